Source: an optimization exercise on an open RTL-to-GDS flow (aim: small area, a short achievable clock period and few clock cycles). Production flows keep margins and buffers that such runs may drop.
RTL that was checked went through simulation tests only; none was proved equivalent to the original.
Runs are listed by start time; runs that overlapped did not see each other's results, and the first one shown may already differ from the original design.
The series may have gaps, and a smaller design here may also do less where the tests do not look.
Only the layout flow was run in runs 1, 3 to 17, 24, 25, 28, 29 and 46 to 48; the RTL was not checked for function there.
No activity file was given, so power comes from the tool's default toggle rates.

==> design.v <==
module LASER(
	CLK,
	RST,
	X,
	Y,
	C1X,
	C1Y,
	C2X,
	C2Y,
	DONE
);
input 		    CLK, RST;
input [3:0]         X, Y;
output reg	    DONE;
output reg [3:0]    C1X, C1Y, C2X, C2Y;
parameter    s_idle    = 'd0,
	     s_input   = 'd1,
	     s_circle1 = 'd2,
             s_circle2 = 'd3,
	     s_check   = 'd4,
	     s_output  = 'd5;
integer    i,j;
reg 	     map[0:15][0:15];
reg [2:0]    current_state, next_state;
reg [5:0]    cover_num1, best_num1, cover_num2, best_num2, previous_sum; 	
reg [6:0]    cnt, cnt1;
reg signed [4:0]    bias_x, bias_y;
reg signed [4:0]    cur_x, cur_y, cir1_x, cir1_y, cir2_x, cir2_y;
reg signed [4:0]    best_x1, best_y1, best_x2, best_y2;
reg signed [4:0]    last_x1, last_y1, last_x2, last_y2;
wire	convergence, search_finish, delay_flag;
wire    outside_x1, outside_y1, outside_x2, outside_y2;
wire signed[5:0]    dis1, dis2; 		
assign dis1 = (cur_x-cir1_x)*(cur_x-cir1_x) + (cur_y-cir1_y)*(cur_y-cir1_y);
assign dis2 = (cur_x-cir2_x)*(cur_x-cir2_x) + (cur_y-cir2_y)*(cur_y-cir2_y);
assign search_finish = (cnt == 'd63 && cnt1 == 'd80);
assign delay_flag = (cnt1 == 'd80);
assign convergence = (best_num1 + best_num2 <= previous_sum );
assign outside_x1 = (cir1_x + bias_x > 'd15 || cir1_x + bias_x < 0);
assign outside_y1 = (cir1_y + bias_y > 'd15 || cir1_y + bias_y < 0);
assign outside_x2 = (cir2_x + bias_x > 'd15 || cir2_x + bias_x < 0);
assign outside_y2 = (cir2_y + bias_y > 'd15 || cir2_y + bias_y < 0);
always@(posedge CLK) begin
        if(RST)	
            current_state <= s_idle;
        else	
	    current_state <= next_state;
end
always@(*) begin
        next_state = current_state;
        case(current_state)
            s_idle   : 			     next_state = s_input;
	    s_input  :  if(cnt == 'd39)	     next_state = s_circle1;
	    s_circle1:  if(search_finish)    next_state = s_circle2;
	    s_circle2:  if(search_finish)    next_state = s_check;
	    s_check  :  if(convergence)	     next_state = s_output;
	                else	             next_state = s_circle2;
	    s_output : 			     next_state = s_input;
        endcase
end
always@(posedge CLK) begin
        case(current_state)
            s_idle   :  if(RST)			       cnt <= 'd0;  
	    s_input  :  if(cnt == 'd39)		       cnt <= 'd0;
		        else 			       cnt <= cnt+1;
	    s_circle1:  if(next_state == s_circle2)    cnt <= 'd0;
		        else if(delay_flag)	       cnt <= cnt+1;
	    s_circle2:  if(next_state == s_check)      cnt <= 'd0;     
	                else if(delay_flag)	       cnt <= cnt+1;
	    s_output :				       cnt <= 'd0;					
        endcase
end
always@(posedge CLK) begin
        case(current_state)
            s_idle   :  if(RST)		  cnt1 <= 'd0;  
	    s_circle1:  if(delay_flag)    cnt1 <= 'd0;
	                else 		  cnt1 <= cnt1+1;
	    s_circle2:  if(delay_flag)	  cnt1 <= 'd0;
		        else 		  cnt1 <= cnt1+1;
	    s_output :			  cnt1 <= 'd0;
    endcase
end
always@(posedge CLK) begin
        case(current_state)
            s_idle   : if(RST)
		           for(i=0;i<16;i=i+1)
		               for(j=0;j<16;j=j+1)
		                   map[i][j] <= 'd0;
	    s_input  : map[X][Y] <= 'd1;
	    s_output : for(i=0;i<16;i=i+1)
		           for(j=0;j<16;j=j+1)
			       map[i][j] <= 'd0;		
        endcase
end
always@(posedge CLK) begin
	case(current_state)
		s_idle   : if(RST)    cur_x <= 0;
		s_circle1: 	      cur_x <= (outside_x1) ? 0 : cir1_x + bias_x;
		s_circle2:	      cur_x <= (outside_x2) ? 0 : cir2_x + bias_x;
		s_output : 	      cur_x <= 0;
	endcase
end
always@(posedge CLK) begin
	case(current_state)
		s_idle   : if(RST)    cur_y <= 0;
		s_circle1: 	      cur_y <= (outside_y1) ? 0 : cir1_y + bias_y;
		s_circle2:	      cur_y <= (outside_y2) ? 0 : cir2_y + bias_y;
		s_output : 	      cur_y <= 0;
	endcase
end
always@(posedge CLK) begin
	case(current_state)
	    s_idle   : 	if(RST)    
                            begin	
                                cir1_x <= 2; 			
                                cir1_y <= 0; 		 	
                            end
	    s_circle1:  if(delay_flag)			
			    begin	
			        if(cir1_x == 'd14)	
                                    begin	
                                        cir1_x <= 2; 			
                                        cir1_y <= cir1_y+2; 	
                                    end
			        else				
                                    begin	
                                        cir1_x <= cir1_x + 2;
				    end
			     end
			 else if(delay_flag)		
                             begin	
                                 cir1_x <= cir1_x + 2;
			     end 
	     s_check  :  if(!convergence)
		             begin   
                                 cir1_x <= best_x2;
		                 cir1_y <= best_y2;
		             end  
	     s_output :	 begin	
                             cir1_x <= 2; 			
                             cir1_y <= 0;
 			 end
	 endcase
end
always@(posedge CLK) begin
	case(current_state)
	    s_idle   : 	if(RST)					
                            begin
                                cir2_x <= 2; 			
                                cir2_y <= 0; 			
                            end
	    s_circle2:  if(delay_flag)
			    begin	
			        if(cir2_x == 'd14)	
                                    begin	
                                        cir2_x <= 2; 			
                                        cir2_y <= cir2_y+2;
                                    end
				else
				    begin
                                	cir2_x <= cir2_x + 2;
				    end
			     end
	    s_check  :  if(!convergence)
		            begin	
                                cir2_x <= 2; 			
                                cir2_y <= 0; 			
                            end
	    s_output :	
		        begin	
                            cir2_x <= 2; 			
                            cir2_y <= 0; 			
                        end
	endcase
end
always@(posedge CLK) begin
	case(current_state)
	    s_idle   :  if(RST)					
                            begin	
                                best_x1 <= 0; 
                                best_y1 <= 0; 												
                            end
	    s_circle1:  if(delay_flag)			
                            begin	
                                best_x1 <= (cover_num1 > best_num1) ? cir1_x : best_x1;
				best_y1 <= (cover_num1 > best_num1) ? cir1_y : best_y1;
                            end
	    s_check  :  if(!convergence)		
                            begin	
                                best_x1 <= best_x2;
			        best_y1 <= best_y2;										
                            end
	    s_output :							
                            begin	
                                best_x1 <= 0; 
				best_y1 <= 0; 												
                            end
	endcase
end
always@(posedge CLK) begin
	case(current_state)
            s_idle   : 	if(RST)					
                            begin
	                        best_x2 <= 0; 
				best_y2 <= 0;
 			    end
	    s_circle2:  if(delay_flag)			
                            begin
                         	best_x2 <= (cover_num2 > best_num2) ? cir2_x : best_x2;
				best_y2 <= (cover_num2 > best_num2) ? cir2_y : best_y2;
                            end 
	    s_output :	begin	
                            best_x2 <= 0; 
			    best_y2 <= 0; 	
                        end
	endcase
end
always@(posedge CLK) begin
	case(current_state)
	    s_idle   : if(RST) 					
                           bias_x <= -'d4;
	    s_circle1: if(bias_x == 'd4)
		           bias_x <= -'d4;
		       else
			   bias_x <= bias_x+1;
	    s_circle2: if(bias_x == 'd4)		
                           bias_x <= -'d4;
		       else	
			   bias_x <= bias_x+1;
	    s_output : bias_x <= -'d4;
	endcase
end
always@(posedge CLK) begin
	case(current_state)
	    s_idle   : if(RST) 					
                           bias_y <= -'d4;
	    s_circle1: if(delay_flag)			
                           bias_y <= -'d4;
		       else if(bias_x == 'd4)	
                           bias_y <= bias_y+1;	 			
	    s_circle2: if(delay_flag)			
                           bias_y <= -'d4;
		       else if(bias_x == 'd4)	
                           bias_y <= bias_y+1;	
	    s_output : bias_y <= -'d4;
	endcase
end
always@(posedge CLK) begin
	case(current_state)
	    s_idle   : if(RST) 												
                           cover_num1 <= 'd0;
	    s_circle1: if(delay_flag)										
                           cover_num1 <= 'd0;
		       else if(outside_x1 || outside_y1)					
                           cover_num1 <= cover_num1;
		       else if(dis1 <= 'sd16  && map[cur_x][cur_y] == 'd1)	
                           cover_num1 <= cover_num1+1;					 
	    s_output : 						 								
                       cover_num1 <= 'd0;
	endcase
end
always@(posedge CLK) begin
	case(current_state)
	    s_idle   : if(RST) 												
                           best_num1 <= 'd0;
	    s_circle1: if(delay_flag)										
                           best_num1 <= (cover_num1 > best_num1) ? cover_num1 : best_num1;					
	    s_check  : if(!convergence)										
                           best_num1 <= best_num2;		
	    s_output : 														
                           best_num1 <= 'd0;
	endcase
end
always@(posedge CLK) begin
	case(current_state)
	    s_idle   : if(RST) 												
                           cover_num2 <= 'd0;				
	    s_circle2: if(delay_flag)										
                           cover_num2 <= 'd0;
		       else if(outside_x2 || outside_y2)					
                           cover_num2 <= cover_num2;
		       else if(dis2 <= 'sd16  && map[cur_x][cur_y] == 'd1)	
                           cover_num2 <= (dis1 > 'sd16) ? cover_num2+1 : cover_num2;	
	    s_output : 														
                       cover_num2 <= 'd0;
	endcase
end
always@(posedge CLK) begin
	case(current_state)
	    s_idle   : if(RST) 												
                           best_num2 <= 'd0;				
	    s_circle2: if(delay_flag)										
                           best_num2 <= (cover_num2 > best_num2) ? cover_num2 : best_num2;
	    s_check	 : if(!convergence)										
                           best_num2 <= 'd0;
	    s_output : 														
                           best_num2 <= 'd0;
	endcase
end
always@(posedge CLK) begin
	case(current_state)
	    s_idle   : if(RST) 	           previous_sum <= 'd0;				
	    s_check  : if(!convergence)    previous_sum <= best_num1 + best_num2;	
	    s_output : 		           previous_sum <= 'd0;
	endcase
end
always@(posedge CLK) begin
	if(current_state == s_check && !convergence)
	begin
	    last_x1 <= best_x1;
	    last_y1 <= best_y1;
	    last_x2 <= best_x2;
	    last_y2 <= best_y2;
	end
	else if(current_state == s_output)
	begin
            last_x1 <= 'd0;
	    last_y1 <= 'd0;
	    last_x2 <= 'd0;
	    last_y2 <= 'd0;
	end
end
always@(posedge CLK) begin
	if(next_state == s_output)    DONE <= 'd1;
	else			      DONE <= 'd0;
end
always@(posedge CLK) begin
	if(next_state == s_output) 
	begin
	    C1X <= last_x1[3:0];
	    C1Y <= last_y1[3:0];
	    C2X <= last_x2[3:0];
	    C2Y <= last_y2[3:0];
	end
	else
	begin
	    C1X <= 'd0;
	    C1Y <= 'd0;
	    C2X <= 'd0;
	    C2Y <= 'd0;
	end
end
endmodule 
==> run.sh <==
#!/bin/bash
# synth_recipe.tcl (not shown) runs the flow's synth.tcl, then flattens the netlist and writes it again
# the make line also repeats each setting of config.mk as NAME=value (left out here)
make -C /OpenROAD-flow-scripts/flow DESIGN_CONFIG=/design/flow/config.mk WORK_HOME=/design/flow/orfs CLKGATE_MAP_FILE= SYNTH_SCRIPT=/design/flow/synth_recipe.tcl finish
==> config.mk <==
export PLATFORM = sky130hd
export DESIGN_NAME = LASER
export DESIGN_NICKNAME = LASER
export VERILOG_FILES = /design/flow/design.v
export SDC_FILE = /design/flow/constraint.sdc
export NUM_CORES = 4
export LEC_CHECK = 0
export CAP_MARGIN = 20
export CORE_MARGIN = 2
export CORE_UTILIZATION = 40
export SLEW_MARGIN = 20
==> constraint.sdc <==
create_clock -name core_clock -period 6.0 [get_ports {CLK}]
set_input_delay 1.2000 -clock core_clock [delete_from_list [all_inputs] [get_ports {CLK}]]
set_output_delay 1.2000 -clock core_clock [all_outputs]
set_load 0.01 [all_outputs]
==> flow_metrics.env, run 1 <==
export IMPL_grt_overflow=0
export IMPL_slew_viol_final=0
export IMPL_area_growth_pct=12.5
export IMPL_async_reset_ff_share_pct=0
export IMPL_seqPwrFrac_pct=44.4
export IMPL_cp_slowest_cell="fa_1"
export IMPL_layout_commonest_cell="dfxtp_1"
export IMPL_portBuffers=22
export IMPL_grtUsageTotal_pct=19.4
export IMPL_synth_largest_area_cell="dfxtp_1"
export IMPL_intPower_w=0.00455
export IMPL_worst_setup_path_type="register to register"
export IMPL_vias_per_cell=5.61
export IMPL_grt_pass1_vias=12500
export IMPL_start_util_pct=40.3
export IMPL_num_antenna_cells=0
export IMPL_switching_share_pct=25.3
export IMPL_syn_area_per_cell_um2=10.9
export IMPL_required_ns=6.28
export IMPL_fp_dieH_um=217
export IMPL_numCtsBuffers=42
export IMPL_seq_area_frac_synth_pct=47.4
export IMPL_fill_cells=4124
export IMPL_placed_cells=2214
export IMPL_p_per_area_nw_per_um2=297
export IMPL_crit_top_cell="inv_1"
export IMPL_drtIter0Drc=1002
export IMPL_ioPinCount=27
export IMPL_fin_cells=2297
export IMPL_drt_total_wl_um=45600
export IMPL_gp_congestion=0.837
export IMPL_cts_tree="yes"
export IMPL_switching_power_w=0.00154
export IMPL_status="complete, no violations"
export IMPL_worst_pin_slew_ns=1.14
export IMPL_period_minus_slack_ns=5.70
export IMPL_final_cell_area_um2=20500
export IMPL_clk_latency_ns=0.58
export IMPL_synth_top_area_share_pct=29.9
export IMPL_critPathBufInv=7
export IMPL_die_area_um2=47300
export IMPL_antenna_left=0
export IMPL_cp_top_family="adder cells"
export IMPL_synth_area_um2=18200
export IMPL_multi_input_area_um2=8870
export IMPL_cts_root_buf="clkbuf_16"
export IMPL_layout_common_cells="dfxtp_1 (272), a22o_1 (189), nand2_1 (141)"
export IMPL_cp_start_kind="register"
export IMPL_dpl_instance_area_um2=19000
export IMPL_max_slew_margin_pct=23.7
export IMPL_cpPeakStageDelay_ns=0.54
export IMPL_end_kind="register"
export IMPL_htreeDepth=2
export IMPL_hold_viol=0
export IMPL_pwr_share_comb_pct=11.7
export IMPL_fin_skew_ns=0.0295
export IMPL_grt_pass1_wl_um=72000
export IMPL_ir_worst_vdd_uv=200
export IMPL_finalSetupViolations=0
export IMPL_dpl_hpwl_um=30400
export IMPL_holdCritPathClass="register to register"
export IMPL_synth_cell_type_count=65
export IMPL_synthCells=1668
export IMPL_maxCapViolCount=0
export IMPL_grt_max_degree=115
export IMPL_synthTopCellsByArea="dfxtp_1 (30%), edfxtp_1 (17%), a22o_1 (9.1%), mux4_2 (6.7%), ha_1 (6.5%)"
export IMPL_synth_seq_cells=378
export IMPL_ys_flop_type="dfxtp_1"
export IMPL_max_freq_mhz=175
export IMPL_regArea_um2=8630
export IMPL_numClockSinks=378
export IMPL_drc=0
export IMPL_p_clk_share_pct=44.0
export IMPL_timing_final_crit_share_pct=95.1
export IMPL_die_x_um=217
export IMPL_drt_pass1_iterations=5
export IMPL_wl_per_cell_um=19.8
export IMPL_p_total_w=0.00609
export IMPL_leakage_nw=7.90
export IMPL_cts_path_max_buffers=3
export IMPL_yosysWarningCount=1
export IMPL_fin_nets=1788
export IMPL_vias=12900
export IMPL_antenna_found_initial=0
export IMPL_crit_arrival_ns=5.99
export IMPL_cp_max_fo=6
export IMPL_fp_row_count=78
export IMPL_core_um2=45200
export IMPL_layout_drive_gt1_share_pct=12.8
export IMPL_path_clk_slew_ns=0.06
export IMPL_synth_edff_count=106
[power by group through the flow]
stage | registers (W) | logic [W] | clock network [W]
2_1_floorplan | 0.00275 | 0.000518 | 0
3_3_place_gp | 0.00276 | 0.000686 | 0
3_5_place_dp | 0.00276 | 0.000700 | 0
4_1_cts | 0.00270 | 0.000705 | 0.00273
5_1_grt | 0.00271 | 0.000793 | 0.00284
6_report | 0.00270 | 0.000712 | 0.00268
[final timing paths]
kind,startpoint,end,slack [ns],cells past startpoint
max reg2reg,cir1_x[1]$_SDFFCE_PN1P_,cover_num2[3]$_SDFFCE_PN0P_,0.30,25
min reg2reg,last_x1[1]$_SDFFCE_PN0P_,C1X[1]$_SDFF_PN0_,0.44,1
min,last_x1[1]$_SDFFCE_PN0P_,C1X[1]$_SDFF_PN0_,0.44,1
max,cir1_x[1]$_SDFFCE_PN1P_,cover_num2[3]$_SDFFCE_PN0P_,0.30,25
[flip-flops by register name, summed over array words and instances, names as in the netlist, 5 cells and up]
name / count
previous_sum: 6
cnt1: 7
cnt: 7
cur_x: 5
cur_y: 5
cover_num1: 6
best_num2: 6
best_num1: 6
bias_x: 5
bias_y: 5
map: 256
cover_num2: 6
[synth_stat cells, drive strengths merged (15+ instances only)]
cell	n
and2	40
nand2	141
a21oi	30
xor2	21
nor3	41
inv	78
clkbuf	84
nor2	83
mux2	24
buf	27
o21ai	104
dfxtp	272
xnor2	50
or2	15
nand3	25
and3	25
nand2b	20
a22o	189
ha	94
fa	20
edfxtp	106
mux4	54
[kinds of logic after synthesis]
family	share of synthesized area, %
XOR/XNOR	3.41
other	0.0412
AND/OR/NAND/NOR	11.4
adder cells (fa/ha/maj)	8.65
buffers and inverters	4.36
multiplexers	8.93
AO/OA/AOI/OAI	15.9
flip-flops	47.4
[metal layers]
| metal | vias up | global-route usage, % | part of all wire (%) |
|---|---|---|---|
| met5 | - | 0 | 0 |
| met4 | 0 | 4.79 | 1.9 |
| met3 | 64 | 3.22 | 5.9 |
| met2 | 358 | 31.1 | 47 |
| met1 | 6395 | 27.5 | 45 |
| li1 | 6069 | - | - |
[timing repair]
action,in CTS,in global routing
buffers inserted,0,4
setup endpoints to repair,0,6
resized for setup,0,2
hold buffers,0,0
[cell type report]
cell class	count	share of cell area (%)
clock inverter	16	0.806
multi-input combinational	1106	43.3
timing repair buffer	58	2.45
inverter	78	1.43
sequential	378	42.1
clock buffer	61	6.28
tap	600	3.66
[metrics by stage]
step | utilization [%] | setup TNS [ns] | hold slack [ns] | worst slack (ns)
after floorplan | - | 0 | 0.420 | 0.566
after global placement | 42.0 | 0 | 0.423 | 0.296
after detailed placement | 42.0 | 0 | 0.426 | 0.237
after CTS | 45.2 | 0 | 0.440 | 0.196
after global routing | 45.4 | -0.320 | 0.465 | -0.0536
final | 45.4 | 0 | 0.438 | 0.295
--- run 2: outline of the changes from run 1 ---
design.v: 343 -> 242 lines; modules unchanged: 0
  LASER: edited, 343 -> 242 lines, shown in part
==> module LASER, changes in run 2, first 35 of 583 lines <==
@@ -1,343 +1,242 @@
-module LASER(
-	CLK,
-	RST,
-	X,
-	Y,
-	C1X,
-	C1Y,
-	C2X,
-	C2Y,
-	DONE
-);
-input 		    CLK, RST;
-input [3:0]         X, Y;
-output reg	    DONE;
-output reg [3:0]    C1X, C1Y, C2X, C2Y;
-parameter    s_idle    = 'd0,
-	     s_input   = 'd1,
-	     s_circle1 = 'd2,
-             s_circle2 = 'd3,
-	     s_check   = 'd4,
-	     s_output  = 'd5;
-integer    i,j;
-reg 	     map[0:15][0:15];
-reg [2:0]    current_state, next_state;
-reg [5:0]    cover_num1, best_num1, cover_num2, best_num2, previous_sum; 	
-reg [6:0]    cnt, cnt1;
-reg signed [4:0]    bias_x, bias_y;
-reg signed [4:0]    cur_x, cur_y, cir1_x, cir1_y, cir2_x, cir2_y;
-reg signed [4:0]    best_x1, best_y1, best_x2, best_y2;
-reg signed [4:0]    last_x1, last_y1, last_x2, last_y2;
-wire	convergence, search_finish, delay_flag;
-wire    outside_x1, outside_y1, outside_x2, outside_y2;
-wire signed[5:0]    dis1, dis2; 		
-assign dis1 = (cur_x-cir1_x)*(cur_x-cir1_x) + (cur_y-cir1_y)*(cur_y-cir1_y);
==> run 2 against run 1 <==
The layout now fails its checks (negative setup slack). Sequential share of layout area down 6.5 points. Total power down 27%. Register-to-register slack worse by 0.35 ns. Hold slack worse by 0.024 ns. Clock skew down 0.012 ns. Count of clock-buffer cells in the layout down 12. Critical path type unchanged. Largest power group is now clock.
==> flow_metrics.env, run 2 <==
export IMPL_status="failed layout checks"
export IMPL_failed_checks="negative setup slack"
export IMPL_clk_latency_ns=0.53
export IMPL_p_per_area_nw_per_um2=264
export IMPL_grtUsageTotal_pct=19.1
export IMPL_drtIter0Drc=670
export IMPL_start_util_pct=40.6
export IMPL_synth_top_area_share_pct=43.1
export IMPL_portBuffers=22
export IMPL_worstRegToRegCells=30
export IMPL_syn_area_per_cell_um2=9.25
export IMPL_dr_wl_met2_um=16500
export IMPL_use_met3_pct=2.59
export IMPL_regArea_um2=6040
export IMPL_die_x_um=191
export IMPL_grt_pass1_vias=10200
export IMPL_period_minus_slack_ns=6.05
export IMPL_fp_dieH_um=191
export IMPL_drc=0
export IMPL_cpPeakStageDelay_ns=0.41
export IMPL_ir_worst_vdd_uv=238
export IMPL_ioPinCount=27
export IMPL_cp_start_kind="register"
export IMPL_gp_congestion=0.901
export IMPL_worst_pin_slew_ns=1.17
export IMPL_setup_tns_ns=-0.310
export IMPL_yosysWarningCount=1
export IMPL_met3_length_um=1280
export IMPL_synth_largest_area_cell="dfxtp_1"
export IMPL_synthCells=1512
export IMPL_drt_met1_wl_um=15600
export IMPL_synthTopCellsByArea="dfxtp_1 (43%), fa_1 (12%), o21ai_0 (8.1%), ha_1 (7.6%), nand2_1 (7.4%)"
export IMPL_synth_edff_count=0
export IMPL_final_cell_area_um2=17000
export IMPL_rrSetupSlack_ns=-0.05
export IMPL_layout_commonest_cell="dfxtp_1"
export IMPL_multi_input_area_um2=7600
export IMPL_leakage_nw=7.30
export IMPL_path_clk_slew_ns=0.06
export IMPL_drt_total_wl_um=34600
export IMPL_grt_use_met1_pct=24.9
export IMPL_r2r_start="sc3[3]$_DFF_P_"
export IMPL_seq_area_frac_synth_pct=43.1
export IMPL_dr_max_layer_used="met4"
export IMPL_r2r_end="b1r[0]$_SDFFE_PP0P_"
export IMPL_area_growth_pct=21.2
export IMPL_wl_per_cell_um=16.7
export IMPL_die_area_um2=36500
export IMPL_holdWs_ns=0.414
export IMPL_numClockSinks=301
export IMPL_grt_util_met2_pct=32.1
export IMPL_setup_slack_ns=-0.0500
export IMPL_synth_area_um2=14000
export IMPL_grt_pass1_wl_um=54600
export IMPL_maxCapViolCount=0
export IMPL_hold_viol=0
export IMPL_cts_path_max_buffers=3
export IMPL_crit_arrival_ns=6.46
export IMPL_min_to="m11[3]$_DFF_P_"
export IMPL_holdCritPathClass="register to register"
export IMPL_vias=10300
export IMPL_cp_max_fo=4
export IMPL_drt_pass1_iterations=6
export IMPL_core_um2=34500
export IMPL_htreeDepth=2
export IMPL_layout_drive_gt1_share_pct=15.4
export IMPL_num_antenna_cells=0
export IMPL_max_slew_margin_pct=22.0
export IMPL_fin_skew_ns=0.0173
export IMPL_grt_overflow=0
export IMPL_hold_buffers=0
export IMPL_cts_root_buf="clkbuf_16"
export IMPL_rsz0062_at_grt="true"
export IMPL_synth_common_cells="dfxtp_1 (301), nand2_1 (274), o21ai_0 (225)"
export IMPL_synth_seq_cells=301
export IMPL_holdPathStages=2
export IMPL_fill_cells=3227
export IMPL_dpl_instance_area_um2=15100
export IMPL_fin_nets=1766
export IMPL_numCtsBuffers=34
export IMPL_finalSetupViolations=10
export IMPL_antenna_left=0
export IMPL_worst_setup_path_type="register to register"
export IMPL_fp_row_count=68
export IMPL_cp_slowest_cell="o21ai_0"
export IMPL_min_delay_start="m11[5]$_DFF_P_"
export IMPL_slew_viol_final=0
export IMPL_top_usage_layer="met2"
export IMPL_ys_flop_type="dfxtp_1"
export IMPL_layout_common_cells="dfxtp_1 (290), nand2_1 (273), o21ai_0 (211)"
export IMPL_async_reset_ff_share_pct=0
export IMPL_required_ns=6.41
export IMPL_vias_per_cell=4.99
export IMPL_timing_final_crit_share_pct=101
export IMPL_antenna_found_initial=0
export IMPL_end_kind="register"
export IMPL_yosysMostFrequentCell="dfxtp_1"
export IMPL_grt_max_degree=225
export IMPL_cts_tree="yes"
export IMPL_synth_cell_type_count=52
export IMPL_dpl_hpwl_um=24400
export IMPL_max_freq_mhz=165
[run 2: cell types whose count changed in the layout (fill, tap and decap cells not counted), moves of 22 or more]
cell,previous run,this run
nand2_1,141,273
a22o_1,189,28
inv_1,77,146
o21ai_0,102,211
edfxtp_1,106,0
buf_4,35,84
ha_1,94,72
mux4_2,54,0
nor3_1,35,10
fa_1,20,79
nor2_1,79,43
xnor2_1,48,13
and2_1,40,10
[run 2: power breakdown]
part | switching, W | leakage [nW] | internal [W] | total [W]
Clock | 0.000858 | 0.582 | 0.00131 | 0.00217
Combinational | 0.000183 | 4.28 | 0.0000910 | 0.000274
Sequential | 0.0000187 | 2.43 | 0.00202 | 0.00204
[run 2: cells by family (layout without fill, tap and decap cells)]
| group | Yosys count | count (layout) | synth area share (%) |
|---|---|---|---|
| mux | 43 | 43 | 3.15 |
| xor+xnor | 19 | 19 | 1.19 |
| other cells | 1 | 4 | 0.0268 |
| flops | 301 | 301 | 43.1 |
| fa+ha+maj | 168 | 168 | 19.5 |
| buf+inv | 233 | 331 | 6.41 |
| simple gates | 404 | 404 | 12.2 |
| compound gates | 343 | 343 | 14.4 |
[run 2: repair_timing]
action                     in CTS  in global routing
setup endpoints to repair      26                 30
pin swaps                      14                 27
cloned                          2                  0
buffers inserted               13                  9
gates resized for setup        45                 69
[run 2: worst max-delay path, delay by kind of cell, from the launching register on]
family                     cells  cell delay (ns)
and+or+nand+nor                8             1.27
muxes                          3             0.80
DFF                            1             0.39
AOI/OAI and AO/OA              9             1.76
buffers and inverters          6             0.63
adders and majority gates      4             1.07
[run 2: area by class of cell]
cell class | count | area share (%)
Timing Repair Buffer | 116 | 5.73
Clock inverter | 12 | 1.15
Sequential cell | 301 | 35.6
Multi-Input combinational cell | 981 | 44.8
Tap cell | 455 | 3.36
Clock buffer | 49 | 5.88
Inverter | 154 | 3.41
[run 2: worst max path at each step]
stage	slack [ns]	startpoint	endpoint
floorplan	0.009	sc2[0]$_DFF_P_	b1s[2]$_SDFFE_PP0P_
global placement	-0.08	sc2[0]$_DFF_P_	b1x[0]$_SDFFE_PP0P_
detailed placement	-0.26	sc2[0]$_DFF_P_	b1x[0]$_SDFFE_PP0P_
CTS	-0.03	sc2[0]$_DFF_P_	b1r[0]$_SDFFE_PP0P_
global route	-0.41	sc3[3]$_DFF_P_	b2r[0]$_SDFFE_PP0P_
finish	-0.05	sc3[3]$_DFF_P_	b1r[0]$_SDFFE_PP0P_
[run 2: per-stage QoR]
step,std cells,util (%),setup slack (ns),power (W)
finish,2068,49.2,-0.0500,0.00448
global route,2068,49.2,-0.406,0.00463
CTS,2061,48.2,-0.0272,0.00450
detailed placement,1985,43.9,-0.262,0.00233
global placement,1985,43.9,-0.0785,0.00233
floorplan,1515,-,0.00946,0.00225
Testbench counts for the RTL of run 2, summed over its fixed seeds: cycles 15,096.
==> run 3: too many edits to list; what changed since run 2 <==
design.v: 242 -> 282 lines; modules unchanged: 0
  LASER: edited, 242 -> 282 lines, not shown
==> run 3 against run 2 <==
Now clean on timing, DRC and antenna. Critical path type unchanged. Die area up 6.4%. Largest cell class is now registers. Setup slack improved by 2.0 ns. Final area fell by 0.98%. Register-to-register slack improved by 2.0 ns. Via count down 7.7%. Total power grew 11%. Highest routed layer unchanged. Synthesized cell count fell by 11%.
==> flow_metrics.env, run 3 <==
export IMPL_status="complete, no violations"
export IMPL_synth_seq_cells=367
export IMPL_cts_setup_buffers=0
export IMPL_slew_viol_final=0
export IMPL_cts_resized=0
export IMPL_antenna_left=0
export IMPL_clk_latency_ns=0.54
export IMPL_dr_wl_met2_um=15400
export IMPL_core_um2=36600
export IMPL_synth_edff_count=0
export IMPL_drt_total_wl_um=32700
export IMPL_dr_max_layer_used="met4"
export IMPL_cp_max_fo=16
export IMPL_synth_top_area_share_pct=49.3
export IMPL_dpl_hpwl_um=23700
export IMPL_numCtsBuffers=37
export IMPL_grt_overflow=0
export IMPL_die_x_um=197
export IMPL_yosysWarningCount=2
export IMPL_synth_common_cells="dfxtp_1 (367), a22o_1 (198), inv_1 (101)"
export IMPL_ys_flop_type="dfxtp_1"
export IMPL_layout_drive_gt1_share_pct=7.54
export IMPL_dpl_instance_area_um2=15600
export IMPL_fill_cells=3389
export IMPL_die_area_um2=38800
export IMPL_cp_slowest_cell="nor2b_1"
export IMPL_cts_path_max_buffers=3
export IMPL_vias_per_cell=5.16
export IMPL_fp_dieH_um=197
export IMPL_portBuffers=22
export IMPL_grt_util_met2_pct=28.7
export IMPL_fin_nets=1507
export IMPL_gp_congestion=0.836
export IMPL_finalSetupViolations=0
export IMPL_async_reset_ff_share_pct=0
export IMPL_vias=9531
export IMPL_grtUsageTotal_pct=17.1
export IMPL_synth_area_um2=14900
export IMPL_path_clk_slew_ns=0.06
export IMPL_worst_pin_slew_ns=0.988
export IMPL_synth_cell_type_count=78
export IMPL_syn_area_per_cell_um2=11.0
export IMPL_grt_use_met1_pct=23.3
export IMPL_crit_arrival_ns=4.48
export IMPL_cp_top_family="simple AND/OR/NAND/NOR gates"
export IMPL_cpPeakStageDelay_ns=0.58
export IMPL_cts_tree="yes"
export IMPL_synthTopCellsByArea="dfxtp_1 (49%), a22o_1 (12%), fa_1 (8.3%), ha_1 (6.7%), inv_1 (2.5%)"
export IMPL_fin_skew_ns=0.0405
export IMPL_met3_length_um=1210
export IMPL_required_ns=6.42
export IMPL_period_minus_slack_ns=4.06
export IMPL_cts_root_buf="clkbuf_16"
export IMPL_synthCells=1350
export IMPL_worst_setup_path_type="register to register"
export IMPL_htreeDepth=2
export IMPL_rsz0062_at_grt="false"
export IMPL_final_cell_area_um2=16800
export IMPL_layout_commonest_cell="dfxtp_1"
export IMPL_timing_final_crit_share_pct=67.6
export IMPL_ir_worst_vdd_uv=202
export IMPL_ioPinCount=27
export IMPL_setup_tns_ns=0
export IMPL_maxCapViolCount=0
export IMPL_drt_pass1_iterations=7
export IMPL_hold_viol=0
export IMPL_grt_pass1_wl_um=52400
export IMPL_drc=0
export IMPL_max_slew_margin_pct=33.9
export IMPL_num_antenna_cells=0
export IMPL_seq_area_frac_synth_pct=49.3
export IMPL_grt_max_degree=225
export IMPL_area_growth_pct=12.7
export IMPL_yosysMostFrequentCell="dfxtp_1"
export IMPL_layout_common_cells="dfxtp_1 (367), a22o_1 (198), inv_1 (101)"
export IMPL_grt_pass1_vias=9320
export IMPL_start_util_pct=40.7
export IMPL_p_per_area_nw_per_um2=296
export IMPL_numClockSinks=367
export IMPL_max_freq_mhz=246
export IMPL_top_usage_layer="met2"
export IMPL_critPathBufInv=0
export IMPL_drtIter0Drc=556
export IMPL_crit_chain="or4_4 -> nor3_4 -> o21ai_4 -> a21oi_2 -> o211ai_2 -> nor3_1 -> nor2b_1 -> o2111a_1 -> o221ai_1 -> o2111ai_2 -> a21o_1 -> nand2_1 -> o311a_1"
export IMPL_antenna_found_initial=0
export IMPL_wl_per_cell_um=17.7
export IMPL_hold_buffers=0
export IMPL_use_met3_pct=2.24
export IMPL_leakage_nw=7.50
export IMPL_holdCritPathClass="register to register"
export IMPL_cp_start_kind="register"
export IMPL_end_kind="register"
export IMPL_drt_met1_wl_um=15400
export IMPL_synth_largest_area_cell="dfxtp_1"
export IMPL_fp_row_count=70
## run 3: cell count changes after synthesis, sizes merged, moves of 21 or more
| cell | before | now |
|---|---|---|
| o21ai | 225 | 39 |
| inv | 154 | 101 |
| nor2 | 48 | 76 |
| fa | 83 | 62 |
| a22o | 28 | 198 |
| nand2 | 274 | 67 |
| dfxtp | 301 | 367 |
## run 3: through the flow
step | worst slack (ns) | cells | util [%] | hold slack (ns) | total power, W
finish | 1.94 | 1848 | 45.9 | 0.321 | 0.00497
floorplan | 2.53 | 1353 | - | 0.310 | 0.00273
CTS | 1.95 | 1845 | 45.8 | 0.323 | 0.00502
global placement | 1.88 | 1780 | 42.5 | 0.316 | 0.00281
detailed placement | 1.91 | 1781 | 42.5 | 0.313 | 0.00281
global route | 1.68 | 1848 | 45.9 | 0.337 | 0.00516
## run 3: worst paths after layout
kind | startpoint | end | slack (ns) | depth (start not counted)
min reg2reg | row2[2]$_DFF_P_ | rr[2]$_DFF_P_ | 0.32 | 0
min | row2[2]$_DFF_P_ | rr[2]$_DFF_P_ | 0.32 | 0
max | sc1[4]$_DFF_P_ | rx[1]$_SDFF_PP0_ | 1.94 | 13
max reg2reg | sc1[4]$_DFF_P_ | rx[1]$_SDFF_PP0_ | 1.94 | 13
## run 3: worst reg2reg max path, cell delays in order (launching register included)
cell and delay, ns:
dfxtp_1 0.35, or4_4 0.57, nor3_4 0.48, o21ai_4 0.16, a21oi_2 0.22, o211ai_2 0.12, nor3_1 0.43, nor2b_1 0.58
o2111a_1 0.29, o221ai_1 0.13, o2111ai_2 0.14, a21o_1 0.14, nand2_1 0.06, o311a_1 0.31
## run 3: power breakdown
| group | total, W | switching (W) | internal [W] |
|---|---|---|---|
| combinational | 0.000252 | 0.000174 | 0.0000784 |
| clock | 0.00221 | 0.000943 | 0.00127 |
| sequential | 0.00250 | 0.0000324 | 0.00247 |
| total | 0.00497 | 0.00115 | 0.00382 |
## run 3: area by class of cell
class | count | area (um2) | share of cell area (%)
clock buffer | 54 | 1050 | 6.25
sequential | 367 | 7350 | 43.8
tap | 468 | 586 | 3.49
timing repair buffer | 39 | 360 | 2.15
multi-input combinational | 809 | 6940 | 41.3
inverter | 101 | 379 | 2.26
clock inverter | 10 | 125 | 0.745
## run 3: cells by family (layout without fill, tap and decap cells)
group,Yosys count,in the layout,synth area share (%)
DFF,367,367,49.3
AOI/OAI and AO/OA,339,339,18.5
xor gates and xnor gates,24,24,1.41
buffers and inverters,177,204,4.58
adders and majority gates,142,142,15.0
other,1,4,0.0252
muxes,28,28,1.89
and+or+nand+nor,272,272,9.20
==> run 4, diff against run 3 <==
--- a/design.v
+++ b/design.v
@@ -4,7 +4,7 @@
 output reg DONE;
 output [3:0] C1X, C1Y, C2X, C2Y;
 reg rq;
-reg [3:0] xq, yq;
+reg [3:0] xq;
 reg [5:0] t;
 reg [2:0] ph;
 reg [15:0] m0;
@@ -21,17 +21,22 @@
 reg [15:0] m12;
 reg [15:0] m13;
 reg [15:0] m14;
-wire we    = ~rq & (t >= 6'd1) & (t <= 6'd40);
-wire keep  = ~rq & (t >= 6'd1) & (t <= 6'd55);
-wire pass2 = (t >= 6'd49);
-wire [3:0] prow = yq - {ph, 1'b0} - 4'd2;
-wire [15:0] pdec = we ? (16'd1 << prow) : 16'd0;
+reg we, keep, pass2, upd, upd2, clr;
+reg [3:0] yo;    
+wire [5:0] tn = rq ? 6'd0 : (t == 6'd60) ? 6'd0 : t + 6'd1;
+wire [15:0] pdec = we ? (16'd1 << yo) : 16'd0;
 always @(posedge CLK) begin
   rq <= RST;
   xq <= X;
-  yq <= Y;
-  if (rq) begin t <= 6'd0; ph <= 3'd0; end
-  else begin t <= (t == 6'd60) ? 6'd0 : t + 6'd1; ph <= ph + 3'd1; end
+  yo <= Y - {ph, 1'b0} - 4'd4;
+  t <= tn;
+  ph <= rq ? 3'd0 : ph + 3'd1;
+  we    <= ~RST & (tn >= 6'd1) & (tn <= 6'd40);
+  keep  <= ~RST & (tn >= 6'd1) & (tn <= 6'd55);
+  pass2 <= (tn >= 6'd49);
+  upd   <= ~RST & (tn >= 6'd44) & (tn <= 6'd59);
+  upd2  <= (tn >= 6'd52);
+  clr   <= RST | (tn == 6'd0);
 end
 always @(posedge CLK) m0 <= (keep ? {m0[1:0], m0[15:2]} : 16'd0) | ((xq == 4'd0) ? pdec : 16'd0);
 always @(posedge CLK) m2 <= (keep ? {m2[1:0], m2[15:2]} : 16'd0) | ((xq == 4'd2) ? pdec : 16'd0);
@@ -260,13 +265,11 @@
 end
 reg [4:0] b1s, b2s;
 reg [2:0] b1x, b1r, b2x, b2r;
-wire upd  = ~rq & (t >= 6'd44) & (t <= 6'd59);
-wire upd2 = (t >= 6'd52);
 wire [4:0] bs = upd2 ? b2s : b1s;
 wire [2:0] br = upd2 ? b2r : b1r;
 wire win = (rs > bs) | ((rs == bs) & (rr < br));
 always @(posedge CLK) begin
-  if (rq | (t == 6'd0)) begin
+  if (clr) begin
     b1s <= 5'd0; b1x <= 3'd0; b1r <= 3'd0;
     b2s <= 5'd0; b2x <= 3'd0; b2r <= 3'd0;
   end else if (upd & win) begin
==> run 4 against run 3 <==
Still clean. Via count grew 1.2%. Count of clock-buffer cells in the layout shrank 1. Global-route usage grew 0.37 points. Final area grew 1.6%. Setup slack lost 0.10 ns. Sequential power grew 3%. Critical path depth grew 1. Register-to-register slack lost 0.10 ns. Clock power grew 18%. Critical path type unchanged. Highest routed layer unchanged.
==> flow_metrics.env, run 4 <==
export IMPL_synthCells=1382
export IMPL_vias=9647
export IMPL_setup_slack_ns=1.84
export IMPL_synthTopCellsByArea="dfxtp_1 (50%), a22o_1 (8.9%), fa_1 (8.3%), ha_1 (6.5%), o21ai_0 (2.8%)"
export IMPL_async_reset_ff_share_pct=0
export IMPL_min_delay_start="row1[2]$_DFF_P_"
export IMPL_worst_setup_path_type="register to register"
export IMPL_path_clk_slew_ns=0.06
export IMPL_die_area_um2=38900
export IMPL_die_x_um=197
export IMPL_ys_flop_type="dfxtp_1"
export IMPL_end_kind="register"
export IMPL_yosysMostFrequentCell="dfxtp_1"
export IMPL_synth_edff_count=0
export IMPL_fp_dieH_um=197
export IMPL_vias_per_cell=5.09
export IMPL_clk_latency_ns=0.55
export IMPL_timing_final_crit_share_pct=69.4
export IMPL_period_minus_slack_ns=4.16
export IMPL_cp_slowest_cell="or4_4"
export IMPL_regArea_um2=7470
export IMPL_start_util_pct=40.7
export IMPL_synth_largest_area_cell="dfxtp_1"
export IMPL_dpl_hpwl_um=24000
export IMPL_fp_row_count=70
export IMPL_grt_overflow=0
export IMPL_num_antenna_cells=0
export IMPL_leakage_nw=7.26
export IMPL_cts_tree="yes"
export IMPL_cts_root_buf="clkbuf_16"
export IMPL_drt_pass1_iterations=8
export IMPL_drt_total_wl_um=33200
export IMPL_drtIter0Drc=510
export IMPL_holdCritPathClass="register to register"
export IMPL_fill_cells=3368
export IMPL_cp_max_fo=11
export IMPL_drc=0
export IMPL_cpPeakStageDelay_ns=0.60
export IMPL_antenna_left=0
export IMPL_multi_input_area_um2=6860
export IMPL_grtUsageTotal_pct=17.5
export IMPL_fin_nets=1548
export IMPL_cp_start_kind="register"
export IMPL_area_growth_pct=14.3
export IMPL_layout_common_cells="dfxtp_1 (372), a22o_1 (152), nand2_1 (104)"
export IMPL_synth_cell_type_count=69
export IMPL_rsz0062_at_grt="false"
export IMPL_max_freq_mhz=240
export IMPL_slew_viol_final=0
export IMPL_htreeDepth=2
export IMPL_portBuffers=22
export IMPL_finalSetupViolations=0
export IMPL_setup_tns_ns=0
export IMPL_r2r_start="sc5[4]$_DFF_P_"
export IMPL_maxCapViolCount=0
export IMPL_cts_path_max_buffers=3
export IMPL_core_um2=36700
export IMPL_worst_pin_slew_ns=1.13
export IMPL_grt_pass1_vias=9695
export IMPL_cp_startpoint="sc5[4]$_DFF_P_"
export IMPL_preCtsSetupSlack_ns=1.86
export IMPL_syn_area_per_cell_um2=10.8
export IMPL_max_slew_margin_pct=23.8
export IMPL_layout_commonest_cell="dfxtp_1"
export IMPL_p_per_area_nw_per_um2=317
export IMPL_antenna_found_initial=0
export IMPL_gp_congestion=0.848
export IMPL_ioPinCount=27
export IMPL_numClockSinks=373
export IMPL_synth_seq_cells=373
export IMPL_layout_drive_gt1_share_pct=7.78
export IMPL_fin_skew_ns=0.0336
export IMPL_wl_per_cell_um=17.5
export IMPL_grt_pass1_wl_um=53700
export IMPL_synth_top_area_share_pct=50.0
export IMPL_seq_area_frac_synth_pct=50.0
export IMPL_crit_chain="or4_4 -> o21bai_4 -> a211oi_2 -> a21oi_1 -> o22ai_1 -> nor4_4 -> o211a_1 -> nor3_1 -> buf_4 -> o21ai_1 -> o2111ai_1 -> or3_4 -> a21oi_2 -> and3b_1"
export IMPL_status="complete, no violations"
export IMPL_cts_resized=0
export IMPL_numCtsBuffers=39
export IMPL_dpl_instance_area_um2=15600
export IMPL_ir_worst_vdd_uv=220
export IMPL_synth_common_cells="dfxtp_1 (373), a22o_1 (152), nand2_1 (104)"
export IMPL_hold_buffers=0
export IMPL_final_cell_area_um2=17100
export IMPL_final_util_pct=46.5
export IMPL_grt_max_degree=225
export IMPL_holdWs_ns=0.325
export IMPL_hold_viol=0
export IMPL_cts_setup_buffers=0
export IMPL_required_ns=6.43
export IMPL_yosysWarningCount=2
export IMPL_crit_arrival_ns=4.59
export IMPL_synth_area_um2=14900
-- run 4: final timing paths --
| kind | slack (ns) | cells after the start | endpoint |
|---|---|---|---|
| max | 1.84 | 14 | rx[2]$_SDFF_PP0_ |
| min | 0.33 | 0 | row2[2]$_DFF_P_ |
| max reg2reg | 1.84 | 14 | rx[2]$_SDFF_PP0_ |
| min reg2reg | 0.33 | 0 | row2[2]$_DFF_P_ |
-- run 4: per-stage QoR --
step / total power (W) / cells
finish: 0.00541 / 1894
global placement: 0.00286 / 1825
CTS: 0.00548 / 1894
global route: 0.00561 / 1894
detailed placement: 0.00286 / 1825
floorplan: 0.00278 / 1385
-- run 4: layout make-up --
class                           count  area share (%)
Sequential cell                   373            43.8
Multi-Input combinational cell    843            40.2
Clock buffer                       53            6.38
Tap cell                          468            3.43
Inverter                          104            2.29
Timing Repair Buffer               37            2.02
Clock inverter                     16            1.88
-- run 4: metal layers --
layer / GRT usage [%] / share of wire [%] / up-vias
met5: 0 / 0 / -
met4: 6.54 / 3.1 / 0
met3: 2.78 / 3.1 / 54
met2: 29.0 / 47 / 178
met1: 23.1 / 47 / 4612
li1: - / - / 4803
-- run 4: critical path: cells and delay by family (launching register included) --
family | cells | cell delay, ns
DFF | 1 | 0.40
and+or+nand+nor | 5 | 1.76
buffers and inverters | 1 | 0.17
AOI/OAI and AO/OA | 8 | 1.72
-- run 4: kinds of logic (layout without fill, tap and decap cells) --
logic type / count (synthesis) / in the layout / share of synthesized area (%)
buf+inv: 169 / 210 / 4.45
other cells: 1 / 4 / 0.0251
xor+xnor: 26 / 26 / 1.52
compound gates: 341 / 341 / 17.2
simple gates: 302 / 302 / 9.98
flops: 373 / 373 / 50.0
fa+ha+maj: 140 / 140 / 14.8
mux: 30 / 30 / 2.02
-- run 4: power by group --
part / internal (W) / switching, W
Sequential: 0.00252 / 0.0000594
Clock: 0.00162 / 0.000980
Combinational: 0.0000735 / 0.000156
==> run 5, diff against run 4 <==
--- a/config.mk
+++ b/config.mk
@@ -8,4 +8,5 @@
 export CAP_MARGIN = 20
 export CORE_MARGIN = 2
 export CORE_UTILIZATION = 40
+export SETUP_SLACK_MARGIN = 3.0
 export SLEW_MARGIN = 20
==> run 5 against run 4 <==
First-iteration DRC count increased by 2.2%. Sequential share of layout area decreased by 0.91 points. Critical path type unchanged. Cell count rose by 1.4%. Largest cell class unchanged. Still clean. Clock skew fell by 0.0075 ns.
==> flow_metrics.env, run 5 <==
export IMPL_synth_area_um2=14900
export IMPL_fp_row_count=70
export IMPL_htreeDepth=2
export IMPL_maxCapViolCount=0
export IMPL_die_x_um=197
export IMPL_hold_viol=0
export IMPL_vias_per_cell=5.09
export IMPL_drtIter0Drc=521
export IMPL_synthCells=1382
export IMPL_dpl_instance_area_um2=15700
export IMPL_ioPinCount=27
export IMPL_period_minus_slack_ns=3.70
export IMPL_start_util_pct=40.7
export IMPL_dpl_hpwl_um=24100
export IMPL_core_um2=36700
export IMPL_rrSetupSlack_ns=2.30
export IMPL_grt_max_degree=225
export IMPL_cp_start_kind="register"
export IMPL_holdWs_ns=0.326
export IMPL_final_cell_area_um2=17500
export IMPL_timing_final_crit_share_pct=61.7
export IMPL_crit_arrival_ns=4.12
export IMPL_slew_viol_final=0
export IMPL_ys_flop_type="dfxtp_1"
export IMPL_drt_pass1_iterations=4
export IMPL_final_util_pct=47.7
export IMPL_setup_slack_ns=2.30
export IMPL_path_clk_slew_ns=0.06
export IMPL_yosysMostFrequentCell="dfxtp_1"
export IMPL_num_antenna_cells=0
export IMPL_fin_cells=1920
export IMPL_synth_edff_count=0
export IMPL_synth_common_cells="dfxtp_1 (373), a22o_1 (152), nand2_1 (104)"
export IMPL_drt_total_wl_um=33600
export IMPL_status="complete, no violations"
export IMPL_layout_drive_gt1_share_pct=12.8
export IMPL_min_delay_start="row1[0]$_DFF_P_"
export IMPL_r2r_end="rx[2]$_SDFF_PP0_"
export IMPL_synth_cell_type_count=69
export IMPL_drc=0
export IMPL_synth_top_area_share_pct=50.0
export IMPL_syn_area_per_cell_um2=10.8
export IMPL_die_area_um2=38900
export IMPL_fin_skew_ns=0.0261
export IMPL_fill_cells=3379
export IMPL_holdCritPathClass="register to register"
export IMPL_min_to="row2[0]$_DFF_P_"
export IMPL_finalSetupViolations=0
export IMPL_yosysWarningCount=2
export IMPL_layout_common_cells="dfxtp_1 (361), a22o_1 (152), nand2_1 (104)"
export IMPL_required_ns=6.42
export IMPL_area_growth_pct=17.1
export IMPL_grtUsageTotal_pct=17.9
export IMPL_p_total_w=0.00533
export IMPL_worst_pin_slew_ns=1.06
export IMPL_vias=9766
export IMPL_leakage_nw=7.46
export IMPL_cts_path_max_buffers=3
export IMPL_antenna_left=0
export IMPL_clk_latency_ns=0.54
export IMPL_synthTopCellsByArea="dfxtp_1 (50%), a22o_1 (8.9%), fa_1 (8.3%), ha_1 (6.5%), o21ai_0 (2.8%)"
export IMPL_layout_commonest_cell="dfxtp_1"
export IMPL_numClockSinks=373
export IMPL_placed_cells=1827
export IMPL_pwr_share_comb_pct=4.5
export IMPL_seq_area_frac_synth_pct=50.0
export IMPL_antenna_found_initial=0
export IMPL_grt_pass1_vias=9952
export IMPL_p_clk_share_pct=47.3
export IMPL_worst_setup_path_type="register to register"
export IMPL_numCtsBuffers=40
export IMPL_portBuffers=22
export IMPL_synth_seq_cells=373
export IMPL_p_per_area_nw_per_um2=305
export IMPL_setup_tns_ns=0
export IMPL_worstRegToRegCells=15
export IMPL_regArea_um2=7500
export IMPL_rsz0062_at_grt="true"
export IMPL_cp_max_fo=5
export IMPL_wl_per_cell_um=17.5
export IMPL_grt_overflow=0
export IMPL_ir_worst_vdd_uv=186
export IMPL_preCtsSetupSlack_ns=1.92
export IMPL_cts_root_buf="clkbuf_16"
export IMPL_seqPwrFrac_pct=48.2
export IMPL_grt_pass1_wl_um=54800
export IMPL_multi_input_area_um2=7100
export IMPL_async_reset_ff_share_pct=0
export IMPL_r2r_start="sc2[4]$_DFF_P_"
export IMPL_max_freq_mhz=270
export IMPL_cts_tree="yes"
export IMPL_intPower_w=0.00412
export IMPL_gp_congestion=0.872
export IMPL_hold_buffers=0
export IMPL_switching_power_w=0.00121
export IMPL_fin_nets=1573
export IMPL_synth_largest_area_cell="dfxtp_1"
export IMPL_fp_dieH_um=197
export IMPL_end_kind="register"
export IMPL_holdPathStages=0
export IMPL_switching_share_pct=22.7
export IMPL_max_slew_margin_pct=28.8
[run 5: cell counts after synthesis]
No cell type changed its count.
[run 5: worst max-delay path by stage]
stage / startpoint / end / slack (ns) / depth (start not counted)
global placement: sc5[4]$_DFF_P_ / rx[1]$_SDFF_PP0_ / 1.82 / 14
detailed placement: sc5[4]$_DFF_P_ / rx[1]$_SDFF_PP0_ / 1.92 / 14
CTS: sc2[4]$_DFF_P_ / rx[2]$_SDFF_PP0_ / 2.31 / 14
finish: sc2[4]$_DFF_P_ / rx[2]$_SDFF_PP0_ / 2.30 / 15
floorplan: sc3[4]$_DFF_P_ / rx[2]$_SDFF_PP0_ / 2.37 / 14
global route: sc2[4]$_DFF_P_ / rx[2]$_SDFF_PP0_ / 2.15 / 14
[run 5: kinds of logic (layout without fill, tap and decap cells)]
family / after synthesis / count (layout) / synth area share (%)
xor gates and xnor gates: 26 / 26 / 1.52
buffers and inverters: 169 / 236 / 4.45
AOI/OAI and AO/OA: 341 / 341 / 17.2
adders and majority gates: 140 / 140 / 14.8
and+or+nand+nor: 302 / 302 / 9.98
muxes: 30 / 30 / 2.02
DFF: 373 / 373 / 50.0
other: 1 / 4 / 0.0251
[run 5: power by group through the flow]
stage	clock, W	sequential, W	combinational, W
detailed placement	0	0.00263	0.000232
CTS	0.00258	0.00257	0.000240
global placement	0	0.00263	0.000231
global route	0.00269	0.00257	0.000269
floorplan	0	0.00259	0.000192
finish	0.00252	0.00257	0.000241
[run 5: what timing repair did]
action                                  in CTS  in global routing
cloned                                       1                  0
resized for setup                           41                 23
setup buffers                               17                  4
endpoints found under the setup margin      29                 26
pin swaps                                   18                 14
[run 5: worst max-delay path, stage by stage, from the launching register on]
cell     delay (ns)
dfxtp_4        0.33
or4_4          0.58
o21ba_4        0.23
o21a_4         0.23
buf_12         0.14
a21oi_4        0.20
o22ai_4        0.12
nor3_4         0.21
o21a_1         0.18
nor3_2         0.06
buf_4          0.16
o221a_1        0.23
and2_4         0.18
or3_4          0.39
a21oi_2        0.17
and3b_1        0.19
[run 5: layout make-up]
class	count	area share, %
Sequential cell	373	42.9
Clock buffer	55	6.62
Tap cell	468	3.35
Timing Repair Buffer	61	3.08
Inverter	104	2.24
Clock inverter	16	1.25
Multi-Input combinational cell	843	40.6
[run 5: routing by layer]
layer	track usage (%)	part of all wire, %	wire length, um	vias up
li1	-	-	-	4858
met1	23.2	46	15600	4705
met2	30.8	49	16400	146
met3	2.68	3.0	1010	57
met4	5.51	2.1	703	0
met5	0	0	0	-
--- run 6: outline of the changes from run 5 ---
design.v: 285 -> 230 lines; modules unchanged: 0
  LASER: edited, 285 -> 230 lines, not shown
--- a/config.mk
+++ b/config.mk
@@ -8,5 +8,4 @@
 export CAP_MARGIN = 20
 export CORE_MARGIN = 2
 export CORE_UTILIZATION = 40
-export SETUP_SLACK_MARGIN = 3.0
 export SLEW_MARGIN = 20
==> run 6 against run 5 <==
Fmax decreased by 4.3%. Setup slack got worse by 0.16 ns. Critical endpoint is now bx[2]$_SDFFE_PP0P_. First-iteration DRC count increased by 40%. Largest cell class is now multi-input gates. Clock power decreased by 2%. Critical path type unchanged. Non-clock buffer count decreased by 19. Final area increased by 18%.
==> flow_metrics.env, run 6 <==
export IMPL_status="complete, no violations"
export IMPL_yosysWarningCount=2
export IMPL_rsz0062_at_grt="false"
export IMPL_synth_edff_count=0
export IMPL_cp_start_kind="register"
export IMPL_worst_setup_path_type="register to register"
export IMPL_setup_tns_ns=0
export IMPL_p_per_area_nw_per_um2=263
export IMPL_die_area_um2=47900
export IMPL_crit_chain="nor2b_1 -> ha_1 -> nand2b_1 -> a21oi_1 -> o21ai_0 -> and3b_1 -> and4_4 -> or4_4 -> o31ai_4 -> mux2_4"
export IMPL_clk_latency_ns=0.57
export IMPL_critPathBufInv=0
export IMPL_path_clk_slew_ns=0.06
export IMPL_synth_common_cells="dfxtp_1 (386), ha_1 (233), inv_1 (182)"
export IMPL_period_minus_slack_ns=3.86
export IMPL_end_kind="register"
export IMPL_htreeDepth=2
export IMPL_area_growth_pct=12.0
export IMPL_vias_per_cell=5.29
export IMPL_p_clk_share_pct=45.4
export IMPL_seq_area_frac_synth_pct=41.8
export IMPL_synth_area_um2=18500
export IMPL_numClockSinks=386
export IMPL_core_um2=45500
export IMPL_cts_root_buf="clkbuf_16"
export IMPL_yosysMostFrequentCell="dfxtp_1"
export IMPL_drc=0
export IMPL_gp_congestion=0.886
export IMPL_num_antenna_cells=0
export IMPL_vias=12900
export IMPL_drtIter0Drc=731
export IMPL_cts_setup_buffers=0
export IMPL_regArea_um2=7730
export IMPL_fill_cells=4307
export IMPL_largest_reg_flops=35
export IMPL_finalSetupViolations=0
export IMPL_rrSetupSlack_ns=2.14
export IMPL_worst_pin_slew_ns=1.04
export IMPL_dpl_hpwl_um=34400
export IMPL_synth_seq_cells=386
export IMPL_holdCritPathClass="register to register"
export IMPL_die_x_um=219
export IMPL_slew_viol_final=0
export IMPL_async_reset_ff_share_pct=0
export IMPL_grt_overflow=0
export IMPL_intPower_w=0.00412
export IMPL_cp_slowest_cell="nor2b_1"
export IMPL_crit_arrival_ns=4.32
export IMPL_synth_cell_type_count=76
export IMPL_timing_final_crit_share_pct=64.4
export IMPL_switching_power_w=0.00131
export IMPL_seqPwrFrac_pct=48.9
export IMPL_cts_tree="yes"
export IMPL_cp_top_family="simple AND/OR/NAND/NOR gates"
export IMPL_multi_input_area_um2=9810
export IMPL_layout_common_cells="dfxtp_1 (385), ha_1 (233), inv_1 (182)"
export IMPL_grt_max_degree=102
export IMPL_maxCapViolCount=0
export IMPL_fin_nets=2123
export IMPL_final_util_pct=45.5
export IMPL_hold_buffers=0
export IMPL_synthTopCellsByArea="dfxtp_1 (42%), ha_1 (16%), a22o_1 (7.2%), fa_1 (7.0%), inv_1 (3.7%)"
export IMPL_largestRegisters="sc x35, mk x23"
export IMPL_grtUsageTotal_pct=19.6
export IMPL_layout_drive_gt1_share_pct=6.40
export IMPL_ir_worst_vdd_uv=234
export IMPL_synth_top_area_share_pct=41.8
export IMPL_fp_dieH_um=219
export IMPL_antenna_found_initial=0
export IMPL_synth_largest_area_cell="dfxtp_1"
export IMPL_fp_row_count=78
export IMPL_antenna_left=0
export IMPL_leakage_nw=9.31
export IMPL_numCtsBuffers=41
export IMPL_required_ns=6.45
export IMPL_grt_pass1_wl_um=72800
export IMPL_hold_viol=0
export IMPL_start_util_pct=40.6
export IMPL_pwr_share_comb_pct=5.6
export IMPL_placed_cells=2371
export IMPL_fin_cells=2444
export IMPL_fin_skew_ns=0.0241
export IMPL_ys_flop_type="dfxtp_1"
export IMPL_max_freq_mhz=259
export IMPL_switching_share_pct=24.2
export IMPL_max_slew_margin_pct=30.5
export IMPL_portBuffers=22
export IMPL_syn_area_per_cell_um2=10.3
export IMPL_cts_path_max_buffers=3
export IMPL_ioPinCount=27
export IMPL_drt_total_wl_um=46300
export IMPL_drt_pass1_iterations=5
export IMPL_p_total_w=0.00543
export IMPL_layout_commonest_cell="dfxtp_1"
export IMPL_cts_resized=0
export IMPL_synthCells=1793
export IMPL_grt_pass1_vias=13000
export IMPL_cpPeakStageDelay_ns=0.65
export IMPL_cp_max_fo=11
export IMPL_wl_per_cell_um=18.9
export IMPL_top_register="sc"
run 6: cell count changes after synthesis, sizes merged, moves of 8 or more:
cell	delta
mux2i	-21
ha	+155
inv	+79
xnor2	+13
a21boi	+13
a21oi	+36
nor2	-13
dfxtp	+13
nand2b	+8
o32ai	+8
a21o	+16
nand3	+18
nand4	+21
nand2	+38
run 6: area by class of cell:
type / instances / area share, %
Multi-Input combinational cell: 1160 / 47.4
Sequential cell: 386 / 37.4
Clock buffer: 59 / 5.53
Tap cell: 600 / 3.63
Inverter: 184 / 3.34
Timing Repair Buffer: 42 / 1.81
Clock inverter: 13 / 0.853
run 6: kinds of logic (layout without fill, tap and decap cells):
group,count (synthesis),count (layout),synth area share (%)
AO/OA/AOI/OAI,423,423,16.9
AND/OR/NAND/NOR,387,387,10.7
flip-flops,386,386,41.8
adder cells (fa/ha/maj),298,298,22.8
buffers and inverters,250,298,5.26
XOR/XNOR,37,37,1.75
multiplexers,11,11,0.678
other,1,4,0.0203
run 6: power groups by stage:
stage,Combinational (W),Clock [W],Sequential [W]
finish,0.000305,0.00247,0.00266
CTS,0.000302,0.00253,0.00266
detailed placement,0.000300,0,0.00271
floorplan,0.000236,0,0.00267
global route,0.000338,0.00264,0.00266
global placement,0.000297,0,0.00271
run 6: final timing paths:
path                                 startpoint                 end  cells past startpoint
worst max-delay path             first2$_DFF_P_  bx[2]$_SDFFE_PP0P_                     10
worst min-delay path            row1[1]$_DFF_P_     row2[1]$_DFF_P_                      0
worst max register to register   first2$_DFF_P_  bx[2]$_SDFFE_PP0P_                     10
worst min register to register  row1[1]$_DFF_P_     row2[1]$_DFF_P_                      0
run 6: through the flow:
stage | setup slack (ns) | hold slack [ns] | area [um2]
5_1_grt | 1.84 | 0.330 | 20700
3_3_place_gp | 2.17 | 0.311 | 19300
3_5_place_dp | 2.10 | 0.312 | 19300
4_1_cts | 2.08 | 0.325 | 20700
2_1_floorplan | 2.52 | 0.310 | 18500
6_report | 2.14 | 0.325 | 20700
run 6: metal layers:
layer | wire, um | up-vias | GRT usage, %
met3 | 1810 | 94 | 2.79
li1 | - | 6318 | -
met5 | 0 | - | 0
met2 | 21700 | 267 | 32.6
met1 | 21200 | 6239 | 25.6
met4 | 1490 | 0 | 7.55
==> run 7, diff against run 6 <==
--- a/config.mk
+++ b/config.mk
@@ -8,4 +8,5 @@
 export CAP_MARGIN = 20
 export CORE_MARGIN = 2
 export CORE_UTILIZATION = 40
+export SETUP_SLACK_MARGIN = 3.3
 export SLEW_MARGIN = 20
==> run 7 against run 6 <==
Critical path depth grew 1. Critical path type unchanged. Combinational power grew 6.9%. First-iteration DRC count grew 12%.
==> flow_metrics.env, run 7 <==
export IMPL_htreeDepth=2
export IMPL_grt_overflow=0
export IMPL_preCtsSetupSlack_ns=2.27
export IMPL_cts_root_buf="clkbuf_16"
export IMPL_die_x_um=219
export IMPL_fill_cells=4236
export IMPL_layout_drive_gt1_share_pct=16.4
export IMPL_clk_latency_ns=0.57
export IMPL_holdWs_ns=0.330
export IMPL_vias_per_cell=5.28
export IMPL_cts_path_max_buffers=3
export IMPL_syn_area_per_cell_um2=10.3
export IMPL_setup_tns_ns=0
export IMPL_drc=0
export IMPL_cts_tree="yes"
export IMPL_gp_congestion=0.965
export IMPL_path_clk_slew_ns=0.07
export IMPL_leakage_nw=9.63
export IMPL_antenna_found_initial=0
export IMPL_grt_max_degree=225
export IMPL_largestRegisters="sc x35, mk x23"
export IMPL_dpl_instance_area_um2=19500
export IMPL_cpPeakStageDelay_ns=0.54
export IMPL_holdCritPathClass="register to register"
export IMPL_p_per_area_nw_per_um2=250
export IMPL_drt_pass1_iterations=5
export IMPL_ioPinCount=27
export IMPL_synth_top_area_share_pct=41.8
export IMPL_max_slew_margin_pct=27.9
export IMPL_ys_flop_type="dfxtp_1"
export IMPL_dpl_hpwl_um=33400
export IMPL_largest_reg_flops=35
export IMPL_required_ns=6.45
export IMPL_numCtsBuffers=40
export IMPL_status="complete, no violations"
export IMPL_rsz0062_at_grt="true"
export IMPL_synthTopCellsByArea="dfxtp_1 (42%), ha_1 (16%), a22o_1 (7.2%), fa_1 (7.0%), inv_1 (3.7%)"
export IMPL_final_cell_area_um2=21700
export IMPL_numClockSinks=386
export IMPL_cp_slowest_cell="or4_4"
export IMPL_finalSetupViolations=0
export IMPL_grt_pass1_wl_um=74000
export IMPL_setup_slack_ns=2.80
export IMPL_synth_edff_count=0
export IMPL_yosysMostFrequentCell="dfxtp_1"
export IMPL_synth_area_um2=18500
export IMPL_synth_common_cells="dfxtp_1 (386), ha_1 (233), inv_1 (182)"
export IMPL_grt_pass1_vias=13300
export IMPL_cp_max_fo=8
export IMPL_period_minus_slack_ns=3.20
export IMPL_synth_cell_type_count=76
export IMPL_drt_total_wl_um=47000
export IMPL_crit_chain="nand2b_4 -> buf_4 -> ha_4 -> a21o_1 -> a21oi_1 -> o21ai_1 -> and3b_1 -> and4_4 -> or4_4 -> o311a_4 -> mux2_4"
export IMPL_layout_common_cells="dfxtp_1 (344), ha_1 (208), inv_1 (159)"
export IMPL_critPathBufInv=1
export IMPL_hold_buffers=0
export IMPL_ir_worst_vdd_uv=213
export IMPL_cp_start_kind="register"
export IMPL_synth_seq_cells=386
export IMPL_top_register="sc"
export IMPL_synth_largest_area_cell="dfxtp_1"
export IMPL_fp_row_count=78
export IMPL_num_antenna_cells=0
export IMPL_drtIter0Drc=820
export IMPL_seq_area_frac_synth_pct=41.8
export IMPL_grtUsageTotal_pct=19.7
export IMPL_crit_arrival_ns=3.64
export IMPL_wl_per_cell_um=18.9
export IMPL_vias=13100
export IMPL_layout_commonest_cell="dfxtp_1"
export IMPL_end_kind="register"
export IMPL_antenna_left=0
export IMPL_core_um2=45500
export IMPL_worst_pin_slew_ns=1.08
export IMPL_async_reset_ff_share_pct=0
export IMPL_fp_dieH_um=219
export IMPL_maxCapViolCount=0
export IMPL_yosysWarningCount=2
export IMPL_max_freq_mhz=313
export IMPL_hold_viol=0
export IMPL_timing_final_crit_share_pct=53.3
export IMPL_die_area_um2=47900
export IMPL_portBuffers=22
export IMPL_area_growth_pct=17.3
export IMPL_worst_setup_path_type="register to register"
export IMPL_cp_top_family="simple AND/OR/NAND/NOR gates"
export IMPL_final_util_pct=47.6
export IMPL_synthCells=1793
export IMPL_slew_viol_final=0
export IMPL_fin_skew_ns=0.0370
export IMPL_start_util_pct=40.6
export IMPL_fin_nets=2165
run 7: cell families after synthesis:
| logic type | count (synthesis) | synth area share [%] |
|---|---|---|
| adders and majority gates | 298 | 22.8 |
| muxes | 11 | 0.678 |
| and+or+nand+nor | 387 | 10.7 |
| DFF | 386 | 41.8 |
| xor gates and xnor gates | 37 | 1.75 |
| buffers and inverters | 250 | 5.26 |
| AOI/OAI and AO/OA | 423 | 16.9 |
| other | 1 | 0.0203 |
run 7: power by group:
group | leakage (nW) | internal [W] | switching [W] | total (W)
combinational | 5.87 | 0.000104 | 0.000222 | 0.000326
sequential | 3.14 | 0.00258 | 0.0000568 | 0.00264
clock | 0.623 | 0.00140 | 0.00104 | 0.00245
run 7: worst paths after layout:
kind | start | to | slack (ns) | depth (start not counted)
setup / recovery | first2$_DFF_P_ | b1x[2]$_SDFFE_PP0P_ | 2.80 | 11
hold reg to reg | row1[2]$_DFF_P_ | row2[2]$_DFF_P_ | 0.33 | 0
hold / removal | row1[2]$_DFF_P_ | row2[2]$_DFF_P_ | 0.33 | 0
setup reg to reg | first2$_DFF_P_ | b1x[2]$_SDFFE_PP0P_ | 2.80 | 11
run 7: layout make-up:
type | instances | area (um2) | area share [%]
clock buffers | 57 | 1160 | 5.34
clock inverters | 14 | 148 | 0.682
inverters | 184 | 706 | 3.26
multi-input cells | 1160 | 10300 | 47.6
flip-flops and latches | 386 | 7830 | 36.1
well taps | 600 | 751 | 3.47
repair buffers | 85 | 758 | 3.50
run 7: repair_timing:
item | 4_1_cts | 5_1_grt
gates resized for setup | 96 | 60
pin swaps | 31 | 30
setup buffers | 37 | 13
hold endpoints to repair | 0 | 0
endpoints found under the setup margin | 42 | 44
run 7: layer usage:
metal / GRT usage [%] / up-vias / wire length [um]
li1: - / 6405 / -
met1: 25.8 / 6364 / 21100
met2: 33.4 / 274 / 22600
met3: 2.41 / 94 / 1920
met4: 7.21 / 0 / 1400
met5: 0 / - / 0
run 7: through the flow:
stage,power [W],cells
global route,0.00561,2486
CTS,0.00545,2473
floorplan,0.00290,1796
detailed placement,0.00300,2365
global placement,0.00300,2364
finish,0.00541,2486
==> run 8, diff against run 7 <==
--- a/design.v
+++ b/design.v
@@ -194,14 +194,22 @@
 wire [4:0] bse = first2 ? 5'd0 : bs;
 wire [2:0] bre = first2 ? 3'd0 : br;
 wire early = row2 < bre;
+function gt5(input [4:0] a, input [4:0] b);
+  reg [4:0] e;
+  begin
+    e = a ~^ b;
+    gt5 = (a[4] & ~b[4]) | (e[4] & a[3] & ~b[3]) | (e[4] & e[3] & a[2] & ~b[2]) |
+          (e[4] & e[3] & e[2] & a[1] & ~b[1]) | (e[4] & e[3] & e[2] & e[1] & a[0] & ~b[0]);
+  end
+endfunction
 reg [6:0] win;
 integer i, j;
 always @(*) begin
   for (i = 0; i < 7; i = i + 1) begin
-    win[i] = early ? (sc[i] >= bse) : (sc[i] > bse);
+    win[i] = early ? ~gt5(bse, sc[i]) : gt5(sc[i], bse);
     for (j = 0; j < 7; j = j + 1)
-      if (j < i) win[i] = win[i] & (sc[i] > sc[j]);
-      else if (j > i) win[i] = win[i] & (sc[i] >= sc[j]);
+      if (j < i) win[i] = win[i] & gt5(sc[i], sc[j]);
+      else if (j > i) win[i] = win[i] & ~gt5(sc[j], sc[i]);
   end
 end
 reg [4:0] ws;
==> run 8 against run 7 <==
First-iteration DRC count up 7.7%. Setup slack better by 0.088 ns. Critical path type unchanged. Clock power up 2%. Highest routed layer unchanged. Critical path depth up 4.
==> flow_metrics.env, run 8 <==
export IMPL_ioPinCount=27
export IMPL_final_cell_area_um2=21600
export IMPL_largestRegisters="sc x35, mk x23"
export IMPL_gp_congestion=0.990
export IMPL_drt_total_wl_um=51200
export IMPL_htreeDepth=2
export IMPL_fin_skew_ns=0.0291
export IMPL_status="complete, no violations"
export IMPL_dr_max_layer_used="met4"
export IMPL_hold_buffers=0
export IMPL_numClockSinks=386
export IMPL_switching_power_w=0.00131
export IMPL_clk_latency_ns=0.57
export IMPL_synth_edff_count=0
export IMPL_dpl_hpwl_um=36100
export IMPL_drc=0
export IMPL_crit_chain="buf_6 -> nand2b_4 -> ha_4 -> or4b_4 -> a21oi_4 -> buf_8 -> buf_4 -> buf_4 -> nor2_1 -> a22oi_2 -> a32o_2 -> nor2_4 -> a31o_4 -> clkbuf_16 -> a31o_1"
export IMPL_largest_reg_flops=35
export IMPL_drtIter0Drc=883
export IMPL_placed_cells=2411
export IMPL_antenna_found_initial=0
export IMPL_finalSetupViolations=0
export IMPL_path_clk_slew_ns=0.06
export IMPL_core_um2=45600
export IMPL_cpPeakStageDelay_ns=0.49
export IMPL_max_slew_margin_pct=28.1
export IMPL_worst_setup_path_type="register to register"
export IMPL_fin_cells=2543
export IMPL_die_area_um2=48100
export IMPL_area_growth_pct=16.3
export IMPL_cp_start_kind="register"
export IMPL_pwr_share_comb_pct=6.9
export IMPL_synth_largest_area_cell="dfxtp_1"
export IMPL_hold_viol=0
export IMPL_switching_share_pct=23.8
export IMPL_leakage_nw=9.10
export IMPL_worstRegToRegCells=15
export IMPL_maxCapViolCount=0
export IMPL_fin_nets=2112
export IMPL_fp_row_count=78
export IMPL_vias=13900
export IMPL_intPower_w=0.00421
export IMPL_start_util_pct=40.7
export IMPL_cp_slowest_cell="or4b_4"
export IMPL_numCtsBuffers=42
export IMPL_cp_max_fo=6
export IMPL_grt_max_degree=225
export IMPL_cts_tree="yes"
export IMPL_antenna_left=0
export IMPL_grtUsageTotal_pct=21.3
export IMPL_required_ns=6.45
export IMPL_grt_pass1_vias=13900
export IMPL_p_total_w=0.00552
export IMPL_yosysWarningCount=2
export IMPL_dr_wl_met2_um=24000
export IMPL_seqPwrFrac_pct=47.7
export IMPL_dpl_instance_area_um2=19200
export IMPL_die_x_um=219
export IMPL_drt_pass1_iterations=6
export IMPL_synth_seq_cells=386
export IMPL_wl_per_cell_um=20.2
export IMPL_crit_top_cell="buf_4"
export IMPL_syn_area_per_cell_um2=9.89
export IMPL_cp_top_family="compound AO/OA/AOI/OAI gates"
export IMPL_synthCells=1874
export IMPL_seq_area_frac_synth_pct=41.7
export IMPL_portBuffers=22
export IMPL_slew_viol_final=0
export IMPL_cts_root_buf="clkbuf_16"
export IMPL_ys_flop_type="dfxtp_1"
export IMPL_holdPathStages=0
export IMPL_drt_met1_wl_um=22200
export IMPL_p_clk_share_pct=45.4
export IMPL_critPathBufInv=5
export IMPL_synth_common_cells="dfxtp_1 (386), inv_1 (170), a22o_1 (157)"
export IMPL_grt_overflow=0
export IMPL_layout_commonest_cell="dfxtp_1"
export IMPL_layout_drive_gt1_share_pct=16.3
export IMPL_period_minus_slack_ns=3.11
export IMPL_p_per_area_nw_per_um2=256
export IMPL_max_freq_mhz=322
export IMPL_end_kind="register"
export IMPL_setup_tns_ns=0
export IMPL_met3_length_um=2620
export IMPL_timing_final_crit_share_pct=51.8
export IMPL_async_reset_ff_share_pct=0
export IMPL_num_antenna_cells=0
export IMPL_worst_pin_slew_ns=1.08
export IMPL_crit_arrival_ns=3.56
export IMPL_ir_worst_vdd_uv=251
export IMPL_rsz0062_at_grt="true"
export IMPL_holdCritPathClass="register to register"
export IMPL_fp_dieH_um=219
export IMPL_yosysMostFrequentCell="dfxtp_1"
export IMPL_worstSetupPathDepth=15
export IMPL_grt_pass1_wl_um=79100
export IMPL_cts_path_max_buffers=3
export IMPL_synthTopCellsByArea="dfxtp_1 (42%), ha_1 (8.4%), a22o_1 (7.4%), fa_1 (7.0%), inv_1 (3.4%)"
export IMPL_synth_top_area_share_pct=41.7
export IMPL_holdWs_ns=0.351
export IMPL_synth_cell_type_count=97
export IMPL_top_register="sc"
export IMPL_layout_common_cells="dfxtp_1 (344), a22o_1 (157), nand2_1 (153)"
export IMPL_synth_area_um2=18500
export IMPL_vias_per_cell=5.48
## run 8: final cells by class
class	instances	area (um2)
fillers	4254	24000
flip-flops and latches	386	7810
repair buffers	97	900
clock buffers	66	1250
inverters	180	697
well taps	600	751
multi-input cells	1206	10100
clock inverters	8	103
## run 8: path summary, 6_finish.rpt
kind | from | slack (ns) | endpoint
setup / recovery | first2$_DFF_P_ | 2.89 | bx[1]$_SDFFE_PP0P_
setup reg to reg | first2$_DFF_P_ | 2.89 | bx[1]$_SDFFE_PP0P_
hold / removal | row1[1]$_DFF_P_ | 0.35 | row2[1]$_DFF_P_
hold reg to reg | row1[1]$_DFF_P_ | 0.35 | row2[1]$_DFF_P_
## run 8: power by group through the flow
| stage | Sequential, W | Clock [W] | Combinational [W] |
|---|---|---|---|
| floorplan | 0.00267 | 0 | 0.000247 |
| global route | 0.00264 | 0.00267 | 0.000408 |
| detailed placement | 0.00269 | 0 | 0.000329 |
| finish | 0.00263 | 0.00251 | 0.000379 |
| global placement | 0.00269 | 0 | 0.000329 |
| CTS | 0.00263 | 0.00256 | 0.000360 |
## run 8: worst reg2reg max path, cell delays in order, from the launching register on
cell and delay [ns]:
dfxtp_4 0.36, buf_6 0.13, nand2b_4 0.14, ha_4 0.15, or4b_4 0.49, a21oi_4 0.16, buf_8 0.15, buf_4 0.13
buf_4 0.10, nor2_1 0.05, a22oi_2 0.18, a32o_2 0.29, nor2_4 0.07, a31o_4 0.27, clkbuf_16 0.15, a31o_1 0.16
## run 8: metrics by stage
step	worst slack [ns]	utilization [%]
after CTS	2.94	46.7
after global placement	2.40	42.1
after floorplan	2.87	-
final	2.89	47.3
after global routing	2.84	47.3
after detailed placement	2.40	42.2
## run 8: metal layers
layer | track usage, % | up-vias
li1 | - | 6625
met1 | 26.8 | 6721
met2 | 35.4 | 445
met3 | 3.56 | 138
met4 | 10.2 | 0
met5 | 0 | -
## run 8: logic make-up (layout without fill, tap and decap cells)
kind of cell             after synthesis  count (layout)  share of synthesized area (%)
flip-flops                           386             386                           41.7
buffers and inverters                285             351                           6.58
AO/OA/AOI/OAI                        509             509                           20.6
adder cells (fa/ha/maj)              194             194                           15.7
other                                  1               4                         0.0202
XOR/XNOR                              48              48                           2.27
multiplexers                          12              12                          0.709
AND/OR/NAND/NOR                      439             439                           12.5
## run 8: timing repair
item                                   4_1_cts  5_1_grt
resized for setup                          126       29
buffers inserted                            38       18
pin swaps                                   38       38
setup endpoints to repair                   45       41
endpoints found under the hold margin        0        0
gates cloned                                 0        1
==> run 9, diff against run 8 <==
--- a/config.mk
+++ b/config.mk
@@ -8,5 +8,4 @@
 export CAP_MARGIN = 20
 export CORE_MARGIN = 2
 export CORE_UTILIZATION = 40
-export SETUP_SLACK_MARGIN = 3.3
 export SLEW_MARGIN = 20
==> run 9 against run 8 <==
Register-to-register slack worse by 0.86 ns. Critical path depth fell by 3. Global-route usage is 0.81 points lower. Setup slack lost 0.86 ns. First-iteration DRC count increased by 25%. Hold slack worse by 0.026 ns. Sequential share of layout area grew 1.6 points. Via count down 3.4%. Critical path type unchanged. Critical endpoint is now bx[2]$_SDFFE_PP0P_. Highest routed layer unchanged.
==> flow_metrics.env, run 9 <==
export IMPL_grt_max_degree=105
export IMPL_timing_final_crit_share_pct=66.1
export IMPL_cp_slowest_cell="dfxtp_1"
export IMPL_status="complete, no violations"
export IMPL_dpl_instance_area_um2=19100
export IMPL_p_total_w=0.00533
export IMPL_clk_latency_ns=0.57
export IMPL_layout_common_cells="dfxtp_1 (385), inv_1 (170), a22o_1 (157)"
export IMPL_cts_path_max_buffers=3
export IMPL_finalSetupViolations=0
export IMPL_numClockSinks=386
export IMPL_fill_cells=4348
export IMPL_min_to="row2[0]$_DFF_P_"
export IMPL_max_slew_margin_pct=26.5
export IMPL_synth_common_cells="dfxtp_1 (386), inv_1 (170), a22o_1 (157)"
export IMPL_cts_resized=0
export IMPL_hold_viol=0
export IMPL_synth_edff_count=0
export IMPL_synth_area_um2=18500
export IMPL_top_register="sc"
export IMPL_fp_dieH_um=219
export IMPL_cts_root_buf="clkbuf_16"
export IMPL_syn_area_per_cell_um2=9.89
export IMPL_p_per_area_nw_per_um2=261
export IMPL_cts_setup_buffers=0
export IMPL_start_util_pct=40.7
export IMPL_die_area_um2=48100
export IMPL_cts_tree="yes"
export IMPL_end_kind="register"
export IMPL_portBuffers=22
export IMPL_yosysMostFrequentCell="dfxtp_1"
export IMPL_largest_reg_flops=35
export IMPL_layout_commonest_cell="dfxtp_1"
export IMPL_cpPeakStageDelay_ns=0.66
export IMPL_synth_seq_cells=386
export IMPL_ir_worst_vdd_uv=329
export IMPL_gp_congestion=0.984
export IMPL_leakage_nw=8.65
export IMPL_worst_pin_slew_ns=1.10
export IMPL_holdWs_ns=0.326
export IMPL_critPathBufInv=1
export IMPL_grtUsageTotal_pct=20.5
export IMPL_ys_flop_type="dfxtp_1"
export IMPL_hold_buffers=0
export IMPL_synth_largest_area_cell="dfxtp_1"
export IMPL_yosysWarningCount=2
export IMPL_fin_cells=2479
export IMPL_antenna_found_initial=0
export IMPL_htreeDepth=2
export IMPL_area_growth_pct=10.2
export IMPL_crit_chain="nand2b_1 -> inv_1 -> ha_1 -> nor2b_1 -> o21ai_0 -> a2111oi_0 -> o31a_1 -> a211oi_1 -> and3_1 -> nor2_8 -> a31o_4 -> mux2_1"
export IMPL_cp_start_kind="register"
export IMPL_numCtsBuffers=41
export IMPL_cp_top_family="simple AND/OR/NAND/NOR gates"
export IMPL_holdCritPathClass="register to register"
export IMPL_regArea_um2=7730
export IMPL_worst_setup_path_type="register to register"
export IMPL_vias_per_cell=5.43
export IMPL_synth_cell_type_count=97
export IMPL_synthCells=1874
export IMPL_crit_arrival_ns=4.40
export IMPL_setup_tns_ns=0
export IMPL_r2r_end="bx[2]$_SDFFE_PP0P_"
export IMPL_synth_top_area_share_pct=41.7
export IMPL_drtIter0Drc=1103
export IMPL_drc=0
export IMPL_ioPinCount=27
export IMPL_core_um2=45600
export IMPL_min_delay_start="row1[0]$_DFF_P_"
export IMPL_grt_pass1_wl_um=76600
export IMPL_fin_nets=2053
export IMPL_async_reset_ff_share_pct=0
export IMPL_drt_pass1_iterations=7
export IMPL_rrSetupSlack_ns=2.04
export IMPL_largestRegisters="sc x35, mk x23"
export IMPL_fin_skew_ns=0.0342
export IMPL_layout_drive_gt1_share_pct=6.60
export IMPL_worstRegToRegCells=12
export IMPL_rsz0062_at_grt="false"
export IMPL_slew_viol_final=0
export IMPL_dpl_hpwl_um=35500
export IMPL_seq_area_frac_synth_pct=41.7
export IMPL_holdPathStages=0
export IMPL_period_minus_slack_ns=3.96
export IMPL_num_antenna_cells=0
export IMPL_vias=13500
export IMPL_path_clk_slew_ns=0.06
export IMPL_wl_per_cell_um=19.7
export IMPL_drt_total_wl_um=48700
export IMPL_r2r_start="first2$_DFF_P_"
export IMPL_die_x_um=219
export IMPL_required_ns=6.44
export IMPL_grt_overflow=0
export IMPL_maxCapViolCount=0
export IMPL_synthTopCellsByArea="dfxtp_1 (42%), ha_1 (8.4%), a22o_1 (7.4%), fa_1 (7.0%), inv_1 (3.4%)"
export IMPL_grt_pass1_vias=13400
export IMPL_max_freq_mhz=252
export IMPL_cp_max_fo=17
export IMPL_antenna_left=0
export IMPL_final_cell_area_um2=20400
export IMPL_placed_cells=2410
export IMPL_fp_row_count=78
export IMPL_multi_input_area_um2=9660
## run 9: how the worst max path moves through the flow
stage	to	from	cells past startpoint	slack [ns]
6_report	bx[2]$_SDFFE_PP0P_	first2$_DFF_P_	12	2.04
3_5_place_dp	bx[2]$_SDFFE_PP0P_	first2$_DFF_P_	12	2.08
2_1_floorplan	b1x[1]$_SDFFE_PP0P_	first2$_DFF_P_	15	2.49
4_1_cts	bx[2]$_SDFFE_PP0P_	first2$_DFF_P_	12	2.08
5_1_grt	bx[2]$_SDFFE_PP0P_	first2$_DFF_P_	12	1.74
3_3_place_gp	bx[2]$_SDFFE_PP0P_	first2$_DFF_P_	12	2.26
## run 9: through the flow
| stage | setup WS, ns | utilization [%] |
|---|---|---|
| after detailed placement | 2.08 | 42.0 |
| after floorplan | 2.49 | - |
| final | 2.04 | 44.8 |
| after CTS | 2.08 | 44.7 |
| after global routing | 1.74 | 44.8 |
| after global placement | 2.26 | 42.0 |
## run 9: logic make-up after synthesis
family / count (synthesis) / synth area share, %
other: 1 / 0.0202
and+or+nand+nor: 439 / 12.5
muxes: 12 / 0.709
adders and majority gates: 194 / 15.7
DFF: 386 / 41.7
buffers and inverters: 285 / 6.58
xor gates and xnor gates: 48 / 2.27
AOI/OAI and AO/OA: 509 / 20.6
## run 9: routing by layer
layer  vias up  track usage [%]  routed length, um  part of all wire (%)
met3       105             2.80               2210                   4.5
li1       6504                -                  -                     -
met2       374             34.2              22600                    46
met4         0             9.26               2040                   4.2
met5         -                0                  0                     0
met1      6467             26.3              21900                    45
## run 9: layout make-up
cell class	instances	share of cell area, %
inverters	180	3.31
clock inverters	9	0.392
clock buffers	59	5.70
flip-flops and latches	386	37.8
well taps	600	3.67
multi-input cells	1206	47.3
repair buffers	39	1.82
## run 9: worst reg2reg max path, stage by stage (launching register included)
cell and delay [ns]:
dfxtp_1 0.66, nand2b_1 0.40, inv_1 0.28, ha_1 0.36, nor2b_1 0.22, o21ai_0 0.12
a2111oi_0 0.44, o31a_1 0.20, a211oi_1 0.05, and3_1 0.33, nor2_8 0.17, a31o_4 0.28
mux2_1 0.34
## run 9: power by group
part	total [W]	switching (W)	internal (W)
sequential	0.00264	0.0000495	0.00259
combinational	0.000330	0.000228	0.000101
clock	0.00236	0.00101	0.00135
total	0.00533	0.00129	0.00405
==> run 10, diff against run 9 <==
--- a/design.v
+++ b/design.v
@@ -24,7 +24,7 @@
 reg we, keep, upd, first2, upd1, clr;
 reg [3:0] yo;    
 reg [24:0] mk;   
-wire [5:0] tn = rq ? 6'd0 : (t == 6'd59) ? 6'd0 : t + 6'd1;
+wire [5:0] tn = rq ? 6'd0 : (t == 6'd58) ? 6'd0 : t + 6'd1;
 wire [2:0] phn = rq ? 3'd0 : ph + 3'd1;
 wire pn = (tn >= 6'd49);
 wire [15:0] pdec = we ? (16'd1 << yo) : 16'd0;
@@ -36,9 +36,9 @@
   ph <= phn;
   we     <= ~RST & (tn >= 6'd1) & (tn <= 6'd40);
   keep   <= ~RST & (tn >= 6'd1) & (tn <= 6'd55);
-  upd    <= ~RST & (tn >= 6'd43) & (tn <= 6'd58);
-  upd1   <= (tn <= 6'd50);
-  first2 <= (tn == 6'd51);
+  upd    <= ~RST & (tn >= 6'd42) & (tn <= 6'd57);
+  upd1   <= (tn <= 6'd49);
+  first2 <= (tn == 6'd50);
   clr    <= RST | (tn == 6'd0);
   mk[0] <= pn ? 8'b00000000 >> phn : 8'b00111111 >> phn;
   mk[1] <= pn ? 8'b00000001 >> phn : 8'b00111111 >> phn;
@@ -150,86 +150,50 @@
 wire w14_2 = m14[2] & mk[5];
 wire w14_3 = m14[3] & mk[10];
 wire w14_4 = m14[4] & mk[0];
-reg [2:0] c0s; reg c00, c04;
-reg [3:0] qa0, qb0;
-reg [3:0] qa1, qb1;
-reg [3:0] qa2, qb2;
-reg [3:0] qa3, qb3;
-reg [3:0] qa4, qb4;
-reg [3:0] qa5, qb5;
-reg [3:0] qa6, qb6;
-reg [2:0] row1, row2;
+reg [4:0] sc [0:6];
+reg [2:0] row1;
 always @(posedge CLK) begin
   row1 <= ph;
-  c0s <= {2'd0, w0_0} + {2'd0, w0_1} + {2'd0, w0_2} + {2'd0, w0_3};
-  c00 <= w0_0; c04 <= w0_4;
-  qa0 <= {3'd0, w2_0} + {3'd0, w2_1} + {3'd0, w2_2} + {3'd0, w2_3} + {3'd0, w2_4} + {3'd0, w3_0} + {3'd0, w3_1} + {3'd0, w3_2} + {3'd0, w3_3};
-  qb0 <= {3'd0, w4_0} + {3'd0, w4_1} + {3'd0, w4_2} + {3'd0, w4_3} + {3'd0, w5_0} + {3'd0, w5_1} + {3'd0, w5_2};
-  qa1 <= {3'd0, w4_0} + {3'd0, w4_1} + {3'd0, w4_2} + {3'd0, w4_3} + {3'd0, w4_4} + {3'd0, w5_0} + {3'd0, w5_1} + {3'd0, w5_2} + {3'd0, w5_3};
-  qb1 <= {3'd0, w6_0} + {3'd0, w6_1} + {3'd0, w6_2} + {3'd0, w6_3} + {3'd0, w7_0} + {3'd0, w7_1} + {3'd0, w7_2};
-  qa2 <= {3'd0, w6_0} + {3'd0, w6_1} + {3'd0, w6_2} + {3'd0, w6_3} + {3'd0, w6_4} + {3'd0, w7_0} + {3'd0, w7_1} + {3'd0, w7_2} + {3'd0, w7_3};
-  qb2 <= {3'd0, w8_0} + {3'd0, w8_1} + {3'd0, w8_2} + {3'd0, w8_3} + {3'd0, w9_0} + {3'd0, w9_1} + {3'd0, w9_2};
-  qa3 <= {3'd0, w8_0} + {3'd0, w8_1} + {3'd0, w8_2} + {3'd0, w8_3} + {3'd0, w8_4} + {3'd0, w9_0} + {3'd0, w9_1} + {3'd0, w9_2} + {3'd0, w9_3};
-  qb3 <= {3'd0, w10_0} + {3'd0, w10_1} + {3'd0, w10_2} + {3'd0, w10_3} + {3'd0, w11_0} + {3'd0, w11_1} + {3'd0, w11_2};
-  qa4 <= {3'd0, w10_0} + {3'd0, w10_1} + {3'd0, w10_2} + {3'd0, w10_3} + {3'd0, w10_4} + {3'd0, w11_0} + {3'd0, w11_1} + {3'd0, w11_2} + {3'd0, w11_3};
-  qb4 <= {3'd0, w12_0} + {3'd0, w12_1} + {3'd0, w12_2} + {3'd0, w12_3} + {3'd0, w13_0} + {3'd0, w13_1} + {3'd0, w13_2};
-  qa5 <= {3'd0, w12_0} + {3'd0, w12_1} + {3'd0, w12_2} + {3'd0, w12_3} + {3'd0, w12_4} + {3'd0, w13_0} + {3'd0, w13_1} + {3'd0, w13_2} + {3'd0, w13_3};
-  qb5 <= {3'd0, w14_0} + {3'd0, w14_1} + {3'd0, w14_2} + {3'd0, w14_3};
-  qa6 <= {3'd0, w14_0} + {3'd0, w14_1} + {3'd0, w14_2} + {3'd0, w14_3} + {3'd0, w14_4};
-  qb6 <= 4'd0;
-end
-reg [4:0] sc [0:6];
-always @(posedge CLK) begin
-  row2 <= row1;
-  sc[0] <= {1'd0, qa0} + {1'd0, qb0} + {2'd0, c0s};
-  sc[1] <= {1'd0, qa1} + {1'd0, qb1} + {4'd0, c00} + {4'd0, c04};
-  sc[2] <= {1'd0, qa2} + {1'd0, qb2} + {2'd0, c0s} + {4'd0, c04};
-  sc[3] <= {1'd0, qa3} + {1'd0, qb3} + {2'd0, c0s} + {4'd0, c04};
-  sc[4] <= {1'd0, qa4} + {1'd0, qb4} + {2'd0, c0s} + {4'd0, c04};
-  sc[5] <= {1'd0, qa5} + {1'd0, qb5} + {4'd0, c00} + {4'd0, c04};
-  sc[6] <= {1'd0, qa6} + {1'd0, qb6} + {2'd0, c0s};
+  sc[0] <= {4'd0, w2_0} + {4'd0, w2_1} + {4'd0, w2_2} + {4'd0, w2_3} + {4'd0, w2_4} + {4'd0, w3_0} + {4'd0, w3_1} + {4'd0, w3_2} + {4'd0, w3_3} + {4'd0, w4_0} + {4'd0, w4_1} + {4'd0, w4_2} + {4'd0, w4_3} + {4'd0, w5_0} + {4'd0, w5_1} + {4'd0, w5_2} + {4'd0, w0_0} + {4'd0, w0_1} + {4'd0, w0_2} + {4'd0, w0_3};
+  sc[1] <= {4'd0, w4_0} + {4'd0, w4_1} + {4'd0, w4_2} + {4'd0, w4_3} + {4'd0, w4_4} + {4'd0, w5_0} + {4'd0, w5_1} + {4'd0, w5_2} + {4'd0, w5_3} + {4'd0, w6_0} + {4'd0, w6_1} + {4'd0, w6_2} + {4'd0, w6_3} + {4'd0, w7_0} + {4'd0, w7_1} + {4'd0, w7_2} + {4'd0, w0_0} + {4'd0, w0_4};
+  sc[2] <= {4'd0, w6_0} + {4'd0, w6_1} + {4'd0, w6_2} + {4'd0, w6_3} + {4'd0, w6_4} + {4'd0, w7_0} + {4'd0, w7_1} + {4'd0, w7_2} + {4'd0, w7_3} + {4'd0, w8_0} + {4'd0, w8_1} + {4'd0, w8_2} + {4'd0, w8_3} + {4'd0, w9_0} + {4'd0, w9_1} + {4'd0, w9_2} + {4'd0, w0_0} + {4'd0, w0_1} + {4'd0, w0_2} + {4'd0, w0_3} + {4'd0, w0_4};
+  sc[3] <= {4'd0, w8_0} + {4'd0, w8_1} + {4'd0, w8_2} + {4'd0, w8_3} + {4'd0, w8_4} + {4'd0, w9_0} + {4'd0, w9_1} + {4'd0, w9_2} + {4'd0, w9_3} + {4'd0, w10_0} + {4'd0, w10_1} + {4'd0, w10_2} + {4'd0, w10_3} + {4'd0, w11_0} + {4'd0, w11_1} + {4'd0, w11_2} + {4'd0, w0_0} + {4'd0, w0_1} + {4'd0, w0_2} + {4'd0, w0_3} + {4'd0, w0_4};
+  sc[4] <= {4'd0, w10_0} + {4'd0, w10_1} + {4'd0, w10_2} + {4'd0, w10_3} + {4'd0, w10_4} + {4'd0, w11_0} + {4'd0, w11_1} + {4'd0, w11_2} + {4'd0, w11_3} + {4'd0, w12_0} + {4'd0, w12_1} + {4'd0, w12_2} + {4'd0, w12_3} + {4'd0, w13_0} + {4'd0, w13_1} + {4'd0, w13_2} + {4'd0, w0_0} + {4'd0, w0_1} + {4'd0, w0_2} + {4'd0, w0_3} + {4'd0, w0_4};
+  sc[5] <= {4'd0, w12_0} + {4'd0, w12_1} + {4'd0, w12_2} + {4'd0, w12_3} + {4'd0, w12_4} + {4'd0, w13_0} + {4'd0, w13_1} + {4'd0, w13_2} + {4'd0, w13_3} + {4'd0, w14_0} + {4'd0, w14_1} + {4'd0, w14_2} + {4'd0, w14_3} + {4'd0, w0_0} + {4'd0, w0_4};
+  sc[6] <= {4'd0, w14_0} + {4'd0, w14_1} + {4'd0, w14_2} + {4'd0, w14_3} + {4'd0, w14_4} + {4'd0, w0_0} + {4'd0, w0_1} + {4'd0, w0_2} + {4'd0, w0_3};
 end
 reg [4:0] bs;
 reg [2:0] bx, br, b1x, b1r;
 wire [4:0] bse = first2 ? 5'd0 : bs;
 wire [2:0] bre = first2 ? 3'd0 : br;
-wire early = row2 < bre;
-function gt5(input [4:0] a, input [4:0] b);
-  reg [4:0] e;
-  begin
-    e = a ~^ b;
-    gt5 = (a[4] & ~b[4]) | (e[4] & a[3] & ~b[3]) | (e[4] & e[3] & a[2] & ~b[2]) |
-          (e[4] & e[3] & e[2] & a[1] & ~b[1]) | (e[4] & e[3] & e[2] & e[1] & a[0] & ~b[0]);
+reg [7:0] al;
+reg [4:0] mx;
+reg any_b;
+integer i, b;
+always @(*) begin
+  al = 8'hff;
+  for (b = 4; b >= 0; b = b - 1) begin
+    any_b = al[7] & bse[b];
+    for (i = 0; i < 7; i = i + 1) any_b = any_b | (al[i] & sc[i][b]);
+    mx[b] = any_b;
+    for (i = 0; i < 7; i = i + 1) al[i] = al[i] & (sc[i][b] | ~any_b);
+    al[7] = al[7] & (bse[b] | ~any_b);
   end
-endfunction
-reg [6:0] win;
-integer i, j;
-always @(*) begin
-  for (i = 0; i < 7; i = i + 1) begin
-    win[i] = early ? ~gt5(bse, sc[i]) : gt5(sc[i], bse);
-    for (j = 0; j < 7; j = j + 1)
-      if (j < i) win[i] = win[i] & gt5(sc[i], sc[j]);
-      else if (j > i) win[i] = win[i] & ~gt5(sc[j], sc[i]);
-  end
-end
-reg [4:0] ws;
-always @(*) begin
-  ws = 5'd0;
-  for (i = 0; i < 7; i = i + 1) ws = ws | (win[i] ? sc[i] : 5'd0);
-end
-wire [2:0] wx = {win[3] | win[4] | win[5] | win[6], win[1] | win[2] | win[5] | win[6],
-                 win[0] | win[2] | win[4] | win[6]};
-wire any = |win;
+end
+wire early = row1 < bre;
+wire rwin = (|al[6:0]) & (~al[7] | early);
+wire [2:0] wx = al[0] ? 3'd1 : al[1] ? 3'd2 : al[2] ? 3'd3 : al[3] ? 3'd4 :
+                al[4] ? 3'd5 : al[5] ? 3'd6 : 3'd7;
 always @(posedge CLK) begin
   if (clr) begin
     bs <= 5'd0; bx <= 3'd0; br <= 3'd0; b1x <= 3'd0; b1r <= 3'd0;
-  end else if (upd & (any | first2)) begin
-    bs <= ws;
-    bx <= any ? wx : 3'd0;
-    br <= any ? row2 : 3'd0;
-    if (upd1) begin b1x <= wx; b1r <= row2; end
+  end else if (upd & (rwin | first2)) begin
+    bs <= rwin ? mx : 5'd0;
+    bx <= rwin ? wx : 3'd0;
+    br <= rwin ? row1 : 3'd0;
+    if (upd1) begin b1x <= wx; b1r <= row1; end
   end
-  DONE <= ~rq & (t == 6'd58);
+  DONE <= ~rq & (t == 6'd57);
 end
 assign C1X = {b1x, 1'b0};
 assign C1Y = {b1r, 1'b0};
--- a/config.mk
+++ b/config.mk
@@ -8,4 +8,5 @@
 export CAP_MARGIN = 20
 export CORE_MARGIN = 2
 export CORE_UTILIZATION = 40
+export SETUP_SLACK_MARGIN = 2.5
 export SLEW_MARGIN = 20
==> run 10 against run 9 <==
First-iteration DRC count fell by 42%. Critical endpoint is now sc[4][4]$_DFF_P_. Utilization rose by 3.8 points. Combinational power fell by 12%. Total power fell by 12%. Register-to-register slack got worse by 0.32 ns. Largest power group unchanged. Sequential share of layout area rose by 1.1 points. Wire length fell by 29%. Critical path depth did not move. Synthesized cell count fell by 27%. Fmax fell by 7.4%. Sequential power fell by 15%. Still clean on timing, DRC and antenna.
==> flow_metrics.env, run 10 <==
export IMPL_status="complete, no violations"
export IMPL_start_util_pct=40.7
export IMPL_cp_start_kind="register"
export IMPL_synth_common_cells="dfxtp_1 (325), nand2_1 (161), a22o_1 (151)"
export IMPL_yosysWarningCount=2
export IMPL_synth_top_area_share_pct=46.0
export IMPL_fin_nets=1567
export IMPL_period_minus_slack_ns=4.28
export IMPL_numClockSinks=325
export IMPL_synth_simple_gate_area_share_pct=11.1
export IMPL_holdCritPathClass="register to register"
export IMPL_fin_skew_ns=0.0114
export IMPL_cts_path_max_buffers=3
export IMPL_cts_tree="yes"
export IMPL_crit_chain="and2_4 -> fa_1 -> inv_4 -> fa_1 -> fa_1 -> fa_1 -> fa_1 -> inv_2 -> fa_2 -> fa_2 -> a21o_1 -> a21o_1"
export IMPL_async_reset_ff_share_pct=0
export IMPL_grt_pass1_wl_um=55600
export IMPL_synth_top_family_by_area="compound AO/OA/AOI/OAI gates"
export IMPL_critPathBufInv=2
export IMPL_die_x_um=192
export IMPL_holdWs_ns=0.415
export IMPL_crit_top_cell="fa_1"
export IMPL_maxCapViolCount=0
export IMPL_worstSetupPathDepth=12
export IMPL_portBuffers=22
export IMPL_end_kind="register"
export IMPL_synth_xor_area_share_pct=1.36
export IMPL_synthCells=1363
export IMPL_crit_arrival_ns=4.68
export IMPL_clk_latency_ns=0.53
export IMPL_grtUsageTotal_pct=19.4
export IMPL_cp_top_family="adder cells"
export IMPL_dpl_instance_area_um2=15000
export IMPL_grt_overflow=0
export IMPL_top_register="sc"
export IMPL_hold_viol=0
export IMPL_required_ns=6.40
export IMPL_finalSetupViolations=0
export IMPL_antenna_left=0
export IMPL_holdPathStages=0
export IMPL_max_slew_margin_pct=29.4
export IMPL_layout_common_cells="dfxtp_1 (300), a22o_1 (151), nand2_1 (149)"
export IMPL_synthTopCellsByArea="dfxtp_1 (46%), fa_1 (12%), a22o_1 (9.4%), nand2_1 (4.3%), ha_1 (4.0%)"
export IMPL_slew_viol_final=0
export IMPL_core_um2=34700
export IMPL_worst_setup_path_type="register to register"
export IMPL_largestRegisters="sc x33, mk x23"
export IMPL_fp_dieH_um=192
export IMPL_synth_edff_count=0
export IMPL_final_cell_area_um2=16900
export IMPL_syn_area_per_cell_um2=10.4
export IMPL_grt_pass1_vias=10100
export IMPL_fin_cells=1907
export IMPL_ys_flop_type="dfxtp_1"
export IMPL_vias=9844
export IMPL_path_clk_slew_ns=0.06
export IMPL_wl_per_cell_um=18.2
export IMPL_drtIter0Drc=645
export IMPL_cp_slowest_cell="fa_1"
export IMPL_synth_largest_area_cell="dfxtp_1"
export IMPL_seq_area_frac_synth_pct=46.0
export IMPL_drt_total_wl_um=34700
export IMPL_ir_worst_vdd_uv=172
export IMPL_layout_drive_gt1_share_pct=18.3
export IMPL_synth_mux_area_share_pct=1.13
export IMPL_numCtsBuffers=35
export IMPL_fp_row_count=68
export IMPL_placed_cells=1793
export IMPL_grt_max_degree=84
export IMPL_hold_buffers=0
export IMPL_worstRegToRegCells=12
export IMPL_rrSetupSlack_ns=1.72
export IMPL_max_freq_mhz=234
export IMPL_cp_max_fo=5
export IMPL_yosysMostFrequentCell="dfxtp_1"
export IMPL_synthAdderAreaFrac_pct=15.7
export IMPL_num_antenna_cells=0
export IMPL_synth_seq_cells=325
export IMPL_setup_tns_ns=0
export IMPL_p_per_area_nw_per_um2=279
export IMPL_timing_final_crit_share_pct=71.4
export IMPL_htreeDepth=2
export IMPL_area_growth_pct=19.3
export IMPL_antenna_found_initial=0
export IMPL_gp_congestion=0.900
export IMPL_ioPinCount=27
export IMPL_layout_commonest_cell="dfxtp_1"
export IMPL_cpPeakStageDelay_ns=0.54
export IMPL_drc=0
export IMPL_drt_pass1_iterations=5
export IMPL_vias_per_cell=5.16
export IMPL_largest_reg_flops=33
export IMPL_dpl_hpwl_um=25200
export IMPL_cts_root_buf="clkbuf_16"
export IMPL_rsz0062_at_grt="true"
export IMPL_synth_cell_type_count=78
export IMPL_worst_pin_slew_ns=1.06
export IMPL_synth_area_um2=14100
export IMPL_synth_compound_area_share_pct=19.8
export IMPL_leakage_nw=7.29
export IMPL_die_area_um2=36900
## run 10: worst reg2reg max path, delay by kind of cell (launching register included)
kind	cells	cell delay, ns
adders and majority gates	7	3.18
DFF	1	0.36
AOI/OAI and AO/OA	2	0.36
and+or+nand+nor	1	0.14
buffers and inverters	2	0.11
## run 10: worst paths after layout
check	start	end
setup / recovery	mk[22]$_SDFF_PP1_	sc[4][4]$_DFF_P_
hold / removal	ph[1]$_DFF_P_	row1[1]$_DFF_P_
setup reg to reg	mk[22]$_SDFF_PP1_	sc[4][4]$_DFF_P_
hold reg to reg	ph[1]$_DFF_P_	row1[1]$_DFF_P_
## run 10: what timing repair did
| action | 4_1_cts | 5_1_grt |
|---|---|---|
| setup buffers | 44 | 9 |
| pin swaps | 31 | 22 |
| setup endpoints to repair | 45 | 45 |
| gates cloned | 1 | 0 |
| gates resized for setup | 71 | 23 |
## run 10: layer usage
layer / GRT usage (%) / part of all wire, % / up-vias / wire length (um)
met2: 33.4 / 48 / 174 / 16700
met5: 0 / 0 / - / 0
met1: 24.6 / 46 / 4764 / 15800
met3: 2.76 / 3.0 / 61 / 1050
met4: 7.66 / 3.4 / 0 / 1180
li1: - / - / 4845 / -
## run 10: kinds of logic (layout without fill, tap and decap cells)
| kind of cell | count (synthesis) | in the layout |
|---|---|---|
| compound gates | 363 | 363 |
| xor+xnor | 22 | 22 |
| fa+ha+maj | 128 | 128 |
| buf+inv | 177 | 262 |
| flops | 325 | 325 |
| mux | 16 | 16 |
| other cells | 1 | 4 |
| simple gates | 331 | 332 |
## run 10: final cells by class
type | count | area [um2]
fillers | 3213 | 17800
flip-flops and latches | 325 | 6570
multi-input cells | 865 | 7360
clock buffers | 46 | 998
repair buffers | 90 | 777
well taps | 455 | 569
clock inverters | 14 | 171
inverters | 112 | 425
## run 10: through the flow
step	setup slack, ns	utilization [%]	power, W
after floorplan	1.88	-	0.00247
after global placement	1.37	43.1	0.00255
after detailed placement	1.24	43.1	0.00256
after CTS	1.73	48.2	0.00475
after global routing	1.59	48.6	0.00487
final	1.72	48.6	0.00471
## run 10: power by group
part           internal [W]  switching, W
clock network       0.00131      0.000861
logic              0.000107      0.000182
registers           0.00218     0.0000701
total               0.00359       0.00111
==> run 11, diff against run 10 <==
--- a/config.mk
+++ b/config.mk
@@ -8,5 +8,5 @@
 export CAP_MARGIN = 20
 export CORE_MARGIN = 2
 export CORE_UTILIZATION = 40
-export SETUP_SLACK_MARGIN = 2.5
+export SETUP_SLACK_MARGIN = 3.2
 export SLEW_MARGIN = 20
==> run 11 against run 10 <==
Still clean. Sequential power is essentially flat. First-iteration DRC count shrank 20%. Global-route usage grew 0.086 points. Utilization grew 0.27 points. Fmax shrank 1.4%. Synthesized area is the same. Register-to-register slack lost 0.06 ns. Final area grew 0.56%. Synthesized cell count is the same. Non-clock buffer count grew 7. Sequential share of layout area shrank 0.25 points. Critical path type unchanged. Largest cell class unchanged.
==> flow_metrics.env, run 11 <==
export IMPL_worst_setup_path_type="register to register"
export IMPL_fp_dieH_um=192
export IMPL_worstRegToRegCells=12
export IMPL_ys_flop_type="dfxtp_1"
export IMPL_grt_pass1_wl_um=56000
export IMPL_layout_commonest_cell="dfxtp_1"
export IMPL_r2r_start="m0[1]$_DFF_P_"
export IMPL_synth_area_um2=14100
export IMPL_grtUsageTotal_pct=19.5
export IMPL_final_util_pct=48.9
export IMPL_path_clk_slew_ns=0.06
export IMPL_largest_reg_flops=33
export IMPL_yosysWarningCount=2
export IMPL_crit_arrival_ns=4.74
export IMPL_switching_share_pct=24.6
export IMPL_max_freq_mhz=230
export IMPL_synth_seq_cells=325
export IMPL_synth_common_cells="dfxtp_1 (325), nand2_1 (161), a22o_1 (151)"
export IMPL_required_ns=6.40
export IMPL_cts_path_max_buffers=3
export IMPL_rsz0062_at_grt="true"
export IMPL_holdCritPathClass="register to register"
export IMPL_holdPathStages=0
export IMPL_fin_nets=1574
export IMPL_htreeDepth=2
export IMPL_layout_drive_gt1_share_pct=19.8
export IMPL_synth_cell_type_count=78
export IMPL_ir_worst_vdd_uv=177
export IMPL_antenna_left=0
export IMPL_numClockSinks=325
export IMPL_yosysMostFrequentCell="dfxtp_1"
export IMPL_portBuffers=22
export IMPL_hold_viol=0
export IMPL_slew_viol_final=0
export IMPL_cts_root_buf="clkbuf_16"
export IMPL_worst_pin_slew_ns=1.05
export IMPL_seq_area_frac_synth_pct=46.0
export IMPL_status="complete, no violations"
export IMPL_timing_final_crit_share_pct=72.4
export IMPL_seqPwrFrac_pct=48.4
export IMPL_min_to="row1[1]$_DFF_P_"
export IMPL_synth_edff_count=0
export IMPL_die_area_um2=36900
export IMPL_intPower_w=0.00350
export IMPL_p_per_area_nw_per_um2=274
export IMPL_syn_area_per_cell_um2=10.4
export IMPL_ioPinCount=27
export IMPL_fin_cells=1917
export IMPL_rrSetupSlack_ns=1.66
export IMPL_synth_top_area_share_pct=46.0
export IMPL_gp_congestion=0.917
export IMPL_cts_tree="yes"
export IMPL_die_x_um=192
export IMPL_largestRegisters="sc x33, mk x23"
export IMPL_period_minus_slack_ns=4.34
export IMPL_maxCapViolCount=0
export IMPL_leakage_nw=7.30
export IMPL_max_slew_margin_pct=30.0
export IMPL_min_delay_start="ph[1]$_DFF_P_"
export IMPL_synth_largest_area_cell="dfxtp_1"
export IMPL_pwr_share_comb_pct=6.5
export IMPL_numCtsBuffers=35
export IMPL_cp_startpoint="m0[1]$_DFF_P_"
export IMPL_area_growth_pct=20.0
export IMPL_hold_buffers=0
export IMPL_layout_common_cells="dfxtp_1 (294), a22o_1 (151), nand2_1 (147)"
export IMPL_num_antenna_cells=0
export IMPL_finalSetupViolations=0
export IMPL_drt_total_wl_um=35400
export IMPL_top_register="sc"
export IMPL_drt_pass1_iterations=5
export IMPL_drc=0
export IMPL_switching_power_w=0.00114
export IMPL_vias_per_cell=5.18
export IMPL_core_um2=34700
export IMPL_setup_tns_ns=0
export IMPL_grt_overflow=0
export IMPL_wl_per_cell_um=18.5
export IMPL_fp_row_count=68
export IMPL_grt_pass1_vias=9809
export IMPL_cp_max_fo=5
export IMPL_cp_start_kind="register"
export IMPL_end_kind="register"
export IMPL_placed_cells=1792
export IMPL_synthTopCellsByArea="dfxtp_1 (46%), fa_1 (12%), a22o_1 (9.4%), nand2_1 (4.3%), ha_1 (4.0%)"
export IMPL_async_reset_ff_share_pct=0
export IMPL_clk_latency_ns=0.53
export IMPL_synthCells=1363
export IMPL_fin_skew_ns=0.0235
export IMPL_p_clk_share_pct=45.2
export IMPL_dpl_hpwl_um=25700
export IMPL_vias=9936
export IMPL_drtIter0Drc=518
export IMPL_start_util_pct=40.7
export IMPL_grt_max_degree=111
export IMPL_r2r_end="sc[3][4]$_DFF_P_"
export IMPL_antenna_found_initial=0
==> run 11: changes by cell type in the layout (fill, tap and decap cells not counted), sizes merged <==
cell | before | now
buf | 68 | 75
bufinv | 3 | 1
clkbuf | 46 | 51
==> run 11: power by group through the flow <==
stage	registers, W	logic [W]	clock network, W
after floorplan	0.00225	0.000225	0
after global placement	0.00229	0.000261	0
after detailed placement	0.00229	0.000264	0
after CTS	0.00224	0.000288	0.00215
after global routing	0.00225	0.000331	0.00224
final	0.00225	0.000300	0.00210
==> run 11: cell type report <==
cell class              count  area, um2
fillers                  3201      17700
multi-input cells         865       7400
flip-flops and latches    325       6560
repair buffers             97        872
well taps                 455        569
clock buffers              51        996
inverters                 112        425
clock inverters            12        136
==> run 11: kinds of logic after synthesis <==
logic type	after synthesis	synth area share [%]
AO/OA/AOI/OAI	363	19.8
AND/OR/NAND/NOR	331	11.1
flip-flops	325	46.0
buffers and inverters	177	4.88
adder cells (fa/ha/maj)	128	15.7
XOR/XNOR	22	1.36
multiplexers	16	1.13
other	1	0.0265
==> run 11: timing repair <==
item                                    in CTS  in global routing
cloned                                       1                  0
setup buffers                               40                 21
endpoints found under the setup margin      49                 50
pin swaps                                   42                 51
resized for setup                           61                 53
==> run 11: stage by stage <==
| stage | instance area (um2) | total power (W) | worst slack, ns | hold WS, ns |
|---|---|---|---|---|
| floorplan | 14300 | 0.00247 | 1.88 | 0.354 |
| global placement | 15000 | 0.00255 | 1.41 | 0.402 |
| detailed placement | 15000 | 0.00256 | 1.29 | 0.408 |
| CTS | 16600 | 0.00468 | 1.66 | 0.417 |
| global route | 17000 | 0.00482 | 1.49 | 0.418 |
| finish | 17000 | 0.00464 | 1.66 | 0.417 |
==> run 11: worst max-delay path, cell delays in order, from the launching register on <==
cell	delay (ns)
dfxtp_2	0.33
and2_4	0.16
fa_1	0.58
inv_4	0.08
fa_1	0.45
fa_1	0.51
fa_1	0.44
fa_1	0.57
inv_2	0.04
fa_2	0.35
fa_2	0.36
a21o_1	0.17
a21o_1	0.17
==> run 11: routing by layer <==
layer / vias up / global-route usage (%) / part of all wire, %
met3: 63 / 2.69 / 3.1
met2: 175 / 33.0 / 48
met5: - / 0 / 0
met4: 0 / 7.31 / 3.5
met1: 4854 / 25.4 / 45
li1: 4844 / - / -
==> run 11: how the worst max path moves through the flow <==
stage	depth (start not counted)	endpoint	slack, ns
2_1_floorplan	12	sc[3][4]$_DFF_P_	1.88
3_3_place_gp	14	bx[1]$_SDFFE_PP0P_	1.41
3_5_place_dp	14	bx[1]$_SDFFE_PP0P_	1.29
4_1_cts	12	sc[4][4]$_DFF_P_	1.66
5_1_grt	15	b1x[1]$_SDFFE_PP0P_	1.49
6_report	12	sc[3][4]$_DFF_P_	1.66
--- run 12: outline of the changes from run 11 ---
design.v: 202 -> 253 lines; modules unchanged: 0
  LASER: edited, 202 -> 253 lines, not shown
--- a/config.mk
+++ b/config.mk
@@ -8,5 +8,5 @@
 export CAP_MARGIN = 20
 export CORE_MARGIN = 2
 export CORE_UTILIZATION = 40
-export SETUP_SLACK_MARGIN = 3.2
+export SETUP_SLACK_MARGIN = 3.3
 export SLEW_MARGIN = 20
==> run 12 against run 11 <==
Sequential share of layout area increased by 0.87 points. Critical path depth unchanged. Fmax increased by 45%. Sequential power increased by 16%. Clock power increased by 15%. Non-clock buffer count decreased by 18. First-iteration DRC count increased by 57%. Via count increased by 22%. Wire length increased by 25%. Synthesized area increased by 18%. Cell count increased by 17%. Register-to-register slack improved by 1.4 ns. Critical path type unchanged. Highest routed layer unchanged.
==> flow_metrics.env, run 12 <==
export IMPL_status="complete, no violations"
export IMPL_layout_common_cells="dfxtp_1 (338), a22o_1 (151), nand2_1 (134)"
export IMPL_cp_endpoint="sc[3][4]$_DFF_P_"
export IMPL_ir_worst_vdd_uv=282
export IMPL_synth_top_area_share_pct=45.5
export IMPL_gp_congestion=0.938
export IMPL_synth_seq_cells=379
export IMPL_yosysWarningCount=2
export IMPL_hold_viol=0
export IMPL_synth_edff_count=0
export IMPL_fp_dieH_um=208
export IMPL_grt_pass1_vias=12100
export IMPL_rrSetupSlack_ns=3.01
export IMPL_setup_slack_ns=3.01
export IMPL_seqPwrFrac_pct=49.1
export IMPL_clk_latency_ns=0.56
export IMPL_antenna_found_initial=0
export IMPL_drt_total_wl_um=44400
export IMPL_preCtsSetupSlack_ns=2.20
export IMPL_largestRegisters="sc x34, mk x23"
export IMPL_synth_area_um2=16700
export IMPL_die_area_um2=43400
export IMPL_vias_per_cell=5.40
export IMPL_syn_area_per_cell_um2=10.1
export IMPL_max_slew_margin_pct=29.1
export IMPL_required_ns=6.43
export IMPL_setup_tns_ns=0
export IMPL_synth_cell_type_count=79
export IMPL_end_kind="register"
export IMPL_cts_path_max_buffers=3
export IMPL_worst_setup_path_type="register to register"
export IMPL_seq_area_frac_synth_pct=45.5
export IMPL_synthCells=1646
export IMPL_ioPinCount=27
export IMPL_layout_commonest_cell="dfxtp_1"
export IMPL_fin_nets=1840
export IMPL_cts_tree="yes"
export IMPL_worstRegToRegCells=12
export IMPL_leakage_nw=8.10
export IMPL_intPower_w=0.00405
export IMPL_switching_power_w=0.00126
export IMPL_finalSetupViolations=0
export IMPL_layout_drive_gt1_share_pct=16.8
export IMPL_grt_max_degree=92
export IMPL_r2r_end="sc[3][4]$_DFF_P_"
export IMPL_switching_share_pct=23.7
export IMPL_cp_start_kind="register"
export IMPL_antenna_left=0
export IMPL_start_util_pct=40.7
export IMPL_path_clk_slew_ns=0.06
export IMPL_hold_buffers=0
export IMPL_synth_common_cells="dfxtp_1 (379), a22o_1 (151), inv_1 (139)"
export IMPL_grt_pass1_wl_um=69000
export IMPL_p_clk_share_pct=45.3
export IMPL_drt_pass1_iterations=5
export IMPL_r2r_start="p0_4[0]$_DFF_P_"
export IMPL_cts_root_buf="clkbuf_16"
export IMPL_dpl_hpwl_um=31400
export IMPL_drc=0
export IMPL_numClockSinks=379
export IMPL_period_minus_slack_ns=2.99
export IMPL_num_antenna_cells=0
export IMPL_cp_max_fo=5
export IMPL_fin_skew_ns=0.0165
export IMPL_max_freq_mhz=334
export IMPL_die_x_um=208
export IMPL_async_reset_ff_share_pct=0
export IMPL_numCtsBuffers=40
export IMPL_vias=12100
export IMPL_cp_startpoint="p0_4[0]$_DFF_P_"
export IMPL_rsz0062_at_grt="true"
export IMPL_p_per_area_nw_per_um2=274
export IMPL_area_growth_pct=16.3
export IMPL_maxCapViolCount=0
export IMPL_slew_viol_final=0
export IMPL_pwr_share_comb_pct=5.6
export IMPL_core_um2=41000
export IMPL_timing_final_crit_share_pct=49.8
export IMPL_fin_cells=2238
export IMPL_htreeDepth=2
export IMPL_crit_arrival_ns=3.42
export IMPL_top_register="sc"
export IMPL_largest_reg_flops=34
export IMPL_synth_largest_area_cell="dfxtp_1"
export IMPL_grtUsageTotal_pct=20.4
export IMPL_drtIter0Drc=815
export IMPL_portBuffers=22
export IMPL_wl_per_cell_um=19.8
export IMPL_fp_row_count=74
export IMPL_placed_cells=2127
export IMPL_holdCritPathClass="register to register"
export IMPL_worst_pin_slew_ns=1.06
export IMPL_grt_overflow=0
export IMPL_synthTopCellsByArea="dfxtp_1 (45%), a22o_1 (7.9%), fa_1 (7.4%), ha_1 (6.6%), inv_1 (3.1%)"
export IMPL_yosysMostFrequentCell="dfxtp_1"
export IMPL_ys_flop_type="dfxtp_1"
[run 12: cell types whose count changed after synthesis, sizes merged, moves of 18 or more]
| cell | change |
|---|---|
| buf | +21 |
| ha | +43 |
| nor2 | +24 |
| fa | -21 |
| maj3 | +18 |
| nor2b | +18 |
| a21oi | +20 |
| inv | +33 |
| nand2 | -22 |
| dfxtp | +54 |
[run 12: area by class of cell]
| class | instances | area (um2) |
|---|---|---|
| clock inverters | 10 | 115 |
| multi-input cells | 1034 | 8510 |
| inverters | 146 | 566 |
| repair buffers | 79 | 711 |
| clock buffers | 58 | 1170 |
| flip-flops and latches | 379 | 7680 |
| well taps | 532 | 666 |
| fillers | 3787 | 21600 |
[run 12: what timing repair did]
action / in CTS / in global routing
endpoints found under the setup margin: 40 / 41
buffers inserted: 29 / 14
gates resized for setup: 98 / 49
pin swaps: 36 / 31
[run 12: worst min-delay path by stage]
stage                          startpoint               to  slack [ns]  cells after the start
after floorplan           row1[0]$_DFF_P_  row2[0]$_DFF_P_        0.31                      0
after global placement    row1[1]$_DFF_P_  row2[1]$_DFF_P_        0.31                      0
after detailed placement  row1[1]$_DFF_P_  row2[1]$_DFF_P_        0.31                      0
after CTS                 row1[1]$_DFF_P_  row2[1]$_DFF_P_        0.33                      0
after global routing      row1[1]$_DFF_P_  row2[1]$_DFF_P_        0.34                      0
final                     row1[1]$_DFF_P_  row2[1]$_DFF_P_        0.33                      0
[run 12: critical path, cell delays in order (launching register included)]
cell	delay (ns)
dfxtp_4	0.38
fa_1	0.54
inv_1	0.05
fa_1	0.50
fa_1	0.42
inv_1	0.07
ha_2	0.17
inv_2	0.04
fa_2	0.36
inv_2	0.06
a21o_1	0.12
a21oi_2	0.05
xnor2_1	0.11
[run 12: per-layer routing]
metal  GRT usage (%)  vias to the layer above  routed length, um
met3            3.02                       85               1640
li1                -                     5803                  -
met5               0                        -                  0
met1            26.0                     5907              19900
met4            8.24                        0               1440
met2            34.6                      288              21400
[run 12: kinds of logic after synthesis]
group	share of synthesized area, %
compound gates	19.4
xor+xnor	2.05
other cells	0.0225
fa+ha+maj	15.1
simple gates	11.8
flops	45.5
mux	0.360
buf+inv	5.80
[run 12: through the flow]
stage	hold WS (ns)	cell area [um2]	power (W)	utilization (%)
final	0.326	19400	0.00532	47.3
after global placement	0.313	17400	0.00293	42.4
after global routing	0.337	19400	0.00551	47.3
after floorplan	0.310	16800	0.00284	-
after detailed placement	0.314	17400	0.00293	42.4
after CTS	0.328	19100	0.00536	46.7
[run 12: power groups by stage]
stage	logic, W	registers (W)	clock network, W
after floorplan	0.000221	0.00262	0
after global placement	0.000258	0.00267	0
after global routing	0.000323	0.00262	0.00257
after CTS	0.000291	0.00261	0.00246
after detailed placement	0.000258	0.00267	0
final	0.000296	0.00261	0.00241
==> run 13, diff against run 12 <==
--- a/design.v
+++ b/design.v
@@ -204,37 +204,55 @@
           (e[4] & e[3] & e[2] & a[1] & ~b[1]) | (e[4] & e[3] & e[2] & e[1] & a[0] & ~b[0]);
   end
 endfunction
-wire c0_1 = gt5(sc[1], sc[0]);   
-wire c0_2 = gt5(sc[2], sc[0]);   
-wire c0_3 = gt5(sc[3], sc[0]);   
-wire c0_4 = gt5(sc[4], sc[0]);   
-wire c0_5 = gt5(sc[5], sc[0]);   
-wire c0_6 = gt5(sc[6], sc[0]);   
-wire c1_2 = gt5(sc[2], sc[1]);   
-wire c1_3 = gt5(sc[3], sc[1]);   
-wire c1_4 = gt5(sc[4], sc[1]);   
-wire c1_5 = gt5(sc[5], sc[1]);   
-wire c1_6 = gt5(sc[6], sc[1]);   
-wire c2_3 = gt5(sc[3], sc[2]);   
-wire c2_4 = gt5(sc[4], sc[2]);   
-wire c2_5 = gt5(sc[5], sc[2]);   
-wire c2_6 = gt5(sc[6], sc[2]);   
-wire c3_4 = gt5(sc[4], sc[3]);   
-wire c3_5 = gt5(sc[5], sc[3]);   
-wire c3_6 = gt5(sc[6], sc[3]);   
-wire c4_5 = gt5(sc[5], sc[4]);   
-wire c4_6 = gt5(sc[6], sc[4]);   
-wire c5_6 = gt5(sc[6], sc[5]);   
-wire win0 = (gt5(sc[0], bs) | (early & (sc[0] == bs))) & ~c0_1 & ~c0_2 & ~c0_3 & ~c0_4 & ~c0_5 & ~c0_6;
-wire win1 = (gt5(sc[1], bs) | (early & (sc[1] == bs))) & c0_1 & ~c1_2 & ~c1_3 & ~c1_4 & ~c1_5 & ~c1_6;
-wire win2 = (gt5(sc[2], bs) | (early & (sc[2] == bs))) & c0_2 & c1_2 & ~c2_3 & ~c2_4 & ~c2_5 & ~c2_6;
-wire win3 = (gt5(sc[3], bs) | (early & (sc[3] == bs))) & c0_3 & c1_3 & c2_3 & ~c3_4 & ~c3_5 & ~c3_6;
-wire win4 = (gt5(sc[4], bs) | (early & (sc[4] == bs))) & c0_4 & c1_4 & c2_4 & c3_4 & ~c4_5 & ~c4_6;
-wire win5 = (gt5(sc[5], bs) | (early & (sc[5] == bs))) & c0_5 & c1_5 & c2_5 & c3_5 & c4_5 & ~c5_6;
-wire win6 = (gt5(sc[6], bs) | (early & (sc[6] == bs))) & c0_6 & c1_6 & c2_6 & c3_6 & c4_6 & c5_6;
-wire [4:0] ws = ({5{win0}} & sc[0]) | ({5{win1}} & sc[1]) | ({5{win2}} & sc[2]) | ({5{win3}} & sc[3]) | ({5{win4}} & sc[4]) | ({5{win5}} & sc[5]) | ({5{win6}} & sc[6]);
-wire rwin = win0 | win1 | win2 | win3 | win4 | win5 | win6;
-wire [2:0] wx = {win3 | win4 | win5 | win6, win1 | win2 | win5 | win6, win0 | win2 | win4 | win6};
+wire mx4 = sc[0][4] | sc[1][4] | sc[2][4] | sc[3][4] | sc[4][4] | sc[5][4] | sc[6][4] | bs[4];
+wire al4_0 = (sc[0][4] | ~mx4);
+wire al4_1 = (sc[1][4] | ~mx4);
+wire al4_2 = (sc[2][4] | ~mx4);
+wire al4_3 = (sc[3][4] | ~mx4);
+wire al4_4 = (sc[4][4] | ~mx4);
+wire al4_5 = (sc[5][4] | ~mx4);
+wire al4_6 = (sc[6][4] | ~mx4);
+wire al4_7 = (bs[4] | ~mx4);
+wire mx3 = (al4_0 & sc[0][3]) | (al4_1 & sc[1][3]) | (al4_2 & sc[2][3]) | (al4_3 & sc[3][3]) | (al4_4 & sc[4][3]) | (al4_5 & sc[5][3]) | (al4_6 & sc[6][3]) | (al4_7 & bs[3]);
+wire al3_0 = al4_0 & (sc[0][3] | ~mx3);
+wire al3_1 = al4_1 & (sc[1][3] | ~mx3);
+wire al3_2 = al4_2 & (sc[2][3] | ~mx3);
+wire al3_3 = al4_3 & (sc[3][3] | ~mx3);
+wire al3_4 = al4_4 & (sc[4][3] | ~mx3);
+wire al3_5 = al4_5 & (sc[5][3] | ~mx3);
+wire al3_6 = al4_6 & (sc[6][3] | ~mx3);
+wire al3_7 = al4_7 & (bs[3] | ~mx3);
+wire mx2 = (al3_0 & sc[0][2]) | (al3_1 & sc[1][2]) | (al3_2 & sc[2][2]) | (al3_3 & sc[3][2]) | (al3_4 & sc[4][2]) | (al3_5 & sc[5][2]) | (al3_6 & sc[6][2]) | (al3_7 & bs[2]);
+wire al2_0 = al3_0 & (sc[0][2] | ~mx2);
+wire al2_1 = al3_1 & (sc[1][2] | ~mx2);
+wire al2_2 = al3_2 & (sc[2][2] | ~mx2);
+wire al2_3 = al3_3 & (sc[3][2] | ~mx2);
+wire al2_4 = al3_4 & (sc[4][2] | ~mx2);
+wire al2_5 = al3_5 & (sc[5][2] | ~mx2);
+wire al2_6 = al3_6 & (sc[6][2] | ~mx2);
+wire al2_7 = al3_7 & (bs[2] | ~mx2);
+wire mx1 = (al2_0 & sc[0][1]) | (al2_1 & sc[1][1]) | (al2_2 & sc[2][1]) | (al2_3 & sc[3][1]) | (al2_4 & sc[4][1]) | (al2_5 & sc[5][1]) | (al2_6 & sc[6][1]) | (al2_7 & bs[1]);
+wire al1_0 = al2_0 & (sc[0][1] | ~mx1);
+wire al1_1 = al2_1 & (sc[1][1] | ~mx1);
+wire al1_2 = al2_2 & (sc[2][1] | ~mx1);
+wire al1_3 = al2_3 & (sc[3][1] | ~mx1);
+wire al1_4 = al2_4 & (sc[4][1] | ~mx1);
+wire al1_5 = al2_5 & (sc[5][1] | ~mx1);
+wire al1_6 = al2_6 & (sc[6][1] | ~mx1);
+wire al1_7 = al2_7 & (bs[1] | ~mx1);
+wire mx0 = (al1_0 & sc[0][0]) | (al1_1 & sc[1][0]) | (al1_2 & sc[2][0]) | (al1_3 & sc[3][0]) | (al1_4 & sc[4][0]) | (al1_5 & sc[5][0]) | (al1_6 & sc[6][0]) | (al1_7 & bs[0]);
+wire al0_0 = al1_0 & (sc[0][0] | ~mx0);
+wire al0_1 = al1_1 & (sc[1][0] | ~mx0);
+wire al0_2 = al1_2 & (sc[2][0] | ~mx0);
+wire al0_3 = al1_3 & (sc[3][0] | ~mx0);
+wire al0_4 = al1_4 & (sc[4][0] | ~mx0);
+wire al0_5 = al1_5 & (sc[5][0] | ~mx0);
+wire al0_6 = al1_6 & (sc[6][0] | ~mx0);
+wire al0_7 = al1_7 & (bs[0] | ~mx0);
+wire [4:0] ws = {mx4, mx3, mx2, mx1, mx0};
+wire rwin = (al0_0 | al0_1 | al0_2 | al0_3 | al0_4 | al0_5 | al0_6) & (~al0_7 | early);
+wire [2:0] wx = al0_0 ? 3'd1 : al0_1 ? 3'd2 : al0_2 ? 3'd3 : al0_3 ? 3'd4 :
+                al0_4 ? 3'd5 : al0_5 ? 3'd6 : 3'd7;
 always @(posedge CLK) begin
   if (clr) begin
     bs <= 5'd0; bx <= 3'd0; br <= 3'd0; b1x <= 3'd0; b1r <= 3'd0;
==> run 13 against run 12 <==
Utilization is 1.0 points higher. Final area is 5.9% lower. Flip-flop and latch count stayed put. Clock skew is 0.035 ns higher. Critical endpoint is now bs[1]$_SDFFE_PP0P_. Combinational power is about 10% higher. Highest routed layer unchanged. Largest power group unchanged. Hold slack better by 0.033 ns. Non-clock buffer count is 6 lower. Sequential power hardly changed. Synthesized cell count is 12% lower.
==> flow_metrics.env, run 13 <==
export IMPL_leakage_nw=7.74
export IMPL_fp_dieH_um=200
export IMPL_timing_final_crit_share_pct=70.7
export IMPL_period_minus_slack_ns=4.24
export IMPL_rsz0062_at_grt="true"
export IMPL_rrSetupSlack_ns=1.76
export IMPL_dr_max_layer_used="met4"
export IMPL_cp_startpoint="sc[2][3]$_DFF_P_"
export IMPL_antenna_left=0
export IMPL_syn_area_per_cell_um2=10.6
export IMPL_placed_cells=1930
export IMPL_num_antenna_cells=0
export IMPL_portBuffers=22
export IMPL_gp_congestion=0.852
export IMPL_fin_nets=1645
export IMPL_cts_path_max_buffers=3
export IMPL_end_kind="register"
export IMPL_drtIter0Drc=469
export IMPL_cts_tree="yes"
export IMPL_cp_endpoint="bs[1]$_SDFFE_PP0P_"
export IMPL_layout_commonest_cell="dfxtp_1"
export IMPL_dpl_instance_area_um2=16100
export IMPL_ioPinCount=27
export IMPL_crit_top_cell="buf_6"
export IMPL_r2r_end="bs[1]$_SDFFE_PP0P_"
export IMPL_cts_root_buf="clkbuf_16"
export IMPL_maxCapViolCount=0
export IMPL_met3_length_um=1090
export IMPL_seq_area_frac_synth_pct=49.3
export IMPL_fin_skew_ns=0.0512
export IMPL_r2r_start="sc[2][3]$_DFF_P_"
export IMPL_final_cell_area_um2=18300
export IMPL_status="complete, no violations"
export IMPL_drt_pass1_iterations=5
export IMPL_antenna_found_initial=0
export IMPL_slew_viol_final=0
export IMPL_worst_setup_path_type="register to register"
export IMPL_area_growth_pct=18.7
export IMPL_numCtsBuffers=40
export IMPL_synth_cell_type_count=82
export IMPL_ir_worst_vdd_uv=211
export IMPL_synthCells=1451
export IMPL_grt_pass1_wl_um=57100
export IMPL_numClockSinks=379
export IMPL_fp_row_count=71
export IMPL_dpl_hpwl_um=25500
export IMPL_crit_chain="or4_4 -> a32oi_4 -> buf_6 -> nand3_1 -> o31a_1 -> a221o_1 -> o211ai_1 -> a221oi_4 -> buf_6 -> a41oi_2 -> o21a_1 -> nor3b_4 -> buf_6 -> a21oi_4 -> o221ai_4 -> o211ai_4 -> buf_4 -> or2_2 -> a21oi_1"
export IMPL_async_reset_ff_share_pct=0
export IMPL_max_freq_mhz=236
export IMPL_grt_overflow=0
export IMPL_synth_seq_cells=379
export IMPL_ys_flop_type="dfxtp_1"
export IMPL_grtUsageTotal_pct=17.7
export IMPL_top_register="sc"
export IMPL_hold_viol=0
export IMPL_finalSetupViolations=0
export IMPL_worstRegToRegCells=19
export IMPL_final_util_pct=48.4
export IMPL_start_util_pct=40.8
export IMPL_path_clk_slew_ns=0.06
export IMPL_grt_max_degree=100
export IMPL_layout_drive_gt1_share_pct=16.3
export IMPL_holdCritPathClass="register to register"
export IMPL_layout_common_cells="dfxtp_1 (364), a22o_1 (153), nand2_1 (142)"
export IMPL_required_ns=6.47
export IMPL_cp_start_kind="register"
export IMPL_drt_met1_wl_um=16600
export IMPL_dr_wl_met2_um=17300
export IMPL_synth_area_um2=15400
export IMPL_max_slew_margin_pct=30.8
export IMPL_synth_largest_area_cell="dfxtp_1"
export IMPL_yosysWarningCount=2
export IMPL_largestRegisters="sc x34, mk x23"
export IMPL_synth_edff_count=0
export IMPL_synthTopCellsByArea="dfxtp_1 (49%), a22o_1 (8.7%), fa_1 (8.1%), ha_1 (5.8%), nand2_1 (3.5%)"
export IMPL_die_x_um=200
export IMPL_cp_slowest_cell="or4_4"
export IMPL_htreeDepth=2
export IMPL_synth_top_area_share_pct=49.3
export IMPL_setup_tns_ns=0
export IMPL_yosysMostFrequentCell="dfxtp_1"
export IMPL_largest_reg_flops=34
export IMPL_vias_per_cell=5.09
export IMPL_cp_max_fo=7
export IMPL_drc=0
export IMPL_hold_buffers=0
export IMPL_worst_pin_slew_ns=1.03
export IMPL_crit_arrival_ns=4.72
export IMPL_p_per_area_nw_per_um2=293
export IMPL_vias=10400
export IMPL_grt_pass1_vias=10400
export IMPL_fin_cells=2037
export IMPL_wl_per_cell_um=17.6
export IMPL_die_area_um2=40100
export IMPL_clk_latency_ns=0.56
export IMPL_synth_common_cells="dfxtp_1 (379), a22o_1 (153), nand2_1 (143)"
export IMPL_cpPeakStageDelay_ns=0.56
export IMPL_drt_total_wl_um=35800
export IMPL_core_um2=37800
[run 13: logic make-up (layout without fill, tap and decap cells)]
family / Yosys count / count (layout) / share of synthesized area [%]
and+or+nand+nor: 340 / 340 / 10.7
buffers and inverters: 178 / 250 / 4.55
other: 1 / 4 / 0.0244
xor gates and xnor gates: 26 / 26 / 1.48
DFF: 379 / 379 / 49.3
muxes: 9 / 9 / 0.586
AOI/OAI and AO/OA: 385 / 385 / 19.5
adders and majority gates: 133 / 133 / 13.8
[run 13: worst min-delay path by stage]
| stage | startpoint | depth (start not counted) | slack, ns | end |
|---|---|---|---|---|
| 4_1_cts | row1[0]$_DFF_P_ | 0 | 0.36 | row2[0]$_DFF_P_ |
| 5_1_grt | row1[0]$_DFF_P_ | 0 | 0.36 | row2[0]$_DFF_P_ |
| 3_3_place_gp | row1[2]$_DFF_P_ | 0 | 0.36 | row2[2]$_DFF_P_ |
| 6_report | row1[0]$_DFF_P_ | 0 | 0.36 | row2[0]$_DFF_P_ |
| 2_1_floorplan | row1[0]$_DFF_P_ | 0 | 0.31 | row2[0]$_DFF_P_ |
| 3_5_place_dp | row1[0]$_DFF_P_ | 0 | 0.35 | row2[0]$_DFF_P_ |
[run 13: what timing repair did]
action                     in CTS  in global routing
resized for setup              82                 52
cloned                          0                  1
pin swaps                      46                 40
setup endpoints to repair      47                 45
buffers inserted               24                 14
[run 13: layout make-up]
class | instances | area, um2
Clock buffer | 50 | 1080
Clock inverter | 16 | 211
Fill cell | 3474 | 19500
Inverter | 111 | 417
Multi-Input combinational cell | 897 | 7620
Sequential cell | 379 | 7620
Tap cell | 511 | 639
Timing Repair Buffer | 73 | 673
[run 13: where the power goes]
part | total [W] | internal (W) | switching [W]
logic | 0.000327 | 0.000127 | 0.000201
clock network | 0.00242 | 0.00141 | 0.00100
registers | 0.00261 | 0.00254 | 0.0000643
total | 0.00535 | 0.00408 | 0.00127
[run 13: metal layers]
metal | GRT usage (%) | vias up
met5 | 0 | -
met2 | 29.8 | 151
met4 | 5.14 | 0
li1 | - | 5137
met3 | 2.44 | 50
met1 | 23.7 | 5024
[run 13: critical path: cells and delay by family, from the launching register on]
kind	cells	cell delay, ns
AO/OA/AOI/OAI	11	2.12
flip-flops	1	0.36
AND/OR/NAND/NOR	4	1.10
buffers and inverters	4	0.61
[run 13: per-stage QoR]
stage          setup WS, ns  hold WS (ns)  total power (W)
6_report               1.76         0.359          0.00535
4_1_cts                1.79         0.357          0.00537
3_5_place_dp           1.13         0.349          0.00293
3_3_place_gp           1.24         0.362          0.00293
2_1_floorplan          2.01         0.310          0.00286
5_1_grt                1.59         0.363          0.00555
==> run 14, diff against run 13 <==
==> design.v: back to that of run 12 <==
--- a/config.mk
+++ b/config.mk
@@ -8,5 +8,5 @@
 export CAP_MARGIN = 20
 export CORE_MARGIN = 2
 export CORE_UTILIZATION = 40
-export SETUP_SLACK_MARGIN = 3.3
+export SETUP_SLACK_MARGIN = 3.6
 export SLEW_MARGIN = 20
==> run 14 against run 13 <==
Critical endpoint is now sc[3][4]$_DFF_P_. Setup slack improved by 1.3 ns. Critical path depth fell by 7. Count of clock-buffer cells in the layout increased by 10. Sequential power is essentially flat. Flip-flop and latch count is the same. Combinational power down 3%. Still clean on timing, DRC and antenna.
==> flow_metrics.env, run 14 <==
export IMPL_status="complete, no violations"
export IMPL_critPathBufInv=4
export IMPL_fp_dieH_um=208
export IMPL_worst_pin_slew_ns=1.20
export IMPL_drtIter0Drc=748
export IMPL_largest_reg_flops=34
export IMPL_synthTopCellsByArea="dfxtp_1 (45%), a22o_1 (7.9%), fa_1 (7.4%), ha_1 (6.6%), inv_1 (3.1%)"
export IMPL_ioPinCount=27
export IMPL_synth_common_cells="dfxtp_1 (379), a22o_1 (151), inv_1 (139)"
export IMPL_placed_cells=2124
export IMPL_numCtsBuffers=39
export IMPL_p_per_area_nw_per_um2=278
export IMPL_ir_worst_vdd_uv=260
export IMPL_synth_edff_count=0
export IMPL_async_reset_ff_share_pct=0
export IMPL_path_clk_slew_ns=0.06
export IMPL_synthCells=1646
export IMPL_leakage_nw=8.07
export IMPL_seq_area_frac_synth_pct=45.5
export IMPL_synth_top_area_share_pct=45.5
export IMPL_vias_per_cell=5.35
export IMPL_max_freq_mhz=335
export IMPL_cpPeakStageDelay_ns=0.54
export IMPL_cp_start_kind="register"
export IMPL_synth_cell_type_count=79
export IMPL_finalSetupViolations=0
export IMPL_layout_drive_gt1_share_pct=17.4
export IMPL_period_minus_slack_ns=2.98
export IMPL_grt_pass1_wl_um=66700
export IMPL_cp_max_fo=5
export IMPL_numClockSinks=379
export IMPL_crit_arrival_ns=3.41
export IMPL_htreeDepth=2
export IMPL_synth_largest_area_cell="dfxtp_1"
export IMPL_antenna_found_initial=0
export IMPL_grt_overflow=0
export IMPL_synth_area_um2=16700
export IMPL_synth_seq_cells=379
export IMPL_core_um2=41000
export IMPL_worst_setup_path_type="register to register"
export IMPL_cp_slowest_cell="fa_1"
export IMPL_holdCritPathClass="register to register"
export IMPL_end_kind="register"
export IMPL_cts_tree="yes"
export IMPL_setup_tns_ns=0
export IMPL_syn_area_per_cell_um2=10.1
export IMPL_ys_flop_type="dfxtp_1"
export IMPL_maxCapViolCount=0
export IMPL_yosysMostFrequentCell="dfxtp_1"
export IMPL_slew_viol_final=0
export IMPL_fp_row_count=74
export IMPL_required_ns=6.43
export IMPL_fin_skew_ns=0.0121
export IMPL_start_util_pct=40.7
export IMPL_top_register="sc"
export IMPL_crit_chain="fa_1 -> inv_2 -> fa_1 -> fa_2 -> inv_2 -> ha_4 -> inv_2 -> fa_2 -> inv_2 -> a21o_1 -> a21oi_2 -> xnor2_1"
export IMPL_timing_final_crit_share_pct=49.7
export IMPL_p_total_w=0.00540
export IMPL_fin_cells=2230
export IMPL_portBuffers=22
export IMPL_drt_pass1_iterations=6
export IMPL_die_x_um=208
export IMPL_dpl_hpwl_um=30000
export IMPL_grtUsageTotal_pct=19.5
export IMPL_die_area_um2=43400
export IMPL_gp_congestion=0.914
export IMPL_cp_top_family="adder cells"
export IMPL_wl_per_cell_um=19.2
export IMPL_grt_max_degree=225
export IMPL_hold_viol=0
export IMPL_num_antenna_cells=0
export IMPL_crit_top_cell="inv_2"
export IMPL_yosysWarningCount=2
export IMPL_layout_commonest_cell="dfxtp_1"
export IMPL_cts_root_buf="clkbuf_16"
export IMPL_antenna_left=0
export IMPL_holdWs_ns=0.326
export IMPL_holdPathStages=0
export IMPL_layout_common_cells="dfxtp_1 (328), a22o_1 (151), nand2_1 (132)"
export IMPL_drc=0
export IMPL_max_slew_margin_pct=20.3
export IMPL_drt_total_wl_um=42800
export IMPL_largestRegisters="sc x34, mk x23"
export IMPL_worstRegToRegCells=12
export IMPL_rsz0062_at_grt="true"
export IMPL_area_growth_pct=16.4
export IMPL_clk_latency_ns=0.54
export IMPL_grt_pass1_vias=11800
export IMPL_fin_nets=1828
export IMPL_cts_path_max_buffers=3
export IMPL_worstSetupPathDepth=12
export IMPL_vias=11900
-- run 14: cell types whose count changed after synthesis, sizes merged, moves of 13 or more --
cell | previous run | this run
buf | 10 | 30
a21oi | 32 | 46
maj3 | 0 | 18
o21ai | 82 | 95
nor2b | 6 | 23
ha | 71 | 88
inv | 111 | 145
nand2b | 11 | 25
a222oi | 0 | 14
-- run 14: routing by layer --
metal | global-route usage [%] | wire length (um) | up-vias
met1 | 25.1 | 19300 | 5824
met3 | 3.22 | 1710 | 91
met4 | 7.64 | 1420 | 0
li1 | - | - | 5776
met5 | 0 | 0 | -
met2 | 32.6 | 20400 | 247
-- run 14: kinds of logic after synthesis --
| kind of cell | Yosys count | synth area share (%) |
|---|---|---|
| AOI/OAI and AO/OA | 427 | 19.4 |
| buffers and inverters | 236 | 5.80 |
| DFF | 379 | 45.5 |
| xor gates and xnor gates | 39 | 2.05 |
| adders and majority gates | 168 | 15.1 |
| other | 1 | 0.0225 |
| and+or+nand+nor | 390 | 11.8 |
| muxes | 6 | 0.360 |
-- run 14: final timing paths --
check	from	slack (ns)	endpoint
max	p0_r4$_DFF_P_	3.02	sc[3][4]$_DFF_P_
min	row1[2]$_DFF_P_	0.33	row2[2]$_DFF_P_
max reg2reg	p0_r4$_DFF_P_	3.02	sc[3][4]$_DFF_P_
min reg2reg	row1[2]$_DFF_P_	0.33	row2[2]$_DFF_P_
-- run 14: power breakdown --
part / switching, W / internal, W / total, W
registers: 0.0000565 / 0.00254 / 0.00259
clock network: 0.000976 / 0.00152 / 0.00249
logic: 0.000199 / 0.000118 / 0.000317
total: 0.00123 / 0.00417 / 0.00540
-- run 14: repair_timing --
action                     in CTS  in global routing
setup endpoints to repair      54                 54
gates cloned                    0                  1
resized for setup             111                 60
pin swaps                      40                 38
setup buffers                  24                 10
hold buffers                    0                  0
-- run 14: through the flow --
step	area, um2	utilization, %	setup slack (ns)
3_5_place_dp	17400	42.5	2.21
4_1_cts	19200	46.7	3.00
5_1_grt	19400	47.4	2.91
6_report	19400	47.4	3.02
3_3_place_gp	17400	42.5	2.15
2_1_floorplan	16800	-	3.16
-- run 14: cell type report --
class                      count  area (um2)
timing repair buffer          68         637
sequential                   379        7700
clock buffer                  60        1210
multi-input combinational   1034        8530
fill                        3819       21600
clock inverter                11         134
inverter                     146         554
tap                          532         666
==> run 15, diff against run 14 <==
--- a/config.mk
+++ b/config.mk
@@ -7,6 +7,6 @@
 export LEC_CHECK = 0
 export CAP_MARGIN = 20
 export CORE_MARGIN = 2
-export CORE_UTILIZATION = 40
-export SETUP_SLACK_MARGIN = 3.6
+export CORE_UTILIZATION = 60
+export SETUP_SLACK_MARGIN = 3.3
 export SLEW_MARGIN = 20
==> run 15 against run 14 <==
Critical path depth up 2. Cell count is 6.8% lower. Synthesized area unchanged. Hold slack got worse by 0.00057 ns. Final area decreased by 1.4%. First-iteration DRC count grew 20%. Utilization rose by 22 points. Fmax shrank 1.5%. Critical path type unchanged. Largest power group unchanged.
==> flow_metrics.env, run 15 <==
export IMPL_finalSetupViolations=0
export IMPL_fp_row_count=61
export IMPL_synthCells=1646
export IMPL_fin_skew_ns=0.0140
export IMPL_hold_viol=0
export IMPL_maxCapViolCount=0
export IMPL_dpl_hpwl_um=29800
export IMPL_drt_met1_wl_um=17900
export IMPL_cts_path_max_buffers=3
export IMPL_synth_common_cells="dfxtp_1 (379), a22o_1 (151), inv_1 (139)"
export IMPL_synth_seq_cells=379
export IMPL_fin_nets=1833
export IMPL_antenna_left=0
export IMPL_worst_setup_path_type="register to register"
export IMPL_path_clk_slew_ns=0.06
export IMPL_drc=0
export IMPL_regArea_um2=7670
export IMPL_ir_worst_vdd_uv=268
export IMPL_vias_per_cell=5.92
export IMPL_die_area_um2=29200
export IMPL_largest_reg_flops=34
export IMPL_dr_max_layer_used="met4"
export IMPL_syn_area_per_cell_um2=10.1
export IMPL_ys_flop_type="dfxtp_1"
export IMPL_num_antenna_cells=0
export IMPL_area_growth_pct=14.8
export IMPL_top_register="sc"
export IMPL_synth_edff_count=0
export IMPL_cts_root_buf="clkbuf_16"
export IMPL_status="complete, no violations"
export IMPL_fill_cells=2073
export IMPL_max_slew_margin_pct=25.4
export IMPL_worst_pin_slew_ns=1.11
export IMPL_rsz0062_at_grt="true"
export IMPL_wl_per_cell_um=20.4
export IMPL_layout_common_cells="dfxtp_1 (337), a22o_1 (151), nand2_1 (132)"
export IMPL_seq_area_frac_synth_pct=45.5
export IMPL_async_reset_ff_share_pct=0
export IMPL_synth_area_um2=16700
export IMPL_cp_start_kind="register"
export IMPL_drt_total_wl_um=42300
export IMPL_ioPinCount=27
export IMPL_die_x_um=171
export IMPL_start_util_pct=60.6
export IMPL_timing_final_crit_share_pct=50.5
export IMPL_holdCritPathClass="register to register"
export IMPL_yosysWarningCount=2
export IMPL_hold_buffers=0
export IMPL_core_um2=27600
export IMPL_clk_latency_ns=0.53
export IMPL_largestRegisters="sc x34, mk x23"
export IMPL_antenna_found_initial=0
export IMPL_p_per_area_nw_per_um2=274
export IMPL_grtUsageTotal_pct=29.0
export IMPL_setup_tns_ns=0
export IMPL_vias=12300
export IMPL_grt_pass1_wl_um=66000
export IMPL_crit_arrival_ns=3.41
export IMPL_slew_viol_final=0
export IMPL_grt_overflow=0
export IMPL_dr_wl_met2_um=20900
export IMPL_synth_largest_area_cell="dfxtp_1"
export IMPL_multi_input_area_um2=8550
export IMPL_portBuffers=22
export IMPL_layout_drive_gt1_share_pct=16.6
export IMPL_numCtsBuffers=39
export IMPL_layout_commonest_cell="dfxtp_1"
export IMPL_synth_cell_type_count=79
export IMPL_grt_max_degree=97
export IMPL_fp_dieH_um=171
export IMPL_leakage_nw=8.05
export IMPL_drtIter0Drc=896
export IMPL_met3_length_um=1660
export IMPL_htreeDepth=2
export IMPL_end_kind="register"
export IMPL_cp_max_fo=5
export IMPL_gp_congestion=0.991
export IMPL_yosysMostFrequentCell="dfxtp_1"
export IMPL_period_minus_slack_ns=3.03
export IMPL_required_ns=6.38
export IMPL_grt_pass1_vias=11900
export IMPL_synthTopCellsByArea="dfxtp_1 (45%), a22o_1 (7.9%), fa_1 (7.4%), ha_1 (6.6%), inv_1 (3.1%)"
export IMPL_crit_chain="inv_2 -> ha_4 -> nand2_4 -> o21a_4 -> maj3_2 -> maj3_2 -> a41oi_4 -> nor4_4 -> buf_6 -> buf_12 -> nor4_4 -> buf_6 -> mux2i_1 -> a211oi_1"
export IMPL_drt_pass1_iterations=5
export IMPL_cpPeakStageDelay_ns=0.35
export IMPL_cp_slowest_cell="dfxtp_4"
export IMPL_max_freq_mhz=330
export IMPL_cts_tree="yes"
export IMPL_synth_top_area_share_pct=45.5
export IMPL_numClockSinks=379
export IMPL_p_total_w=0.00525
## run 15: cell counts after synthesis
No cell type changed its count.
## run 15: timing repair
| action | 4_1_cts | 5_1_grt |
|---|---|---|
| pin swaps | 40 | 20 |
| cloned | 0 | 0 |
| buffers inserted | 26 | 16 |
| resized for setup | 87 | 57 |
| endpoints found under the setup margin | 44 | 49 |
## run 15: power by group
part           internal, W  switching, W  total [W]
combinational     0.000123      0.000185   0.000308
sequential         0.00254     0.0000698    0.00261
clock              0.00137      0.000958    0.00233
## run 15: metrics by stage
step	hold WS, ns	setup slack (ns)	instances	cell area, um2	utilization, %
2_1_floorplan	0.310	3.16	1649	16800	-
3_3_place_gp	0.312	2.31	1966	17200	62.3
3_5_place_dp	0.312	2.24	1966	17200	62.3
4_1_cts	0.325	2.97	2060	18900	68.5
5_1_grt	0.343	2.87	2078	19200	69.5
6_report	0.325	2.97	2078	19200	69.5
## run 15: layout make-up
cell class / count / share of cell area (%)
clock inverter: 10 / 0.509
clock buffer: 58 / 6.00
timing repair buffer: 73 / 3.46
tap: 378 / 2.47
sequential: 379 / 40.1
multi-input combinational: 1034 / 44.6
inverter: 146 / 2.89
## run 15: critical path, delay by kind of cell, from the launching register on
kind	cells	cell delay [ns]
fa+ha+maj	3	0.97
compound gates	3	0.50
buf+inv	4	0.49
flops	1	0.35
simple gates	3	0.35
mux	1	0.22
## run 15: layer usage
layer / vias to the layer above / track usage, %
li1: 5802 / -
met1: 5972 / 36.1
met2: 392 / 50.5
met3: 130 / 3.42
met4: 0 / 13.3
met5: - / 0
## run 15: cell families (layout without fill, tap and decap cells)
logic type	after synthesis	after routing	share of synthesized area, %
AO/OA/AOI/OAI	427	427	19.4
XOR/XNOR	39	39	2.05
adder cells (fa/ha/maj)	168	168	15.1
buffers and inverters	236	287	5.80
flip-flops	379	379	45.5
multiplexers	6	6	0.360
other	1	4	0.0225
AND/OR/NAND/NOR	390	390	11.8
## run 15: path summary, 6_finish.rpt
| check | start | end | slack (ns) | cells past startpoint |
|---|---|---|---|---|
| setup / recovery | br[2]$_SDFFE_PP0P_ | b1r[1]$_SDFFE_PP0P_ | 2.97 | 14 |
| setup reg to reg | br[2]$_SDFFE_PP0P_ | b1r[1]$_SDFFE_PP0P_ | 2.97 | 14 |
| hold / removal | row1[0]$_DFF_P_ | row2[0]$_DFF_P_ | 0.33 | 0 |
| hold reg to reg | row1[0]$_DFF_P_ | row2[0]$_DFF_P_ | 0.33 | 0 |
## Run 16: large edit since run 15, in outline
design.v: 253 -> 251 lines; modules unchanged: 0
  LASER: edited, 253 -> 251 lines, not shown
--- a/config.mk
+++ b/config.mk
@@ -7,6 +7,6 @@
 export LEC_CHECK = 0
 export CAP_MARGIN = 20
 export CORE_MARGIN = 2
-export CORE_UTILIZATION = 60
+export CORE_UTILIZATION = 40
 export SETUP_SLACK_MARGIN = 3.3
 export SLEW_MARGIN = 20
==> run 16 against run 15 <==
First-iteration DRC count is 20% lower. Wire length is 8.1% lower. Global-route usage is 9.1 points lower. Count of clock-buffer cells in the layout is 6 lower. Setup slack hardly changed. Clock power hardly changed. Die area is 34% higher. Critical path type unchanged. Critical endpoint is now bs[1]$_SDFFE_PP0P_.
==> flow_metrics.env, run 16 <==
export IMPL_status="complete, no violations"
export IMPL_placed_cells=1860
export IMPL_hold_viol=0
export IMPL_clk_latency_ns=0.53
export IMPL_core_um2=36700
export IMPL_timing_final_crit_share_pct=50.5
export IMPL_gp_congestion=0.932
export IMPL_p_per_area_nw_per_um2=297
export IMPL_start_util_pct=40.8
export IMPL_drc=0
export IMPL_worst_pin_slew_ns=1.10
export IMPL_fin_skew_ns=0.0319
export IMPL_finalSetupViolations=0
export IMPL_seq_area_frac_synth_pct=46.4
export IMPL_ir_worst_vdd_uv=254
export IMPL_dpl_hpwl_um=26500
export IMPL_antenna_found_initial=0
export IMPL_synth_edff_count=0
export IMPL_async_reset_ff_share_pct=0
export IMPL_die_x_um=197
export IMPL_layout_common_cells="dfxtp_1 (308), a22o_1 (148), nand2_1 (131)"
export IMPL_drt_pass1_iterations=5
export IMPL_max_freq_mhz=330
export IMPL_max_slew_margin_pct=26.1
export IMPL_slew_viol_final=0
export IMPL_drtIter0Drc=714
export IMPL_required_ns=6.40
export IMPL_synth_top_area_share_pct=46.4
export IMPL_synth_largest_area_cell="dfxtp_1"
export IMPL_num_antenna_cells=0
export IMPL_cts_path_max_buffers=3
export IMPL_p_total_w=0.00520
export IMPL_grt_overflow=0
export IMPL_grt_pass1_wl_um=61000
export IMPL_layout_drive_gt1_share_pct=16.7
export IMPL_layout_commonest_cell="dfxtp_1"
export IMPL_fin_nets=1612
export IMPL_cts_tree="yes"
export IMPL_fp_dieH_um=197
export IMPL_synth_seq_cells=347
export IMPL_htreeDepth=2
export IMPL_final_util_pct=47.8
export IMPL_vias=10800
export IMPL_fp_row_count=70
export IMPL_cp_max_fo=8
export IMPL_antenna_left=0
export IMPL_wl_per_cell_um=19.8
export IMPL_period_minus_slack_ns=3.03
export IMPL_maxCapViolCount=0
export IMPL_dpl_instance_area_um2=15500
export IMPL_synth_common_cells="dfxtp_1 (347), a22o_1 (148), nand2_1 (131)"
export IMPL_fin_cells=1969
export IMPL_die_area_um2=39000
export IMPL_ys_flop_type="dfxtp_1"
export IMPL_syn_area_per_cell_um2=10.3
export IMPL_vias_per_cell=5.49
export IMPL_leakage_nw=7.04
export IMPL_end_kind="register"
export IMPL_portBuffers=22
export IMPL_rsz0062_at_grt="true"
export IMPL_cp_start_kind="register"
export IMPL_drt_total_wl_um=38900
export IMPL_area_growth_pct=17.1
export IMPL_holdCritPathClass="register to register"
export IMPL_grt_pass1_vias=10700
export IMPL_synth_cell_type_count=80
export IMPL_yosysMostFrequentCell="dfxtp_1"
export IMPL_synth_area_um2=15000
export IMPL_path_clk_slew_ns=0.06
export IMPL_numCtsBuffers=37
export IMPL_top_register="sc"
export IMPL_setup_tns_ns=0
export IMPL_final_cell_area_um2=17500
export IMPL_cts_root_buf="clkbuf_16"
export IMPL_numClockSinks=347
export IMPL_synthTopCellsByArea="dfxtp_1 (46%), a22o_1 (8.7%), fa_1 (8.0%), ha_1 (5.6%), nand2_1 (3.3%)"
export IMPL_worst_setup_path_type="register to register"
export IMPL_grt_max_degree=107
export IMPL_synthCells=1448
export IMPL_yosysWarningCount=2
export IMPL_largest_reg_flops=34
export IMPL_crit_arrival_ns=3.43
export IMPL_grtUsageTotal_pct=20.0
export IMPL_ioPinCount=27
run 16: critical path: stages (launching register included):
cell	delay [ns]
dfxtp_4	0.35
nor2b_1	0.13
maj3_2	0.31
maj3_2	0.34
maj3_2	0.34
a21oi_4	0.21
nor4b_4	0.07
buf_6	0.15
or3_4	0.36
o21ai_4	0.31
mux2_4	0.34
run 16: cell type report:
| class | instances | area [um2] |
|---|---|---|
| fill | 3394 | 19200 |
| multi-input combinational | 899 | 7480 |
| sequential | 347 | 7050 |
| clock buffer | 52 | 1060 |
| timing repair buffer | 75 | 721 |
| tap | 468 | 586 |
| inverter | 115 | 449 |
| clock inverter | 13 | 180 |
run 16: path summary, 6_finish.rpt:
check                       end  cells past startpoint  slack (ns)        startpoint
max          bs[1]$_SDFFE_PP0P_                     10        2.97  sc[4][0]$_DFF_P_
min reg2reg     row2[0]$_DFF_P_                      0        0.33   row1[0]$_DFF_P_
max reg2reg  bs[1]$_SDFFE_PP0P_                     10        2.97  sc[4][0]$_DFF_P_
min             row2[0]$_DFF_P_                      0        0.33   row1[0]$_DFF_P_
run 16: cell families after synthesis:
logic type	count (synthesis)	share of synthesized area, %
buf+inv	205	5.66
other cells	1	0.0250
mux	10	0.769
simple gates	322	11.1
flops	347	46.4
compound gates	400	20.1
xor+xnor	17	0.994
fa+ha+maj	146	15.0
run 16: what timing repair did:
item | CTS | global route
pin swaps | 22 | 31
gates cloned | 0 | 1
gates resized for setup | 70 | 53
buffers inserted | 17 | 24
hold buffers | 0 | 0
endpoints found under the setup margin | 23 | 18
run 16: where the power goes:
part	switching [W]	internal, W	total [W]
clock	0.000903	0.00141	0.00231
sequential	0.000132	0.00236	0.00249
combinational	0.000248	0.000146	0.000394
run 16: metrics by stage:
stage / worst slack, ns / hold slack [ns]
2_1_floorplan: 3.28 / 0.310
3_3_place_gp: 2.61 / 0.310
3_5_place_dp: 2.66 / 0.319
4_1_cts: 3.03 / 0.332
5_1_grt: 2.92 / 0.341
6_report: 2.97 / 0.328
run 16: metal layers:
layer	track usage, %	routed length [um]
met3	2.65	1780
met4	6.32	1050
met1	26.9	17600
met5	0	0
met2	33.2	18500
==> run 17, diff against run 16 <==
--- a/config.mk
+++ b/config.mk
@@ -8,5 +8,5 @@
 export CAP_MARGIN = 20
 export CORE_MARGIN = 2
 export CORE_UTILIZATION = 40
-export SETUP_SLACK_MARGIN = 3.3
+export SETUP_SLACK_MARGIN = 3.6
 export SLEW_MARGIN = 20
==> run 17 against run 16 <==
Still clean. Flip-flop and latch count unchanged. Hold slack better by 0.0088 ns. Combinational power barely moved. Utilization rose by 0.20 points. Clock skew rose by 0.0051 ns. Total power down 0.57%. Die area is the same. Non-clock buffer count up 11. Setup slack improved by 0.092 ns. Synthesized cell count is the same. Largest cell class unchanged. Highest routed layer unchanged.
==> flow_metrics.env, run 17 <==
export IMPL_holdWs_ns=0.337
export IMPL_async_reset_ff_share_pct=0
export IMPL_ys_flop_type="dfxtp_1"
export IMPL_cts_path_max_buffers=3
export IMPL_required_ns=6.43
export IMPL_end_kind="register"
export IMPL_synthTopCellsByArea="dfxtp_1 (46%), a22o_1 (8.7%), fa_1 (8.0%), ha_1 (5.6%), nand2_1 (3.3%)"
export IMPL_synth_cell_type_count=80
export IMPL_largest_reg_flops=34
export IMPL_gp_congestion=0.961
export IMPL_r2r_start="sc[3][0]$_DFF_P_"
export IMPL_fin_cells=1982
export IMPL_die_area_um2=39000
export IMPL_core_um2=36700
export IMPL_leakage_nw=7.12
export IMPL_fill_cells=3300
export IMPL_cp_start_kind="register"
export IMPL_cts_root_buf="clkbuf_16"
export IMPL_finalSetupViolations=0
export IMPL_worstRegToRegCells=10
export IMPL_synthCells=1448
export IMPL_synth_largest_area_cell="dfxtp_1"
export IMPL_syn_area_per_cell_um2=10.3
export IMPL_slew_viol_final=0
export IMPL_wl_per_cell_um=19.6
export IMPL_start_util_pct=40.8
export IMPL_preCtsSetupSlack_ns=2.57
export IMPL_ioPinCount=27
export IMPL_min_to="row2[2]$_DFF_P_"
export IMPL_min_delay_start="row1[2]$_DFF_P_"
export IMPL_grt_pass1_vias=10500
export IMPL_layout_drive_gt1_share_pct=19.9
export IMPL_grt_max_degree=65
export IMPL_numCtsBuffers=38
export IMPL_synth_edff_count=0
export IMPL_worst_pin_slew_ns=1.12
export IMPL_antenna_left=0
export IMPL_synth_common_cells="dfxtp_1 (347), a22o_1 (148), nand2_1 (131)"
export IMPL_fp_dieH_um=197
export IMPL_holdPathStages=0
export IMPL_r2r_end="bs[1]$_SDFFE_PP0P_"
export IMPL_yosysMostFrequentCell="dfxtp_1"
export IMPL_numClockSinks=347
export IMPL_final_util_pct=48.0
export IMPL_grt_pass1_wl_um=61500
export IMPL_drc=0
export IMPL_yosysWarningCount=2
export IMPL_worst_setup_path_type="register to register"
export IMPL_grt_overflow=0
export IMPL_timing_final_crit_share_pct=49.0
export IMPL_fin_skew_ns=0.0371
export IMPL_placed_cells=1862
export IMPL_p_per_area_nw_per_um2=294
export IMPL_maxCapViolCount=0
export IMPL_period_minus_slack_ns=2.94
export IMPL_synth_area_um2=15000
export IMPL_htreeDepth=2
export IMPL_setup_slack_ns=3.06
export IMPL_dpl_hpwl_um=26400
export IMPL_fin_nets=1624
export IMPL_crit_arrival_ns=3.37
export IMPL_grtUsageTotal_pct=20.2
export IMPL_max_freq_mhz=340
export IMPL_hold_viol=0
export IMPL_status="complete, no violations"
export IMPL_vias=10800
export IMPL_setup_tns_ns=0
export IMPL_cp_max_fo=4
export IMPL_drt_total_wl_um=38900
export IMPL_area_growth_pct=17.5
export IMPL_rrSetupSlack_ns=3.06
export IMPL_max_slew_margin_pct=25.3
export IMPL_fp_row_count=70
export IMPL_die_x_um=197
export IMPL_vias_per_cell=5.47
export IMPL_drt_pass1_iterations=6
export IMPL_rsz0062_at_grt="true"
export IMPL_top_register="sc"
export IMPL_synth_seq_cells=347
export IMPL_ir_worst_vdd_uv=237
export IMPL_num_antenna_cells=0
export IMPL_path_clk_slew_ns=0.06
export IMPL_antenna_found_initial=1
export IMPL_portBuffers=22
export IMPL_layout_commonest_cell="dfxtp_1"
export IMPL_seq_area_frac_synth_pct=46.4
export IMPL_synth_top_area_share_pct=46.4
export IMPL_layout_common_cells="dfxtp_1 (291), a22o_1 (148), nand2_1 (130)"
export IMPL_holdCritPathClass="register to register"
export IMPL_clk_latency_ns=0.56
export IMPL_drtIter0Drc=787
export IMPL_cts_tree="yes"
## run 17: cell counts after synthesis
No cell type changed its count.
## run 17: power by group
part | switching, W | internal (W)
Sequential | 0.000136 | 0.00236
Clock | 0.000931 | 0.00134
Combinational | 0.000251 | 0.000145
## run 17: timing repair
item | in CTS | in global routing
pin swaps | 54 | 26
hold buffers | 0 | 0
gates resized for setup | 164 | 27
setup endpoints to repair | 62 | 37
gates cloned | 1 | 0
setup buffers | 42 | 9
## run 17: worst max path at each step
stage | startpoint | end | slack, ns | cells after the start
2_1_floorplan | sc[0][0]$_DFF_P_ | bs[0]$_SDFFE_PP0P_ | 3.28 | 10
5_1_grt | sc[4][0]$_DFF_P_ | br[0]$_SDFFE_PP0P_ | 3.00 | 14
3_5_place_dp | sc[6][3]$_DFF_P_ | bs[0]$_SDFFE_PP0P_ | 2.57 | 8
3_3_place_gp | sc[6][3]$_DFF_P_ | bs[0]$_SDFFE_PP0P_ | 2.59 | 8
6_report | sc[3][0]$_DFF_P_ | bs[1]$_SDFFE_PP0P_ | 3.06 | 10
4_1_cts | sc[4][0]$_DFF_P_ | bs[1]$_SDFFE_PP0P_ | 3.11 | 10
## run 17: per-stage QoR
stage          area (um2)  power (W)
6_report            17600    0.00517
2_1_floorplan       15000    0.00276
5_1_grt             17600    0.00537
4_1_cts             17400    0.00522
3_3_place_gp        15500    0.00290
3_5_place_dp        15500    0.00291
## run 17: cell families after synthesis
family	after synthesis	synth area share, %
flip-flops	347	46.4
buffers and inverters	205	5.66
XOR/XNOR	17	0.994
other	1	0.0250
adder cells (fa/ha/maj)	146	15.0
multiplexers	10	0.769
AND/OR/NAND/NOR	322	11.1
AO/OA/AOI/OAI	400	20.1
## run 17: routing by layer
metal	GRT usage (%)	vias up	share of wire (%)
li1	-	5194	-
met5	0	-	0
met1	26.9	5279	46
met3	3.02	82	4.7
met2	33.0	293	47
met4	8.10	0	3.2
## run 17: area by class of cell
| class | instances | area, um2 | share of cell area [%] |
|---|---|---|---|
| inverter | 115 | 444 | 2.52 |
| tap | 468 | 586 | 3.33 |
| sequential | 347 | 7070 | 40.2 |
| clock buffer | 58 | 1130 | 6.40 |
| timing repair buffer | 86 | 757 | 4.30 |
| multi-input combinational | 899 | 7500 | 42.6 |
| clock inverter | 9 | 113 | 0.640 |
## run 17: worst max-delay path, stage by stage (launching register included)
cell and delay (ns):
dfxtp_4 0.36, nor2b_1 0.13, maj3_2 0.30, maj3_2 0.33
maj3_2 0.32, a21oi_2 0.19, nor4b_4 0.07, buf_6 0.15
or3_4 0.41, o21ai_4 0.25, mux2_4 0.33
==> run 18, diff against run 17 <==
--- a/design.v
+++ b/design.v
@@ -23,7 +23,7 @@
 reg [15:0] m14;
 reg we, keep, cut, v6, v5, upd, last1, clr;
 reg [3:0] yo;    
-wire [5:0] tn = rq ? 6'd0 : (t == 6'd59) ? 6'd0 : t + 6'd1;
+wire [5:0] tn = rq ? 6'd0 : (t == 6'd60) ? 6'd0 : t + 6'd1;
 wire [2:0] phn = (tn == 6'd0) ? 3'd7 : ph + 3'd1;
 wire [15:0] pdec = we ? (16'd1 << yo) : 16'd0;
 always @(posedge CLK) begin
@@ -37,8 +37,8 @@
   cut   <= (tn >= 6'd41) & (tn <= 6'd48);
   v6    <= (phn <= 3'd6);
   v5    <= (phn <= 3'd5);
-  upd   <= ~RST & (tn >= 6'd43) & (tn <= 6'd58);
-  last1 <= (tn == 6'd50);
+  upd   <= ~RST & (tn >= 6'd44) & (tn <= 6'd59);
+  last1 <= (tn == 6'd51);
   clr   <= RST | (tn == 6'd0);
 end
 localparam [7:0] E0_0 = 8'b11111010, E0_1 = 8'b01111111;
@@ -192,8 +192,6 @@
   sc[5] <= {2'd0, e12} + {3'd0, f12} + {2'd0, e14} + {4'd0, c00} + {4'd0, c04};
   sc[6] <= {2'd0, e14} + {3'd0, f14} + {2'd0, c0s};
 end
-reg [4:0] bs;
-reg [2:0] bx, br, b1x, b1r;
 function gt5(input [4:0] a, input [4:0] b);
   reg [4:0] e;
   begin
@@ -223,26 +221,33 @@
 wire c4_5 = gt5(sc[5], sc[4]);   
 wire c4_6 = gt5(sc[6], sc[4]);   
 wire c5_6 = gt5(sc[6], sc[5]);   
-wire win0 = gt5(sc[0], bs) & ~c0_1 & ~c0_2 & ~c0_3 & ~c0_4 & ~c0_5 & ~c0_6;
-wire win1 = gt5(sc[1], bs) & c0_1 & ~c1_2 & ~c1_3 & ~c1_4 & ~c1_5 & ~c1_6;
-wire win2 = gt5(sc[2], bs) & c0_2 & c1_2 & ~c2_3 & ~c2_4 & ~c2_5 & ~c2_6;
-wire win3 = gt5(sc[3], bs) & c0_3 & c1_3 & c2_3 & ~c3_4 & ~c3_5 & ~c3_6;
-wire win4 = gt5(sc[4], bs) & c0_4 & c1_4 & c2_4 & c3_4 & ~c4_5 & ~c4_6;
-wire win5 = gt5(sc[5], bs) & c0_5 & c1_5 & c2_5 & c3_5 & c4_5 & ~c5_6;
-wire win6 = gt5(sc[6], bs) & c0_6 & c1_6 & c2_6 & c3_6 & c4_6 & c5_6;
-wire [4:0] ws = ({5{win0}} & sc[0]) | ({5{win1}} & sc[1]) | ({5{win2}} & sc[2]) | ({5{win3}} & sc[3]) | ({5{win4}} & sc[4]) | ({5{win5}} & sc[5]) | ({5{win6}} & sc[6]);
-wire rwin = win0 | win1 | win2 | win3 | win4 | win5 | win6;
-wire [2:0] wx = {win3 | win4 | win5 | win6, win1 | win2 | win5 | win6, win0 | win2 | win4 | win6};
+wire win0 = ~c0_1 & ~c0_2 & ~c0_3 & ~c0_4 & ~c0_5 & ~c0_6;
+wire win1 = c0_1 & ~c1_2 & ~c1_3 & ~c1_4 & ~c1_5 & ~c1_6;
+wire win2 = c0_2 & c1_2 & ~c2_3 & ~c2_4 & ~c2_5 & ~c2_6;
+wire win3 = c0_3 & c1_3 & c2_3 & ~c3_4 & ~c3_5 & ~c3_6;
+wire win4 = c0_4 & c1_4 & c2_4 & c3_4 & ~c4_5 & ~c4_6;
+wire win5 = c0_5 & c1_5 & c2_5 & c3_5 & c4_5 & ~c5_6;
+wire win6 = c0_6 & c1_6 & c2_6 & c3_6 & c4_6 & c5_6;
+reg [4:0] rs;
+reg [2:0] rx, row3;
+always @(posedge CLK) begin
+  rs <= ({5{win0}} & sc[0]) | ({5{win1}} & sc[1]) | ({5{win2}} & sc[2]) | ({5{win3}} & sc[3]) | ({5{win4}} & sc[4]) | ({5{win5}} & sc[5]) | ({5{win6}} & sc[6]);
+  rx <= {win3 | win4 | win5 | win6, win1 | win2 | win5 | win6, win0 | win2 | win4 | win6};
+  row3 <= row2;
+end
+reg [4:0] bs;
+reg [2:0] bx, br, b1x, b1r;
+wire rwin = gt5(rs, bs);
 always @(posedge CLK) begin
   if (clr) begin
     bs <= 5'd0; bx <= 3'd0; br <= 3'd0; b1x <= 3'd0; b1r <= 3'd0;
   end else if (last1) begin
-    b1x <= rwin ? wx : bx; b1r <= rwin ? row2 : br;
+    b1x <= rwin ? rx : bx; b1r <= rwin ? row3 : br;
     bs <= 5'd0; bx <= 3'd0; br <= 3'd0;
   end else if (upd & rwin) begin
-    bs <= ws; bx <= wx; br <= row2;
+    bs <= rs; bx <= rx; br <= row3;
   end
-  DONE <= ~rq & (t == 6'd58);
+  DONE <= ~rq & (t == 6'd59);
 end
 assign C1X = {b1x, 1'b0};
 assign C1Y = {b1r, 1'b0};
--- a/config.mk
+++ b/config.mk
@@ -8,5 +8,5 @@
 export CAP_MARGIN = 20
 export CORE_MARGIN = 2
 export CORE_UTILIZATION = 40
-export SETUP_SLACK_MARGIN = 3.6
+export SETUP_SLACK_MARGIN = 4.0
 export SLEW_MARGIN = 20
==> run 18 against run 17 <==
Synthesized cell count shrank 3.3%. Setup slack better by 0.54 ns. Utilization rose by 0.97 points. Still clean. Cell count decreased by 2.0%.
==> flow_metrics.env, run 18 <==
export IMPL_ys_flop_type="dfxtp_1"
export IMPL_antenna_found_initial=0
export IMPL_max_slew_margin_pct=25.6
export IMPL_maxCapViolCount=0
export IMPL_drtIter0Drc=612
export IMPL_die_x_um=195
export IMPL_critPathBufInv=4
export IMPL_worst_setup_path_type="register to register"
export IMPL_dpl_hpwl_um=24300
export IMPL_grt_pass1_vias=10500
export IMPL_vias=10400
export IMPL_holdWs_ns=0.326
export IMPL_holdCritPathClass="register to register"
export IMPL_synth_top_area_share_pct=49.0
export IMPL_crit_chain="fa_1 -> inv_2 -> fa_1 -> inv_1 -> fa_2 -> inv_2 -> fa_1 -> inv_1"
export IMPL_max_freq_mhz=417
export IMPL_yosysMostFrequentCell="dfxtp_1"
export IMPL_required_ns=6.45
export IMPL_synth_common_cells="dfxtp_1 (358), a22o_1 (149), nand2_1 (120)"
export IMPL_fp_dieH_um=195
export IMPL_hold_buffers=0
export IMPL_numCtsBuffers=39
export IMPL_final_cell_area_um2=17800
export IMPL_setup_tns_ns=0
export IMPL_grt_pass1_wl_um=58300
export IMPL_grtUsageTotal_pct=19.1
export IMPL_p_per_area_nw_per_um2=306
export IMPL_cts_tree="yes"
export IMPL_top_register="sc"
export IMPL_fin_skew_ns=0.0201
export IMPL_synth_largest_area_cell="dfxtp_1"
export IMPL_setup_slack_ns=3.60
export IMPL_synth_cell_type_count=71
export IMPL_end_kind="register"
export IMPL_start_util_pct=40.3
export IMPL_worst_pin_slew_ns=1.11
export IMPL_rsz0062_at_grt="true"
export IMPL_area_growth_pct=21.5
export IMPL_drt_total_wl_um=36900
export IMPL_drc=0
export IMPL_dpl_instance_area_um2=15300
export IMPL_cp_start_kind="register"
export IMPL_clk_latency_ns=0.52
export IMPL_layout_commonest_cell="dfxtp_1"
export IMPL_synth_seq_cells=358
export IMPL_htreeDepth=2
export IMPL_antenna_left=0
export IMPL_period_minus_slack_ns=2.40
export IMPL_path_clk_slew_ns=0.06
export IMPL_yosysWarningCount=2
export IMPL_fp_row_count=70
export IMPL_wl_per_cell_um=19.0
export IMPL_largest_reg_flops=34
export IMPL_die_area_um2=38100
export IMPL_cp_slowest_cell="fa_1"
export IMPL_vias_per_cell=5.36
export IMPL_grt_overflow=0
export IMPL_fin_nets=1578
export IMPL_numClockSinks=358
export IMPL_ir_worst_vdd_uv=191
export IMPL_synthCells=1400
export IMPL_status="complete, no violations"
export IMPL_cpPeakStageDelay_ns=0.56
export IMPL_hold_viol=0
export IMPL_gp_congestion=0.933
export IMPL_drt_pass1_iterations=5
export IMPL_async_reset_ff_share_pct=0
export IMPL_grt_max_degree=99
export IMPL_fill_cells=3276
export IMPL_core_um2=36300
export IMPL_num_antenna_cells=0
export IMPL_crit_top_cell="fa_1"
export IMPL_crit_arrival_ns=2.85
export IMPL_cts_root_buf="clkbuf_16"
export IMPL_slew_viol_final=0
export IMPL_cp_max_fo=2
export IMPL_portBuffers=22
export IMPL_seq_area_frac_synth_pct=49.0
export IMPL_syn_area_per_cell_um2=10.5
export IMPL_leakage_nw=7.17
export IMPL_layout_drive_gt1_share_pct=24.5
export IMPL_finalSetupViolations=0
export IMPL_timing_final_crit_share_pct=40.0
export IMPL_cts_path_max_buffers=3
export IMPL_synth_edff_count=0
export IMPL_cp_top_family="adder cells"
export IMPL_synthTopCellsByArea="dfxtp_1 (49%), a22o_1 (8.9%), fa_1 (8.2%), ha_1 (5.3%), nand2_1 (3.1%)"
export IMPL_synth_area_um2=14600
export IMPL_layout_common_cells="dfxtp_1 (289), a22o_1 (149), nand2_1 (113)"
export IMPL_preCtsSetupSlack_ns=3.27
export IMPL_ioPinCount=27
run 18: changes by cell type after synthesis, moves of 6 or more:
cell / previous run / this run
buf_2: 14 / 2
clkbuf_1: 63 / 75
dfxtp_1: 347 / 358
nand2_1: 131 / 120
a221oi_1: 1 / 10
maj3_2: 11 / 2
a311oi_1: 9 / 2
a31oi_1: 12 / 5
mux2i_1: 7 / 14
a222oi_1: 11 / 5
a2bb2oi_1: 0 / 6
o22ai_1: 13 / 7
run 18: through the flow:
step / std cells / util [%] / total power [W]
finish: 1943 / 48.9 / 0.00543
global route: 1943 / 48.9 / 0.00564
CTS: 1918 / 47.7 / 0.00547
detailed placement: 1818 / 42.2 / 0.00296
global placement: 1818 / 42.2 / 0.00296
floorplan: 1403 / - / 0.00283
run 18: what timing repair did:
item / 4_1_cts / 5_1_grt
pin swaps: 31 / 40
resized for setup: 206 / 68
setup buffers: 29 / 24
gates cloned: 1 / 0
endpoints found under the setup margin: 179 / 127
run 18: worst register-to-register path, stage by stage (launching register included):
cell and delay, ns:
dfxtp_2 0.33, fa_1 0.56, inv_2 0.04, fa_1 0.48
inv_1 0.06, fa_2 0.34, inv_2 0.06, fa_1 0.40
inv_1 0.06
run 18: where the power goes:
part           switching (W)  internal (W)
Clock               0.000944       0.00154
Sequential          0.000137       0.00244
Combinational       0.000240      0.000140
run 18: layout make-up:
type	instances	area [um2]	share of cell area [%]
repair buffers	85	736	4.14
well taps	468	586	3.29
clock inverters	16	220	1.24
multi-input cells	848	7330	41.2
clock buffers	54	1130	6.37
flip-flops and latches	358	7330	41.2
inverters	114	452	2.54
run 18: kinds of logic after synthesis:
kind of cell | count (synthesis) | synth area share (%)
xor gates and xnor gates | 17 | 1.02
DFF | 358 | 49.0
buffers and inverters | 198 | 5.26
muxes | 14 | 0.957
and+or+nand+nor | 295 | 9.75
adders and majority gates | 134 | 14.3
AOI/OAI and AO/OA | 383 | 19.7
other | 1 | 0.0256
run 18: final timing paths:
check                          to             from  slack [ns]  cells past startpoint
setup reg to reg   e10[1]$_DFF_P_   m11[1]$_DFF_P_        3.60                      8
hold reg to reg   row3[0]$_DFF_P_  row2[0]$_DFF_P_        0.33                      0
setup / recovery   e10[1]$_DFF_P_   m11[1]$_DFF_P_        3.60                      8
hold / removal    row3[0]$_DFF_P_  row2[0]$_DFF_P_        0.33                      0
run 18: per-layer routing:
metal,vias up,share of wire [%],track usage (%)
met5,-,0,0
met4,0,3.0,5.91
met3,90,4.3,2.47
met2,276,47,32.2
met1,5064,46,25.5
li1,4990,-,-
Testbench counts for the RTL of run 18, summed over its fixed seeds: cycles 15,608.
==> run 19, diff against run 18 <==
--- a/config.mk
+++ b/config.mk
@@ -8,5 +8,5 @@
 export CAP_MARGIN = 20
 export CORE_MARGIN = 2
 export CORE_UTILIZATION = 40
-export SETUP_SLACK_MARGIN = 4.0
+export SETUP_SLACK_MARGIN = 3.6
 export SLEW_MARGIN = 20
==> run 19 against run 18 <==
Clock skew is 0.015 ns higher. Non-clock buffer count is 41 lower. Combinational power is 9.0% lower. Largest power group unchanged. Highest routed layer unchanged.
==> flow_metrics.env, run 19 <==
export IMPL_antenna_found_initial=1
export IMPL_yosysMostFrequentCell="dfxtp_1"
export IMPL_top_usage_layer="met2"
export IMPL_layout_common_cells="dfxtp_1 (324), a22o_1 (149), nand2_1 (119)"
export IMPL_holdCritPathClass="register to register"
export IMPL_die_x_um=195
export IMPL_grt_pass1_vias=9925
export IMPL_fin_skew_ns=0.0355
export IMPL_synth_edff_count=0
export IMPL_p_per_area_nw_per_um2=316
export IMPL_synth_common_cells="dfxtp_1 (358), a22o_1 (149), nand2_1 (120)"
export IMPL_drt_total_wl_um=35100
export IMPL_antenna_left=0
export IMPL_area_growth_pct=15.6
export IMPL_grt_util_met2_pct=29.6
export IMPL_synth_top_family_by_area="compound AO/OA/AOI/OAI gates"
export IMPL_required_ns=6.45
export IMPL_numClockSinks=358
export IMPL_max_freq_mhz=419
export IMPL_cts_path_max_buffers=3
export IMPL_numCtsBuffers=38
export IMPL_drt_pass1_iterations=7
export IMPL_switching_power_w=0.00131
export IMPL_synthCells=1400
export IMPL_start_util_pct=40.3
export IMPL_synthAdderAreaFrac_pct=14.3
export IMPL_synthTopCellsByArea="dfxtp_1 (49%), a22o_1 (8.9%), fa_1 (8.2%), ha_1 (5.3%), nand2_1 (3.1%)"
export IMPL_fill_cells=3380
export IMPL_fp_dieH_um=195
export IMPL_seqPwrFrac_pct=48.0
export IMPL_cts_tree="yes"
export IMPL_maxCapViolCount=0
export IMPL_yosysWarningCount=2
export IMPL_vias_per_cell=5.36
export IMPL_grt_pass1_wl_um=56000
export IMPL_pwr_share_comb_pct=6.5
export IMPL_holdWs_ns=0.317
export IMPL_largest_reg_flops=34
export IMPL_async_reset_ff_share_pct=0
export IMPL_p_clk_share_pct=45.6
export IMPL_synth_area_um2=14600
export IMPL_synth_largest_area_cell="dfxtp_1"
export IMPL_portBuffers=22
export IMPL_worst_pin_slew_ns=1.10
export IMPL_grtUsageTotal_pct=18.4
export IMPL_fp_row_count=70
export IMPL_multi_input_area_um2=6960
export IMPL_finalSetupViolations=0
export IMPL_grt_max_degree=97
export IMPL_seq_area_frac_synth_pct=49.0
export IMPL_path_clk_slew_ns=0.06
export IMPL_synth_compound_area_share_pct=19.7
export IMPL_core_um2=36300
export IMPL_intPower_w=0.00403
export IMPL_top_register="sc"
export IMPL_cp_start_kind="register"
export IMPL_layout_commonest_cell="dfxtp_1"
export IMPL_synth_xor_area_share_pct=1.02
export IMPL_layout_drive_gt1_share_pct=12.9
export IMPL_synth_simple_gate_area_share_pct=9.75
export IMPL_max_slew_margin_pct=26.4
export IMPL_vias=10200
export IMPL_drc=0
export IMPL_use_met3_pct=2.94
export IMPL_cp_max_fo=2
export IMPL_syn_area_per_cell_um2=10.5
export IMPL_ioPinCount=27
export IMPL_gp_congestion=0.942
export IMPL_hold_buffers=0
export IMPL_crit_arrival_ns=2.84
export IMPL_slew_viol_final=0
export IMPL_synth_mux_area_share_pct=0.957
export IMPL_synth_seq_cells=358
export IMPL_grt_overflow=0
export IMPL_fin_nets=1537
export IMPL_regArea_um2=7230
export IMPL_worst_setup_path_type="register to register"
export IMPL_timing_final_crit_share_pct=39.8
export IMPL_ys_flop_type="dfxtp_1"
export IMPL_clk_latency_ns=0.54
export IMPL_synth_cell_type_count=71
export IMPL_wl_per_cell_um=18.5
export IMPL_leakage_nw=6.96
export IMPL_die_area_um2=38100
export IMPL_hold_viol=0
export IMPL_drtIter0Drc=679
export IMPL_status="complete, no violations"
export IMPL_setup_tns_ns=0
export IMPL_ir_worst_vdd_uv=240
export IMPL_num_antenna_cells=0
export IMPL_switching_share_pct=24.5
export IMPL_htreeDepth=2
export IMPL_cts_root_buf="clkbuf_16"
export IMPL_rsz0062_at_grt="true"
export IMPL_end_kind="register"
export IMPL_synth_top_area_share_pct=49.0
export IMPL_dpl_hpwl_um=24500
export IMPL_period_minus_slack_ns=2.39
export IMPL_grt_use_met1_pct=25.4
run 19: changes by cell type in the layout (fill, tap and decap cells not counted), moves of 12 or more:
| cell | previous run | this run |
|---|---|---|
| buf_4 | 56 | 19 |
| dfxtp_1 | 289 | 324 |
| dfxtp_4 | 31 | 8 |
| fa_1 | 35 | 54 |
| fa_2 | 25 | 6 |
| buf_6 | 18 | 2 |
| ha_1 | 48 | 62 |
| inv_1 | 86 | 99 |
| dfxtp_2 | 38 | 26 |
| ha_4 | 12 | 0 |
run 19: per-stage QoR:
step | std cells | util (%) | worst slack [ns] | instance area [um2] | power [W]
finish | 1901 | 46.5 | 3.61 | 16900 | 0.00534
global route | 1901 | 46.5 | 3.54 | 16900 | 0.00554
CTS | 1895 | 46.1 | 3.60 | 16800 | 0.00538
detailed placement | 1817 | 41.8 | 3.16 | 15200 | 0.00293
global placement | 1817 | 41.8 | 3.09 | 15200 | 0.00293
floorplan | 1403 | - | 3.62 | 14600 | 0.00281
run 19: what timing repair did:
action / CTS / global route
setup endpoints to repair: 155 / 129
resized for setup: 76 / 41
cloned: 0 / 2
pin swaps: 21 / 21
endpoints found under the hold margin: 0 / 0
setup buffers: 10 / 4
run 19: worst max-delay path: stages (launching register included):
cell and delay [ns]:
dfxtp_2 0.33, fa_1 0.55, inv_2 0.04, fa_1 0.52, inv_1 0.05, fa_2 0.33
inv_2 0.06, fa_1 0.39, inv_1 0.06
run 19: path summary, 6_finish.rpt:
| kind | startpoint | endpoint | slack, ns | cells past startpoint |
|---|---|---|---|---|
| worst max-delay path | m6[0]$_DFF_P_ | e6[1]$_DFF_P_ | 3.61 | 8 |
| worst min-delay path | row1[1]$_DFF_P_ | row2[1]$_DFF_P_ | 0.32 | 0 |
| worst max register to register | m6[0]$_DFF_P_ | e6[1]$_DFF_P_ | 3.61 | 8 |
| worst min register to register | row1[1]$_DFF_P_ | row2[1]$_DFF_P_ | 0.32 | 0 |
run 19: power groups by stage:
stage,logic (W),clock network [W],registers [W]
3_5_place_dp,0.000317,0,0.00262
3_3_place_gp,0.000316,0,0.00262
2_1_floorplan,0.000283,0,0.00253
5_1_grt,0.000381,0.00259,0.00258
6_report,0.000345,0.00243,0.00256
4_1_cts,0.000335,0.00248,0.00256
run 19: layout make-up:
type	instances	area share, %
well taps	468	3.46
clock inverters	18	1.58
repair buffers	44	2.29
clock buffers	50	6.24
flip-flops and latches	358	42.7
multi-input cells	849	41.1
inverters	114	2.56
run 19: per-layer routing:
metal,wire (um),vias up
met5,0,-
met4,1060,0
met3,1550,90
met2,15900,265
met1,16600,4944
li1,-,4895
==> run 20, diff against run 19 <==
--- a/config.mk
+++ b/config.mk
@@ -5,6 +5,7 @@
 export SDC_FILE = /design/flow/constraint.sdc
 export NUM_CORES = 4
 export LEC_CHECK = 0
+export ABC_AREA = 1
 export CAP_MARGIN = 20
 export CORE_MARGIN = 2
 export CORE_UTILIZATION = 40
==> run 20 against run 19 <==
Via count is 9.8% higher. Highest routed layer unchanged. Die area rose by 2.7%. Hold slack gained 0.013 ns. Critical endpoint is now e2[1]$_DFF_P_.
==> flow_metrics.env, run 20 <==
export IMPL_status="complete, no violations"
export IMPL_htreeDepth=2
export IMPL_hold_buffers=0
export IMPL_core_um2=37300
export IMPL_switching_share_pct=24.3
export IMPL_grtUsageTotal_pct=18.5
export IMPL_cts_resized=37
export IMPL_fin_nets=1929
export IMPL_largest_reg_flops=34
export IMPL_synthCells=1805
export IMPL_synth_seq_cells=358
export IMPL_seqPwrFrac_pct=49.9
export IMPL_drc=0
export IMPL_setup_tns_ns=0
export IMPL_async_reset_ff_share_pct=0
export IMPL_period_minus_slack_ns=2.37
export IMPL_finalSetupViolations=0
export IMPL_ioPinCount=27
export IMPL_fin_skew_ns=0.0214
export IMPL_grt_pass1_wl_um=57600
export IMPL_gp_congestion=0.910
export IMPL_synth_cell_type_count=43
export IMPL_cts_setup_buffers=0
export IMPL_vias=11200
export IMPL_layout_commonest_cell="nand2_1"
export IMPL_fp_row_count=71
export IMPL_path_clk_slew_ns=0.06
export IMPL_slew_viol_final=0
export IMPL_num_antenna_cells=0
export IMPL_synth_common_cells="nand2_1 (509), dfxtp_1 (358), o21ai_0 (252)"
export IMPL_drt_pass1_iterations=5
export IMPL_portBuffers=22
export IMPL_p_per_area_nw_per_um2=301
export IMPL_pwr_share_comb_pct=6.2
export IMPL_ys_flop_type="dfxtp_1"
export IMPL_wl_per_cell_um=15.6
export IMPL_dpl_hpwl_um=25400
export IMPL_cts_tree="yes"
export IMPL_required_ns=6.46
export IMPL_area_growth_pct=11.6
export IMPL_yosysMostFrequentCell="nand2_1"
export IMPL_crit_chain="fa_1 -> inv_2 -> fa_1 -> inv_2 -> fa_2 -> inv_2 -> fa_1 -> inv_1"
export IMPL_cts_root_buf="clkbuf_16"
export IMPL_cpPeakStageDelay_ns=0.55
export IMPL_timing_final_crit_share_pct=39.5
export IMPL_p_total_w=0.00506
export IMPL_intPower_w=0.00383
export IMPL_antenna_found_initial=0
export IMPL_synth_area_um2=15000
export IMPL_cts_path_max_buffers=3
export IMPL_leakage_nw=7.18
export IMPL_layout_drive_gt1_share_pct=8.18
export IMPL_start_util_pct=40.3
export IMPL_p_clk_share_pct=44.0
export IMPL_drt_total_wl_um=35900
export IMPL_synth_largest_area_cell="dfxtp_1"
export IMPL_synthTopCellsByArea="dfxtp_1 (48%), nand2_1 (13%), o21ai_0 (8.4%), fa_1 (8.0%), ha_1 (5.2%)"
export IMPL_grt_overflow=0
export IMPL_hold_viol=0
export IMPL_vias_per_cell=4.88
export IMPL_max_slew_margin_pct=37.5
export IMPL_ir_worst_vdd_uv=190
export IMPL_synth_edff_count=0
export IMPL_clk_latency_ns=0.53
export IMPL_switching_power_w=0.00123
export IMPL_yosysWarningCount=2
export IMPL_seq_area_frac_synth_pct=47.7
export IMPL_grt_max_degree=114
export IMPL_syn_area_per_cell_um2=8.33
export IMPL_top_register="sc"
export IMPL_drtIter0Drc=699
export IMPL_cp_slowest_cell="fa_1"
export IMPL_layout_common_cells="nand2_1 (509), dfxtp_1 (343), o21ai_0 (252)"
export IMPL_max_freq_mhz=422
export IMPL_maxCapViolCount=0
export IMPL_cp_max_fo=2
export IMPL_rsz0062_at_grt="true"
export IMPL_numClockSinks=358
export IMPL_worst_setup_path_type="register to register"
export IMPL_die_area_um2=39200
export IMPL_end_kind="register"
export IMPL_cp_start_kind="register"
export IMPL_numCtsBuffers=38
export IMPL_die_x_um=198
export IMPL_worst_pin_slew_ns=0.934
export IMPL_grt_pass1_vias=10800
export IMPL_fp_dieH_um=198
export IMPL_crit_arrival_ns=2.83
export IMPL_holdCritPathClass="register to register"
export IMPL_antenna_left=0
export IMPL_final_util_pct=45.0
export IMPL_synth_top_area_share_pct=47.7
[run 20: changes by cell type after synthesis, moves of 16 or more]
| cell | previous run | this run |
|---|---|---|
| o22ai_1 | 7 | 26 |
| nand2_1 | 120 | 509 |
| nand2b_1 | 18 | 0 |
| nor2b_1 | 20 | 1 |
| and2_1 | 24 | 0 |
| inv_1 | 113 | 199 |
| clkbuf_1 | 75 | 59 |
| a22o_1 | 149 | 0 |
| inv_2 | 0 | 21 |
| nand3_1 | 18 | 52 |
| o21ai_0 | 82 | 252 |
[run 20: power groups by stage]
stage	clock network, W	registers (W)	logic, W
2_1_floorplan	0	0.00253	0.000242
3_3_place_gp	0	0.00258	0.000295
3_5_place_dp	0	0.00258	0.000298
4_1_cts	0.00227	0.00253	0.000300
5_1_grt	0.00237	0.00253	0.000352
6_report	0.00222	0.00252	0.000312
[run 20: kinds of logic after synthesis]
group / count (synthesis) / synth area share (%)
flip-flops: 358 / 47.7
adder cells (fa/ha/maj): 122 / 13.1
XOR/XNOR: 14 / 0.816
other: 1 / 0.0249
buffers and inverters: 300 / 7.83
AO/OA/AOI/OAI: 350 / 12.4
AND/OR/NAND/NOR: 660 / 18.1
[run 20: path summary, 6_finish.rpt]
check / slack (ns) / end / depth (start not counted) / startpoint
worst max register to register: 3.63 / e2[1]$_DFF_P_ / 8 / m2[0]$_DFF_P_
worst max-delay path: 3.63 / e2[1]$_DFF_P_ / 8 / m2[0]$_DFF_P_
worst min register to register: 0.33 / row2[0]$_DFF_P_ / 0 / row1[0]$_DFF_P_
worst min-delay path: 0.33 / row2[0]$_DFF_P_ / 0 / row1[0]$_DFF_P_
[run 20: critical path: cells and delay by family, from the launching register on]
| family | cells | cell delay [ns] |
|---|---|---|
| buffers and inverters | 4 | 0.19 |
| adders and majority gates | 4 | 1.76 |
| DFF | 1 | 0.33 |
[run 20: final cells by class]
| cell class | count | area (um2) |
|---|---|---|
| inverters | 224 | 841 |
| repair buffers | 25 | 253 |
| clock inverters | 10 | 73.8 |
| multi-input cells | 1150 | 6720 |
| flip-flops and latches | 358 | 7190 |
| fillers | 3682 | 20500 |
| well taps | 474 | 593 |
| clock buffers | 54 | 1110 |
[run 20: per-layer routing]
layer	vias to the layer above	share of wire (%)	track usage, %
li1	5692	-	-
met1	5223	47	24.7
met2	225	48	31.4
met3	52	4.0	2.55
met4	0	1.8	5.10
met5	-	0	0
[run 20: per-stage QoR]
step / setup WS (ns) / cells / hold slack (ns) / cell area, um2
final: 3.63 / 2295 / 0.329 / 16800
after CTS: 3.60 / 2294 / 0.329 / 16700
after global placement: 3.14 / 2230 / 0.312 / 15500
after detailed placement: 3.15 / 2230 / 0.315 / 15500
after global routing: 3.54 / 2295 / 0.339 / 16800
after floorplan: 3.62 / 1808 / 0.310 / 15000
==> run 21, diff against run 20 <==
--- a/design.v
+++ b/design.v
@@ -5,8 +5,6 @@
 output [3:0] C1X, C1Y, C2X, C2Y;
 reg rq;
 reg [3:0] xq;
-reg [5:0] t;
-reg [2:0] ph;
 reg [15:0] m0;
 reg [15:0] m2;
 reg [15:0] m3;
@@ -21,25 +19,25 @@
 reg [15:0] m12;
 reg [15:0] m13;
 reg [15:0] m14;
+reg [5:0] u;
+wire [2:0] ph = u[2:0];
 reg we, keep, cut, v6, v5, upd, last1, clr;
 reg [3:0] yo;    
-wire [5:0] tn = rq ? 6'd0 : (t == 6'd60) ? 6'd0 : t + 6'd1;
-wire [2:0] phn = (tn == 6'd0) ? 3'd7 : ph + 3'd1;
+wire [5:0] un = (rq | (u == 6'd59)) ? 6'd63 : u + 6'd1;
 wire [15:0] pdec = we ? (16'd1 << yo) : 16'd0;
 always @(posedge CLK) begin
   rq <= RST;
   xq <= X;
   yo <= Y - {ph, 1'b0} - 4'd4;
-  t <= tn;
-  ph <= phn;
-  we    <= ~RST & (tn >= 6'd1) & (tn <= 6'd40);
-  keep  <= ~RST & (tn >= 6'd1) & (tn <= 6'd55);
-  cut   <= (tn >= 6'd41) & (tn <= 6'd48);
-  v6    <= (phn <= 3'd6);
-  v5    <= (phn <= 3'd5);
-  upd   <= ~RST & (tn >= 6'd44) & (tn <= 6'd59);
-  last1 <= (tn == 6'd51);
-  clr   <= RST | (tn == 6'd0);
+  u <= un;
+  we    <= ~RST & (un <= 6'd39);
+  keep  <= ~RST & (un <= 6'd54);
+  cut   <= (un >= 6'd40) & (un <= 6'd47);
+  v6    <= (un[2:0] <= 3'd6);
+  v5    <= (un[2:0] <= 3'd5);
+  upd   <= ~RST & (un >= 6'd43) & (un <= 6'd58);
+  last1 <= (un == 6'd50);
+  clr   <= RST | (un == 6'd63);
 end
 localparam [7:0] E0_0 = 8'b11111010, E0_1 = 8'b01111111;
 wire [1:0] wr0 = m0[1:0] & ~({2{cut}} & {E0_1[ph], E0_0[ph]});
@@ -161,9 +159,7 @@
 reg [2:0] e10; reg [1:0] f10;
 reg [2:0] e12; reg [1:0] f12;
 reg [2:0] e14; reg [1:0] f14;
-reg [2:0] row1, row2;
-always @(posedge CLK) begin
-  row1 <= ph;
+always @(posedge CLK) begin
   c0s <= {2'd0, w0_0} + {2'd0, w0_1} + {2'd0, w0_2} + {2'd0, w0_3};
   c00 <= w0_0; c04 <= w0_4;
   e2 <= {2'd0, w2_0} + {2'd0, w2_1} + {2'd0, w2_2} + {2'd0, w2_3} + {2'd0, w3_0} + {2'd0, w3_1} + {2'd0, w3_2};
@@ -183,7 +179,6 @@
 end
 reg [4:0] sc [0:6];
 always @(posedge CLK) begin
-  row2 <= row1;
   sc[0] <= {2'd0, e2} + {3'd0, f2} + {2'd0, e4} + {2'd0, c0s};
   sc[1] <= {2'd0, e4} + {3'd0, f4} + {2'd0, e6} + {4'd0, c00} + {4'd0, c04};
   sc[2] <= {2'd0, e6} + {3'd0, f6} + {2'd0, e8} + {2'd0, c0s} + {4'd0, c04};
@@ -229,15 +224,15 @@
 wire win5 = c0_5 & c1_5 & c2_5 & c3_5 & c4_5 & ~c5_6;
 wire win6 = c0_6 & c1_6 & c2_6 & c3_6 & c4_6 & c5_6;
 reg [4:0] rs;
-reg [2:0] rx, row3;
+reg [2:0] rx;
 always @(posedge CLK) begin
   rs <= ({5{win0}} & sc[0]) | ({5{win1}} & sc[1]) | ({5{win2}} & sc[2]) | ({5{win3}} & sc[3]) | ({5{win4}} & sc[4]) | ({5{win5}} & sc[5]) | ({5{win6}} & sc[6]);
   rx <= {win3 | win4 | win5 | win6, win1 | win2 | win5 | win6, win0 | win2 | win4 | win6};
-  row3 <= row2;
 end
 reg [4:0] bs;
 reg [2:0] bx, br, b1x, b1r;
 wire rwin = gt5(rs, bs);
+wire [2:0] row3 = ph - 3'd3;    
 always @(posedge CLK) begin
   if (clr) begin
     bs <= 5'd0; bx <= 3'd0; br <= 3'd0; b1x <= 3'd0; b1r <= 3'd0;
@@ -247,7 +242,7 @@
   end else if (upd & rwin) begin
     bs <= rs; bx <= rx; br <= row3;
   end
-  DONE <= ~rq & (t == 6'd59);
+  DONE <= ~rq & (u == 6'd58);
 end
 assign C1X = {b1x, 1'b0};
 assign C1Y = {b1r, 1'b0};
==> run 21 against run 20 <==
Largest cell class unchanged. Clock skew down 0.0011 ns. Non-clock buffer count rose by 4. Combinational power rose by 75%. Total power grew 3.7%. Still clean on timing, DRC and antenna. Final area shrank 1.7%. Cell count fell by 1.3%. Hold slack better by 0.048 ns. Flip-flop and latch count is 12 lower. First-iteration DRC count increased by 7.7%.
==> flow_metrics.env, run 21 <==
export IMPL_status="complete, no violations"
export IMPL_worst_pin_slew_ns=0.916
export IMPL_end_kind="register"
export IMPL_holdCritPathClass="register to register"
export IMPL_die_x_um=196
export IMPL_start_util_pct=40.5
export IMPL_multi_input_area_um2=6640
export IMPL_drt_total_wl_um=35700
export IMPL_regArea_um2=6950
export IMPL_fp_row_count=70
export IMPL_synthAdderAreaFrac_pct=13.2
export IMPL_met3_length_um=1690
export IMPL_dr_max_layer_used="met4"
export IMPL_drtIter0Drc=753
export IMPL_layout_commonest_cell="nand2_1"
export IMPL_path_clk_slew_ns=0.06
export IMPL_cts_path_max_buffers=3
export IMPL_synth_compound_area_share_pct=12.7
export IMPL_max_slew_margin_pct=38.7
export IMPL_top_register="sc"
export IMPL_period_minus_slack_ns=2.37
export IMPL_ys_flop_type="dfxtp_1"
export IMPL_crit_arrival_ns=2.84
export IMPL_grt_overflow=0
export IMPL_holdWs_ns=0.377
export IMPL_dpl_hpwl_um=25100
export IMPL_synth_edff_count=0
export IMPL_worst_setup_path_type="register to register"
export IMPL_grt_pass1_vias=10900
export IMPL_synthTopCellsByArea="dfxtp_1 (47%), nand2_1 (13%), o21ai_0 (8.3%), fa_1 (8.1%), ha_1 (5.0%)"
export IMPL_syn_area_per_cell_um2=8.28
export IMPL_p_total_w=0.00524
export IMPL_synth_xor_area_share_pct=0.832
export IMPL_seq_area_frac_synth_pct=47.0
export IMPL_clk_latency_ns=0.53
export IMPL_p_per_area_nw_per_um2=318
export IMPL_fp_dieH_um=196
export IMPL_die_area_um2=38400
export IMPL_synth_top_area_share_pct=47.0
export IMPL_layout_common_cells="nand2_1 (503), dfxtp_1 (331), o21ai_0 (245)"
export IMPL_maxCapViolCount=0
export IMPL_antenna_found_initial=0
export IMPL_synth_seq_cells=346
export IMPL_yosysWarningCount=2
export IMPL_cp_max_fo=2
export IMPL_portBuffers=22
export IMPL_numCtsBuffers=36
export IMPL_timing_final_crit_share_pct=39.5
export IMPL_antenna_left=0
export IMPL_synth_largest_area_cell="dfxtp_1"
export IMPL_synthCells=1780
export IMPL_drc=0
export IMPL_hold_buffers=0
export IMPL_ioPinCount=27
export IMPL_grt_max_degree=90
export IMPL_cp_start_kind="register"
export IMPL_gp_congestion=0.908
export IMPL_vias=11100
export IMPL_rsz0062_at_grt="true"
export IMPL_wl_per_cell_um=15.8
export IMPL_max_freq_mhz=422
export IMPL_synth_area_um2=14700
export IMPL_hold_viol=0
export IMPL_drt_met1_wl_um=16500
export IMPL_drt_pass1_iterations=6
export IMPL_synth_simple_gate_area_share_pct=18.1
export IMPL_dpl_instance_area_um2=15200
export IMPL_async_reset_ff_share_pct=0
export IMPL_vias_per_cell=4.90
export IMPL_finalSetupViolations=0
export IMPL_ir_worst_vdd_uv=226
export IMPL_layout_drive_gt1_share_pct=8.95
export IMPL_area_growth_pct=11.9
export IMPL_fin_nets=1901
export IMPL_grtUsageTotal_pct=19.0
export IMPL_dr_wl_met2_um=16500
export IMPL_cts_tree="yes"
export IMPL_grt_pass1_wl_um=58600
export IMPL_core_um2=36400
export IMPL_slew_viol_final=0
export IMPL_fill_cells=3579
export IMPL_synth_common_cells="nand2_1 (503), dfxtp_1 (346), o21ai_0 (245)"
export IMPL_final_cell_area_um2=16500
export IMPL_numClockSinks=346
export IMPL_cts_root_buf="clkbuf_16"
export IMPL_synth_mux_area_share_pct=0
export IMPL_yosysMostFrequentCell="nand2_1"
export IMPL_htreeDepth=2
export IMPL_required_ns=6.46
export IMPL_largest_reg_flops=34
export IMPL_synth_top_family_by_area="simple AND/OR/NAND/NOR gates"
export IMPL_synth_cell_type_count=39
export IMPL_setup_tns_ns=0
export IMPL_num_antenna_cells=0
export IMPL_leakage_nw=7.04
export IMPL_fin_skew_ns=0.0203
## run 21: changes by cell type in the layout (fill, tap and decap cells not counted), sizes merged, moves of 3 or more
| cell | previous run | this run |
|---|---|---|
| a211oi | 1 | 4 |
| buf | 3 | 7 |
| clkinv | 10 | 18 |
| dfxtp | 358 | 346 |
| ha | 62 | 59 |
| inv | 222 | 210 |
| nand2 | 518 | 521 |
| nand3 | 53 | 43 |
| nand4 | 6 | 13 |
| nor2 | 66 | 58 |
## run 21: routing by layer
metal	GRT usage [%]	vias to the layer above
li1	-	5609
met1	25.5	5160
met2	31.6	262
met3	2.85	66
met4	6.06	0
met5	0	-
## run 21: power by group
part / internal [W] / switching, W
logic: 0.000139 / 0.000408
clock network: 0.00133 / 0.000911
registers: 0.00236 / 0.0000901
## run 21: layout make-up
class,instances,share of cell area [%]
sequential,346,42.1
multi-input combinational,1137,40.2
clock buffer,56,6.77
inverter,222,5.10
tap,468,3.55
timing repair buffer,29,1.56
clock inverter,8,0.652
## run 21: path summary, 6_finish.rpt
kind / depth (start not counted) / slack, ns / to / startpoint
setup / recovery: 8 / 3.63 / e2[1]$_DFF_P_ / m3[1]$_DFF_P_
hold / removal: 0 / 0.38 / c00$_DFF_P_ / m0[0]$_DFF_P_
setup reg to reg: 8 / 3.63 / e2[1]$_DFF_P_ / m3[1]$_DFF_P_
hold reg to reg: 0 / 0.38 / c00$_DFF_P_ / m0[0]$_DFF_P_
## run 21: kinds of logic after synthesis
logic type	Yosys count
flip-flops	346
other	1
AO/OA/AOI/OAI	350
AND/OR/NAND/NOR	650
buffers and inverters	300
adder cells (fa/ha/maj)	119
XOR/XNOR	14
## run 21: worst max-delay path, cell delays in order (launching register included)
cell	delay, ns
dfxtp_2	0.33
fa_1	0.54
inv_2	0.04
fa_1	0.48
inv_2	0.04
fa_2	0.35
inv_2	0.06
fa_1	0.40
inv_1	0.06
## run 21: what timing repair did
action,CTS,global route
endpoints found under the setup margin,27,12
resized for setup,34,14
buffers inserted,3,1
pin swaps,14,13
## run 21: through the flow
step	utilization (%)	std cells	setup slack [ns]
after global routing	45.3	2266	3.54
after floorplan	-	1783	3.62
after detailed placement	41.8	2198	3.13
final	45.3	2266	3.63
after global placement	41.8	2198	3.15
after CTS	45.2	2265	3.60
Testbench counts for the RTL of run 21, summed over its fixed seeds: cycles 15,608.
==> run 22, diff against run 21 <==
--- a/config.mk
+++ b/config.mk
@@ -8,6 +8,6 @@
 export ABC_AREA = 1
 export CAP_MARGIN = 20
 export CORE_MARGIN = 2
-export CORE_UTILIZATION = 40
+export CORE_UTILIZATION = 60
 export SETUP_SLACK_MARGIN = 3.6
 export SLEW_MARGIN = 20
==> run 22 against run 21 <==
Wire length down 0.41%. Highest routed layer unchanged. Still clean. Largest power group unchanged. First-iteration DRC count up 26%. Cell count down 6.5%. Final area down 0.93%. Hold slack worse by 0.058 ns. Count of clock-buffer cells in the layout down 5. Clock power up 3%. Critical path depth unchanged.
==> flow_metrics.env, run 22 <==
export IMPL_status="complete, no violations"
export IMPL_crit_arrival_ns=2.84
export IMPL_die_area_um2=25800
export IMPL_p_per_area_nw_per_um2=326
export IMPL_drc=0
export IMPL_holdCritPathClass="register to register"
export IMPL_async_reset_ff_share_pct=0
export IMPL_synthCells=1780
export IMPL_portBuffers=22
export IMPL_cts_path_max_buffers=3
export IMPL_synth_area_um2=14700
export IMPL_synth_seq_cells=346
export IMPL_synth_top_area_share_pct=47.0
export IMPL_slew_viol_final=0
export IMPL_maxCapViolCount=0
export IMPL_grtUsageTotal_pct=28.1
export IMPL_r2r_start="m8[0]$_DFF_P_"
export IMPL_max_freq_mhz=419
export IMPL_ys_flop_type="dfxtp_1"
export IMPL_dr_max_layer_used="met4"
export IMPL_drtIter0Drc=952
export IMPL_cp_endpoint="e8[1]$_DFF_P_"
export IMPL_synth_common_cells="nand2_1 (503), dfxtp_1 (346), o21ai_0 (245)"
export IMPL_die_x_um=161
export IMPL_grt_pass1_wl_um=57900
export IMPL_antenna_found_initial=0
export IMPL_cp_startpoint="m8[0]$_DFF_P_"
export IMPL_cts_tree="yes"
export IMPL_area_growth_pct=10.8
export IMPL_vias=11300
export IMPL_end_kind="register"
export IMPL_dr_wl_met2_um=17100
export IMPL_synth_edff_count=0
export IMPL_leakage_nw=7.06
export IMPL_top_register="sc"
export IMPL_numClockSinks=346
export IMPL_path_clk_slew_ns=0.06
export IMPL_yosysWarningCount=2
export IMPL_rsz0062_at_grt="true"
export IMPL_setup_tns_ns=0
export IMPL_grt_overflow=0
export IMPL_met3_length_um=1590
export IMPL_syn_area_per_cell_um2=8.28
export IMPL_ioPinCount=27
export IMPL_synthTopCellsByArea="dfxtp_1 (47%), nand2_1 (13%), o21ai_0 (8.3%), fa_1 (8.1%), ha_1 (5.0%)"
export IMPL_fin_skew_ns=0.0391
export IMPL_drt_met1_wl_um=15500
export IMPL_dpl_hpwl_um=24700
export IMPL_period_minus_slack_ns=2.39
export IMPL_wl_per_cell_um=16.8
export IMPL_start_util_pct=60.8
export IMPL_worst_setup_path_type="register to register"
export IMPL_gp_congestion=0.902
export IMPL_drt_pass1_iterations=5
export IMPL_ir_worst_vdd_uv=287
export IMPL_r2r_end="e8[1]$_DFF_P_"
export IMPL_numCtsBuffers=36
export IMPL_synth_cell_type_count=39
export IMPL_worstRegToRegCells=8
export IMPL_clk_latency_ns=0.53
export IMPL_drt_total_wl_um=35500
export IMPL_grt_pass1_vias=11000
export IMPL_required_ns=6.46
export IMPL_yosysMostFrequentCell="nand2_1"
export IMPL_layout_common_cells="nand2_1 (503), dfxtp_1 (333), o21ai_0 (245)"
export IMPL_holdWs_ns=0.320
export IMPL_hold_viol=0
export IMPL_cts_root_buf="clkbuf_16"
export IMPL_layout_drive_gt1_share_pct=8.58
export IMPL_grt_max_degree=91
export IMPL_rrSetupSlack_ns=3.61
export IMPL_vias_per_cell=5.32
export IMPL_htreeDepth=2
export IMPL_num_antenna_cells=0
export IMPL_synth_largest_area_cell="dfxtp_1"
export IMPL_timing_final_crit_share_pct=39.8
export IMPL_max_slew_margin_pct=40.8
export IMPL_hold_buffers=0
export IMPL_fp_dieH_um=161
export IMPL_antenna_left=0
export IMPL_cp_max_fo=2
export IMPL_layout_commonest_cell="nand2_1"
export IMPL_cp_start_kind="register"
export IMPL_largest_reg_flops=34
export IMPL_fin_nets=1900
export IMPL_worst_pin_slew_ns=0.887
export IMPL_core_um2=24200
export IMPL_fp_row_count=57
export IMPL_seq_area_frac_synth_pct=47.0
export IMPL_finalSetupViolations=0
[run 22: routing by layer]
layer | global-route usage, % | vias up
met4 | 10.8 | 0
li1 | - | 5601
met2 | 48.1 | 307
met3 | 3.67 | 96
met1 | 36.5 | 5264
met5 | 0 | -
[run 22: through the flow]
step / cells / power [W] / setup WS, ns / cell area (um2) / utilization [%]
after detailed placement: 2054 / 0.00305 / 3.15 / 15000 / 62.0
after global routing: 2119 / 0.00553 / 3.53 / 16300 / 67.4
after floorplan: 1783 / 0.00289 / 3.62 / 14800 / -
after global placement: 2054 / 0.00305 / 3.17 / 15000 / 62.0
final: 2119 / 0.00533 / 3.61 / 16300 / 67.4
after CTS: 2119 / 0.00536 / 3.60 / 16300 / 67.4
[run 22: kinds of logic (layout without fill, tap and decap cells)]
kind of cell               after synthesis  after routing  share of synthesized area [%]
other                                    1              4                         0.0254
DFF                                    346            346                           47.0
AOI/OAI and AO/OA                      350            350                           12.7
and+or+nand+nor                        650            650                           18.1
xor gates and xnor gates                14             14                          0.832
buffers and inverters                  300            312                           8.21
adders and majority gates              119            119                           13.2
[run 22: power by group]
group          internal (W)  switching, W  total [W]
registers           0.00236     0.0000996    0.00246
clock network       0.00142      0.000894    0.00232
logic              0.000139      0.000416   0.000555
total               0.00392       0.00141    0.00533
[run 22: how the worst min path moves through the flow]
stage	from	depth (start not counted)	slack [ns]	endpoint
floorplan	m0[0]$_DFF_P_	0	0.33	c00$_DFF_P_
global placement	m0[0]$_DFF_P_	0	0.34	c00$_DFF_P_
detailed placement	m0[0]$_DFF_P_	0	0.34	c00$_DFF_P_
CTS	m0[0]$_DFF_P_	0	0.32	c00$_DFF_P_
global route	m0[0]$_DFF_P_	0	0.33	c00$_DFF_P_
finish	m0[0]$_DFF_P_	0	0.32	c00$_DFF_P_
[run 22: layout make-up]
class                      count  area (um2)
sequential                   346        6950
inverter                     222         841
clock inverter                11         198
fill                        2003        7910
tap                          324         405
timing repair buffer          28         249
clock buffer                  51        1070
multi-input combinational   1137        6630
[run 22: worst max-delay path, stage by stage (launching register included)]
cell and delay [ns]:
dfxtp_2 0.33, fa_1 0.56, inv_2 0.04, fa_1 0.48, inv_2 0.04, fa_2 0.35
inv_2 0.06, fa_1 0.39, inv_1 0.06
[run 22: timing repair]
| item | in CTS | in global routing |
|---|---|---|
| pin swaps | 14 | 9 |
| hold endpoints to repair | 0 | 0 |
| buffers inserted | 3 | 0 |
| gates resized for setup | 37 | 4 |
| setup endpoints to repair | 27 | 8 |
==> run 23, diff against run 22 <==
--- a/config.mk
+++ b/config.mk
@@ -8,6 +8,8 @@
 export ABC_AREA = 1
 export CAP_MARGIN = 20
 export CORE_MARGIN = 2
-export CORE_UTILIZATION = 60
+export CORE_UTILIZATION = 40
+export CTS_BUF_LIST = sky130_fd_sc_hd__clkbuf_8
+export CTS_CLUSTER_SIZE = 40
 export SETUP_SLACK_MARGIN = 3.6
 export SLEW_MARGIN = 20
==> run 23 against run 22 <==
Utilization down 22 points. Fmax down 0.56%. Hold slack better by 0.068 ns. Count of clock-buffer cells in the layout up 17. Combinational power down 2%. First-iteration DRC count down 23%. Via count down 0.89%. Die area up 49%. Final area up 0.50%. Cell count up 8.6%. Setup slack worse by 0.013 ns. Sequential power about the same.
==> flow_metrics.env, run 23 <==
export IMPL_max_slew_margin_pct=39.5
export IMPL_drc=0
export IMPL_numClockSinks=346
export IMPL_area_growth_pct=11.4
export IMPL_fin_skew_ns=0.0442
export IMPL_setup_tns_ns=0
export IMPL_synth_area_um2=14700
export IMPL_rsz0062_at_grt="true"
export IMPL_crit_arrival_ns=1.20
export IMPL_worst_setup_path_type="register to output pin"
export IMPL_finalSetupViolations=0
export IMPL_cp_slowest_cell="dfxtp_1"
export IMPL_maxCapViolCount=0
export IMPL_grt_overflow=0
export IMPL_hold_buffers=0
export IMPL_cp_top_family="flip-flops"
export IMPL_p_clk_share_pct=40.4
export IMPL_synthCells=1780
export IMPL_holdCritPathClass="register to register"
export IMPL_async_reset_ff_share_pct=0
export IMPL_grt_pass1_wl_um=58700
export IMPL_seq_area_frac_synth_pct=47.0
export IMPL_leakage_nw=7.07
export IMPL_fin_nets=1923
export IMPL_yosysMostFrequentCell="nand2_1"
export IMPL_fp_dieH_um=196
export IMPL_cts_path_max_buffers=3
export IMPL_slew_viol_final=0
export IMPL_synth_cell_type_count=39
export IMPL_grtUsageTotal_pct=19.0
export IMPL_drt_pass1_iterations=5
export IMPL_status="complete, no violations"
export IMPL_clk_latency_ns=0.60
export IMPL_cpPeakStageDelay_ns=0.36
export IMPL_numCtsBuffers=55
export IMPL_switching_power_w=0.00141
export IMPL_grt_pass1_vias=10900
export IMPL_max_freq_mhz=417
export IMPL_yosysWarningCount=2
export IMPL_largest_reg_flops=34
export IMPL_layout_common_cells="nand2_1 (503), dfxtp_1 (329), o21ai_0 (245)"
export IMPL_synth_edff_count=0
export IMPL_vias=11200
export IMPL_cp_max_fo=3
export IMPL_syn_area_per_cell_um2=8.28
export IMPL_crit_chain="clkdlybuf4s15_1"
export IMPL_die_area_um2=38400
export IMPL_dpl_hpwl_um=25100
export IMPL_path_clk_slew_ns=0.06
export IMPL_intPower_w=0.00362
export IMPL_layout_drive_gt1_share_pct=10.9
export IMPL_synth_largest_area_cell="dfxtp_1"
export IMPL_worst_pin_slew_ns=0.904
export IMPL_switching_share_pct=28.1
export IMPL_fp_row_count=70
export IMPL_grt_max_degree=90
export IMPL_start_util_pct=40.5
export IMPL_drtIter0Drc=734
export IMPL_antenna_found_initial=0
export IMPL_cts_root_buf="clkbuf_8"
export IMPL_core_um2=36400
export IMPL_htreeDepth=2
export IMPL_synth_seq_cells=346
export IMPL_ir_worst_vdd_uv=282
export IMPL_end_kind="output pin"
export IMPL_hold_viol=0
export IMPL_cp_start_kind="register"
export IMPL_rrSetupSlack_ns=3.62
export IMPL_top_register="sc"
export IMPL_required_ns=4.80
export IMPL_portBuffers=22
export IMPL_ys_flop_type="dfxtp_1"
export IMPL_p_per_area_nw_per_um2=307
export IMPL_pwr_share_comb_pct=10.8
export IMPL_final_util_pct=45.1
export IMPL_synth_common_cells="nand2_1 (503), dfxtp_1 (346), o21ai_0 (245)"
export IMPL_wl_per_cell_um=15.5
export IMPL_cts_tree="yes"
export IMPL_drt_total_wl_um=35700
export IMPL_seqPwrFrac_pct=48.7
export IMPL_synth_top_area_share_pct=47.0
export IMPL_die_x_um=196
export IMPL_period_minus_slack_ns=2.40
export IMPL_antenna_left=0
export IMPL_vias_per_cell=4.85
export IMPL_timing_final_crit_share_pct=40.0
export IMPL_synthTopCellsByArea="dfxtp_1 (47%), nand2_1 (13%), o21ai_0 (8.3%), fa_1 (8.1%), ha_1 (5.0%)"
export IMPL_num_antenna_cells=0
export IMPL_critPathBufInv=1
export IMPL_ioPinCount=27
export IMPL_gp_congestion=0.908
export IMPL_layout_commonest_cell="nand2_1"
## run 23: final timing paths
kind | start | endpoint | depth (start not counted)
max | br[2]$_SDFFE_PP0P_ | C2Y[3] | 1
min | m0[0]$_DFF_P_ | c00$_DFF_P_ | 0
max reg2reg | m3[1]$_DFF_P_ | e2[1]$_DFF_P_ | 8
min reg2reg | m0[0]$_DFF_P_ | c00$_DFF_P_ | 0
## run 23: timing repair
item | in CTS | in global routing
buffers inserted | 5 | 2
endpoints found under the setup margin | 27 | 19
pin swaps | 18 | 7
resized for setup | 58 | 13
## run 23: logic make-up (layout without fill, tap and decap cells)
family,Yosys count,after routing,synth area share [%]
flops,346,346,47.0
fa+ha+maj,119,119,13.2
xor+xnor,14,14,0.832
simple gates,650,650,18.1
buf+inv,300,351,8.21
other cells,1,4,0.0254
compound gates,350,350,12.7
## run 23: area by class of cell
class	count	area, um2
clock inverter	29	204
tap	468	586
fill	3597	20000
timing repair buffer	32	272
multi-input combinational	1137	6630
clock buffer	68	936
inverter	222	841
sequential	346	6950
## run 23: power groups by stage
stage / clock, W / sequential (W) / combinational [W]
after CTS: 0.00208 / 0.00246 / 0.000547
after global placement: 0 / 0.00251 / 0.000538
after floorplan: 0 / 0.00245 / 0.000442
final: 0.00204 / 0.00245 / 0.000545
after global routing: 0.00219 / 0.00247 / 0.000609
after detailed placement: 0 / 0.00250 / 0.000541
## run 23: per-stage QoR
stage	setup slack (ns)	total power [W]	hold slack (ns)	instance area, um2	instances
finish	3.60	0.00503	0.388	16400	2302
global route	3.53	0.00527	0.405	16400	2302
CTS	3.53	0.00508	0.398	16400	2300
detailed placement	3.13	0.00305	0.345	15200	2198
global placement	3.15	0.00304	0.351	15200	2198
floorplan	3.62	0.00289	0.331	14800	1783
## run 23: routing by layer
metal	up-vias	track usage, %	wire length (um)
met2	246	31.6	16500
met3	58	2.89	1540
li1	5665	-	-
met1	5199	25.5	16800
met5	-	0	0
met4	0	5.86	836
==> run 24, diff against run 23 <==
--- a/design.v
+++ b/design.v
@@ -151,41 +151,65 @@
 wire w14_2 = m14[2] & v6;
 wire w14_3 = m14[3] & v6;
 wire w14_4 = m14[4] & v5;
-reg [2:0] c0s; reg c00, c04;
-reg [2:0] e2; reg [1:0] f2;
-reg [2:0] e4; reg [1:0] f4;
-reg [2:0] e6; reg [1:0] f6;
-reg [2:0] e8; reg [1:0] f8;
-reg [2:0] e10; reg [1:0] f10;
-reg [2:0] e12; reg [1:0] f12;
-reg [2:0] e14; reg [1:0] f14;
-always @(posedge CLK) begin
-  c0s <= {2'd0, w0_0} + {2'd0, w0_1} + {2'd0, w0_2} + {2'd0, w0_3};
-  c00 <= w0_0; c04 <= w0_4;
-  e2 <= {2'd0, w2_0} + {2'd0, w2_1} + {2'd0, w2_2} + {2'd0, w2_3} + {2'd0, w3_0} + {2'd0, w3_1} + {2'd0, w3_2};
-  f2 <= {1'd0, w2_4} + {1'd0, w3_3};
-  e4 <= {2'd0, w4_0} + {2'd0, w4_1} + {2'd0, w4_2} + {2'd0, w4_3} + {2'd0, w5_0} + {2'd0, w5_1} + {2'd0, w5_2};
-  f4 <= {1'd0, w4_4} + {1'd0, w5_3};
-  e6 <= {2'd0, w6_0} + {2'd0, w6_1} + {2'd0, w6_2} + {2'd0, w6_3} + {2'd0, w7_0} + {2'd0, w7_1} + {2'd0, w7_2};
-  f6 <= {1'd0, w6_4} + {1'd0, w7_3};
-  e8 <= {2'd0, w8_0} + {2'd0, w8_1} + {2'd0, w8_2} + {2'd0, w8_3} + {2'd0, w9_0} + {2'd0, w9_1} + {2'd0, w9_2};
-  f8 <= {1'd0, w8_4} + {1'd0, w9_3};
-  e10 <= {2'd0, w10_0} + {2'd0, w10_1} + {2'd0, w10_2} + {2'd0, w10_3} + {2'd0, w11_0} + {2'd0, w11_1} + {2'd0, w11_2};
-  f10 <= {1'd0, w10_4} + {1'd0, w11_3};
-  e12 <= {2'd0, w12_0} + {2'd0, w12_1} + {2'd0, w12_2} + {2'd0, w12_3} + {2'd0, w13_0} + {2'd0, w13_1} + {2'd0, w13_2};
-  f12 <= {1'd0, w12_4} + {1'd0, w13_3};
-  e14 <= {2'd0, w14_0} + {2'd0, w14_1} + {2'd0, w14_2} + {2'd0, w14_3};
-  f14 <= {1'd0, w14_4};
+reg c0s, c0c, c03, c00, c04;
+reg [2:0] e2; reg g2, h2;
+reg [2:0] e4; reg g4, h4;
+reg [2:0] e6; reg g6, h6;
+reg [2:0] e8; reg g8, h8;
+reg [2:0] e10; reg g10, h10;
+reg [2:0] e12; reg g12, h12;
+reg [2:0] e14; reg g14;
+wire as1_2, ac1_2, as2_2, ac2_2, as3_2, ac3_2, as4_2, ac4_2;
+assign {ac1_2, as1_2} = {1'b0, w2_0} + {1'b0, w2_1} + {1'b0, w2_2};
+assign {ac2_2, as2_2} = {1'b0, w3_0} + {1'b0, w3_1} + {1'b0, w3_2};
+assign {ac3_2, as3_2} = {1'b0, as1_2} + {1'b0, as2_2} + {1'b0, w2_3};
+assign {ac4_2, as4_2} = {1'b0, ac1_2} + {1'b0, ac2_2} + {1'b0, ac3_2};
+wire as1_4, ac1_4, as2_4, ac2_4, as3_4, ac3_4, as4_4, ac4_4;
+assign {ac1_4, as1_4} = {1'b0, w4_0} + {1'b0, w4_1} + {1'b0, w4_2};
+assign {ac2_4, as2_4} = {1'b0, w5_0} + {1'b0, w5_1} + {1'b0, w5_2};
+assign {ac3_4, as3_4} = {1'b0, as1_4} + {1'b0, as2_4} + {1'b0, w4_3};
+assign {ac4_4, as4_4} = {1'b0, ac1_4} + {1'b0, ac2_4} + {1'b0, ac3_4};
+wire as1_6, ac1_6, as2_6, ac2_6, as3_6, ac3_6, as4_6, ac4_6;
+assign {ac1_6, as1_6} = {1'b0, w6_0} + {1'b0, w6_1} + {1'b0, w6_2};
+assign {ac2_6, as2_6} = {1'b0, w7_0} + {1'b0, w7_1} + {1'b0, w7_2};
+assign {ac3_6, as3_6} = {1'b0, as1_6} + {1'b0, as2_6} + {1'b0, w6_3};
+assign {ac4_6, as4_6} = {1'b0, ac1_6} + {1'b0, ac2_6} + {1'b0, ac3_6};
+wire as1_8, ac1_8, as2_8, ac2_8, as3_8, ac3_8, as4_8, ac4_8;
+assign {ac1_8, as1_8} = {1'b0, w8_0} + {1'b0, w8_1} + {1'b0, w8_2};
+assign {ac2_8, as2_8} = {1'b0, w9_0} + {1'b0, w9_1} + {1'b0, w9_2};
+assign {ac3_8, as3_8} = {1'b0, as1_8} + {1'b0, as2_8} + {1'b0, w8_3};
+assign {ac4_8, as4_8} = {1'b0, ac1_8} + {1'b0, ac2_8} + {1'b0, ac3_8};
+wire as1_10, ac1_10, as2_10, ac2_10, as3_10, ac3_10, as4_10, ac4_10;
+assign {ac1_10, as1_10} = {1'b0, w10_0} + {1'b0, w10_1} + {1'b0, w10_2};
+assign {ac2_10, as2_10} = {1'b0, w11_0} + {1'b0, w11_1} + {1'b0, w11_2};
+assign {ac3_10, as3_10} = {1'b0, as1_10} + {1'b0, as2_10} + {1'b0, w10_3};
+assign {ac4_10, as4_10} = {1'b0, ac1_10} + {1'b0, ac2_10} + {1'b0, ac3_10};
+wire as1_12, ac1_12, as2_12, ac2_12, as3_12, ac3_12, as4_12, ac4_12;
+assign {ac1_12, as1_12} = {1'b0, w12_0} + {1'b0, w12_1} + {1'b0, w12_2};
+assign {ac2_12, as2_12} = {1'b0, w13_0} + {1'b0, w13_1} + {1'b0, w13_2};
+assign {ac3_12, as3_12} = {1'b0, as1_12} + {1'b0, as2_12} + {1'b0, w12_3};
+assign {ac4_12, as4_12} = {1'b0, ac1_12} + {1'b0, ac2_12} + {1'b0, ac3_12};
+wire as1_0, ac1_0;
+assign {ac1_0, as1_0} = {1'b0, w0_0} + {1'b0, w0_1} + {1'b0, w0_2};
+always @(posedge CLK) begin
+  c0s <= as1_0; c0c <= ac1_0; c03 <= w0_3; c00 <= w0_0; c04 <= w0_4;
+  e2 <= {ac4_2, as4_2, as3_2}; g2 <= w2_4; h2 <= w3_3;
+  e4 <= {ac4_4, as4_4, as3_4}; g4 <= w4_4; h4 <= w5_3;
+  e6 <= {ac4_6, as4_6, as3_6}; g6 <= w6_4; h6 <= w7_3;
+  e8 <= {ac4_8, as4_8, as3_8}; g8 <= w8_4; h8 <= w9_3;
+  e10 <= {ac4_10, as4_10, as3_10}; g10 <= w10_4; h10 <= w11_3;
+  e12 <= {ac4_12, as4_12, as3_12}; g12 <= w12_4; h12 <= w13_3;
+  e14 <= {2'd0, w14_0} + {2'd0, w14_1} + {2'd0, w14_2} + {2'd0, w14_3}; g14 <= w14_4;
 end
 reg [4:0] sc [0:6];
 always @(posedge CLK) begin
-  sc[0] <= {2'd0, e2} + {3'd0, f2} + {2'd0, e4} + {2'd0, c0s};
-  sc[1] <= {2'd0, e4} + {3'd0, f4} + {2'd0, e6} + {4'd0, c00} + {4'd0, c04};
-  sc[2] <= {2'd0, e6} + {3'd0, f6} + {2'd0, e8} + {2'd0, c0s} + {4'd0, c04};
-  sc[3] <= {2'd0, e8} + {3'd0, f8} + {2'd0, e10} + {2'd0, c0s} + {4'd0, c04};
-  sc[4] <= {2'd0, e10} + {3'd0, f10} + {2'd0, e12} + {2'd0, c0s} + {4'd0, c04};
-  sc[5] <= {2'd0, e12} + {3'd0, f12} + {2'd0, e14} + {4'd0, c00} + {4'd0, c04};
-  sc[6] <= {2'd0, e14} + {3'd0, f14} + {2'd0, c0s};
+  sc[0] <= {2'd0, e2} + {4'd0, g2} + {4'd0, h2} + {2'd0, e4} + {4'd0, c0s} + {3'd0, c0c, 1'b0} + {4'd0, c03};
+  sc[1] <= {2'd0, e4} + {4'd0, g4} + {4'd0, h4} + {2'd0, e6} + {4'd0, c00} + {4'd0, c04};
+  sc[2] <= {2'd0, e6} + {4'd0, g6} + {4'd0, h6} + {2'd0, e8} + {4'd0, c0s} + {3'd0, c0c, 1'b0} + {4'd0, c03} + {4'd0, c04};
+  sc[3] <= {2'd0, e8} + {4'd0, g8} + {4'd0, h8} + {2'd0, e10} + {4'd0, c0s} + {3'd0, c0c, 1'b0} + {4'd0, c03} + {4'd0, c04};
+  sc[4] <= {2'd0, e10} + {4'd0, g10} + {4'd0, h10} + {2'd0, e12} + {4'd0, c0s} + {3'd0, c0c, 1'b0} + {4'd0, c03} + {4'd0, c04};
+  sc[5] <= {2'd0, e12} + {4'd0, g12} + {4'd0, h12} + {2'd0, e14} + {4'd0, c00} + {4'd0, c04};
+  sc[6] <= {2'd0, e14} + {4'd0, g14} + {4'd0, c0s} + {3'd0, c0c, 1'b0} + {4'd0, c03};
 end
 function gt5(input [4:0] a, input [4:0] b);
   reg [4:0] e;
--- a/config.mk
+++ b/config.mk
@@ -9,7 +9,5 @@
 export CAP_MARGIN = 20
 export CORE_MARGIN = 2
 export CORE_UTILIZATION = 40
-export CTS_BUF_LIST = sky130_fd_sc_hd__clkbuf_8
-export CTS_CLUSTER_SIZE = 40
-export SETUP_SLACK_MARGIN = 3.6
+export SETUP_SLACK_MARGIN = 3.7
 export SLEW_MARGIN = 20
==> run 24 against run 23 <==
Synthesized area up 2.2%. Highest routed layer unchanged. Global-route usage up 0.13 points. Critical path type is now register to register. Final area up 3.6%. Clock skew down 0.026 ns. Count of clock-buffer cells in the layout down 19. Wire length up 2.2%. Synthesized cell count up 4.7%. Total power up 8.7%. Via count up 1.2%. Setup slack worse by 0.12 ns.
==> flow_metrics.env, run 24 <==
export IMPL_syn_area_per_cell_um2=8.09
export IMPL_hold_viol=0
export IMPL_cp_startpoint="c03$_DFF_P_"
export IMPL_cts_root_buf="clkbuf_16"
export IMPL_grt_max_degree=86
export IMPL_cp_max_fo=5
export IMPL_dpl_hpwl_um=25800
export IMPL_layout_drive_gt1_share_pct=8.49
export IMPL_area_growth_pct=12.9
export IMPL_period_minus_slack_ns=2.52
export IMPL_synth_cell_type_count=36
export IMPL_holdCritPathClass="register to register"
export IMPL_drt_total_wl_um=36500
export IMPL_fill_cells=3718
export IMPL_hold_buffers=0
export IMPL_crit_arrival_ns=2.94
export IMPL_maxCapViolCount=0
export IMPL_largest_reg_flops=34
export IMPL_r2r_start="c03$_DFF_P_"
export IMPL_critPathBufInv=2
export IMPL_cts_path_max_buffers=3
export IMPL_clk_latency_ns=0.54
export IMPL_grtUsageTotal_pct=19.1
export IMPL_numClockSinks=346
export IMPL_seq_area_frac_synth_pct=46.0
export IMPL_slew_viol_final=0
export IMPL_preCtsSetupSlack_ns=3.18
export IMPL_gp_congestion=0.891
export IMPL_htreeDepth=2
export IMPL_synth_edff_count=0
export IMPL_antenna_left=0
export IMPL_grt_overflow=0
export IMPL_grt_pass1_wl_um=59200
export IMPL_cpPeakStageDelay_ns=0.51
export IMPL_required_ns=6.41
export IMPL_vias=11300
export IMPL_die_area_um2=39200
export IMPL_cp_slowest_cell="fa_1"
export IMPL_end_kind="register"
export IMPL_layout_commonest_cell="nand2_1"
export IMPL_synth_area_um2=15100
export IMPL_rsz0062_at_grt="true"
export IMPL_synth_common_cells="nand2_1 (521), dfxtp_1 (346), o21ai_0 (254)"
export IMPL_min_delay_start="m0[0]$_DFF_P_"
export IMPL_max_slew_margin_pct=49.6
export IMPL_async_reset_ff_share_pct=0
export IMPL_max_freq_mhz=396
export IMPL_layout_common_cells="nand2_1 (519), dfxtp_1 (333), o21ai_0 (252)"
export IMPL_antenna_found_initial=0
export IMPL_synth_largest_area_cell="dfxtp_1"
export IMPL_regArea_um2=6960
export IMPL_crit_chain="fa_1 -> inv_1 -> fa_1 -> inv_2 -> fa_2 -> fa_2 -> a21oi_2 -> o21bai_1"
export IMPL_timing_final_crit_share_pct=42.0
export IMPL_multi_input_area_um2=6870
export IMPL_synth_seq_cells=346
export IMPL_cp_start_kind="register"
export IMPL_final_util_pct=45.5
export IMPL_path_clk_slew_ns=0.06
export IMPL_vias_per_cell=4.72
export IMPL_worst_pin_slew_ns=0.757
export IMPL_grt_pass1_vias=10900
export IMPL_fp_dieH_um=198
export IMPL_ioPinCount=27
export IMPL_worst_setup_path_type="register to register"
export IMPL_fp_row_count=71
export IMPL_top_register="sc"
export IMPL_fin_skew_ns=0.0179
export IMPL_ir_worst_vdd_uv=242
export IMPL_ys_flop_type="dfxtp_1"
export IMPL_synth_top_area_share_pct=46.0
export IMPL_synthTopCellsByArea="dfxtp_1 (46%), nand2_1 (13%), o21ai_0 (8.4%), fa_1 (8.0%), inv_1 (6.2%)"
export IMPL_finalSetupViolations=0
export IMPL_synthCells=1863
export IMPL_cts_tree="yes"
export IMPL_placed_cells=2320
export IMPL_holdWs_ns=0.385
export IMPL_num_antenna_cells=0
export IMPL_core_um2=37400
export IMPL_fin_cells=2396
export IMPL_p_per_area_nw_per_um2=322
export IMPL_start_util_pct=40.3
export IMPL_fin_nets=1996
export IMPL_numCtsBuffers=38
export IMPL_wl_per_cell_um=15.2
export IMPL_leakage_nw=7.40
export IMPL_yosysWarningCount=2
export IMPL_die_x_um=198
export IMPL_status="complete, no violations"
export IMPL_cp_top_family="adder cells"
export IMPL_drtIter0Drc=647
export IMPL_portBuffers=22
export IMPL_yosysMostFrequentCell="nand2_1"
export IMPL_setup_tns_ns=0
export IMPL_drc=0
export IMPL_drt_pass1_iterations=6
export IMPL_setup_slack_ns=3.48
[run 24: cell type report]
class / instances / share of cell area (%)
tap: 511 / 3.76
multi-input combinational: 1175 / 40.4
sequential: 346 / 40.9
inverter: 264 / 5.83
clock buffer: 49 / 6.25
timing repair buffer: 30 / 1.31
clock inverter: 21 / 1.57
[run 24: through the flow]
| step | area, um2 | power, W |
|---|---|---|
| after floorplan | 15100 | 0.00292 |
| after global routing | 17000 | 0.00571 |
| after CTS | 17000 | 0.00551 |
| after global placement | 15600 | 0.00309 |
| final | 17000 | 0.00547 |
| after detailed placement | 15600 | 0.00310 |
[run 24: power by group]
part           leakage [nW]  switching [W]  internal [W]
sequential             2.80       0.000136       0.00237
clock                 0.646       0.000959       0.00144
combinational          3.95       0.000418      0.000147
total                  7.40        0.00151       0.00396
[run 24: cell families (layout without fill, tap and decap cells)]
kind of cell | count (synthesis) | in the layout | synth area share, %
other | 1 | 4 | 0.0249
xor gates and xnor gates | 18 | 18 | 1.05
adders and majority gates | 131 | 131 | 13.9
and+or+nand+nor | 675 | 675 | 17.9
DFF | 346 | 346 | 46.0
buffers and inverters | 345 | 364 | 8.94
AOI/OAI and AO/OA | 347 | 347 | 12.2
[run 24: repair_timing]
| action | 4_1_cts | 5_1_grt |
|---|---|---|
| pin swaps | 4 | 7 |
| buffers inserted | 3 | 3 |
| setup endpoints to repair | 44 | 46 |
| resized for setup | 59 | 25 |
[run 24: path summary, 6_finish.rpt]
path	to	slack, ns	cells after the start
min	c00$_DFF_P_	0.39	0
max reg2reg	sc[4][4]$_DFF_P_	3.48	8
min reg2reg	c00$_DFF_P_	0.39	0
max	sc[4][4]$_DFF_P_	3.48	8
[run 24: metal layers]
metal | track usage [%] | up-vias | wire length [um]
met5 | 0 | - | 0
met4 | 4.96 | 0 | 690
met3 | 2.74 | 55 | 1420
met2 | 31.8 | 211 | 17000
met1 | 26.0 | 5224 | 17300
li1 | - | 5814 | -
==> run 25, diff against run 24 <==
--- a/config.mk
+++ b/config.mk
@@ -9,5 +9,5 @@
 export CAP_MARGIN = 20
 export CORE_MARGIN = 2
 export CORE_UTILIZATION = 40
-export SETUP_SLACK_MARGIN = 3.7
+export SETUP_SLACK_MARGIN = 3.6
 export SLEW_MARGIN = 20
==> run 25 against run 24 <==
Final area is 0.48% lower. Cell count unchanged. Via count grew 1.3%. Global-route usage shrank 0.21 points. Hold slack improved by 0.016 ns. Utilization down 0.22 points. Combinational power is 4.8% lower. Clock skew rose by 0.013 ns.
==> flow_metrics.env, run 25 <==
export IMPL_placed_cells=2320
export IMPL_htreeDepth=2
export IMPL_worst_pin_slew_ns=0.846
export IMPL_num_antenna_cells=0
export IMPL_cp_top_family="adder cells"
export IMPL_max_slew_margin_pct=43.6
export IMPL_synthCells=1863
export IMPL_die_area_um2=39200
export IMPL_preCtsSetupSlack_ns=3.18
export IMPL_drt_pass1_iterations=5
export IMPL_dr_wl_met2_um=16700
export IMPL_cts_root_buf="clkbuf_16"
export IMPL_layout_drive_gt1_share_pct=6.63
export IMPL_cts_path_max_buffers=3
export IMPL_grt_max_degree=87
export IMPL_max_freq_mhz=405
export IMPL_end_kind="register"
export IMPL_synth_cell_type_count=36
export IMPL_regArea_um2=6950
export IMPL_layout_common_cells="nand2_1 (519), dfxtp_1 (337), o21ai_0 (253)"
export IMPL_cp_slowest_cell="fa_1"
export IMPL_worstRegToRegCells=8
export IMPL_drc=0
export IMPL_synth_edff_count=0
export IMPL_synth_seq_cells=346
export IMPL_fin_skew_ns=0.0309
export IMPL_worst_setup_path_type="register to register"
export IMPL_required_ns=6.41
export IMPL_timing_final_crit_share_pct=41.1
export IMPL_ioPinCount=27
export IMPL_vias_per_cell=4.78
export IMPL_grt_pass1_wl_um=58900
export IMPL_path_clk_slew_ns=0.06
export IMPL_die_x_um=198
export IMPL_seq_area_frac_synth_pct=46.0
export IMPL_core_um2=37400
export IMPL_cp_max_fo=5
export IMPL_multi_input_area_um2=6860
export IMPL_rsz0062_at_grt="true"
export IMPL_grt_pass1_vias=11100
export IMPL_critPathBufInv=2
export IMPL_synthTopCellsByArea="dfxtp_1 (46%), nand2_1 (13%), o21ai_0 (8.4%), fa_1 (8.0%), inv_1 (6.2%)"
export IMPL_finalSetupViolations=0
export IMPL_synth_area_um2=15100
export IMPL_cpPeakStageDelay_ns=0.50
export IMPL_start_util_pct=40.3
export IMPL_synth_top_area_share_pct=46.0
export IMPL_antenna_found_initial=0
export IMPL_vias=11400
export IMPL_fin_cells=2396
export IMPL_period_minus_slack_ns=2.47
export IMPL_setup_slack_ns=3.53
export IMPL_slew_viol_final=0
export IMPL_area_growth_pct=12.3
export IMPL_cp_start_kind="register"
export IMPL_cts_tree="yes"
export IMPL_p_per_area_nw_per_um2=309
export IMPL_setup_tns_ns=0
export IMPL_dpl_hpwl_um=25700
export IMPL_grtUsageTotal_pct=18.9
export IMPL_largest_reg_flops=34
export IMPL_fp_row_count=71
export IMPL_dr_max_layer_used="met4"
export IMPL_fin_nets=2000
export IMPL_worstSetupPathDepth=8
export IMPL_drt_met1_wl_um=16900
export IMPL_ys_flop_type="dfxtp_1"
export IMPL_numClockSinks=346
export IMPL_numCtsBuffers=38
export IMPL_leakage_nw=7.37
export IMPL_syn_area_per_cell_um2=8.09
export IMPL_holdWs_ns=0.401
export IMPL_drtIter0Drc=681
export IMPL_status="complete, no violations"
export IMPL_clk_latency_ns=0.53
export IMPL_yosysMostFrequentCell="nand2_1"
export IMPL_holdPathStages=0
export IMPL_drt_total_wl_um=36000
export IMPL_portBuffers=22
export IMPL_grt_overflow=0
export IMPL_synth_common_cells="nand2_1 (521), dfxtp_1 (346), o21ai_0 (254)"
export IMPL_yosysWarningCount=2
export IMPL_maxCapViolCount=0
export IMPL_layout_commonest_cell="nand2_1"
export IMPL_hold_viol=0
export IMPL_crit_arrival_ns=2.88
export IMPL_ir_worst_vdd_uv=278
export IMPL_gp_congestion=0.913
export IMPL_antenna_left=0
export IMPL_met3_length_um=1510
export IMPL_fill_cells=3644
export IMPL_top_register="sc"
export IMPL_async_reset_ff_share_pct=0
export IMPL_fp_dieH_um=198
export IMPL_final_util_pct=45.3
export IMPL_wl_per_cell_um=15.0
export IMPL_holdCritPathClass="register to register"
export IMPL_synth_largest_area_cell="dfxtp_1"
export IMPL_crit_chain="fa_1 -> inv_1 -> fa_1 -> inv_1 -> fa_2 -> fa_2 -> a21oi_2 -> o21bai_1"
run 25: cell counts after synthesis:
No cell type changed its count.
run 25: final timing paths:
path / start / end / slack [ns]
min: m0[0]$_DFF_P_ / c00$_DFF_P_ / 0.40
max: c0s$_DFF_P_ / sc[2][4]$_DFF_P_ / 3.53
min reg2reg: m0[0]$_DFF_P_ / c00$_DFF_P_ / 0.40
max reg2reg: c0s$_DFF_P_ / sc[2][4]$_DFF_P_ / 3.53
run 25: repair_timing:
action	in CTS	in global routing
pin swaps	12	8
hold buffers	0	0
endpoints found under the setup margin	32	29
buffers inserted	6	3
gates resized for setup	21	18
run 25: metrics by stage:
stage	power, W	cell area (um2)
after detailed placement	0.00309	15600
after global routing	0.00546	16900
after floorplan	0.00292	15100
after CTS	0.00527	16900
after global placement	0.00308	15600
final	0.00523	16900
run 25: where the power goes:
group | leakage [nW] | internal, W | switching [W]
registers | 2.80 | 0.00237 | 0.000142
clock network | 0.576 | 0.00127 | 0.000909
logic | 3.99 | 0.000141 | 0.000396
total | 7.37 | 0.00378 | 0.00145
run 25: logic make-up (layout without fill, tap and decap cells):
group                      count (synthesis)  in the layout  share of synthesized area, %
AOI/OAI and AO/OA                        347            347                          12.2
DFF                                      346            346                          46.0
xor gates and xnor gates                  18             18                          1.05
and+or+nand+nor                          675            675                          17.9
other                                      1              4                        0.0249
buffers and inverters                    345            364                          8.94
adders and majority gates                131            131                          13.9
run 25: final cells by class:
cell class	instances	area share, %
clock buffers	59	6.50
clock inverters	7	0.510
inverters	264	5.85
multi-input cells	1175	40.5
flip-flops and latches	346	41.1
well taps	511	3.78
repair buffers	34	1.80
run 25: metal layers:
metal,track usage [%],vias up
li1,-,5818
met4,5.79,0
met3,2.73,71
met2,31.5,234
met5,0,-
met1,25.3,5326
==> run 26, diff against run 25 <==
==> design.v: back to that of run 21 <==
--- a/config.mk
+++ b/config.mk
@@ -9,5 +9,6 @@
 export CAP_MARGIN = 20
 export CORE_MARGIN = 2
 export CORE_UTILIZATION = 40
+export CTS_BUF_LIST = sky130_fd_sc_hd__clkbuf_4 sky130_fd_sc_hd__clkbuf_8
 export SETUP_SLACK_MARGIN = 3.6
 export SLEW_MARGIN = 20
==> run 26 against run 25 <==
Clock skew increased by 0.013 ns. Wire length decreased by 0.60%. Setup slack improved by 0.10 ns. Synthesized cell count decreased by 4.5%. Final area decreased by 2.7%. Via count decreased by 2.3%. Utilization decreased by 0.065 points. Flip-flop and latch count unchanged. Critical endpoint is now e2[1]$_DFF_P_. Hold slack got worse by 0.0070 ns.
==> flow_metrics.env, run 26 <==
export IMPL_seq_area_frac_synth_pct=47.0
export IMPL_syn_area_per_cell_um2=8.28
export IMPL_grt_pass1_vias=11000
export IMPL_grt_overflow=0
export IMPL_holdWs_ns=0.394
export IMPL_cts_root_buf="clkbuf_8"
export IMPL_gp_congestion=0.908
export IMPL_crit_top_cell="fa_1"
export IMPL_pwr_share_comb_pct=10.6
export IMPL_start_util_pct=40.5
export IMPL_critPathBufInv=4
export IMPL_synth_area_um2=14700
export IMPL_maxCapViolCount=0
export IMPL_max_freq_mhz=422
export IMPL_synth_largest_area_cell="dfxtp_1"
export IMPL_p_clk_share_pct=41.4
export IMPL_wl_per_cell_um=15.6
export IMPL_vias_per_cell=4.86
export IMPL_leakage_nw=7.05
export IMPL_yosysWarningCount=2
export IMPL_cp_start_kind="register"
export IMPL_drt_total_wl_um=35800
export IMPL_dr_wl_met2_um=16800
export IMPL_required_ns=6.52
export IMPL_placed_cells=2198
export IMPL_seqPwrFrac_pct=48.0
export IMPL_numClockSinks=346
export IMPL_numCtsBuffers=55
export IMPL_cp_slowest_cell="fa_1"
export IMPL_slew_viol_final=0
export IMPL_crit_arrival_ns=2.88
export IMPL_drt_pass1_iterations=5
export IMPL_portBuffers=22
export IMPL_drt_met1_wl_um=16600
export IMPL_synth_seq_cells=346
export IMPL_layout_common_cells="nand2_1 (503), dfxtp_1 (329), o21ai_0 (245)"
export IMPL_fp_row_count=70
export IMPL_synth_cell_type_count=39
export IMPL_synthTopCellsByArea="dfxtp_1 (47%), nand2_1 (13%), o21ai_0 (8.3%), fa_1 (8.1%), ha_1 (5.0%)"
export IMPL_synthCells=1780
export IMPL_rsz0062_at_grt="true"
export IMPL_switching_power_w=0.00141
export IMPL_cpPeakStageDelay_ns=0.55
export IMPL_status="complete, no violations"
export IMPL_finalSetupViolations=0
export IMPL_core_um2=36400
export IMPL_num_antenna_cells=0
export IMPL_timing_final_crit_share_pct=39.5
export IMPL_fill_cells=3589
export IMPL_cts_path_max_buffers=3
export IMPL_layout_commonest_cell="nand2_1"
export IMPL_die_x_um=196
export IMPL_drtIter0Drc=664
export IMPL_area_growth_pct=11.7
export IMPL_clk_latency_ns=0.61
export IMPL_worst_pin_slew_ns=0.911
export IMPL_rrSetupSlack_ns=3.63
export IMPL_holdCritPathClass="register to register"
export IMPL_htreeDepth=2
export IMPL_drc=0
export IMPL_grt_pass1_wl_um=58900
export IMPL_cp_max_fo=2
export IMPL_fin_skew_ns=0.0440
export IMPL_intPower_w=0.00371
export IMPL_ioPinCount=27
export IMPL_end_kind="register"
export IMPL_vias=11200
export IMPL_top_register="sc"
export IMPL_synth_edff_count=0
export IMPL_synth_top_area_share_pct=47.0
export IMPL_die_area_um2=38400
export IMPL_path_clk_slew_ns=0.06
export IMPL_grt_max_degree=90
export IMPL_layout_drive_gt1_share_pct=11.7
export IMPL_period_minus_slack_ns=2.37
export IMPL_met3_length_um=1550
export IMPL_largest_reg_flops=34
export IMPL_antenna_left=0
export IMPL_grtUsageTotal_pct=19.1
export IMPL_cts_tree="yes"
export IMPL_yosysMostFrequentCell="nand2_1"
export IMPL_async_reset_ff_share_pct=0
export IMPL_max_slew_margin_pct=39.0
export IMPL_p_per_area_nw_per_um2=311
export IMPL_fin_cells=2302
export IMPL_fin_nets=1923
export IMPL_synth_common_cells="nand2_1 (503), dfxtp_1 (346), o21ai_0 (245)"
export IMPL_fp_dieH_um=196
export IMPL_worst_setup_path_type="register to register"
export IMPL_antenna_found_initial=0
export IMPL_ys_flop_type="dfxtp_1"
export IMPL_crit_chain="fa_1 -> inv_2 -> fa_1 -> inv_1 -> fa_2 -> inv_2 -> fa_1 -> inv_1"
export IMPL_ir_worst_vdd_uv=220
export IMPL_switching_share_pct=27.5
export IMPL_dr_max_layer_used="met4"
export IMPL_cp_top_family="adder cells"
export IMPL_dpl_hpwl_um=25100
export IMPL_setup_tns_ns=0
export IMPL_hold_viol=0
## run 26: kinds of logic (layout without fill, tap and decap cells)
group                      Yosys count  after routing  synth area share [%]
DFF                                346            346                  47.0
adders and majority gates          119            119                  13.2
and+or+nand+nor                    650            650                  18.1
xor gates and xnor gates            14             14                 0.832
other                                1              4                0.0254
AOI/OAI and AO/OA                  350            350                  12.7
buffers and inverters              300            351                  8.21
## run 26: timing repair
item                                    4_1_cts  5_1_grt
hold endpoints to repair                      0        0
gates resized for setup                      53       18
setup buffers                                 5        2
endpoints found under the setup margin       27       19
hold buffers                                  0        0
pin swaps                                    14        7
## run 26: cell type report
class / count / area, um2 / area share (%)
sequential: 346 / 6950 / 42.2
multi-input combinational: 1137 / 6640 / 40.3
clock buffer: 84 / 1050 / 6.37
inverter: 222 / 841 / 5.11
tap: 468 / 586 / 3.56
timing repair buffer: 32 / 267 / 1.62
clock inverter: 13 / 136 / 0.828
## run 26: path summary, 6_finish.rpt
check,from,end,cells after the start
worst min register to register,m0[0]$_DFF_P_,c00$_DFF_P_,0
worst max-delay path,m3[1]$_DFF_P_,e2[1]$_DFF_P_,8
worst max register to register,m3[1]$_DFF_P_,e2[1]$_DFF_P_,8
worst min-delay path,m0[0]$_DFF_P_,c00$_DFF_P_,0
## run 26: routing by layer
| metal | global-route usage (%) | up-vias |
|---|---|---|
| met2 | 32.0 | 232 |
| met5 | 0 | - |
| met4 | 6.48 | 0 |
| met1 | 25.3 | 5234 |
| li1 | - | 5655 |
| met3 | 2.82 | 60 |
## run 26: power groups by stage
stage / Sequential (W) / Clock (W) / Combinational (W)
final: 0.00245 / 0.00212 / 0.000543
after global routing: 0.00247 / 0.00227 / 0.000608
after CTS: 0.00246 / 0.00217 / 0.000546
after detailed placement: 0.00250 / 0 / 0.000541
after global placement: 0.00251 / 0 / 0.000538
after floorplan: 0.00245 / 0 / 0.000442
## run 26: per-stage QoR
stage | cell area [um2] | utilization [%] | setup WS (ns) | power, W
after floorplan | 14800 | - | 3.62 | 0.00289
after global placement | 15200 | 41.8 | 3.15 | 0.00304
after detailed placement | 15200 | 41.8 | 3.13 | 0.00305
after CTS | 16500 | 45.2 | 3.53 | 0.00517
after global routing | 16500 | 45.2 | 3.53 | 0.00535
final | 16500 | 45.2 | 3.63 | 0.00512
Testbench counts for the RTL of run 26, summed over its fixed seeds: cycles 15,608.
==> run 27, diff against run 26 <==
--- a/config.mk
+++ b/config.mk
@@ -10,5 +10,5 @@
 export CORE_MARGIN = 2
 export CORE_UTILIZATION = 40
 export CTS_BUF_LIST = sky130_fd_sc_hd__clkbuf_4 sky130_fd_sc_hd__clkbuf_8
-export SETUP_SLACK_MARGIN = 3.6
+export SETUP_SLACK_MARGIN = 3.45
 export SLEW_MARGIN = 20
==> run 27 against run 26 <==
Still clean. Critical path depth unchanged. Synthesized cell count unchanged. Final area about the same. Utilization about the same. Count of clock-buffer cells in the layout increased by 8. Clock power increased by 4%. Total power increased by 1.9%. Register-to-register slack got worse by 0.08 ns. Flip-flop and latch count unchanged. Sequential power about the same. Die area unchanged. Critical endpoint is now e12[1]$_DFF_P_.
==> flow_metrics.env, run 27 <==
export IMPL_max_slew_margin_pct=38.4
export IMPL_area_growth_pct=11.8
export IMPL_p_total_w=0.00521
export IMPL_max_freq_mhz=408
export IMPL_dr_wl_met2_um=16300
export IMPL_top_register="sc"
export IMPL_maxCapViolCount=0
export IMPL_final_util_pct=45.2
export IMPL_yosysWarningCount=2
export IMPL_drt_total_wl_um=35600
export IMPL_cp_start_kind="register"
export IMPL_wl_per_cell_um=15.5
export IMPL_dpl_instance_area_um2=15200
export IMPL_final_cell_area_um2=16500
export IMPL_synth_seq_cells=346
export IMPL_fill_cells=3614
export IMPL_grtUsageTotal_pct=19.2
export IMPL_required_ns=6.53
export IMPL_yosysMostFrequentCell="nand2_1"
export IMPL_syn_area_per_cell_um2=8.28
export IMPL_antenna_left=0
export IMPL_fp_dieH_um=196
export IMPL_grt_max_degree=90
export IMPL_fin_skew_ns=0.0318
export IMPL_largest_reg_flops=34
export IMPL_cp_max_fo=2
export IMPL_finalSetupViolations=0
export IMPL_grt_overflow=0
export IMPL_cts_path_max_buffers=3
export IMPL_synth_area_um2=14700
export IMPL_ir_worst_vdd_uv=280
export IMPL_cts_tree="yes"
export IMPL_numCtsBuffers=55
export IMPL_layout_commonest_cell="nand2_1"
export IMPL_met3_length_um=1630
export IMPL_synth_top_area_share_pct=47.0
export IMPL_worst_setup_path_type="register to register"
export IMPL_drc=0
export IMPL_drt_met1_wl_um=16700
export IMPL_dr_max_layer_used="met5"
export IMPL_gp_congestion=0.922
export IMPL_seq_area_frac_synth_pct=47.0
export IMPL_leakage_nw=7.10
export IMPL_layout_common_cells="nand2_1 (503), dfxtp_1 (339), o21ai_0 (245)"
export IMPL_start_util_pct=40.5
export IMPL_async_reset_ff_share_pct=0
export IMPL_rsz0062_at_grt="false"
export IMPL_grt_pass1_vias=11100
export IMPL_vias=11200
export IMPL_synth_cell_type_count=39
export IMPL_fp_row_count=70
export IMPL_core_um2=36400
export IMPL_timing_final_crit_share_pct=40.8
export IMPL_clk_latency_ns=0.61
export IMPL_drt_pass1_iterations=5
export IMPL_layout_drive_gt1_share_pct=10.1
export IMPL_path_clk_slew_ns=0.07
export IMPL_vias_per_cell=4.88
export IMPL_cts_root_buf="clkbuf_8"
export IMPL_rrSetupSlack_ns=3.55
export IMPL_num_antenna_cells=0
export IMPL_die_x_um=196
export IMPL_status="complete, no violations"
export IMPL_slew_viol_final=0
export IMPL_synth_edff_count=0
export IMPL_antenna_found_initial=1
export IMPL_cp_endpoint="e12[1]$_DFF_P_"
export IMPL_ys_flop_type="dfxtp_1"
export IMPL_crit_arrival_ns=2.98
export IMPL_r2r_start="m12[0]$_DFF_P_"
export IMPL_htreeDepth=2
export IMPL_synth_common_cells="nand2_1 (503), dfxtp_1 (346), o21ai_0 (245)"
export IMPL_fin_nets=1916
export IMPL_holdCritPathClass="register to register"
export IMPL_worstRegToRegCells=8
export IMPL_numClockSinks=346
export IMPL_portBuffers=22
export IMPL_period_minus_slack_ns=2.45
export IMPL_setup_tns_ns=0
export IMPL_ioPinCount=27
export IMPL_dpl_hpwl_um=25000
export IMPL_synth_largest_area_cell="dfxtp_1"
export IMPL_drtIter0Drc=754
export IMPL_grt_pass1_wl_um=59500
export IMPL_r2r_end="e12[1]$_DFF_P_"
export IMPL_die_area_um2=38400
export IMPL_synthTopCellsByArea="dfxtp_1 (47%), nand2_1 (13%), o21ai_0 (8.3%), fa_1 (8.1%), ha_1 (5.0%)"
export IMPL_p_per_area_nw_per_um2=316
export IMPL_cp_startpoint="m12[0]$_DFF_P_"
export IMPL_synthCells=1780
export IMPL_worst_pin_slew_ns=0.921
export IMPL_hold_viol=0
export IMPL_end_kind="register"
export IMPL_cts_setup_buffers=0
[run 27: final cells by class]
type                    instances  area (um2)  area share, %
clock buffers                  92        1150           6.96
flip-flops and latches        346        6940           42.1
multi-input cells            1137        6630           40.2
clock inverters                 8         116          0.706
inverters                     222         841           5.10
repair buffers                 25         226           1.37
well taps                     468         586           3.55
[run 27: where the power goes]
part	switching (W)	leakage, nW	internal, W	total, W
sequential	0.0000968	2.80	0.00236	0.00246
clock	0.000916	0.671	0.00129	0.00221
combinational	0.000402	3.64	0.000138	0.000540
total	0.00141	7.10	0.00380	0.00521
[run 27: metrics by stage]
stage	hold WS (ns)	std cells	setup slack, ns
CTS	0.357	2298	3.48
global placement	0.342	2198	3.15
detailed placement	0.345	2198	3.13
floorplan	0.331	1783	3.58
finish	0.354	2298	3.55
global route	0.369	2298	3.43
[run 27: how the worst min path moves through the flow]
stage	from	endpoint	slack, ns	cells after the start
final	m0[0]$_DFF_P_	c00$_DFF_P_	0.35	0
after CTS	m0[0]$_DFF_P_	c00$_DFF_P_	0.36	0
after global routing	m0[0]$_DFF_P_	c00$_DFF_P_	0.37	0
after global placement	m0[0]$_DFF_P_	c00$_DFF_P_	0.34	0
after floorplan	m0[0]$_DFF_P_	c00$_DFF_P_	0.33	0
after detailed placement	m0[0]$_DFF_P_	c00$_DFF_P_	0.35	0
[run 27: cells by family (layout without fill, tap and decap cells)]
logic type               count (synthesis)  in the layout  synth area share [%]
AO/OA/AOI/OAI                          350            350                  12.7
XOR/XNOR                                14             14                 0.832
adder cells (fa/ha/maj)                119            119                  13.2
buffers and inverters                  300            347                  8.21
flip-flops                             346            346                  47.0
other                                    1              4                0.0254
AND/OR/NAND/NOR                        650            650                  18.1
[run 27: metal layers]
| metal | GRT usage, % | vias to the layer above |
|---|---|---|
| met5 | 0 | - |
| met4 | 6.87 | 2 |
| met3 | 3.09 | 72 |
| met2 | 31.1 | 258 |
| met1 | 26.0 | 5243 |
| li1 | - | 5647 |
[run 27: what timing repair did]
action	in CTS	in global routing
gates resized for setup	13	17
pin swaps	0	3
hold buffers	0	0
setup endpoints to repair	13	13
cloned	0	0
[run 27: critical path, cell delays in order, from the launching register on]
cell,delay [ns]
dfxtp_2,0.33
fa_1,0.53
inv_1,0.06
fa_1,0.52
inv_1,0.05
fa_2,0.35
inv_2,0.06
fa_1,0.42
inv_1,0.06
==> run 28, diff against run 27 <==
--- a/design.v
+++ b/design.v
@@ -4,7 +4,6 @@
 output reg DONE;
 output [3:0] C1X, C1Y, C2X, C2Y;
 reg rq;
-reg [3:0] xq;
 reg [15:0] m0;
 reg [15:0] m2;
 reg [15:0] m3;
@@ -22,13 +21,11 @@
 reg [5:0] u;
 wire [2:0] ph = u[2:0];
 reg we, keep, cut, v6, v5, upd, last1, clr;
-reg [3:0] yo;    
-wire [5:0] un = (rq | (u == 6'd59)) ? 6'd63 : u + 6'd1;
+wire [5:0] un = (rq | (u == 6'd59)) ? 6'd0 : u + 6'd1;
+wire [3:0] yo = Y - {ph, 1'b0} - 4'd2;    
 wire [15:0] pdec = we ? (16'd1 << yo) : 16'd0;
 always @(posedge CLK) begin
   rq <= RST;
-  xq <= X;
-  yo <= Y - {ph, 1'b0} - 4'd4;
   u <= un;
   we    <= ~RST & (un <= 6'd39);
   keep  <= ~RST & (un <= 6'd54);
@@ -37,50 +34,50 @@
   v5    <= (un[2:0] <= 3'd5);
   upd   <= ~RST & (un >= 6'd43) & (un <= 6'd58);
   last1 <= (un == 6'd50);
-  clr   <= RST | (un == 6'd63);
+  clr   <= RST | (un == 6'd0);
 end
 localparam [7:0] E0_0 = 8'b11111010, E0_1 = 8'b01111111;
 wire [1:0] wr0 = m0[1:0] & ~({2{cut}} & {E0_1[ph], E0_0[ph]});
-always @(posedge CLK) m0 <= (keep ? {wr0, m0[15:2]} : 16'd0) | ((xq == 4'd0) ? pdec : 16'd0);
+always @(posedge CLK) m0 <= (keep ? {wr0, m0[15:2]} : 16'd0) | ((X == 4'd0) ? pdec : 16'd0);
 localparam [7:0] E2_0 = 8'b01110111, E2_1 = 8'b10101111;
 wire [1:0] wr2 = m2[1:0] & ~({2{cut}} & {E2_1[ph], E2_0[ph]});
-always @(posedge CLK) m2 <= (keep ? {wr2, m2[15:2]} : 16'd0) | ((xq == 4'd2) ? pdec : 16'd0);
+always @(posedge CLK) m2 <= (keep ? {wr2, m2[15:2]} : 16'd0) | ((X == 4'd2) ? pdec : 16'd0);
 localparam [7:0] E3_0 = 8'b01110111, E3_1 = 8'b10101111;
 wire [1:0] wr3 = m3[1:0] & ~({2{cut}} & {E3_1[ph], E3_0[ph]});
-always @(posedge CLK) m3 <= (keep ? {wr3, m3[15:2]} : 16'd0) | ((xq == 4'd3) ? pdec : 16'd0);
+always @(posedge CLK) m3 <= (keep ? {wr3, m3[15:2]} : 16'd0) | ((X == 4'd3) ? pdec : 16'd0);
 localparam [7:0] E4_0 = 8'b11111111, E4_1 = 8'b10101111;
 wire [1:0] wr4 = m4[1:0] & ~({2{cut}} & {E4_1[ph], E4_0[ph]});
-always @(posedge CLK) m4 <= (keep ? {wr4, m4[15:2]} : 16'd0) | ((xq == 4'd4) ? pdec : 16'd0);
+always @(posedge CLK) m4 <= (keep ? {wr4, m4[15:2]} : 16'd0) | ((X == 4'd4) ? pdec : 16'd0);
 localparam [7:0] E5_0 = 8'b01110111, E5_1 = 8'b10101111;
 wire [1:0] wr5 = m5[1:0] & ~({2{cut}} & {E5_1[ph], E5_0[ph]});
-always @(posedge CLK) m5 <= (keep ? {wr5, m5[15:2]} : 16'd0) | ((xq == 4'd5) ? pdec : 16'd0);
+always @(posedge CLK) m5 <= (keep ? {wr5, m5[15:2]} : 16'd0) | ((X == 4'd5) ? pdec : 16'd0);
 localparam [7:0] E6_0 = 8'b01110111, E6_1 = 8'b10101111;
 wire [1:0] wr6 = m6[1:0] & ~({2{cut}} & {E6_1[ph], E6_0[ph]});
-always @(posedge CLK) m6 <= (keep ? {wr6, m6[15:2]} : 16'd0) | ((xq == 4'd6) ? pdec : 16'd0);
+always @(posedge CLK) m6 <= (keep ? {wr6, m6[15:2]} : 16'd0) | ((X == 4'd6) ? pdec : 16'd0);
 localparam [7:0] E7_0 = 8'b01110111, E7_1 = 8'b01101111;
 wire [1:0] wr7 = m7[1:0] & ~({2{cut}} & {E7_1[ph], E7_0[ph]});
-always @(posedge CLK) m7 <= (keep ? {wr7, m7[15:2]} : 16'd0) | ((xq == 4'd7) ? pdec : 16'd0);
+always @(posedge CLK) m7 <= (keep ? {wr7, m7[15:2]} : 16'd0) | ((X == 4'd7) ? pdec : 16'd0);
 localparam [7:0] E8_0 = 8'b11111010, E8_1 = 8'b01111111;
 wire [1:0] wr8 = m8[1:0] & ~({2{cut}} & {E8_1[ph], E8_0[ph]});
-always @(posedge CLK) m8 <= (keep ? {wr8, m8[15:2]} : 16'd0) | ((xq == 4'd8) ? pdec : 16'd0);
+always @(posedge CLK) m8 <= (keep ? {wr8, m8[15:2]} : 16'd0) | ((X == 4'd8) ? pdec : 16'd0);
 localparam [7:0] E9_0 = 8'b11011000, E9_1 = 8'b11110111;
 wire [1:0] wr9 = m9[1:0] & ~({2{cut}} & {E9_1[ph], E9_0[ph]});
-always @(posedge CLK) m9 <= (keep ? {wr9, m9[15:2]} : 16'd0) | ((xq == 4'd9) ? pdec : 16'd0);
+always @(posedge CLK) m9 <= (keep ? {wr9, m9[15:2]} : 16'd0) | ((X == 4'd9) ? pdec : 16'd0);
 localparam [7:0] E10_0 = 8'b11111111, E10_1 = 8'b11010111;
 wire [1:0] wr10 = m10[1:0] & ~({2{cut}} & {E10_1[ph], E10_0[ph]});
-always @(posedge CLK) m10 <= (keep ? {wr10, m10[15:2]} : 16'd0) | ((xq == 4'd10) ? pdec : 16'd0);
+always @(posedge CLK) m10 <= (keep ? {wr10, m10[15:2]} : 16'd0) | ((X == 4'd10) ? pdec : 16'd0);
 localparam [7:0] E11_0 = 8'b10101111, E11_1 = 8'b11111000;
 wire [1:0] wr11 = m11[1:0] & ~({2{cut}} & {E11_1[ph], E11_0[ph]});
-always @(posedge CLK) m11 <= (keep ? {wr11, m11[15:2]} : 16'd0) | ((xq == 4'd11) ? pdec : 16'd0);
+always @(posedge CLK) m11 <= (keep ? {wr11, m11[15:2]} : 16'd0) | ((X == 4'd11) ? pdec : 16'd0);
 localparam [7:0] E12_0 = 8'b11111111, E12_1 = 8'b10101111;
 wire [1:0] wr12 = m12[1:0] & ~({2{cut}} & {E12_1[ph], E12_0[ph]});
-always @(posedge CLK) m12 <= (keep ? {wr12, m12[15:2]} : 16'd0) | ((xq == 4'd12) ? pdec : 16'd0);
+always @(posedge CLK) m12 <= (keep ? {wr12, m12[15:2]} : 16'd0) | ((X == 4'd12) ? pdec : 16'd0);
 localparam [7:0] E13_0 = 8'b11011000, E13_1 = 8'b01111111;
 wire [1:0] wr13 = m13[1:0] & ~({2{cut}} & {E13_1[ph], E13_0[ph]});
-always @(posedge CLK) m13 <= (keep ? {wr13, m13[15:2]} : 16'd0) | ((xq == 4'd13) ? pdec : 16'd0);
+always @(posedge CLK) m13 <= (keep ? {wr13, m13[15:2]} : 16'd0) | ((X == 4'd13) ? pdec : 16'd0);
 localparam [7:0] E14_0 = 8'b11111111, E14_1 = 8'b11010111;
 wire [1:0] wr14 = m14[1:0] & ~({2{cut}} & {E14_1[ph], E14_0[ph]});
-always @(posedge CLK) m14 <= (keep ? {wr14, m14[15:2]} : 16'd0) | ((xq == 4'd14) ? pdec : 16'd0);
+always @(posedge CLK) m14 <= (keep ? {wr14, m14[15:2]} : 16'd0) | ((X == 4'd14) ? pdec : 16'd0);
 wire w0_0 = m0[0];
 wire w0_1 = m0[1];
 wire w0_2 = m0[2] & v6;
--- a/config.mk
+++ b/config.mk
@@ -10,5 +10,5 @@
 export CORE_MARGIN = 2
 export CORE_UTILIZATION = 40
 export CTS_BUF_LIST = sky130_fd_sc_hd__clkbuf_4 sky130_fd_sc_hd__clkbuf_8
-export SETUP_SLACK_MARGIN = 3.45
+export SETUP_SLACK_MARGIN = 3.6
 export SLEW_MARGIN = 20
==> run 28 against run 27 <==
Die area grew 3.3%. Register-to-register slack gained 0.09 ns. Wire length grew 16%. Critical path type is now input port to register.
==> flow_metrics.env, run 28 <==
export IMPL_max_freq_mhz=392
export IMPL_finalSetupViolations=0
export IMPL_yosysWarningCount=2
export IMPL_die_area_um2=39700
export IMPL_layout_drive_gt1_share_pct=22.1
export IMPL_grt_pass1_vias=11400
export IMPL_synth_top_area_share_pct=44.4
export IMPL_drt_total_wl_um=41200
export IMPL_grt_pass1_wl_um=64300
export IMPL_async_reset_ff_share_pct=0
export IMPL_fin_skew_ns=0.0457
export IMPL_rsz0062_at_grt="true"
export IMPL_top_register="sc"
export IMPL_critPathBufInv=5
export IMPL_path_clk_slew_ns=0.07
export IMPL_worst_setup_path_type="input port to register"
export IMPL_dpl_instance_area_um2=15700
export IMPL_synth_area_um2=15200
export IMPL_hold_buffers=0
export IMPL_fp_row_count=71
export IMPL_start_util_pct=40.5
export IMPL_fp_dieH_um=199
export IMPL_timing_final_crit_share_pct=42.6
export IMPL_placed_cells=2248
export IMPL_required_ns=6.57
export IMPL_cpPeakStageDelay_ns=0.37
export IMPL_maxCapViolCount=0
export IMPL_synth_cell_type_count=47
export IMPL_cp_max_fo=7
export IMPL_final_cell_area_um2=18000
export IMPL_synth_largest_area_cell="dfxtp_1"
export IMPL_layout_commonest_cell="nand2_1"
export IMPL_cp_start_kind="input port"
export IMPL_synth_seq_cells=338
export IMPL_hold_viol=0
export IMPL_synthCells=1790
export IMPL_slew_viol_final=0
export IMPL_holdCritPathClass="register to register"
export IMPL_cts_root_buf="clkbuf_8"
export IMPL_fin_nets=1964
export IMPL_cts_path_max_buffers=3
export IMPL_end_kind="register"
export IMPL_num_antenna_cells=0
export IMPL_fin_cells=2387
export IMPL_worst_pin_slew_ns=1.07
export IMPL_drtIter0Drc=816
export IMPL_yosysMostFrequentCell="nand2_1"
export IMPL_wl_per_cell_um=17.3
export IMPL_cts_tree="yes"
export IMPL_vias_per_cell=4.94
export IMPL_crit_arrival_ns=3.12
export IMPL_area_growth_pct=17.9
export IMPL_grt_overflow=0
export IMPL_vias=11800
export IMPL_p_total_w=0.00503
export IMPL_clk_latency_ns=0.67
export IMPL_largest_reg_flops=34
export IMPL_core_um2=37600
export IMPL_p_per_area_nw_per_um2=280
export IMPL_ir_worst_vdd_uv=424
export IMPL_setup_tns_ns=0
export IMPL_ys_flop_type="dfxtp_1"
export IMPL_crit_chain="buf_8 -> inv_8 -> ha_4 -> inv_4 -> fa_2 -> xnor2_2 -> or2_4 -> nand2_8 -> buf_12 -> inv_16 -> nand2_4 -> o22ai_1"
export IMPL_leakage_nw=7.56
export IMPL_drc=0
export IMPL_period_minus_slack_ns=2.55
export IMPL_synth_edff_count=0
export IMPL_max_slew_margin_pct=28.7
export IMPL_drt_pass1_iterations=7
export IMPL_cp_slowest_cell="fa_2"
export IMPL_synthTopCellsByArea="dfxtp_1 (44%), nand2_1 (13%), fa_1 (7.9%), ha_1 (5.0%), inv_1 (4.9%)"
export IMPL_cp_top_family="adder cells"
export IMPL_grtUsageTotal_pct=21.1
export IMPL_antenna_found_initial=0
export IMPL_numClockSinks=338
export IMPL_antenna_left=0
export IMPL_layout_common_cells="nand2_1 (499), dfxtp_1 (317), inv_1 (184)"
export IMPL_ioPinCount=27
export IMPL_status="complete, no violations"
export IMPL_die_x_um=199
export IMPL_portBuffers=22
export IMPL_synth_common_cells="nand2_1 (513), dfxtp_1 (338), inv_1 (197)"
export IMPL_numCtsBuffers=56
export IMPL_syn_area_per_cell_um2=8.51
export IMPL_dpl_hpwl_um=27200
export IMPL_seq_area_frac_synth_pct=44.4
export IMPL_htreeDepth=2
export IMPL_grt_max_degree=114
export IMPL_gp_congestion=0.908
==> run 28: changes by cell type after synthesis, moves of 18 or more <==
cell      before  now
o21ai_2        1   82
buf_6          4   22
o21ai_0      245  104
clkbuf_1      60   36
nor2_1        45   71
o21ai_1       21   66
==> run 28: cell families after synthesis <==
family | count (synthesis) | share of synthesized area, %
compound gates | 333 | 13.9
xor+xnor | 12 | 0.739
fa+ha+maj | 121 | 12.9
buf+inv | 296 | 8.82
flops | 338 | 44.4
other cells | 1 | 0.0246
simple gates | 689 | 19.2
==> run 28: worst paths after layout <==
kind	slack [ns]	end	depth (start not counted)	start
max	3.45	m11[14]$_DFF_P_	12	Y[1]
min	0.38	c00$_DFF_P_	0	m0[0]$_DFF_P_
max reg2reg	3.64	e10[1]$_DFF_P_	8	m10[0]$_DFF_P_
min reg2reg	0.38	c00$_DFF_P_	0	m0[0]$_DFF_P_
==> run 28: timing repair <==
item | CTS | global route
setup buffers | 10 | 14
setup endpoints to repair | 257 | 207
gates resized for setup | 153 | 81
gates cloned | 12 | 1
pin swaps | 32 | 21
==> run 28: layer usage <==
metal,global-route usage (%),share of wire (%),up-vias
met3,2.94,5.4,97
met2,35.6,48,365
met1,27.2,43,5521
met5,0,0,-
li1,-,-,5805
met4,8.54,3.6,0
==> run 28: power by group <==
group | switching (W) | leakage (nW) | internal [W]
registers | 0.0000390 | 2.74 | 0.00228
clock network | 0.000949 | 0.655 | 0.00124
logic | 0.000359 | 4.17 | 0.000166
total | 0.00135 | 7.56 | 0.00368
==> run 28: cell type report <==
class / count / area (um2)
fillers: 3548 / 19600
multi-input cells: 1170 / 7870
flip-flops and latches: 338 / 6800
clock buffers: 89 / 1120
inverters: 215 / 840
well taps: 511 / 639
repair buffers: 50 / 532
clock inverters: 12 / 124
repair inverters: 2 / 36.3
==> run 28: per-stage QoR <==
stage	hold WS [ns]	worst slack [ns]	utilization, %
5_1_grt	0.377	3.45	47.8
3_5_place_dp	0.364	2.28	41.7
6_report	0.381	3.45	47.8
2_1_floorplan	0.331	3.10	-
4_1_cts	0.362	3.56	46.4
3_3_place_gp	0.357	2.34	41.7
==> run 28: worst reg2reg max path: cells and delay by family, from the launching register on <==
family                   cells  cell delay [ns]
flip-flops                   1             0.33
adder cells (fa/ha/maj)      4             1.75
buffers and inverters        4             0.22
==> run 29, diff against run 28 <==
--- a/config.mk
+++ b/config.mk
@@ -9,6 +9,5 @@
 export CAP_MARGIN = 20
 export CORE_MARGIN = 2
 export CORE_UTILIZATION = 40
-export CTS_BUF_LIST = sky130_fd_sc_hd__clkbuf_4 sky130_fd_sc_hd__clkbuf_8
 export SETUP_SLACK_MARGIN = 3.6
 export SLEW_MARGIN = 20
==> run 29 against run 28 <==
Register-to-register slack worse by 0.04 ns. Synthesized area stayed put. Count of clock-buffer cells in the layout is 35 lower. Cell count is 0.92% lower. Clock power is 2% higher. Utilization is 1.1 points higher. Via count is 1.2% higher. Combinational power is 14% higher. Synthesized cell count stayed put. First-iteration DRC count is 4.4% higher. Hold slack worse by 0.0047 ns. Critical path type unchanged. Largest power group unchanged.
==> flow_metrics.env, run 29 <==
export IMPL_fp_dieH_um=199
export IMPL_fin_skew_ns=0.0231
export IMPL_ir_worst_vdd_uv=206
export IMPL_synth_common_cells="nand2_1 (513), dfxtp_1 (338), inv_1 (197)"
export IMPL_numClockSinks=338
export IMPL_layout_common_cells="nand2_1 (498), dfxtp_1 (325), inv_1 (184)"
export IMPL_syn_area_per_cell_um2=8.51
export IMPL_die_x_um=199
export IMPL_max_slew_margin_pct=23.6
export IMPL_rrSetupSlack_ns=3.60
export IMPL_synthTopCellsByArea="dfxtp_1 (44%), nand2_1 (13%), fa_1 (7.9%), ha_1 (5.0%), inv_1 (4.9%)"
export IMPL_synth_edff_count=0
export IMPL_antenna_found_initial=0
export IMPL_async_reset_ff_share_pct=0
export IMPL_regArea_um2=6790
export IMPL_grt_pass1_wl_um=67300
export IMPL_core_um2=37600
export IMPL_num_antenna_cells=0
export IMPL_holdCritPathClass="register to register"
export IMPL_cts_root_buf="clkbuf_16"
export IMPL_worst_pin_slew_ns=1.15
export IMPL_portBuffers=22
export IMPL_cpPeakStageDelay_ns=0.36
export IMPL_cts_tree="yes"
export IMPL_drt_pass1_iterations=5
export IMPL_cp_start_kind="input port"
export IMPL_synth_seq_cells=338
export IMPL_grt_util_met2_pct=38.1
export IMPL_fin_cells=2365
export IMPL_finalSetupViolations=0
export IMPL_die_area_um2=39700
export IMPL_drtIter0Drc=852
export IMPL_top_usage_layer="met2"
export IMPL_synthCells=1790
export IMPL_use_met3_pct=3.11
export IMPL_grt_max_degree=114
export IMPL_drc=0
export IMPL_end_kind="register"
export IMPL_synth_top_family_by_area="simple AND/OR/NAND/NOR gates"
export IMPL_clk_latency_ns=0.54
export IMPL_yosysWarningCount=2
export IMPL_synth_simple_gate_area_share_pct=19.2
export IMPL_multi_input_area_um2=8210
export IMPL_worst_setup_path_type="input port to register"
export IMPL_required_ns=6.37
export IMPL_crit_top_cell="nand2_8"
export IMPL_synth_area_um2=15200
export IMPL_layout_drive_gt1_share_pct=22.1
export IMPL_cp_max_fo=8
export IMPL_vias_per_cell=5.04
export IMPL_synth_xor_area_share_pct=0.739
export IMPL_placed_cells=2248
export IMPL_preCtsSetupSlack_ns=2.28
export IMPL_ioPinCount=27
export IMPL_setup_slack_ns=3.34
export IMPL_grtUsageTotal_pct=22.1
export IMPL_yosysMostFrequentCell="nand2_1"
export IMPL_synth_largest_area_cell="dfxtp_1"
export IMPL_setup_tns_ns=0
export IMPL_cts_path_max_buffers=3
export IMPL_largest_reg_flops=34
export IMPL_gp_congestion=0.908
export IMPL_grt_overflow=0
export IMPL_hold_viol=0
export IMPL_dpl_hpwl_um=27200
export IMPL_numCtsBuffers=37
export IMPL_area_growth_pct=20.6
export IMPL_grt_pass1_vias=11600
export IMPL_rsz0062_at_grt="true"
export IMPL_grt_use_met1_pct=27.9
export IMPL_seq_area_frac_synth_pct=44.4
export IMPL_antenna_left=0
export IMPL_crit_chain="buf_8 -> inv_8 -> ha_4 -> inv_4 -> fa_2 -> xnor2_2 -> or2_4 -> nand2_8 -> inv_16 -> nand2_8 -> o22ai_2"
export IMPL_fp_row_count=71
export IMPL_vias=11900
export IMPL_htreeDepth=2
export IMPL_path_clk_slew_ns=0.06
export IMPL_layout_commonest_cell="nand2_1"
export IMPL_critPathBufInv=4
export IMPL_p_total_w=0.00516
export IMPL_period_minus_slack_ns=2.66
export IMPL_drt_total_wl_um=43000
export IMPL_final_cell_area_um2=18400
export IMPL_crit_arrival_ns=3.03
export IMPL_fill_cells=3465
export IMPL_synth_mux_area_share_pct=0
export IMPL_slew_viol_final=0
export IMPL_synth_compound_area_share_pct=13.9
export IMPL_hold_buffers=0
export IMPL_synth_cell_type_count=47
export IMPL_timing_final_crit_share_pct=44.4
export IMPL_status="complete, no violations"
export IMPL_cp_slowest_cell="fa_2"
export IMPL_ys_flop_type="dfxtp_1"
export IMPL_p_per_area_nw_per_um2=281
export IMPL_synth_top_area_share_pct=44.4
export IMPL_fin_nets=1960
export IMPL_max_freq_mhz=376
export IMPL_maxCapViolCount=0
export IMPL_cp_top_family="simple AND/OR/NAND/NOR gates"
export IMPL_start_util_pct=40.5
export IMPL_wl_per_cell_um=18.2
export IMPL_leakage_nw=7.63
export IMPL_dpl_instance_area_um2=15700
export IMPL_top_register="sc"
export IMPL_synthAdderAreaFrac_pct=12.9
==> run 29: cell counts after synthesis <==
No cell type changed its count.
==> run 29: stage by stage <==
stage | util, % | hold slack [ns]
floorplan | - | 0.331
global placement | 41.7 | 0.357
detailed placement | 41.7 | 0.364
CTS | 48.5 | 0.372
global route | 48.9 | 0.389
finish | 48.9 | 0.377
==> run 29: cell type report <==
class,count,area share (%)
clock buffer,54,5.98
clock inverter,10,0.551
inverter,215,4.57
multi-input combinational,1176,44.7
sequential,338,37.0
tap,511,3.48
timing repair buffer,59,3.59
timing repair inverter,2,0.197
==> run 29: kinds of logic (layout without fill, tap and decap cells) <==
kind of cell,Yosys count,after routing
other,1,4
adders and majority gates,121,121
and+or+nand+nor,689,706
AOI/OAI and AO/OA,333,333
DFF,338,338
buffers and inverters,296,340
xor gates and xnor gates,12,12
==> run 29: worst paths after layout <==
path,start,to,cells after the start
max,Y[1],m3[14]$_DFF_P_,11
min,m0[0]$_DFF_P_,c00$_DFF_P_,0
max reg2reg,m12[0]$_DFF_P_,e12[1]$_DFF_P_,8
min reg2reg,m0[0]$_DFF_P_,c00$_DFF_P_,0
==> run 29: per-layer routing <==
metal	vias to the layer above	share of wire, %
met2	382	49
met4	0	4.0
li1	5795	-
met1	5648	42
met5	-	0
met3	106	4.9
==> run 29: report_power, final <==
part | internal, W | switching, W | leakage [nW]
Clock | 0.00132 | 0.000920 | 0.599
Combinational | 0.000194 | 0.000406 | 4.30
Sequential | 0.00228 | 0.0000395 | 2.73
Total | 0.00379 | 0.00137 | 7.63
==> run 29: repair_timing <==
item	CTS	global route
endpoints found under the setup margin	257	237
buffers inserted	27	6
pin swaps	41	11
resized for setup	232	31
gates cloned	19	0
==> run 30, diff against run 29 <==
==> design.v: back to that of run 21 <==
--- a/config.mk
+++ b/config.mk
@@ -6,8 +6,9 @@
 export NUM_CORES = 4
 export LEC_CHECK = 0
 export ABC_AREA = 1
-export CAP_MARGIN = 20
+export CAP_MARGIN = 5
 export CORE_MARGIN = 2
 export CORE_UTILIZATION = 40
+export CTS_BUF_LIST = sky130_fd_sc_hd__clkbuf_4 sky130_fd_sc_hd__clkbuf_8
 export SETUP_SLACK_MARGIN = 3.6
-export SLEW_MARGIN = 20
+export SLEW_MARGIN = 5
==> run 30 against run 29 <==
Still clean. Count of clock-buffer cells in the layout up 30. Hold slack better by 0.017 ns. Final area down 10%. Register-to-register slack better by 0.03 ns. Via count down 6.3%. Critical path depth down 3. Utilization down 3.7 points. Die area down 3.2%. Sequential share of layout area up 5.3 points. Critical path type is now register to register. Critical endpoint is now e2[1]$_DFF_P_.
==> flow_metrics.env, run 30 <==
export IMPL_status="complete, no violations"
export IMPL_finalSetupViolations=0
export IMPL_critPathBufInv=4
export IMPL_max_slew_margin_pct=39.0
export IMPL_drt_pass1_iterations=5
export IMPL_dpl_hpwl_um=25100
export IMPL_worst_pin_slew_ns=0.911
export IMPL_vias_per_cell=4.86
export IMPL_ir_worst_vdd_uv=220
export IMPL_yosysWarningCount=2
export IMPL_cpPeakStageDelay_ns=0.55
export IMPL_preCtsSetupSlack_ns=3.13
export IMPL_layout_drive_gt1_share_pct=11.7
export IMPL_synth_common_cells="nand2_1 (503), dfxtp_1 (346), o21ai_0 (245)"
export IMPL_die_x_um=196
export IMPL_synth_largest_area_cell="dfxtp_1"
export IMPL_core_um2=36400
export IMPL_crit_top_cell="fa_1"
export IMPL_placed_cells=2198
export IMPL_crit_chain="fa_1 -> inv_2 -> fa_1 -> inv_1 -> fa_2 -> inv_2 -> fa_1 -> inv_1"
export IMPL_cts_tree="yes"
export IMPL_ioPinCount=27
export IMPL_min_to="c00$_DFF_P_"
export IMPL_numClockSinks=346
export IMPL_syn_area_per_cell_um2=8.28
export IMPL_fin_cells=2302
export IMPL_fp_row_count=70
export IMPL_portBuffers=22
export IMPL_vias=11200
export IMPL_slew_viol_final=0
export IMPL_holdWs_ns=0.394
export IMPL_drt_met1_wl_um=16600
export IMPL_gp_congestion=0.908
export IMPL_holdCritPathClass="register to register"
export IMPL_r2r_end="e2[1]$_DFF_P_"
export IMPL_synthCells=1780
export IMPL_synth_top_area_share_pct=47.0
export IMPL_synthTopCellsByArea="dfxtp_1 (47%), nand2_1 (13%), o21ai_0 (8.3%), fa_1 (8.1%), ha_1 (5.0%)"
export IMPL_grt_pass1_vias=11000
export IMPL_max_freq_mhz=422
export IMPL_setup_slack_ns=3.63
export IMPL_layout_common_cells="nand2_1 (503), dfxtp_1 (329), o21ai_0 (245)"
export IMPL_start_util_pct=40.5
export IMPL_seq_area_frac_synth_pct=47.0
export IMPL_leakage_nw=7.05
export IMPL_dr_wl_met2_um=16800
export IMPL_ys_flop_type="dfxtp_1"
export IMPL_path_clk_slew_ns=0.06
export IMPL_cp_max_fo=2
export IMPL_wl_per_cell_um=15.6
export IMPL_cp_top_family="adder cells"
export IMPL_grt_max_degree=90
export IMPL_maxCapViolCount=0
export IMPL_drtIter0Drc=664
export IMPL_crit_arrival_ns=2.88
export IMPL_timing_final_crit_share_pct=39.5
export IMPL_dr_max_layer_used="met4"
export IMPL_drc=0
export IMPL_min_delay_start="m0[0]$_DFF_P_"
export IMPL_period_minus_slack_ns=2.37
export IMPL_worstRegToRegCells=8
export IMPL_area_growth_pct=11.7
export IMPL_yosysMostFrequentCell="nand2_1"
export IMPL_cts_root_buf="clkbuf_8"
export IMPL_cp_start_kind="register"
export IMPL_use_met3_pct=2.82
export IMPL_p_per_area_nw_per_um2=311
export IMPL_layout_commonest_cell="nand2_1"
export IMPL_synth_seq_cells=346
export IMPL_r2r_start="m3[1]$_DFF_P_"
export IMPL_antenna_left=0
export IMPL_rsz0062_at_grt="true"
export IMPL_async_reset_ff_share_pct=0
export IMPL_drt_total_wl_um=35800
export IMPL_htreeDepth=2
export IMPL_synth_edff_count=0
export IMPL_num_antenna_cells=0
export IMPL_grt_pass1_wl_um=58900
export IMPL_grt_use_met1_pct=25.3
export IMPL_top_register="sc"
export IMPL_cp_slowest_cell="fa_1"
export IMPL_met3_length_um=1550
export IMPL_grt_util_met2_pct=32.0
export IMPL_fin_skew_ns=0.0440
export IMPL_grtUsageTotal_pct=19.1
export IMPL_grt_overflow=0
export IMPL_hold_viol=0
export IMPL_antenna_found_initial=0
export IMPL_required_ns=6.52
export IMPL_die_area_um2=38400
export IMPL_largest_reg_flops=34
export IMPL_worst_setup_path_type="register to register"
export IMPL_holdPathStages=0
export IMPL_fill_cells=3589
export IMPL_setup_tns_ns=0
export IMPL_end_kind="register"
export IMPL_numCtsBuffers=55
export IMPL_rrSetupSlack_ns=3.63
export IMPL_cts_path_max_buffers=3
export IMPL_synth_area_um2=14700
export IMPL_fp_dieH_um=196
export IMPL_top_usage_layer="met2"
export IMPL_fin_nets=1923
export IMPL_clk_latency_ns=0.61
export IMPL_synth_cell_type_count=39
==> run 30: cell types whose count changed in the layout (fill, tap and decap cells not counted), sizes merged, moves of 4 or more <==
cell         previous run  this run
o21ai                 252       267
nor2                   85        58
inv                   220       213
dlygate4sd2             8         0
a21oi                  24        29
clkinv                  6        20
dfxtp                 338       346
nand2                 556       521
buf                    39        10
nand3                  47        43
clkbuf                 56        91
nor3                    5        13
==> run 30: worst max-delay path by stage <==
| stage | start | to | slack, ns | cells after the start |
|---|---|---|---|---|
| 5_1_grt | m5[1]$_DFF_P_ | e4[1]$_DFF_P_ | 3.53 | 8 |
| 4_1_cts | br[2]$_SDFFE_PP0P_ | C2Y[3] | 3.53 | 1 |
| 6_report | m3[1]$_DFF_P_ | e2[1]$_DFF_P_ | 3.63 | 8 |
| 2_1_floorplan | m10[0]$_DFF_P_ | e10[1]$_DFF_P_ | 3.62 | 8 |
| 3_5_place_dp | Y[2] | yo[3]$_DFF_P_ | 3.13 | 6 |
| 3_3_place_gp | Y[2] | yo[3]$_DFF_P_ | 3.15 | 6 |
==> run 30: report_power, final <==
part / internal (W) / switching [W] / total (W)
sequential: 0.00236 / 0.0000898 / 0.00245
clock: 0.00121 / 0.000911 / 0.00212
combinational: 0.000138 / 0.000405 / 0.000543
total: 0.00371 / 0.00141 / 0.00512
==> run 30: layout make-up <==
type | count | area (um2) | area share, %
Inverter | 222 | 841 | 5.11
Tap cell | 468 | 586 | 3.56
Clock inverter | 13 | 136 | 0.828
Clock buffer | 84 | 1050 | 6.37
Multi-Input combinational cell | 1137 | 6640 | 40.3
Sequential cell | 346 | 6950 | 42.2
Timing Repair Buffer | 32 | 267 | 1.62
==> run 30: worst register-to-register path, cell delays in order (launching register included) <==
cell and delay (ns):
dfxtp_2 0.33, fa_1 0.55, inv_2 0.04, fa_1 0.47
inv_1 0.05, fa_2 0.33, inv_2 0.07, fa_1 0.38
inv_1 0.06
==> run 30: repair_timing <==
action                                  in CTS  in global routing
endpoints found under the setup margin      27                 19
setup buffers                                5                  2
hold endpoints to repair                     0                  0
hold buffers                                 0                  0
pin swaps                                   14                  7
cloned                                       0                  0
gates resized for setup                     53                 18
==> run 30: cell families after synthesis <==
logic type | synth area share (%)
simple gates | 18.1
compound gates | 12.7
flops | 47.0
buf+inv | 8.21
fa+ha+maj | 13.2
xor+xnor | 0.832
other cells | 0.0254
==> run 30: through the flow <==
step                      util, %  total power, W  instance area [um2]
after floorplan                 -         0.00289                14800
after global placement       41.8         0.00304                15200
after detailed placement     41.8         0.00305                15200
after CTS                    45.2         0.00517                16500
after global routing         45.2         0.00535                16500
final                        45.2         0.00512                16500
Testbench counts for the RTL of run 30, summed over its fixed seeds: cycles 15,608.
==> run 31, diff against run 30 <==
--- a/config.mk
+++ b/config.mk
@@ -6,9 +6,10 @@
 export NUM_CORES = 4
 export LEC_CHECK = 0
 export ABC_AREA = 1
-export CAP_MARGIN = 5
+export CAP_MARGIN = 20
 export CORE_MARGIN = 2
 export CORE_UTILIZATION = 40
 export CTS_BUF_LIST = sky130_fd_sc_hd__clkbuf_4 sky130_fd_sc_hd__clkbuf_8
+export PLACE_DENSITY = 0.75
 export SETUP_SLACK_MARGIN = 3.6
-export SLEW_MARGIN = 5
+export SLEW_MARGIN = 20
==> run 31 against run 30 <==
Still clean on timing, DRC and antenna. Fmax fell by 0.78%. Sequential power rose by 2%. Clock skew fell by 0.0058 ns. Die area did not move. Synthesized cell count did not move. Wire length fell by 4.0%. Combinational power fell by about 10%. First-iteration DRC count rose by 48%. Via count rose by 2.3%.
==> flow_metrics.env, run 31 <==
export IMPL_status="complete, no violations"
export IMPL_cts_path_max_buffers=3
export IMPL_end_kind="register"
export IMPL_core_um2=36400
export IMPL_fill_cells=3484
export IMPL_largest_reg_flops=34
export IMPL_htreeDepth=2
export IMPL_numCtsBuffers=53
export IMPL_multi_input_area_um2=6630
export IMPL_fp_dieH_um=196
export IMPL_drt_total_wl_um=34400
export IMPL_crit_arrival_ns=2.88
export IMPL_antenna_found_initial=0
export IMPL_maxCapViolCount=0
export IMPL_async_reset_ff_share_pct=0
export IMPL_synth_cell_type_count=39
export IMPL_period_minus_slack_ns=2.39
export IMPL_cts_root_buf="clkbuf_8"
export IMPL_synthCells=1780
export IMPL_fin_nets=1915
export IMPL_synth_area_um2=14700
export IMPL_slew_viol_final=0
export IMPL_fin_skew_ns=0.0382
export IMPL_top_register="sc"
export IMPL_syn_area_per_cell_um2=8.28
export IMPL_grt_pass1_wl_um=56700
export IMPL_start_util_pct=40.5
export IMPL_grt_overflow=0
export IMPL_synth_largest_area_cell="dfxtp_1"
export IMPL_required_ns=6.49
export IMPL_drc=0
export IMPL_vias_per_cell=4.99
export IMPL_die_area_um2=38400
export IMPL_holdWs_ns=0.351
export IMPL_ir_worst_vdd_uv=280
export IMPL_seq_area_frac_synth_pct=47.0
export IMPL_synth_top_area_share_pct=47.0
export IMPL_layout_drive_gt1_share_pct=11.6
export IMPL_p_per_area_nw_per_um2=311
export IMPL_finalSetupViolations=0
export IMPL_synth_edff_count=0
export IMPL_path_clk_slew_ns=0.06
export IMPL_holdCritPathClass="register to register"
export IMPL_layout_commonest_cell="nand2_1"
export IMPL_synth_seq_cells=346
export IMPL_cp_max_fo=2
export IMPL_ys_flop_type="dfxtp_1"
export IMPL_setup_tns_ns=0
export IMPL_worst_pin_slew_ns=0.929
export IMPL_regArea_um2=6960
export IMPL_worst_setup_path_type="register to register"
export IMPL_max_freq_mhz=419
export IMPL_die_x_um=196
export IMPL_grt_pass1_vias=11300
export IMPL_synthTopCellsByArea="dfxtp_1 (47%), nand2_1 (13%), o21ai_0 (8.3%), fa_1 (8.1%), ha_1 (5.0%)"
export IMPL_grt_max_degree=96
export IMPL_area_growth_pct=11.6
export IMPL_hold_viol=0
export IMPL_placed_cells=2197
export IMPL_yosysWarningCount=2
export IMPL_yosysMostFrequentCell="nand2_1"
export IMPL_dpl_hpwl_um=24500
export IMPL_cts_tree="yes"
export IMPL_layout_common_cells="nand2_1 (503), dfxtp_1 (325), o21ai_0 (245)"
export IMPL_gp_congestion=0.910
export IMPL_portBuffers=22
export IMPL_wl_per_cell_um=15.0
export IMPL_antenna_left=0
export IMPL_drtIter0Drc=985
export IMPL_max_slew_margin_pct=37.8
export IMPL_cp_start_kind="register"
export IMPL_ioPinCount=27
export IMPL_clk_latency_ns=0.59
export IMPL_fin_cells=2293
export IMPL_rsz0062_at_grt="true"
export IMPL_num_antenna_cells=0
export IMPL_drt_pass1_iterations=5
export IMPL_numClockSinks=346
export IMPL_grtUsageTotal_pct=18.1
export IMPL_hold_buffers=0
export IMPL_fp_row_count=70
export IMPL_timing_final_crit_share_pct=39.8
export IMPL_synth_common_cells="nand2_1 (503), dfxtp_1 (346), o21ai_0 (245)"
export IMPL_vias=11400
export IMPL_leakage_nw=7.01
==> run 31: cell counts after synthesis <==
No cell type changed its count.
==> run 31: cells by family (layout without fill, tap and decap cells) <==
| family | after synthesis | after routing | share of synthesized area [%] |
|---|---|---|---|
| other | 1 | 4 | 0.0254 |
| AND/OR/NAND/NOR | 650 | 650 | 18.1 |
| adder cells (fa/ha/maj) | 119 | 119 | 13.2 |
| XOR/XNOR | 14 | 14 | 0.832 |
| AO/OA/AOI/OAI | 350 | 350 | 12.7 |
| flip-flops | 346 | 346 | 47.0 |
| buffers and inverters | 300 | 342 | 8.21 |
==> run 31: stage by stage <==
| stage | util, % | total power, W | worst slack (ns) | area [um2] |
|---|---|---|---|---|
| detailed placement | 41.7 | 0.00303 | 3.12 | 15200 |
| global route | 45.2 | 0.00533 | 3.56 | 16500 |
| finish | 45.2 | 0.00512 | 3.61 | 16500 |
| CTS | 45.1 | 0.00514 | 3.49 | 16400 |
| global placement | 41.7 | 0.00302 | 3.16 | 15200 |
| floorplan | - | 0.00289 | 3.62 | 14800 |
==> run 31: layout make-up <==
type | instances | area share [%]
flip-flops and latches | 346 | 42.3
multi-input cells | 1137 | 40.3
clock buffers | 85 | 6.58
inverters | 222 | 5.11
well taps | 468 | 3.56
repair buffers | 26 | 1.44
clock inverters | 9 | 0.700
==> run 31: power by group <==
part	switching (W)	internal, W
Sequential	0.000146	0.00237
Combinational	0.000353	0.000133
Clock	0.000884	0.00123
Total	0.00138	0.00373
==> run 31: worst max-delay path, cell delays in order (launching register included) <==
cell,delay (ns)
dfxtp_2,0.33
fa_1,0.55
inv_2,0.04
fa_1,0.48
inv_2,0.04
fa_2,0.32
inv_2,0.06
fa_1,0.41
inv_1,0.06
==> run 31: layer usage <==
metal | vias up | GRT usage [%] | wire length, um
met5 | - | 0 | 0
met4 | 0 | 6.71 | 1090
met3 | 91 | 2.89 | 1870
met2 | 367 | 30.6 | 16300
met1 | 5325 | 23.3 | 15100
li1 | 5650 | - | -
==> run 31: worst paths after layout <==
path	from	to	slack (ns)	cells past startpoint
max reg2reg	m5[1]$_DFF_P_	e4[1]$_DFF_P_	3.61	8
max	m5[1]$_DFF_P_	e4[1]$_DFF_P_	3.61	8
min reg2reg	m0[0]$_DFF_P_	c00$_DFF_P_	0.35	0
min	m0[0]$_DFF_P_	c00$_DFF_P_	0.35	0
==> run 31: repair_timing <==
| action | in CTS | in global routing |
|---|---|---|
| setup buffers | 2 | 0 |
| endpoints found under the setup margin | 33 | 22 |
| pin swaps | 10 | 14 |
| gates resized for setup | 50 | 27 |
==> run 32, diff against run 31 <==
--- a/config.mk
+++ b/config.mk
@@ -6,10 +6,10 @@
 export NUM_CORES = 4
 export LEC_CHECK = 0
 export ABC_AREA = 1
+export ABC_CLOCK_PERIOD_IN_PS = 2400
 export CAP_MARGIN = 20
 export CORE_MARGIN = 2
 export CORE_UTILIZATION = 40
 export CTS_BUF_LIST = sky130_fd_sc_hd__clkbuf_4 sky130_fd_sc_hd__clkbuf_8
-export PLACE_DENSITY = 0.75
 export SETUP_SLACK_MARGIN = 3.6
 export SLEW_MARGIN = 20
==> run 32 against run 31 <==
Utilization hardly changed. Largest cell class unchanged. Critical path depth stayed put. Synthesized cell count stayed put. Highest routed layer unchanged. Cell count is 0.39% higher. Critical endpoint is now e2[1]$_DFF_P_.
==> flow_metrics.env, run 32 <==
export IMPL_layout_drive_gt1_share_pct=11.7
export IMPL_maxCapViolCount=0
export IMPL_synth_compound_area_share_pct=12.7
export IMPL_synth_top_family_by_area="simple AND/OR/NAND/NOR gates"
export IMPL_holdCritPathClass="register to register"
export IMPL_hold_viol=0
export IMPL_vias=11200
export IMPL_synth_common_cells="nand2_1 (503), dfxtp_1 (346), o21ai_0 (245)"
export IMPL_antenna_found_initial=0
export IMPL_clk_latency_ns=0.61
export IMPL_synthTopCellsByArea="dfxtp_1 (47%), nand2_1 (13%), o21ai_0 (8.3%), fa_1 (8.1%), ha_1 (5.0%)"
export IMPL_cp_startpoint="m3[1]$_DFF_P_"
export IMPL_cp_max_fo=2
export IMPL_drc=0
export IMPL_core_um2=36400
export IMPL_min_delay_start="m0[0]$_DFF_P_"
export IMPL_cts_root_buf="clkbuf_8"
export IMPL_area_growth_pct=11.7
export IMPL_p_total_w=0.00512
export IMPL_crit_top_cell="fa_1"
export IMPL_grtUsageTotal_pct=19.1
export IMPL_worstRegToRegCells=8
export IMPL_timing_final_crit_share_pct=39.5
export IMPL_slew_viol_final=0
export IMPL_synth_cell_type_count=39
export IMPL_cp_top_family="adder cells"
export IMPL_grt_pass1_vias=11000
export IMPL_syn_area_per_cell_um2=8.28
export IMPL_numClockSinks=346
export IMPL_layout_commonest_cell="nand2_1"
export IMPL_synth_xor_area_share_pct=0.832
export IMPL_grt_pass1_wl_um=58900
export IMPL_vias_per_cell=4.86
export IMPL_worstSetupPathDepth=8
export IMPL_top_register="sc"
export IMPL_period_minus_slack_ns=2.37
export IMPL_synth_simple_gate_area_share_pct=18.1
export IMPL_fp_row_count=70
export IMPL_dpl_instance_area_um2=15200
export IMPL_async_reset_ff_share_pct=0
export IMPL_cp_start_kind="register"
export IMPL_final_util_pct=45.2
export IMPL_yosysWarningCount=2
export IMPL_max_slew_margin_pct=39.0
export IMPL_worst_pin_slew_ns=0.911
export IMPL_synthCells=1780
export IMPL_synthAdderAreaFrac_pct=13.2
export IMPL_gp_congestion=0.908
export IMPL_worst_setup_path_type="register to register"
export IMPL_cpPeakStageDelay_ns=0.55
export IMPL_fin_skew_ns=0.0440
export IMPL_drt_pass1_iterations=5
export IMPL_start_util_pct=40.5
export IMPL_yosysMostFrequentCell="nand2_1"
export IMPL_grt_overflow=0
export IMPL_synth_largest_area_cell="dfxtp_1"
export IMPL_antenna_left=0
export IMPL_crit_chain="fa_1 -> inv_2 -> fa_1 -> inv_1 -> fa_2 -> inv_2 -> fa_1 -> inv_1"
export IMPL_grt_max_degree=90
export IMPL_cts_path_max_buffers=3
export IMPL_seq_area_frac_synth_pct=47.0
export IMPL_synth_area_um2=14700
export IMPL_max_freq_mhz=422
export IMPL_ys_flop_type="dfxtp_1"
export IMPL_required_ns=6.52
export IMPL_critPathBufInv=4
export IMPL_num_antenna_cells=0
export IMPL_wl_per_cell_um=15.6
export IMPL_portBuffers=22
export IMPL_end_kind="register"
export IMPL_cts_tree="yes"
export IMPL_ioPinCount=27
export IMPL_final_cell_area_um2=16500
export IMPL_fp_dieH_um=196
export IMPL_rsz0062_at_grt="true"
export IMPL_drtIter0Drc=664
export IMPL_setup_tns_ns=0
export IMPL_cp_slowest_cell="fa_1"
export IMPL_holdPathStages=0
export IMPL_p_per_area_nw_per_um2=311
export IMPL_path_clk_slew_ns=0.06
export IMPL_fin_nets=1923
export IMPL_synth_top_area_share_pct=47.0
export IMPL_die_x_um=196
export IMPL_r2r_start="m3[1]$_DFF_P_"
export IMPL_ir_worst_vdd_uv=220
export IMPL_htreeDepth=2
export IMPL_synth_mux_area_share_pct=0
export IMPL_status="complete, no violations"
export IMPL_largest_reg_flops=34
export IMPL_synth_seq_cells=346
export IMPL_layout_common_cells="nand2_1 (503), dfxtp_1 (329), o21ai_0 (245)"
export IMPL_die_area_um2=38400
export IMPL_drt_total_wl_um=35800
export IMPL_crit_arrival_ns=2.88
export IMPL_synth_edff_count=0
export IMPL_leakage_nw=7.05
export IMPL_numCtsBuffers=55
export IMPL_holdWs_ns=0.394
export IMPL_hold_buffers=0
export IMPL_dpl_hpwl_um=25100
export IMPL_finalSetupViolations=0
==> run 32: final timing paths <==
kind / endpoint / slack, ns
setup reg to reg: e2[1]$_DFF_P_ / 3.63
hold / removal: c00$_DFF_P_ / 0.39
hold reg to reg: c00$_DFF_P_ / 0.39
setup / recovery: e2[1]$_DFF_P_ / 3.63
==> run 32: metal layers <==
| layer | vias up | track usage (%) | share of wire [%] | wire (um) |
|---|---|---|---|---|
| met5 | - | 0 | 0 | 0 |
| met4 | 0 | 6.48 | 2.3 | 820 |
| met3 | 60 | 2.82 | 4.3 | 1550 |
| met2 | 232 | 32.0 | 47 | 16800 |
| met1 | 5234 | 25.3 | 46 | 16600 |
| li1 | 5655 | - | - | - |
==> run 32: cell families (layout without fill, tap and decap cells) <==
family | count (synthesis) | count (layout)
AND/OR/NAND/NOR | 650 | 650
AO/OA/AOI/OAI | 350 | 350
flip-flops | 346 | 346
buffers and inverters | 300 | 351
adder cells (fa/ha/maj) | 119 | 119
XOR/XNOR | 14 | 14
other | 1 | 4
==> run 32: timing repair <==
| item | in CTS | in global routing |
|---|---|---|
| setup buffers | 5 | 2 |
| setup endpoints to repair | 27 | 19 |
| gates resized for setup | 53 | 18 |
| pin swaps | 14 | 7 |
==> run 32: final cells by class <==
| cell class | count | area, um2 |
|---|---|---|
| Multi-Input combinational cell | 1137 | 6640 |
| Timing Repair Buffer | 32 | 267 |
| Fill cell | 3589 | 20000 |
| Inverter | 222 | 841 |
| Tap cell | 468 | 586 |
| Clock inverter | 13 | 136 |
| Sequential cell | 346 | 6950 |
| Clock buffer | 84 | 1050 |
==> run 32: power breakdown <==
group	internal, W	leakage [nW]	switching, W
clock	0.00121	0.637	0.000911
combinational	0.000138	3.62	0.000405
sequential	0.00236	2.80	0.0000898
==> run 32: through the flow <==
| stage | instances | setup slack [ns] |
|---|---|---|
| 4_1_cts | 2300 | 3.53 |
| 5_1_grt | 2302 | 3.53 |
| 6_report | 2302 | 3.63 |
| 3_3_place_gp | 2198 | 3.15 |
| 2_1_floorplan | 1783 | 3.62 |
| 3_5_place_dp | 2198 | 3.13 |
==> run 33, diff against run 32 <==
--- a/config.mk
+++ b/config.mk
@@ -5,7 +5,7 @@
 export SDC_FILE = /design/flow/constraint.sdc
 export NUM_CORES = 4
 export LEC_CHECK = 0
-export ABC_AREA = 1
+export ABC_AREA = 0
 export ABC_CLOCK_PERIOD_IN_PS = 2400
 export CAP_MARGIN = 20
 export CORE_MARGIN = 2
==> run 33 against run 32 <==
Still clean. Die area shrank 1.8%. Synthesized cell count shrank 21%. Sequential share of layout area shrank 0.15 points. Setup slack gained 0.017 ns. Non-clock buffer count grew 16. Critical path depth is the same. Critical path type unchanged. Largest power group unchanged. Highest routed layer unchanged.
==> flow_metrics.env, run 33 <==
export IMPL_gp_congestion=0.931
export IMPL_intPower_w=0.00376
export IMPL_num_antenna_cells=0
export IMPL_dpl_hpwl_um=25500
export IMPL_synth_edff_count=0
export IMPL_grt_use_met1_pct=25.5
export IMPL_drt_total_wl_um=36900
export IMPL_min_delay_start="m0[0]$_DFF_P_"
export IMPL_r2r_end="e12[1]$_DFF_P_"
export IMPL_core_um2=35600
export IMPL_cts_path_max_buffers=3
export IMPL_drt_pass1_iterations=6
export IMPL_setup_tns_ns=0
export IMPL_drtIter0Drc=603
export IMPL_seqPwrFrac_pct=48.0
export IMPL_required_ns=6.59
export IMPL_grt_util_met2_pct=32.2
export IMPL_hold_viol=0
export IMPL_synthTopCellsByArea="dfxtp_1 (48%), a22o_1 (8.9%), fa_1 (8.3%), ha_1 (5.1%), nand2_1 (3.5%)"
export IMPL_grtUsageTotal_pct=19.6
export IMPL_yosysWarningCount=2
export IMPL_fp_dieH_um=194
export IMPL_cp_start_kind="register"
export IMPL_seq_area_frac_synth_pct=47.9
export IMPL_portBuffers=22
export IMPL_final_util_pct=46.8
export IMPL_p_per_area_nw_per_um2=319
export IMPL_vias=10500
export IMPL_worst_setup_path_type="register to register"
export IMPL_use_met3_pct=3.25
export IMPL_p_clk_share_pct=40.7
export IMPL_clk_latency_ns=0.65
export IMPL_placed_cells=1816
export IMPL_vias_per_cell=5.43
export IMPL_min_to="c00$_DFF_P_"
export IMPL_dpl_instance_area_um2=15000
export IMPL_ir_worst_vdd_uv=245
export IMPL_fin_nets=1556
export IMPL_fp_row_count=69
export IMPL_finalSetupViolations=0
export IMPL_path_clk_slew_ns=0.06
export IMPL_status="complete, no violations"
export IMPL_final_cell_area_um2=16700
export IMPL_end_kind="register"
export IMPL_grt_max_degree=82
export IMPL_worstRegToRegCells=8
export IMPL_layout_commonest_cell="dfxtp_1"
export IMPL_timing_final_crit_share_pct=39.2
export IMPL_cts_root_buf="clkbuf_8"
export IMPL_numCtsBuffers=56
export IMPL_start_util_pct=40.7
export IMPL_area_growth_pct=15.1
export IMPL_die_area_um2=37700
export IMPL_yosysMostFrequentCell="dfxtp_1"
export IMPL_ys_flop_type="dfxtp_1"
export IMPL_holdCritPathClass="register to register"
export IMPL_switching_power_w=0.00156
export IMPL_cts_tree="yes"
export IMPL_layout_common_cells="dfxtp_1 (293), a22o_1 (147), nand2_1 (133)"
export IMPL_die_x_um=194
export IMPL_pwr_share_comb_pct=11.3
export IMPL_holdPathStages=0
export IMPL_syn_area_per_cell_um2=10.3
export IMPL_synth_largest_area_cell="dfxtp_1"
export IMPL_synth_cell_type_count=79
export IMPL_maxCapViolCount=0
export IMPL_grt_pass1_wl_um=59200
export IMPL_antenna_found_initial=0
export IMPL_fin_skew_ns=0.0486
export IMPL_numClockSinks=346
export IMPL_top_usage_layer="met2"
export IMPL_top_register="sc"
export IMPL_rrSetupSlack_ns=3.65
export IMPL_htreeDepth=2
export IMPL_largest_reg_flops=34
export IMPL_cp_max_fo=2
export IMPL_synth_top_area_share_pct=47.9
export IMPL_antenna_left=0
export IMPL_ioPinCount=27
export IMPL_max_slew_margin_pct=38.0
export IMPL_synthCells=1399
export IMPL_crit_arrival_ns=2.94
export IMPL_drc=0
export IMPL_layout_drive_gt1_share_pct=19.0
export IMPL_fill_cells=3354
export IMPL_period_minus_slack_ns=2.35
export IMPL_synth_seq_cells=346
export IMPL_wl_per_cell_um=19.1
export IMPL_async_reset_ff_share_pct=0
export IMPL_synth_common_cells="dfxtp_1 (346), a22o_1 (147), nand2_1 (134)"
export IMPL_rsz0062_at_grt="true"
export IMPL_r2r_start="m13[1]$_DFF_P_"
export IMPL_max_freq_mhz=425
export IMPL_grt_pass1_vias=10500
export IMPL_leakage_nw=6.74
export IMPL_synth_area_um2=14500
export IMPL_switching_share_pct=29.3
export IMPL_worst_pin_slew_ns=0.926
export IMPL_slew_viol_final=0
export IMPL_hold_buffers=0
export IMPL_fin_cells=1931
export IMPL_grt_overflow=0
-- run 33: cell type report --
cell class	instances	area [um2]	share of cell area (%)
multi-input cells	862	7060	42.3
clock buffers	91	1150	6.88
inverters	113	424	2.55
repair buffers	48	364	2.19
clock inverters	10	83.8	0.503
flip-flops and latches	346	7010	42.1
well taps	461	577	3.46
-- run 33: worst max-delay path by stage --
| stage | slack (ns) | startpoint | end | cells after the start |
|---|---|---|---|---|
| global placement | 3.15 | Y[2] | yo[3]$_DFF_P_ | 6 |
| CTS | 3.50 | br[0]$_SDFFE_PP0P_ | C2Y[1] | 1 |
| finish | 3.65 | m13[1]$_DFF_P_ | e12[1]$_DFF_P_ | 8 |
| global route | 3.50 | u[0]$_DFF_P_ | upd$_DFF_P_ | 6 |
| detailed placement | 3.16 | Y[2] | yo[3]$_DFF_P_ | 6 |
| floorplan | 3.62 | m10[0]$_DFF_P_ | e10[1]$_DFF_P_ | 8 |
-- run 33: cell families after synthesis --
group                    count (synthesis)  synth area share (%)
XOR/XNOR                                15                 0.908
flip-flops                             346                  47.9
multiplexers                             4                 0.277
other                                    1                0.0259
AND/OR/NAND/NOR                        328                  11.4
buffers and inverters                  194                  5.43
adder cells (fa/ha/maj)                123                  13.7
AO/OA/AOI/OAI                          388                  20.4
-- run 33: layer usage --
layer,vias to the layer above,routed length (um)
met1,5139,16400
met2,266,17600
met5,-,0
met4,0,1290
li1,4999,-
met3,81,1640
-- run 33: power groups by stage --
stage | Sequential (W) | Combinational [W] | Clock (W)
final | 0.00255 | 0.000601 | 0.00217
after global routing | 0.00257 | 0.000662 | 0.00233
after CTS | 0.00255 | 0.000585 | 0.00223
after detailed placement | 0.00260 | 0.000575 | 0
after global placement | 0.00260 | 0.000574 | 0
after floorplan | 0.00246 | 0.000504 | 0
-- run 33: timing repair --
action / in CTS / in global routing
gates cloned: 0 / 0
buffers inserted: 6 / 8
hold endpoints to repair: 0 / 0
gates resized for setup: 99 / 70
endpoints found under the setup margin: 121 / 111
pin swaps: 13 / 30
-- run 33: worst max-delay path, cell delays in order (launching register included) --
cell and delay [ns]:
dfxtp_2 0.33, fa_1 0.54, inv_2 0.04, fa_1 0.48
inv_2 0.04, fa_2 0.34, inv_2 0.06, fa_1 0.40
inv_1 0.06
-- run 33: through the flow --
step | setup slack [ns] | power (W) | hold WS, ns
global placement | 3.15 | 0.00317 | 0.378
finish | 3.65 | 0.00532 | 0.410
CTS | 3.50 | 0.00537 | 0.405
floorplan | 3.62 | 0.00296 | 0.351
detailed placement | 3.16 | 0.00317 | 0.396
global route | 3.50 | 0.00556 | 0.422
==> run 34, diff against run 33 <==
--- a/design.v
+++ b/design.v
@@ -195,43 +195,25 @@
           (e[4] & e[3] & e[2] & a[1] & ~b[1]) | (e[4] & e[3] & e[2] & e[1] & a[0] & ~b[0]);
   end
 endfunction
-wire c0_1 = gt5(sc[1], sc[0]);   
-wire c0_2 = gt5(sc[2], sc[0]);   
-wire c0_3 = gt5(sc[3], sc[0]);   
-wire c0_4 = gt5(sc[4], sc[0]);   
-wire c0_5 = gt5(sc[5], sc[0]);   
-wire c0_6 = gt5(sc[6], sc[0]);   
-wire c1_2 = gt5(sc[2], sc[1]);   
-wire c1_3 = gt5(sc[3], sc[1]);   
-wire c1_4 = gt5(sc[4], sc[1]);   
-wire c1_5 = gt5(sc[5], sc[1]);   
-wire c1_6 = gt5(sc[6], sc[1]);   
-wire c2_3 = gt5(sc[3], sc[2]);   
-wire c2_4 = gt5(sc[4], sc[2]);   
-wire c2_5 = gt5(sc[5], sc[2]);   
-wire c2_6 = gt5(sc[6], sc[2]);   
-wire c3_4 = gt5(sc[4], sc[3]);   
-wire c3_5 = gt5(sc[5], sc[3]);   
-wire c3_6 = gt5(sc[6], sc[3]);   
-wire c4_5 = gt5(sc[5], sc[4]);   
-wire c4_6 = gt5(sc[6], sc[4]);   
-wire c5_6 = gt5(sc[6], sc[5]);   
-wire win0 = ~c0_1 & ~c0_2 & ~c0_3 & ~c0_4 & ~c0_5 & ~c0_6;
-wire win1 = c0_1 & ~c1_2 & ~c1_3 & ~c1_4 & ~c1_5 & ~c1_6;
-wire win2 = c0_2 & c1_2 & ~c2_3 & ~c2_4 & ~c2_5 & ~c2_6;
-wire win3 = c0_3 & c1_3 & c2_3 & ~c3_4 & ~c3_5 & ~c3_6;
-wire win4 = c0_4 & c1_4 & c2_4 & c3_4 & ~c4_5 & ~c4_6;
-wire win5 = c0_5 & c1_5 & c2_5 & c3_5 & c4_5 & ~c5_6;
-wire win6 = c0_6 & c1_6 & c2_6 & c3_6 & c4_6 & c5_6;
-reg [4:0] rs;
-reg [2:0] rx;
-always @(posedge CLK) begin
-  rs <= ({5{win0}} & sc[0]) | ({5{win1}} & sc[1]) | ({5{win2}} & sc[2]) | ({5{win3}} & sc[3]) | ({5{win4}} & sc[4]) | ({5{win5}} & sc[5]) | ({5{win6}} & sc[6]);
-  rx <= {win3 | win4 | win5 | win6, win1 | win2 | win5 | win6, win0 | win2 | win4 | win6};
+wire g01 = gt5(sc[1], sc[0]), g23 = gt5(sc[3], sc[2]), g45 = gt5(sc[5], sc[4]);
+wire [4:0] s01 = g01 ? sc[1] : sc[0];
+wire [4:0] s23 = g23 ? sc[3] : sc[2];
+wire [4:0] s45 = g45 ? sc[5] : sc[4];
+wire ga = gt5(s23, s01), gb = gt5(sc[6], s45);
+reg [4:0] as, bs6;
+reg [2:0] ax, bx6;
+always @(posedge CLK) begin
+  as <= ga ? s23 : s01;
+  ax <= ga ? (g23 ? 3'd4 : 3'd3) : (g01 ? 3'd2 : 3'd1);
+  bs6 <= gb ? sc[6] : s45;
+  bx6 <= gb ? 3'd7 : (g45 ? 3'd6 : 3'd5);
 end
 reg [4:0] bs;
 reg [2:0] bx, br, b1x, b1r;
-wire rwin = gt5(rs, bs);
+wire gab = gt5(bs6, as);
+wire rwin = gab ? gt5(bs6, bs) : gt5(as, bs);
+wire [4:0] rs = gab ? bs6 : as;
+wire [2:0] rx = gab ? bx6 : ax;
 wire [2:0] row3 = ph - 3'd3;    
 always @(posedge CLK) begin
   if (clr) begin
--- a/config.mk
+++ b/config.mk
@@ -5,8 +5,7 @@
 export SDC_FILE = /design/flow/constraint.sdc
 export NUM_CORES = 4
 export LEC_CHECK = 0
-export ABC_AREA = 0
-export ABC_CLOCK_PERIOD_IN_PS = 2400
+export ABC_AREA = 1
 export CAP_MARGIN = 20
 export CORE_MARGIN = 2
 export CORE_UTILIZATION = 40
==> run 34 against run 33 <==
Still clean. Count of clock-buffer cells in the layout decreased by 4. Fmax decreased by 1.0%. Synthesized cell count increased by 12%. Final area decreased by 6.2%. Flip-flop and latch count increased by 7. Sequential power about the same. Synthesized area decreased by 4.4%. Register-to-register slack got worse by 0.02 ns. Via count decreased by 7.4%. Largest cell class is now registers.
==> flow_metrics.env, run 34 <==
export IMPL_grt_pass1_wl_um=49300
export IMPL_worst_pin_slew_ns=0.827
export IMPL_gp_congestion=0.856
export IMPL_r2r_end="e6[1]$_DFF_P_"
export IMPL_synth_top_area_share_pct=51.1
export IMPL_syn_area_per_cell_um2=8.85
export IMPL_antenna_found_initial=0
export IMPL_seqPwrFrac_pct=46.7
export IMPL_synth_common_cells="nand2_1 (422), dfxtp_1 (353), o21ai_0 (223)"
export IMPL_p_per_area_nw_per_um2=351
export IMPL_intPower_w=0.00393
export IMPL_drtIter0Drc=592
export IMPL_dpl_hpwl_um=20200
export IMPL_synthAdderAreaFrac_pct=13.3
export IMPL_num_antenna_cells=0
export IMPL_cp_max_fo=2
export IMPL_synth_compound_area_share_pct=11.7
export IMPL_antenna_left=0
export IMPL_end_kind="register"
export IMPL_ys_flop_type="dfxtp_1"
export IMPL_synth_simple_gate_area_share_pct=15.8
export IMPL_hold_viol=0
export IMPL_layout_drive_gt1_share_pct=11.5
export IMPL_synth_edff_count=0
export IMPL_synth_xor_area_share_pct=0.823
export IMPL_synth_cell_type_count=49
export IMPL_rsz0062_at_grt="true"
export IMPL_r2r_start="m6[0]$_DFF_P_"
export IMPL_synth_seq_cells=353
export IMPL_synthTopCellsByArea="dfxtp_1 (51%), nand2_1 (11%), fa_1 (8.7%), o21ai_0 (8.1%), inv_1 (4.8%)"
export IMPL_synth_largest_area_cell="dfxtp_1"
export IMPL_holdPathStages=0
export IMPL_placed_cells=1979
export IMPL_synth_area_um2=13800
export IMPL_timing_final_crit_share_pct=39.6
export IMPL_yosysMostFrequentCell="nand2_1"
export IMPL_crit_arrival_ns=2.91
export IMPL_preCtsSetupSlack_ns=3.15
export IMPL_dr_wl_met2_um=13600
export IMPL_seq_area_frac_synth_pct=51.1
export IMPL_min_to="c00$_DFF_P_"
export IMPL_layout_common_cells="nand2_1 (422), dfxtp_1 (333), o21ai_0 (222)"
export IMPL_switching_power_w=0.00156
export IMPL_die_x_um=190
export IMPL_drt_total_wl_um=29200
export IMPL_clk_latency_ns=0.60
export IMPL_cts_path_max_buffers=3
export IMPL_top_register="sc"
export IMPL_vias_per_cell=4.68
export IMPL_final_util_pct=45.6
export IMPL_drt_pass1_iterations=4
export IMPL_area_growth_pct=13.1
export IMPL_maxCapViolCount=0
export IMPL_synthCells=1563
export IMPL_hold_buffers=0
export IMPL_portBuffers=22
export IMPL_start_util_pct=40.3
export IMPL_ioPinCount=27
export IMPL_cp_start_kind="register"
export IMPL_grt_max_degree=107
export IMPL_cp_startpoint="m6[0]$_DFF_P_"
export IMPL_setup_slack_ns=3.63
export IMPL_async_reset_ff_share_pct=0
export IMPL_drc=0
export IMPL_leakage_nw=6.65
export IMPL_wl_per_cell_um=14.1
export IMPL_p_clk_share_pct=40.3
export IMPL_min_delay_start="m0[0]$_DFF_P_"
export IMPL_grtUsageTotal_pct=17.0
export IMPL_vias=9713
export IMPL_status="complete, no violations"
export IMPL_fin_cells=2076
export IMPL_drt_met1_wl_um=13500
export IMPL_synth_top_family_by_area="simple AND/OR/NAND/NOR gates"
export IMPL_finalSetupViolations=0
export IMPL_grt_pass1_vias=9649
export IMPL_setup_tns_ns=0
export IMPL_path_clk_slew_ns=0.06
export IMPL_dr_max_layer_used="met4"
export IMPL_switching_share_pct=28.4
export IMPL_fin_skew_ns=0.0247
export IMPL_numCtsBuffers=56
export IMPL_slew_viol_final=0
export IMPL_worstRegToRegCells=8
export IMPL_max_slew_margin_pct=44.8
export IMPL_layout_commonest_cell="nand2_1"
export IMPL_fin_nets=1705
export IMPL_die_area_um2=36100
export IMPL_cts_root_buf="clkbuf_8"
export IMPL_htreeDepth=2
export IMPL_worst_setup_path_type="register to register"
export IMPL_core_um2=34300
export IMPL_met3_length_um=1200
export IMPL_synth_mux_area_share_pct=0.145
export IMPL_ir_worst_vdd_uv=170
export IMPL_largest_reg_flops=34
export IMPL_rrSetupSlack_ns=3.63
export IMPL_fp_dieH_um=190
export IMPL_cts_tree="yes"
export IMPL_fp_row_count=68
export IMPL_pwr_share_comb_pct=12.9
export IMPL_numClockSinks=353
export IMPL_max_freq_mhz=421
export IMPL_grt_overflow=0
export IMPL_period_minus_slack_ns=2.37
export IMPL_required_ns=6.54
export IMPL_holdCritPathClass="register to register"
export IMPL_yosysWarningCount=2
==> run 34: power groups by stage <==
stage	Combinational, W	Sequential, W	Clock (W)
detailed placement	0.000708	0.00262	0
CTS	0.000709	0.00257	0.00227
floorplan	0.000579	0.00252	0
finish	0.000711	0.00257	0.00222
global placement	0.000701	0.00262	0
global route	0.000798	0.00258	0.00238
==> run 34: metal layers <==
metal / track usage [%] / vias up
li1: - / 5001
met1: 21.8 / 4485
met2: 28.4 / 182
met3: 3.34 / 45
met4: 6.47 / 0
met5: 0 / -
==> run 34: cell families (layout without fill, tap and decap cells) <==
group           count (synthesis)  after routing
other cells                     1              4
xor+xnor                       13             13
fa+ha+maj                     111            111
simple gates                  532            532
flops                         353            353
mux                             2              2
buf+inv                       251            306
compound gates                300            300
==> run 34: through the flow <==
stage                     hold slack, ns  instance area (um2)  power [W]
after floorplan                    0.331                13800    0.00310
after global placement             0.339                14400    0.00332
after detailed placement           0.344                14400    0.00332
after CTS                          0.356                15600    0.00555
after global routing               0.360                15600    0.00577
final                              0.356                15600    0.00549
==> run 34: layout make-up <==
| type | count | area (um2) |
|---|---|---|
| well taps | 455 | 569 |
| clock inverters | 8 | 148 |
| repair buffers | 27 | 224 |
| fillers | 3265 | 18700 |
| multi-input cells | 962 | 5810 |
| repair inverters | 1 | 5.00 |
| clock buffers | 87 | 1080 |
| inverters | 183 | 693 |
| flip-flops and latches | 353 | 7100 |
==> run 34: worst max-delay path, stage by stage, from the launching register on <==
cell and delay (ns):
dfxtp_2 0.33, fa_1 0.54, inv_1 0.05, fa_1 0.49, inv_2 0.04, fa_2 0.35, inv_2 0.06, fa_1 0.40
inv_1 0.06
==> run 34: timing repair <==
| item | in CTS | in global routing |
|---|---|---|
| buffers inserted | 0 | 1 |
| gates resized for setup | 56 | 32 |
| setup endpoints to repair | 27 | 38 |
| pin swaps | 10 | 18 |
| cloned | 0 | 1 |
==> run 34: worst max path at each step <==
stage	cells past startpoint	to	slack (ns)
6_report	8	e6[1]$_DFF_P_	3.63
3_5_place_dp	6	yo[3]$_DFF_P_	3.15
3_3_place_gp	6	yo[3]$_DFF_P_	3.16
4_1_cts	1	C2Y[2]	3.52
5_1_grt	8	e2[1]$_DFF_P_	3.56
2_1_floorplan	8	e10[1]$_DFF_P_	3.62
Testbench counts for the RTL of run 34, summed over its fixed seeds: cycles 15,608.
==> run 35, diff against run 34 <==
--- a/design.v
+++ b/design.v
@@ -152,6 +152,36 @@
 wire w14_3 = m14[3] & v6;
 wire w14_4 = m14[4] & v5;
 reg [2:0] c0s; reg c00, c04;
+wire fs1_2, fc1_2, fs2_2, fc2_2, fs3_2, fc3_2, fs4_2, fc4_2;
+assign {fc1_2, fs1_2} = {1'b0, w2_0} + {1'b0, w2_1} + {1'b0, w2_2};
+assign {fc2_2, fs2_2} = {1'b0, w3_0} + {1'b0, w3_1} + {1'b0, w3_2};
+assign {fc3_2, fs3_2} = {1'b0, fs1_2} + {1'b0, fs2_2} + {1'b0, w2_3};
+assign {fc4_2, fs4_2} = {1'b0, fc1_2} + {1'b0, fc2_2} + {1'b0, fc3_2};
+wire fs1_4, fc1_4, fs2_4, fc2_4, fs3_4, fc3_4, fs4_4, fc4_4;
+assign {fc1_4, fs1_4} = {1'b0, w4_0} + {1'b0, w4_1} + {1'b0, w4_2};
+assign {fc2_4, fs2_4} = {1'b0, w5_0} + {1'b0, w5_1} + {1'b0, w5_2};
+assign {fc3_4, fs3_4} = {1'b0, fs1_4} + {1'b0, fs2_4} + {1'b0, w4_3};
+assign {fc4_4, fs4_4} = {1'b0, fc1_4} + {1'b0, fc2_4} + {1'b0, fc3_4};
+wire fs1_6, fc1_6, fs2_6, fc2_6, fs3_6, fc3_6, fs4_6, fc4_6;
+assign {fc1_6, fs1_6} = {1'b0, w6_0} + {1'b0, w6_1} + {1'b0, w6_2};
+assign {fc2_6, fs2_6} = {1'b0, w7_0} + {1'b0, w7_1} + {1'b0, w7_2};
+assign {fc3_6, fs3_6} = {1'b0, fs1_6} + {1'b0, fs2_6} + {1'b0, w6_3};
+assign {fc4_6, fs4_6} = {1'b0, fc1_6} + {1'b0, fc2_6} + {1'b0, fc3_6};
+wire fs1_8, fc1_8, fs2_8, fc2_8, fs3_8, fc3_8, fs4_8, fc4_8;
+assign {fc1_8, fs1_8} = {1'b0, w8_0} + {1'b0, w8_1} + {1'b0, w8_2};
+assign {fc2_8, fs2_8} = {1'b0, w9_0} + {1'b0, w9_1} + {1'b0, w9_2};
+assign {fc3_8, fs3_8} = {1'b0, fs1_8} + {1'b0, fs2_8} + {1'b0, w8_3};
+assign {fc4_8, fs4_8} = {1'b0, fc1_8} + {1'b0, fc2_8} + {1'b0, fc3_8};
+wire fs1_10, fc1_10, fs2_10, fc2_10, fs3_10, fc3_10, fs4_10, fc4_10;
+assign {fc1_10, fs1_10} = {1'b0, w10_0} + {1'b0, w10_1} + {1'b0, w10_2};
+assign {fc2_10, fs2_10} = {1'b0, w11_0} + {1'b0, w11_1} + {1'b0, w11_2};
+assign {fc3_10, fs3_10} = {1'b0, fs1_10} + {1'b0, fs2_10} + {1'b0, w10_3};
+assign {fc4_10, fs4_10} = {1'b0, fc1_10} + {1'b0, fc2_10} + {1'b0, fc3_10};
+wire fs1_12, fc1_12, fs2_12, fc2_12, fs3_12, fc3_12, fs4_12, fc4_12;
+assign {fc1_12, fs1_12} = {1'b0, w12_0} + {1'b0, w12_1} + {1'b0, w12_2};
+assign {fc2_12, fs2_12} = {1'b0, w13_0} + {1'b0, w13_1} + {1'b0, w13_2};
+assign {fc3_12, fs3_12} = {1'b0, fs1_12} + {1'b0, fs2_12} + {1'b0, w12_3};
+assign {fc4_12, fs4_12} = {1'b0, fc1_12} + {1'b0, fc2_12} + {1'b0, fc3_12};
 reg [2:0] e2; reg [1:0] f2;
 reg [2:0] e4; reg [1:0] f4;
 reg [2:0] e6; reg [1:0] f6;
@@ -162,17 +192,17 @@
 always @(posedge CLK) begin
   c0s <= {2'd0, w0_0} + {2'd0, w0_1} + {2'd0, w0_2} + {2'd0, w0_3};
   c00 <= w0_0; c04 <= w0_4;
-  e2 <= {2'd0, w2_0} + {2'd0, w2_1} + {2'd0, w2_2} + {2'd0, w2_3} + {2'd0, w3_0} + {2'd0, w3_1} + {2'd0, w3_2};
+  e2 <= {fc4_2, fs4_2, fs3_2};
   f2 <= {1'd0, w2_4} + {1'd0, w3_3};
-  e4 <= {2'd0, w4_0} + {2'd0, w4_1} + {2'd0, w4_2} + {2'd0, w4_3} + {2'd0, w5_0} + {2'd0, w5_1} + {2'd0, w5_2};
+  e4 <= {fc4_4, fs4_4, fs3_4};
   f4 <= {1'd0, w4_4} + {1'd0, w5_3};
-  e6 <= {2'd0, w6_0} + {2'd0, w6_1} + {2'd0, w6_2} + {2'd0, w6_3} + {2'd0, w7_0} + {2'd0, w7_1} + {2'd0, w7_2};
+  e6 <= {fc4_6, fs4_6, fs3_6};
   f6 <= {1'd0, w6_4} + {1'd0, w7_3};
-  e8 <= {2'd0, w8_0} + {2'd0, w8_1} + {2'd0, w8_2} + {2'd0, w8_3} + {2'd0, w9_0} + {2'd0, w9_1} + {2'd0, w9_2};
+  e8 <= {fc4_8, fs4_8, fs3_8};
   f8 <= {1'd0, w8_4} + {1'd0, w9_3};
-  e10 <= {2'd0, w10_0} + {2'd0, w10_1} + {2'd0, w10_2} + {2'd0, w10_3} + {2'd0, w11_0} + {2'd0, w11_1} + {2'd0, w11_2};
+  e10 <= {fc4_10, fs4_10, fs3_10};
   f10 <= {1'd0, w10_4} + {1'd0, w11_3};
-  e12 <= {2'd0, w12_0} + {2'd0, w12_1} + {2'd0, w12_2} + {2'd0, w12_3} + {2'd0, w13_0} + {2'd0, w13_1} + {2'd0, w13_2};
+  e12 <= {fc4_12, fs4_12, fs3_12};
   f12 <= {1'd0, w12_4} + {1'd0, w13_3};
   e14 <= {2'd0, w14_0} + {2'd0, w14_1} + {2'd0, w14_2} + {2'd0, w14_3};
   f14 <= {1'd0, w14_4};
==> run 35 against run 34 <==
Via count is 0.88% higher. Hold slack got worse by 0.0023 ns. Largest power group unchanged. Synthesized area is 0.14% higher. Total power is 4.6% lower. Global-route usage is 0.39 points lower. Still clean. Sequential power hardly changed. Final area fell by 0.36%. Flip-flop and latch count stayed put. Utilization is 0.16 points lower.
==> flow_metrics.env, run 35 <==
export IMPL_status="complete, no violations"
export IMPL_seqPwrFrac_pct=48.9
export IMPL_syn_area_per_cell_um2=8.71
export IMPL_holdCritPathClass="register to register"
export IMPL_cts_root_buf="clkbuf_8"
export IMPL_leakage_nw=6.76
export IMPL_grt_use_met1_pct=22.1
export IMPL_required_ns=4.80
export IMPL_top_register="sc"
export IMPL_cp_start_kind="register"
export IMPL_r2r_start="c0s[1]$_DFF_P_"
export IMPL_fin_skew_ns=0.0540
export IMPL_crit_chain="dlygate4sd2_1"
export IMPL_min_to="c00$_DFF_P_"
export IMPL_worst_pin_slew_ns=0.936
export IMPL_end_kind="output pin"
export IMPL_dpl_instance_area_um2=14400
export IMPL_cpPeakStageDelay_ns=0.29
export IMPL_num_antenna_cells=0
export IMPL_intPower_w=0.00374
export IMPL_grtUsageTotal_pct=16.6
export IMPL_grt_max_degree=112
export IMPL_antenna_left=0
export IMPL_synth_common_cells="nand2_1 (424), dfxtp_1 (353), o21ai_0 (224)"
export IMPL_cp_top_family="flip-flops"
export IMPL_p_clk_share_pct=39.2
export IMPL_ioPinCount=27
export IMPL_synth_seq_cells=353
export IMPL_gp_congestion=0.856
export IMPL_use_met3_pct=2.58
export IMPL_dpl_hpwl_um=20200
export IMPL_synth_largest_area_cell="dfxtp_1"
export IMPL_slew_viol_final=0
export IMPL_grt_util_met2_pct=27.9
export IMPL_portBuffers=22
export IMPL_layout_common_cells="nand2_1 (423), dfxtp_1 (346), o21ai_0 (223)"
export IMPL_fp_row_count=68
export IMPL_preCtsSetupSlack_ns=3.14
export IMPL_htreeDepth=2
export IMPL_async_reset_ff_share_pct=0
export IMPL_start_util_pct=40.4
export IMPL_rrSetupSlack_ns=3.73
export IMPL_ir_worst_vdd_uv=166
export IMPL_critPathBufInv=1
export IMPL_wl_per_cell_um=13.8
export IMPL_vias_per_cell=4.65
export IMPL_min_delay_start="m0[0]$_DFF_P_"
export IMPL_numCtsBuffers=55
export IMPL_regArea_um2=7080
export IMPL_switching_power_w=0.00150
export IMPL_synth_top_area_share_pct=51.0
export IMPL_final_cell_area_um2=15600
export IMPL_drtIter0Drc=545
export IMPL_drc=0
export IMPL_timing_final_crit_share_pct=39.0
export IMPL_synthCells=1590
export IMPL_vias=9798
export IMPL_max_slew_margin_pct=37.3
export IMPL_synth_edff_count=0
export IMPL_synthTopCellsByArea="dfxtp_1 (51%), nand2_1 (11%), fa_1 (8.7%), o21ai_0 (8.1%), inv_1 (5.4%)"
export IMPL_cp_startpoint="DONE$_DFF_P_"
export IMPL_path_clk_slew_ns=0.07
export IMPL_fp_dieH_um=190
export IMPL_cts_tree="yes"
export IMPL_ys_flop_type="dfxtp_1"
export IMPL_antenna_found_initial=0
export IMPL_r2r_end="sc[0][3]$_DFF_P_"
export IMPL_cp_max_fo=1
export IMPL_fin_nets=1733
export IMPL_area_growth_pct=12.5
export IMPL_layout_commonest_cell="nand2_1"
export IMPL_pwr_share_comb_pct=12.0
export IMPL_numClockSinks=353
export IMPL_grt_pass1_wl_um=48900
export IMPL_maxCapViolCount=0
export IMPL_placed_cells=2005
export IMPL_yosysWarningCount=2
export IMPL_top_usage_layer="met2"
export IMPL_p_per_area_nw_per_um2=336
export IMPL_layout_drive_gt1_share_pct=8.47
export IMPL_grt_pass1_vias=9616
export IMPL_synth_cell_type_count=35
export IMPL_yosysMostFrequentCell="nand2_1"
export IMPL_holdPathStages=0
export IMPL_worstRegToRegCells=6
export IMPL_seq_area_frac_synth_pct=51.0
export IMPL_hold_buffers=0
export IMPL_core_um2=34300
export IMPL_setup_tns_ns=0
export IMPL_worst_setup_path_type="register to output pin"
export IMPL_synth_area_um2=13800
export IMPL_finalSetupViolations=0
export IMPL_multi_input_area_um2=5760
export IMPL_largest_reg_flops=34
export IMPL_hold_viol=0
export IMPL_p_total_w=0.00524
export IMPL_drt_pass1_iterations=4
export IMPL_switching_share_pct=28.6
export IMPL_rsz0062_at_grt="true"
export IMPL_period_minus_slack_ns=2.34
export IMPL_drt_total_wl_um=29000
export IMPL_fin_cells=2107
export IMPL_max_freq_mhz=428
export IMPL_cp_slowest_cell="dfxtp_1"
export IMPL_cts_path_max_buffers=3
export IMPL_clk_latency_ns=0.59
export IMPL_setup_slack_ns=3.66
export IMPL_crit_arrival_ns=1.14
export IMPL_grt_overflow=0
export IMPL_fill_cells=3335
export IMPL_die_area_um2=36100
export IMPL_die_x_um=190
==> run 35: timing repair <==
action / in CTS / in global routing
buffers inserted: 0 / 4
pin swaps: 0 / 1
endpoints found under the setup margin: 32 / 35
cloned: 0 / 0
gates resized for setup: 31 / 15
==> run 35: layout make-up <==
type                       instances  share of cell area (%)
timing repair buffer              28                    1.58
tap                              455                    3.65
inverter                         204                    4.92
multi-input combinational        969                    37.0
clock inverter                    11                   0.466
sequential                       353                    45.5
clock buffer                      87                    6.92
==> run 35: worst max-delay path by stage <==
stage	to	cells past startpoint	slack [ns]
finish	DONE	1	3.66
global placement	yo[3]$_DFF_P_	6	3.15
global route	bx[0]$_SDFFE_PP0P_	11	3.59
floorplan	yo[3]$_DFF_P_	5	3.66
detailed placement	yo[3]$_DFF_P_	6	3.14
CTS	C2X[1]	1	3.54
==> run 35: kinds of logic (layout without fill, tap and decap cells) <==
logic type      Yosys count  in the layout  share of synthesized area [%]
compound gates          297            297                           11.4
xor+xnor                 14             14                          0.886
fa+ha+maj               112            112                           13.4
buf+inv                 271            330                           7.48
flops                   353            353                           51.0
other cells               1              4                         0.0271
simple gates            542            542                           15.8
==> run 35: metrics by stage <==
step	utilization [%]	hold slack [ns]
after floorplan	-	0.331
after global placement	42.0	0.338
after detailed placement	42.0	0.339
after CTS	45.4	0.355
after global routing	45.4	0.369
final	45.4	0.353
==> run 35: power by group through the flow <==
stage,sequential [W],clock (W),combinational (W)
2_1_floorplan,0.00251,0,0.000535
3_3_place_gp,0.00261,0,0.000617
3_5_place_dp,0.00261,0,0.000627
4_1_cts,0.00256,0.00210,0.000628
5_1_grt,0.00258,0.00221,0.000715
6_report,0.00256,0.00205,0.000627
==> run 35: routing by layer <==
metal	routed length [um]	up-vias
met4	652	0
met3	955	54
li1	-	5064
met5	0	-
met2	13600	164
met1	13800	4516
Testbench counts for the RTL of run 35, summed over its fixed seeds: cycles 15,608.
==> run 36, diff against run 35 <==
--- a/config.mk
+++ b/config.mk
@@ -10,5 +10,5 @@
 export CORE_MARGIN = 2
 export CORE_UTILIZATION = 40
 export CTS_BUF_LIST = sky130_fd_sc_hd__clkbuf_4 sky130_fd_sc_hd__clkbuf_8
-export SETUP_SLACK_MARGIN = 3.6
+export SETUP_SLACK_MARGIN = 3.8
 export SLEW_MARGIN = 20
==> run 36 against run 35 <==
Via count grew 1.3%. Critical path type unchanged. Cell count up 0.90%. Sequential power shrank 2%. Still clean. Synthesized cell count is the same.
==> flow_metrics.env, run 36 <==
export IMPL_status="complete, no violations"
export IMPL_required_ns=4.80
export IMPL_critPathBufInv=1
export IMPL_die_area_um2=36100
export IMPL_vias=9923
export IMPL_max_slew_margin_pct=31.7
export IMPL_num_antenna_cells=0
export IMPL_dpl_hpwl_um=20300
export IMPL_setup_tns_ns=0
export IMPL_drt_pass1_iterations=5
export IMPL_worst_pin_slew_ns=1.02
export IMPL_crit_chain="buf_6"
export IMPL_ys_flop_type="dfxtp_1"
export IMPL_synth_largest_area_cell="dfxtp_1"
export IMPL_cpPeakStageDelay_ns=0.33
export IMPL_synth_seq_cells=353
export IMPL_drc=0
export IMPL_cts_tree="yes"
export IMPL_grtUsageTotal_pct=16.8
export IMPL_htreeDepth=2
export IMPL_antenna_left=0
export IMPL_cts_root_buf="clkbuf_8"
export IMPL_grt_pass1_wl_um=48900
export IMPL_yosysMostFrequentCell="nand2_1"
export IMPL_cp_max_fo=2
export IMPL_layout_drive_gt1_share_pct=12.6
export IMPL_fill_cells=3244
export IMPL_finalSetupViolations=0
export IMPL_slew_viol_final=0
export IMPL_worst_setup_path_type="register to output pin"
export IMPL_crit_arrival_ns=1.04
export IMPL_numCtsBuffers=57
export IMPL_async_reset_ff_share_pct=0
export IMPL_max_freq_mhz=446
export IMPL_fin_skew_ns=0.0246
export IMPL_cp_top_family="flip-flops"
export IMPL_largest_reg_flops=34
export IMPL_fp_dieH_um=190
export IMPL_core_um2=34300
export IMPL_final_util_pct=46.6
export IMPL_numClockSinks=353
export IMPL_end_kind="output pin"
export IMPL_drtIter0Drc=588
export IMPL_cp_slowest_cell="dfxtp_2"
export IMPL_rsz0062_at_grt="true"
export IMPL_top_register="sc"
export IMPL_hold_viol=0
export IMPL_seq_area_frac_synth_pct=51.0
export IMPL_synth_edff_count=0
export IMPL_gp_congestion=0.819
export IMPL_maxCapViolCount=0
export IMPL_area_growth_pct=15.4
export IMPL_leakage_nw=6.92
export IMPL_synthCells=1590
export IMPL_synth_cell_type_count=35
export IMPL_syn_area_per_cell_um2=8.71
export IMPL_fp_row_count=68
export IMPL_start_util_pct=40.4
export IMPL_cp_start_kind="register"
export IMPL_die_x_um=190
export IMPL_synth_area_um2=13800
export IMPL_wl_per_cell_um=13.9
export IMPL_path_clk_slew_ns=0.06
export IMPL_portBuffers=22
export IMPL_period_minus_slack_ns=2.24
export IMPL_ioPinCount=27
export IMPL_ir_worst_vdd_uv=208
export IMPL_layout_commonest_cell="nand2_1"
export IMPL_clk_latency_ns=0.62
export IMPL_synthTopCellsByArea="dfxtp_1 (51%), nand2_1 (11%), fa_1 (8.7%), o21ai_0 (8.1%), inv_1 (5.4%)"
export IMPL_holdCritPathClass="register to register"
export IMPL_drt_total_wl_um=29600
export IMPL_grt_max_degree=108
export IMPL_antenna_found_initial=1
export IMPL_fin_nets=1749
export IMPL_timing_final_crit_share_pct=37.3
export IMPL_layout_common_cells="nand2_1 (418), dfxtp_1 (329), o21ai_0 (222)"
export IMPL_synth_common_cells="nand2_1 (424), dfxtp_1 (353), o21ai_0 (224)"
export IMPL_vias_per_cell=4.67
export IMPL_cts_path_max_buffers=3
export IMPL_grt_overflow=0
export IMPL_synth_top_area_share_pct=51.0
export IMPL_p_per_area_nw_per_um2=341
export IMPL_yosysWarningCount=2
export IMPL_grt_pass1_vias=9732
## run 36: cell count changes in the layout (fill, tap and decap cells not counted), moves of 5 or more
cell / before / now
buf_4: 5 / 17
dfxtp_2: 4 / 20
nand2_1: 423 / 418
ha_2: 0 / 5
fa_1: 60 / 47
clkbuf_8: 68 / 73
dfxtp_1: 346 / 329
ha_1: 52 / 46
buf_6: 1 / 13
clkbuf_4: 19 / 13
nand2_4: 3 / 8
clkbuf_2: 5 / 0
fa_2: 0 / 13
## run 36: path summary, 6_finish.rpt
check                     end                start  depth (start not counted)  slack (ns)
max                    C1X[3]  b1x[2]$_SDFFE_PP0P_                          1        3.76
min               c00$_DFF_P_        m0[0]$_DFF_P_                          0        0.35
max reg2reg  sc[4][2]$_DFF_P_       c0s[1]$_DFF_P_                          6        3.77
min reg2reg       c00$_DFF_P_        m0[0]$_DFF_P_                          0        0.35
## run 36: worst reg2reg max path: stages, from the launching register on
cell and delay (ns):
dfxtp_4 0.38, fa_1 0.47, fa_1 0.51, ha_2 0.19, inv_2 0.04, fa_2 0.50, inv_1 0.03
## run 36: cell families (layout without fill, tap and decap cells)
| group | after synthesis | in the layout | share of synthesized area [%] |
|---|---|---|---|
| buffers and inverters | 271 | 348 | 7.48 |
| other | 1 | 4 | 0.0271 |
| adders and majority gates | 112 | 112 | 13.4 |
| AOI/OAI and AO/OA | 297 | 297 | 11.4 |
| and+or+nand+nor | 542 | 543 | 15.8 |
| xor gates and xnor gates | 14 | 14 | 0.886 |
| DFF | 353 | 353 | 51.0 |
## run 36: layout make-up
type	count	area [um2]	area share [%]
flip-flops and latches	353	7110	44.5
multi-input cells	970	5880	36.8
clock buffers	86	1100	6.90
inverters	204	769	4.81
well taps	455	569	3.56
repair buffers	41	409	2.56
clock inverters	17	145	0.908
## run 36: report_power, final
part	internal (W)	switching, W
registers	0.00243	0.0000876
clock network	0.00123	0.000957
logic	0.000216	0.000528
## run 36: metrics by stage
step	instance area, um2	hold WS (ns)	worst slack, ns	total power [W]	instances
2_1_floorplan	13900	0.331	3.71	0.00306	1593
3_3_place_gp	14400	0.337	3.21	0.00324	2006
3_5_place_dp	14400	0.338	3.20	0.00324	2006
4_1_cts	15800	0.351	3.70	0.00546	2116
5_1_grt	16000	0.357	3.70	0.00572	2126
6_report	16000	0.352	3.76	0.00544	2126
## run 36: repair_timing
item,4_1_cts,5_1_grt
setup buffers,6,9
pin swaps,10,24
setup endpoints to repair,36,51
resized for setup,95,35
gates cloned,1,1
hold buffers,0,0
## run 36: routing by layer
metal	vias up	routed length [um]	GRT usage, %
met1	4606	14000	22.1
met2	160	13900	27.8
li1	5097	-	-
met4	2	663	5.78
met3	58	1080	3.10
met5	-	13	0
==> run 37, diff against run 36 <==
--- a/config.mk
+++ b/config.mk
@@ -10,5 +10,5 @@
 export CORE_MARGIN = 2
 export CORE_UTILIZATION = 40
 export CTS_BUF_LIST = sky130_fd_sc_hd__clkbuf_4 sky130_fd_sc_hd__clkbuf_8
-export SETUP_SLACK_MARGIN = 3.8
+export SETUP_SLACK_MARGIN = 3.7
 export SLEW_MARGIN = 20
==> run 37 against run 36 <==
Highest routed layer is now met4. Still clean on timing, DRC and antenna. Critical path depth is the same. Synthesized cell count unchanged. Fmax shrank 0.36%. Total power down 0.48%. Hold slack got worse by 0.0030 ns. Register-to-register slack is essentially flat. Non-clock buffer count decreased by 4. Count of clock-buffer cells in the layout down 1. Sequential share of layout area rose by 0.46 points. Final area decreased by 1.1%. Wire length shrank 0.55%.
==> flow_metrics.env, run 37 <==
export IMPL_clk_latency_ns=0.60
export IMPL_setup_tns_ns=0
export IMPL_cp_slowest_cell="dfxtp_2"
export IMPL_ys_flop_type="dfxtp_1"
export IMPL_start_util_pct=40.4
export IMPL_async_reset_ff_share_pct=0
export IMPL_drt_pass1_iterations=5
export IMPL_top_register="sc"
export IMPL_fin_nets=1743
export IMPL_synth_common_cells="nand2_1 (424), dfxtp_1 (353), o21ai_0 (224)"
export IMPL_timing_final_crit_share_pct=37.5
export IMPL_antenna_left=0
export IMPL_setup_slack_ns=3.75
export IMPL_vias_per_cell=4.70
export IMPL_cts_root_buf="clkbuf_8"
export IMPL_synth_area_um2=13800
export IMPL_antenna_found_initial=0
export IMPL_cpPeakStageDelay_ns=0.35
export IMPL_yosysMostFrequentCell="nand2_1"
export IMPL_crit_arrival_ns=1.05
export IMPL_max_slew_margin_pct=34.9
export IMPL_area_growth_pct=14.2
export IMPL_critPathBufInv=1
export IMPL_numClockSinks=353
export IMPL_p_per_area_nw_per_um2=343
export IMPL_maxCapViolCount=0
export IMPL_hold_viol=0
export IMPL_period_minus_slack_ns=2.25
export IMPL_portBuffers=22
export IMPL_worst_pin_slew_ns=0.973
export IMPL_path_clk_slew_ns=0.06
export IMPL_syn_area_per_cell_um2=8.71
export IMPL_synth_edff_count=0
export IMPL_drt_total_wl_um=29500
export IMPL_holdCritPathClass="register to register"
export IMPL_drc=0
export IMPL_finalSetupViolations=0
export IMPL_layout_common_cells="nand2_1 (423), dfxtp_1 (334), o21ai_0 (222)"
export IMPL_cp_top_family="flip-flops"
export IMPL_grt_max_degree=117
export IMPL_synthTopCellsByArea="dfxtp_1 (51%), nand2_1 (11%), fa_1 (8.7%), o21ai_0 (8.1%), inv_1 (5.4%)"
export IMPL_ir_worst_vdd_uv=231
export IMPL_synthCells=1590
export IMPL_preCtsSetupSlack_ns=3.20
export IMPL_slew_viol_final=0
export IMPL_layout_drive_gt1_share_pct=10.5
export IMPL_required_ns=4.80
export IMPL_worst_setup_path_type="register to output pin"
export IMPL_fill_cells=3314
export IMPL_cp_max_fo=3
export IMPL_crit_chain="buf_6"
export IMPL_grtUsageTotal_pct=16.6
export IMPL_largest_reg_flops=34
export IMPL_fp_dieH_um=190
export IMPL_vias=9961
export IMPL_gp_congestion=0.831
export IMPL_rsz0062_at_grt="false"
export IMPL_cts_path_max_buffers=3
export IMPL_dpl_hpwl_um=20400
export IMPL_yosysWarningCount=2
export IMPL_fin_skew_ns=0.0486
export IMPL_grt_pass1_wl_um=48700
export IMPL_status="complete, no violations"
export IMPL_fp_row_count=68
export IMPL_core_um2=34300
export IMPL_drtIter0Drc=544
export IMPL_num_antenna_cells=0
export IMPL_grt_pass1_vias=9629
export IMPL_seq_area_frac_synth_pct=51.0
export IMPL_synth_largest_area_cell="dfxtp_1"
export IMPL_max_freq_mhz=445
export IMPL_cp_start_kind="register"
export IMPL_htreeDepth=2
export IMPL_final_util_pct=46.1
export IMPL_wl_per_cell_um=13.9
export IMPL_cts_tree="yes"
export IMPL_synth_seq_cells=353
export IMPL_grt_overflow=0
export IMPL_layout_commonest_cell="nand2_1"
export IMPL_synth_cell_type_count=35
export IMPL_leakage_nw=6.88
export IMPL_numCtsBuffers=56
export IMPL_die_x_um=190
export IMPL_die_area_um2=36100
export IMPL_ioPinCount=27
export IMPL_end_kind="output pin"
export IMPL_synth_top_area_share_pct=51.0
## run 37: cell counts after synthesis
Identical to the previous run, type by type.
## run 37: logic make-up (layout without fill, tap and decap cells)
family	Yosys count	in the layout	synth area share, %
flip-flops	353	353	51.0
AO/OA/AOI/OAI	297	297	11.4
other	1	4	0.0271
AND/OR/NAND/NOR	542	542	15.8
adder cells (fa/ha/maj)	112	112	13.4
buffers and inverters	271	341	7.48
XOR/XNOR	14	14	0.886
## run 37: power by group
group          internal (W)  switching (W)
logic              0.000191       0.000488
clock network       0.00126       0.000938
registers           0.00243       0.000112
## run 37: final timing paths
kind                 startpoint               end  slack, ns  depth (start not counted)
max          bx[2]$_SDFFE_PP0P_            C2X[3]       3.75                          1
min               m0[0]$_DFF_P_       c00$_DFF_P_       0.35                          0
max reg2reg      c0s[0]$_DFF_P_  sc[4][3]$_DFF_P_       3.77                          7
min reg2reg       m0[0]$_DFF_P_       c00$_DFF_P_       0.35                          0
## run 37: routing by layer
layer | up-vias | global-route usage (%) | wire, um
met1 | 4630 | 22.1 | 13700
met5 | - | 0 | 0
met3 | 54 | 2.82 | 1190
met2 | 193 | 27.4 | 13900
li1 | 5084 | - | -
met4 | 0 | 5.37 | 612
## run 37: final cells by class
type | instances | area [um2] | share of cell area, %
clock inverter | 15 | 146 | 0.926
tap | 455 | 569 | 3.60
timing repair buffer | 37 | 338 | 2.14
multi-input combinational | 969 | 5780 | 36.6
sequential | 353 | 7100 | 44.9
inverter | 204 | 769 | 4.87
clock buffer | 85 | 1100 | 6.97
## run 37: timing repair
item                                    CTS  global route
hold buffers                              0             0
resized for setup                        65            26
pin swaps                                 1             8
endpoints found under the setup margin   38            40
setup buffers                             0            13
## run 37: stage by stage
| step | hold WS (ns) | instance area [um2] | instances | power, W |
|---|---|---|---|---|
| finish | 0.349 | 15800 | 2118 | 0.00542 |
| global route | 0.355 | 15800 | 2118 | 0.00568 |
| CTS | 0.348 | 15600 | 2105 | 0.00544 |
| detailed placement | 0.335 | 14400 | 2005 | 0.00323 |
| global placement | 0.338 | 14400 | 2005 | 0.00323 |
| floorplan | 0.331 | 13900 | 1593 | 0.00305 |
==> run 38: too many edits to list; what changed since run 37 <==
design.v: 263 -> 395 lines; modules unchanged: 0
  LASER: edited, 263 -> 395 lines, not shown
==> run 38 against run 37 <==
Largest power group unchanged. Setup slack worse by 0.00053 ns. Combinational power is 2.9% lower. Critical endpoint is now sc[2][3]$_DFF_P_. Largest cell class unchanged. Flip-flop and latch count stayed put. Still clean on timing, DRC and antenna.
==> flow_metrics.env, run 38 <==
export IMPL_status="complete, no violations"
export IMPL_grt_pass1_vias=9455
export IMPL_dpl_hpwl_um=20300
export IMPL_slew_viol_final=0
export IMPL_yosysMostFrequentCell="nand2_1"
export IMPL_cpPeakStageDelay_ns=0.56
export IMPL_holdCritPathClass="register to register"
export IMPL_async_reset_ff_share_pct=0
export IMPL_wl_per_cell_um=14.0
export IMPL_num_antenna_cells=0
export IMPL_layout_drive_gt1_share_pct=11.6
export IMPL_synth_edff_count=0
export IMPL_crit_top_cell="fa_1"
export IMPL_htreeDepth=2
export IMPL_leakage_nw=6.60
export IMPL_grtUsageTotal_pct=16.7
export IMPL_worst_setup_path_type="register to register"
export IMPL_rsz0062_at_grt="true"
export IMPL_vias=9540
export IMPL_crit_chain="fa_1 -> fa_1 -> ha_2 -> fa_2 -> ha_4"
export IMPL_fin_nets=1691
export IMPL_area_growth_pct=14.1
export IMPL_cp_slowest_cell="fa_1"
export IMPL_cp_start_kind="register"
export IMPL_antenna_found_initial=2
export IMPL_grt_overflow=0
export IMPL_end_kind="register"
export IMPL_layout_commonest_cell="nand2_1"
export IMPL_clk_latency_ns=0.59
export IMPL_max_slew_margin_pct=49.3
export IMPL_cts_path_max_buffers=3
export IMPL_synth_largest_area_cell="dfxtp_1"
export IMPL_cts_root_buf="clkbuf_8"
export IMPL_drtIter0Drc=532
export IMPL_fin_skew_ns=0.0289
export IMPL_met3_length_um=1140
export IMPL_required_ns=6.46
export IMPL_drt_met1_wl_um=13400
export IMPL_fill_cells=3240
export IMPL_placed_cells=1961
export IMPL_finalSetupViolations=0
export IMPL_cp_max_fo=5
export IMPL_path_clk_slew_ns=0.06
export IMPL_portBuffers=22
export IMPL_synth_area_um2=13600
export IMPL_antenna_left=0
export IMPL_cp_top_family="adder cells"
export IMPL_drt_pass1_iterations=7
export IMPL_drt_total_wl_um=29100
export IMPL_core_um2=33500
export IMPL_ir_worst_vdd_uv=146
export IMPL_synth_cell_type_count=39
export IMPL_numCtsBuffers=57
export IMPL_hold_viol=0
export IMPL_fin_cells=2072
export IMPL_numClockSinks=353
export IMPL_synth_seq_cells=353
export IMPL_drc=0
export IMPL_synth_common_cells="nand2_1 (409), dfxtp_1 (353), o21ai_0 (215)"
export IMPL_grt_max_degree=97
export IMPL_seq_area_frac_synth_pct=51.8
export IMPL_max_freq_mhz=445
export IMPL_vias_per_cell=4.60
export IMPL_syn_area_per_cell_um2=8.78
export IMPL_start_util_pct=40.7
export IMPL_ioPinCount=27
export IMPL_crit_arrival_ns=2.71
export IMPL_synthCells=1554
export IMPL_die_area_um2=35600
export IMPL_p_per_area_nw_per_um2=349
export IMPL_period_minus_slack_ns=2.25
export IMPL_maxCapViolCount=0
export IMPL_layout_common_cells="nand2_1 (408), dfxtp_1 (335), o21ai_0 (214)"
export IMPL_hold_buffers=0
export IMPL_die_x_um=189
export IMPL_largest_reg_flops=34
export IMPL_synth_top_area_share_pct=51.8
export IMPL_cts_tree="yes"
export IMPL_setup_tns_ns=0
export IMPL_fp_dieH_um=189
export IMPL_yosysWarningCount=2
export IMPL_fp_row_count=67
export IMPL_critPathBufInv=0
export IMPL_ys_flop_type="dfxtp_1"
export IMPL_timing_final_crit_share_pct=37.5
export IMPL_top_register="sc"
export IMPL_gp_congestion=0.807
export IMPL_dr_max_layer_used="met5"
export IMPL_dr_wl_met2_um=13800
export IMPL_synthTopCellsByArea="dfxtp_1 (52%), nand2_1 (11%), fa_1 (9.5%), o21ai_0 (7.9%), inv_1 (5.7%)"
export IMPL_worst_pin_slew_ns=0.760
export IMPL_grt_pass1_wl_um=48200
==> run 38: path summary, 6_finish.rpt <==
| kind | start | to | slack [ns] | cells after the start |
|---|---|---|---|---|
| min | m0[0]$_DFF_P_ | c00$_DFF_P_ | 0.34 | 0 |
| min reg2reg | m0[0]$_DFF_P_ | c00$_DFF_P_ | 0.34 | 0 |
| max reg2reg | c0c$_DFF_P_ | sc[2][3]$_DFF_P_ | 3.75 | 5 |
| max | c0c$_DFF_P_ | sc[2][3]$_DFF_P_ | 3.75 | 5 |
==> run 38: power breakdown <==
part	internal, W	total [W]	switching, W
registers	0.00242	0.00255	0.000123
logic	0.000170	0.000659	0.000489
clock network	0.00131	0.00223	0.000918
==> run 38: stage by stage <==
stage / total power (W) / setup slack (ns) / util (%) / cell area, um2 / hold WS (ns)
after floorplan: 0.00304 / 3.71 / - / 13700 / 0.331
after global placement: 0.00323 / 3.27 / 42.3 / 14200 / 0.338
after detailed placement: 0.00324 / 3.25 / 42.3 / 14200 / 0.339
after CTS: 0.00549 / 3.70 / 46.2 / 15500 / 0.352
after global routing: 0.00570 / 3.63 / 46.5 / 15600 / 0.350
final: 0.00543 / 3.75 / 46.5 / 15600 / 0.343
==> run 38: layout make-up <==
type,instances,area [um2],area share (%)
inverters,214,807,5.18
multi-input cells,921,5570,35.7
well taps,448,561,3.60
clock inverters,12,125,0.803
clock buffers,91,1160,7.44
repair buffers,33,264,1.69
flip-flops and latches,353,7090,45.5
==> run 38: routing by layer <==
metal  global-route usage, %  vias to the layer above
met2                    28.5                      162
met1                    21.4                     4394
li1                        -                     4935
met5                       0                        -
met3                    3.13                       47
met4                    5.29                        2
==> run 38: timing repair <==
| action | in CTS | in global routing |
|---|---|---|
| setup endpoints to repair | 28 | 32 |
| gates cloned | 0 | 0 |
| pin swaps | 10 | 14 |
| setup buffers | 2 | 6 |
| gates resized for setup | 77 | 18 |
| endpoints found under the hold margin | 0 | 0 |
==> run 38: cells by family after synthesis <==
logic type	synth area share, %
simple gates	15.6
buf+inv	7.97
flops	51.8
xor+xnor	0.321
other cells	0.0275
fa+ha+maj	12.8
compound gates	11.5
Testbench counts for the RTL of run 38, summed over its fixed seeds: cycles 15,608.
==> run 39, diff against run 38 <==
--- a/config.mk
+++ b/config.mk
@@ -9,6 +9,8 @@
 export CAP_MARGIN = 20
 export CORE_MARGIN = 2
 export CORE_UTILIZATION = 40
-export CTS_BUF_LIST = sky130_fd_sc_hd__clkbuf_4 sky130_fd_sc_hd__clkbuf_8
+export CTS_BUF_LIST = sky130_fd_sc_hd__clkbuf_16
+export CTS_CLUSTER_DIAMETER = 200
+export CTS_CLUSTER_SIZE = 30
 export SETUP_SLACK_MARGIN = 3.7
 export SLEW_MARGIN = 20
==> run 39 against run 38 <==
Critical path type unchanged. Count of clock-buffer cells in the layout is 76 lower. Via count is 2.5% lower. Critical endpoint is now sc[4][3]$_DFF_P_. Register-to-register slack got worse by 0.02 ns. Final area decreased by 5.4%. Largest power group unchanged. Clock power decreased by 49%. Clock skew is 0.018 ns lower.
==> flow_metrics.env, run 39 <==
export IMPL_die_x_um=189
export IMPL_ioPinCount=27
export IMPL_async_reset_ff_share_pct=0
export IMPL_num_antenna_cells=0
export IMPL_cts_root_buf="clkbuf_16"
export IMPL_ir_worst_vdd_uv=225
export IMPL_holdCritPathClass="register to register"
export IMPL_core_um2=33500
export IMPL_fill_cells=3287
export IMPL_start_util_pct=40.7
export IMPL_p_per_area_nw_per_um2=295
export IMPL_end_kind="register"
export IMPL_drt_total_wl_um=28300
export IMPL_synth_edff_count=0
export IMPL_grt_pass1_wl_um=46800
export IMPL_synth_seq_cells=353
export IMPL_clk_latency_ns=0.50
export IMPL_placed_cells=1961
export IMPL_rsz0062_at_grt="true"
export IMPL_period_minus_slack_ns=2.27
export IMPL_timing_final_crit_share_pct=37.8
export IMPL_slew_viol_final=0
export IMPL_max_freq_mhz=441
export IMPL_synthCells=1554
export IMPL_synth_largest_area_cell="dfxtp_1"
export IMPL_drc=0
export IMPL_largest_reg_flops=34
export IMPL_setup_tns_ns=0
export IMPL_htreeDepth=1
export IMPL_regArea_um2=7100
export IMPL_vias=9305
export IMPL_layout_commonest_cell="nand2_1"
export IMPL_syn_area_per_cell_um2=8.78
export IMPL_fin_skew_ns=0.0112
export IMPL_wl_per_cell_um=14.3
export IMPL_numClockSinks=353
export IMPL_layout_common_cells="nand2_1 (408), dfxtp_1 (331), o21ai_0 (214)"
export IMPL_grt_max_degree=97
export IMPL_synth_area_um2=13600
export IMPL_cts_tree="yes"
export IMPL_drt_pass1_iterations=5
export IMPL_grt_overflow=0
export IMPL_cp_start_kind="register"
export IMPL_final_util_pct=43.9
export IMPL_worst_setup_path_type="register to register"
export IMPL_die_area_um2=35600
export IMPL_multi_input_area_um2=5610
export IMPL_fin_nets=1651
export IMPL_maxCapViolCount=0
export IMPL_hold_buffers=0
export IMPL_synth_cell_type_count=39
export IMPL_cts_path_max_buffers=3
export IMPL_yosysMostFrequentCell="nand2_1"
export IMPL_dpl_hpwl_um=20300
export IMPL_ys_flop_type="dfxtp_1"
export IMPL_portBuffers=22
export IMPL_finalSetupViolations=0
export IMPL_fin_cells=1988
export IMPL_hold_viol=0
export IMPL_required_ns=6.46
export IMPL_yosysWarningCount=2
export IMPL_gp_congestion=0.807
export IMPL_layout_drive_gt1_share_pct=7.14
export IMPL_leakage_nw=6.10
export IMPL_status="complete, no violations"
export IMPL_numCtsBuffers=15
export IMPL_area_growth_pct=7.97
export IMPL_cp_max_fo=5
export IMPL_synth_common_cells="nand2_1 (409), dfxtp_1 (353), o21ai_0 (215)"
export IMPL_seq_area_frac_synth_pct=51.8
export IMPL_antenna_left=0
export IMPL_antenna_found_initial=2
export IMPL_drtIter0Drc=561
export IMPL_fp_row_count=67
export IMPL_crit_arrival_ns=2.73
export IMPL_p_total_w=0.00435
export IMPL_grt_pass1_vias=9007
export IMPL_worst_pin_slew_ns=0.743
export IMPL_synthTopCellsByArea="dfxtp_1 (52%), nand2_1 (11%), fa_1 (9.5%), o21ai_0 (7.9%), inv_1 (5.7%)"
export IMPL_top_register="sc"
export IMPL_path_clk_slew_ns=0.11
export IMPL_max_slew_margin_pct=50.5
export IMPL_synth_top_area_share_pct=51.8
export IMPL_fp_dieH_um=189
export IMPL_grtUsageTotal_pct=16.1
export IMPL_vias_per_cell=4.68
## run 39: cell count changes in the layout (fill, tap and decap cells not counted), sizes merged
cell and delta:
clkinv -9, buf -5, clkbuf -73, clkdlybuf4s15 +3, bufinv -2, nand2 +1
inv +1
## run 39: per-layer routing
layer | vias to the layer above | track usage (%) | routed length [um]
met2 | 147 | 28.3 | 13600
met5 | - | 0 | 12
li1 | 4805 | - | -
met3 | 30 | 1.92 | 1030
met4 | 2 | 3.43 | 501
met1 | 4321 | 21.4 | 13200
## run 39: kinds of logic (layout without fill, tap and decap cells)
group	count (synthesis)	count (layout)	share of synthesized area, %
adders and majority gates	101	101	12.8
AOI/OAI and AO/OA	290	290	11.5
DFF	353	353	51.8
and+or+nand+nor	521	522	15.6
xor gates and xnor gates	5	5	0.321
other	1	4	0.0275
buffers and inverters	283	265	7.97
## run 39: path summary, 6_finish.rpt
path	start	endpoint	slack (ns)	cells after the start
setup / recovery	c0c$_DFF_P_	sc[4][3]$_DFF_P_	3.73	5
hold reg to reg	m0[0]$_DFF_P_	c00$_DFF_P_	0.35	0
setup reg to reg	c0c$_DFF_P_	sc[4][3]$_DFF_P_	3.73	5
hold / removal	m0[0]$_DFF_P_	c00$_DFF_P_	0.35	0
## run 39: area by class of cell
type                            count  share of cell area (%)
Clock buffer                       15                    2.55
Clock inverter                      2                  0.0849
Inverter                          214                    5.48
Multi-Input combinational cell    922                    38.0
Sequential cell                   353                    48.2
Tap cell                          448                    3.80
Timing Repair Buffer               34                    1.84
## run 39: worst max-delay path: stages, from the launching register on
cell and delay (ns):
dfxtp_4 0.40, fa_1 0.55, fa_1 0.42, ha_2 0.20, fa_2 0.39, ha_4 0.27
## run 39: what timing repair did
action / in CTS / in global routing
setup endpoints to repair: 29 / 43
cloned: 0 / 1
setup buffers: 4 / 5
gates resized for setup: 60 / 34
pin swaps: 11 / 18
## run 39: power by group
group	switching (W)	internal [W]
logic	0.000491	0.000170
registers	0.000123	0.00242
clock network	0.000685	0.000460
total	0.00130	0.00305
## run 39: through the flow
step                      hold WS, ns  area [um2]  setup slack (ns)
after floorplan                 0.331       13700              3.71
after global placement          0.338       14200              3.27
after detailed placement        0.339       14200              3.25
after CTS                       0.359       14600              3.68
after global routing            0.359       14700              3.65
final                           0.350       14700              3.73
==> run 40, diff against run 39 <==
--- a/config.mk
+++ b/config.mk
@@ -10,7 +10,7 @@
 export CORE_MARGIN = 2
 export CORE_UTILIZATION = 40
 export CTS_BUF_LIST = sky130_fd_sc_hd__clkbuf_16
-export CTS_CLUSTER_DIAMETER = 200
-export CTS_CLUSTER_SIZE = 30
+export CTS_CLUSTER_DIAMETER = 150
+export CTS_CLUSTER_SIZE = 20
 export SETUP_SLACK_MARGIN = 3.7
 export SLEW_MARGIN = 20
==> run 40 against run 39 <==
Final area is 0.82% higher. Die area stayed put. Global-route usage hardly changed. Utilization is 0.36 points higher. Synthesized area stayed put. First-iteration DRC count is 2.0% lower. Fmax is 0.52% higher. Clock power is 18% higher. Largest power group unchanged. Flip-flop and latch count stayed put. Sequential share of layout area is 0.37 points lower.
==> flow_metrics.env, run 40 <==
export IMPL_status="complete, no violations"
export IMPL_cp_slowest_cell="dfxtp_2"
export IMPL_top_register="sc"
export IMPL_leakage_nw=6.17
export IMPL_antenna_left=0
export IMPL_crit_arrival_ns=1.06
export IMPL_end_kind="output pin"
export IMPL_synth_seq_cells=353
export IMPL_synth_largest_area_cell="dfxtp_1"
export IMPL_slew_viol_final=0
export IMPL_grt_max_degree=97
export IMPL_vias_per_cell=4.68
export IMPL_max_slew_margin_pct=48.5
export IMPL_vias=9319
export IMPL_portBuffers=22
export IMPL_maxCapViolCount=0
export IMPL_synth_edff_count=0
export IMPL_drtIter0Drc=550
export IMPL_wl_per_cell_um=14.3
export IMPL_holdPathStages=0
export IMPL_drt_total_wl_um=28400
export IMPL_dpl_hpwl_um=20300
export IMPL_final_util_pct=44.3
export IMPL_syn_area_per_cell_um2=8.78
export IMPL_fin_nets=1655
export IMPL_synth_common_cells="nand2_1 (409), dfxtp_1 (353), o21ai_0 (215)"
export IMPL_async_reset_ff_share_pct=0
export IMPL_dpl_instance_area_um2=14200
export IMPL_area_growth_pct=8.86
export IMPL_fp_row_count=67
export IMPL_required_ns=4.80
export IMPL_ys_flop_type="dfxtp_1"
export IMPL_max_freq_mhz=443
export IMPL_crit_chain="clkdlybuf4s15_2"
export IMPL_layout_common_cells="nand2_1 (408), dfxtp_1 (330), o21ai_0 (214)"
export IMPL_start_util_pct=40.7
export IMPL_numClockSinks=353
export IMPL_cp_top_family="flip-flops"
export IMPL_fin_skew_ns=0.00882
export IMPL_die_x_um=189
export IMPL_worstRegToRegCells=5
export IMPL_cts_root_buf="clkbuf_16"
export IMPL_synthCells=1554
export IMPL_setup_tns_ns=0
export IMPL_gp_congestion=0.807
export IMPL_grt_pass1_vias=9073
export IMPL_period_minus_slack_ns=2.26
export IMPL_synth_cell_type_count=39
export IMPL_worstSetupPathDepth=1
export IMPL_cp_start_kind="register"
export IMPL_grtUsageTotal_pct=16.2
export IMPL_synthTopCellsByArea="dfxtp_1 (52%), nand2_1 (11%), fa_1 (9.5%), o21ai_0 (7.9%), inv_1 (5.7%)"
export IMPL_cpPeakStageDelay_ns=0.33
export IMPL_rsz0062_at_grt="true"
export IMPL_path_clk_slew_ns=0.08
export IMPL_die_area_um2=35600
export IMPL_ioPinCount=27
export IMPL_seq_area_frac_synth_pct=51.8
export IMPL_clk_latency_ns=0.52
export IMPL_cp_max_fo=2
export IMPL_cts_path_max_buffers=3
export IMPL_layout_drive_gt1_share_pct=7.32
export IMPL_synth_area_um2=13600
export IMPL_numCtsBuffers=21
export IMPL_antenna_found_initial=2
export IMPL_timing_final_crit_share_pct=37.6
export IMPL_holdCritPathClass="register to register"
export IMPL_largest_reg_flops=34
export IMPL_finalSetupViolations=0
export IMPL_grt_pass1_wl_um=46800
export IMPL_htreeDepth=1
export IMPL_fp_dieH_um=189
export IMPL_yosysWarningCount=2
export IMPL_ir_worst_vdd_uv=151
export IMPL_yosysMostFrequentCell="nand2_1"
export IMPL_worst_pin_slew_ns=0.769
export IMPL_core_um2=33500
export IMPL_synth_top_area_share_pct=51.8
export IMPL_final_cell_area_um2=14900
export IMPL_cts_tree="yes"
export IMPL_critPathBufInv=1
export IMPL_drt_pass1_iterations=5
export IMPL_drc=0
export IMPL_hold_viol=0
export IMPL_p_per_area_nw_per_um2=306
export IMPL_grt_overflow=0
export IMPL_layout_commonest_cell="nand2_1"
export IMPL_worst_setup_path_type="register to output pin"
## run 40: cell types whose count changed in the layout (fill, tap and decap cells not counted), sizes merged
cell	change
diode	+1
nand2	-1
clkdlybuf4s15	-2
clkbuf	+4
buf	+3
## run 40: report_power, final
part,total [W],internal [W],switching (W)
combinational,0.000658,0.000169,0.000489
sequential,0.00254,0.00242,0.000122
clock,0.00135,0.000628,0.000726
## run 40: cells by family after synthesis
logic type | count (synthesis) | synth area share [%]
adders and majority gates | 101 | 12.8
other | 1 | 0.0275
AOI/OAI and AO/OA | 290 | 11.5
xor gates and xnor gates | 5 | 0.321
buffers and inverters | 283 | 7.97
DFF | 353 | 51.8
and+or+nand+nor | 521 | 15.6
## run 40: per-stage QoR
| step | power, W | setup WS [ns] | cells | hold slack [ns] |
|---|---|---|---|---|
| after floorplan | 0.00304 | 3.71 | 1557 | 0.331 |
| after global placement | 0.00323 | 3.27 | 1961 | 0.338 |
| after detailed placement | 0.00324 | 3.25 | 1961 | 0.339 |
| after CTS | 0.00459 | 3.68 | 1988 | 0.355 |
| after global routing | 0.00478 | 3.65 | 1992 | 0.355 |
| final | 0.00455 | 3.74 | 1993 | 0.347 |
## run 40: worst paths after layout
kind | start | endpoint | slack [ns]
max reg2reg | c0c$_DFF_P_ | sc[2][3]$_DFF_P_ | 3.76
min reg2reg | m0[0]$_DFF_P_ | c00$_DFF_P_ | 0.35
min | m0[0]$_DFF_P_ | c00$_DFF_P_ | 0.35
max | b1r[2]$_SDFFE_PP0P_ | C1Y[3] | 3.74
## run 40: per-layer routing
| layer | part of all wire (%) | global-route usage, % | vias to the layer above |
|---|---|---|---|
| met5 | 0.042 | 0 | - |
| met3 | 3.5 | 2.20 | 34 |
| li1 | - | - | 4826 |
| met1 | 47 | 21.1 | 4326 |
| met4 | 1.8 | 3.76 | 2 |
| met2 | 48 | 28.4 | 131 |
## run 40: final cells by class
| cell class | count | area (um2) |
|---|---|---|
| fill | 3286 | 18700 |
| sequential | 353 | 7110 |
| multi-input combinational | 921 | 5590 |
| inverter | 214 | 807 |
| tap | 448 | 561 |
| clock buffer | 21 | 526 |
| timing repair buffer | 33 | 251 |
| clock inverter | 2 | 12.5 |
| antenna | 1 | 2.50 |
## run 40: timing repair
| item | in CTS | in global routing |
|---|---|---|
| hold buffers | 0 | 0 |
| pin swaps | 6 | 11 |
| buffers inserted | 4 | 4 |
| setup endpoints to repair | 28 | 42 |
| gates resized for setup | 66 | 31 |
==> run 41, diff against run 40 <==
--- a/config.mk
+++ b/config.mk
@@ -11,6 +11,6 @@
 export CORE_UTILIZATION = 40
 export CTS_BUF_LIST = sky130_fd_sc_hd__clkbuf_16
 export CTS_CLUSTER_DIAMETER = 150
-export CTS_CLUSTER_SIZE = 20
-export SETUP_SLACK_MARGIN = 3.7
+export CTS_CLUSTER_SIZE = 25
+export SETUP_SLACK_MARGIN = 3.75
 export SLEW_MARGIN = 20
==> run 41 against run 40 <==
Critical path type is now register to register. Clock power decreased by 3%. Count of clock-buffer cells in the layout decreased by 2. Still clean on timing, DRC and antenna. Largest cell class unchanged. Fmax is essentially flat.
==> flow_metrics.env, run 41 <==
export IMPL_status="complete, no violations"
export IMPL_setup_tns_ns=0
export IMPL_drc=0
export IMPL_timing_final_crit_share_pct=37.6
export IMPL_cts_root_buf="clkbuf_16"
export IMPL_numCtsBuffers=18
export IMPL_die_area_um2=35600
export IMPL_htreeDepth=1
export IMPL_portBuffers=22
export IMPL_slew_viol_final=0
export IMPL_layout_drive_gt1_share_pct=7.95
export IMPL_holdWs_ns=0.356
export IMPL_fin_nets=1657
export IMPL_synth_area_um2=13600
export IMPL_async_reset_ff_share_pct=0
export IMPL_required_ns=6.46
export IMPL_path_clk_slew_ns=0.09
export IMPL_ioPinCount=27
export IMPL_grt_max_degree=108
export IMPL_hold_buffers=0
export IMPL_antenna_found_initial=0
export IMPL_p_per_area_nw_per_um2=303
export IMPL_crit_arrival_ns=2.72
export IMPL_ys_flop_type="dfxtp_1"
export IMPL_drtIter0Drc=523
export IMPL_rsz0062_at_grt="true"
export IMPL_grtUsageTotal_pct=15.8
export IMPL_grt_pass1_wl_um=45800
export IMPL_synth_top_area_share_pct=51.8
export IMPL_max_slew_margin_pct=49.8
export IMPL_drt_pass1_iterations=5
export IMPL_cts_tree="yes"
export IMPL_gp_congestion=0.814
export IMPL_yosysWarningCount=2
export IMPL_dpl_hpwl_um=20200
export IMPL_fp_row_count=67
export IMPL_grt_overflow=0
export IMPL_start_util_pct=40.7
export IMPL_synth_seq_cells=353
export IMPL_placed_cells=1961
export IMPL_largest_reg_flops=34
export IMPL_cts_path_max_buffers=3
export IMPL_num_antenna_cells=0
export IMPL_top_register="sc"
export IMPL_fp_dieH_um=189
export IMPL_period_minus_slack_ns=2.26
export IMPL_grt_pass1_vias=8778
export IMPL_seq_area_frac_synth_pct=51.8
export IMPL_clk_latency_ns=0.52
export IMPL_end_kind="register"
export IMPL_synthCells=1554
export IMPL_core_um2=33500
export IMPL_area_growth_pct=9.08
export IMPL_maxCapViolCount=0
export IMPL_worst_pin_slew_ns=0.754
export IMPL_synth_cell_type_count=39
export IMPL_yosysMostFrequentCell="nand2_1"
export IMPL_finalSetupViolations=0
export IMPL_setup_slack_ns=3.74
export IMPL_synth_common_cells="nand2_1 (409), dfxtp_1 (353), o21ai_0 (215)"
export IMPL_layout_commonest_cell="nand2_1"
export IMPL_syn_area_per_cell_um2=8.78
export IMPL_worst_setup_path_type="register to register"
export IMPL_fin_cells=1995
export IMPL_hold_viol=0
export IMPL_synth_largest_area_cell="dfxtp_1"
export IMPL_holdCritPathClass="register to register"
export IMPL_vias=9252
export IMPL_wl_per_cell_um=14.0
export IMPL_ir_worst_vdd_uv=204
export IMPL_cp_max_fo=5
export IMPL_synthTopCellsByArea="dfxtp_1 (52%), nand2_1 (11%), fa_1 (9.5%), o21ai_0 (7.9%), inv_1 (5.7%)"
export IMPL_cp_start_kind="register"
export IMPL_max_freq_mhz=443
export IMPL_antenna_left=0
export IMPL_leakage_nw=6.18
export IMPL_p_total_w=0.00451
export IMPL_numClockSinks=353
export IMPL_synth_edff_count=0
export IMPL_fin_skew_ns=0.0321
export IMPL_die_x_um=189
export IMPL_layout_common_cells="nand2_1 (408), dfxtp_1 (329), o21ai_0 (214)"
export IMPL_drt_total_wl_um=27900
export IMPL_preCtsSetupSlack_ns=3.27
export IMPL_vias_per_cell=4.64
## run 41: changes by cell type in the layout (fill, tap and decap cells not counted), sizes merged
| cell | change |
|---|---|
| clkinv | +1 |
| diode | -1 |
| clkbuf | -3 |
| inv | -1 |
| clkdlybuf4s15 | -1 |
| buf | +6 |
| nand2 | +1 |
## run 41: worst max-delay path: stages, from the launching register on
cell	delay (ns)
dfxtp_4	0.39
fa_1	0.57
fa_1	0.43
ha_2	0.20
fa_2	0.35
ha_4	0.27
## run 41: area by class of cell
class | instances | area, um2
repair buffers | 37 | 279
multi-input cells | 922 | 5630
well taps | 448 | 561
flip-flops and latches | 353 | 7110
inverters | 214 | 805
fillers | 3285 | 18600
clock buffers | 19 | 475
clock inverters | 2 | 33.8
## run 41: worst paths after layout
| kind | start | to | slack (ns) | depth (start not counted) |
|---|---|---|---|---|
| max | c0c$_DFF_P_ | sc[2][3]$_DFF_P_ | 3.74 | 5 |
| min reg2reg | m0[0]$_DFF_P_ | c00$_DFF_P_ | 0.36 | 0 |
| max reg2reg | c0c$_DFF_P_ | sc[2][3]$_DFF_P_ | 3.74 | 5 |
| min | m0[0]$_DFF_P_ | c00$_DFF_P_ | 0.36 | 0 |
## run 41: through the flow
stage               area [um2]  util (%)
detailed placement       14200      42.3
global placement         14200      42.3
floorplan                13700         -
CTS                      14800      44.1
global route             14900      44.4
finish                   14900      44.4
## run 41: per-layer routing
layer | wire length, um | part of all wire [%] | global-route usage [%]
met4 | 575 | 2.1 | 3.70
met1 | 13200 | 47 | 21.2
met2 | 13300 | 48 | 27.2
met3 | 845 | 3.0 | 1.73
met5 | 0 | 0 | 0
## run 41: logic make-up after synthesis
| group | share of synthesized area (%) |
|---|---|
| compound gates | 11.5 |
| flops | 51.8 |
| xor+xnor | 0.321 |
| other cells | 0.0275 |
| buf+inv | 7.97 |
| simple gates | 15.6 |
| fa+ha+maj | 12.8 |
## run 41: power by group
group | total [W] | switching, W | internal (W) | leakage (nW)
logic | 0.000678 | 0.000499 | 0.000179 | 3.07
registers | 0.00253 | 0.000113 | 0.00242 | 2.86
clock network | 0.00131 | 0.000727 | 0.000579 | 0.251
total | 0.00451 | 0.00134 | 0.00317 | 6.18
## run 41: repair_timing
action | in CTS | in global routing
gates cloned | 0 | 1
gates resized for setup | 84 | 20
endpoints found under the hold margin | 0 | 0
buffers inserted | 9 | 3
pin swaps | 14 | 11
endpoints found under the setup margin | 36 | 29
==> run 42, diff against run 41 <==
--- a/config.mk
+++ b/config.mk
@@ -8,9 +8,9 @@
 export ABC_AREA = 1
 export CAP_MARGIN = 20
 export CORE_MARGIN = 2
-export CORE_UTILIZATION = 40
+export CORE_UTILIZATION = 55
 export CTS_BUF_LIST = sky130_fd_sc_hd__clkbuf_16
 export CTS_CLUSTER_DIAMETER = 150
-export CTS_CLUSTER_SIZE = 25
-export SETUP_SLACK_MARGIN = 3.75
+export CTS_CLUSTER_SIZE = 20
+export SETUP_SLACK_MARGIN = 3.7
 export SLEW_MARGIN = 20
==> run 42 against run 41 <==
Still clean on timing, DRC and antenna. Synthesized area is the same. Wire length up 5.4%. Hold slack worse by 0.012 ns. Critical path type unchanged.
==> flow_metrics.env, run 42 <==
export IMPL_cp_slowest_cell="fa_1"
export IMPL_cpPeakStageDelay_ns=0.51
export IMPL_synth_edff_count=0
export IMPL_seqPwrFrac_pct=55.4
export IMPL_synthCells=1554
export IMPL_layout_common_cells="nand2_1 (409), dfxtp_1 (334), o21ai_0 (214)"
export IMPL_numCtsBuffers=21
export IMPL_syn_area_per_cell_um2=8.78
export IMPL_fp_row_count=57
export IMPL_synth_xor_area_share_pct=0.321
export IMPL_layout_commonest_cell="nand2_1"
export IMPL_fill_cells=2181
export IMPL_required_ns=6.41
export IMPL_p_clk_share_pct=30.1
export IMPL_vias_per_cell=5.01
export IMPL_synthTopCellsByArea="dfxtp_1 (52%), nand2_1 (11%), fa_1 (9.5%), o21ai_0 (7.9%), inv_1 (5.7%)"
export IMPL_ir_worst_vdd_uv=257
export IMPL_period_minus_slack_ns=2.30
export IMPL_holdPathStages=0
export IMPL_switching_power_w=0.00134
export IMPL_drt_total_wl_um=29400
export IMPL_wl_per_cell_um=15.7
export IMPL_grt_max_degree=93
export IMPL_async_reset_ff_share_pct=0
export IMPL_synth_area_um2=13600
export IMPL_setup_tns_ns=0
export IMPL_yosysWarningCount=2
export IMPL_synth_top_family_by_area="simple AND/OR/NAND/NOR gates"
export IMPL_setup_slack_ns=3.70
export IMPL_timing_final_crit_share_pct=38.4
export IMPL_min_delay_start="m0[0]$_DFF_P_"
export IMPL_drtIter0Drc=673
export IMPL_crit_top_cell="fa_1"
export IMPL_synth_cell_type_count=39
export IMPL_portBuffers=22
export IMPL_die_area_um2=26100
export IMPL_slew_viol_final=0
export IMPL_vias=9387
export IMPL_synth_simple_gate_area_share_pct=15.6
export IMPL_hold_viol=0
export IMPL_switching_share_pct=29.3
export IMPL_worstRegToRegCells=5
export IMPL_intPower_w=0.00322
export IMPL_hold_buffers=0
export IMPL_synth_compound_area_share_pct=11.5
export IMPL_cp_max_fo=2
export IMPL_clk_latency_ns=0.53
export IMPL_rrSetupSlack_ns=3.70
export IMPL_layout_drive_gt1_share_pct=7.29
export IMPL_crit_chain="fa_1 -> fa_1 -> ha_2 -> fa_2 -> ha_4"
export IMPL_worst_pin_slew_ns=0.869
export IMPL_core_um2=24300
export IMPL_r2r_start="e8[1]$_DFF_P_"
export IMPL_drc=0
export IMPL_fin_skew_ns=0.0201
export IMPL_synth_largest_area_cell="dfxtp_1"
export IMPL_synth_seq_cells=353
export IMPL_area_growth_pct=7.75
export IMPL_cts_path_max_buffers=3
export IMPL_max_slew_margin_pct=42.1
export IMPL_preCtsSetupSlack_ns=3.25
export IMPL_dpl_hpwl_um=20200
export IMPL_crit_arrival_ns=2.71
export IMPL_p_per_area_nw_per_um2=310
export IMPL_grt_overflow=0
export IMPL_fin_nets=1660
export IMPL_yosysMostFrequentCell="nand2_1"
export IMPL_critPathBufInv=0
export IMPL_ioPinCount=27
export IMPL_start_util_pct=56.1
export IMPL_status="complete, no violations"
export IMPL_htreeDepth=1
export IMPL_synthAdderAreaFrac_pct=12.8
export IMPL_drt_pass1_iterations=5
export IMPL_synth_mux_area_share_pct=0
export IMPL_cts_tree="yes"
export IMPL_worstSetupPathDepth=5
export IMPL_min_to="c00$_DFF_P_"
export IMPL_gp_congestion=0.863
export IMPL_cp_start_kind="register"
export IMPL_grt_pass1_wl_um=47900
export IMPL_grtUsageTotal_pct=23.1
export IMPL_grt_pass1_vias=8977
export IMPL_synth_common_cells="nand2_1 (409), dfxtp_1 (353), o21ai_0 (215)"
export IMPL_antenna_left=0
export IMPL_holdCritPathClass="register to register"
export IMPL_num_antenna_cells=0
export IMPL_maxCapViolCount=0
export IMPL_numClockSinks=353
export IMPL_top_register="sc"
export IMPL_pwr_share_comb_pct=14.5
export IMPL_r2r_end="sc[3][3]$_DFF_P_"
export IMPL_end_kind="register"
export IMPL_rsz0062_at_grt="true"
export IMPL_antenna_found_initial=0
export IMPL_placed_cells=1837
export IMPL_max_freq_mhz=435
export IMPL_worst_setup_path_type="register to register"
export IMPL_cts_root_buf="clkbuf_16"
export IMPL_largest_reg_flops=34
export IMPL_fp_dieH_um=162
export IMPL_cp_top_family="adder cells"
export IMPL_fin_cells=1874
export IMPL_final_util_pct=60.5
export IMPL_path_clk_slew_ns=0.08
export IMPL_finalSetupViolations=0
export IMPL_seq_area_frac_synth_pct=51.8
export IMPL_synth_top_area_share_pct=51.8
export IMPL_die_x_um=162
export IMPL_ys_flop_type="dfxtp_1"
export IMPL_leakage_nw=6.20
[run 42: cell count changes in the layout (fill, tap and decap cells not counted), moves of 2 or more]
cell,delta
ha_4,-3
inv_6,+2
fa_1,+3
dfxtp_4,-2
fa_2,-3
ha_1,+2
clkbuf_16,+2
dfxtp_1,+5
buf_2,-2
dfxtp_2,-3
[run 42: metal layers]
layer / GRT usage, % / part of all wire, % / wire length [um] / up-vias
met1: 32.9 / 48 / 14200 / 4384
met3: 2.54 / 3.5 / 1020 / 33
met2: 38.2 / 46 / 13600 / 144
li1: - / - / - / 4826
met4: 4.87 / 1.9 / 555 / 0
met5: 0 / 0 / 0 / -
[run 42: logic make-up after synthesis]
family	Yosys count
XOR/XNOR	5
AND/OR/NAND/NOR	521
adder cells (fa/ha/maj)	101
other	1
AO/OA/AOI/OAI	290
buffers and inverters	283
flip-flops	353
[run 42: worst max path at each step]
stage                  startpoint                to  slack (ns)
3_3_place_gp                 Y[2]     yo[3]$_DFF_P_        3.27
4_1_cts        br[0]$_SDFFE_PP0P_            C2Y[1]        3.67
3_5_place_dp                 Y[2]     yo[3]$_DFF_P_        3.25
5_1_grt              u[0]$_DFF_P_       upd$_DFF_P_        3.60
2_1_floorplan         c0s$_DFF_P_  sc[2][3]$_DFF_P_        3.71
6_report            e8[1]$_DFF_P_  sc[3][3]$_DFF_P_        3.70
[run 42: final cells by class]
type	count	area [um2]	share of cell area [%]
clock inverter	3	21.3	0.145
timing repair buffer	36	270	1.84
clock buffer	21	526	3.57
timing repair inverter	1	5.00	0.0340
inverter	214	807	5.49
tap	324	405	2.76
sequential	353	7100	48.3
multi-input combinational	922	5570	37.9
[run 42: metrics by stage]
stage | hold WS (ns) | power [W] | instance area, um2
6_report | 0.344 | 0.00455 | 14700
5_1_grt | 0.357 | 0.00478 | 14700
4_1_cts | 0.354 | 0.00459 | 14600
3_5_place_dp | 0.339 | 0.00322 | 14000
3_3_place_gp | 0.336 | 0.00323 | 14000
2_1_floorplan | 0.331 | 0.00304 | 13700
[run 42: power by group through the flow]
stage / clock (W) / combinational, W / sequential, W
floorplan: 0 / 0.000535 / 0.00250
global placement: 0 / 0.000647 / 0.00258
detailed placement: 0 / 0.000646 / 0.00258
CTS: 0.00142 / 0.000650 / 0.00252
global route: 0.00150 / 0.000740 / 0.00254
finish: 0.00137 / 0.000661 / 0.00252
[run 42: repair_timing]
action,in CTS,in global routing
setup endpoints to repair,21,34
cloned,0,2
gates resized for setup,65,24
pin swaps,1,14
setup buffers,5,6
==> run 43, diff against run 42 <==
--- a/config.mk
+++ b/config.mk
@@ -8,9 +8,10 @@
 export ABC_AREA = 1
 export CAP_MARGIN = 20
 export CORE_MARGIN = 2
-export CORE_UTILIZATION = 55
+export CORE_UTILIZATION = 40
 export CTS_BUF_LIST = sky130_fd_sc_hd__clkbuf_16
 export CTS_CLUSTER_DIAMETER = 150
 export CTS_CLUSTER_SIZE = 20
+export GPL_TIMING_DRIVEN = 0
 export SETUP_SLACK_MARGIN = 3.7
 export SLEW_MARGIN = 20
==> run 43 against run 42 <==
Still clean. Total power increased by 3.1%. Count of clock-buffer cells in the layout unchanged. Cell count increased by 10%. Hold slack improved by 0.012 ns. Setup slack about the same. Via count increased by 5.0%. Register-to-register slack about the same. Die area increased by 37%. Final area increased by 3.2%. Largest power group unchanged.
==> flow_metrics.env, run 43 <==
export IMPL_cp_max_fo=10
export IMPL_path_clk_slew_ns=0.08
export IMPL_synth_common_cells="nand2_1 (409), dfxtp_1 (353), o21ai_0 (215)"
export IMPL_synth_area_um2=13600
export IMPL_p_total_w=0.00469
export IMPL_switching_power_w=0.00142
export IMPL_p_clk_share_pct=29.4
export IMPL_r2r_start="keep$_DFF_P_"
export IMPL_start_util_pct=40.7
export IMPL_status="complete, no violations"
export IMPL_seq_area_frac_synth_pct=51.8
export IMPL_rsz0062_at_grt="true"
export IMPL_finalSetupViolations=0
export IMPL_synth_edff_count=0
export IMPL_crit_arrival_ns=2.67
export IMPL_drc=0
export IMPL_switching_share_pct=30.2
export IMPL_gp_congestion=0.894
export IMPL_end_kind="register"
export IMPL_largest_reg_flops=34
export IMPL_drt_total_wl_um=31500
export IMPL_max_slew_margin_pct=36.5
export IMPL_synth_top_area_share_pct=51.8
export IMPL_synth_cell_type_count=39
export IMPL_yosysWarningCount=2
export IMPL_leakage_nw=6.33
export IMPL_cp_start_kind="register"
export IMPL_clk_latency_ns=0.53
export IMPL_wl_per_cell_um=15.2
export IMPL_max_freq_mhz=434
export IMPL_maxCapViolCount=0
export IMPL_hold_viol=0
export IMPL_cts_path_max_buffers=3
export IMPL_synthCells=1554
export IMPL_dpl_instance_area_um2=14400
export IMPL_fp_row_count=67
export IMPL_portBuffers=22
export IMPL_syn_area_per_cell_um2=8.78
export IMPL_dpl_hpwl_um=23100
export IMPL_placed_cells=2027
export IMPL_fp_dieH_um=189
export IMPL_die_x_um=189
export IMPL_layout_common_cells="nand2_1 (409), dfxtp_1 (331), o21ai_0 (214)"
export IMPL_htreeDepth=1
export IMPL_grt_pass1_wl_um=50700
export IMPL_async_reset_ff_share_pct=0
export IMPL_antenna_found_initial=0
export IMPL_cts_root_buf="clkbuf_16"
export IMPL_timing_final_crit_share_pct=38.4
export IMPL_holdCritPathClass="register to register"
export IMPL_grtUsageTotal_pct=18.0
export IMPL_worst_pin_slew_ns=0.952
export IMPL_yosysMostFrequentCell="nand2_1"
export IMPL_top_register="sc"
export IMPL_numClockSinks=353
export IMPL_area_growth_pct=11.2
export IMPL_setup_slack_ns=3.70
export IMPL_ioPinCount=27
export IMPL_drtIter0Drc=735
export IMPL_cp_startpoint="keep$_DFF_P_"
export IMPL_fin_cells=2066
export IMPL_die_area_um2=35600
export IMPL_pwr_share_comb_pct=17.9
export IMPL_layout_drive_gt1_share_pct=7.97
export IMPL_ys_flop_type="dfxtp_1"
export IMPL_preCtsSetupSlack_ns=3.05
export IMPL_fin_skew_ns=0.0273
export IMPL_vias_per_cell=4.77
export IMPL_required_ns=6.37
export IMPL_grt_overflow=0
export IMPL_min_delay_start="m0[0]$_DFF_P_"
export IMPL_slew_viol_final=0
export IMPL_num_antenna_cells=0
export IMPL_synthTopCellsByArea="dfxtp_1 (52%), nand2_1 (11%), fa_1 (9.5%), o21ai_0 (7.9%), inv_1 (5.7%)"
export IMPL_grt_max_degree=21
export IMPL_antenna_left=0
export IMPL_cts_tree="yes"
export IMPL_core_um2=33500
export IMPL_worst_setup_path_type="register to register"
export IMPL_vias=9855
export IMPL_layout_commonest_cell="nand2_1"
export IMPL_intPower_w=0.00328
export IMPL_setup_tns_ns=0
export IMPL_grt_pass1_vias=9507
export IMPL_synth_seq_cells=353
export IMPL_seqPwrFrac_pct=52.7
export IMPL_period_minus_slack_ns=2.30
export IMPL_numCtsBuffers=21
export IMPL_synth_largest_area_cell="dfxtp_1"
export IMPL_final_cell_area_um2=15200
export IMPL_fin_nets=1729
export IMPL_drt_pass1_iterations=5
export IMPL_ir_worst_vdd_uv=206
export IMPL_p_per_area_nw_per_um2=309
[run 43: cell types whose count changed in the layout (fill, tap and decap cells not counted), sizes merged]
| cell | delta |
|---|---|
| clkdlybuf4s15 | -1 |
| clkinv | +1 |
| clkinvlp | -2 |
| clkbuf | +60 |
| inv | -1 |
| buf | +11 |
[run 43: power by group through the flow]
| stage | registers (W) | logic, W | clock network, W |
|---|---|---|---|
| final | 0.00247 | 0.000841 | 0.00138 |
| after global routing | 0.00248 | 0.000927 | 0.00150 |
| after CTS | 0.00247 | 0.000821 | 0.00141 |
| after detailed placement | 0.00253 | 0.000796 | 0 |
| after global placement | 0.00253 | 0.000784 | 0 |
| after floorplan | 0.00250 | 0.000535 | 0 |
[run 43: cells by family (layout without fill, tap and decap cells)]
kind of cell	after synthesis	count (layout)	share of synthesized area [%]
fa+ha+maj	101	101	12.8
flops	353	353	51.8
other cells	1	4	0.0275
xor+xnor	5	5	0.321
compound gates	290	290	11.5
simple gates	521	522	15.6
buf+inv	283	343	7.97
[run 43: metrics by stage]
step	util, %	hold WS (ns)
global route	45.2	0.352
global placement	43.1	0.340
detailed placement	43.1	0.340
CTS	45.0	0.360
finish	45.2	0.356
floorplan	-	0.331
[run 43: worst paths after layout]
kind,end,slack [ns],cells after the start
max,m6[15]$_DFF_P_,3.70,4
min,c00$_DFF_P_,0.36,0
max reg2reg,m6[15]$_DFF_P_,3.70,4
min reg2reg,c00$_DFF_P_,0.36,0
[run 43: layout make-up]
type | instances | area (um2)
plain buffers | 69 | 317
clock buffers | 21 | 526
clock inverters | 2 | 17.5
fillers | 3283 | 18400
inverters | 214 | 807
multi-input cells | 922 | 5580
flip-flops and latches | 353 | 7100
well taps | 448 | 561
repair buffers | 37 | 268
[run 43: layer usage]
layer  global-route usage (%)  part of all wire, %  wire length (um)
met5                        0                    0                 0
met4                     7.12                  3.9              1240
met3                     2.59                  5.2              1630
met2                     29.8                   45             14300
met1                     23.7                   45             14300
[run 43: repair_timing]
action | CTS | global route
hold buffers | 0 | 0
resized for setup | 70 | 33
cloned | 0 | 1
setup buffers | 7 | 8
endpoints found under the setup margin | 54 | 30
pin swaps | 6 | 12
[run 43: critical path, cell delays in order, from the launching register on]
cell	delay, ns
dfxtp_1	0.32
clkbuf_1	0.60
inv_1	0.26
clkbuf_1	0.39
o32ai_1	0.59
==> run 44, diff against run 43 <==
--- a/config.mk
+++ b/config.mk
@@ -12,6 +12,5 @@
 export CTS_BUF_LIST = sky130_fd_sc_hd__clkbuf_16
 export CTS_CLUSTER_DIAMETER = 150
 export CTS_CLUSTER_SIZE = 20
-export GPL_TIMING_DRIVEN = 0
-export SETUP_SLACK_MARGIN = 3.7
+export SETUP_SLACK_MARGIN = 3.62
 export SLEW_MARGIN = 20
==> run 44 against run 43 <==
Critical path depth decreased by 3. Count of clock-buffer cells in the layout unchanged. Flip-flop and latch count unchanged. Largest cell class unchanged. Final area decreased by 2.6%. Still clean. Die area unchanged. Clock skew decreased by 0.0030 ns. Highest routed layer unchanged.
==> flow_metrics.env, run 44 <==
export IMPL_synth_xor_area_share_pct=0.321
export IMPL_drt_total_wl_um=28200
export IMPL_synth_top_area_share_pct=51.8
export IMPL_use_met3_pct=2.09
export IMPL_finalSetupViolations=0
export IMPL_area_growth_pct=8.30
export IMPL_cpPeakStageDelay_ns=0.36
export IMPL_async_reset_ff_share_pct=0
export IMPL_synth_cell_type_count=39
export IMPL_drt_pass1_iterations=5
export IMPL_fp_dieH_um=189
export IMPL_die_area_um2=35600
export IMPL_fin_nets=1650
export IMPL_path_clk_slew_ns=0.08
export IMPL_hold_buffers=0
export IMPL_cts_tree="yes"
export IMPL_top_usage_layer="met2"
export IMPL_grt_pass1_vias=8858
export IMPL_preCtsSetupSlack_ns=3.18
export IMPL_placed_cells=1961
export IMPL_synth_simple_gate_area_share_pct=15.6
export IMPL_synth_top_family_by_area="simple AND/OR/NAND/NOR gates"
export IMPL_synth_edff_count=0
export IMPL_setup_slack_ns=3.67
export IMPL_top_register="sc"
export IMPL_numClockSinks=353
export IMPL_synth_common_cells="nand2_1 (409), dfxtp_1 (353), o21ai_0 (215)"
export IMPL_grt_overflow=0
export IMPL_numCtsBuffers=21
export IMPL_intPower_w=0.00321
export IMPL_synthCells=1554
export IMPL_synth_compound_area_share_pct=11.5
export IMPL_layout_commonest_cell="nand2_1"
export IMPL_grt_use_met1_pct=21.3
export IMPL_seq_area_frac_synth_pct=51.8
export IMPL_cp_slowest_cell="dfxtp_2"
export IMPL_p_clk_share_pct=30.3
export IMPL_cp_top_family="flip-flops"
export IMPL_vias_per_cell=4.65
export IMPL_synthTopCellsByArea="dfxtp_1 (52%), nand2_1 (11%), fa_1 (9.5%), o21ai_0 (7.9%), inv_1 (5.7%)"
export IMPL_core_um2=33500
export IMPL_drtIter0Drc=569
export IMPL_synth_seq_cells=353
export IMPL_cp_max_fo=3
export IMPL_setup_tns_ns=0
export IMPL_leakage_nw=6.15
export IMPL_crit_chain="clkdlybuf4s15_1"
export IMPL_switching_power_w=0.00135
export IMPL_end_kind="output pin"
export IMPL_period_minus_slack_ns=2.33
export IMPL_vias=9241
export IMPL_switching_share_pct=29.6
export IMPL_portBuffers=22
export IMPL_antenna_left=0
export IMPL_slew_viol_final=0
export IMPL_yosysWarningCount=2
export IMPL_fp_row_count=67
export IMPL_start_util_pct=40.7
export IMPL_seqPwrFrac_pct=55.6
export IMPL_required_ns=4.80
export IMPL_fin_cells=1988
export IMPL_syn_area_per_cell_um2=8.78
export IMPL_status="complete, no violations"
export IMPL_p_per_area_nw_per_um2=308
export IMPL_cp_start_kind="register"
export IMPL_grt_util_met2_pct=27.5
export IMPL_pwr_share_comb_pct=14.1
export IMPL_layout_drive_gt1_share_pct=4.94
export IMPL_grt_pass1_wl_um=46100
export IMPL_layout_common_cells="nand2_1 (409), dfxtp_1 (343), o21ai_0 (214)"
export IMPL_max_slew_margin_pct=47.9
export IMPL_critPathBufInv=1
export IMPL_die_x_um=189
export IMPL_maxCapViolCount=0
export IMPL_num_antenna_cells=0
export IMPL_synthAdderAreaFrac_pct=12.8
export IMPL_largest_reg_flops=34
export IMPL_synth_area_um2=13600
export IMPL_dpl_hpwl_um=20300
export IMPL_timing_final_crit_share_pct=38.8
export IMPL_synth_largest_area_cell="dfxtp_1"
export IMPL_worst_pin_slew_ns=0.781
export IMPL_wl_per_cell_um=14.2
export IMPL_cts_path_max_buffers=3
export IMPL_htreeDepth=1
export IMPL_max_freq_mhz=430
export IMPL_crit_arrival_ns=1.13
export IMPL_rsz0062_at_grt="true"
export IMPL_gp_congestion=0.790
export IMPL_synth_mux_area_share_pct=0
export IMPL_ioPinCount=27
export IMPL_ir_worst_vdd_uv=159
export IMPL_grtUsageTotal_pct=15.9
export IMPL_drc=0
export IMPL_cts_root_buf="clkbuf_16"
export IMPL_clk_latency_ns=0.53
export IMPL_holdCritPathClass="register to register"
export IMPL_ys_flop_type="dfxtp_1"
export IMPL_grt_max_degree=89
export IMPL_hold_viol=0
export IMPL_yosysMostFrequentCell="nand2_1"
export IMPL_worst_setup_path_type="register to output pin"
export IMPL_fin_skew_ns=0.0243
export IMPL_antenna_found_initial=0
-- run 44: cell type report --
cell class / count / area, um2
repair inverters: 1 / 5.00
flip-flops and latches: 353 / 7090
fillers: 3324 / 18800
clock buffers: 21 / 526
repair buffers: 27 / 250
multi-input cells: 921 / 5520
inverters: 214 / 807
well taps: 448 / 561
clock inverters: 3 / 21.3
-- run 44: power groups by stage --
stage	combinational [W]	clock [W]	sequential [W]
final	0.000641	0.00138	0.00254
after global routing	0.000723	0.00152	0.00255
after CTS	0.000642	0.00142	0.00254
after detailed placement	0.000641	0	0.00259
after global placement	0.000636	0	0.00259
after floorplan	0.000533	0	0.00250
-- run 44: through the flow --
stage / power [W] / instance area, um2 / hold slack [ns] / util, %
6_report: 0.00456 / 14800 / 0.367 / 44.1
3_3_place_gp: 0.00323 / 14200 / 0.337 / 42.3
4_1_cts: 0.00460 / 14700 / 0.368 / 43.9
2_1_floorplan: 0.00304 / 13700 / 0.331 / -
3_5_place_dp: 0.00323 / 14200 / 0.353 / 42.3
5_1_grt: 0.00479 / 14800 / 0.380 / 44.1
-- run 44: worst paths after layout --
path,start,to,slack [ns],cells past startpoint
worst max-delay path,br[0]$_SDFFE_PP0P_,C2Y[1],3.67,1
worst min-delay path,m0[0]$_DFF_P_,c00$_DFF_P_,0.37,0
worst max register to register,c0c$_DFF_P_,sc[3][3]$_DFF_P_,3.70,5
worst min register to register,m0[0]$_DFF_P_,c00$_DFF_P_,0.37,0
-- run 44: routing by layer --
metal  part of all wire (%)  routed length (um)  vias to the layer above
met5                      0                   0                        -
met4                    1.9                 538                        0
met3                    3.7                1040                       32
met2                     48               13600                      139
met1                     46               13000                     4266
li1                       -                   -                     4804
-- run 44: repair_timing --
action	in CTS	in global routing
gates resized for setup	25	25
pin swaps	0	4
gates cloned	0	1
buffers inserted	0	2
setup endpoints to repair	20	27
hold endpoints to repair	0	0
-- run 44: logic make-up after synthesis --
logic type / Yosys count
simple gates: 521
flops: 353
compound gates: 290
buf+inv: 283
fa+ha+maj: 101
xor+xnor: 5
other cells: 1
==> run 45, diff against run 44 <==
--- a/config.mk
+++ b/config.mk
@@ -12,5 +12,5 @@
 export CTS_BUF_LIST = sky130_fd_sc_hd__clkbuf_16
 export CTS_CLUSTER_DIAMETER = 150
 export CTS_CLUSTER_SIZE = 20
-export SETUP_SLACK_MARGIN = 3.62
+export SETUP_SLACK_MARGIN = 3.8
 export SLEW_MARGIN = 20
==> run 45 against run 44 <==
Still clean. Global-route usage is 0.37 points higher. Final area is 2.2% higher. Wire length is 3.8% higher. Utilization is 0.96 points higher. Via count is 2.3% higher. First-iteration DRC count is 5.1% higher. Cell count is 0.70% higher. Hold slack worse by 0.022 ns. Count of clock-buffer cells in the layout stayed put. Clock power hardly changed. Critical path type is now register to register. Largest power group unchanged. Highest routed layer unchanged.
==> flow_metrics.env, run 45 <==
export IMPL_status="complete, no violations"
export IMPL_worstRegToRegCells=5
export IMPL_grt_overflow=0
export IMPL_drt_pass1_iterations=6
export IMPL_die_x_um=189
export IMPL_vias=9455
export IMPL_async_reset_ff_share_pct=0
export IMPL_max_freq_mhz=454
export IMPL_multi_input_area_um2=5670
export IMPL_seq_area_frac_synth_pct=51.8
export IMPL_area_growth_pct=10.7
export IMPL_ys_flop_type="dfxtp_1"
export IMPL_num_antenna_cells=0
export IMPL_ioPinCount=27
export IMPL_min_delay_start="m0[0]$_DFF_P_"
export IMPL_drtIter0Drc=598
export IMPL_setup_slack_ns=3.80
export IMPL_synthTopCellsByArea="dfxtp_1 (52%), nand2_1 (11%), fa_1 (9.5%), o21ai_0 (7.9%), inv_1 (5.7%)"
export IMPL_synth_cell_type_count=39
export IMPL_slew_viol_final=0
export IMPL_crit_top_cell="fa_1"
export IMPL_fin_nets=1664
export IMPL_synth_area_um2=13600
export IMPL_cp_start_kind="register"
export IMPL_top_register="sc"
export IMPL_cp_slowest_cell="fa_1"
export IMPL_syn_area_per_cell_um2=8.78
export IMPL_yosysWarningCount=2
export IMPL_ir_worst_vdd_uv=153
export IMPL_numCtsBuffers=21
export IMPL_max_slew_margin_pct=49.2
export IMPL_fin_skew_ns=0.0194
export IMPL_p_clk_share_pct=29.6
export IMPL_drc=0
export IMPL_fp_dieH_um=189
export IMPL_period_minus_slack_ns=2.20
export IMPL_fill_cells=3293
export IMPL_regArea_um2=7120
export IMPL_intPower_w=0.00325
export IMPL_path_clk_slew_ns=0.08
export IMPL_synth_top_area_share_pct=51.8
export IMPL_worst_pin_slew_ns=0.762
export IMPL_portBuffers=22
export IMPL_die_area_um2=35600
export IMPL_largest_reg_flops=34
export IMPL_clk_latency_ns=0.53
export IMPL_hold_viol=0
export IMPL_htreeDepth=1
export IMPL_maxCapViolCount=0
export IMPL_final_util_pct=45.0
export IMPL_grt_pass1_vias=9014
export IMPL_holdWs_ns=0.345
export IMPL_numClockSinks=353
export IMPL_layout_commonest_cell="nand2_1"
export IMPL_fp_row_count=67
export IMPL_end_kind="register"
export IMPL_core_um2=33500
export IMPL_hold_buffers=0
export IMPL_crit_chain="fa_1 -> fa_1 -> ha_2 -> fa_2 -> ha_4"
export IMPL_worstSetupPathDepth=5
export IMPL_grtUsageTotal_pct=16.3
export IMPL_pwr_share_comb_pct=15.5
export IMPL_cts_root_buf="clkbuf_16"
export IMPL_cp_top_family="adder cells"
export IMPL_wl_per_cell_um=14.6
export IMPL_synth_largest_area_cell="dfxtp_1"
export IMPL_switching_power_w=0.00138
export IMPL_switching_share_pct=29.8
export IMPL_holdPathStages=0
export IMPL_antenna_found_initial=0
export IMPL_cpPeakStageDelay_ns=0.50
export IMPL_r2r_end="sc[2][3]$_DFF_P_"
export IMPL_synthCells=1554
export IMPL_cp_max_fo=5
export IMPL_seqPwrFrac_pct=54.9
export IMPL_timing_final_crit_share_pct=36.7
export IMPL_rrSetupSlack_ns=3.80
export IMPL_critPathBufInv=0
export IMPL_finalSetupViolations=0
export IMPL_leakage_nw=6.25
export IMPL_dpl_hpwl_um=20400
export IMPL_min_to="c00$_DFF_P_"
export IMPL_grt_max_degree=103
export IMPL_drt_total_wl_um=29200
export IMPL_grt_pass1_wl_um=46800
export IMPL_synth_edff_count=0
export IMPL_cts_path_max_buffers=3
export IMPL_yosysMostFrequentCell="nand2_1"
export IMPL_p_per_area_nw_per_um2=307
export IMPL_crit_arrival_ns=2.67
export IMPL_rsz0062_at_grt="true"
export IMPL_synth_seq_cells=353
export IMPL_preCtsSetupSlack_ns=3.24
export IMPL_antenna_left=0
export IMPL_r2r_start="c0c$_DFF_P_"
export IMPL_layout_common_cells="nand2_1 (408), dfxtp_1 (326), o21ai_0 (213)"
export IMPL_start_util_pct=40.7
export IMPL_required_ns=6.47
export IMPL_holdCritPathClass="register to register"
export IMPL_vias_per_cell=4.72
export IMPL_gp_congestion=0.846
export IMPL_layout_drive_gt1_share_pct=9.27
export IMPL_synth_common_cells="nand2_1 (409), dfxtp_1 (353), o21ai_0 (215)"
export IMPL_setup_tns_ns=0
export IMPL_cts_tree="yes"
export IMPL_worst_setup_path_type="register to register"
## run 45: how the worst max path moves through the flow
stage                            from          endpoint  slack (ns)
after floorplan           c0c$_DFF_P_  sc[2][3]$_DFF_P_        3.80
after global placement           Y[2]     yo[3]$_DFF_P_        3.25
after detailed placement         Y[2]     yo[3]$_DFF_P_        3.24
after CTS                 c0c$_DFF_P_  sc[4][3]$_DFF_P_        3.74
after global routing      c0s$_DFF_P_  sc[2][3]$_DFF_P_        3.74
final                     c0c$_DFF_P_  sc[2][3]$_DFF_P_        3.80
## run 45: kinds of logic (layout without fill, tap and decap cells)
group	Yosys count	after routing	share of synthesized area (%)
AOI/OAI and AO/OA	290	290	11.5
xor gates and xnor gates	5	5	0.321
adders and majority gates	101	101	12.8
buffers and inverters	283	279	7.97
DFF	353	353	51.8
other	1	4	0.0275
and+or+nand+nor	521	522	15.6
## run 45: layout make-up
| type | count | share of cell area, % |
|---|---|---|
| clock buffers | 21 | 3.48 |
| clock inverters | 3 | 0.108 |
| inverters | 214 | 5.36 |
| multi-input cells | 922 | 37.5 |
| flip-flops and latches | 353 | 47.1 |
| well taps | 448 | 3.71 |
| repair buffers | 41 | 2.70 |
## run 45: through the flow
step                instances  total power, W  area (um2)
finish                   2002         0.00463       15100
global route             2002         0.00486       15100
CTS                      1992         0.00462       14900
detailed placement       1961         0.00325       14200
global placement         1961         0.00324       14200
floorplan                1557         0.00304       13700
## run 45: power by group through the flow
stage | combinational (W) | sequential, W | clock (W)
detailed placement | 0.000660 | 0.00259 | 0
CTS | 0.000670 | 0.00254 | 0.00141
finish | 0.000717 | 0.00254 | 0.00137
floorplan | 0.000540 | 0.00250 | 0
global placement | 0.000649 | 0.00259 | 0
global route | 0.000801 | 0.00256 | 0.00150
## run 45: metal layers
layer | share of wire, % | up-vias | global-route usage (%)
met5 | 0 | - | 0
met4 | 2.1 | 0 | 3.70
met3 | 4.2 | 42 | 2.14
met2 | 49 | 198 | 28.9
met1 | 45 | 4385 | 21.1
li1 | - | 4830 | -
## run 45: timing repair
item | 4_1_cts | 5_1_grt
buffers inserted | 6 | 9
gates resized for setup | 94 | 30
endpoints found under the setup margin | 35 | 51
gates cloned | 1 | 1
pin swaps | 18 | 10
==> run 46, diff against run 45 <==
--- a/design.v
+++ b/design.v
@@ -346,8 +346,8 @@
   sc[2] <= {sa2_c53, sa2_s53, sa2_s52, sa2_s50, sa2_s47};
   sc[3] <= {sa3_c62, sa3_s62, sa3_s61, sa3_s59, sa3_s56};
   sc[4] <= {sa4_c71, sa4_s71, sa4_s70, sa4_s68, sa4_s65};
-  sc[5] <= {sa5_c79, sa5_s79, sa5_s78, sa5_s76, sa5_s74};
-  sc[6] <= {1'b0, sa6_c84, sa6_s84, sa6_s83, sa6_s81};
+  sc[5] <= {1'd0, sa5_s79, sa5_s78, sa5_s76, sa5_s74};
+  sc[6] <= {1'd0, sa6_c84, sa6_s84, sa6_s83, sa6_s81};
 end
 function gt5(input [4:0] a, input [4:0] b);
   reg [4:0] e;
==> run 46 against run 45 <==
Still clean on timing, DRC and antenna. Hold slack better by 0.0033 ns. Synthesized cell count up 0.84%. Via count grew 0.79%. Die area is essentially flat. Cell count is 0.65% higher. Register-to-register slack about the same. Critical path type unchanged. Highest routed layer unchanged.
==> flow_metrics.env, run 46 <==
export IMPL_status="complete, no violations"
export IMPL_ir_worst_vdd_uv=185
export IMPL_drt_total_wl_um=29600
export IMPL_largest_reg_flops=33
export IMPL_synth_largest_area_cell="dfxtp_1"
export IMPL_ioPinCount=27
export IMPL_cts_root_buf="clkbuf_16"
export IMPL_cts_tree="yes"
export IMPL_synth_edff_count=0
export IMPL_hold_viol=0
export IMPL_start_util_pct=40.6
export IMPL_vias=9530
export IMPL_setup_tns_ns=0
export IMPL_max_freq_mhz=452
export IMPL_synth_area_um2=13700
export IMPL_syn_area_per_cell_um2=8.71
export IMPL_layout_common_cells="nand2_1 (417), dfxtp_1 (328), o21ai_0 (215)"
export IMPL_rsz0062_at_grt="true"
export IMPL_die_x_um=189
export IMPL_cp_start_kind="register"
export IMPL_drtIter0Drc=594
export IMPL_gp_congestion=0.843
export IMPL_required_ns=6.47
export IMPL_async_reset_ff_share_pct=0
export IMPL_crit_chain="fa_1 -> fa_1 -> ha_2 -> fa_2 -> ha_4"
export IMPL_top_register="sc"
export IMPL_holdCritPathClass="register to register"
export IMPL_slew_viol_final=0
export IMPL_fill_cells=3244
export IMPL_core_um2=33600
export IMPL_preCtsSetupSlack_ns=3.25
export IMPL_synthCells=1567
export IMPL_synth_common_cells="nand2_1 (419), dfxtp_1 (352), o21ai_0 (217)"
export IMPL_fp_dieH_um=189
export IMPL_cpPeakStageDelay_ns=0.56
export IMPL_drt_pass1_iterations=5
export IMPL_leakage_nw=6.35
export IMPL_area_growth_pct=10.5
export IMPL_regArea_um2=7090
export IMPL_cp_slowest_cell="fa_1"
export IMPL_yosysWarningCount=2
export IMPL_htreeDepth=1
export IMPL_antenna_left=0
export IMPL_p_per_area_nw_per_um2=309
export IMPL_max_slew_margin_pct=27.3
export IMPL_grt_overflow=0
export IMPL_layout_commonest_cell="nand2_1"
export IMPL_numCtsBuffers=21
export IMPL_grtUsageTotal_pct=16.8
export IMPL_die_area_um2=35600
export IMPL_grt_pass1_vias=9078
export IMPL_period_minus_slack_ns=2.21
export IMPL_timing_final_crit_share_pct=36.9
export IMPL_wl_per_cell_um=14.7
export IMPL_crit_arrival_ns=2.68
export IMPL_crit_top_cell="fa_1"
export IMPL_critPathBufInv=0
export IMPL_antenna_found_initial=1
export IMPL_cp_max_fo=2
export IMPL_synth_top_area_share_pct=51.6
export IMPL_fin_nets=1674
export IMPL_ys_flop_type="dfxtp_1"
export IMPL_end_kind="register"
export IMPL_cts_path_max_buffers=3
export IMPL_worst_pin_slew_ns=1.09
export IMPL_grt_max_degree=115
export IMPL_vias_per_cell=4.73
export IMPL_fp_row_count=67
export IMPL_fin_skew_ns=0.0268
export IMPL_setup_slack_ns=3.79
export IMPL_synthTopCellsByArea="dfxtp_1 (52%), nand2_1 (12%), fa_1 (9.5%), o21ai_0 (8.0%), inv_1 (5.8%)"
export IMPL_clk_latency_ns=0.53
export IMPL_drc=0
export IMPL_layout_drive_gt1_share_pct=9.26
export IMPL_cp_top_family="adder cells"
export IMPL_portBuffers=22
export IMPL_yosysMostFrequentCell="nand2_1"
export IMPL_path_clk_slew_ns=0.08
export IMPL_finalSetupViolations=0
export IMPL_synth_cell_type_count=39
export IMPL_dpl_hpwl_um=20600
export IMPL_maxCapViolCount=0
export IMPL_multi_input_area_um2=5650
export IMPL_worst_setup_path_type="register to register"
export IMPL_synth_seq_cells=352
export IMPL_grt_pass1_wl_um=48300
export IMPL_seq_area_frac_synth_pct=51.6
export IMPL_numClockSinks=352
export IMPL_hold_buffers=0
-- run 46: area by class of cell --
type                    count  area share (%)
repair buffers             38            2.65
well taps                 448            3.71
diodes                      1          0.0166
clock inverters             3           0.108
clock buffers              21            3.48
flip-flops and latches    352            47.0
inverters                 223            5.60
multi-input cells         929            37.4
-- run 46: what timing repair did --
item	in CTS	in global routing
cloned	2	0
pin swaps	14	12
setup buffers	4	8
setup endpoints to repair	36	38
gates resized for setup	92	30
-- run 46: metal layers --
layer / up-vias / global-route usage [%] / wire (um)
met5: - / 0 / 0
met4: 0 / 4.69 / 748
met3: 48 / 2.37 / 1330
met2: 174 / 27.9 / 13600
met1: 4463 / 23.0 / 13900
li1: 4845 / - / -
-- run 46: worst paths after layout --
kind             startpoint          endpoint  slack, ns  cells past startpoint
max          e10[1]$_DFF_P_  sc[4][3]$_DFF_P_       3.79                      5
min           m0[0]$_DFF_P_       c00$_DFF_P_       0.35                      0
max reg2reg  e10[1]$_DFF_P_  sc[4][3]$_DFF_P_       3.79                      5
min reg2reg   m0[0]$_DFF_P_       c00$_DFF_P_       0.35                      0
-- run 46: through the flow --
stage                     hold slack [ns]  util (%)  total power, W  cells  cell area (um2)
after CTS                           0.349      44.5         0.00468   2006            15000
after global placement              0.338      42.4         0.00327   1976            14300
after detailed placement            0.339      42.4         0.00327   1976            14300
after floorplan                     0.331         -         0.00305   1570            13700
after global routing                0.358      44.9         0.00489   2014            15100
final                               0.348      44.9         0.00467   2015            15100
-- run 46: kinds of logic (layout without fill, tap and decap cells) --
family                   count (synthesis)  after routing  synth area share, %
flip-flops                             352            352                 51.6
buffers and inverters                  290            285                 8.17
other                                    1              5               0.0275
multiplexers                             1              1               0.0733
AND/OR/NAND/NOR                        541            542                 16.3
AO/OA/AOI/OAI                          277            277                 10.8
XOR/XNOR                                 6              6                0.385
adder cells (fa/ha/maj)                 99             99                 12.6
-- run 46: power breakdown --
| group | internal, W | switching [W] | leakage, nW |
|---|---|---|---|
| clock network | 0.000629 | 0.000748 | 0.274 |
| registers | 0.00242 | 0.000123 | 2.85 |
| logic | 0.000226 | 0.000525 | 3.22 |
==> run 47, diff against run 46 <==
--- a/config.mk
+++ b/config.mk
@@ -12,5 +12,5 @@
 export CTS_BUF_LIST = sky130_fd_sc_hd__clkbuf_16
 export CTS_CLUSTER_DIAMETER = 150
 export CTS_CLUSTER_SIZE = 20
-export SETUP_SLACK_MARGIN = 3.8
+export SETUP_SLACK_MARGIN = 3.7
 export SLEW_MARGIN = 20
==> run 47 against run 46 <==
Still clean on timing, DRC and antenna. Synthesized area is the same. Final area shrank 1.6%. Clock skew shrank 0.012 ns. Clock power is essentially flat. Setup slack lost 0.047 ns. Critical path type is now register to output pin. Critical endpoint is now C1X[1]. Highest routed layer unchanged.
==> flow_metrics.env, run 47 <==
export IMPL_status="complete, no violations"
export IMPL_ioPinCount=27
export IMPL_grt_pass1_wl_um=47200
export IMPL_antenna_left=0
export IMPL_layout_common_cells="nand2_1 (418), dfxtp_1 (331), o21ai_0 (216)"
export IMPL_holdCritPathClass="register to register"
export IMPL_dpl_instance_area_um2=14200
export IMPL_p_per_area_nw_per_um2=309
export IMPL_min_delay_start="m0[0]$_DFF_P_"
export IMPL_drtIter0Drc=655
export IMPL_async_reset_ff_share_pct=0
export IMPL_seq_area_frac_synth_pct=51.6
export IMPL_cpPeakStageDelay_ns=0.33
export IMPL_holdPathStages=0
export IMPL_syn_area_per_cell_um2=8.71
export IMPL_layout_commonest_cell="nand2_1"
export IMPL_maxCapViolCount=0
export IMPL_drt_pass1_iterations=5
export IMPL_drc=0
export IMPL_synth_common_cells="nand2_1 (419), dfxtp_1 (352), o21ai_0 (217)"
export IMPL_end_kind="output pin"
export IMPL_numClockSinks=352
export IMPL_core_um2=33600
export IMPL_fp_row_count=67
export IMPL_numCtsBuffers=21
export IMPL_largest_reg_flops=33
export IMPL_wl_per_cell_um=14.2
export IMPL_synth_area_um2=13700
export IMPL_gp_congestion=0.846
export IMPL_grt_max_degree=109
export IMPL_hold_viol=0
export IMPL_top_register="sc"
export IMPL_worst_pin_slew_ns=1.10
export IMPL_yosysWarningCount=2
export IMPL_finalSetupViolations=0
export IMPL_htreeDepth=1
export IMPL_worst_setup_path_type="register to output pin"
export IMPL_synthCells=1567
export IMPL_start_util_pct=40.6
export IMPL_dpl_hpwl_um=20000
export IMPL_fin_skew_ns=0.0146
export IMPL_grt_pass1_vias=9179
export IMPL_timing_final_crit_share_pct=37.7
export IMPL_r2r_end="sc[2][3]$_DFF_P_"
export IMPL_holdWs_ns=0.353
export IMPL_preCtsSetupSlack_ns=3.26
export IMPL_slew_viol_final=0
export IMPL_worstRegToRegCells=5
export IMPL_hold_buffers=0
export IMPL_layout_drive_gt1_share_pct=7.63
export IMPL_crit_chain="clkdlybuf4s15_2"
export IMPL_fp_dieH_um=189
export IMPL_cts_tree="yes"
export IMPL_synth_cell_type_count=39
export IMPL_required_ns=4.80
export IMPL_path_clk_slew_ns=0.08
export IMPL_die_x_um=189
export IMPL_max_freq_mhz=442
export IMPL_area_growth_pct=8.72
export IMPL_rrSetupSlack_ns=3.75
export IMPL_r2r_start="e6[1]$_DFF_P_"
export IMPL_setup_slack_ns=3.74
export IMPL_clk_latency_ns=0.52
export IMPL_yosysMostFrequentCell="nand2_1"
export IMPL_cts_path_max_buffers=3
export IMPL_min_to="c00$_DFF_P_"
export IMPL_vias=9386
export IMPL_synth_edff_count=0
export IMPL_synth_seq_cells=352
export IMPL_antenna_found_initial=0
export IMPL_fin_nets=1668
export IMPL_drt_total_wl_um=28500
export IMPL_cts_root_buf="clkbuf_16"
export IMPL_num_antenna_cells=0
export IMPL_vias_per_cell=4.68
export IMPL_synth_largest_area_cell="dfxtp_1"
export IMPL_setup_tns_ns=0
export IMPL_cp_top_family="flip-flops"
export IMPL_grtUsageTotal_pct=16.3
export IMPL_synth_top_area_share_pct=51.6
export IMPL_rsz0062_at_grt="false"
export IMPL_synthTopCellsByArea="dfxtp_1 (52%), nand2_1 (12%), fa_1 (9.5%), o21ai_0 (8.0%), inv_1 (5.8%)"
export IMPL_ys_flop_type="dfxtp_1"
export IMPL_die_area_um2=35600
export IMPL_final_util_pct=44.2
export IMPL_leakage_nw=6.28
export IMPL_cp_slowest_cell="dfxtp_2"
export IMPL_period_minus_slack_ns=2.26
export IMPL_cp_start_kind="register"
export IMPL_final_cell_area_um2=14800
export IMPL_crit_arrival_ns=1.06
export IMPL_max_slew_margin_pct=26.5
export IMPL_portBuffers=22
export IMPL_cp_max_fo=2
export IMPL_ir_worst_vdd_uv=153
export IMPL_critPathBufInv=1
export IMPL_grt_overflow=0
run 47: cell counts after synthesis:
No cell type changed its count.
run 47: logic make-up (layout without fill, tap and decap cells):
family                     Yosys count  in the layout  share of synthesized area, %
adders and majority gates           99             99                          12.6
buffers and inverters              290            278                          8.17
AOI/OAI and AO/OA                  277            277                          10.8
and+or+nand+nor                    541            542                          16.3
xor gates and xnor gates             6              6                         0.385
other                                1              4                        0.0275
muxes                                1              1                        0.0733
DFF                                352            352                          51.6
run 47: worst reg2reg max path, stage by stage, from the launching register on:
cell     delay, ns
dfxtp_2       0.34
fa_1          0.56
fa_1          0.43
ha_2          0.21
fa_2          0.33
ha_1          0.28
run 47: how the worst max path moves through the flow:
stage,from,endpoint,depth (start not counted)
4_1_cts,br[2]$_SDFFE_PP0P_,C2Y[3],1
3_3_place_gp,Y[2],yo[3]$_DFF_P_,6
6_report,b1x[0]$_SDFFE_PP0P_,C1X[1],1
3_5_place_dp,Y[1],yo[3]$_DFF_P_,6
5_1_grt,c0s$_DFF_P_,sc[2][3]$_DFF_P_,7
2_1_floorplan,c0s$_DFF_P_,sc[2][3]$_DFF_P_,7
run 47: report_power, final:
part,internal [W],leakage (nW),switching (W)
registers,0.00241,2.85,0.000102
logic,0.000179,3.15,0.000524
clock network,0.000629,0.269,0.000737
run 47: layout make-up:
class	count	area [um2]
clock buffer	21	526
clock inverter	2	12.5
fill	3243	18800
inverter	223	837
multi-input combinational	929	5580
sequential	352	7080
tap	448	561
timing repair buffer	32	253
run 47: layer usage:
metal  routed length, um  up-vias  global-route usage [%]
met5                   0        -                       0
met4                 892        0                    5.56
met3                1020       43                    2.10
met2               13200      164                    27.8
met1               13300     4347                    21.2
li1                    -     4832                       -
run 47: metrics by stage:
stage / power [W] / cells
after floorplan: 0.00305 / 1570
after global placement: 0.00325 / 1976
after detailed placement: 0.00326 / 1976
after CTS: 0.00461 / 2002
after global routing: 0.00480 / 2007
final: 0.00458 / 2007
run 47: repair_timing:
item	CTS	global route
gates resized for setup	59	33
pin swaps	5	14
setup buffers	2	5
cloned	1	0
endpoints found under the setup margin	28	31
==> run 48, diff against run 47 <==
--- a/design.v
+++ b/design.v
@@ -4,7 +4,6 @@
 output reg DONE;
 output [3:0] C1X, C1Y, C2X, C2Y;
 reg rq;
-reg [3:0] xq;
 reg [15:0] m0;
 reg [15:0] m2;
 reg [15:0] m3;
@@ -22,14 +21,32 @@
 reg [5:0] u;
 wire [2:0] ph = u[2:0];
 reg we, keep, cut, v6, v5, upd, last1, clr;
-reg [3:0] yo;    
-wire [5:0] un = (rq | (u == 6'd59)) ? 6'd63 : u + 6'd1;
-wire [15:0] pdec = we ? (16'd1 << yo) : 16'd0;
+reg [2:0] rot;   
+wire [5:0] un = (rq | (u == 6'd59)) ? 6'd0 : u + 6'd1;
+wire [7:0] yd = 8'd1 << Y[3:1];
+wire [15:0] ydd = {yd, yd} >> rot;
+wire [7:0] pair = we ? ydd[7:0] : 8'd0;
+wire [15:0] pdec;
+assign pdec[0] = pair[0] & ~Y[0];
+assign pdec[1] = pair[0] & Y[0];
+assign pdec[2] = pair[1] & ~Y[0];
+assign pdec[3] = pair[1] & Y[0];
+assign pdec[4] = pair[2] & ~Y[0];
+assign pdec[5] = pair[2] & Y[0];
+assign pdec[6] = pair[3] & ~Y[0];
+assign pdec[7] = pair[3] & Y[0];
+assign pdec[8] = pair[4] & ~Y[0];
+assign pdec[9] = pair[4] & Y[0];
+assign pdec[10] = pair[5] & ~Y[0];
+assign pdec[11] = pair[5] & Y[0];
+assign pdec[12] = pair[6] & ~Y[0];
+assign pdec[13] = pair[6] & Y[0];
+assign pdec[14] = pair[7] & ~Y[0];
+assign pdec[15] = pair[7] & Y[0];
 always @(posedge CLK) begin
   rq <= RST;
-  xq <= X;
-  yo <= Y - {ph, 1'b0} - 4'd4;
   u <= un;
+  rot   <= un[2:0] + 3'd1;
   we    <= ~RST & (un <= 6'd39);
   keep  <= ~RST & (un <= 6'd54);
   cut   <= (un >= 6'd40) & (un <= 6'd47);
@@ -37,50 +54,50 @@
   v5    <= (un[2:0] <= 3'd5);
   upd   <= ~RST & (un >= 6'd43) & (un <= 6'd58);
   last1 <= (un == 6'd50);
-  clr   <= RST | (un == 6'd63);
+  clr   <= RST | (un == 6'd0);
 end
 localparam [7:0] E0_0 = 8'b11111010, E0_1 = 8'b01111111;
 wire [1:0] wr0 = m0[1:0] & ~({2{cut}} & {E0_1[ph], E0_0[ph]});
-always @(posedge CLK) m0 <= (keep ? {wr0, m0[15:2]} : 16'd0) | ((xq == 4'd0) ? pdec : 16'd0);
+always @(posedge CLK) m0 <= (keep ? {wr0, m0[15:2]} : 16'd0) | ((X == 4'd0) ? pdec : 16'd0);
 localparam [7:0] E2_0 = 8'b01110111, E2_1 = 8'b10101111;
 wire [1:0] wr2 = m2[1:0] & ~({2{cut}} & {E2_1[ph], E2_0[ph]});
-always @(posedge CLK) m2 <= (keep ? {wr2, m2[15:2]} : 16'd0) | ((xq == 4'd2) ? pdec : 16'd0);
+always @(posedge CLK) m2 <= (keep ? {wr2, m2[15:2]} : 16'd0) | ((X == 4'd2) ? pdec : 16'd0);
 localparam [7:0] E3_0 = 8'b01110111, E3_1 = 8'b10101111;
 wire [1:0] wr3 = m3[1:0] & ~({2{cut}} & {E3_1[ph], E3_0[ph]});
-always @(posedge CLK) m3 <= (keep ? {wr3, m3[15:2]} : 16'd0) | ((xq == 4'd3) ? pdec : 16'd0);
+always @(posedge CLK) m3 <= (keep ? {wr3, m3[15:2]} : 16'd0) | ((X == 4'd3) ? pdec : 16'd0);
 localparam [7:0] E4_0 = 8'b11111111, E4_1 = 8'b10101111;
 wire [1:0] wr4 = m4[1:0] & ~({2{cut}} & {E4_1[ph], E4_0[ph]});
-always @(posedge CLK) m4 <= (keep ? {wr4, m4[15:2]} : 16'd0) | ((xq == 4'd4) ? pdec : 16'd0);
+always @(posedge CLK) m4 <= (keep ? {wr4, m4[15:2]} : 16'd0) | ((X == 4'd4) ? pdec : 16'd0);
 localparam [7:0] E5_0 = 8'b01110111, E5_1 = 8'b10101111;
 wire [1:0] wr5 = m5[1:0] & ~({2{cut}} & {E5_1[ph], E5_0[ph]});
-always @(posedge CLK) m5 <= (keep ? {wr5, m5[15:2]} : 16'd0) | ((xq == 4'd5) ? pdec : 16'd0);
+always @(posedge CLK) m5 <= (keep ? {wr5, m5[15:2]} : 16'd0) | ((X == 4'd5) ? pdec : 16'd0);
 localparam [7:0] E6_0 = 8'b01110111, E6_1 = 8'b10101111;
 wire [1:0] wr6 = m6[1:0] & ~({2{cut}} & {E6_1[ph], E6_0[ph]});
-always @(posedge CLK) m6 <= (keep ? {wr6, m6[15:2]} : 16'd0) | ((xq == 4'd6) ? pdec : 16'd0);
+always @(posedge CLK) m6 <= (keep ? {wr6, m6[15:2]} : 16'd0) | ((X == 4'd6) ? pdec : 16'd0);
 localparam [7:0] E7_0 = 8'b01110111, E7_1 = 8'b01101111;
 wire [1:0] wr7 = m7[1:0] & ~({2{cut}} & {E7_1[ph], E7_0[ph]});
-always @(posedge CLK) m7 <= (keep ? {wr7, m7[15:2]} : 16'd0) | ((xq == 4'd7) ? pdec : 16'd0);
+always @(posedge CLK) m7 <= (keep ? {wr7, m7[15:2]} : 16'd0) | ((X == 4'd7) ? pdec : 16'd0);
 localparam [7:0] E8_0 = 8'b11111010, E8_1 = 8'b01111111;
 wire [1:0] wr8 = m8[1:0] & ~({2{cut}} & {E8_1[ph], E8_0[ph]});
-always @(posedge CLK) m8 <= (keep ? {wr8, m8[15:2]} : 16'd0) | ((xq == 4'd8) ? pdec : 16'd0);
+always @(posedge CLK) m8 <= (keep ? {wr8, m8[15:2]} : 16'd0) | ((X == 4'd8) ? pdec : 16'd0);
 localparam [7:0] E9_0 = 8'b11011000, E9_1 = 8'b11110111;
 wire [1:0] wr9 = m9[1:0] & ~({2{cut}} & {E9_1[ph], E9_0[ph]});
-always @(posedge CLK) m9 <= (keep ? {wr9, m9[15:2]} : 16'd0) | ((xq == 4'd9) ? pdec : 16'd0);
+always @(posedge CLK) m9 <= (keep ? {wr9, m9[15:2]} : 16'd0) | ((X == 4'd9) ? pdec : 16'd0);
 localparam [7:0] E10_0 = 8'b11111111, E10_1 = 8'b11010111;
 wire [1:0] wr10 = m10[1:0] & ~({2{cut}} & {E10_1[ph], E10_0[ph]});
-always @(posedge CLK) m10 <= (keep ? {wr10, m10[15:2]} : 16'd0) | ((xq == 4'd10) ? pdec : 16'd0);
+always @(posedge CLK) m10 <= (keep ? {wr10, m10[15:2]} : 16'd0) | ((X == 4'd10) ? pdec : 16'd0);
 localparam [7:0] E11_0 = 8'b10101111, E11_1 = 8'b11111000;
 wire [1:0] wr11 = m11[1:0] & ~({2{cut}} & {E11_1[ph], E11_0[ph]});
-always @(posedge CLK) m11 <= (keep ? {wr11, m11[15:2]} : 16'd0) | ((xq == 4'd11) ? pdec : 16'd0);
+always @(posedge CLK) m11 <= (keep ? {wr11, m11[15:2]} : 16'd0) | ((X == 4'd11) ? pdec : 16'd0);
 localparam [7:0] E12_0 = 8'b11111111, E12_1 = 8'b10101111;
 wire [1:0] wr12 = m12[1:0] & ~({2{cut}} & {E12_1[ph], E12_0[ph]});
-always @(posedge CLK) m12 <= (keep ? {wr12, m12[15:2]} : 16'd0) | ((xq == 4'd12) ? pdec : 16'd0);
+always @(posedge CLK) m12 <= (keep ? {wr12, m12[15:2]} : 16'd0) | ((X == 4'd12) ? pdec : 16'd0);
 localparam [7:0] E13_0 = 8'b11011000, E13_1 = 8'b01111111;
 wire [1:0] wr13 = m13[1:0] & ~({2{cut}} & {E13_1[ph], E13_0[ph]});
-always @(posedge CLK) m13 <= (keep ? {wr13, m13[15:2]} : 16'd0) | ((xq == 4'd13) ? pdec : 16'd0);
+always @(posedge CLK) m13 <= (keep ? {wr13, m13[15:2]} : 16'd0) | ((X == 4'd13) ? pdec : 16'd0);
 localparam [7:0] E14_0 = 8'b11111111, E14_1 = 8'b11010111;
 wire [1:0] wr14 = m14[1:0] & ~({2{cut}} & {E14_1[ph], E14_0[ph]});
-always @(posedge CLK) m14 <= (keep ? {wr14, m14[15:2]} : 16'd0) | ((xq == 4'd14) ? pdec : 16'd0);
+always @(posedge CLK) m14 <= (keep ? {wr14, m14[15:2]} : 16'd0) | ((X == 4'd14) ? pdec : 16'd0);
 wire w0_0 = m0[0];
 wire w0_1 = m0[1];
 wire w0_2 = m0[2] & v6;
==> run 48 against run 47 <==
Hold slack lost 0.0011 ns. Critical path depth grew 4. Cell count grew 3.9%. Wire length grew 14%. Largest cell class unchanged.
==> flow_metrics.env, run 48 <==
export IMPL_synth_edff_count=0
export IMPL_area_growth_pct=12.6
export IMPL_yosysWarningCount=2
export IMPL_holdCritPathClass="register to register"
export IMPL_max_freq_mhz=439
export IMPL_start_util_pct=40.6
export IMPL_synth_top_area_share_pct=48.2
export IMPL_setup_tns_ns=0
export IMPL_antenna_found_initial=0
export IMPL_hold_viol=0
export IMPL_drc=0
export IMPL_syn_area_per_cell_um2=8.92
export IMPL_wl_per_cell_um=15.6
export IMPL_cts_root_buf="clkbuf_16"
export IMPL_core_um2=35500
export IMPL_synthCells=1615
export IMPL_layout_common_cells="nand2_1 (400), dfxtp_1 (331), inv_1 (222)"
export IMPL_largest_reg_flops=33
export IMPL_worst_setup_path_type="register to register"
export IMPL_async_reset_ff_share_pct=0
export IMPL_drt_total_wl_um=32500
export IMPL_top_register="sc"
export IMPL_fp_row_count=69
export IMPL_numClockSinks=347
export IMPL_timing_final_crit_share_pct=38.0
export IMPL_synth_common_cells="nand2_1 (424), dfxtp_1 (347), inv_1 (227)"
export IMPL_status="complete, no violations"
export IMPL_grt_pass1_wl_um=52500
export IMPL_fill_cells=3362
export IMPL_maxCapViolCount=0
export IMPL_dpl_hpwl_um=22200
export IMPL_fin_nets=1732
export IMPL_clk_latency_ns=0.52
export IMPL_fp_dieH_um=194
export IMPL_grtUsageTotal_pct=17.2
export IMPL_drtIter0Drc=632
export IMPL_rsz0062_at_grt="true"
export IMPL_synth_seq_cells=347
export IMPL_max_slew_margin_pct=34.4
export IMPL_required_ns=6.41
export IMPL_htreeDepth=1
export IMPL_worst_pin_slew_ns=0.983
export IMPL_numCtsBuffers=21
export IMPL_synth_largest_area_cell="dfxtp_1"
export IMPL_end_kind="register"
export IMPL_cp_start_kind="register"
export IMPL_grt_pass1_vias=9803
export IMPL_synth_area_um2=14400
export IMPL_ir_worst_vdd_uv=201
export IMPL_hold_buffers=0
export IMPL_crit_arrival_ns=2.69
export IMPL_ioPinCount=27
export IMPL_synth_cell_type_count=49
export IMPL_layout_drive_gt1_share_pct=18.4
export IMPL_fin_skew_ns=0.0179
export IMPL_p_per_area_nw_per_um2=278
export IMPL_die_x_um=194
export IMPL_cp_max_fo=5
export IMPL_seq_area_frac_synth_pct=48.2
export IMPL_grt_overflow=0
export IMPL_antenna_left=0
export IMPL_yosysMostFrequentCell="nand2_1"
export IMPL_die_area_um2=37500
export IMPL_cts_path_max_buffers=3
export IMPL_path_clk_slew_ns=0.08
export IMPL_vias_per_cell=4.83
export IMPL_slew_viol_final=0
export IMPL_cts_tree="yes"
export IMPL_num_antenna_cells=0
export IMPL_layout_commonest_cell="nand2_1"
export IMPL_final_util_pct=45.7
export IMPL_period_minus_slack_ns=2.28
export IMPL_grt_max_degree=86
export IMPL_gp_congestion=0.847
export IMPL_portBuffers=22
export IMPL_vias=10100
export IMPL_leakage_nw=6.90
export IMPL_ys_flop_type="dfxtp_1"
export IMPL_drt_pass1_iterations=5
export IMPL_synthTopCellsByArea="dfxtp_1 (48%), nand2_1 (11%), fa_1 (8.9%), o21ai_2 (6.4%), inv_1 (5.9%)"
export IMPL_finalSetupViolations=0
==> run 48: cell types whose count changed after synthesis, sizes merged, moves of 8 or more <==
cell,delta
nand3,+24
nor3,-10
nor2,-10
o21ai,+15
clkbuf,-27
dlygate4sd1,+8
buf,+24
inv,+11
==> run 48: routing by layer <==
layer  up-vias  share of wire (%)  GRT usage, %
met4         0                3.5          5.82
met1      4716                 46          23.4
met3        57                3.3          1.97
li1       5109                  -             -
met2       179                 47          28.4
met5         -                  0             0
==> run 48: report_power, final <==
part	total, W	leakage, nW	switching, W	internal, W
clock	0.00138	0.276	0.000745	0.000634
combinational	0.000709	3.81	0.000479	0.000229
sequential	0.00243	2.81	0.0000537	0.00237
==> run 48: worst paths after layout <==
kind                               startpoint                to  slack (ns)  cells after the start
worst max-delay path              c0c$_DFF_P_  sc[2][3]$_DFF_P_        3.72                      5
worst min-delay path            m0[0]$_DFF_P_       c00$_DFF_P_        0.35                      0
worst max register to register    c0c$_DFF_P_  sc[2][3]$_DFF_P_        3.72                      5
worst min register to register  m0[0]$_DFF_P_       c00$_DFF_P_        0.35                      0
==> run 48: cell families after synthesis <==
kind of cell | count (synthesis) | synth area share (%)
compound gates | 308 | 14.6
xor+xnor | 3 | 0.182
fa+ha+maj | 99 | 11.9
buf+inv | 305 | 9.27
flops | 347 | 48.2
mux | 2 | 0.139
other cells | 1 | 0.0260
simple gates | 550 | 15.6
==> run 48: layout make-up <==
class	instances	area [um2]	area share, %
clock buffer	21	526	3.24
clock inverter	3	28.8	0.177
inverter	233	895	5.52
multi-input combinational	972	6780	41.8
sequential	347	6970	43.0
tap	461	577	3.56
timing repair buffer	48	435	2.69
==> run 48: per-stage QoR <==
stage | std cells | hold slack, ns | setup WS, ns | power [W] | cell area [um2]
floorplan | 1618 | 0.331 | 3.69 | 0.00295 | 14400
global placement | 2032 | 0.340 | 2.42 | 0.00307 | 14800
detailed placement | 2032 | 0.337 | 2.39 | 0.00308 | 14800
CTS | 2072 | 0.354 | 3.69 | 0.00450 | 15900
global route | 2085 | 0.372 | 3.63 | 0.00473 | 16200
finish | 2085 | 0.352 | 3.72 | 0.00451 | 16200
==> run 48: timing repair <==
action	4_1_cts	5_1_grt
resized for setup	157	82
endpoints found under the setup margin	256	253
gates cloned	4	2
pin swaps	13	24
hold endpoints to repair	0	0
setup buffers	12	11
==> run 48: critical path, stage by stage (launching register included) <==
cell and delay [ns]:
dfxtp_4 0.39, fa_1 0.52, fa_1 0.49, ha_2 0.19, fa_2 0.35, ha_4 0.24

## separate check: timing with driven ports
The results above use ideal ports. As a check the final layouts listed here were re-extracted and re-timed, cells and wires unchanged. Step 1: set_driving_cell puts a clkbuf_16 on CLK and a buf_2 on each other input, an assumption about the parent block. Step 2, shift: input delay + t, output delay - t, t = (earliest + latest rising clock arrival at the registers) / 2. This alone moves slack from input paths to output paths. a / b / c = ideal / step 1 / step 2; a / b = the first two.
run | t, ns | slack for setup (ns) | slew at the worst register clock pin (ns) | worst slew at a driven data input, ns
run 1 | 0.615 | 0.295 / 0.295 / 0.295 | 0.06 / 0.06 | 0.03
run 2 | 0.579 | -0.050 / -0.050 / -0.050 | 0.06 / 0.06 | 0.03
run 3 | 0.570 | 1.942 / 1.942 / 1.942 | 0.06 / 0.06 | 0.03
run 4 | 0.586 | 1.838 / 1.838 / 1.838 | 0.06 / 0.06 | 0.03
run 5 | 0.583 | 2.300 / 2.300 / 2.300 | 0.06 / 0.06 | 0.03
run 6 | 0.617 | 2.135 / 2.135 / 2.135 | 0.06 / 0.06 | 0.04
run 7 | 0.603 | 2.805 / 2.805 / 2.805 | 0.07 / 0.07 | 0.03
run 8 | 0.605 | 2.893 / 2.893 / 2.893 | 0.06 / 0.06 | 0.04
run 9 | 0.601 | 2.036 / 2.036 / 2.036 | 0.06 / 0.06 | 0.03
run 10 | 0.571 | 1.718 / 1.718 / 1.718 | 0.06 / 0.06 | 0.04
run 11 | 0.569 | 1.658 / 1.658 / 1.658 | 0.06 / 0.06 | 0.04
run 12 | 0.603 | 3.010 / 3.010 / 3.010 | 0.06 / 0.06 | 0.04
run 13 | 0.587 | 1.755 / 1.755 / 1.755 | 0.06 / 0.06 | 0.03
run 14 | 0.591 | 3.017 / 3.017 / 3.017 | 0.06 / 0.06 | 0.03
run 15 | 0.569 | 2.971 / 2.971 / 2.971 | 0.06 / 0.06 | 0.03
run 16 | 0.564 | 2.971 / 2.971 / 2.971 | 0.06 / 0.06 | 0.03
run 17 | 0.587 | 3.063 / 3.063 / 3.063 | 0.06 / 0.06 | 0.03
run 18 | 0.565 | 3.601 / 3.601 / 3.524 | 0.06 / 0.06 | 0.03
run 19 | 0.569 | 3.614 / 3.612 / 3.148 | 0.06 / 0.06 | 0.03
run 20 | 0.573 | 3.632 / 3.602 / 3.145 | 0.06 / 0.06 | 0.03
run 21 | 0.572 | 3.628 / 3.604 / 3.109 | 0.06 / 0.06 | 0.03
run 22 | 0.563 | 3.615 / 3.611 / 3.134 | 0.06 / 0.06 | 0.04
run 23 | 0.629 | 3.601 / 3.555 / 3.111 | 0.07 / 0.07 | 0.03
run 24 | 0.581 | 3.477 / 3.477 / 3.186 | 0.06 / 0.06 | 0.04
run 25 | 0.570 | 3.532 / 3.532 / 3.178 | 0.06 / 0.06 | 0.04
run 26 | 0.641 | 3.632 / 3.608 / 3.096 | 0.06 / 0.06 | 0.03
run 27 | 0.637 | 3.550 / 3.534 / 3.113 | 0.07 / 0.07 | 0.05
run 28 | 0.691 | 3.446 / 3.439 / 2.748 | 0.07 / 0.07 | 0.05
run 29 | 0.580 | 3.338 / 3.335 / 2.755 | 0.07 / 0.07 | 0.05
run 30 | 0.641 | 3.632 / 3.608 / 3.096 | 0.06 / 0.06 | 0.03
run 31 | 0.611 | 3.614 / 3.614 / 3.127 | 0.07 / 0.07 | 0.03
run 32 | 0.641 | 3.632 / 3.608 / 3.096 | 0.06 / 0.06 | 0.03
run 33 | 0.672 | 3.650 / 3.612 / 3.144 | 0.07 / 0.07 | 0.04
run 34 | 0.641 | 3.625 / 3.605 / 3.156 | 0.06 / 0.06 | 0.04
run 35 | 0.613 | 3.661 / 3.613 / 3.129 | 0.07 / 0.07 | 0.03
run 36 | 0.651 | 3.759 / 3.713 / 3.214 | 0.07 / 0.07 | 0.03
run 37 | 0.621 | 3.751 / 3.707 / 3.215 | 0.07 / 0.07 | 0.03
run 38 | 0.621 | 3.751 / 3.711 / 3.233 | 0.07 / 0.07 | 0.03
run 39 | 0.546 | 3.732 / 3.694 / 3.251 | 0.11 / 0.11 | 0.03
run 40 | 0.560 | 3.744 / 3.695 / 3.245 | 0.08 / 0.08 | 0.03
run 41 | 0.551 | 3.742 / 3.742 / 3.292 | 0.10 / 0.10 | 0.03
run 42 | 0.568 | 3.699 / 3.698 / 3.256 | 0.09 / 0.09 | 0.03
run 43 | 0.567 | 3.698 / 3.698 / 3.257 | 0.09 / 0.09 | 0.04
run 44 | 0.569 | 3.673 / 3.622 / 3.162 | 0.08 / 0.08 | 0.03
run 45 | 0.568 | 3.798 / 3.762 / 3.493 | 0.08 / 0.08 | 0.03
run 46 | 0.566 | 3.787 / 3.755 / 3.279 | 0.09 / 0.09 | 0.04
run 47 | 0.561 | 3.739 / 3.689 / 3.255 | 0.09 / 0.09 | 0.03
run 48 | 0.568 | 3.721 / 3.691 / 3.186 | 0.09 / 0.09 | 0.03
The setup slack of run 28, which loses most, moves by -0.007 ns with the drivers and by -0.698 ns with both steps.
